This is an optimization exercise on Yosys and OpenROAD, whose aim is small area, a short achievable clock period and few clock cycles per item, not a production implementation. RTL that was checked went through simulation tests only; none was proved equivalent to the original. Order is by start time. A run may have started before the one above it ended, and the first run may already hold edits. Not every run is shown, and edits may drop behaviour that the tests do not exercise. No functional check of the RTL was part of runs 3 to 12, 27, 29, 32 to 35, 38, 42, 43, 46 to 48, 50, 51 and 53.

==> flow/design.v <==
module half_adder
  (
   input  A,
   input  B,
   output S,
   output CO
   );
   assign S  = (A^B);
   assign CO = (A&B);
endmodule
module full_adder
  (
   input  A,
   input  B,
   input  CI,
   output S,
   output CO
   );
   assign S  = (A^B) ^ CI;
   assign CO = ((A^B)&CI) | (A&B);
endmodule
`timescale 1ns / 1ps
module mult(
    input [7:0] a,
    input [7:0] b,
    output [15:0] x
    );
    wire S11, S12, S13, S14, S15, S16, S17, S18, S19, S1A, S1B, S1C, S1D;
    wire C11, C12, C13, C14, C15, C16, C17, C18, C19, C1A, C1B, C1C, C1D;
    wire S24, S25, S26, S27, S28, S29, S2A;
    wire C24, C25, C26, C27, C28, C29, C2A;
    wire S37;
    wire C37;
    wire S42, S43, S44, S45, S46, S47, S48, S49, S4A, S4B;
    wire C42, C43, C44, C45, C46, C47, C48, C49, C4A, C4B;
    wire S56, S57, S58;
    wire C56, C57, C58;
    wire S63, S64, S65, S66, S67, S68, S69, S6A, S6B, S6C;
    wire C63, C64, C65, C66, C67, C68, C69, C6A, C6B, C6C;
    wire S74, S75, S76, S77, S78, S79, S7A, S7B, S7C, S7D, S7E;
    wire C74, C75, C76, C77, C78, C79, C7A, C7B, C7C, C7D, C7E;
    half_adder ha11(a[1] & b[0], a[0] & b[1],              S11, C11);
    full_adder fa11(a[2] & b[0], a[1] & b[1], a[0] & b[2], S12, C12);
    full_adder fa12(a[3] & b[0], a[2] & b[1], a[1] & b[2], S13, C13);
    full_adder fa13(a[4] & b[0], a[3] & b[1], a[2] & b[2], S14, C14);
    full_adder fa14(a[5] & b[0], a[4] & b[1], a[3] & b[2], S15, C15);
    full_adder fa15(a[6] & b[0], a[5] & b[1], a[4] & b[2], S16, C16);
    full_adder fa16(a[7] & b[0], a[6] & b[1], a[5] & b[2], S17, C17);
    full_adder fa17(a[7] & b[1], a[6] & b[2], a[5] & b[3], S18, C18);
    full_adder fa18(a[7] & b[2], a[6] & b[3], a[5] & b[4], S19, C19);
    full_adder fa19(a[7] & b[3], a[6] & b[4], a[5] & b[5], S1A, C1A);
    full_adder fa1A(a[7] & b[4], a[6] & b[5], a[5] & b[6], S1B, C1B);
    full_adder fa1B(a[7] & b[5], a[6] & b[6], a[5] & b[7], S1C, C1C);
    half_adder ha12(a[7] & b[6], a[6] & b[7],              S1D, C1D);
    half_adder ha13(a[1] & b[3], a[0] & b[4],              S24, C24);
    full_adder fa1C(a[2] & b[3], a[1] & b[4], a[0] & b[5], S25, C25);
    full_adder fa1D(a[3] & b[3], a[2] & b[4], a[1] & b[5], S26, C26);
    full_adder fa1E(a[4] & b[3], a[3] & b[4], a[2] & b[5], S27, C27);
    full_adder fa1F(a[4] & b[4], a[3] & b[5], a[2] & b[6], S28, C28);
    full_adder fa1G(a[4] & b[5], a[3] & b[6], a[2] & b[7], S29, C29);
    half_adder ha14(a[4] & b[6], a[3] & b[7],              S2A, C2A);
    half_adder ha15(a[1] & b[6], a[0] & b[7],              S37, C37);
    half_adder ha21(S12, C11,              S42, C42);
    full_adder fa21(S13, C12, a[0] & b[3], S43, C43);
    full_adder fa22(S14, C13, S24,         S44, C44);
    full_adder fa23(S15, C14, S25,         S45, C45);
    full_adder fa24(S16, C15, S26,         S46, C46);
    full_adder fa25(S17, C16, S27,         S47, C47);
    full_adder fa26(S18, C17, S28,         S48, C48);
    full_adder fa27(S19, C18, S29,         S49, C49);
    full_adder fa28(S1A, C19, S2A,         S4A, C4A);
    full_adder fa29(S1B, C1A, a[4] & b[7], S4B, C4B);
    half_adder ha22(C25, a[0] & b[6],      S56, C56);
    half_adder ha23(C26, S37,              S57, C57);
    full_adder fa2A(C27, a[1] & b[7], C37, S58, C58);
    half_adder ha31(S43, C42,      S63, C63);
    half_adder ha32(S44, C43,      S64, C64);
    full_adder fa31(S45, C44, C24, S65, C65);
    full_adder fa32(S46, C45, S56, S66, C66);
    full_adder fa33(S47, C46, S57, S67, C67);       
    full_adder fa34(S48, C47, S58, S68, C68);
    full_adder fa35(S49, C48, C28, S69, C69);
    full_adder fa36(S4A, C49, C29, S6A, C6A);
    full_adder fa37(S4B, C4A, C2A, S6B, C6B);
    full_adder fa38(S1C, C1B, C4B, S6C, C6C);
    half_adder ha41(S64,         C63,      S74, C74);
    half_adder ha42(S65,         C64,      S75, C75);
    half_adder ha43(S66,         C65,      S76, C76);
    full_adder fa41(S67,         C66, C56, S77, C77);
    full_adder fa42(S68,         C67, C57, S78, C78);
    full_adder fa43(S69,         C68, C58, S79, C79);
    half_adder ha44(S6A,         C69,      S7A, C7A);
    half_adder ha45(S6B,         C6A,      S7B, C7B);
    half_adder ha46(S6C,         C6B,      S7C, C7C);
    full_adder fa44(S1D,         C1C, C6C, S7D, C7D);
    half_adder ha47(a[7] & b[7], C1D,      S7E, C7E);
    assign x = {1'b0, S7E, S7D, S7C, S7B, S7A, S79, S78, S77, S76, S75,  S74,  S63,  S42,  S11, a[0] & b[0]}
             + {C7E,  C7D, C7C, C7B, C7A, C79, C78, C77, C76, C75, C74, 1'b0, 1'b0, 1'b0, 1'b0, 1'b0};
endmodule
`timescale 1ns / 1ps
module fifo
(
    input CLK,
    input RST,
    input WR,
    input RD,
    input [15:0] DIN,
    output reg [15:0] DOUT,
    output reg almostFULL,
    output reg FULL,
    output reg OVER,
    output reg EMPTY,
    output reg UNDER,
    output reg VALID
);
reg [2:0] WPTR;          
reg [2:0] RPTR;          
reg [15:0] MEM [0:7];    
always @(posedge CLK) begin
    if (WR == 1'b1 && FULL != 1'b1) begin
        MEM[WPTR] <= DIN;
    end
end
always @(posedge CLK) begin
    if (RST == 1'b1) begin
        WPTR <= 3'b000;
    end else if (WR == 1'b1 && FULL != 1'b1) begin
        WPTR <= WPTR + 3'b001;
    end
end
always @(posedge CLK) begin
    if (RST == 1'b1) begin
        RPTR <= 3'b000;
    end else if (RD == 1'b1 && EMPTY != 1'b1) begin
        RPTR <= RPTR + 3'b001;
    end
end
always @(posedge CLK) begin
    if (RST == 1'b1) begin
        almostFULL <= 1'b0;
    end else if (WPTR + 3'b010 == RPTR && WR == 1'b1 && RD == 1'b0) begin
        almostFULL <= 1'b1;
    end else if (WPTR + 3'b001 == RPTR && WR == 1'b0 && RD == 1'b1) begin
        almostFULL <= 1'b0;
    end
end
always @(posedge CLK) begin
    if (RST == 1'b1) begin
        FULL <= 1'b0;
    end else if (WPTR + 3'b001 == RPTR && WR == 1'b1 && RD == 1'b0) begin
        FULL <= 1'b1;
    end else if (RPTR == WPTR && RD == 1'b1) begin
        FULL <= 1'b0;
    end
end
always @(posedge CLK) begin
    if (RST == 1'b1) begin
        OVER <= 1'b0;
    end else if (FULL == 1'b1 && WR == 1'b1) begin
        OVER <= 1'b1;
    end else begin
        OVER <= 1'b0;
    end
end
always @(posedge CLK) begin
    if (RST == 1'b1) begin
        EMPTY <= 1'b1;
    end else if (RPTR + 3'b001 == WPTR && RD == 1'b1 && WR == 1'b0) begin
        EMPTY <= 1'b1;
    end else if (EMPTY == 1'b1 && WR == 1'b1) begin
        EMPTY <= 1'b0;
    end
end
always @(posedge CLK) begin
    if (RST == 1'b1) begin
        UNDER <= 1'b0;
    end else if (EMPTY == 1'b1 && RD == 1'b1) begin
        UNDER <= 1'b1;
    end else begin
        UNDER <= 1'b0;
    end
end
always @(posedge CLK) begin
    if (RST == 1'b1) begin
        DOUT <= 16'd0;
    end else if (RD == 1'b1 && EMPTY == 1'b0) begin
        DOUT <= MEM[RPTR];
    end
end
always @(posedge CLK) begin
    if (RST == 1'b1) begin
        VALID <= 1'b0;
    end else if (RD == 1'b1 && EMPTY == 1'b0) begin
        VALID <= 1'b1;
    end else begin
        VALID <= 1'b0;
    end
end
endmodule    
`timescale 1ns / 1ps
module kadai4 (
    input CLK,
    input RST,
    input [7:0] A,
    input [7:0] B,
    input ACK,
    input START,
    input HALT,
    output [15:0] X,
    output X_VALID,
    output REQ_AB
);
reg [1:0] CUR;
reg [1:0] NXT;
wire UNI_RST;
wire WR_0, WR_1;
wire RD_0, RD_1;
wire FULL_0, FULL_1;
wire EMPTY_0, EMPTY_1;
wire [15:0] DOUT_0;
wire [15:0] DIN_1;
wire VALID_0;
fifo u_fifo0 (
    .CLK(CLK),
    .RST(UNI_RST),
    .WR(WR_0),
    .RD(RD_0),
    .DIN({A, B}),
    .DOUT(DOUT_0),
    .FULL(FULL_0),
    .EMPTY(EMPTY_0),
    .VALID(VALID_0)
);
mult ml (
    .a(DOUT_0[15:8]),
    .b(DOUT_0[7:0]),
    .x(DIN_1)
);
fifo u_fifo1 (
    .CLK(CLK),
    .RST(UNI_RST),
    .WR(WR_1),
    .RD(RD_1),
    .DIN(DIN_1),
    .DOUT(X),
    .FULL(FULL_1),
    .EMPTY(EMPTY_1),
    .VALID(X_VALID)
);
localparam  S_IDLE = 2'b00,
            S_INPUT = 2'b01,
            S_EXEC = 2'b10,
            S_OUTPUT = 2'b11;
assign UNI_RST = RST || HALT;
always @(posedge CLK) begin
    if (RST == 1'b1) begin
        CUR <= S_IDLE;
    end else begin
        CUR <= NXT;
    end
end
always @* begin
    case (CUR)
        S_IDLE:     
            if (START == 1'b1) begin
                NXT <= S_INPUT;
            end else begin
                NXT <= S_IDLE;
            end
        S_INPUT:
            if (HALT == 1'b1) begin
                NXT <= S_IDLE;
            end else if (FULL_0 == 1'b1) begin
                NXT <= S_EXEC;
            end else begin
                NXT <= S_INPUT;
            end
        S_EXEC:
            if (HALT == 1'b1) begin
                NXT <= S_IDLE;
            end else if (FULL_1 == 1'b1) begin
                NXT <= S_OUTPUT;
            end else begin
                NXT <= S_EXEC;
            end
        S_OUTPUT:
            if (HALT == 1'b1) begin
                NXT <= S_IDLE;
            end else if (EMPTY_1 == 1'b1) begin
                NXT <= S_IDLE;
            end else begin
                NXT <= S_OUTPUT;
            end
        default:
            NXT <= S_IDLE;
    endcase
end
assign REQ_AB = (CUR == S_INPUT) && !FULL_0;
assign WR_0 = (CUR == S_INPUT) && REQ_AB && ACK;
assign RD_0 = (CUR == S_EXEC) && !EMPTY_0 && !FULL_1;
assign WR_1 = (CUR == S_EXEC) && VALID_0;
assign RD_1 = (CUR == S_OUTPUT) && !EMPTY_1;
endmodule    
==> flow/run.sh <==
#!/bin/bash
# synth_recipe.tcl (not shown) runs the flow's synth.tcl, then flattens the netlist and writes it again
# the make line also repeats each setting of config.mk as NAME=value (left out here)
make -C /OpenROAD-flow-scripts/flow DESIGN_CONFIG=/design/flow/config.mk WORK_HOME=/design/flow/orfs CLKGATE_MAP_FILE= SYNTH_SCRIPT=/design/flow/synth_recipe.tcl finish
==> flow/config.mk <==
export PLATFORM = sky130hd
export DESIGN_NAME = kadai4
export DESIGN_NICKNAME = kadai4
export VERILOG_FILES = /design/flow/design.v
export SDC_FILE = /design/flow/constraint.sdc
export NUM_CORES = 4
export LEC_CHECK = 0
export CAP_MARGIN = 20
export CORE_MARGIN = 2
export CORE_UTILIZATION = 40
export SLEW_MARGIN = 20
==> flow/constraint.sdc <==
create_clock -name core_clock -period 5.0 [get_ports {CLK}]
set_input_delay 1.0000 -clock core_clock [delete_from_list [all_inputs] [get_ports {CLK}]]
set_output_delay 1.0000 -clock core_clock [all_outputs]
set_load 0.01 [all_outputs]
==> summary.txt, run 1 <==
Run status
  – Run status: no timing/DRC/antenna violations

Critical path
  – Worst R2R Setup Slack: 320 ps
  – Critical path class: register to register
  – Crit. End Element: register
  – Worst path required time: 5270 ps
  – CP Launch Type: register
  – Critical Path AT: 4950 ps
  – Crit-path max FO: 9

Routing
  – DR vias: 6923
  – Initial drt markers: 316
  – First-pass DRT Iterations: 5
  – Drt via density: 5.08
  – DRT antenna net count: 0
  – WL/cell: 18.6 um
  – DRC viols: 0
  – Total Wirelength: 25.3 mm

Logic synthesis
  – Top_reg_cell synth: edfxtp_1
  – Post-Syn Nets: 922
  – Seq cells post-synth: 308
  – Post-synth EDFFs: 256
  – Syn Area/Cell: 16.5 sq um
  – Yosys warns: 2
  – Synth Cell Area: 13700 sq um
  – Ys async rst share: 0%
  – Cells after synthesis: 831
  – Count of cell types in the netlist: 52
  – Sequential share of the synthesized area: 63.8%

STA
  – Final Setup Violations: 0
  – Relative slew slack: 38.1%
  – Final hold violation count: 0
  – RSZ-0062 raised after global routing: no
  – Tcrit/Tclk final: 93.7%
  – Final setup skew: 11.8 ps
  – Final hold slack: 520 ps
  – Worst Max-Slew Pin Slew: 928 ps
  – Crit path time final: 4680 ps
  – Setup TNS: 0 ps
  – Max-slew violation count: 0
  – Highest clock rate: 0.213 GHz

Floorplan
  – Initial Util: 40.7%
  – # rows: 67
  – DIE HEIGHT: 189 um
  – Num ports: 39
  – Die footprint: 35700 sq um
  – CORE AREA: 33600 sq um
  – Die X: 189 um

Global route
  – Largest net degree at the start of global routing: 37
  – Vias in the first global route: 7117
  – Most Crowded Layer GR: met2
  – Initial antenna violation count: 0
  – M1 GR Usage: 19.8%
  – Grt total ovfl: 0
  – First-pass GRT wire length: 40.5 mm
  – GR Util met3: 1.98%
  – Total track usage: 14.4%
  – GR Util met2: 24.4%

Flow run
  – Max cap viols: 0

Finish
  – Antenna Cells: 0
  – Fin util: 46.2%
  – Commonest non-fill, non-tap cell in the layout: edfxtp_1
  – Synth-to-Final Area Change: 13.6%
  – Total Nets Final: 981
  – Layout cell share with drive strength beyond 1: 15.8%
  – Commonest non-fill, non-tap cells in the layout: 256 x edfxtp_1, 61 x mux4_2, 50 x dfxtp_1
  – Post-route cell area: 15500 sq um

Hold path
  – Hold WC Path Type: register to register

CTS
  – CTS tree: built
  – Hold buffers post-CTS: 0
  – H-tree lvl count: 1
  – CTS Buf Count: 31
  – Clock Pin Slew Worst Setup and Hold Paths: 60 ps
  – Clock Latency Late Sink: 550 ps
  – Maximum buffer depth of the clock tree: 3
  – CTS sink count: 308
  – Setup Fix Bufs, Post-CTS: 0
  – Clock Tree Root: clkbuf_16
  – Post-CTS sizing: 0

Place
  – Dpl hpwl: 15.8 mm
  – GPL Wtd Cong: 0.777
  – Area after DPL: 14600 sq um
  – I/O Buffers: 38
[area by class of cell]
class	count	area (sq um)
inverters	40	150
repair buffers	69	613
flip-flops and latches	308	8730
clock inverters	10	46.3
fillers	2909	18100
multi-input cells	440	4550
well taps	448	561
clock buffers	48	891
[logic make-up after synthesis]
kind of cell | after synthesis | share of synthesized area, %
compound gates | 92 | 3.76
xor+xnor | 30 | 1.92
fa+ha+maj | 70 | 8.54
buf+inv | 83 | 3.14
flops | 308 | 63.8
mux | 99 | 13.2
simple gates | 149 | 5.69
[worst max-delay path, stage by stage (launching register included)]
cell and delay [ps]:
dfxtp_1 390, and2_1 200, fa_1 550, inv_1 60, fa_1 460, fa_1 550
inv_1 40, ha_1 280, ha_1 230, fa_1 400, a21o_1 240, a2111oi_2 380
a21oi_1 150, xor2_1 480
[routing by layer]
metal / routed length [um] / vias to the layer above
li1: - / 3247
met1: 11700 / 3532
met2: 12400 / 105
met3: 773 / 39
met4: 501 / 0
met5: 0 / -
[cell usage after synthesis (all sizes together) (14+ instances only)]
| master | number | area share (%) |
|---|---|---|
| o21ai | 34 | 1.2 |
| ha | 31 | 2.8 |
| fa | 39 | 5.7 |
| edfxtp | 256 | 56 |
| nand2 | 44 | 1.2 |
| xor2 | 14 | 0.90 |
| buf | 31 | 1.7 |
| dfxtp | 52 | 7.6 |
| mux4 | 64 | 11 |
| xnor2 | 16 | 1.0 |
| nor2 | 34 | 0.93 |
| inv | 40 | 1.1 |
| mux2i | 35 | 2.6 |
| a21oi | 43 | 1.6 |
| and2 | 37 | 1.7 |
[state kept, by name (all words and copies together), names as in the netlist]
signal / flops
u_fifo0.FULL: 1
u_fifo0.EMPTY: 1
u_fifo1.MEM: 128
u_fifo1.RPTR: 3
u_fifo1.FULL: 1
u_fifo0.MEM: 128
u_fifo1.EMPTY: 1
u_fifo1.DOUT: 16
u_fifo1.WPTR: 3
u_fifo0.DOUT: 16
CUR: 2
u_fifo0.WPTR: 3
u_fifo1.VALID: 1
u_fifo0.RPTR: 3
u_fifo0.VALID: 1
[metrics by stage]
stage,instances,setup WS [ps]
after CTS,1363,277
final,1363,316
after floorplan,831,676
after detailed placement,1305,305
after global routing,1363,29.0
after global placement,1305,462
[path summary, 6_finish.rpt]
check	startpoint	end	cells past startpoint
max	u_fifo0.DOUT[3]$_SDFFE_PP0P_	u_fifo1.MEM[7][13]$_DFFE_PP_	13
min	u_fifo1.DOUT[3]$_SDFFE_PP0P_	u_fifo1.DOUT[3]$_SDFFE_PP0P_	2
max reg2reg	u_fifo0.DOUT[3]$_SDFFE_PP0P_	u_fifo1.MEM[7][13]$_DFFE_PP_	13
min reg2reg	u_fifo1.DOUT[3]$_SDFFE_PP0P_	u_fifo1.DOUT[3]$_SDFFE_PP0P_	2
Testbench counts, summed over its fixed seeds: cycles 5,568, items 1,536.
Power of run 1 is not shown: the default activity estimate is doubtful for this run.
==> run 2: changes to the inputs <==
==> flow/design.v (replaced) <==
module mult(
    input [7:0] a,
    input [7:0] b,
    output [15:0] x
    );
    assign x = a * b;
endmodule
`timescale 1ns / 1ps
module kadai4 (
    input CLK,
    input RST,
    input [7:0] A,
    input [7:0] B,
    input ACK,
    input START,
    input HALT,
    output [15:0] X,
    output X_VALID,
    output REQ_AB
);
localparam  S_IDLE = 2'd0,
            S_INPUT = 2'd1,
            S_OUTPUT = 2'd2;
reg [15:0] r0, r1, r2, r3, r4, r5, r6, r7;
reg [1:0] st;
reg [2:0] cnt;       
reg [2:0] w;         
reg req;
reg vld;
wire abort = RST | HALT;
wire acc = req & ACK;
wire last_acc = acc & (cnt == 3'd7);
wire conv = last_acc | (st == S_OUTPUT);
wire [15:0] prod;
mult ml (
    .a(r6[15:8]),
    .b(r6[7:0]),
    .x(prod)
);
always @(posedge CLK) begin
    r0 <= acc ? {A, B} : r7;
    r1 <= r0;
    r2 <= r1;
    r3 <= r2;
    r4 <= r3;
    r5 <= r4;
    r6 <= r5;
    r7 <= conv ? prod : r6;
end
always @(posedge CLK) begin
    if (abort) begin
        st <= S_IDLE;
        req <= 1'b0;
        vld <= 1'b0;
    end else begin
        vld <= conv;
        case (st)
            S_IDLE:
                if (START) begin
                    st <= S_INPUT;
                    req <= 1'b1;
                    cnt <= 3'd0;
                end
            S_INPUT:
                if (acc) begin
                    cnt <= cnt + 3'd1;
                    if (cnt == 3'd7) begin
                        st <= S_OUTPUT;
                        req <= 1'b0;
                    end
                end else if (req) begin
                    req <= 1'b0;
                    w <= 3'd7;
                end else begin
                    w <= w - 3'd1;
                    if (w == 3'd1) req <= 1'b1;
                end
            default: begin
                cnt <= cnt + 3'd1;
                if (cnt == 3'd6) st <= S_IDLE;
            end
        endcase
    end
end
assign X = r7;
assign X_VALID = vld;
assign REQ_AB = req;
endmodule    
==> run 2 against run 1 <==
- flip-flop and latch count fell by 170
- setup slack better by 270 ps
- die area down 59%
- register-to-register slack improved by 270 ps
- count of clock-buffer cells in the layout shrank 28
- synthesized area down 60%
- cell count shrank 48%
- non-clock buffer count shrank 29
- design area down 57%
- highest routed layer unchanged
==> summary.txt, run 2 <==
Logic synthesis
  – Yosys warns: 1 (-1)
  – Commonest cells in the netlist: 132 x dfxtp_1, 53 x and2_1, 50 x inv_1, 41 x ha_1, 37 x nand2_1
  – Top post-synthesis cells by area: dfxtp_1 48%, fa_1 13%, ha_1 9.3%
  – Syn Area/Cell: 11.7 sq um (-29%)
  – Count of cell types in the netlist: 42 (-19%)
  – Sequential share of the synthesized area: 51.1% (-13 points)
  – Yosys top cell by area: dfxtp_1
  – Seq cells post-synth: 138 (-55%)
  – Ys async rst share: 0% (unchanged)
  – Post-synth EDFFs: 6 (-98%)
  – Post-Syn Nets: 569 (-38%)
  – Synth Cell Area: 5520 sq um (-60%)
  – Top_reg_cell synth: dfxtp_1
  – Synth top area share: 47.9% (-8.3 points)
  – Most common cell in the netlist: dfxtp_1
  – Cells after synthesis: 471 (-43%)

STA
  – Final setup skew: 5.38 ps (-6.38 ps)
  – Highest clock rate: 0.227 GHz (+6.1%)
  – Relative slew slack: 39.5% (+1.4 points)
  – RSZ-0062 raised after global routing: no
  – Final hold violation count: 0 (unchanged)
  – Setup ws final: 586 ps (+270 ps)
  – Tcrit/Tclk final: 88.3% (-5.4 points)
  – Crit path time final: 4410 ps (-270 ps)
  – Worst Max-Slew Pin Slew: 907 ps (-20.8 ps)
  – Max-slew violation count: 0 (unchanged)
  – Final Setup Violations: 0 (unchanged)
  – Setup TNS: 0 ps (unchanged)

Floorplan
  – Initial Util: 41.3% (+0.64 points)
  – DIE HEIGHT: 121 um (-36%)
  – # rows: 42 (-37%)
  – Num ports: 39 (unchanged)
  – Die X: 121 um (-36%)
  – CORE AREA: 13300 sq um (-60%)
  – Die footprint: 14800 sq um (-59%)

Critical path
  – Worst path buffer plus inverter count: 3 (+1)
  – Reg2reg path depth: 14 (+1)
  – Reg-to-reg startpoint: r6[5]$_DFF_P_
  – CP Launch Type: register
  – Critical path class: register to register
  – Family with the most delay on the worst path: adder cells
  – Most common cell on crit path: fa_1
  – Reg2Reg Capture Point: r7[13]$_DFF_P_
  – CP peak stage delay: 580 ps (+30 ps)
  – CP Cell Sequence: nand2_1 -> fa_1 -> fa_1 -> inv_1 -> fa_1 -> inv_1 -> fa_1 -> inv_1 -> ha_1 -> o211ai_1 -> a21oi_1 -> o2111ai_1 -> and3b_1 -> o31ai_1
  – Worst R2R Setup Slack: 590 ps (+270 ps)
  – Crit-path max FO: 9 (unchanged)
  – Critical Path AT: 4740 ps (-210 ps)
  – Critical path's slowest cell: dfxtp_1
  – Worst path required time: 5330 ps (+60 ps)
  – Crit. End Element: register

Hold path
  – Worst hold stages: 0 (-2)
  – Hold_sp: r4[2]$_DFF_P_
  – Hold path endpoint: r5[2]$_DFF_P_
  – Hold WC Path Type: register to register

CTS
  – CTS Buf Count: 17 (-45%)
  – Clock Pin Slew Worst Setup and Hold Paths: 60 ps (about the same)
  – CTS tree: built
  – Post-CTS sizing: 0 (unchanged)
  – Clock Tree Root: clkbuf_16
  – Clock Latency Late Sink: 410 ps (-140 ps)
  – H-tree lvl count: 4 (+3)
  – Hold buffers post-CTS: 0 (unchanged)
  – CTS sink count: 138 (-55%)
  – Setup Fix Bufs, Post-CTS: 0 (unchanged)
  – Maximum buffer depth of the clock tree: 2 (-1)

Global route
  – Largest net degree at the start of global routing: 19 (-49%)
  – First-pass GRT wire length: 16.6 mm (-59%)
  – Initial antenna violation count: 0 (unchanged)
  – Total track usage: 15.1% (+0.66 points)
  – Vias in the first global route: 3412 (-52%)
  – Grt total ovfl: 0 (unchanged)

Flow run
  – Max cap viols: 0 (unchanged)

Routing
  – DRT antenna net count: 0 (unchanged)
  – Drt via density: 4.55 (-11%)
  – DR vias: 3241 (-53%)
  – Total Wirelength: 9.75 mm (-61%)
  – Initial drt markers: 122 (-61%)
  – WL/cell: 13.7 um (-26%)
  – DRC viols: 0 (unchanged)
  – First-pass DRT Iterations: 5 (unchanged)

Place
  – Pre-CTS setup slack: 615 ps (+310 ps)
  – I/O Buffers: 38 (unchanged)
  – Dpl hpwl: 7.10 mm (-55%)
  – GPL Wtd Cong: 0.859 (+10%)
  – Area after DPL: 6090 sq um (-58%)

Finish
  – Commonest non-fill, non-tap cell in the layout: dfxtp_1
  – Multi-input gate area: 2460 sq um (-46%)
  – Antenna Cells: 0 (unchanged)
  – Register area: 2820 sq um (-68%)
  – Synth-to-Final Area Change: 21.4%
  – Post-route cell area: 6700 sq um (-57%)
  – Fin util: 50.2% (+4.0 points)
  – Total Nets Final: 622 (-37%)
  – Commonest non-fill, non-tap cells in the layout: 132 x dfxtp_1, 53 x and2_1, 50 x inv_1
  – Fillcell total: 1255 (-57%)
  – Layout cell share with drive strength beyond 1: 10.4% (-5.4 points)

Run status
  – Run status: no timing/DRC/antenna violations
## run 2: worst max-delay path by stage
stage,start,endpoint,depth (start not counted)
after CTS,r6[9]$_DFF_P_,r7[13]$_DFF_P_,14
after global routing,r6[9]$_DFF_P_,r7[15]$_DFF_P_,14
after floorplan,r6[7]$_DFF_P_,r7[15]$_DFF_P_,14
after detailed placement,r6[9]$_DFF_P_,r7[13]$_DFF_P_,14
after global placement,r6[9]$_DFF_P_,r7[13]$_DFF_P_,14
final,r6[5]$_DFF_P_,r7[13]$_DFF_P_,14
## run 2: final cells by class
| class | count | share of cell area, % |
|---|---|---|
| Clock buffer | 20 | 7.13 |
| Clock inverter | 12 | 2.03 |
| Sequential cell | 138 | 42.1 |
| Timing Repair Buffer | 40 | 5.90 |
| Tap cell | 176 | 3.29 |
| Inverter | 51 | 2.89 |
| Multi-Input combinational cell | 276 | 36.6 |
## run 2: per-layer routing
layer	track usage, %	wire (um)	vias to the layer above
li1	-	-	1615
met1	19.1	4520	1560
met2	23.7	4770	52
met3	4.37	309	14
met4	7.18	161	0
met5	0	0	-
## run 2: cells by family (layout without fill, tap and decap cells)
group           after synthesis  after routing  synth area share [%]
mux                          16             16                  3.26
compound gates               45             45                  5.24
simple gates                127            127                  11.9
flops                       138            138                  51.1
buf+inv                      57            123                  4.35
xor+xnor                     11             11                  1.75
fa+ha+maj                    77             77                  22.4
## run 2: per-stage QoR
| stage | hold WS, ps | std cells |
|---|---|---|
| global route | 324 | 713 |
| detailed placement | 312 | 681 |
| floorplan | 310 | 471 |
| finish | 319 | 713 |
| global placement | 310 | 681 |
| CTS | 320 | 713 |
Testbench counts for the RTL of run 2, summed over its fixed seeds: cycles 3,264, items 1,536.
Power of run 2 is not shown: the default activity estimate is doubtful for this run.
==> run 3: changes to the inputs <==
--- a/flow/design.v
+++ b/flow/design.v
@@ -31,4 +31,2 @@
 wire acc = req & ACK;
-wire last_acc = acc & (cnt == 3'd7);
-wire conv = last_acc | (st == S_OUTPUT);
 wire [15:0] prod;
@@ -40,3 +38,3 @@
 always @(posedge CLK) begin
-    r0 <= acc ? {A, B} : r7;
+    r0 <= acc ? {A, B} : r6;
     r1 <= r0;
@@ -47,3 +45,3 @@
     r6 <= r5;
-    r7 <= conv ? prod : r6;
+    r7 <= prod;
 end
@@ -55,3 +53,2 @@
     end else begin
-        vld <= conv;
         case (st)
@@ -69,2 +66,3 @@
                         req <= 1'b0;
+                        vld <= 1'b1;
                     end
@@ -72,3 +70,3 @@
                     req <= 1'b0;
-                    w <= 3'd7;
+                    w <= 3'd6;
                 end else begin
@@ -79,3 +77,6 @@
                 cnt <= cnt + 3'd1;
-                if (cnt == 3'd6) st <= S_IDLE;
+                if (cnt == 3'd7) begin
+                    st <= S_IDLE;
+                    vld <= 1'b0;
+                end
             end
--- a/flow/config.mk
+++ b/flow/config.mk
@@ -7,2 +7,3 @@
 export LEC_CHECK = 0
+export ABC_CLOCK_PERIOD_IN_PS = 2500
 export CAP_MARGIN = 20
@@ -10,2 +11,3 @@
 export CORE_UTILIZATION = 40
+export SETUP_SLACK_MARGIN = 2.5
 export SLEW_MARGIN = 20
==> run 3 against run 2 <==
- flip-flop and latch count unchanged
- cell count down 1.5%
- register-to-register slack better by 710 ps
- synthesized cell count down 5.9%
- non-clock buffer count up 15
- global-route usage down 1.1 points
- utilization up 2.6 points
- fmax up 19%
==> summary.txt, run 3 <==
Run status
  – Run status: no timing/DRC/antenna violations

Floorplan
  – # rows: 42 (unchanged)
  – Initial Util: 40.8% (-0.54 points)
  – CORE AREA: 13200 sq um (-1.2%)
  – Die X: 120 um (-1.2%)
  – Num ports: 39 (unchanged)
  – DIE HEIGHT: 120 um (-1.2%)
  – Die footprint: 14400 sq um (-2.4%)

Logic synthesis
  – Ys async rst share: 0% (unchanged)
  – Top_reg_cell synth: dfxtp_1
  – Top post-synthesis cells by area: dfxtp_1 49%, fa_1 13%, ha_1 9.3%
  – Synth top area share: 49.1% (+1.2 points)
  – Yosys warns: 1 (unchanged)
  – Yosys top cell by area: dfxtp_1
  – Most common cell in the netlist: dfxtp_1
  – Post-synth EDFFs: 6 (unchanged)
  – Count of cell types in the netlist: 41 (-2.4%)
  – Syn Area/Cell: 12.2 sq um (+3.7%)
  – Seq cells post-synth: 138 (unchanged)
  – Post-Syn Nets: 540 (-5.1%)
  – Commonest cells in the netlist: 132 x dfxtp_1, 59 x inv_1, 54 x and2_1, 40 x ha_1, 36 x fa_1
  – Sequential share of the synthesized area: 52.4% (+1.3 points)
  – Cells after synthesis: 443 (-5.9%)
  – Synth Cell Area: 5380 sq um (-2.5%)

Global route
  – Grt total ovfl: 0 (unchanged)
  – Total track usage: 14.0% (-1.1 points)
  – Largest net degree at the start of global routing: 22 (+3)
  – First-pass GRT wire length: 15.4 mm (-7.0%)
  – Vias in the first global route: 3319 (-2.7%)
  – Initial antenna violation count: 0 (unchanged)

Place
  – Area after DPL: 6130 sq um (+0.68%)
  – GPL Wtd Cong: 0.827 (-3.7%)
  – Dpl hpwl: 6.34 mm (-11%)
  – I/O Buffers: 38 (unchanged)

Finish
  – Fin util: 52.8% (+2.6 points)
  – Layout cell share with drive strength beyond 1: 24.5% (+14 points)
  – Antenna Cells: 0 (unchanged)
  – Synth-to-Final Area Change: 29.4%
  – Post-route cell area: 6970 sq um (+3.9%)
  – Commonest non-fill, non-tap cell in the layout: dfxtp_1
  – Total Nets Final: 610 (-1.9%)
  – Commonest non-fill, non-tap cells in the layout: 116 x dfxtp_1, 51 x inv_1, 45 x and2_1
  – Fillcell total: 1133 (-9.7%)

CTS
  – CTS tree: built
  – CTS sink count: 138 (unchanged)
  – Hold buffers post-CTS: 0 (unchanged)
  – Clock Tree Root: clkbuf_16
  – Clock Pin Slew Worst Setup and Hold Paths: 60 ps (about the same)
  – Clock Latency Late Sink: 410 ps (about the same)
  – CTS Buf Count: 17 (unchanged)
  – Maximum buffer depth of the clock tree: 2 (unchanged)
  – H-tree lvl count: 4 (unchanged)

Hold path
  – Hold WC Path Type: register to register

Critical path
  – CP Launch Type: register
  – Crit-path max FO: 7 (-2)
  – Critical Path AT: 3990 ps (-750 ps)
  – Worst path required time: 5290 ps (-40 ps)
  – Crit. End Element: register
  – Critical path class: register to register

Routing
  – First-pass DRT Iterations: 4 (-1)
  – Total Wirelength: 9.06 mm (-7.1%)
  – Drt via density: 4.44 (-2.4%)
  – Initial drt markers: 99 (-19%)
  – DR vias: 3116 (-3.9%)
  – DRC viols: 0 (unchanged)
  – WL/cell: 12.9 um (-5.7%)
  – DRT antenna net count: 0 (unchanged)

STA
  – Highest clock rate: 0.270 GHz (+19%)
  – Worst Max-Slew Pin Slew: 468 ps (-439 ps)
  – Final setup skew: 7.47 ps (+2.09 ps)
  – Max-slew violation count: 0 (unchanged)
  – RSZ-0062 raised after global routing: yes
  – Relative slew slack: 68.6% (+29 points)
  – Final Setup Violations: 0 (unchanged)
  – Final hold slack: 316 ps (-2.71 ps)
  – Setup TNS: 0 ps (unchanged)
  – Final hold violation count: 0 (unchanged)
  – Tcrit/Tclk final: 74.0% (-14 points)
  – Crit path time final: 3700 ps (-712 ps)

Flow run
  – Max cap viols: 0 (unchanged)
==> run 3: cell types whose count changed after synthesis, moves of 3 or more <==
cell,delta
a21oi_1,-4
buf_6,-3
inv_1,+9
nand2_1,-20
nand3_1,+5
nor2_1,-7
o21ai_0,-6
xnor2_1,+7
xor2_1,-7
==> run 3: layer usage <==
metal	track usage (%)	wire length, um
met1	16.7	4360
met3	4.90	305
met5	0	0
met4	6.25	179
met2	22.7	4210
==> run 3: cell families after synthesis <==
family / count (synthesis) / synth area share [%]
AO/OA/AOI/OAI: 33 / 4.49
XOR/XNOR: 11 / 1.79
adder cells (fa/ha/maj): 76 / 22.7
buffers and inverters: 63 / 4.49
flip-flops: 138 / 52.4
multiplexers: 16 / 3.35
AND/OR/NAND/NOR: 106 / 10.8
==> run 3: cell type report <==
| type | count | area (sq um) | area share, % |
|---|---|---|---|
| Tap cell | 176 | 220 | 3.16 |
| Sequential cell | 138 | 2870 | 41.2 |
| Clock inverter | 7 | 65.1 | 0.934 |
| Multi-Input combinational cell | 242 | 2560 | 36.8 |
| Clock buffer | 25 | 495 | 7.11 |
| Timing Repair Buffer | 55 | 527 | 7.56 |
| Inverter | 59 | 221 | 3.18 |
==> run 3: path summary, 6_finish.rpt <==
check	from	slack, ps	cells after the start	endpoint
hold / removal	r2[8]$_DFF_P_	320	0	r3[8]$_DFF_P_
setup / recovery	r6[5]$_DFF_P_	1300	14	r7[15]$_DFF_P_
hold reg to reg	r2[8]$_DFF_P_	320	0	r3[8]$_DFF_P_
setup reg to reg	r6[5]$_DFF_P_	1300	14	r7[15]$_DFF_P_
==> run 3: worst max-delay path, cell delays in order (launching register included) <==
cell and delay [ps]:
dfxtp_4 380, nand2_2 70, fa_1 520, fa_1 500, inv_1 50, fa_1 480
inv_1 50, fa_1 490, inv_2 50, ha_4 240, a21oi_4 180, nor2_2 80
a211oi_4 240, o2111a_1 230, a211oi_2 40
==> run 3: timing repair <==
item / 4_1_cts / 5_1_grt
setup buffers: 11 / 6
resized for setup: 22 / 22
pin swaps: 15 / 14
cloned: 0 / 0
endpoints found under the setup margin: 18 / 19
==> run 3: metrics by stage <==
step | std cells | setup WS [ps]
2_1_floorplan | 443 | 1430
3_3_place_gp | 653 | 1210
3_5_place_dp | 653 | 1140
4_1_cts | 696 | 1280
5_1_grt | 702 | 1120
6_report | 702 | 1300
Power of run 3 is not shown: the default activity estimate is doubtful for this run.
==> run 4: changes to the inputs <==
--- a/flow/config.mk
+++ b/flow/config.mk
@@ -7,3 +7,3 @@
 export LEC_CHECK = 0
-export ABC_CLOCK_PERIOD_IN_PS = 2500
+export ABC_CLOCK_PERIOD_IN_PS = 2000
 export CAP_MARGIN = 20
@@ -11,3 +11,3 @@
 export CORE_UTILIZATION = 40
-export SETUP_SLACK_MARGIN = 2.5
+export SETUP_SLACK_MARGIN = 2.0
 export SLEW_MARGIN = 20
==> run 4 against run 3 <==
- still clean
- hold slack improved by 3.4 ps
- synthesized cell count did not move
- setup slack got worse by 9.3 ps
- die area did not move
- critical path depth fell by 1
- sequential share of layout area fell by 0.073 points
- via count fell by 0.16%
- wire length fell by 1.3%
- first-iteration DRC count fell by 12%
- highest routed layer unchanged
==> summary.txt, run 4 <==
Place
  – Pre-CTS setup slack: 1180 ps (+32.5 ps)
  – I/O Buffers: 38 (unchanged)
  – Dpl hpwl: 6.16 mm (-2.8%)
  – GPL Wtd Cong: 0.817 (-1.2%)

Routing
  – First-pass DRT Iterations: 4 (unchanged)
  – Total Wirelength: 8.94 mm (-1.3%)
  – WL/cell: 12.7 um (-1.6%)
  – Drt via density: 4.42 (-0.44%)
  – DRT antenna net count: 0 (unchanged)
  – DR vias: 3111 (-0.16%)
  – DRC viols: 0 (unchanged)
  – Initial drt markers: 87 (-12%)

Critical path
  – Worst path buffer plus inverter count: 3 (unchanged)
  – Critical path's slowest cell: fa_1
  – CP Launch Type: register
  – Most common cell on crit path: fa_1
  – Crit-path max FO: 6 (-1)
  – Family with the most delay on the worst path: adder cells
  – CP peak stage delay: 530 ps (about the same)
  – Crit. End Element: register
  – Critical Path AT: 4040 ps (+50 ps)
  – CP Cell Sequence: buf_6 -> and2_4 -> fa_2 -> fa_1 -> inv_2 -> fa_1 -> fa_1 -> inv_2 -> ha_4 -> and3_4 -> a211oi_4 -> o21ai_2 -> a211oi_2
  – Critical path class: register to register
  – Worst path required time: 5330 ps (+40 ps)

Global route
  – Total track usage: 13.8% (-0.24 points)
  – Largest net degree at the start of global routing: 22 (unchanged)
  – Vias in the first global route: 3224 (-2.9%)
  – Grt total ovfl: 0 (unchanged)
  – First-pass GRT wire length: 15.1 mm (-2.0%)
  – Initial antenna violation count: 0 (unchanged)

Logic synthesis
  – Sequential share of the synthesized area: 52.4% (unchanged)
  – Most common cell in the netlist: dfxtp_1
  – Post-synth EDFFs: 6 (unchanged)
  – Synth Cell Area: 5380 sq um (unchanged)
  – Syn Area/Cell: 12.2 sq um (unchanged)
  – Top post-synthesis cells by area: dfxtp_1 49%, fa_1 13%, ha_1 9.3%
  – Commonest cells in the netlist: 132 x dfxtp_1, 59 x inv_1, 54 x and2_1, 40 x ha_1, 36 x fa_1
  – Count of cell types in the netlist: 41 (unchanged)
  – Yosys top cell by area: dfxtp_1
  – Top_reg_cell synth: dfxtp_1
  – Yosys warns: 1 (unchanged)
  – Cells after synthesis: 443 (unchanged)
  – Seq cells post-synth: 138 (unchanged)
  – Ys async rst share: 0% (unchanged)
  – Synth top area share: 49.1% (unchanged)
  – Post-Syn Nets: 540 (unchanged)

STA
  – Setup TNS: 0 ps (unchanged)
  – Worst Max-Slew Pin Slew: 994 ps (+526 ps)
  – Max-slew violation count: 0 (unchanged)
  – Final hold violation count: 0 (unchanged)
  – RSZ-0062 raised after global routing: yes
  – Final setup skew: 3.87 ps (-3.60 ps)
  – Tcrit/Tclk final: 74.2% (+0.19 points)
  – Crit path time final: 3710 ps (+9.33 ps)
  – Final Setup Violations: 0 (unchanged)
  – Relative slew slack: 33.7% (-35 points)
  – Setup ws final: 1290 ps (-9.33 ps)
  – Highest clock rate: 0.269 GHz (-0.25%)

Finish
  – Layout cell share with drive strength beyond 1: 23.1% (-1.4 points)
  – Fillcell total: 1125 (-0.71%)
  – Antenna Cells: 0 (unchanged)
  – Synth-to-Final Area Change: 29.5% (about the same)
  – Commonest non-fill, non-tap cell in the layout: dfxtp_1
  – Total Nets Final: 614 (+0.66%)
  – Commonest non-fill, non-tap cells in the layout: 118 x dfxtp_1, 50 x and2_1, 49 x inv_1

Floorplan
  – CORE AREA: 13200 sq um (unchanged)
  – Num ports: 39 (unchanged)
  – DIE HEIGHT: 120 um (unchanged)
  – Initial Util: 40.8% (unchanged)
  – Die footprint: 14400 sq um (unchanged)
  – Die X: 120 um (unchanged)
  – # rows: 42 (unchanged)

CTS
  – Clock Tree Root: clkbuf_16
  – Maximum buffer depth of the clock tree: 2 (unchanged)
  – Clock Pin Slew Worst Setup and Hold Paths: 60 ps (about the same)
  – CTS Buf Count: 17 (unchanged)
  – CTS tree: built
  – Clock Latency Late Sink: 410 ps (about the same)
  – H-tree lvl count: 4 (unchanged)
  – CTS sink count: 138 (unchanged)

Run status
  – Run status: no timing/DRC/antenna violations

Flow run
  – Max cap viols: 0 (unchanged)

Hold path
  – Hold WC Path Type: register to register
## run 4: worst register-to-register path, cell delays in order, from the launching register on
cell and delay [ps]:
dfxtp_4 360, buf_6 120, and2_4 130, fa_2 370, fa_1 510, inv_2 40
fa_1 470, fa_1 530, inv_2 50, ha_4 260, and3_4 190, a211oi_4 300
o21ai_2 130, a211oi_2 180
## run 4: logic make-up (layout without fill, tap and decap cells)
family	Yosys count	after routing	synth area share, %
DFF	138	138	52.4
and+or+nand+nor	106	106	10.8
adders and majority gates	76	76	22.7
buffers and inverters	63	148	4.49
AOI/OAI and AO/OA	33	33	4.49
muxes	16	16	3.35
xor gates and xnor gates	11	11	1.79
## run 4: area by class of cell
type / instances / area, sq um / share of cell area (%)
Sequential cell: 138 / 2870 / 41.2
Multi-Input combinational cell: 242 / 2540 / 36.4
Timing Repair Buffer: 59 / 561 / 8.04
Clock buffer: 23 / 468 / 6.71
Inverter: 59 / 221 / 3.18
Tap cell: 176 / 220 / 3.16
Clock inverter: 7 / 92.6 / 1.33
## run 4: final timing paths
path                       start        endpoint  slack [ps]  cells past startpoint
hold reg to reg    r5[9]$_DFF_P_   r6[9]$_DFF_P_         320                      0
hold / removal     r5[9]$_DFF_P_   r6[9]$_DFF_P_         320                      0
setup reg to reg  r6[11]$_DFF_P_  r7[15]$_DFF_P_        1290                     13
setup / recovery  r6[11]$_DFF_P_  r7[15]$_DFF_P_        1290                     13
## run 4: metrics by stage
stage	util, %	cells	area [sq um]	hold WS [ps]
after floorplan	-	443	5520	309
after global placement	46.2	653	6100	310
after detailed placement	46.2	653	6100	312
after CTS	51.7	693	6810	321
after global routing	52.9	704	6970	325
final	52.9	704	6970	319
## run 4: repair_timing
item	in CTS	in global routing
cloned	0	0
endpoints found under the setup margin	10	11
pin swaps	20	14
hold endpoints to repair	0	0
buffers inserted	10	11
gates resized for setup	22	26
hold buffers	0	0
## run 4: layer usage
layer	track usage, %	up-vias	part of all wire (%)
li1	-	1559	-
met1	17.1	1492	47
met2	21.6	41	47
met3	4.56	19	3.4
met4	6.62	0	2.1
met5	0	-	0
Power of run 4 is not shown: the default activity estimate is doubtful for this run.
==> run 5: changes to the inputs <==
--- a/flow/design.v
+++ b/flow/design.v
@@ -1,7 +1,19 @@
-module mult(
+module mult_part1(
     input [7:0] a,
     input [7:0] b,
+    output [10:0] p0,
+    output [10:0] p1,
+    output [9:0] p2
+    );
+    assign p0 = a * b[2:0];
+    assign p1 = a * b[5:3];
+    assign p2 = a * b[7:6];
+endmodule
+module mult_part2(
+    input [10:0] p0,
+    input [10:0] p1,
+    input [9:0] p2,
     output [15:0] x
     );
-    assign x = a * b;
+    assign x = p0 + {p1, 3'b000} + {p2, 6'b000000};
 endmodule
@@ -31,6 +43,18 @@
 wire acc = req & ACK;
+wire [10:0] pp0, pp1;
+wire [9:0] pp2;
+reg [10:0] e0, e1;
+reg [9:0] e2;
 wire [15:0] prod;
-mult ml (
-    .a(r6[15:8]),
-    .b(r6[7:0]),
+mult_part1 ml1 (
+    .a(r5[15:8]),
+    .b(r5[7:0]),
+    .p0(pp0),
+    .p1(pp1),
+    .p2(pp2)
+);
+mult_part2 ml2 (
+    .p0(e0),
+    .p1(e1),
+    .p2(e2),
     .x(prod)
@@ -45,2 +69,5 @@
     r6 <= r5;
+    e0 <= pp0;
+    e1 <= pp1;
+    e2 <= pp2;
     r7 <= prod;
--- a/flow/config.mk
+++ b/flow/config.mk
@@ -11,3 +11,3 @@
 export CORE_UTILIZATION = 40
-export SETUP_SLACK_MARGIN = 2.0
+export SETUP_SLACK_MARGIN = 3.0
 export SLEW_MARGIN = 20
==> run 5 against run 4 <==
- design area rose by 20%
- utilization rose by 1.9 points
- sequential share of layout area rose by 0.96 points
- clock skew rose by 2.2 ps
- critical path type unchanged
- cell count rose by 24%
- critical path depth did not move
- synthesized area rose by 17%
- count of clock-buffer cells in the layout fell by 4
==> summary.txt, run 5 <==
STA
  – Highest clock rate: 0.368 GHz (+37%)
  – Final setup skew: 6.10 ps (+2.22 ps)
  – Crit path time final: 2720 ps (-995 ps)
  – Final hold violation count: 0 (unchanged)
  – RSZ-0062 raised after global routing: yes
  – Setup TNS: 0 ps (unchanged)
  – Setup ws final: 2280 ps (+995 ps)
  – Max-slew violation count: 0 (unchanged)
  – Final Setup Violations: 0 (unchanged)
  – Tcrit/Tclk final: 54.3% (-20 points)
  – Relative slew slack: 74.3% (+41 points)
  – Worst Max-Slew Pin Slew: 384 ps (-610 ps)

Routing
  – Initial drt markers: 130 (+49%)
  – First-pass DRT Iterations: 4 (unchanged)
  – Drt via density: 4.61 (+4.3%)
  – DRT antenna net count: 0 (unchanged)
  – DRC viols: 0 (unchanged)
  – WL/cell: 13.2 um (+4.3%)
  – DR vias: 4029 (+30%)
  – Total Wirelength: 11.6 mm (+30%)

CTS
  – CTS tree: built
  – Clock Tree Root: clkbuf_16
  – Clock Latency Late Sink: 420 ps (about the same)
  – CTS Buf Count: 17 (unchanged)
  – Hold buffers post-CTS: 0 (unchanged)
  – Maximum buffer depth of the clock tree: 2 (unchanged)
  – CTS sink count: 170 (+23%)
  – H-tree lvl count: 4 (unchanged)
  – Clock Pin Slew Worst Setup and Hold Paths: 70 ps (about the same)

Logic synthesis
  – Post-Syn Nets: 638 (+18%)
  – Ys async rst share: 0% (unchanged)
  – Top_reg_cell synth: dfxtp_1
  – Post-Synth XOR/XNOR Area: 4.61% (+2.8 points)
  – Adder-Cell Fraction of Synth Area: 15.0% (-7.7 points)
  – Most common cell in the netlist: dfxtp_1
  – Yosys warns: 1 (unchanged)
  – Complex-gate fraction of the synthesized area: 7.36% (+2.9 points)
  – Commonest cells in the netlist: 164 x dfxtp_1, 53 x nand2_1, 48 x ha_1, 47 x inv_1, 29 x nor2_1
  – Synth Cell Area: 6270 sq um (+17%)
  – Top post-synthesis cells by area: dfxtp_1 52%, ha_1 9.6%, fa_1 5.4%
  – Mux share of post-synthesis cell area: 2.87% (-0.47 points)
  – Post-synth EDFFs: 6 (unchanged)
  – Main combinational cell family by area after synthesis: adder cells
  – Sequential share of the synthesized area: 55.2% (+2.8 points)
  – Count of cell types in the netlist: 45 (+9.8%)
  – Cells after synthesis: 552 (+25%)
  – Synth top area share: 52.4% (+3.3 points)
  – Syn Area/Cell: 11.4 sq um (-6.5%)
  – Simple-gate share of the synthesized area: 11.8% (+1.0 points)
  – Seq cells post-synth: 170 (+23%)
  – Yosys top cell by area: dfxtp_1

Floorplan
  – Die X: 129 um (+7.7%)
  – # rows: 45 (+7.1%)
  – DIE HEIGHT: 129 um (+7.7%)
  – Die footprint: 16700 sq um (+16%)
  – Num ports: 39 (unchanged)
  – CORE AREA: 15300 sq um (+16%)
  – Initial Util: 41.1% (+0.29 points)

Critical path
  – Critical Path AT: 3080 ps (-960 ps)
  – Reg-to-reg startpoint: e1[0]$_DFF_P_
  – Critical path class: register to register
  – CP startpoint: e1[0]$_DFF_P_
  – Worst path required time: 5360 ps (+30 ps)
  – Crit-path max FO: 2 (-4)
  – Crit. End Element: register
  – CP Launch Type: register

Place
  – I/O Buffers: 38 (unchanged)
  – Pre-CTS setup slack: 1830 ps (+652 ps)
  – GPL Wtd Cong: 0.767 (-6.1%)
  – Area after DPL: 7020 sq um (+15%)
  – Cell total after placement: 797 (+22%)
  – Dpl hpwl: 7.43 mm (+21%)

Finish
  – Synth-to-Final Area Change: 33.3%
  – Total Nets Final: 736 (+20%)
  – Final non-filler cell total: 874 (+24%)
  – Post-route cell area: 8360 sq um (+20%)
  – Layout cell share with drive strength beyond 1: 33.9% (+11 points)
  – Commonest non-fill, non-tap cell in the layout: dfxtp_1
  – Commonest non-fill, non-tap cells in the layout: 143 x dfxtp_1, 44 x nand2_1, 36 x inv_1
  – Antenna Cells: 0 (unchanged)

Global route
  – Initial antenna violation count: 0 (unchanged)
  – First-pass GRT wire length: 19.6 mm (+30%)
  – Largest net degree at the start of global routing: 17 (-23%)
  – Total track usage: 15.4% (+1.7 points)
  – Grt total ovfl: 0 (unchanged)
  – Vias in the first global route: 4129 (+28%)

Flow run
  – Max cap viols: 0 (unchanged)

Hold path
  – Hold WC Path Type: register to register
  – Hold_sp: r0[13]$_DFF_P_

Run status
  – Run status: no timing/DRC/antenna violations
## run 5: cell types whose count changed in the layout (fill, tap and decap cells not counted), sizes merged, moves of 7 or more
cell,delta
and2,-26
buf,+26
clkdlybuf4s50,-18
dfxtp,+32
fa,-19
ha,+8
inv,-7
nand2,+36
nor2,+16
nor3,+10
xnor2,+15
xor2,+7
## run 5: through the flow
step,utilization (%),hold slack [ps]
global placement,46.0,310
finish,54.8,324
global route,54.8,331
floorplan,-,310
detailed placement,46.0,312
CTS,53.9,322
## run 5: what timing repair did
item,CTS,global route
cloned,1,0
setup endpoints to repair,68,40
gates resized for setup,123,41
endpoints found under the hold margin,0,0
pin swaps,71,43
buffers inserted,38,6
## run 5: kinds of logic (layout without fill, tap and decap cells)
| logic type | after synthesis | after routing |
|---|---|---|
| buf+inv | 51 | 161 |
| compound gates | 64 | 64 |
| simple gates | 153 | 154 |
| fa+ha+maj | 65 | 65 |
| mux | 16 | 16 |
| flops | 170 | 170 |
| xor+xnor | 33 | 33 |
## run 5: worst max-delay path, stage by stage, from the launching register on
cell,delay (ps)
dfxtp_2,330
ha_4,160
buf_4,140
a211oi_4,250
o211ai_1,150
a31oi_1,260
nand2b_1,150
xnor2_1,120
ha_1,270
a21o_1,170
a21o_1,180
a41o_1,220
a21oi_2,130
xnor2_1,120
## run 5: final timing paths
path	endpoint	slack, ps	cells past startpoint
hold / removal	r1[13]$_DFF_P_	320	0
hold reg to reg	r1[13]$_DFF_P_	320	0
setup reg to reg	r7[15]$_DFF_P_	2280	13
setup / recovery	r7[15]$_DFF_P_	2280	13
## run 5: layer usage
metal	up-vias	global-route usage (%)	routed length, um
li1	2030	-	-
met5	-	0	0
met1	1908	18.3	5280
met2	70	25.5	5550
met3	21	5.04	460
met4	0	7.16	289
## run 5: cell type report
type	count	area [sq um]
fillers	1300	6900
flip-flops and latches	170	3520
multi-input cells	332	3140
repair buffers	82	697
clock buffers	19	433
well taps	211	264
inverters	47	176
clock inverters	13	130
Power of run 5 is not shown: the default activity estimate is doubtful for this run.
==> run 6: changes to the inputs <==
--- a/flow/config.mk
+++ b/flow/config.mk
@@ -7,3 +7,3 @@
 export LEC_CHECK = 0
-export ABC_CLOCK_PERIOD_IN_PS = 2000
+export ABC_CLOCK_PERIOD_IN_PS = 2300
 export CAP_MARGIN = 20
@@ -11,3 +11,3 @@
 export CORE_UTILIZATION = 40
-export SETUP_SLACK_MARGIN = 3.0
+export SETUP_SLACK_MARGIN = 2.7
 export SLEW_MARGIN = 20
==> run 6 against run 5 <==
- still clean
- die area unchanged
- global-route usage down 1.2 points
- non-clock buffer count down 8
- fmax up 1.5%
- clock skew up 3.8 ps
- critical path type unchanged
- largest cell class unchanged
==> summary.txt, run 6 <==
CTS
  – CTS Buf Count: 17 (unchanged)
  – Clock Latency Late Sink: 430 ps (about the same)
  – Maximum buffer depth of the clock tree: 2 (unchanged)
  – CTS tree: built
  – CTS sink count: 170 (unchanged)
  – Clock Tree Root: clkbuf_16
  – H-tree lvl count: 4 (unchanged)
  – Clock Pin Slew Worst Setup and Hold Paths: 60 ps (about the same)

Logic synthesis
  – Commonest cells in the netlist: 164 x dfxtp_1, 53 x nand2_1, 48 x ha_1, 47 x inv_1, 29 x nor2_1
  – Ys async rst share: 0% (unchanged)
  – Yosys top cell by area: dfxtp_1
  – Seq cells post-synth: 170 (unchanged)
  – Synth Cell Area: 6270 sq um (unchanged)
  – Top post-synthesis cells by area: dfxtp_1 52%, ha_1 9.6%, fa_1 5.4%
  – Yosys warns: 1 (unchanged)
  – Mux share of post-synthesis cell area: 2.87% (unchanged)
  – Top_reg_cell synth: dfxtp_1
  – Main combinational cell family by area after synthesis: adder cells
  – Count of cell types in the netlist: 45 (unchanged)
  – Cells after synthesis: 552 (unchanged)
  – Simple-gate share of the synthesized area: 11.8% (unchanged)
  – Complex-gate fraction of the synthesized area: 7.36% (unchanged)
  – Post-Syn Nets: 638 (unchanged)
  – Sequential share of the synthesized area: 55.2% (unchanged)
  – Adder-Cell Fraction of Synth Area: 15.0% (unchanged)
  – Post-synth EDFFs: 6 (unchanged)
  – Synth top area share: 52.4% (unchanged)
  – Most common cell in the netlist: dfxtp_1
  – Syn Area/Cell: 11.4 sq um (unchanged)
  – Post-Synth XOR/XNOR Area: 4.61% (unchanged)

Global route
  – Vias in the first global route: 4114 (-0.36%)
  – Grt total ovfl: 0 (unchanged)
  – Largest net degree at the start of global routing: 21 (+4)
  – First-pass GRT wire length: 18.4 mm (-6.0%)
  – Initial antenna violation count: 0 (unchanged)
  – Total track usage: 14.3% (-1.2 points)

STA
  – RSZ-0062 raised after global routing: yes
  – Final Setup Violations: 0 (unchanged)
  – Final hold violation count: 0 (unchanged)
  – Final setup skew: 9.89 ps (+3.80 ps)
  – Worst Max-Slew Pin Slew: 610 ps (+226 ps)
  – Setup TNS: 0 ps (unchanged)
  – Tcrit/Tclk final: 53.5% (-0.81 points)
  – Setup ws final: 2320 ps (+40.7 ps)
  – Highest clock rate: 0.374 GHz (+1.5%)
  – Relative slew slack: 58.9% (-15 points)
  – Crit path time final: 2680 ps (-40.7 ps)
  – Max-slew violation count: 0 (unchanged)

Critical path
  – Critical path class: register to register
  – Critical Path AT: 3030 ps (-50 ps)
  – Crit-path max FO: 3 (+1)
  – CP Launch Type: register
  – Worst path required time: 5360 ps (about the same)
  – Crit. End Element: register

Floorplan
  – # rows: 45 (unchanged)
  – CORE AREA: 15300 sq um (unchanged)
  – Die X: 129 um (unchanged)
  – Die footprint: 16700 sq um (unchanged)
  – Initial Util: 41.1% (unchanged)
  – Num ports: 39 (unchanged)
  – DIE HEIGHT: 129 um (unchanged)

Routing
  – DRT antenna net count: 0 (unchanged)
  – Drt via density: 4.57 (-0.87%)
  – DRC viols: 0 (unchanged)
  – DR vias: 3953 (-1.9%)
  – WL/cell: 13.0 um (-2.1%)
  – Initial drt markers: 147 (+13%)
  – First-pass DRT Iterations: 4 (unchanged)
  – Total Wirelength: 11.2 mm (-3.1%)

Finish
  – Commonest non-fill, non-tap cells in the layout: 145 x dfxtp_1, 46 x nand2_1, 43 x inv_1
  – Final non-filler cell total: 865 (-1.0%)
  – Fin util: 54.2% (-0.59 points)
  – Antenna Cells: 0 (unchanged)
  – Total Nets Final: 727 (-1.2%)
  – Layout cell share with drive strength beyond 1: 27.7% (-6.3 points)
  – Commonest non-fill, non-tap cell in the layout: dfxtp_1
  – Synth-to-Final Area Change: 31.9%

Place
  – Dpl hpwl: 7.17 mm (-3.5%)
  – GPL Wtd Cong: 0.803 (+4.7%)
  – Cell total after placement: 797 (unchanged)
  – I/O Buffers: 38 (unchanged)
  – Pre-CTS setup slack: 1760 ps (-65.6 ps)

Hold path
  – Hold WC Path Type: register to register

Run status
  – Run status: no timing/DRC/antenna violations

Flow run
  – Max cap viols: 0 (unchanged)
run 6: repair_timing:
action / in CTS / in global routing
setup buffers: 18 / 18
pin swaps: 36 / 54
hold buffers: 0 / 0
setup endpoints to repair: 44 / 26
gates resized for setup: 65 / 57
run 6: area by class of cell:
class | count | area [sq um]
Clock buffer | 18 | 439
Clock inverter | 14 | 163
Fill cell | 1300 | 6990
Inverter | 47 | 176
Multi-Input combinational cell | 331 | 3000
Sequential cell | 170 | 3520
Tap cell | 211 | 264
Timing Repair Buffer | 74 | 703
run 6: layer usage:
layer / track usage (%) / vias up / share of wire [%]
li1: - / 2007 / -
met1: 16.2 / 1863 / 45
met2: 24.2 / 61 / 50
met3: 4.34 / 22 / 3.2
met4: 7.67 / 0 / 2.3
met5: 0 / - / 0
run 6: worst max-delay path, stage by stage, from the launching register on:
cell and delay (ps):
dfxtp_2 340, ha_4 140, inv_2 30, fa_2 330
nand2b_4 160, a21oi_4 150, o31ai_4 90, a211oi_2 250
xor2_1 200, ha_1 270, a21o_1 180, a41o_1 210
a21oi_2 130, xnor2_1 120
run 6: final timing paths:
check / depth (start not counted) / slack [ps] / to / startpoint
setup reg to reg: 13 / 2320 / r7[15]$_DFF_P_ / e0[3]$_DFF_P_
hold / removal: 0 / 320 / r5[8]$_DFF_P_ / r4[8]$_DFF_P_
hold reg to reg: 0 / 320 / r5[8]$_DFF_P_ / r4[8]$_DFF_P_
setup / recovery: 13 / 2320 / r7[15]$_DFF_P_ / e0[3]$_DFF_P_
run 6: cells by family after synthesis:
logic type,after synthesis
DFF,170
buffers and inverters,51
and+or+nand+nor,153
adders and majority gates,65
AOI/OAI and AO/OA,64
muxes,16
xor gates and xnor gates,33
run 6: metrics by stage:
stage	hold WS, ps	area, sq um
floorplan	310	6290
global placement	310	6910
detailed placement	312	6910
CTS	325	7840
global route	329	8270
finish	325	8270
Power of run 6 is not shown: the default activity estimate is doubtful for this run.
--- run 7: outline of the changes from run 6 ---
flow/design.v: 116 -> 227 lines; modules unchanged: 0
  mult_s1: new, 106 lines, not shown
  mult_s2: new, 32 lines, not shown
  kadai4: edited, 96 -> 88 lines, not shown
  removed: mult_part1, mult_part2
--- a/flow/config.mk
+++ b/flow/config.mk
@@ -7,3 +7,3 @@
 export LEC_CHECK = 0
-export ABC_CLOCK_PERIOD_IN_PS = 2300
+export ABC_CLOCK_PERIOD_IN_PS = 2000
 export CAP_MARGIN = 20
@@ -11,3 +11,3 @@
 export CORE_UTILIZATION = 40
-export SETUP_SLACK_MARGIN = 2.7
+export SETUP_SLACK_MARGIN = 3.0
 export SLEW_MARGIN = 20
==> run 7 against run 6 <==
- still clean on timing, DRC and antenna
- design area decreased by 11%
- wire length fell by 19%
- register-to-register slack improved by 440 ps
- global-route usage decreased by 1.4 points
- critical endpoint is now r7[11]$_DFF_P_
- largest cell class unchanged
==> summary.txt, run 7 <==
Run status
  – Run status: no timing/DRC/antenna violations

Critical path
  – Worst R2R Setup Slack: 2760 ps (+440 ps)
  – CP Launch Type: register
  – Critical path class: register to register
  – Reg-to-reg startpoint: e[12]$_DFF_P_
  – Reg2reg path depth: 9 (-4)
  – Worst path required time: 5300 ps (-60 ps)
  – Critical Path AT: 2540 ps (-490 ps)
  – Crit-path max FO: 5 (+2)
  – Crit. End Element: register
  – Reg2Reg Capture Point: r7[11]$_DFF_P_

CTS
  – CTS Buf Count: 17 (unchanged)
  – CTS sink count: 178 (+4.7%)
  – Clock Tree Root: clkbuf_16
  – Clock Pin Slew Worst Setup and Hold Paths: 60 ps (about the same)
  – H-tree lvl count: 4 (unchanged)
  – CTS tree: built
  – Maximum buffer depth of the clock tree: 2 (unchanged)
  – Hold buffers post-CTS: 0 (unchanged)
  – Clock Latency Late Sink: 420 ps (about the same)

Finish
  – Max reg flops: 40
  – Antenna Cells: 0 (unchanged)
  – Layout cell share with drive strength beyond 1: 22.9% (-4.8 points)
  – Fillcell total: 1314 (+1.1%)
  – Total Nets Final: 598 (-18%)
  – Largest register by flop count: e
  – Final non-filler cell total: 712 (-18%)
  – Register area: 3660 sq um (+4.0%)
  – Commonest non-fill, non-tap cell in the layout: dfxtp_1
  – Synth-to-Final Area Change: 23.2%
  – Commonest non-fill, non-tap cells in the layout: 160 x dfxtp_1, 51 x and2_1, 32 x inv_1, 32 x fa_1
  – Fin util: 50.5% (-3.7 points)
  – Multi-input gate area: 2290 sq um (-24%)

Global route
  – Total track usage: 12.9% (-1.4 points)
  – Vias in the first global route: 3272 (-20%)
  – Initial antenna violation count: 0 (unchanged)
  – Largest net degree at the start of global routing: 20 (-4.8%)
  – Grt total ovfl: 0 (unchanged)
  – First-pass GRT wire length: 15.8 mm (-14%)

STA
  – Final Setup Violations: 0 (unchanged)
  – Highest clock rate: 0.447 GHz (+20%)
  – Tcrit/Tclk final: 44.8% (-8.8 points)
  – RSZ-0062 raised after global routing: yes
  – Setup ws final: 2760 ps (+439 ps)
  – Final hold violation count: 0 (unchanged)
  – Relative slew slack: 75.9% (+17 points)
  – Max-slew violation count: 0 (unchanged)
  – Final setup skew: 8.71 ps (-1.18 ps)
  – Crit path time final: 2240 ps (-439 ps)
  – Setup TNS: 0 ps (unchanged)
  – Worst Max-Slew Pin Slew: 361 ps (-249 ps)

Routing
  – DR vias: 3093 (-22%)
  – DRT antenna net count: 0 (unchanged)
  – DRC viols: 0 (unchanged)
  – WL/cell: 12.7 um (-1.9%)
  – Drt via density: 4.34 (-4.9%)
  – Total Wirelength: 9.06 mm (-19%)
  – First-pass DRT Iterations: 4 (unchanged)
  – Initial drt markers: 115 (-22%)

Place
  – GPL Wtd Cong: 0.776 (-3.3%)
  – I/O Buffers: 38 (unchanged)
  – Pre-CTS setup slack: 2180 ps (+421 ps)
  – Cell total after placement: 666 (-16%)
  – Dpl hpwl: 6.09 mm (-15%)

Hold path
  – Worst hold stages: 0 (unchanged)
  – Hold path endpoint: r2[9]$_DFF_P_
  – Hold WC Path Type: register to register
  – Hold_sp: r1[9]$_DFF_P_

Logic synthesis
  – Sequential share of the synthesized area: 60.9% (+5.6 points)
  – Top post-synthesis cells by area: dfxtp_1 58%, fa_1 12%, and2_1 6.1%
  – Yosys top cell by area: dfxtp_1
  – Post-Syn Nets: 530 (-17%)
  – Count of cell types in the netlist: 36 (-20%)
  – Commonest cells in the netlist: 172 x dfxtp_1, 58 x and2_1, 40 x inv_1, 36 x fa_1, 25 x ha_1
  – Post-synth EDFFs: 6 (unchanged)
  – Top_reg_cell synth: dfxtp_1
  – Ys async rst share: 0% (unchanged)
  – Cells after synthesis: 448 (-19%)
  – Synth top area share: 57.8% (+5.5 points)
  – Syn Area/Cell: 13.3 sq um (+17%)
  – Seq cells post-synth: 178 (+4.7%)
  – Synth Cell Area: 5950 sq um (-5.1%)
  – Most common cell in the netlist: dfxtp_1
  – Yosys warns: 1 (unchanged)

Floorplan
  – Die footprint: 15900 sq um (-4.9%)
  – # rows: 44 (-2.2%)
  – CORE AREA: 14500 sq um (-4.7%)
  – DIE HEIGHT: 126 um (-2.5%)
  – Initial Util: 41.0% (-0.14 points)
  – Die X: 126 um (-2.5%)
  – Num ports: 39 (unchanged)

Flow run
  – Max cap viols: 0 (unchanged)
-- run 7: cell types whose count changed in the layout (fill, tap and decap cells not counted), sizes merged, moves of 7 or more --
cell and delta:
a211oi -8, and2 +31, buf -19, clkbuf +13, clkdlybuf4s50 -9, dfxtp +8
dlymetal6s2s -7, fa +19, ha -23, inv -10, nand2 -38, nor2 -17
nor3 -11, xnor2 -15
-- run 7: cells by family (layout without fill, tap and decap cells) --
group | Yosys count | count (layout) | share of synthesized area [%]
AO/OA/AOI/OAI | 35 | 35 | 4.39
multiplexers | 16 | 16 | 3.03
AND/OR/NAND/NOR | 101 | 101 | 9.63
adder cells (fa/ha/maj) | 61 | 61 | 17.4
flip-flops | 178 | 178 | 60.9
XOR/XNOR | 13 | 13 | 1.91
buffers and inverters | 44 | 124 | 2.82
-- run 7: final cells by class --
class | instances | area share, %
timing repair buffer | 53 | 5.95
multi-input combinational | 226 | 31.2
clock inverter | 10 | 1.36
clock buffer | 21 | 6.41
inverter | 40 | 2.05
tap | 184 | 3.14
sequential | 178 | 49.9
-- run 7: metal layers --
metal  global-route usage [%]  part of all wire (%)
met1                     15.9                    47
met3                     4.33                   3.5
met4                     5.62                   1.9
met5                        0                     0
met2                     20.6                    47
-- run 7: how the worst max path moves through the flow --
stage / start / end / slack (ps) / cells after the start
floorplan: e[14]$_DFF_P_ / r7[11]$_DFF_P_ / 2850 / 9
global placement: ACK / w[0]$_SDFFCE_PP0P_ / 2250 / 3
detailed placement: ACK / w[2]$_SDFFCE_PP1P_ / 2180 / 3
CTS: e[12]$_DFF_P_ / r7[11]$_DFF_P_ / 2700 / 9
global route: e[12]$_DFF_P_ / r7[15]$_DFF_P_ / 2650 / 9
finish: e[12]$_DFF_P_ / r7[11]$_DFF_P_ / 2760 / 9
-- run 7: repair_timing --
item	in CTS	in global routing
resized for setup	62	25
setup endpoints to repair	60	29
pin swaps	14	7
setup buffers	9	6
-- run 7: stage by stage --
step | hold slack (ps) | cell area [sq um]
5_1_grt | 326 | 7340
4_1_cts | 323 | 7320
2_1_floorplan | 310 | 6020
3_5_place_dp | 312 | 6610
3_3_place_gp | 310 | 6610
6_report | 323 | 7340
-- run 7: critical path, stage by stage, from the launching register on --
cell and delay [ps]:
dfxtp_2 320, inv_2 30, fa_1 540, inv_2 50, ha_4 230, a21o_4 230, a221oi_4 340, nand2_1 110
a21boi_2 190, xnor2_1 90
Power of run 7 is not shown: the default activity estimate is doubtful for this run.
==> run 8: changes to the inputs <==
--- a/flow/design.v
+++ b/flow/design.v
@@ -3,3 +3,3 @@
     input [7:0] b,
-    output [39:0] e
+    output [28:0] e
     );
@@ -65,2 +65,26 @@
     wire t60 = (t40 & (a[5] & b[7])) | (t40 & (a[6] & b[6])) | ((a[5] & b[7]) & (a[6] & b[6]));
+    wire t61 = (a[0] & b[2]) ^ (a[1] & b[1]);
+    wire t62 = (a[0] & b[2]) & (a[1] & b[1]);
+    wire t63 = t41 ^ (a[2] & b[1]) ^ (a[3] & b[0]);
+    wire t64 = (t41 & (a[2] & b[1])) | (t41 & (a[3] & b[0])) | ((a[2] & b[1]) & (a[3] & b[0]));
+    wire t65 = t42 ^ t43 ^ (a[4] & b[0]);
+    wire t66 = (t42 & t43) | (t42 & (a[4] & b[0])) | (t43 & (a[4] & b[0]));
+    wire t67 = t44 ^ t45 ^ (a[5] & b[0]);
+    wire t68 = (t44 & t45) | (t44 & (a[5] & b[0])) | (t45 & (a[5] & b[0]));
+    wire t69 = t46 ^ t47 ^ t21;
+    wire t70 = (t46 & t47) | (t46 & t21) | (t47 & t21);
+    wire t71 = t48 ^ t49 ^ t25;
+    wire t72 = (t48 & t49) | (t48 & t25) | (t49 & t25);
+    wire t73 = t50 ^ t51 ^ t29;
+    wire t74 = (t50 & t51) | (t50 & t29) | (t51 & t29);
+    wire t75 = t52 ^ t53 ^ t33;
+    wire t76 = (t52 & t53) | (t52 & t33) | (t53 & t33);
+    wire t77 = t54 ^ t55 ^ t37;
+    wire t78 = (t54 & t55) | (t54 & t37) | (t55 & t37);
+    wire t79 = t56 ^ t57 ^ (a[7] & b[4]);
+    wire t80 = (t56 & t57) | (t56 & (a[7] & b[4])) | (t57 & (a[7] & b[4]));
+    wire t81 = t58 ^ t59 ^ (a[7] & b[5]);
+    wire t82 = (t58 & t59) | (t58 & (a[7] & b[5])) | (t59 & (a[7] & b[5]));
+    wire t83 = t60 ^ (a[6] & b[7]) ^ (a[7] & b[6]);
+    wire t84 = (t60 & (a[6] & b[7])) | (t60 & (a[7] & b[6])) | ((a[6] & b[7]) & (a[7] & b[6]));
     assign e[0] = (a[0] & b[0]);
@@ -68,70 +92,35 @@
     assign e[2] = (a[1] & b[0]);
-    assign e[3] = (a[0] & b[2]);
-    assign e[4] = (a[1] & b[1]);
-    assign e[5] = (a[2] & b[0]);
-    assign e[6] = t41;
-    assign e[7] = (a[2] & b[1]);
-    assign e[8] = (a[3] & b[0]);
-    assign e[9] = t42;
-    assign e[10] = t43;
-    assign e[11] = (a[4] & b[0]);
-    assign e[12] = t44;
-    assign e[13] = t45;
-    assign e[14] = (a[5] & b[0]);
-    assign e[15] = t46;
-    assign e[16] = t47;
-    assign e[17] = t21;
-    assign e[18] = t48;
-    assign e[19] = t49;
-    assign e[20] = t25;
-    assign e[21] = t50;
-    assign e[22] = t51;
-    assign e[23] = t29;
-    assign e[24] = t52;
-    assign e[25] = t53;
-    assign e[26] = t33;
-    assign e[27] = t54;
-    assign e[28] = t55;
-    assign e[29] = t37;
-    assign e[30] = t56;
-    assign e[31] = t57;
-    assign e[32] = (a[7] & b[4]);
-    assign e[33] = t58;
-    assign e[34] = t59;
-    assign e[35] = (a[7] & b[5]);
-    assign e[36] = t60;
-    assign e[37] = (a[6] & b[7]);
-    assign e[38] = (a[7] & b[6]);
-    assign e[39] = (a[7] & b[7]);
+    assign e[3] = t61;
+    assign e[4] = (a[2] & b[0]);
+    assign e[5] = t62;
+    assign e[6] = t63;
+    assign e[7] = t64;
+    assign e[8] = t65;
+    assign e[9] = t66;
+    assign e[10] = t67;
+    assign e[11] = t68;
+    assign e[12] = t69;
+    assign e[13] = t70;
+    assign e[14] = t71;
+    assign e[15] = t72;
+    assign e[16] = t73;
+    assign e[17] = t74;
+    assign e[18] = t75;
+    assign e[19] = t76;
+    assign e[20] = t77;
+    assign e[21] = t78;
+    assign e[22] = t79;
+    assign e[23] = t80;
+    assign e[24] = t81;
+    assign e[25] = t82;
+    assign e[26] = t83;
+    assign e[27] = t84;
+    assign e[28] = (a[7] & b[7]);
 endmodule
 module mult_s2(
-    input [39:0] e,
+    input [28:0] e,
     output [15:0] x
     );
-    wire t1 = e[3] ^ e[4];
-    wire t2 = e[3] & e[4];
-    wire t3 = e[6] ^ e[7] ^ e[8];
-    wire t4 = (e[6] & e[7]) | (e[6] & e[8]) | (e[7] & e[8]);
-    wire t5 = e[9] ^ e[10] ^ e[11];
-    wire t6 = (e[9] & e[10]) | (e[9] & e[11]) | (e[10] & e[11]);
-    wire t7 = e[12] ^ e[13] ^ e[14];
-    wire t8 = (e[12] & e[13]) | (e[12] & e[14]) | (e[13] & e[14]);
-    wire t9 = e[15] ^ e[16] ^ e[17];
-    wire t10 = (e[15] & e[16]) | (e[15] & e[17]) | (e[16] & e[17]);
-    wire t11 = e[18] ^ e[19] ^ e[20];
-    wire t12 = (e[18] & e[19]) | (e[18] & e[20]) | (e[19] & e[20]);
-    wire t13 = e[21] ^ e[22] ^ e[23];
-    wire t14 = (e[21] & e[22]) | (e[21] & e[23]) | (e[22] & e[23]);
-    wire t15 = e[24] ^ e[25] ^ e[26];
-    wire t16 = (e[24] & e[25]) | (e[24] & e[26]) | (e[25] & e[26]);
-    wire t17 = e[27] ^ e[28] ^ e[29];
-    wire t18 = (e[27] & e[28]) | (e[27] & e[29]) | (e[28] & e[29]);
-    wire t19 = e[30] ^ e[31] ^ e[32];
-    wire t20 = (e[30] & e[31]) | (e[30] & e[32]) | (e[31] & e[32]);
-    wire t21 = e[33] ^ e[34] ^ e[35];
-    wire t22 = (e[33] & e[34]) | (e[33] & e[35]) | (e[34] & e[35]);
-    wire t23 = e[36] ^ e[37] ^ e[38];
-    wire t24 = (e[36] & e[37]) | (e[36] & e[38]) | (e[37] & e[38]);
-    wire [15:0] r0 = {1'b0, t24, t22, t20, t18, t16, t14, t12, t10, t8, t6, t4, t2, t1, e[1], e[0]};
-    wire [15:0] r1 = {1'b0, e[39], t23, t21, t19, t17, t15, t13, t11, t9, t7, t5, t3, e[5], e[2], 1'b0};
+    wire [15:0] r0 = {1'b0, e[27], e[25], e[23], e[21], e[19], e[17], e[15], e[13], e[11], e[9], e[7], e[5], e[3], e[1], e[0]};
+    wire [15:0] r1 = {1'b0, e[28], e[26], e[24], e[22], e[20], e[18], e[16], e[14], e[12], e[10], e[8], e[6], e[4], e[2], 1'b0};
     assign x = r0 + r1;
@@ -155,3 +144,3 @@
 reg [15:0] r0, r1, r2, r3, r4, r5, r6, r7;
-reg [39:0] e;
+reg [28:0] e;
 reg [1:0] st;
@@ -163,3 +152,3 @@
 wire acc = req & ACK;
-wire [39:0] part;
+wire [28:0] part;
 wire [15:0] prod;
==> run 8 against run 7 <==
- fmax fell by 15%
- design area shrank 0.87%
- critical path depth decreased by 2
- register-to-register slack got worse by 410 ps
- clock skew grew 2.0 ps
- largest cell class unchanged
- synthesized cell count rose by 0.45%
==> summary.txt, run 8 <==
Logic synthesis
  – Count of cell types in the netlist: 39 (+8.3%)
  – Synth top area share: 56.2% (-1.7 points)
  – Yosys top cell by area: dfxtp_1
  – Top post-synthesis cells by area: dfxtp_1 56%, fa_1 13%, ha_1 5.5%
  – Syn Area/Cell: 12.7 sq um (-4.1%)
  – Commonest cells in the netlist: 161 x dfxtp_1, 47 x and2_1, 39 x inv_1, 36 x fa_1
  – Most common cell in the netlist: dfxtp_1
  – Ys async rst share: 0% (unchanged)
  – Top_reg_cell synth: dfxtp_1
  – Synth Cell Area: 5740 sq um (-3.6%)
  – Cells after synthesis: 450 (+0.45%)
  – Post-Syn Nets: 532 (+0.38%)
  – Seq cells post-synth: 167 (-6.2%)
  – Yosys warns: 1 (unchanged)
  – Post-synth EDFFs: 6 (unchanged)
  – Sequential share of the synthesized area: 59.3% (-1.5 points)

Floorplan
  – Die footprint: 15300 sq um (-3.5%)
  – Die X: 124 um (-1.8%)
  – DIE HEIGHT: 124 um (-1.8%)
  – # rows: 43 (-2.3%)
  – CORE AREA: 13900 sq um (-4.1%)
  – Initial Util: 41.2% (+0.21 points)
  – Num ports: 39 (unchanged)

Critical path
  – Critical Path AT: 3000 ps (+460 ps)
  – CP peak stage delay: 510 ps (-30 ps)
  – CP Launch Type: register
  – Crit. End Element: register
  – Critical path class: register to register
  – Worst path required time: 5350 ps (+50 ps)
  – Critical path's slowest cell: fa_2
  – CP Cell Sequence: and2_4 -> fa_2 -> fa_1 -> inv_1 -> fa_1 -> inv_2 -> fa_2
  – Crit-path max FO: 6 (+1)

STA
  – Final hold violation count: 0 (unchanged)
  – Tcrit/Tclk final: 52.9% (+8.1 points)
  – Setup ws final: 2360 ps (-407 ps)
  – Highest clock rate: 0.378 GHz (-15%)
  – Max-slew violation count: 0 (unchanged)
  – Worst Max-Slew Pin Slew: 383 ps (+21.9 ps)
  – Relative slew slack: 74.5% (-1.5 points)
  – Setup TNS: 0 ps (unchanged)
  – RSZ-0062 raised after global routing: yes
  – Final setup skew: 10.7 ps (+1.98 ps)
  – Final Setup Violations: 0 (unchanged)
  – Crit path time final: 2640 ps (+407 ps)

Routing
  – Drt via density: 4.47 (+3.0%)
  – DR vias: 3181 (+2.8%)
  – DRC viols: 0 (unchanged)
  – WL/cell: 12.7 um (-0.17%)
  – Initial drt markers: 104 (-9.6%)
  – First-pass DRT Iterations: 4 (unchanged)
  – DRT antenna net count: 0 (unchanged)
  – Total Wirelength: 9.03 mm (-0.31%)

Place
  – GPL Wtd Cong: 0.861 (+11%)
  – Pre-CTS setup slack: 2340 ps (+153 ps)
  – Dpl hpwl: 6.14 mm (+0.94%)
  – I/O Buffers: 38 (unchanged)

Finish
  – Total Nets Final: 601 (+0.50%)
  – Synth-to-Final Area Change: 26.8%
  – Commonest non-fill, non-tap cells in the layout: 150 x dfxtp_1, 37 x and2_1, 28 x inv_1
  – Fin util: 52.2% (+1.7 points)
  – Layout cell share with drive strength beyond 1: 25.2% (+2.3 points)
  – Commonest non-fill, non-tap cell in the layout: dfxtp_1
  – Antenna Cells: 0 (unchanged)
  – Fillcell total: 1195 (-9.1%)
  – Multi-input gate area: 2320 sq um (+1.6%)
  – Max reg flops: 29 (-28%)
  – Largest register by flop count: e
  – Register area: 3440 sq um (-6.0%)

Global route
  – Vias in the first global route: 3314 (+1.3%)
  – Largest net degree at the start of global routing: 20 (unchanged)
  – First-pass GRT wire length: 15.3 mm (-2.8%)
  – Grt total ovfl: 0 (unchanged)
  – Initial antenna violation count: 0 (unchanged)
  – Total track usage: 13.4% (+0.54 points)

Hold path
  – Hold WC Path Type: register to register

CTS
  – CTS Buf Count: 17 (unchanged)
  – H-tree lvl count: 4 (unchanged)
  – Hold buffers post-CTS: 0 (unchanged)
  – Maximum buffer depth of the clock tree: 2 (unchanged)
  – Clock Latency Late Sink: 420 ps (about the same)
  – Clock Tree Root: clkbuf_16
  – CTS tree: built
  – Clock Pin Slew Worst Setup and Hold Paths: 60 ps (about the same)
  – CTS sink count: 167 (-6.2%)

Run status
  – Run status: no timing/DRC/antenna violations

Flow run
  – Max cap viols: 0 (unchanged)
## run 8: cell count changes after synthesis, moves of 3 or more
cell and delta:
dfxtp_1 -11, o21ai_0 +4, nor2_1 +3, nand2b_1 +3, and2_1 -11, nand2_1 +10
## run 8: kinds of logic (layout without fill, tap and decap cells)
| logic type | after synthesis | in the layout | synth area share (%) |
|---|---|---|---|
| adders and majority gates | 61 | 61 | 18.0 |
| and+or+nand+nor | 113 | 113 | 10.6 |
| xor gates and xnor gates | 11 | 11 | 1.68 |
| DFF | 167 | 167 | 59.3 |
| buffers and inverters | 44 | 125 | 2.94 |
| muxes | 17 | 17 | 3.32 |
| AOI/OAI and AO/OA | 37 | 37 | 4.10 |
## run 8: routing by layer
layer / vias to the layer above / wire length, um / global-route usage, %
met1: 1512 / 4150 / 15.7
met2: 58 / 4240 / 21.5
li1: 1589 / - / -
met3: 22 / 399 / 4.99
met4: 0 / 242 / 7.03
met5: - / 0 / 0
## run 8: final timing paths
check	slack, ps	from	depth (start not counted)	to
worst max-delay path	2360	r5[9]$_DFF_P_	7	e[16]$_DFF_P_
worst min-delay path	320	r3[6]$_DFF_P_	0	r4[6]$_DFF_P_
worst max register to register	2360	r5[9]$_DFF_P_	7	e[16]$_DFF_P_
worst min register to register	320	r3[6]$_DFF_P_	0	r4[6]$_DFF_P_
## run 8: layout make-up
type | instances | share of cell area (%)
clock buffers | 22 | 6.95
clock inverters | 9 | 1.55
inverters | 39 | 2.01
multi-input cells | 239 | 32.0
flip-flops and latches | 167 | 47.3
well taps | 180 | 3.10
repair buffers | 55 | 7.11
## run 8: repair_timing
action | in CTS | in global routing
setup endpoints to repair | 43 | 35
setup buffers | 11 | 6
pin swaps | 15 | 14
gates resized for setup | 72 | 18
## run 8: through the flow
stage / instance area [sq um] / std cells / hold WS, ps
after floorplan: 5810 / 450 / 309
after global placement: 6390 / 663 / 310
after detailed placement: 6390 / 663 / 312
after CTS: 7180 / 705 / 322
after global routing: 7270 / 711 / 328
final: 7270 / 711 / 321
## run 8: worst max-delay path: cells and delay by family, from the launching register on
family | cells | cell delay, ps
buffers and inverters | 2 | 90
and+or+nand+nor | 1 | 160
adders and majority gates | 4 | 1960
DFF | 1 | 360
Power of run 8 is not shown: the default activity estimate is doubtful for this run.
==> run 9: changes to the inputs <==
==> flow/design.v: back to that of run 7 <==
--- a/flow/config.mk
+++ b/flow/config.mk
@@ -11,2 +11,5 @@
 export CORE_UTILIZATION = 40
+export CTS_BUF_LIST = sky130_fd_sc_hd__clkbuf_4 sky130_fd_sc_hd__clkbuf_8
+export CTS_CLUSTER_DIAMETER = 200
+export CTS_CLUSTER_SIZE = 50
 export SETUP_SLACK_MARGIN = 3.0
==> run 9 against run 8 <==
- global-route usage shrank 0.48 points
- highest routed layer unchanged
- still clean
- count of clock-buffer cells in the layout fell by 1
- critical endpoint is now r7[11]$_DFF_P_
- non-clock buffer count is 1 lower
- cell count increased by 0.28%
- flip-flop and latch count grew 11
- fmax increased by 19%
- design area down 2.0%
- utilization fell by 3.2 points
==> summary.txt, run 9 <==
Run status
  – Run status: no timing/DRC/antenna violations

Finish
  – Synth-to-Final Area Change: 19.7%
  – Fin util: 49.0% (-3.2 points)
  – Commonest non-fill, non-tap cell in the layout: dfxtp_1
  – Commonest non-fill, non-tap cells in the layout: 159 x dfxtp_1, 50 x and2_1, 32 x inv_1, 32 x fa_1
  – Total Nets Final: 599 (-0.33%)
  – Post-route cell area: 7120 sq um (-2.0%)
  – Layout cell share with drive strength beyond 1: 25.0% (-0.28 points)
  – Antenna Cells: 0 (unchanged)
  – Max reg flops: 40 (+38%)
  – Largest register by flop count: e
  – Fillcell total: 1356 (+13%)

Flow run
  – Max cap viols: 0 (unchanged)

STA
  – Final hold violation count: 0 (unchanged)
  – Highest clock rate: 0.449 GHz (+19%)
  – Final hold slack: 327 ps (+5.46 ps)
  – Setup TNS: 0 ps (unchanged)
  – Max-slew violation count: 0 (unchanged)
  – RSZ-0062 raised after global routing: yes
  – Final setup skew: 11.5 ps (+0.752 ps)
  – Relative slew slack: 75.0% (+0.53 points)
  – Crit path time final: 2230 ps (-419 ps)
  – Tcrit/Tclk final: 44.5% (-8.4 points)
  – Worst Max-Slew Pin Slew: 375 ps (-7.99 ps)
  – Final Setup Violations: 0 (unchanged)

Logic synthesis
  – Post-synth EDFFs: 6 (unchanged)
  – Seq cells post-synth: 178 (+6.6%)
  – Synth Cell Area: 5950 sq um (+3.8%)
  – Sequential share of the synthesized area: 60.9% (+1.5 points)
  – Top post-synthesis cells by area: dfxtp_1 58%, fa_1 12%, and2_1 6.1%
  – Most common cell in the netlist: dfxtp_1
  – Cells after synthesis: 448 (-0.44%)
  – Syn Area/Cell: 13.3 sq um (+4.2%)
  – Synth top area share: 57.8% (+1.7 points)
  – Post-Syn Nets: 530 (-0.38%)
  – Commonest cells in the netlist: 172 x dfxtp_1, 58 x and2_1, 40 x inv_1, 36 x fa_1, 25 x ha_1
  – Yosys warns: 1 (unchanged)
  – Top_reg_cell synth: dfxtp_1
  – Ys async rst share: 0% (unchanged)
  – Count of cell types in the netlist: 36 (-7.7%)
  – Yosys top cell by area: dfxtp_1

Critical path
  – Critical Path AT: 2560 ps (-440 ps)
  – Critical path class: register to register
  – Reg2reg path depth: 9 (+2)
  – CP Depth: 9 (+2)
  – Worst R2R Setup Slack: 2770 ps (+420 ps)
  – Worst path buffer plus inverter count: 2 (unchanged)
  – Worst setup path end: r7[11]$_DFF_P_
  – Critical path's slowest cell: fa_1
  – Worst path required time: 5340 ps (about the same)
  – Reg-to-reg startpoint: e[12]$_DFF_P_
  – CP Launch Type: register
  – Most common cell on crit path: inv_2
  – Crit. End Element: register
  – Reg2Reg Capture Point: r7[11]$_DFF_P_
  – Family with the most delay on the worst path: adder cells
  – CP Cell Sequence: inv_2 -> fa_1 -> inv_2 -> ha_4 -> a21o_4 -> a221oi_4 -> nand2_1 -> a21boi_2 -> xnor2_1
  – CP startpoint: e[12]$_DFF_P_
  – CP peak stage delay: 540 ps (+30 ps)
  – Crit-path max FO: 5 (-1)

CTS
  – Maximum buffer depth of the clock tree: 2 (unchanged)
  – Clock Latency Late Sink: 450 ps (+30 ps)
  – Clock Pin Slew Worst Setup and Hold Paths: 80 ps (+20 ps)
  – H-tree lvl count: 4 (unchanged)
  – Hold buffers post-CTS: 0 (unchanged)
  – Clock Tree Root: clkbuf_8
  – CTS tree: built
  – CTS sink count: 178 (+6.6%)
  – CTS Buf Count: 17 (unchanged)

Hold path
  – Hold_sp: r4[12]$_DFF_P_
  – Hold WC Path Type: register to register

Floorplan
  – Num ports: 39 (unchanged)
  – # rows: 44 (+2.3%)
  – CORE AREA: 14500 sq um (+4.3%)
  – DIE HEIGHT: 126 um (+1.8%)
  – Initial Util: 41.0% (-0.21 points)
  – Die footprint: 15900 sq um (+3.7%)
  – Die X: 126 um (+1.8%)

Global route
  – First-pass GRT wire length: 15.8 mm (+3.4%)
  – Grt total ovfl: 0 (unchanged)
  – Initial antenna violation count: 0 (unchanged)
  – Total track usage: 12.9% (-0.48 points)
  – Largest net degree at the start of global routing: 20 (unchanged)
  – Vias in the first global route: 3280 (-1.0%)

Routing
  – DRT antenna net count: 0 (unchanged)
  – DR vias: 3091 (-2.8%)
  – First-pass DRT Iterations: 4 (unchanged)
  – Total Wirelength: 9.16 mm (+1.3%)
  – DRC viols: 0 (unchanged)
  – Initial drt markers: 134 (+29%)
  – Drt via density: 4.34 (-3.1%)
  – WL/cell: 12.8 um (+1.1%)

Place
  – Dpl hpwl: 6.09 mm (-0.93%)
  – I/O Buffers: 38 (unchanged)
  – GPL Wtd Cong: 0.776 (-9.9%)
  – Area after DPL: 6610 sq um (+3.4%)
run 9: final cells by class:
cell class                      instances  area (sq um)  share of cell area [%]
Timing Repair Buffer                   54           414                    5.81
Tap cell                              184           230                    3.23
Multi-Input combinational cell        226          2280                    32.1
Clock inverter                         10           100                    1.41
Clock buffer                           21           283                    3.97
Sequential cell                       178          3660                    51.4
Inverter                               40           150                    2.11
run 9: what timing repair did:
| action | CTS | global route |
|---|---|---|
| setup buffers | 11 | 5 |
| endpoints found under the hold margin | 0 | 0 |
| cloned | 0 | 0 |
| pin swaps | 14 | 9 |
| gates resized for setup | 95 | 16 |
| setup endpoints to repair | 58 | 22 |
run 9: worst min-delay path by stage:
stage | to | cells past startpoint
2_1_floorplan | r5[10]$_DFF_P_ | 0
5_1_grt | r4[11]$_DFF_P_ | 0
3_5_place_dp | r5[12]$_DFF_P_ | 0
4_1_cts | r5[12]$_DFF_P_ | 0
6_report | r5[12]$_DFF_P_ | 0
3_3_place_gp | r4[11]$_DFF_P_ | 0
run 9: per-layer routing:
metal,GRT usage (%),up-vias,routed length (um)
met2,20.6,47,4350
li1,-,1568,-
met1,16.2,1464,4280
met4,6.01,0,171
met5,0,-,0
met3,3.99,12,349
run 9: cells by family (layout without fill, tap and decap cells):
logic type               count (synthesis)  in the layout  synth area share, %
buffers and inverters                   44            125                 2.82
adder cells (fa/ha/maj)                 61             61                 17.4
XOR/XNOR                                13             13                 1.91
AND/OR/NAND/NOR                        101            101                 9.63
flip-flops                             178            178                 60.9
AO/OA/AOI/OAI                           35             35                 4.39
multiplexers                            16             16                 3.03
run 9: metrics by stage:
stage,cells,setup WS [ps]
after global routing,713,2660
after floorplan,448,2850
after CTS,708,2700
final,713,2770
after detailed placement,666,2180
after global placement,666,2250
Power of run 9 is not shown: the default activity estimate is doubtful for this run.
==> run 10: changes to the inputs <==
--- a/flow/config.mk
+++ b/flow/config.mk
@@ -11,5 +11,5 @@
 export CORE_UTILIZATION = 40
-export CTS_BUF_LIST = sky130_fd_sc_hd__clkbuf_4 sky130_fd_sc_hd__clkbuf_8
-export CTS_CLUSTER_DIAMETER = 200
-export CTS_CLUSTER_SIZE = 50
+export CTS_BUF_LIST = sky130_fd_sc_hd__clkbuf_8
+export CTS_CLUSTER_DIAMETER = 100
+export CTS_CLUSTER_SIZE = 30
 export SETUP_SLACK_MARGIN = 3.0
==> run 10 against run 9 <==
- utilization about the same
- critical path depth unchanged
- synthesized area unchanged
- critical path type unchanged
- highest routed layer unchanged
==> summary.txt, run 10 <==
STA
  – Final setup skew: 11.3 ps (-0.190 ps)
  – RSZ-0062 raised after global routing: yes
  – Max-slew violation count: 0 (unchanged)
  – Worst Max-Slew Pin Slew: 386 ps (+11.2 ps)
  – Relative slew slack: 74.2% (-0.75 points)
  – Final hold slack: 327 ps (+0.00900 ps)
  – Crit path time final: 2220 ps (-0.670 ps)
  – Final Setup Violations: 0 (unchanged)
  – Highest clock rate: 0.450 GHz (about the same)
  – Setup TNS: 0 ps (unchanged)
  – Tcrit/Tclk final: 44.5% (about the same)
  – Final hold violation count: 0 (unchanged)

Finish
  – Max reg flops: 40 (unchanged)
  – Post-route cell area: 7120 sq um (about the same)
  – Largest register by flop count: e
  – Total Nets Final: 599 (unchanged)
  – Commonest non-fill, non-tap cells in the layout: 159 x dfxtp_1, 50 x and2_1, 33 x inv_1
  – Layout cell share with drive strength beyond 1: 24.8% (-0.19 points)
  – Antenna Cells: 0 (unchanged)
  – Synth-to-Final Area Change: 19.6% (about the same)
  – Commonest non-fill, non-tap cell in the layout: dfxtp_1

CTS
  – Clock Latency Late Sink: 450 ps (about the same)
  – Clock Tree Root: clkbuf_8
  – CTS sink count: 178 (unchanged)
  – CTS Buf Count: 17 (unchanged)
  – Clock Pin Slew Worst Setup and Hold Paths: 80 ps (about the same)
  – Hold buffers post-CTS: 0 (unchanged)
  – H-tree lvl count: 4 (unchanged)
  – CTS tree: built
  – Maximum buffer depth of the clock tree: 2 (unchanged)

Floorplan
  – Die footprint: 15900 sq um (unchanged)
  – Num ports: 39 (unchanged)
  – CORE AREA: 14500 sq um (unchanged)
  – DIE HEIGHT: 126 um (unchanged)
  – # rows: 44 (unchanged)
  – Initial Util: 41.0% (unchanged)
  – Die X: 126 um (unchanged)

Hold path
  – Worst hold stages: 0 (unchanged)
  – Hold WC Path Type: register to register
  – Hold path endpoint: r5[12]$_DFF_P_
  – Hold_sp: r4[12]$_DFF_P_

Global route
  – Grt total ovfl: 0 (unchanged)
  – GR Util met3: 3.99% (unchanged)
  – GR Util met2: 20.7% (+0.032 points)
  – Initial antenna violation count: 0 (unchanged)
  – Most Crowded Layer GR: met2
  – Total track usage: 13.0% (+0.062 points)
  – Largest net degree at the start of global routing: 20 (unchanged)
  – M1 GR Usage: 16.3% (+0.16 points)
  – Vias in the first global route: 3289 (+0.27%)
  – First-pass GRT wire length: 15.9 mm (+0.57%)

Logic synthesis
  – Syn Area/Cell: 13.3 sq um (unchanged)
  – Synth Cell Area: 5950 sq um (unchanged)
  – Commonest cells in the netlist: 172 x dfxtp_1, 58 x and2_1, 40 x inv_1, 36 x fa_1, 25 x ha_1
  – Top_reg_cell synth: dfxtp_1
  – Synth top area share: 57.8% (unchanged)
  – Seq cells post-synth: 178 (unchanged)
  – Sequential share of the synthesized area: 60.9% (unchanged)
  – Yosys warns: 1 (unchanged)
  – Post-Syn Nets: 530 (unchanged)
  – Cells after synthesis: 448 (unchanged)
  – Most common cell in the netlist: dfxtp_1
  – Post-synth EDFFs: 6 (unchanged)
  – Count of cell types in the netlist: 36 (unchanged)
  – Ys async rst share: 0% (unchanged)
  – Top post-synthesis cells by area: dfxtp_1 58%, fa_1 12%, and2_1 6.1%
  – Yosys top cell by area: dfxtp_1

Place
  – GPL Wtd Cong: 0.776 (unchanged)
  – I/O Buffers: 38 (unchanged)
  – Dpl hpwl: 6.09 mm (unchanged)
  – Area after DPL: 6610 sq um (unchanged)

Critical path
  – Worst path required time: 5380 ps (+40 ps)
  – Reg-to-reg startpoint: e[12]$_DFF_P_
  – Critical path class: register to register
  – CP Launch Type: register
  – Crit-path max FO: 5 (unchanged)
  – Critical Path AT: 2600 ps (+40 ps)
  – Reg2Reg Capture Point: r7[11]$_DFF_P_
  – Reg2reg path depth: 9 (unchanged)
  – CP startpoint: e[12]$_DFF_P_
  – Worst R2R Setup Slack: 2780 ps (about the same)
  – Crit. End Element: register

Flow run
  – Max cap viols: 0 (unchanged)

Routing
  – DRC viols: 0 (unchanged)
  – DR vias: 3086 (-0.16%)
  – Total Wirelength: 9.17 mm (+0.11%)
  – DRT antenna net count: 0 (unchanged)
  – WL/cell: 12.9 um (+0.11%)
  – Initial drt markers: 133 (-0.75%)
  – Drt via density: 4.33 (-0.16%)
  – First-pass DRT Iterations: 4 (unchanged)

Run status
  – Run status: no timing/DRC/antenna violations
==> run 10: cell types whose count changed in the layout (fill, tap and decap cells not counted) <==
cell,delta
clkbuf_4,-1
inv_1,+1
==> run 10: kinds of logic (layout without fill, tap and decap cells) <==
kind of cell	count (synthesis)	count (layout)	synth area share, %
xor gates and xnor gates	13	13	1.91
buffers and inverters	44	125	2.82
AOI/OAI and AO/OA	35	35	4.39
DFF	178	178	60.9
muxes	16	16	3.03
and+or+nand+nor	101	101	9.63
adders and majority gates	61	61	17.4
==> run 10: layer usage <==
metal  share of wire (%)  wire (um)  vias to the layer above
li1                    -          -                     1568
met1                  47       4280                     1459
met2                  48       4360                       47
met3                 3.8        349                       12
met4                 1.9        171                        0
met5                   0          0                        -
==> run 10: area by class of cell <==
| cell class | count | area [sq um] |
|---|---|---|
| Clock buffer | 20 | 275 |
| Fill cell | 1357 | 7410 |
| Sequential cell | 178 | 3660 |
| Inverter | 40 | 150 |
| Multi-Input combinational cell | 226 | 2280 |
| Clock inverter | 11 | 104 |
| Tap cell | 184 | 230 |
| Timing Repair Buffer | 54 | 414 |
==> run 10: how the worst max path moves through the flow <==
stage	end	slack, ps
2_1_floorplan	r7[11]$_DFF_P_	2850
3_3_place_gp	w[0]$_SDFFCE_PP0P_	2250
3_5_place_dp	w[2]$_SDFFCE_PP1P_	2180
4_1_cts	r7[11]$_DFF_P_	2700
5_1_grt	r7[15]$_DFF_P_	2660
6_report	r7[11]$_DFF_P_	2780
==> run 10: what timing repair did <==
action	4_1_cts	5_1_grt
endpoints found under the setup margin	58	22
gates resized for setup	95	16
buffers inserted	11	5
pin swaps	14	9
==> run 10: through the flow <==
step                      util, %  instances  setup WS [ps]
after global routing         49.0        713           2660
after global placement       45.5        666           2250
after floorplan                 -        448           2850
after detailed placement     45.5        666           2180
after CTS                    48.6        708           2700
final                        49.0        713           2780
==> run 10: critical path, stage by stage, from the launching register on <==
cell,delay [ps]
dfxtp_2,330
inv_2,30
fa_1,540
inv_2,50
ha_4,230
a21o_4,220
a221oi_4,340
nand2_1,110
a21boi_2,180
xnor2_1,130
Power of run 10 is not shown: the default activity estimate is doubtful for this run.
==> run 11: changes to the inputs <==
--- a/flow/config.mk
+++ b/flow/config.mk
@@ -10,6 +10,7 @@
 export CORE_MARGIN = 2
-export CORE_UTILIZATION = 40
+export CORE_UTILIZATION = 60
 export CTS_BUF_LIST = sky130_fd_sc_hd__clkbuf_8
-export CTS_CLUSTER_DIAMETER = 100
-export CTS_CLUSTER_SIZE = 30
+export CTS_CLUSTER_DIAMETER = 400
+export CTS_CLUSTER_SIZE = 60
+export PLACE_DENSITY = 0.7
 export SETUP_SLACK_MARGIN = 3.0
==> run 11 against run 10 <==
- flip-flop and latch count did not move
- clock skew fell by 0.81 ps
- first-iteration DRC count fell by 45%
- hold slack got worse by 1.8 ps
- wire length fell by 4.9%
- count of clock-buffer cells in the layout fell by 2
- sequential share of layout area fell by 0.099 points
- utilization rose by 25 points
- largest cell class unchanged
- setup slack got worse by 45 ps
- via count rose by 2.2%
- die area fell by 32%
- cell count fell by 6.5%
==> summary.txt, run 11 <==
Logic synthesis
  – Post-Syn Nets: 530 (unchanged)
  – Seq cells post-synth: 178 (unchanged)
  – Adder-Cell Fraction of Synth Area: 17.4% (unchanged)
  – Cells after synthesis: 448 (unchanged)
  – Synth Cell Area: 5950 sq um (unchanged)
  – Post-Synth XOR/XNOR Area: 1.91% (unchanged)
  – Count of cell types in the netlist: 36 (unchanged)
  – Ys async rst share: 0% (unchanged)
  – Simple-gate share of the synthesized area: 9.63% (unchanged)
  – Most common cell in the netlist: dfxtp_1
  – Yosys warns: 1 (unchanged)
  – Main combinational cell family by area after synthesis: adder cells
  – Top post-synthesis cells by area: dfxtp_1 58%, fa_1 12%, and2_1 6.1%
  – Sequential share of the synthesized area: 60.9% (unchanged)
  – Yosys top cell by area: dfxtp_1
  – Post-synth EDFFs: 6 (unchanged)
  – Top_reg_cell synth: dfxtp_1
  – Commonest cells in the netlist: 172 x dfxtp_1, 58 x and2_1, 40 x inv_1, 36 x fa_1, 25 x ha_1
  – Synth top area share: 57.8% (unchanged)
  – Mux share of post-synthesis cell area: 3.03% (unchanged)
  – Complex-gate fraction of the synthesized area: 4.39% (unchanged)
  – Syn Area/Cell: 13.3 sq um (unchanged)

CTS
  – CTS Buf Count: 17 (unchanged)
  – CTS sink count: 178 (unchanged)
  – Clock Latency Late Sink: 440 ps (about the same)
  – CTS tree: built
  – Hold buffers post-CTS: 0 (unchanged)
  – Clock Tree Root: clkbuf_8
  – Maximum buffer depth of the clock tree: 2 (unchanged)
  – Clock Pin Slew Worst Setup and Hold Paths: 90 ps (about the same)
  – H-tree lvl count: 4 (unchanged)

STA
  – Highest clock rate: 0.441 GHz (-2.0%)
  – RSZ-0062 raised after global routing: yes
  – Setup TNS: 0 ps (unchanged)
  – Max-slew violation count: 0 (unchanged)
  – Final hold slack: 325 ps (-1.77 ps)
  – Final Setup Violations: 0 (unchanged)
  – Final setup skew: 10.4 ps (-0.814 ps)
  – Relative slew slack: 76.0% (+1.8 points)
  – Worst Max-Slew Pin Slew: 359 ps (-27.1 ps)
  – Crit path time final: 2270 ps (+45.0 ps)
  – Tcrit/Tclk final: 45.4% (+0.90 points)
  – Final hold violation count: 0 (unchanged)

Routing
  – Uppermost layer routed: met4
  – DRC viols: 0 (unchanged)
  – Initial drt markers: 73 (-45%)
  – First-pass DRT Iterations: 4 (unchanged)
  – DRT antenna net count: 0 (unchanged)
  – DR WL met2: 4.19 mm (-3.9%)
  – Drt via density: 4.73 (+9.3%)
  – Detailed-routed wire length on met3: 283 um (-19%)
  – Total Wirelength: 8.71 mm (-4.9%)
  – WL/cell: 13.1 um (+1.6%)
  – Routed length on met1: 4.06 mm (-5.2%)
  – DR vias: 3154 (+2.2%)

Hold path
  – Hold_sp: r0[0]$_DFF_P_
  – Hold WC Path Type: register to register

Finish
  – Largest register by flop count: e
  – Max reg flops: 40 (unchanged)
  – Total Nets Final: 603 (+0.67%)
  – Commonest non-fill, non-tap cells in the layout: 157 x dfxtp_1, 52 x and2_1, 31 x inv_1, 31 x fa_1
  – Commonest non-fill, non-tap cell in the layout: dfxtp_1
  – Layout cell share with drive strength beyond 1: 26.0% (+1.3 points)
  – Synth-to-Final Area Change: 19.8%
  – Antenna Cells: 0 (unchanged)

Critical path
  – Crit-path max FO: 5 (unchanged)
  – Worst path required time: 5370 ps (about the same)
  – Crit. End Element: register
  – Critical path class: register to register
  – CP Launch Type: register
  – Reg-to-reg startpoint: e[14]$_DFF_P_
  – CP startpoint: e[14]$_DFF_P_
  – Critical Path AT: 2640 ps (+40 ps)

Floorplan
  – Num ports: 39 (unchanged)
  – Die footprint: 10700 sq um (-32%)
  – Initial Util: 61.5% (+21 points)
  – DIE HEIGHT: 104 um (-18%)
  – CORE AREA: 9680 sq um (-33%)
  – Die X: 104 um (-18%)
  – # rows: 36 (-18%)

Place
  – Dpl hpwl: 5.90 mm (-3.1%)
  – I/O Buffers: 38 (unchanged)
  – GPL Wtd Cong: 0.749 (-3.6%)

Flow run
  – Max cap viols: 0 (unchanged)

Global route
  – Vias in the first global route: 3353 (+1.9%)
  – Initial antenna violation count: 0 (unchanged)
  – First-pass GRT wire length: 15.3 mm (-3.9%)
  – Largest net degree at the start of global routing: 20 (unchanged)
  – Total track usage: 18.3% (+5.2 points)
  – Grt total ovfl: 0 (unchanged)

Run status
  – Run status: no timing/DRC/antenna violations
[run 11: cell counts after synthesis]
Identical to the previous run, type by type.
[run 11: what timing repair did]
action                     in CTS  in global routing
gates cloned                    0                  0
setup endpoints to repair      58                 25
buffers inserted               15                  5
resized for setup              95                 19
pin swaps                      17                 14
[run 11: layout make-up]
| type | instances | area (sq um) |
|---|---|---|
| fillers | 691 | 2550 |
| inverters | 40 | 150 |
| repair buffers | 58 | 452 |
| well taps | 133 | 166 |
| clock inverters | 14 | 169 |
| multi-input cells | 226 | 2290 |
| clock buffers | 18 | 248 |
| flip-flops and latches | 178 | 3660 |
[run 11: layer usage]
metal | up-vias | track usage [%]
met4 | 0 | 8.59
met2 | 46 | 30.4
met3 | 17 | 4.72
li1 | 1584 | -
met5 | - | 0
met1 | 1507 | 22.3
[run 11: worst max-delay path, stage by stage (launching register included)]
cell,delay [ps]
dfxtp_2,330
inv_2,30
fa_1,540
inv_2,50
ha_4,220
a21o_4,220
a221oi_4,360
nand2_1,110
a21boi_2,200
xnor2_1,140
[run 11: through the flow]
step	instances	worst slack, ps	utilization, %	area (sq um)
after floorplan	448	2850	-	6020
after global placement	615	2280	67.6	6540
after detailed placement	615	2220	67.6	6540
after CTS	662	2710	73.2	7090
after global routing	667	2660	73.7	7130
final	667	2730	73.7	7130
[run 11: kinds of logic (layout without fill, tap and decap cells)]
| logic type | count (synthesis) | after routing |
|---|---|---|
| buffers and inverters | 44 | 130 |
| flip-flops | 178 | 178 |
| adder cells (fa/ha/maj) | 61 | 61 |
| XOR/XNOR | 13 | 13 |
| AO/OA/AOI/OAI | 35 | 35 |
| multiplexers | 16 | 16 |
| AND/OR/NAND/NOR | 101 | 101 |
[run 11: worst paths after layout]
check	to	slack (ps)	cells past startpoint
worst max-delay path	r7[11]$_DFF_P_	2730	9
worst min-delay path	r1[0]$_DFF_P_	320	0
worst max register to register	r7[11]$_DFF_P_	2730	9
worst min register to register	r1[0]$_DFF_P_	320	0
Power of run 11 is not shown: the default activity estimate is doubtful for this run.
==> run 12: changes to the inputs <==
--- a/flow/config.mk
+++ b/flow/config.mk
@@ -10,7 +10,5 @@
 export CORE_MARGIN = 2
-export CORE_UTILIZATION = 60
+export CORE_UTILIZATION = 70
 export CTS_BUF_LIST = sky130_fd_sc_hd__clkbuf_8
-export CTS_CLUSTER_DIAMETER = 400
-export CTS_CLUSTER_SIZE = 60
-export PLACE_DENSITY = 0.7
+export PLACE_DENSITY = 0.8
 export SETUP_SLACK_MARGIN = 3.0
==> run 12 against run 11 <==
- count of clock-buffer cells in the layout down 1
- design area shrank 0.49%
- flip-flop and latch count stayed put
- wire length is 22% higher
- clock skew is 1.9 ps higher
- register-to-register slack better by 30 ps
- non-clock buffer count increased by 1
- cell count fell by 4.0%
- global-route usage is 6.4 points higher
- synthesized cell count unchanged
- critical path type unchanged
- via count increased by 4.1%
- still clean
==> summary.txt, run 12 <==
Finish
  – Layout cell share with drive strength beyond 1: 27.1% (+1.1 points)
  – Synth-to-Final Area Change: 19.2%
  – Largest register by flop count: e
  – Commonest non-fill, non-tap cell in the layout: dfxtp_1
  – Total Nets Final: 604 (+0.17%)
  – Max reg flops: 40 (unchanged)
  – Commonest non-fill, non-tap cells in the layout: 158 x dfxtp_1, 49 x and2_1, 31 x fa_1
  – Fin util: 86.4% (+13 points)
  – Antenna Cells: 0 (unchanged)

Logic synthesis
  – Seq cells post-synth: 178 (unchanged)
  – Commonest cells in the netlist: 172 x dfxtp_1, 58 x and2_1, 40 x inv_1, 36 x fa_1, 25 x ha_1
  – Mux share of post-synthesis cell area: 3.03% (unchanged)
  – Post-synth EDFFs: 6 (unchanged)
  – Top post-synthesis cells by area: dfxtp_1 58%, fa_1 12%, and2_1 6.1%
  – Main combinational cell family by area after synthesis: adder cells
  – Simple-gate share of the synthesized area: 9.63% (unchanged)
  – Ys async rst share: 0% (unchanged)
  – Syn Area/Cell: 13.3 sq um (unchanged)
  – Yosys warns: 1 (unchanged)
  – Top_reg_cell synth: dfxtp_1
  – Complex-gate fraction of the synthesized area: 4.39% (unchanged)
  – Most common cell in the netlist: dfxtp_1
  – Synth Cell Area: 5950 sq um (unchanged)
  – Yosys top cell by area: dfxtp_1
  – Synth top area share: 57.8% (unchanged)
  – Adder-Cell Fraction of Synth Area: 17.4% (unchanged)
  – Cells after synthesis: 448 (unchanged)
  – Post-Syn Nets: 530 (unchanged)
  – Sequential share of the synthesized area: 60.9% (unchanged)
  – Post-Synth XOR/XNOR Area: 1.91% (unchanged)
  – Count of cell types in the netlist: 36 (unchanged)

Global route
  – Largest net degree at the start of global routing: 20 (unchanged)
  – Total track usage: 24.6% (+6.4 points)
  – Initial antenna violation count: 0 (unchanged)
  – Grt total ovfl: 0 (unchanged)
  – Vias in the first global route: 3385 (+0.95%)
  – First-pass GRT wire length: 16.2 mm (+6.1%)

STA
  – Relative slew slack: 71.0% (-5.1 points)
  – Max-slew violation count: 0 (unchanged)
  – RSZ-0062 raised after global routing: yes
  – Setup TNS: 0 ps (unchanged)
  – Highest clock rate: 0.446 GHz (+1.2%)
  – Tcrit/Tclk final: 44.8% (-0.55 points)
  – Worst Max-Slew Pin Slew: 435 ps (+76.2 ps)
  – Final Setup Violations: 0 (unchanged)
  – Final hold violation count: 0 (unchanged)
  – Final setup skew: 12.3 ps (+1.89 ps)
  – Crit path time final: 2240 ps (-27.4 ps)

Floorplan
  – Die footprint: 9260 sq um (-14%)
  – CORE AREA: 8220 sq um (-15%)
  – DIE HEIGHT: 96.2 um (-7.1%)
  – Num ports: 39 (unchanged)
  – Die X: 96.2 um (-7.1%)
  – # rows: 33 (-8.3%)
  – Initial Util: 72.5% (+11 points)

Routing
  – DRT antenna net count: 0 (unchanged)
  – WL/cell: 16.6 um (+27%)
  – Drt via density: 5.13 (+8.5%)
  – Initial drt markers: 108 (+48%)
  – First-pass DRT Iterations: 4 (unchanged)
  – DRC viols: 0 (unchanged)
  – Total Wirelength: 10.6 mm (+22%)
  – DR vias: 3284 (+4.1%)

Critical path
  – CP Launch Type: register
  – Worst path required time: 5390 ps (+20 ps)
  – Critical path class: register to register
  – Crit. End Element: register
  – Critical Path AT: 2630 ps (about the same)
  – Crit-path max FO: 6 (+1)

Place
  – GPL Wtd Cong: 0.742 (-0.84%)
  – I/O Buffers: 38 (unchanged)
  – Dpl hpwl: 6.51 mm (+10%)

CTS
  – H-tree lvl count: 4 (unchanged)
  – Clock Latency Late Sink: 440 ps (about the same)
  – Clock Pin Slew Worst Setup and Hold Paths: 100 ps (about the same)
  – Clock Tree Root: clkbuf_8
  – CTS Buf Count: 17 (unchanged)
  – CTS sink count: 178 (unchanged)
  – CTS tree: built
  – Maximum buffer depth of the clock tree: 2 (unchanged)
  – Hold buffers post-CTS: 0 (unchanged)

Flow run
  – Max cap viols: 0 (unchanged)

Hold path
  – Hold WC Path Type: register to register

Run status
  – Run status: no timing/DRC/antenna violations
[run 12: cell type report]
type                       instances  area [sq um]
tap                              105           131
timing repair buffer              59           455
multi-input combinational        226          2300
clock buffer                      17           234
sequential                       178          3660
fill                             371          1120
inverter                          40           150
clock inverter                    15           166
[run 12: what timing repair did]
action / in CTS / in global routing
pin swaps: 18 / 9
endpoints found under the hold margin: 0 / 0
gates resized for setup: 97 / 22
buffers inserted: 13 / 8
endpoints found under the setup margin: 59 / 31
[run 12: worst paths after layout]
kind	cells past startpoint	endpoint	slack, ps	start
max	6	e[25]$_DFF_P_	2760	r5[5]$_DFF_P_
max reg2reg	6	e[25]$_DFF_P_	2760	r5[5]$_DFF_P_
min	0	r4[9]$_DFF_P_	330	r3[9]$_DFF_P_
min reg2reg	0	r4[9]$_DFF_P_	330	r3[9]$_DFF_P_
[run 12: cell families after synthesis]
group	Yosys count
mux	16
flops	178
simple gates	101
compound gates	35
fa+ha+maj	61
xor+xnor	13
buf+inv	44
[run 12: critical path, stage by stage (launching register included)]
cell and delay [ps]:
dfxtp_4 390, and2_4 150, fa_1 540, inv_1 50, fa_2 520, inv_2 40
fa_2 500
[run 12: stage by stage]
step	std cells	cell area [sq um]	setup WS, ps	hold slack (ps)
after floorplan	448	6020	2850	310
after global placement	587	6510	2300	310
after detailed placement	587	6510	2240	312
after CTS	632	7030	2750	328
after global routing	640	7100	2710	334
final	640	7100	2760	333
[run 12: layer usage]
metal / vias to the layer above / routed length [um] / global-route usage, %
met5: - / 0 / 0
met4: 0 / 178 / 9.29
met3: 14 / 323 / 6.42
met2: 70 / 5720 / 43.9
met1: 1621 / 4420 / 28.3
li1: 1579 / - / -
Power of run 12 is not shown: the default activity estimate is doubtful for this run.
--- run 13: outline of the changes from run 12 ---
flow/design.v: 227 -> 216 lines; modules unchanged: 0
  mult_s1: edited, 106 -> 91 lines, not shown
  mult_s2: edited, 32 -> 34 lines, not shown
  kadai4: edited, 88 -> 90 lines, not shown
--- a/flow/config.mk
+++ b/flow/config.mk
@@ -7,9 +7,10 @@
 export LEC_CHECK = 0
-export ABC_CLOCK_PERIOD_IN_PS = 2000
+export ABC_CLOCK_PERIOD_IN_PS = 1800
 export CAP_MARGIN = 20
 export CORE_MARGIN = 2
-export CORE_UTILIZATION = 70
+export CORE_UTILIZATION = 40
 export CTS_BUF_LIST = sky130_fd_sc_hd__clkbuf_8
-export PLACE_DENSITY = 0.8
-export SETUP_SLACK_MARGIN = 3.0
+export CTS_CLUSTER_DIAMETER = 100
+export CTS_CLUSTER_SIZE = 30
+export SETUP_SLACK_MARGIN = 3.2
 export SLEW_MARGIN = 20
==> run 13 against run 12 <==
- still clean
- synthesized area down 3.8%
- hold slack worse by 8.5 ps
- clock skew down 1.5 ps
- die area up 65%
- non-clock buffer count down 6
- wire length down 9.5%
- flip-flop and latch count down 15
- register-to-register slack worse by 98 ps
- highest routed layer unchanged
==> summary.txt, run 13 <==
STA
  – Final hold slack: 324 ps (-8.55 ps)
  – RSZ-0062 raised after global routing: yes
  – Crit path time final: 2340 ps (+97.7 ps)
  – Max-slew violation count: 0 (unchanged)
  – Relative slew slack: 71.7% (+0.78 points)
  – Highest clock rate: 0.427 GHz (-4.2%)
  – Worst Max-Slew Pin Slew: 418 ps (-16.6 ps)
  – Final setup skew: 10.8 ps (-1.54 ps)
  – Setup TNS: 0 ps (unchanged)
  – Tcrit/Tclk final: 46.8% (+2.0 points)
  – Final Setup Violations: 0 (unchanged)
  – Final hold violation count: 0 (unchanged)

Hold path
  – Hold WC Path Type: register to register

Global route
  – Largest net degree at the start of global routing: 17 (-15%)
  – Grt total ovfl: 0 (unchanged)
  – Vias in the first global route: 3418 (+0.97%)
  – Initial antenna violation count: 0 (unchanged)
  – First-pass GRT wire length: 16.2 mm (-0.21%)
  – Total track usage: 14.3% (-10 points)

Critical path
  – Critical path class: register to register
  – Crit. End Element: register
  – CP Launch Type: register
  – Worst path required time: 5310 ps (-80 ps)
  – Critical Path AT: 2650 ps (+20 ps)
  – Crit-path max FO: 5 (-1)

Routing
  – DRC viols: 0 (unchanged)
  – Initial drt markers: 177 (+64%)
  – DRT antenna net count: 0 (unchanged)
  – Total Wirelength: 9.62 mm (-9.5%)
  – DR vias: 3220 (-1.9%)
  – Drt via density: 4.50 (-12%)
  – WL/cell: 13.5 um (-19%)
  – First-pass DRT Iterations: 4 (unchanged)

Floorplan
  – CORE AREA: 13900 sq um (+70%)
  – Die footprint: 15300 sq um (+65%)
  – Initial Util: 41.1% (-31 points)
  – DIE HEIGHT: 124 um (+29%)
  – Die X: 124 um (+29%)
  – # rows: 43 (+30%)
  – Num ports: 39 (unchanged)

Finish
  – Commonest non-fill, non-tap cells in the layout: 138 x dfxtp_1, 46 x inv_1, 45 x and2_1
  – Commonest non-fill, non-tap cell in the layout: dfxtp_1
  – Fillcell total: 1194 (+220%)
  – Largest register by flop count: e
  – Max reg flops: 25 (-38%)
  – Total Nets Final: 605 (+0.17%)
  – Antenna Cells: 0 (unchanged)
  – Post-route cell area: 7080 sq um (-0.19%)
  – Final non-filler cell total: 715 (+12%)
  – Layout cell share with drive strength beyond 1: 26.7% (-0.37 points)
  – Synth-to-Final Area Change: 23.7%

CTS
  – Clock Tree Root: clkbuf_8
  – CTS tree: built
  – CTS Buf Count: 17 (unchanged)
  – Clock Latency Late Sink: 450 ps (about the same)
  – H-tree lvl count: 4 (unchanged)
  – Maximum buffer depth of the clock tree: 2 (unchanged)
  – Clock Pin Slew Worst Setup and Hold Paths: 80 ps (-20 ps)
  – CTS sink count: 163 (-8.4%)

Logic synthesis
  – Synth Cell Area: 5730 sq um (-3.8%)
  – Post-synth EDFFs: 6 (unchanged)
  – Post-Syn Nets: 539 (+1.7%)
  – Ys async rst share: 0% (unchanged)
  – Syn Area/Cell: 12.5 sq um (-5.7%)
  – Commonest cells in the netlist: 157 x dfxtp_1, 51 x and2_1, 45 x inv_1, 36 x fa_1, 25 x ha_1
  – Seq cells post-synth: 163 (-8.4%)
  – Yosys top cell by area: dfxtp_1
  – Top post-synthesis cells by area: dfxtp_1 55%, fa_1 13%, and2_1 5.6%
  – Top_reg_cell synth: dfxtp_1
  – Synth top area share: 54.9% (-3.0 points)
  – Most common cell in the netlist: dfxtp_1
  – Cells after synthesis: 457 (+2.0%)
  – Sequential share of the synthesized area: 58.0% (-2.8 points)
  – Yosys warns: 1 (unchanged)
  – Count of cell types in the netlist: 36 (unchanged)

Place
  – Dpl hpwl: 6.82 mm (+4.7%)
  – GPL Wtd Cong: 0.775 (+4.3%)
  – Cell total after placement: 669 (+14%)
  – Area after DPL: 6420 sq um (-1.3%)
  – I/O Buffers: 38 (unchanged)

Run status
  – Run status: no timing/DRC/antenna violations

Flow run
  – Max cap viols: 0 (unchanged)
==> run 13: cell count changes in the layout (fill, tap and decap cells not counted), sizes merged, moves of 4 or more <==
cell / delta
and2: -7
buf: -5
dfxtp: -15
inv: +5
nand2: +5
nand3: +4
nor2: +7
nor3: +6
==> run 13: metrics by stage <==
step	setup WS (ps)	util (%)
3_5_place_dp	2570	46.1
5_1_grt	2600	50.8
4_1_cts	2700	50.0
2_1_floorplan	2800	-
3_3_place_gp	2630	46.1
6_report	2660	50.8
==> run 13: critical path: stages (launching register included) <==
cell       delay [ps]
dfxtp_4           380
nand2_2            70
fa_1              490
inv_2              50
ha_4              260
a21o_1            190
a21oi_2            80
buf_4             150
o221ai_4          210
mux2i_1           290
a2111oi_2          50
==> run 13: timing repair <==
action                                  in CTS  in global routing
resized for setup                          109                 26
endpoints found under the setup margin      46                 46
pin swaps                                   22                 16
hold buffers                                 0                  0
buffers inserted                            12                  3
hold endpoints to repair                     0                  0
==> run 13: cell families (layout without fill, tap and decap cells) <==
group | after synthesis | after routing | synth area share, %
DFF | 163 | 163 | 58.0
and+or+nand+nor | 117 | 117 | 10.9
adders and majority gates | 61 | 61 | 18.0
buffers and inverters | 51 | 129 | 3.39
AOI/OAI and AO/OA | 38 | 38 | 4.83
muxes | 17 | 17 | 3.32
xor gates and xnor gates | 10 | 10 | 1.53
==> run 13: path summary, 6_finish.rpt <==
path	startpoint	to	slack [ps]	cells past startpoint
worst max-delay path	r6[0]$_DFF_P_	r7[13]$_DFF_P_	2660	10
worst min-delay path	r4[11]$_DFF_P_	r5[11]$_DFF_P_	320	0
worst max register to register	r6[0]$_DFF_P_	r7[13]$_DFF_P_	2660	10
worst min register to register	r4[11]$_DFF_P_	r5[11]$_DFF_P_	320	0
==> run 13: area by class of cell <==
cell class / count / area, sq um / share of cell area, %
Timing Repair Buffer: 53 / 473 / 6.68
Sequential cell: 163 / 3370 / 47.6
Tap cell: 180 / 225 / 3.18
Multi-Input combinational cell: 243 / 2450 / 34.6
Inverter: 45 / 169 / 2.38
Clock inverter: 13 / 145 / 2.05
Clock buffer: 18 / 248 / 3.50
==> run 13: per-layer routing <==
metal | track usage, % | part of all wire, %
met3 | 5.82 | 4.9
met1 | 17.2 | 45
met4 | 5.82 | 2.0
met5 | 0 | 0
met2 | 22.9 | 48
Testbench counts for the RTL of run 13, summed over its fixed seeds: cycles 3,264, items 1,536.
Power of run 13 is not shown: the default activity estimate is doubtful for this run.
==> run 14: changes to the inputs <==
--- a/flow/config.mk
+++ b/flow/config.mk
@@ -7,3 +7,3 @@
 export LEC_CHECK = 0
-export ABC_CLOCK_PERIOD_IN_PS = 1800
+export ABC_CLOCK_PERIOD_IN_PS = 2000
 export CAP_MARGIN = 20
@@ -14,3 +14,3 @@
 export CTS_CLUSTER_SIZE = 30
-export SETUP_SLACK_MARGIN = 3.2
+export SETUP_SLACK_MARGIN = 3.0
 export SLEW_MARGIN = 20
==> run 14 against run 13 <==
- register-to-register slack improved by 40 ps
- setup slack improved by 41 ps
- still clean
- count of clock-buffer cells in the layout decreased by 1
- synthesized cell count did not move
- wire length fell by 4.3%
- synthesized area is the same
- flip-flop and latch count stayed put
- cell count decreased by 0.14%
- clock skew up 1.7 ps
- design area is 2.4% lower
- sequential share of layout area is 1.1 points higher
==> summary.txt, run 14 <==
Floorplan
  – Num ports: 39 (unchanged)
  – # rows: 43 (unchanged)
  – Initial Util: 41.1% (unchanged)
  – CORE AREA: 13900 sq um (unchanged)
  – DIE HEIGHT: 124 um (unchanged)
  – Die footprint: 15300 sq um (unchanged)
  – Die X: 124 um (unchanged)

Routing
  – First-pass DRT Iterations: 6 (+2)
  – Total Wirelength: 9.21 mm (-4.3%)
  – Initial drt markers: 128 (-28%)
  – WL/cell: 12.9 um (-4.2%)
  – DRT antenna net count: 0 (unchanged)
  – DRC viols: 0 (unchanged)
  – Drt via density: 4.55 (+0.98%)
  – DR vias: 3247 (+0.84%)

Global route
  – Total track usage: 13.4% (-0.91 points)
  – Grt total ovfl: 0 (unchanged)
  – Vias in the first global route: 3312 (-3.1%)
  – First-pass GRT wire length: 15.2 mm (-6.1%)
  – Largest net degree at the start of global routing: 20 (+3)
  – Initial antenna violation count: 0 (unchanged)

Logic synthesis
  – Syn Area/Cell: 12.5 sq um (unchanged)
  – Count of cell types in the netlist: 36 (unchanged)
  – Top post-synthesis cells by area: dfxtp_1 55%, fa_1 13%, and2_1 5.6%
  – Synth Cell Area: 5730 sq um (unchanged)
  – Post-synth EDFFs: 6 (unchanged)
  – Ys async rst share: 0% (unchanged)
  – Top_reg_cell synth: dfxtp_1
  – Cells after synthesis: 457 (unchanged)
  – Most common cell in the netlist: dfxtp_1
  – Commonest cells in the netlist: 157 x dfxtp_1, 51 x and2_1, 45 x inv_1, 36 x fa_1, 25 x ha_1
  – Sequential share of the synthesized area: 58.0% (unchanged)
  – Synth top area share: 54.9% (unchanged)
  – Seq cells post-synth: 163 (unchanged)
  – Yosys top cell by area: dfxtp_1
  – Post-Syn Nets: 539 (unchanged)
  – Yosys warns: 1 (unchanged)

Finish
  – Multi-input gate area: 2390 sq um (-2.6%)
  – Antenna Cells: 0 (unchanged)
  – Largest register by flop count: e
  – Synth-to-Final Area Change: 20.7%
  – Total Nets Final: 604 (-0.17%)
  – Commonest non-fill, non-tap cell in the layout: dfxtp_1
  – Layout cell share with drive strength beyond 1: 25.1% (-1.6 points)
  – Commonest non-fill, non-tap cells in the layout: 142 x dfxtp_1, 45 x and2_1, 44 x inv_1
  – Fillcell total: 1227 (+2.8%)
  – Register area: 3370 sq um (-0.15%)
  – Max reg flops: 25 (unchanged)

CTS
  – Hold buffers post-CTS: 0 (unchanged)
  – CTS sink count: 163 (unchanged)
  – H-tree lvl count: 4 (unchanged)
  – Clock Tree Root: clkbuf_8
  – CTS tree: built
  – CTS Buf Count: 17 (unchanged)
  – Clock Pin Slew Worst Setup and Hold Paths: 80 ps (about the same)
  – Maximum buffer depth of the clock tree: 2 (unchanged)
  – Clock Latency Late Sink: 440 ps (about the same)

Run status
  – Run status: no timing/DRC/antenna violations

STA
  – Final setup skew: 12.5 ps (+1.75 ps)
  – Relative slew slack: 74.2% (+2.5 points)
  – Max-slew violation count: 0 (unchanged)
  – Setup TNS: 0 ps (unchanged)
  – Final Setup Violations: 0 (unchanged)
  – Final hold violation count: 0 (unchanged)
  – Worst Max-Slew Pin Slew: 384 ps (-33.9 ps)
  – Highest clock rate: 0.435 GHz (+1.8%)
  – Crit path time final: 2300 ps (-40.6 ps)
  – RSZ-0062 raised after global routing: yes
  – Tcrit/Tclk final: 46.0% (-0.81 points)

Critical path
  – Crit. End Element: register
  – Reg-to-reg startpoint: r6[0]$_DFF_P_
  – Worst path required time: 5350 ps (+40 ps)
  – CP peak stage delay: 500 ps (about the same)
  – Worst setup path end: r7[8]$_DFF_P_
  – Reg2Reg Capture Point: r7[8]$_DFF_P_
  – Critical path's slowest cell: fa_1
  – Crit-path max FO: 5 (unchanged)
  – Worst path buffer plus inverter count: 1 (-1)
  – Worst R2R Setup Slack: 2700 ps (+40 ps)
  – CP Launch Type: register
  – CP Depth: 9 (-1)
  – Family with the most delay on the worst path: adder cells
  – Critical path class: register to register
  – Reg2reg path depth: 9 (-1)
  – CP Cell Sequence: nand2_2 -> fa_1 -> inv_2 -> ha_4 -> a21o_1 -> a31oi_4 -> a21boi_2 -> or4_1 -> o311ai_1
  – Critical Path AT: 2650 ps (about the same)
  – CP startpoint: r6[0]$_DFF_P_

Place
  – Dpl hpwl: 6.68 mm (-2.0%)
  – GPL Wtd Cong: 0.837 (+8.1%)
  – I/O Buffers: 38 (unchanged)

Flow run
  – Max cap viols: 0 (unchanged)

Hold path
  – Hold WC Path Type: register to register
-- run 14: cell types whose count changed in the layout (fill, tap and decap cells not counted), sizes merged, moves of 2 or more --
cell	delta
dlymetal6s2s	-3
clkinvlp	+3
clkdlybuf4s50	+3
bufinv	-2
-- run 14: cells by family after synthesis --
kind of cell | after synthesis | synth area share (%)
adder cells (fa/ha/maj) | 61 | 18.0
AND/OR/NAND/NOR | 117 | 10.9
multiplexers | 17 | 3.32
XOR/XNOR | 10 | 1.53
flip-flops | 163 | 58.0
buffers and inverters | 51 | 3.39
AO/OA/AOI/OAI | 38 | 4.83
-- run 14: layout make-up --
cell class,instances,area share (%)
clock buffers,17,3.38
clock inverters,14,1.65
inverters,45,2.44
multi-input cells,243,34.5
flip-flops and latches,163,48.7
well taps,180,3.26
repair buffers,52,6.03
-- run 14: metal layers --
metal,part of all wire [%],vias up,GRT usage [%]
li1,-,1606,-
met1,47,1561,16.4
met2,46,55,21.2
met3,3.8,25,4.08
met4,2.9,0,7.24
met5,0,-,0
-- run 14: what timing repair did --
item / 4_1_cts / 5_1_grt
resized for setup: 115 / 19
endpoints found under the setup margin: 61 / 24
buffers inserted: 10 / 4
pin swaps: 17 / 10
-- run 14: metrics by stage --
stage,hold slack [ps],cell area [sq um],instances,utilization (%),setup slack [ps]
finish,325,6910,714,49.6,2700
global route,328,6910,714,49.6,2600
CTS,325,6860,710,49.2,2690
detailed placement,312,6360,669,45.7,2190
global placement,310,6360,669,45.7,2250
floorplan,310,5790,457,-,2800
-- run 14: worst min-delay path by stage --
stage	startpoint	to	slack, ps	depth (start not counted)
after floorplan	r4[10]$_DFF_P_	r5[10]$_DFF_P_	310	0
after global placement	r2[4]$_DFF_P_	r3[4]$_DFF_P_	310	0
after detailed placement	r4[5]$_DFF_P_	r5[5]$_DFF_P_	310	0
after CTS	r4[12]$_DFF_P_	r5[12]$_DFF_P_	330	0
after global routing	r4[12]$_DFF_P_	r5[12]$_DFF_P_	330	0
final	r4[12]$_DFF_P_	r5[12]$_DFF_P_	320	0
Power of run 14 is not shown: the default activity estimate is doubtful for this run.
==> run 15: changes to the inputs <==
==> flow/flow/run.sh (new file) <==
#!/bin/bash
# The standard layout, with Yosys's full-adder extraction left out: the adder
# trees are mapped by ABC from plain gates instead of sky130 fa/ha cells.
set -euo pipefail
bash standard.sh ADDER_MAP_FILE= finish > flow.log 2>&1
==> flow/standard.sh (new file) <==
#!/bin/bash
# synth_recipe.tcl (not shown) runs the flow's synth.tcl, then flattens the netlist and writes it again
# the make line also repeats each setting of config.mk as NAME=value (left out here)
make -C /OpenROAD-flow-scripts/flow DESIGN_CONFIG=/design/flow/config.mk WORK_HOME=/design/flow/orfs CLKGATE_MAP_FILE= SYNTH_SCRIPT=/design/flow/synth_recipe.tcl "${@:-finish}"
removed: flow/run.sh
==> run 15 against run 14 <==
- via count grew 34%
- synthesized cell count grew 39%
- still clean on timing, DRC and antenna
- cell count grew 29%
- sequential share of layout area shrank 3.9 points
- synthesized area grew 11%
==> summary.txt, run 15 <==
Run status
  – Run status: no timing/DRC/antenna violations

Floorplan
  – CORE AREA: 15700 sq um (+13%)
  – Initial Util: 40.4% (-0.72 points)
  – DIE HEIGHT: 130 um (+5.1%)
  – Num ports: 39 (unchanged)
  – Die footprint: 16900 sq um (+10%)
  – Die X: 130 um (+5.1%)
  – # rows: 46 (+7.0%)

Logic synthesis
  – Simple-gate share of the synthesized area: 13.7% (+2.9 points)
  – Count of cell types in the netlist: 64 (+78%)
  – Adder-Cell Fraction of Synth Area: 2.86% (-15 points)
  – Post-Synth XOR/XNOR Area: 12.5% (+11 points)
  – Most common cell in the netlist: dfxtp_1
  – Commonest cells in the netlist: 157 x dfxtp_1, 103 x nand2_1, 53 x xnor2_1, 47 x nor2_1, 32 x xor2_1
  – Ys async rst share: 0% (unchanged)
  – Complex-gate fraction of the synthesized area: 12.7% (+7.9 points)
  – Top post-synthesis cells by area: dfxtp_1 50%, xnor2_1 7.3%, nand2_1 6.1%
  – Sequential share of the synthesized area: 52.4% (-5.6 points)
  – Post-synth EDFFs: 6 (unchanged)
  – Post-Syn Nets: 654 (+21%)
  – Main combinational cell family by area after synthesis: simple AND/OR/NAND/NOR gates
  – Seq cells post-synth: 163 (unchanged)
  – Synth top area share: 49.5% (-5.3 points)
  – Mux share of post-synthesis cell area: 3.18% (-0.15 points)
  – Synth Cell Area: 6340 sq um (+11%)
  – Yosys warns: 1 (unchanged)
  – Cells after synthesis: 633 (+39%)
  – Syn Area/Cell: 10.0 sq um (-20%)
  – Top_reg_cell synth: dfxtp_1
  – Yosys top cell by area: dfxtp_1

Global route
  – Grt total ovfl: 0 (unchanged)
  – Initial antenna violation count: 0 (unchanged)
  – Total track usage: 14.5% (+1.1 points)
  – Vias in the first global route: 3978 (+20%)
  – First-pass GRT wire length: 19.0 mm (+25%)
  – Largest net degree at the start of global routing: 24 (+20%)

STA
  – RSZ-0062 raised after global routing: yes
  – Final hold violation count: 0 (unchanged)
  – Setup TNS: 0 ps (unchanged)
  – Highest clock rate: 0.480 GHz (+10%)
  – Crit path time final: 2080 ps (-216 ps)
  – Relative slew slack: 66.9% (-7.3 points)
  – Worst Max-Slew Pin Slew: 496 ps (+112 ps)
  – Tcrit/Tclk final: 41.7% (-4.3 points)
  – Final setup skew: 9.09 ps (-3.46 ps)
  – Max-slew violation count: 0 (unchanged)
  – Final Setup Violations: 0 (unchanged)

Finish
  – Synth-to-Final Area Change: 18.9%
  – Largest register by flop count: e
  – Fin util: 48.0% (-1.6 points)
  – Total Nets Final: 710 (+18%)
  – Commonest non-fill, non-tap cell in the layout: dfxtp_1
  – Final non-filler cell total: 918 (+29%)
  – Commonest non-fill, non-tap cells in the layout: 136 x dfxtp_1, 102 x nand2_1, 51 x xnor2_1
  – Antenna Cells: 0 (unchanged)
  – Max reg flops: 25 (unchanged)
  – Layout cell share with drive strength beyond 1: 20.1% (-5.0 points)

Critical path
  – CP Cell Sequence: nand4_4 -> o21bai_4 -> a41oi_4 -> o31ai_4 -> o2bb2ai_2 -> a31oi_2 -> or3_4 -> xnor2_1
  – Family with the most delay on the worst path: compound AO/OA/AOI/OAI gates
  – Critical Path AT: 2430 ps (-220 ps)
  – Crit-path max FO: 5 (unchanged)
  – Critical path's slowest cell: dfxtp_4
  – Critical path class: register to register
  – Worst path buffer plus inverter count: 0 (-1)
  – Crit. End Element: register
  – Worst path required time: 5340 ps (about the same)
  – CP Launch Type: register
  – CP peak stage delay: 400 ps (-100 ps)

CTS
  – Hold buffers post-CTS: 0 (unchanged)
  – CTS sink count: 163 (unchanged)
  – Maximum buffer depth of the clock tree: 2 (unchanged)
  – CTS tree: built
  – Clock Tree Root: clkbuf_8
  – Clock Latency Late Sink: 450 ps (about the same)
  – CTS Buf Count: 17 (unchanged)
  – Clock Pin Slew Worst Setup and Hold Paths: 80 ps (about the same)
  – H-tree lvl count: 4 (unchanged)

Routing
  – First-pass DRT Iterations: 6 (unchanged)
  – DRT antenna net count: 0 (unchanged)
  – DR vias: 4358 (+34%)
  – WL/cell: 12.5 um (-3.4%)
  – DRC viols: 0 (unchanged)
  – Drt via density: 4.75 (+4.4%)
  – Total Wirelength: 11.4 mm (+24%)
  – Initial drt markers: 210 (+64%)

Place
  – I/O Buffers: 38 (unchanged)
  – Dpl hpwl: 7.93 mm (+19%)
  – GPL Wtd Cong: 0.777 (-7.1%)
  – Cell total after placement: 864 (+29%)

Hold path
  – Hold WC Path Type: register to register

Flow run
  – Max cap viols: 0 (unchanged)
run 15: cell types whose count changed in the layout (fill, tap and decap cells not counted), moves of 17 or more:
cell	before	now
nand2_1	16	102
fa_1	29	0
nor2_1	18	46
xor2_1	0	31
ha_1	19	0
and2_1	45	12
maj3_1	0	17
xnor2_1	10	51
o21ai_0	1	21
inv_1	44	18
run 15: worst reg2reg max path, stage by stage (launching register included):
cell and delay (ps):
dfxtp_4 400, nand4_4 160, o21bai_4 200, a41oi_4 130, o31ai_4 260, o2bb2ai_2 180, a31oi_2 140, or3_4 400
xnor2_1 130
run 15: worst paths after layout:
path | start | endpoint | slack (ps) | cells after the start
worst max-delay path | r6[8]$_DFF_P_ | r7[10]$_DFF_P_ | 2920 | 8
worst min-delay path | r4[7]$_DFF_P_ | r5[7]$_DFF_P_ | 320 | 0
worst max register to register | r6[8]$_DFF_P_ | r7[10]$_DFF_P_ | 2920 | 8
worst min register to register | r4[7]$_DFF_P_ | r5[7]$_DFF_P_ | 320 | 0
run 15: cell type report:
cell class,instances,area [sq um]
Timing Repair Buffer,60,459
Clock inverter,12,120
Inverter,17,63.8
Sequential cell,163,3380
Tap cell,216,270
Fill cell,1461,8170
Clock buffer,20,275
Multi-Input combinational cell,430,2980
run 15: cell families (layout without fill, tap and decap cells):
| family | Yosys count | count (layout) |
|---|---|---|
| multiplexers | 18 | 18 |
| AO/OA/AOI/OAI | 112 | 112 |
| AND/OR/NAND/NOR | 195 | 195 |
| XOR/XNOR | 87 | 87 |
| adder cells (fa/ha/maj) | 18 | 18 |
| flip-flops | 163 | 163 |
| buffers and inverters | 40 | 109 |
run 15: per-layer routing:
layer | up-vias | GRT usage [%] | routed length (um)
met5 | - | 0 | 0
met4 | 0 | 5.69 | 151
met3 | 12 | 3.90 | 507
met2 | 104 | 22.9 | 5450
met1 | 1996 | 18.9 | 5330
li1 | 2246 | - | -
run 15: through the flow:
stage,hold WS [ps],worst slack [ps],area (sq um)
floorplan,310,2960,6380
global route,326,2780,7540
detailed placement,312,2200,6920
global placement,310,2290,6920
CTS,328,2860,7480
finish,325,2920,7540
run 15: what timing repair did:
| action | CTS | global route |
|---|---|---|
| buffers inserted | 18 | 4 |
| setup endpoints to repair | 55 | 17 |
| pin swaps | 19 | 3 |
| gates resized for setup | 110 | 14 |
Power of run 15 is not shown: the default activity estimate is doubtful for this run.
==> run 16: changes to the inputs <==
--- a/flow/config.mk
+++ b/flow/config.mk
@@ -7,3 +7,3 @@
 export LEC_CHECK = 0
-export ABC_CLOCK_PERIOD_IN_PS = 2000
+export ABC_CLOCK_PERIOD_IN_PS = 1500
 export CAP_MARGIN = 20
==> run 16 against run 15 <==
- register-to-register slack about the same
- flip-flop and latch count unchanged
- utilization unchanged
- sequential share of layout area unchanged
- global-route usage unchanged
- fmax unchanged
==> summary.txt, run 16 <==
Logic synthesis
  – Most common cell in the netlist: dfxtp_1
  – Ys async rst share: 0% (unchanged)
  – Syn Area/Cell: 10.0 sq um (unchanged)
  – Yosys warns: 1 (unchanged)
  – Seq cells post-synth: 163 (unchanged)
  – Count of cell types in the netlist: 64 (unchanged)
  – Commonest cells in the netlist: 157 x dfxtp_1, 103 x nand2_1, 53 x xnor2_1, 47 x nor2_1, 32 x xor2_1
  – Post-synth EDFFs: 6 (unchanged)
  – Sequential share of the synthesized area: 52.4% (unchanged)
  – Post-Syn Nets: 654 (unchanged)
  – Top post-synthesis cells by area: dfxtp_1 50%, xnor2_1 7.3%, nand2_1 6.1%
  – Yosys top cell by area: dfxtp_1
  – Top_reg_cell synth: dfxtp_1
  – Synth Cell Area: 6340 sq um (unchanged)
  – Cells after synthesis: 633 (unchanged)
  – Synth top area share: 49.5% (unchanged)

Finish
  – Commonest non-fill, non-tap cell in the layout: dfxtp_1
  – Final non-filler cell total: 918 (unchanged)
  – Synth-to-Final Area Change: 18.9% (unchanged)
  – Max reg flops: 25 (unchanged)
  – Layout cell share with drive strength beyond 1: 20.1% (unchanged)
  – Multi-input gate area: 2980 sq um (unchanged)
  – Fillcell total: 1461 (unchanged)
  – Commonest non-fill, non-tap cells in the layout: 136 x dfxtp_1, 102 x nand2_1, 51 x xnor2_1
  – Largest register by flop count: e
  – Register area: 3380 sq um (unchanged)
  – Total Nets Final: 710 (unchanged)
  – Antenna Cells: 0 (unchanged)

Critical path
  – Worst R2R Setup Slack: 2920 ps (about the same)
  – Critical Path AT: 2430 ps (about the same)
  – Worst path required time: 5340 ps (about the same)
  – CP Launch Type: register
  – Critical path's slowest cell: dfxtp_4
  – Crit-path max FO: 5 (unchanged)
  – Reg2Reg Capture Point: r7[10]$_DFF_P_
  – Critical path class: register to register
  – CP Depth: 8 (unchanged)
  – Reg-to-reg startpoint: r6[8]$_DFF_P_
  – Crit. End Element: register
  – Family with the most delay on the worst path: compound AO/OA/AOI/OAI gates
  – Worst path buffer plus inverter count: 0 (unchanged)
  – CP Cell Sequence: nand4_4 -> o21bai_4 -> a41oi_4 -> o31ai_4 -> o2bb2ai_2 -> a31oi_2 -> or3_4 -> xnor2_1
  – CP peak stage delay: 400 ps (about the same)
  – Reg2reg path depth: 8 (unchanged)

Global route
  – Vias in the first global route: 3978 (unchanged)
  – Largest net degree at the start of global routing: 24 (unchanged)
  – Total track usage: 14.5% (unchanged)
  – Grt total ovfl: 0 (unchanged)
  – First-pass GRT wire length: 19.0 mm (unchanged)
  – Initial antenna violation count: 0 (unchanged)

STA
  – Worst Max-Slew Pin Slew: 496 ps (unchanged)
  – Setup TNS: 0 ps (unchanged)
  – Final setup skew: 9.09 ps (unchanged)
  – Highest clock rate: 0.480 GHz (unchanged)
  – Max-slew violation count: 0 (unchanged)
  – Relative slew slack: 66.9% (unchanged)
  – Final hold violation count: 0 (unchanged)
  – Tcrit/Tclk final: 41.7% (unchanged)
  – RSZ-0062 raised after global routing: yes
  – Final Setup Violations: 0 (unchanged)
  – Crit path time final: 2080 ps (unchanged)

Place
  – Cell total after placement: 864 (unchanged)
  – GPL Wtd Cong: 0.777 (unchanged)
  – Dpl hpwl: 7.93 mm (unchanged)
  – I/O Buffers: 38 (unchanged)

Hold path
  – Hold_sp: r4[7]$_DFF_P_
  – Hold path endpoint: r5[7]$_DFF_P_
  – Worst hold stages: 0 (unchanged)
  – Hold WC Path Type: register to register

Flow run
  – Max cap viols: 0 (unchanged)

CTS
  – Clock Tree Root: clkbuf_8
  – Maximum buffer depth of the clock tree: 2 (unchanged)
  – CTS Buf Count: 17 (unchanged)
  – Hold buffers post-CTS: 0 (unchanged)
  – CTS sink count: 163 (unchanged)
  – Clock Latency Late Sink: 450 ps (about the same)
  – CTS tree: built
  – H-tree lvl count: 4 (unchanged)
  – Clock Pin Slew Worst Setup and Hold Paths: 80 ps (about the same)

Floorplan
  – # rows: 46 (unchanged)
  – Die footprint: 16900 sq um (unchanged)
  – Num ports: 39 (unchanged)
  – Die X: 130 um (unchanged)
  – Initial Util: 40.4% (unchanged)
  – CORE AREA: 15700 sq um (unchanged)
  – DIE HEIGHT: 130 um (unchanged)

Routing
  – DRC viols: 0 (unchanged)
  – Drt via density: 4.75 (unchanged)
  – DR vias: 4358 (unchanged)
  – Total Wirelength: 11.4 mm (unchanged)
  – DRT antenna net count: 0 (unchanged)
  – Initial drt markers: 210 (unchanged)
  – WL/cell: 12.5 um (unchanged)
  – First-pass DRT Iterations: 6 (unchanged)

Run status
  – Run status: no timing/DRC/antenna violations
==> run 16: kinds of logic after synthesis <==
logic type / count (synthesis) / share of synthesized area, %
xor+xnor: 87 / 12.5
fa+ha+maj: 18 / 2.86
mux: 18 / 3.18
compound gates: 112 / 12.7
simple gates: 195 / 13.7
flops: 163 / 52.4
buf+inv: 40 / 2.64
==> run 16: area by class of cell <==
type                            instances  share of cell area [%]
Multi-Input combinational cell        430                    39.5
Tap cell                              216                    3.58
Clock buffer                           20                    3.65
Timing Repair Buffer                   60                    6.09
Clock inverter                         12                    1.59
Inverter                               17                   0.846
Sequential cell                       163                    44.8
==> run 16: routing by layer <==
metal	share of wire (%)	GRT usage (%)	wire (um)
met5	0	0	0
met4	1.3	5.69	151
met3	4.4	3.90	507
met2	48	22.9	5450
met1	47	18.9	5330
==> run 16: worst register-to-register path, stage by stage, from the launching register on <==
cell and delay [ps]:
dfxtp_4 400, nand4_4 160, o21bai_4 200, a41oi_4 130, o31ai_4 260, o2bb2ai_2 180
a31oi_2 140, or3_4 400, xnor2_1 130
==> run 16: what timing repair did <==
action,CTS,global route
gates resized for setup,110,14
endpoints found under the setup margin,55,17
buffers inserted,18,4
pin swaps,19,3
==> run 16: worst max-delay path by stage <==
stage,startpoint,to,slack [ps]
4_1_cts,r6[8]$_DFF_P_,r7[10]$_DFF_P_,2860
6_report,r6[8]$_DFF_P_,r7[10]$_DFF_P_,2920
3_3_place_gp,ACK,w[0]$_SDFFCE_PP0P_,2290
2_1_floorplan,r6[8]$_DFF_P_,r7[10]$_DFF_P_,2960
5_1_grt,r6[8]$_DFF_P_,r7[10]$_DFF_P_,2780
3_5_place_dp,ACK,w[2]$_SDFFCE_PP1P_,2200
==> run 16: stage by stage <==
stage,hold slack (ps),cell area (sq um),worst slack (ps),util [%]
after CTS,328,7480,2860,47.6
after global placement,310,6920,2290,44.1
after detailed placement,312,6920,2200,44.1
after floorplan,310,6380,2960,-
after global routing,326,7540,2780,48.0
final,325,7540,2920,48.0
Power of run 16 is not shown: the default activity estimate is doubtful for this run.
==> run 17: changes to the inputs <==
--- a/flow/design.v
+++ b/flow/design.v
@@ -3,3 +3,3 @@
     input [7:0] b,
-    output [24:0] e
+    output [23:0] e
     );
@@ -65,27 +65,50 @@
     wire t60 = (t40 & (a[5] & b[7])) | (t40 & (a[6] & b[6])) | ((a[5] & b[7]) & (a[6] & b[6]));
-    assign e[0] = t41;
-    assign e[1] = t42;
-    assign e[2] = t43;
-    assign e[3] = t44;
-    assign e[4] = t45;
-    assign e[5] = t46;
-    assign e[6] = t47;
-    assign e[7] = t21;
-    assign e[8] = t48;
-    assign e[9] = t49;
-    assign e[10] = t25;
-    assign e[11] = t50;
-    assign e[12] = t51;
-    assign e[13] = t29;
-    assign e[14] = t52;
-    assign e[15] = t53;
-    assign e[16] = t33;
-    assign e[17] = t54;
-    assign e[18] = t55;
-    assign e[19] = t37;
-    assign e[20] = t56;
-    assign e[21] = t57;
-    assign e[22] = t58;
-    assign e[23] = t59;
-    assign e[24] = t60;
+    wire t61 = (a[0] & b[2]) ^ (a[1] & b[1]);
+    wire t62 = (a[0] & b[2]) & (a[1] & b[1]);
+    wire t63 = t41 ^ (a[2] & b[1]) ^ (a[3] & b[0]);
+    wire t64 = (t41 & (a[2] & b[1])) | (t41 & (a[3] & b[0])) | ((a[2] & b[1]) & (a[3] & b[0]));
+    wire t65 = t42 ^ t43 ^ (a[4] & b[0]);
+    wire t66 = (t42 & t43) | (t42 & (a[4] & b[0])) | (t43 & (a[4] & b[0]));
+    wire t67 = t44 ^ t45 ^ (a[5] & b[0]);
+    wire t68 = (t44 & t45) | (t44 & (a[5] & b[0])) | (t45 & (a[5] & b[0]));
+    wire t69 = t46 ^ t47 ^ t21;
+    wire t70 = (t46 & t47) | (t46 & t21) | (t47 & t21);
+    wire t71 = t48 ^ t49 ^ t25;
+    wire t72 = (t48 & t49) | (t48 & t25) | (t49 & t25);
+    wire t73 = t50 ^ t51 ^ t29;
+    wire t74 = (t50 & t51) | (t50 & t29) | (t51 & t29);
+    wire t75 = t52 ^ t53 ^ t33;
+    wire t76 = (t52 & t53) | (t52 & t33) | (t53 & t33);
+    wire t77 = t54 ^ t55 ^ t37;
+    wire t78 = (t54 & t55) | (t54 & t37) | (t55 & t37);
+    wire t79 = t56 ^ t57 ^ (a[7] & b[4]);
+    wire t80 = (t56 & t57) | (t56 & (a[7] & b[4])) | (t57 & (a[7] & b[4]));
+    wire t81 = t58 ^ t59 ^ (a[7] & b[5]);
+    wire t82 = (t58 & t59) | (t58 & (a[7] & b[5])) | (t59 & (a[7] & b[5]));
+    wire t83 = t60 ^ (a[6] & b[7]) ^ (a[7] & b[6]);
+    wire t84 = (t60 & (a[6] & b[7])) | (t60 & (a[7] & b[6])) | ((a[6] & b[7]) & (a[7] & b[6]));
+    assign e[0] = t61;
+    assign e[1] = t62;
+    assign e[2] = t63;
+    assign e[3] = t64;
+    assign e[4] = t65;
+    assign e[5] = t66;
+    assign e[6] = t67;
+    assign e[7] = t68;
+    assign e[8] = t69;
+    assign e[9] = t70;
+    assign e[10] = t71;
+    assign e[11] = t72;
+    assign e[12] = t73;
+    assign e[13] = t74;
+    assign e[14] = t75;
+    assign e[15] = t76;
+    assign e[16] = t77;
+    assign e[17] = t78;
+    assign e[18] = t79;
+    assign e[19] = t80;
+    assign e[20] = t81;
+    assign e[21] = t82;
+    assign e[22] = t83;
+    assign e[23] = t84;
 endmodule
@@ -94,31 +117,7 @@
     input [7:0] b,
-    input [24:0] e,
+    input [23:0] e,
     output [15:0] x
     );
-    wire t1 = (a[0] & b[2]) ^ (a[1] & b[1]);
-    wire t2 = (a[0] & b[2]) & (a[1] & b[1]);
-    wire t3 = e[0] ^ (a[2] & b[1]) ^ (a[3] & b[0]);
-    wire t4 = (e[0] & (a[2] & b[1])) | (e[0] & (a[3] & b[0])) | ((a[2] & b[1]) & (a[3] & b[0]));
-    wire t5 = e[1] ^ e[2] ^ (a[4] & b[0]);
-    wire t6 = (e[1] & e[2]) | (e[1] & (a[4] & b[0])) | (e[2] & (a[4] & b[0]));
-    wire t7 = e[3] ^ e[4] ^ (a[5] & b[0]);
-    wire t8 = (e[3] & e[4]) | (e[3] & (a[5] & b[0])) | (e[4] & (a[5] & b[0]));
-    wire t9 = e[5] ^ e[6] ^ e[7];
-    wire t10 = (e[5] & e[6]) | (e[5] & e[7]) | (e[6] & e[7]);
-    wire t11 = e[8] ^ e[9] ^ e[10];
-    wire t12 = (e[8] & e[9]) | (e[8] & e[10]) | (e[9] & e[10]);
-    wire t13 = e[11] ^ e[12] ^ e[13];
-    wire t14 = (e[11] & e[12]) | (e[11] & e[13]) | (e[12] & e[13]);
-    wire t15 = e[14] ^ e[15] ^ e[16];
-    wire t16 = (e[14] & e[15]) | (e[14] & e[16]) | (e[15] & e[16]);
-    wire t17 = e[17] ^ e[18] ^ e[19];
-    wire t18 = (e[17] & e[18]) | (e[17] & e[19]) | (e[18] & e[19]);
-    wire t19 = e[20] ^ e[21] ^ (a[7] & b[4]);
-    wire t20 = (e[20] & e[21]) | (e[20] & (a[7] & b[4])) | (e[21] & (a[7] & b[4]));
-    wire t21 = e[22] ^ e[23] ^ (a[7] & b[5]);
-    wire t22 = (e[22] & e[23]) | (e[22] & (a[7] & b[5])) | (e[23] & (a[7] & b[5]));
-    wire t23 = e[24] ^ (a[6] & b[7]) ^ (a[7] & b[6]);
-    wire t24 = (e[24] & (a[6] & b[7])) | (e[24] & (a[7] & b[6])) | ((a[6] & b[7]) & (a[7] & b[6]));
-    wire [15:0] r0 = {1'b0, t24, t22, t20, t18, t16, t14, t12, t10, t8, t6, t4, t2, t1, (a[0] & b[1]), (a[0] & b[0])};
-    wire [15:0] r1 = {1'b0, (a[7] & b[7]), t23, t21, t19, t17, t15, t13, t11, t9, t7, t5, t3, (a[2] & b[0]), (a[1] & b[0]), 1'b0};
+    wire [15:0] r0 = {1'b0, e[23], e[21], e[19], e[17], e[15], e[13], e[11], e[9], e[7], e[5], e[3], e[1], e[0], (a[0] & b[1]), (a[0] & b[0])};
+    wire [15:0] r1 = {1'b0, (a[7] & b[7]), e[22], e[20], e[18], e[16], e[14], e[12], e[10], e[8], e[6], e[4], e[2], (a[2] & b[0]), (a[1] & b[0]), 1'b0};
     assign x = r0 + r1;
@@ -142,3 +141,3 @@
 reg [15:0] r0, r1, r2, r3, r4, r5, r6, r7;
-reg [24:0] e;
+reg [23:0] e;
 reg [1:0] st;
@@ -150,3 +149,3 @@
 wire acc = req & ACK;
-wire [24:0] part;
+wire [23:0] part;
 wire [15:0] prod;
--- a/flow/config.mk
+++ b/flow/config.mk
@@ -7,3 +7,3 @@
 export LEC_CHECK = 0
-export ABC_CLOCK_PERIOD_IN_PS = 1500
+export ABC_CLOCK_PERIOD_IN_PS = 2000
 export CAP_MARGIN = 20
==> run 17 against run 16 <==
- still clean
- synthesized cell count down 13%
- clock skew up 0.58 ps
- setup slack better by 82 ps
- global-route usage down 1.0 points
- sequential share of layout area up 1.4 points
- utilization up 2.6 points
- critical path type unchanged
- largest cell class unchanged
==> summary.txt, run 17 <==
Run status
  – Run status: no timing/DRC/antenna violations

Logic synthesis
  – Commonest cells in the netlist: 156 x dfxtp_1, 72 x nand2_1, 70 x xnor2_1, 38 x nor2_1, 27 x xor2_1
  – Sequential share of the synthesized area: 56.4% (+4.1 points)
  – Yosys warns: 1 (unchanged)
  – Most common cell in the netlist: dfxtp_1
  – Ys async rst share: 0% (unchanged)
  – Top post-synthesis cells by area: dfxtp_1 53%, xnor2_1 10%, nand2_1 4.6%
  – Count of cell types in the netlist: 50 (-22%)
  – Post-Syn Nets: 572 (-13%)
  – Synth Cell Area: 5850 sq um (-7.8%)
  – Post-synth EDFFs: 6 (unchanged)
  – Synth top area share: 53.4% (+3.8 points)
  – Seq cells post-synth: 162 (-0.61%)
  – Cells after synthesis: 551 (-13%)
  – Top_reg_cell synth: dfxtp_1
  – Yosys top cell by area: dfxtp_1
  – Syn Area/Cell: 10.6 sq um (+6.0%)

STA
  – Final hold violation count: 0 (unchanged)
  – Max-slew violation count: 0 (unchanged)
  – Tcrit/Tclk final: 40.0% (-1.6 points)
  – Worst Max-Slew Pin Slew: 358 ps (-139 ps)
  – Setup TNS: 0 ps (unchanged)
  – Highest clock rate: 0.500 GHz (+4.1%)
  – Final Setup Violations: 0 (unchanged)
  – Crit path time final: 2000 ps (-82.3 ps)
  – Final setup skew: 9.67 ps (+0.578 ps)
  – Relative slew slack: 76.0% (+9.1 points)
  – RSZ-0062 raised after global routing: yes

Critical path
  – Critical path class: register to register
  – Crit-path max FO: 8 (+3)
  – Critical Path AT: 2340 ps (-90 ps)
  – Worst path required time: 5340 ps (about the same)
  – Crit. End Element: register
  – CP Launch Type: register
  – Worst R2R Setup Slack: 3000 ps (+80 ps)

Finish
  – Commonest non-fill, non-tap cell in the layout: dfxtp_1
  – Largest register by flop count: e
  – Antenna Cells: 0 (unchanged)
  – Max reg flops: 24 (-4.0%)
  – Commonest non-fill, non-tap cells in the layout: 134 x dfxtp_1, 67 x nand2_1, 61 x xnor2_1
  – Synth-to-Final Area Change: 24.6%
  – Layout cell share with drive strength beyond 1: 28.1% (+8.0 points)
  – Total Nets Final: 645 (-9.2%)

CTS
  – CTS tree: built
  – CTS Buf Count: 17 (unchanged)
  – Hold buffers post-CTS: 0 (unchanged)
  – Clock Tree Root: clkbuf_8
  – CTS sink count: 162 (-0.61%)
  – Clock Latency Late Sink: 440 ps (about the same)
  – Clock Pin Slew Worst Setup and Hold Paths: 80 ps (about the same)
  – H-tree lvl count: 4 (unchanged)
  – Maximum buffer depth of the clock tree: 2 (unchanged)

Global route
  – Total track usage: 13.5% (-1.0 points)
  – Initial antenna violation count: 0 (unchanged)
  – First-pass GRT wire length: 16.7 mm (-12%)
  – Largest net degree at the start of global routing: 18 (-25%)
  – Grt total ovfl: 0 (unchanged)
  – Vias in the first global route: 3645 (-8.4%)

Floorplan
  – CORE AREA: 14400 sq um (-8.2%)
  – Die footprint: 15600 sq um (-7.5%)
  – Die X: 125 um (-3.8%)
  – # rows: 44 (-4.3%)
  – Initial Util: 40.6% (+0.20 points)
  – DIE HEIGHT: 125 um (-3.8%)
  – Num ports: 39 (unchanged)

Routing
  – WL/cell: 12.4 um (-0.39%)
  – DRT antenna net count: 0 (unchanged)
  – First-pass DRT Iterations: 4 (-2)
  – Total Wirelength: 10.2 mm (-11%)
  – Drt via density: 4.67 (-1.6%)
  – DR vias: 3834 (-12%)
  – Initial drt markers: 209 (-0.48%)
  – DRC viols: 0 (unchanged)

Place
  – Dpl hpwl: 6.47 mm (-18%)
  – GPL Wtd Cong: 0.777 (about the same)
  – I/O Buffers: 38 (unchanged)

Hold path
  – Hold WC Path Type: register to register

Flow run
  – Max cap viols: 0 (unchanged)
[run 17: stage by stage]
step / setup WS, ps / hold WS, ps / std cells / util [%] / instance area (sq um)
6_report: 3000 / 326 / 821 / 50.6 / 7290
4_1_cts: 2990 / 326 / 813 / 49.1 / 7080
5_1_grt: 2910 / 330 / 821 / 50.6 / 7290
2_1_floorplan: 2990 / 310 / 551 / - / 5870
3_5_place_dp: 2190 / 312 / 755 / 44.2 / 6370
3_3_place_gp: 2240 / 310 / 755 / 44.2 / 6370
[run 17: cells by family (layout without fill, tap and decap cells)]
group                    Yosys count  after routing  share of synthesized area [%]
flip-flops                       162            162                           56.4
XOR/XNOR                          99             99                           15.1
multiplexers                      16             16                           3.08
AO/OA/AOI/OAI                     70             70                           7.31
adder cells (fa/ha/maj)           23             23                           4.08
buffers and inverters             28            114                           2.39
AND/OR/NAND/NOR                  153            153                           11.6
[run 17: per-layer routing]
metal | vias to the layer above | global-route usage, % | part of all wire, %
li1 | 1969 | - | -
met1 | 1764 | 15.7 | 45
met2 | 80 | 21.8 | 48
met3 | 21 | 4.58 | 4.3
met4 | 0 | 7.52 | 2.6
met5 | - | 0 | 0
[run 17: final cells by class]
cell class | count | area, sq um
multi-input combinational | 361 | 2670
fill | 1298 | 7130
tap | 184 | 230
clock inverter | 14 | 185
inverter | 10 | 37.5
timing repair buffer | 72 | 557
clock buffer | 18 | 248
sequential | 162 | 3370
[run 17: worst max-delay path, cell delays in order (launching register included)]
cell and delay [ps]:
dfxtp_4 420, nand2_2 70, maj3_2 330, xnor2_2 200, xor2_2 190, and3_1 200
nor2_2 60, xnor2_2 150, maj3_2 290
[run 17: final timing paths]
| kind | from | end | cells past startpoint |
|---|---|---|---|
| worst max register to register | r5[10]$_DFF_P_ | e[13]$_DFF_P_ | 8 |
| worst max-delay path | r5[10]$_DFF_P_ | e[13]$_DFF_P_ | 8 |
| worst min-delay path | r4[12]$_DFF_P_ | r5[12]$_DFF_P_ | 0 |
| worst min register to register | r4[12]$_DFF_P_ | r5[12]$_DFF_P_ | 0 |
[run 17: what timing repair did]
action | 4_1_cts | 5_1_grt
endpoints found under the hold margin | 0 | 0
setup endpoints to repair | 54 | 14
buffers inserted | 26 | 8
pin swaps | 13 | 25
gates resized for setup | 125 | 37
Testbench counts for the RTL of run 17, summed over its fixed seeds: cycles 3,264, items 1,536.
Power of run 17 is not shown: the default activity estimate is doubtful for this run.
==> run 18: changes to the inputs <==
--- a/flow/config.mk
+++ b/flow/config.mk
@@ -14,3 +14,3 @@
 export CTS_CLUSTER_SIZE = 30
-export SETUP_SLACK_MARGIN = 3.0
+export SETUP_SLACK_MARGIN = 2.8
 export SLEW_MARGIN = 20
==> run 18 against run 17 <==
- register-to-register slack worse by 110 ps
- design area down 4.8%
- sequential share of layout area up 2.1 points
- critical endpoint is now e[15]$_DFF_P_
- largest cell class unchanged
==> summary.txt, run 18 <==
Run status
  – Run status: no timing/DRC/antenna violations

Critical path
  – CP Launch Type: register
  – Worst path required time: 5330 ps (about the same)
  – Critical Path AT: 2440 ps (+100 ps)
  – Worst path buffer plus inverter count: 1 (+1)
  – Family with the most delay on the worst path: compound AO/OA/AOI/OAI gates
  – Crit-path max FO: 13 (+5)
  – Most common cell on crit path: a21oi_1
  – Crit. End Element: register
  – CP Cell Sequence: buf_4 -> xor2_1 -> a22o_1 -> nand2_1 -> o311ai_0 -> a21oi_1 -> a21oi_1 -> maj3_1
  – Critical path class: register to register
  – Critical path's slowest cell: dfxtp_4
  – CP peak stage delay: 390 ps (-30 ps)

STA
  – Crit path time final: 2110 ps (+108 ps)
  – Final setup skew: 13.4 ps (+3.71 ps)
  – Setup TNS: 0 ps (unchanged)
  – Relative slew slack: 70.1% (-5.9 points)
  – RSZ-0062 raised after global routing: no
  – Max-slew violation count: 0 (unchanged)
  – Final hold violation count: 0 (unchanged)
  – Highest clock rate: 0.474 GHz (-5.1%)
  – Final Setup Violations: 0 (unchanged)
  – Worst Max-Slew Pin Slew: 445 ps (+87.5 ps)
  – Tcrit/Tclk final: 42.2% (+2.2 points)

Finish
  – Total Nets Final: 619 (-4.0%)
  – Synth-to-Final Area Change: 18.6%
  – Layout cell share with drive strength beyond 1: 15.5% (-13 points)
  – Fillcell total: 1354 (+4.3%)
  – Commonest non-fill, non-tap cell in the layout: dfxtp_1
  – Commonest non-fill, non-tap cells in the layout: 142 x dfxtp_1, 71 x nand2_1, 67 x xnor2_1
  – Largest register by flop count: e
  – Antenna Cells: 0 (unchanged)
  – Max reg flops: 24 (unchanged)

Logic synthesis
  – Post-synth EDFFs: 6 (unchanged)
  – Top_reg_cell synth: dfxtp_1
  – Seq cells post-synth: 162 (unchanged)
  – Cells after synthesis: 551 (unchanged)
  – Yosys top cell by area: dfxtp_1
  – Count of cell types in the netlist: 50 (unchanged)
  – Sequential share of the synthesized area: 56.4% (unchanged)
  – Syn Area/Cell: 10.6 sq um (unchanged)
  – Synth Cell Area: 5850 sq um (unchanged)
  – Most common cell in the netlist: dfxtp_1
  – Commonest cells in the netlist: 156 x dfxtp_1, 72 x nand2_1, 70 x xnor2_1, 38 x nor2_1, 27 x xor2_1
  – Synth top area share: 53.4% (unchanged)
  – Top post-synthesis cells by area: dfxtp_1 53%, xnor2_1 10%, nand2_1 4.6%
  – Post-Syn Nets: 572 (unchanged)
  – Ys async rst share: 0% (unchanged)
  – Yosys warns: 1 (unchanged)

Place
  – GPL Wtd Cong: 0.786 (+1.2%)
  – I/O Buffers: 38 (unchanged)
  – Dpl hpwl: 6.50 mm (+0.49%)

Floorplan
  – Die X: 125 um (unchanged)
  – DIE HEIGHT: 125 um (unchanged)
  – Initial Util: 40.6% (unchanged)
  – CORE AREA: 14400 sq um (unchanged)
  – Num ports: 39 (unchanged)
  – Die footprint: 15600 sq um (unchanged)
  – # rows: 44 (unchanged)

Routing
  – Drt via density: 4.64 (-0.58%)
  – First-pass DRT Iterations: 4 (unchanged)
  – DRT antenna net count: 0 (unchanged)
  – Initial drt markers: 272 (+30%)
  – DRC viols: 0 (unchanged)
  – Total Wirelength: 9.32 mm (-8.6%)
  – WL/cell: 11.7 um (-5.6%)
  – DR vias: 3691 (-3.7%)

CTS
  – Clock Pin Slew Worst Setup and Hold Paths: 80 ps (about the same)
  – Hold buffers post-CTS: 0 (unchanged)
  – Maximum buffer depth of the clock tree: 2 (unchanged)
  – Clock Latency Late Sink: 440 ps (about the same)
  – H-tree lvl count: 4 (unchanged)
  – CTS sink count: 162 (unchanged)
  – CTS Buf Count: 17 (unchanged)
  – CTS tree: built
  – Clock Tree Root: clkbuf_8

Global route
  – Largest net degree at the start of global routing: 20 (+2)
  – Vias in the first global route: 3494 (-4.1%)
  – Grt total ovfl: 0 (unchanged)
  – Total track usage: 12.6% (-0.83 points)
  – First-pass GRT wire length: 15.8 mm (-5.1%)
  – Initial antenna violation count: 0 (unchanged)

Hold path
  – Hold WC Path Type: register to register

Flow run
  – Max cap viols: 0 (unchanged)
-- run 18: cell counts after synthesis --
No cell type changed its count.
-- run 18: per-layer routing --
layer / vias up / wire (um) / GRT usage [%] / part of all wire (%)
met4: 0 / 104 / 4.90 / 1.1
met1: 1703 / 4350 / 15.4 / 47
li1: 1915 / - / - / -
met5: - / 0 / 0 / 0
met3: 8 / 398 / 4.62 / 4.3
met2: 65 / 4470 / 20.5 / 48
-- run 18: layout make-up --
class | count | area (sq um) | share of cell area (%)
sequential | 162 | 3350 | 48.3
multi-input combinational | 361 | 2500 | 36.0
timing repair buffer | 46 | 422 | 6.08
clock buffer | 21 | 289 | 4.17
tap | 184 | 230 | 3.32
clock inverter | 11 | 113 | 1.62
inverter | 10 | 37.5 | 0.541
-- run 18: per-stage QoR --
stage	std cells	area (sq um)	utilization, %	hold WS (ps)	setup slack [ps]
2_1_floorplan	551	5850	-	310	2930
3_3_place_gp	755	6360	44.1	310	2160
3_5_place_dp	755	6360	44.1	312	2060
4_1_cts	788	6780	47.0	317	2540
5_1_grt	795	6940	48.1	323	2810
6_report	795	6940	48.1	315	2890
-- run 18: kinds of logic after synthesis --
kind of cell | count (synthesis) | synth area share (%)
adders and majority gates | 23 | 4.08
DFF | 162 | 56.4
buffers and inverters | 28 | 2.39
AOI/OAI and AO/OA | 70 | 7.31
and+or+nand+nor | 153 | 11.6
xor gates and xnor gates | 99 | 15.1
muxes | 16 | 3.08
-- run 18: timing repair --
item                                    4_1_cts  5_1_grt
gates resized for setup                      33       26
pin swaps                                     1        3
gates cloned                                  0        0
buffers inserted                              1        7
endpoints found under the setup margin       34       15
-- run 18: worst paths after layout --
kind / from / end / slack (ps) / depth (start not counted)
worst min-delay path: r4[7]$_DFF_P_ / r5[7]$_DFF_P_ / 310 / 0
worst max register to register: r5[7]$_DFF_P_ / e[15]$_DFF_P_ / 2890 / 8
worst max-delay path: r5[7]$_DFF_P_ / e[15]$_DFF_P_ / 2890 / 8
worst min register to register: r4[7]$_DFF_P_ / r5[7]$_DFF_P_ / 310 / 0
-- run 18: worst reg2reg max path, delay by kind of cell (launching register included) --
| family | cells | cell delay (ps) |
|---|---|---|
| fa+ha+maj | 1 | 360 |
| flops | 1 | 390 |
| compound gates | 4 | 880 |
| xor+xnor | 1 | 150 |
| simple gates | 1 | 80 |
| buf+inv | 1 | 150 |
Power of run 18 is not shown: the default activity estimate is doubtful for this run.
==> run 19: changes to the inputs <==
==> flow/flow/run.sh (replaced) <==
#!/bin/bash
# The standard layout, with Yosys's full-adder extraction left out (the adder
# trees are mapped by ABC from plain gates instead of sky130 fa/ha cells),
# plain buffers on the ports, and no dummy loads in the clock tree.
set -euo pipefail
bash standard.sh ADDER_MAP_FILE= \
  "BUFFER_PORTS_ARGS=-buffer_cell sky130_fd_sc_hd__buf_2" \
  "CTS_ARGS=-sink_clustering_enable -repair_clock_nets -dont_use_dummy_load -sink_clustering_size 30 -sink_clustering_max_diameter 100 -buf_list sky130_fd_sc_hd__clkbuf_8" \
  finish > flow.log 2>&1
--- a/flow/config.mk
+++ b/flow/config.mk
@@ -14,3 +14,3 @@
 export CTS_CLUSTER_SIZE = 30
-export SETUP_SLACK_MARGIN = 2.8
+export SETUP_SLACK_MARGIN = 3.0
 export SLEW_MARGIN = 20
==> run 19 against run 18 <==
- still clean
- sequential share of layout area shrank 0.22 points
- via count up 2.2%
- synthesized cell count did not move
- cell count up 2.0%
- global-route usage grew 0.43 points
- first-iteration DRC count fell by 39%
- synthesized area unchanged
- die area unchanged
- hold slack improved by 1.4 ps
- register-to-register slack better by 90 ps
- critical path type unchanged
==> summary.txt, run 19 <==
Place
  – I/O Buffers: 38 (unchanged)
  – Cell total after placement: 755 (unchanged)
  – GPL Wtd Cong: 0.768 (-2.3%)
  – Area after DPL: 6180 sq um (-2.8%)
  – Dpl hpwl: 6.41 mm (-1.4%)

Logic synthesis
  – Sequential share of the synthesized area: 56.4% (unchanged)
  – Top post-synthesis cells by area: dfxtp_1 53%, xnor2_1 10%, nand2_1 4.6%
  – Most common cell in the netlist: dfxtp_1
  – Mux share of post-synthesis cell area: 3.08% (unchanged)
  – Syn Area/Cell: 10.6 sq um (unchanged)
  – Yosys warns: 1 (unchanged)
  – Main combinational cell family by area after synthesis: XOR/XNOR gates
  – Synth Cell Area: 5850 sq um (unchanged)
  – Post-Syn Nets: 572 (unchanged)
  – Seq cells post-synth: 162 (unchanged)
  – Simple-gate share of the synthesized area: 11.6% (unchanged)
  – Complex-gate fraction of the synthesized area: 7.31% (unchanged)
  – Yosys top cell by area: dfxtp_1
  – Ys async rst share: 0% (unchanged)
  – Synth top area share: 53.4% (unchanged)
  – Cells after synthesis: 551 (unchanged)
  – Post-Synth XOR/XNOR Area: 15.1% (unchanged)
  – Top_reg_cell synth: dfxtp_1
  – Post-synth EDFFs: 6 (unchanged)
  – Commonest cells in the netlist: 156 x dfxtp_1, 72 x nand2_1, 70 x xnor2_1, 38 x nor2_1, 27 x xor2_1
  – Adder-Cell Fraction of Synth Area: 4.08% (unchanged)
  – Count of cell types in the netlist: 50 (unchanged)

Finish
  – Commonest non-fill, non-tap cell in the layout: dfxtp_1
  – Post-route cell area: 7010 sq um (+1.1%)
  – Fillcell total: 1327 (-2.0%)
  – Final non-filler cell total: 811 (+2.0%)
  – Largest register by flop count: e
  – Register area: 3370 sq um (+0.60%)
  – Synth-to-Final Area Change: 19.8%
  – Multi-input gate area: 2650 sq um (+6.0%)
  – Antenna Cells: 0 (unchanged)
  – Layout cell share with drive strength beyond 1: 29.8% (+14 points)
  – Max reg flops: 24 (unchanged)
  – Commonest non-fill, non-tap cells in the layout: 132 x dfxtp_1, 71 x nand2_1, 61 x xnor2_1
  – Total Nets Final: 650 (+5.0%)

Run status
  – Run status: no timing/DRC/antenna violations

CTS
  – CTS sink count: 162 (unchanged)
  – Hold buffers post-CTS: 0 (unchanged)
  – H-tree lvl count: 4 (unchanged)
  – CTS Buf Count: 17 (unchanged)
  – Clock Tree Root: clkbuf_8
  – Clock Latency Late Sink: 440 ps (about the same)
  – Maximum buffer depth of the clock tree: 2 (unchanged)
  – Clock Pin Slew Worst Setup and Hold Paths: 90 ps (about the same)
  – CTS tree: built

Routing
  – First-pass DRT Iterations: 4 (unchanged)
  – Initial drt markers: 167 (-39%)
  – Drt via density: 4.65 (+0.15%)
  – DR vias: 3771 (+2.2%)
  – DRC viols: 0 (unchanged)
  – Total Wirelength: 9.81 mm (+5.3%)
  – DRT antenna net count: 0 (unchanged)
  – WL/cell: 12.1 um (+3.2%)

STA
  – Worst Max-Slew Pin Slew: 455 ps (+9.79 ps)
  – Tcrit/Tclk final: 40.3% (-1.8 points)
  – Crit path time final: 2020 ps (-92.3 ps)
  – Final setup skew: 21.3 ps (+7.95 ps)
  – Relative slew slack: 69.6% (-0.53 points)
  – Setup TNS: 0 ps (unchanged)
  – Final hold violation count: 0 (unchanged)
  – RSZ-0062 raised after global routing: yes
  – Highest clock rate: 0.496 GHz (+4.6%)
  – Final Setup Violations: 0 (unchanged)
  – Max-slew violation count: 0 (unchanged)

Critical path
  – Crit. End Element: register
  – CP Launch Type: register
  – Critical path class: register to register
  – Worst path required time: 5320 ps (about the same)
  – Crit-path max FO: 9 (-4)
  – Worst R2R Setup Slack: 2980 ps (+90 ps)
  – Critical Path AT: 2330 ps (-110 ps)

Global route
  – GR Util met3: 4.41% (-0.21 points)
  – GR Util met2: 21.7% (+1.3 points)
  – Initial antenna violation count: 0 (unchanged)
  – M1 GR Usage: 15.1% (-0.28 points)
  – First-pass GRT wire length: 16.2 mm (+2.3%)
  – Vias in the first global route: 3577 (+2.4%)
  – Most Crowded Layer GR: met2
  – Largest net degree at the start of global routing: 18 (-10%)
  – Total track usage: 13.1% (+0.43 points)
  – Grt total ovfl: 0 (unchanged)

Floorplan
  – Num ports: 39 (unchanged)
  – CORE AREA: 14400 sq um (unchanged)
  – Die footprint: 15600 sq um (unchanged)
  – Die X: 125 um (unchanged)
  – Initial Util: 40.6% (unchanged)
  – # rows: 44 (unchanged)
  – DIE HEIGHT: 125 um (unchanged)

Hold path
  – Hold WC Path Type: register to register

Flow run
  – Max cap viols: 0 (unchanged)
[run 19: cell counts after synthesis]
Identical to the previous run, type by type.
[run 19: per-stage QoR]
| stage | utilization (%) | hold WS, ps | setup slack, ps |
|---|---|---|---|
| floorplan | - | 310 | 2990 |
| global placement | 42.9 | 310 | 2580 |
| detailed placement | 42.9 | 312 | 2500 |
| CTS | 47.1 | 320 | 2980 |
| global route | 48.6 | 326 | 2860 |
| finish | 48.6 | 316 | 2980 |
[run 19: final cells by class]
| class | count | share of cell area [%] |
|---|---|---|
| Inverter | 10 | 0.535 |
| Clock buffer | 17 | 3.34 |
| Tap cell | 184 | 3.28 |
| Timing Repair Buffer | 77 | 7.03 |
| Sequential cell | 162 | 48.1 |
| Multi-Input combinational cell | 361 | 37.8 |
[run 19: path summary, 6_finish.rpt]
kind	start	endpoint	cells past startpoint
worst max-delay path	r5[5]$_DFF_P_	e[13]$_DFF_P_	8
worst min-delay path	r2[4]$_DFF_P_	r3[4]$_DFF_P_	0
worst max register to register	r5[5]$_DFF_P_	e[13]$_DFF_P_	8
worst min register to register	r2[4]$_DFF_P_	r3[4]$_DFF_P_	0
[run 19: kinds of logic (layout without fill, tap and decap cells)]
group | Yosys count | in the layout
muxes | 16 | 16
xor gates and xnor gates | 99 | 99
AOI/OAI and AO/OA | 70 | 70
adders and majority gates | 23 | 23
DFF | 162 | 162
and+or+nand+nor | 153 | 153
buffers and inverters | 28 | 104
[run 19: worst max-delay path: stages (launching register included)]
cell and delay, ps:
dfxtp_4 400, buf_4 150, and2_2 170, o22ai_1 90, a31oi_1 140, nand2_1 110
xor2_2 170, maj3_2 360, maj3_2 290
[run 19: repair_timing]
item                                    4_1_cts  5_1_grt
buffers inserted                             24       15
endpoints found under the setup margin       19       17
pin swaps                                    12       17
resized for setup                            54       26
[run 19: metal layers]
| layer | vias up | share of wire (%) |
|---|---|---|
| met5 | - | 0 |
| met4 | 0 | 2.3 |
| met3 | 20 | 5.0 |
| met2 | 91 | 47 |
| met1 | 1701 | 46 |
| li1 | 1959 | - |
Power of run 19 is not shown: the default activity estimate is doubtful for this run.
==> run 20: changes to the inputs <==
--- a/flow/flow/run.sh
+++ b/flow/flow/run.sh
@@ -7,3 +7,3 @@
   "BUFFER_PORTS_ARGS=-buffer_cell sky130_fd_sc_hd__buf_2" \
-  "CTS_ARGS=-sink_clustering_enable -repair_clock_nets -dont_use_dummy_load -sink_clustering_size 30 -sink_clustering_max_diameter 100 -buf_list sky130_fd_sc_hd__clkbuf_8" \
+  "CTS_ARGS=-sink_clustering_enable -repair_clock_nets -dont_use_dummy_load -sink_clustering_size 40 -sink_clustering_max_diameter 150 -buf_list {sky130_fd_sc_hd__clkbuf_4 sky130_fd_sc_hd__clkbuf_8}" \
   finish > flow.log 2>&1
==> run 20 against run 19 <==
- utilization did not move
- hold slack did not move
- synthesized cell count did not move
- via count did not move
- design area did not move
- first-iteration DRC count did not move
- sequential share of layout area did not move
- non-clock buffer count did not move
- die area did not move
- critical path depth did not move
- register-to-register slack barely moved
- critical path type unchanged
- critical endpoint unchanged
- largest cell class unchanged
- highest routed layer unchanged
==> summary.txt, run 20 <==
Logic synthesis
  – Count of cell types in the netlist: 50 (unchanged)
  – Yosys top cell by area: dfxtp_1
  – Most common cell in the netlist: dfxtp_1
  – Cells after synthesis: 551 (unchanged)
  – Top post-synthesis cells by area: dfxtp_1 53%, xnor2_1 10%, nand2_1 4.6%
  – Post-Syn Nets: 572 (unchanged)
  – Syn Area/Cell: 10.6 sq um (unchanged)
  – Top_reg_cell synth: dfxtp_1
  – Seq cells post-synth: 162 (unchanged)
  – Yosys warns: 1 (unchanged)
  – Synth Cell Area: 5850 sq um (unchanged)
  – Sequential share of the synthesized area: 56.4% (unchanged)
  – Commonest cells in the netlist: 156 x dfxtp_1, 72 x nand2_1, 70 x xnor2_1, 38 x nor2_1, 27 x xor2_1
  – Post-synth EDFFs: 6 (unchanged)
  – Synth top area share: 53.4% (unchanged)
  – Ys async rst share: 0% (unchanged)

Finish
  – Max reg flops: 24 (unchanged)
  – Largest register by flop count: e
  – Commonest non-fill, non-tap cells in the layout: 132 x dfxtp_1, 71 x nand2_1, 61 x xnor2_1
  – Commonest non-fill, non-tap cell in the layout: dfxtp_1
  – Antenna Cells: 0 (unchanged)
  – Layout cell share with drive strength beyond 1: 29.8% (unchanged)
  – Synth-to-Final Area Change: 19.8% (unchanged)
  – Total Nets Final: 650 (unchanged)

Critical path
  – Crit. End Element: register
  – Critical Path AT: 2330 ps (about the same)
  – Critical path class: register to register
  – Crit-path max FO: 9 (unchanged)
  – Worst path required time: 5320 ps (about the same)
  – CP Launch Type: register

CTS
  – CTS tree: built
  – Clock Pin Slew Worst Setup and Hold Paths: 90 ps (about the same)
  – CTS sink count: 162 (unchanged)
  – Maximum buffer depth of the clock tree: 2 (unchanged)
  – Hold buffers post-CTS: 0 (unchanged)
  – H-tree lvl count: 4 (unchanged)
  – Clock Tree Root: clkbuf_8
  – CTS Buf Count: 17 (unchanged)
  – Clock Latency Late Sink: 440 ps (about the same)

Routing
  – Drt via density: 4.65 (unchanged)
  – DRT antenna net count: 0 (unchanged)
  – DR vias: 3771 (unchanged)
  – DRC viols: 0 (unchanged)
  – First-pass DRT Iterations: 4 (unchanged)
  – Total Wirelength: 9.81 mm (unchanged)
  – WL/cell: 12.1 um (unchanged)
  – Initial drt markers: 167 (unchanged)

Floorplan
  – # rows: 44 (unchanged)
  – Die X: 125 um (unchanged)
  – Die footprint: 15600 sq um (unchanged)
  – CORE AREA: 14400 sq um (unchanged)
  – DIE HEIGHT: 125 um (unchanged)
  – Initial Util: 40.6% (unchanged)
  – Num ports: 39 (unchanged)

Global route
  – Initial antenna violation count: 0 (unchanged)
  – First-pass GRT wire length: 16.2 mm (unchanged)
  – GR Util met3: 4.41% (unchanged)
  – Grt total ovfl: 0 (unchanged)
  – GR Util met2: 21.7% (unchanged)
  – M1 GR Usage: 15.1% (unchanged)
  – Most Crowded Layer GR: met2
  – Largest net degree at the start of global routing: 18 (unchanged)
  – Total track usage: 13.1% (unchanged)
  – Vias in the first global route: 3577 (unchanged)

STA
  – Max-slew violation count: 0 (unchanged)
  – Worst Max-Slew Pin Slew: 455 ps (unchanged)
  – RSZ-0062 raised after global routing: yes
  – Crit path time final: 2020 ps (unchanged)
  – Final hold violation count: 0 (unchanged)
  – Setup TNS: 0 ps (unchanged)
  – Relative slew slack: 69.6% (unchanged)
  – Tcrit/Tclk final: 40.3% (unchanged)
  – Final setup skew: 21.3 ps (unchanged)
  – Final Setup Violations: 0 (unchanged)
  – Highest clock rate: 0.496 GHz (unchanged)

Flow run
  – Max cap viols: 0 (unchanged)

Hold path
  – Hold WC Path Type: register to register

Place
  – GPL Wtd Cong: 0.768 (unchanged)
  – Dpl hpwl: 6.41 mm (unchanged)
  – I/O Buffers: 38 (unchanged)

Run status
  – Run status: no timing/DRC/antenna violations
run 20: worst max-delay path: stages, from the launching register on:
cell and delay [ps]:
dfxtp_4 400, buf_4 150, and2_2 170, o22ai_1 90
a31oi_1 140, nand2_1 110, xor2_2 170, maj3_2 360
maj3_2 290
run 20: worst paths after layout:
kind,start,cells after the start,slack [ps],endpoint
max,r5[5]$_DFF_P_,8,2980,e[13]$_DFF_P_
min,r2[4]$_DFF_P_,0,320,r3[4]$_DFF_P_
max reg2reg,r5[5]$_DFF_P_,8,2980,e[13]$_DFF_P_
min reg2reg,r2[4]$_DFF_P_,0,320,r3[4]$_DFF_P_
run 20: cell families after synthesis:
kind of cell    after synthesis  synth area share (%)
fa+ha+maj                    23                  4.08
flops                       162                  56.4
buf+inv                      28                  2.39
compound gates               70                  7.31
xor+xnor                     99                  15.1
simple gates                153                  11.6
mux                          16                  3.08
run 20: metrics by stage:
step | setup slack [ps] | cell area (sq um) | util, % | cells | hold slack (ps)
2_1_floorplan | 2990 | 5870 | - | 551 | 310
3_3_place_gp | 2580 | 6180 | 42.9 | 755 | 310
6_report | 2980 | 7010 | 48.6 | 811 | 316
5_1_grt | 2860 | 7010 | 48.6 | 811 | 326
3_5_place_dp | 2500 | 6180 | 42.9 | 755 | 312
4_1_cts | 2980 | 6800 | 47.1 | 796 | 320
run 20: cell type report:
cell class                      count  area (sq um)
Tap cell                          184           230
Inverter                           10          37.5
Multi-Input combinational cell    361          2650
Sequential cell                   162          3370
Clock buffer                       17           234
Fill cell                        1327          7410
Timing Repair Buffer               77           493
run 20: per-layer routing:
layer  share of wire, %  vias to the layer above
li1                   -                     1959
met4                2.3                        0
met1                 46                     1701
met3                5.0                       20
met5                  0                        -
met2                 47                       91
run 20: what timing repair did:
item | CTS | global route
setup buffers | 24 | 15
resized for setup | 54 | 26
setup endpoints to repair | 19 | 17
pin swaps | 12 | 17
Power of run 20 is not shown: the default activity estimate is doubtful for this run.
==> run 21: changes to the inputs <==
--- a/flow/flow/run.sh
+++ b/flow/flow/run.sh
@@ -7,3 +7,3 @@
   "BUFFER_PORTS_ARGS=-buffer_cell sky130_fd_sc_hd__buf_2" \
-  "CTS_ARGS=-sink_clustering_enable -repair_clock_nets -dont_use_dummy_load -sink_clustering_size 40 -sink_clustering_max_diameter 150 -buf_list {sky130_fd_sc_hd__clkbuf_4 sky130_fd_sc_hd__clkbuf_8}" \
+  "CTS_ARGS=-sink_clustering_enable -repair_clock_nets -dont_use_dummy_load -sink_clustering_size 30 -sink_clustering_max_diameter 100 -buf_list sky130_fd_sc_hd__clkbuf_8" \
   finish > flow.log 2>&1
--- a/flow/config.mk
+++ b/flow/config.mk
@@ -7,2 +7,3 @@
 export LEC_CHECK = 0
+export ABC_AREA = 1
 export ABC_CLOCK_PERIOD_IN_PS = 2000
==> run 21 against run 20 <==
- still clean on timing, DRC and antenna
- design area shrank 2.6%
- setup slack gained 83 ps
- wire length grew 12%
- global-route usage grew 1.7 points
- count of clock-buffer cells in the layout is the same
- critical path type is now register to output port
- largest cell class unchanged
==> summary.txt, run 21 <==
Critical path
  – CP Launch Type: register
  – Family with the most delay on the worst path: flip-flops
  – CP peak stage delay: 370 ps (-30 ps)
  – Worst R2R Setup Slack: 3210 ps (+230 ps)
  – Critical path class: register to output port
  – Reg2reg path depth: 9 (+1)
  – Reg-to-reg startpoint: r6[10]$_DFF_P_
  – Worst setup path end: REQ_AB
  – Crit-path max FO: 5 (-4)
  – Critical path's slowest cell: dfxtp_4
  – CP startpoint: req$_SDFFE_PP0P_
  – CP Depth: 1 (-7)
  – Reg2Reg Capture Point: r7[15]$_DFF_P_
  – Worst path buffer plus inverter count: 1 (unchanged)
  – Worst path required time: 4000 ps (-1320 ps)
  – Critical Path AT: 930 ps (-1400 ps)
  – CP Cell Sequence: buf_2
  – Crit. End Element: output port

Place
  – I/O Buffers: 38 (unchanged)
  – Pre-CTS setup slack: 2170 ps (-326 ps)
  – GPL Wtd Cong: 0.805 (+4.8%)
  – Area after DPL: 6560 sq um (+6.1%)
  – Dpl hpwl: 8.43 mm (+31%)

CTS
  – H-tree lvl count: 4 (unchanged)
  – CTS sink count: 162 (unchanged)
  – Clock Pin Slew Worst Setup and Hold Paths: 70 ps (-20 ps)
  – Clock Tree Root: clkbuf_8
  – CTS tree: built
  – CTS Buf Count: 17 (unchanged)
  – Maximum buffer depth of the clock tree: 2 (unchanged)
  – Clock Latency Late Sink: 440 ps (about the same)

Floorplan
  – Die footprint: 16500 sq um (+5.9%)
  – DIE HEIGHT: 129 um (+2.9%)
  – Die X: 129 um (+2.9%)
  – Initial Util: 40.8% (+0.27 points)
  – CORE AREA: 15200 sq um (+5.4%)
  – Num ports: 39 (unchanged)
  – # rows: 45 (+2.3%)

Global route
  – Largest net degree at the start of global routing: 19 (+1)
  – Total track usage: 14.8% (+1.7 points)
  – Grt total ovfl: 0 (unchanged)
  – Initial antenna violation count: 1 (+1)
  – First-pass GRT wire length: 19.1 mm (+18%)
  – Vias in the first global route: 4297 (+20%)

Routing
  – Total Wirelength: 11.0 mm (+12%)
  – Initial drt markers: 145 (-13%)
  – DR vias: 4672 (+24%)
  – DRC viols: 0 (unchanged)
  – First-pass DRT Iterations: 5 (+1)
  – WL/cell: 10.6 um (-12%)
  – DRT antenna net count: 0 (unchanged)
  – Drt via density: 4.53 (-2.6%)

STA
  – Max-slew violation count: 0 (unchanged)
  – RSZ-0062 raised after global routing: no
  – Relative slew slack: 70.9% (+1.4 points)
  – Setup ws final: 3070 ps (+82.5 ps)
  – Worst Max-Slew Pin Slew: 435 ps (-20.1 ps)
  – Final hold violation count: 0 (unchanged)
  – Tcrit/Tclk final: 38.7% (-1.7 points)
  – Final hold slack: 317 ps (+0.802 ps)
  – Crit path time final: 1930 ps (-82.5 ps)
  – Highest clock rate: 0.517 GHz (+4.3%)
  – Final Setup Violations: 0 (unchanged)
  – Final setup skew: 20.3 ps (-1.04 ps)
  – Setup TNS: 0 ps (unchanged)

Logic synthesis
  – Sequential share of the synthesized area: 53.2% (-3.2 points)
  – Syn Area/Cell: 7.74 sq um (-27%)
  – Yosys top cell by area: dfxtp_1
  – Synth Cell Area: 6210 sq um (+6.1%)
  – Ys async rst share: 0% (unchanged)
  – Seq cells post-synth: 162 (unchanged)
  – Top_reg_cell synth: dfxtp_1
  – Post-synth EDFFs: 6 (unchanged)
  – Post-Syn Nets: 823 (+44%)
  – Count of cell types in the netlist: 37 (-26%)
  – Cells after synthesis: 802 (+46%)
  – Commonest cells in the netlist: 318 x nand2_1, 156 x dfxtp_1, 82 x inv_1, 52 x nand3_1, 48 x nor2_1
  – Top post-synthesis cells by area: dfxtp_1 50%, nand2_1 19%, inv_1 5.0%
  – Most common cell in the netlist: nand2_1
  – Synth top area share: 50.3% (-3.1 points)
  – Yosys warns: 1 (unchanged)

Finish
  – Total Nets Final: 867 (+33%)
  – Antenna Cells: 0 (unchanged)
  – Synth-to-Final Area Change: 10.0%
  – Largest register by flop count: e
  – Commonest non-fill, non-tap cell in the layout: nand2_1
  – Commonest non-fill, non-tap cells in the layout: 317 x nand2_1, 143 x dfxtp_1, 82 x inv_1
  – Post-route cell area: 6830 sq um (-2.6%)
  – Max reg flops: 24 (unchanged)
  – Layout cell share with drive strength beyond 1: 12.1% (-18 points)

Hold path
  – Hold_sp: r4[12]$_DFF_P_
  – Hold WC Path Type: register to register

Run status
  – Run status: no timing/DRC/antenna violations

Flow run
  – Max cap viols: 0 (unchanged)
-- run 21: cell types whose count changed after synthesis, moves of 8 or more --
cell	change
nand2_1	+246
inv_1	+72
xnor2_1	-64
nand3_1	+46
maj3_1	-16
mux2_2	-16
nand3_2	+12
nor2_1	+10
and2_1	-9
nand2_2	+8
-- run 21: area by class of cell --
cell class / count / area [sq um]
Multi-Input combinational cell: 542 / 2520
Sequential cell: 162 / 3330
Tap cell: 188 / 235
Inverter: 84 / 317
Fill cell: 1543 / 8370
Timing Repair Buffer: 39 / 198
Clock buffer: 17 / 234
-- run 21: how the worst min path moves through the flow --
stage / to / cells after the start / slack [ps]
global route: r5[9]$_DFF_P_ / 0 / 330
detailed placement: r1[8]$_DFF_P_ / 0 / 310
finish: r5[12]$_DFF_P_ / 0 / 320
floorplan: r1[0]$_DFF_P_ / 0 / 310
CTS: r5[12]$_DFF_P_ / 0 / 310
global placement: r3[3]$_DFF_P_ / 0 / 310
-- run 21: routing by layer --
layer / track usage, % / routed length (um)
met1: 19.0 / 5590
met2: 22.9 / 4720
met3: 4.20 / 423
met4: 7.29 / 248
met5: 0 / 12
-- run 21: kinds of logic (layout without fill, tap and decap cells) --
kind of cell / count (synthesis) / in the layout / share of synthesized area [%]
flip-flops: 162 / 162 / 53.2
buffers and inverters: 98 / 140 / 6.31
AND/OR/NAND/NOR: 454 / 454 / 30.8
XOR/XNOR: 32 / 32 / 4.51
AO/OA/AOI/OAI: 56 / 56 / 5.18
-- run 21: what timing repair did --
item                       CTS  global route
setup endpoints to repair   18            23
hold buffers                 0             0
gates resized for setup      2            17
hold endpoints to repair     0             0
setup buffers                0             1
gates cloned                 0             0
-- run 21: stage by stage --
| stage | util [%] | cells |
|---|---|---|
| 3_5_place_dp | 43.1 | 1014 |
| 4_1_cts | 44.7 | 1031 |
| 3_3_place_gp | 43.1 | 1014 |
| 6_report | 44.9 | 1032 |
| 5_1_grt | 44.9 | 1032 |
| 2_1_floorplan | - | 802 |
Power of run 21 is not shown: the default activity estimate is doubtful for this run.
==> run 22: changes to the inputs <==
==> flow/design.v: back to that of run 13 <==
==> flow/run.sh (new file) <==
#!/bin/bash
# synth_recipe.tcl (not shown) runs the flow's synth.tcl, then flattens the netlist and writes it again
# the make line also repeats each setting of config.mk as NAME=value (left out here)
make -C /OpenROAD-flow-scripts/flow DESIGN_CONFIG=/design/flow/config.mk WORK_HOME=/design/flow/orfs CLKGATE_MAP_FILE= SYNTH_SCRIPT=/design/flow/synth_recipe.tcl finish
removed: flow/flow/run.sh
removed: flow/standard.sh
==> run 22 against run 21 <==
- via count fell by 19%
- hold slack improved by 7.2 ps
- count of clock-buffer cells in the layout rose by 1
- die area fell by 3.7%
- critical path type is now register to register
- wire length fell by 4.8%
- clock skew fell by 12 ps
- flip-flop and latch count rose by 1
- synthesized cell count fell by 24%
- sequential share of layout area fell by 2.8 points
- synthesized area fell by 3.8%
- critical path depth rose by 4
==> summary.txt, run 22 <==
Run status
  – Run status: no timing/DRC/antenna violations

Flow run
  – Max cap viols: 0 (unchanged)

Hold path
  – Hold WC Path Type: register to register
  – Worst hold stages: 0 (unchanged)
  – Hold path endpoint: r4[6]$_DFF_P_
  – Hold_sp: r3[6]$_DFF_P_

Logic synthesis
  – Cells after synthesis: 606 (-24%)
  – Count of cell types in the netlist: 29 (-22%)
  – Post-Syn Nets: 688 (-16%)
  – Yosys top cell by area: dfxtp_1
  – Post-synth EDFFs: 6 (unchanged)
  – Most common cell in the netlist: nand2_1
  – Commonest cells in the netlist: 177 x nand2_1, 157 x dfxtp_1, 118 x inv_1, 36 x fa_1
  – Sequential share of the synthesized area: 55.6% (+2.4 points)
  – Synth top area share: 52.6% (+2.3 points)
  – Synth Cell Area: 5970 sq um (-3.8%)
  – Top_reg_cell synth: dfxtp_1
  – Seq cells post-synth: 163 (+0.62%)
  – Top post-synthesis cells by area: dfxtp_1 53%, fa_1 12%, nand2_1 11%
  – Ys async rst share: 0% (unchanged)
  – Syn Area/Cell: 9.86 sq um (+27%)
  – Yosys warns: 1 (unchanged)

Finish
  – Post-route cell area: 7360 sq um (+7.7%)
  – Multi-input gate area: 2450 sq um (-2.7%)
  – Antenna Cells: 0 (unchanged)
  – Commonest non-fill, non-tap cells in the layout: 153 x nand2_1, 135 x dfxtp_1, 113 x inv_1
  – Final non-filler cell total: 874 (-15%)
  – Fin util: 50.5% (+5.5 points)
  – Register area: 3380 sq um (+1.5%)
  – Max reg flops: 25 (+4.2%)
  – Synth-to-Final Area Change: 23.2%
  – Layout cell share with drive strength beyond 1: 24.5% (+12 points)
  – Largest register by flop count: e
  – Commonest non-fill, non-tap cell in the layout: nand2_1
  – Fillcell total: 1380 (-11%)
  – Total Nets Final: 760 (-12%)

Critical path
  – CP Launch Type: register
  – Critical path class: register to register
  – Crit-path max FO: 4 (-1)
  – Critical Path AT: 2370 ps (+1440 ps)
  – Reg2Reg Capture Point: e[12]$_DFF_P_
  – CP Cell Sequence: nand2_2 -> inv_2 -> fa_2 -> fa_1 -> fa_1
  – Crit. End Element: register
  – CP peak stage delay: 570 ps (+200 ps)
  – Critical path's slowest cell: fa_2
  – Reg-to-reg startpoint: r5[7]$_DFF_P_
  – Most common cell on crit path: fa_1
  – Reg2reg path depth: 5 (-4)
  – Worst path required time: 5320 ps (+1320 ps)
  – Worst R2R Setup Slack: 2950 ps (-260 ps)

CTS
  – CTS Buf Count: 17 (unchanged)
  – CTS sink count: 163 (+0.62%)
  – Clock Pin Slew Worst Setup and Hold Paths: 80 ps (about the same)
  – H-tree lvl count: 4 (unchanged)
  – Maximum buffer depth of the clock tree: 2 (unchanged)
  – Hold buffers post-CTS: 0 (unchanged)
  – Clock Tree Root: clkbuf_8
  – Clock Latency Late Sink: 440 ps (about the same)
  – CTS tree: built

Floorplan
  – # rows: 44 (-2.2%)
  – DIE HEIGHT: 126 um (-1.8%)
  – CORE AREA: 14600 sq um (-4.0%)
  – Die footprint: 15900 sq um (-3.7%)
  – Die X: 126 um (-1.8%)
  – Num ports: 39 (unchanged)
  – Initial Util: 41.0% (+0.11 points)

Routing
  – First-pass DRT Iterations: 4 (-1)
  – DR vias: 3772 (-19%)
  – Drt via density: 4.32 (-4.7%)
  – DRC viols: 0 (unchanged)
  – Initial drt markers: 141 (-2.8%)
  – WL/cell: 12.0 um (+12%)
  – Total Wirelength: 10.5 mm (-4.8%)
  – DRT antenna net count: 0 (unchanged)

STA
  – RSZ-0062 raised after global routing: yes
  – Highest clock rate: 0.487 GHz (-5.7%)
  – Worst Max-Slew Pin Slew: 306 ps (-129 ps)
  – Final hold violation count: 0 (unchanged)
  – Max-slew violation count: 0 (unchanged)
  – Final hold slack: 324 ps (+7.24 ps)
  – Relative slew slack: 79.6% (+8.7 points)
  – Final Setup Violations: 0 (unchanged)
  – Tcrit/Tclk final: 41.0% (+2.4 points)
  – Setup ws final: 2950 ps (-118 ps)
  – Crit path time final: 2050 ps (+118 ps)
  – Final setup skew: 8.34 ps (-11.9 ps)
  – Setup TNS: 0 ps (unchanged)

Place
  – Pre-CTS setup slack: 2540 ps (+370 ps)
  – Area after DPL: 6580 sq um (+0.34%)
  – Dpl hpwl: 7.39 mm (-12%)
  – I/O Buffers: 38 (unchanged)
  – GPL Wtd Cong: 0.846 (+5.1%)
  – Cell total after placement: 825 (-19%)

Global route
  – Grt total ovfl: 0 (unchanged)
  – Largest net degree at the start of global routing: 19 (unchanged)
  – Vias in the first global route: 3799 (-12%)
  – Initial antenna violation count: 0 (-1)
  – Total track usage: 13.8% (-0.96 points)
  – First-pass GRT wire length: 17.1 mm (-10%)
==> run 22: cell types whose count changed in the layout (fill, tap and decap cells not counted), moves of 15 or more <==
cell and delta:
a21oi_1 -23, xor2_1 -23, buf_4 +15, nor2_1 -28, clkdlybuf4s50_1 +20, buf_2 -22, inv_1 +31, fa_1 +34
nand2_1 -164, nand3_1 -45, nand2_2 +16
==> run 22: how the worst max path moves through the flow <==
stage	start	to	slack [ps]	cells past startpoint
2_1_floorplan	r5[7]$_DFF_P_	e[9]$_DFF_P_	2990	5
3_3_place_gp	ACK	req$_SDFFE_PP0P_	2570	8
3_5_place_dp	ACK	req$_SDFFE_PP0P_	2540	8
4_1_cts	r5[7]$_DFF_P_	e[15]$_DFF_P_	2950	5
5_1_grt	r6[0]$_DFF_P_	r7[13]$_DFF_P_	2890	13
6_report	r5[7]$_DFF_P_	e[12]$_DFF_P_	2950	5
==> run 22: layer usage <==
metal,up-vias,wire [um],track usage (%)
li1,1927,-,-
met1,1747,4890,16.6
met2,79,4870,22.7
met3,19,472,4.16
met4,0,234,6.40
met5,-,0,0
==> run 22: worst max-delay path: cells and delay by family, from the launching register on <==
kind                     cells  cell delay, ps
adder cells (fa/ha/maj)      3            1450
buffers and inverters        1              40
flip-flops                   1             370
AND/OR/NAND/NOR              1              70
==> run 22: final cells by class <==
type	instances	share of cell area (%)
multi-input combinational	317	33.3
tap	184	3.13
inverter	123	6.31
sequential	163	45.9
timing repair buffer	56	6.17
clock buffer	18	3.37
clock inverter	13	1.80
==> run 22: cell families after synthesis <==
logic type | after synthesis | synth area share, %
flip-flops | 163 | 55.6
buffers and inverters | 126 | 7.94
XOR/XNOR | 8 | 1.17
adder cells (fa/ha/maj) | 61 | 17.3
AO/OA/AOI/OAI | 13 | 1.40
AND/OR/NAND/NOR | 235 | 16.6
==> run 22: what timing repair did <==
action | CTS | global route
gates cloned | 0 | 0
endpoints found under the setup margin | 36 | 24
pin swaps | 3 | 23
gates resized for setup | 100 | 66
buffers inserted | 10 | 8
Testbench counts for the RTL of run 22, summed over its fixed seeds: cycles 3,264, items 1,536.
Power of run 22 is not shown: the default activity estimate is doubtful for this run.
==> run 23: changes to the inputs <==
==> flow/flow/run.sh (new file) <==
#!/bin/bash
# The standard layout, with Yosys's full-adder extraction left out (the adder
# trees are mapped by ABC from plain gates instead of sky130 fa/ha cells),
# plain buffers on the ports, and no dummy loads in the clock tree.
set -euo pipefail
bash standard.sh ADDER_MAP_FILE= \
  "BUFFER_PORTS_ARGS=-buffer_cell sky130_fd_sc_hd__buf_2" \
  "CTS_ARGS=-sink_clustering_enable -repair_clock_nets -dont_use_dummy_load -sink_clustering_size 30 -sink_clustering_max_diameter 100 -buf_list sky130_fd_sc_hd__clkbuf_8" \
  finish > flow.log 2>&1
==> flow/standard.sh (new file) <==
#!/bin/bash
# synth_recipe.tcl (not shown) runs the flow's synth.tcl, then flattens the netlist and writes it again
# the make line also repeats each setting of config.mk as NAME=value (left out here)
make -C /OpenROAD-flow-scripts/flow DESIGN_CONFIG=/design/flow/config.mk WORK_HOME=/design/flow/orfs CLKGATE_MAP_FILE= SYNTH_SCRIPT=/design/flow/synth_recipe.tcl "${@:-finish}"
removed: flow/run.sh
==> run 23 against run 22 <==
- count of clock-buffer cells in the layout is 1 lower
- non-clock buffer count is 17 lower
- flip-flop and latch count unchanged
- register-to-register slack gained 330 ps
- cell count increased by 23%
- sequential share of layout area is 2.2 points higher
- die area increased by 4.7%
- hold slack worse by 24 ps
- critical path type is now register to output port
- via count rose by 21%
==> summary.txt, run 23 <==
Critical path
  – Critical Path AT: 900 ps (-1470 ps)
  – Critical path's slowest cell: dfxtp_4
  – Family with the most delay on the worst path: flip-flops
  – CP Cell Sequence: buf_2
  – CP Launch Type: register
  – Crit-path max FO: 2 (-2)
  – Critical path class: register to output port
  – Crit. End Element: output port
  – Worst path buffer plus inverter count: 1 (unchanged)
  – Worst R2R Setup Slack: 3280 ps (+330 ps)
  – Worst path required time: 4000 ps (-1320 ps)
  – CP peak stage delay: 340 ps (-230 ps)

Finish
  – Fin util: 45.5% (-5.0 points)
  – Antenna Cells: 0 (unchanged)
  – Commonest non-fill, non-tap cells in the layout: 327 x nand2_1, 151 x dfxtp_1, 98 x inv_1
  – Largest register by flop count: e
  – Layout cell share with drive strength beyond 1: 11.4% (-13 points)
  – Synth-to-Final Area Change: 10.7%
  – Total Nets Final: 885 (+16%)
  – Max reg flops: 25 (unchanged)
  – Commonest non-fill, non-tap cell in the layout: nand2_1

Floorplan
  – Die X: 129 um (+2.3%)
  – CORE AREA: 15300 sq um (+4.6%)
  – Num ports: 39 (unchanged)
  – DIE HEIGHT: 129 um (+2.3%)
  – Initial Util: 41.1% (+0.11 points)
  – Die footprint: 16700 sq um (+4.7%)
  – # rows: 45 (+2.3%)

Place
  – Dpl hpwl: 8.16 mm (+10%)
  – I/O Buffers: 38 (unchanged)
  – GPL Wtd Cong: 0.837 (-1.2%)
  – Pre-CTS setup slack: 2560 ps (+12.5 ps)

Global route
  – Grt total ovfl: 0 (unchanged)
  – Vias in the first global route: 4096 (+7.8%)
  – Initial antenna violation count: 0 (unchanged)
  – Largest net degree at the start of global routing: 20 (+1)
  – First-pass GRT wire length: 18.1 mm (+5.8%)
  – Total track usage: 13.9% (+0.064 points)

Logic synthesis
  – Top post-synthesis cells by area: dfxtp_1 50%, nand2_1 20%, inv_1 5.9%
  – Yosys top cell by area: dfxtp_1
  – Yosys warns: 1 (unchanged)
  – Seq cells post-synth: 163 (unchanged)
  – Post-synth EDFFs: 6 (unchanged)
  – Count of cell types in the netlist: 38 (+31%)
  – Syn Area/Cell: 7.70 sq um (-22%)
  – Commonest cells in the netlist: 328 x nand2_1, 157 x dfxtp_1, 98 x inv_1, 50 x nor2_1, 42 x nand3_1
  – Top_reg_cell synth: dfxtp_1
  – Ys async rst share: 0% (unchanged)
  – Synth Cell Area: 6260 sq um (+4.9%)
  – Cells after synthesis: 814 (+34%)
  – Most common cell in the netlist: nand2_1
  – Sequential share of the synthesized area: 53.0% (-2.6 points)
  – Synth top area share: 50.2% (-2.4 points)
  – Post-Syn Nets: 835 (+21%)

STA
  – Worst Max-Slew Pin Slew: 498 ps (+192 ps)
  – Setup ws final: 3100 ps (+148 ps)
  – Setup TNS: 0 ps (unchanged)
  – Highest clock rate: 0.525 GHz (+7.8%)
  – Crit path time final: 1900 ps (-148 ps)
  – Final Setup Violations: 0 (unchanged)
  – Final hold violation count: 0 (unchanged)
  – Tcrit/Tclk final: 38.1% (-3.0 points)
  – Final setup skew: 38.6 ps (+30.3 ps)
  – Max-slew violation count: 0 (unchanged)
  – RSZ-0062 raised after global routing: no
  – Relative slew slack: 66.7% (-13 points)

Flow run
  – Max cap viols: 0 (unchanged)

CTS
  – H-tree lvl count: 4 (unchanged)
  – Clock Tree Root: clkbuf_8
  – CTS tree: built
  – Clock Latency Late Sink: 440 ps (about the same)
  – Hold buffers post-CTS: 0 (unchanged)
  – CTS sink count: 163 (unchanged)
  – Maximum buffer depth of the clock tree: 2 (unchanged)
  – Clock Pin Slew Worst Setup and Hold Paths: 80 ps (about the same)
  – CTS Buf Count: 17 (unchanged)

Routing
  – Drt via density: 4.25 (-1.6%)
  – First-pass DRT Iterations: 4 (unchanged)
  – DRT antenna net count: 0 (unchanged)
  – WL/cell: 9.77 um (-18%)
  – DRC viols: 0 (unchanged)
  – DR vias: 4558 (+21%)
  – Total Wirelength: 10.5 mm (+0.17%)
  – Initial drt markers: 217 (+54%)

Hold path
  – Hold WC Path Type: register to register

Run status
  – Run status: no timing/DRC/antenna violations
## run 23: cell count changes after synthesis, sizes merged, moves of 5 or more
| cell | previous run | this run |
|---|---|---|
| nand2 | 186 | 345 |
| a21boi | 0 | 5 |
| ha | 25 | 0 |
| inv | 123 | 102 |
| fa | 36 | 0 |
| o21ai | 3 | 14 |
| a21oi | 7 | 17 |
| nand3 | 11 | 47 |
| xor2 | 3 | 31 |
| nor2 | 32 | 54 |
## run 23: timing repair
action,4_1_cts,5_1_grt
buffers inserted,0,1
endpoints found under the setup margin,1,34
pin swaps,0,0
resized for setup,1,7
cloned,0,0
## run 23: per-layer routing
layer | global-route usage (%) | share of wire, %
met1 | 17.6 | 52
met4 | 7.10 | 2.1
met3 | 3.22 | 3.1
met2 | 22.2 | 43
met5 | 0 | 0
## run 23: cells by family (layout without fill, tap and decap cells)
kind of cell,after synthesis,in the layout,synth area share (%)
compound gates,45,45,4.47
xor+xnor,34,34,4.87
buf+inv,112,160,6.87
flops,163,163,53.0
simple gates,460,460,30.7
## run 23: cell type report
class / count / area, sq um
clock buffers: 17 / 234
repair buffers: 39 / 198
well taps: 211 / 264
multi-input cells: 539 / 2510
fillers: 1530 / 8320
flip-flops and latches: 163 / 3330
inverters: 104 / 393
## run 23: worst paths after layout
check,from,endpoint,cells past startpoint
setup / recovery,req$_SDFFE_PP0P_,REQ_AB,1
hold / removal,r4[12]$_DFF_P_,r5[12]$_DFF_P_,0
setup reg to reg,r6[7]$_DFF_P_,r7[14]$_DFF_P_,11
hold reg to reg,r4[12]$_DFF_P_,r5[12]$_DFF_P_,0
## run 23: through the flow
stage / hold slack [ps] / area, sq um / cells
2_1_floorplan: 310 / 6260 / 814
3_3_place_gp: 310 / 6680 / 1055
3_5_place_dp: 312 / 6680 / 1055
4_1_cts: 303 / 6920 / 1072
5_1_grt: 310 / 6940 / 1073
6_report: 300 / 6940 / 1073
Power of run 23 is not shown: the default activity estimate is doubtful for this run.
==> run 24: changes to the inputs <==
==> flow/design.v: back to that of run 17 <==
--- a/flow/config.mk
+++ b/flow/config.mk
@@ -11,3 +11,3 @@
 export CORE_MARGIN = 2
-export CORE_UTILIZATION = 40
+export CORE_UTILIZATION = 55
 export CTS_BUF_LIST = sky130_fd_sc_hd__clkbuf_8
@@ -15,2 +15,3 @@
 export CTS_CLUSTER_SIZE = 30
+export PLACE_DENSITY = 0.7
 export SETUP_SLACK_MARGIN = 3.0
==> run 24 against run 23 <==
- flip-flop and latch count is 1 lower
- design area down 2.4%
- sequential share of layout area rose by 1.0 points
- first-iteration DRC count fell by 11%
- wire length rose by 3.8%
- critical path depth unchanged
- hold slack improved by 4.0 ps
- synthesized cell count down 1.5%
- register-to-register slack got worse by 70 ps
- synthesized area fell by 0.90%
- critical path type unchanged
- critical endpoint unchanged
==> summary.txt, run 24 <==
Critical path
  – Reg2Reg Capture Point: r7[15]$_DFF_P_
  – CP peak stage delay: 350 ps (about the same)
  – Worst path required time: 4000 ps (about the same)
  – Crit-path max FO: 3 (+1)
  – CP Cell Sequence: buf_2
  – Crit. End Element: output port
  – Reg2reg path depth: 10 (-1)
  – CP Launch Type: register
  – Critical Path AT: 920 ps (+20 ps)
  – Critical path's slowest cell: dfxtp_4
  – Critical path class: register to output port
  – Reg-to-reg startpoint: r6[0]$_DFF_P_
  – Worst R2R Setup Slack: 3210 ps (-70 ps)
  – Family with the most delay on the worst path: flip-flops
  – Worst path buffer plus inverter count: 1 (unchanged)

STA
  – Final Setup Violations: 0 (unchanged)
  – Tcrit/Tclk final: 38.4% (+0.30 points)
  – Setup TNS: 0 ps (unchanged)
  – RSZ-0062 raised after global routing: yes
  – Highest clock rate: 0.521 GHz (-0.79%)
  – Final setup skew: 31.7 ps (-6.91 ps)
  – Relative slew slack: 72.0% (+5.3 points)
  – Max-slew violation count: 0 (unchanged)
  – Worst Max-Slew Pin Slew: 419 ps (-79.2 ps)
  – Final hold violation count: 0 (unchanged)
  – Crit path time final: 1920 ps (+15.2 ps)

Floorplan
  – DIE HEIGHT: 110 um (-15%)
  – Initial Util: 56.8% (+16 points)
  – CORE AREA: 10900 sq um (-28%)
  – # rows: 38 (-16%)
  – Die X: 110 um (-15%)
  – Num ports: 39 (unchanged)
  – Die footprint: 12200 sq um (-27%)

Flow run
  – Max cap viols: 0 (unchanged)

Routing
  – Drt via density: 4.83 (+14%)
  – DRC viols: 0 (unchanged)
  – DRT antenna net count: 0 (unchanged)
  – WL/cell: 11.0 um (+13%)
  – DR vias: 4756 (+4.3%)
  – Total Wirelength: 10.9 mm (+3.8%)
  – Initial drt markers: 194 (-11%)
  – First-pass DRT Iterations: 4 (unchanged)

Finish
  – Commonest non-fill, non-tap cell in the layout: nand2_1
  – Total Nets Final: 868 (-1.9%)
  – Max reg flops: 24 (-4.0%)
  – Layout cell share with drive strength beyond 1: 12.2% (+0.82 points)
  – Largest register by flop count: e
  – Commonest non-fill, non-tap cells in the layout: 317 x nand2_1, 143 x dfxtp_1, 82 x inv_1
  – Fillcell total: 994 (-35%)
  – Synth-to-Final Area Change: 9.03%
  – Antenna Cells: 0 (unchanged)

CTS
  – Hold buffers post-CTS: 0 (unchanged)
  – CTS tree: built
  – CTS Buf Count: 17 (unchanged)
  – Clock Tree Root: clkbuf_8
  – CTS sink count: 162 (-0.61%)
  – H-tree lvl count: 4 (unchanged)
  – Clock Latency Late Sink: 440 ps (about the same)
  – Clock Pin Slew Worst Setup and Hold Paths: 70 ps (about the same)
  – Maximum buffer depth of the clock tree: 2 (unchanged)

Logic synthesis
  – Post-Syn Nets: 823 (-1.4%)
  – Count of cell types in the netlist: 37 (-2.6%)
  – Post-synth EDFFs: 6 (unchanged)
  – Cells after synthesis: 802 (-1.5%)
  – Yosys warns: 1 (unchanged)
  – Top_reg_cell synth: dfxtp_1
  – Ys async rst share: 0% (unchanged)
  – Sequential share of the synthesized area: 53.2% (+0.16 points)
  – Most common cell in the netlist: nand2_1
  – Synth Cell Area: 6210 sq um (-0.90%)
  – Yosys top cell by area: dfxtp_1
  – Synth top area share: 50.3% (+0.13 points)
  – Seq cells post-synth: 162 (-0.61%)
  – Top post-synthesis cells by area: dfxtp_1 50%, nand2_1 19%, inv_1 5.0%
  – Syn Area/Cell: 7.74 sq um (+0.58%)
  – Commonest cells in the netlist: 318 x nand2_1, 156 x dfxtp_1, 82 x inv_1, 52 x nand3_1, 48 x nor2_1

Global route
  – First-pass GRT wire length: 18.7 mm (+3.6%)
  – Vias in the first global route: 4506 (+10%)
  – Largest net degree at the start of global routing: 19 (-5.0%)
  – Grt total ovfl: 0 (unchanged)
  – Total track usage: 20.3% (+6.4 points)
  – Initial antenna violation count: 0 (unchanged)

Hold path
  – Hold WC Path Type: register to register
  – Hold path endpoint: r3[0]$_DFF_P_
  – Worst hold stages: 0 (unchanged)
  – Hold_sp: r2[0]$_DFF_P_

Place
  – GPL Wtd Cong: 0.819 (-2.1%)
  – I/O Buffers: 38 (unchanged)
  – Dpl hpwl: 8.19 mm (+0.39%)

Run status
  – Run status: no timing/DRC/antenna violations
-- run 24: worst max-delay path by stage --
stage | startpoint | endpoint | slack, ps | cells past startpoint
after floorplan | HALT | cnt[0]$_SDFFCE_PP0P_ | 3080 | 3
after global placement | ACK | req$_SDFFE_PP0P_ | 2280 | 6
after detailed placement | ACK | req$_SDFFE_PP0P_ | 2130 | 6
after CTS | req$_SDFFE_PP0P_ | REQ_AB | 3010 | 1
after global routing | r5[6]$_DFF_P_ | e[16]$_DFF_P_ | 2960 | 15
final | req$_SDFFE_PP0P_ | REQ_AB | 3080 | 1
-- run 24: layout make-up --
class | count | area (sq um) | share of cell area, %
Sequential cell | 162 | 3320 | 49.1
Multi-Input combinational cell | 542 | 2520 | 37.2
Inverter | 84 | 317 | 4.68
Clock buffer | 17 | 234 | 3.46
Timing Repair Buffer | 40 | 205 | 3.03
Tap cell | 140 | 175 | 2.59
-- run 24: repair_timing --
action / in CTS / in global routing
setup buffers: 0 / 2
resized for setup: 4 / 13
endpoints found under the setup margin: 18 / 19
pin swaps: 0 / 0
-- run 24: cell families (layout without fill, tap and decap cells) --
family	count (synthesis)	count (layout)	share of synthesized area [%]
AOI/OAI and AO/OA	56	56	5.18
DFF	162	162	53.2
xor gates and xnor gates	32	32	4.51
buffers and inverters	98	141	6.31
and+or+nand+nor	454	454	30.8
-- run 24: stage by stage --
| step | cells | utilization, % | setup WS (ps) | area, sq um | hold slack, ps |
|---|---|---|---|---|---|
| floorplan | 802 | - | 3080 | 6210 | 310 |
| global placement | 966 | 59.4 | 2280 | 6500 | 310 |
| detailed placement | 966 | 59.4 | 2130 | 6500 | 312 |
| CTS | 983 | 61.6 | 3010 | 6740 | 306 |
| global route | 985 | 61.9 | 2960 | 6770 | 310 |
| finish | 985 | 61.9 | 3080 | 6770 | 304 |
-- run 24: per-layer routing --
metal	track usage (%)	routed length, um	vias to the layer above
met2	33.8	5030	89
met3	6.58	468	25
met4	9.55	255	0
met5	0	0	-
li1	-	-	2568
met1	23.6	5120	2074
Testbench counts for the RTL of run 24, summed over its fixed seeds: cycles 3,264, items 1,536.
Power of run 24 is not shown: the default activity estimate is doubtful for this run.
==> run 25: changes to the inputs <==
--- a/flow/config.mk
+++ b/flow/config.mk
@@ -11,3 +11,3 @@
 export CORE_MARGIN = 2
-export CORE_UTILIZATION = 55
+export CORE_UTILIZATION = 40
 export CTS_BUF_LIST = sky130_fd_sc_hd__clkbuf_8
@@ -15,4 +15,3 @@
 export CTS_CLUSTER_SIZE = 30
-export PLACE_DENSITY = 0.7
-export SETUP_SLACK_MARGIN = 3.0
+export SETUP_SLACK_MARGIN = 3.2
 export SLEW_MARGIN = 20
==> run 25 against run 24 <==
- still clean
- critical path depth did not move
- flip-flop and latch count did not move
- hold slack improved by 19 ps
- critical path type unchanged
- critical endpoint unchanged
- highest routed layer unchanged
==> summary.txt, run 25 <==
Logic synthesis
  – Most common cell in the netlist: nand2_1
  – Yosys top cell by area: dfxtp_1
  – Main combinational cell family by area after synthesis: simple AND/OR/NAND/NOR gates
  – Top post-synthesis cells by area: dfxtp_1 50%, nand2_1 19%, inv_1 5.0%
  – Synth Cell Area: 6210 sq um (unchanged)
  – Sequential share of the synthesized area: 53.2% (unchanged)
  – Cells after synthesis: 802 (unchanged)
  – Seq cells post-synth: 162 (unchanged)
  – Post-synth EDFFs: 6 (unchanged)
  – Adder-Cell Fraction of Synth Area: 0% (unchanged)
  – Simple-gate share of the synthesized area: 30.8% (unchanged)
  – Synth top area share: 50.3% (unchanged)
  – Post-Synth XOR/XNOR Area: 4.51% (unchanged)
  – Complex-gate fraction of the synthesized area: 5.18% (unchanged)
  – Commonest cells in the netlist: 318 x nand2_1, 156 x dfxtp_1, 82 x inv_1, 52 x nand3_1, 48 x nor2_1
  – Syn Area/Cell: 7.74 sq um (unchanged)
  – Mux share of post-synthesis cell area: 0% (unchanged)
  – Post-Syn Nets: 823 (unchanged)
  – Yosys warns: 1 (unchanged)
  – Ys async rst share: 0% (unchanged)
  – Count of cell types in the netlist: 37 (unchanged)
  – Top_reg_cell synth: dfxtp_1

Global route
  – Vias in the first global route: 4271 (-5.2%)
  – Largest net degree at the start of global routing: 19 (unchanged)
  – Total track usage: 14.7% (-5.5 points)
  – Grt total ovfl: 0 (unchanged)
  – First-pass GRT wire length: 19.0 mm (+1.5%)
  – Initial antenna violation count: 0 (unchanged)

Critical path
  – Family with the most delay on the worst path: flip-flops
  – Crit. End Element: output port
  – CP peak stage delay: 350 ps (about the same)
  – Worst R2R Setup Slack: 3280 ps (+70 ps)
  – Critical path class: register to output port
  – CP Cell Sequence: buf_6
  – CP Launch Type: register
  – Worst path buffer plus inverter count: 1 (unchanged)
  – Critical path's slowest cell: dfxtp_4
  – Reg2reg path depth: 13 (+3)
  – Critical Path AT: 900 ps (-20 ps)
  – Crit-path max FO: 2 (-1)
  – Reg-to-reg startpoint: r5[8]$_DFF_P_
  – Worst path required time: 4000 ps (about the same)
  – Reg2Reg Capture Point: e[12]$_DFF_P_

STA
  – Crit path time final: 1900 ps (-19.4 ps)
  – Final hold violation count: 0 (unchanged)
  – Highest clock rate: 0.527 GHz (+1.0%)
  – Max-slew violation count: 0 (unchanged)
  – Tcrit/Tclk final: 38.0% (-0.39 points)
  – Relative slew slack: 69.7% (-2.3 points)
  – Setup TNS: 0 ps (unchanged)
  – Worst Max-Slew Pin Slew: 453 ps (+33.9 ps)
  – Final Setup Violations: 0 (unchanged)
  – RSZ-0062 raised after global routing: yes
  – Setup ws final: 3100 ps (+19.4 ps)
  – Final setup skew: 31.1 ps (-0.577 ps)

Place
  – GPL Wtd Cong: 0.782 (-4.5%)
  – Dpl hpwl: 8.46 mm (+3.3%)
  – Pre-CTS setup slack: 2660 ps (+533 ps)
  – I/O Buffers: 38 (unchanged)
  – Area after DPL: 6580 sq um (+1.3%)

CTS
  – CTS Buf Count: 17 (unchanged)
  – Clock Pin Slew Worst Setup and Hold Paths: 80 ps (about the same)
  – Clock Latency Late Sink: 430 ps (about the same)
  – CTS tree: built
  – Clock Tree Root: clkbuf_8
  – Maximum buffer depth of the clock tree: 2 (unchanged)
  – Hold buffers post-CTS: 0 (unchanged)
  – CTS sink count: 162 (unchanged)
  – H-tree lvl count: 4 (unchanged)

Hold path
  – Hold_sp: r1[9]$_DFF_P_
  – Hold path endpoint: r2[9]$_DFF_P_
  – Worst hold stages: 0 (unchanged)
  – Hold WC Path Type: register to register

Finish
  – Commonest non-fill, non-tap cell in the layout: nand2_1
  – Max reg flops: 24 (unchanged)
  – Total Nets Final: 884 (+1.8%)
  – Fin util: 47.2% (-15 points)
  – Antenna Cells: 0 (unchanged)
  – Commonest non-fill, non-tap cells in the layout: 300 x nand2_1, 138 x dfxtp_1, 77 x inv_1
  – Synth-to-Final Area Change: 15.6%
  – Layout cell share with drive strength beyond 1: 18.7% (+6.5 points)
  – Fillcell total: 1506 (+52%)
  – Largest register by flop count: e
  – Post-route cell area: 7180 sq um (+6.0%)

Routing
  – DRT antenna net count: 0 (unchanged)
  – DRC viols: 0 (unchanged)
  – Initial drt markers: 136 (-30%)
  – DR vias: 4770 (+0.29%)
  – WL/cell: 10.6 um (-3.7%)
  – Total Wirelength: 11.2 mm (+2.5%)
  – First-pass DRT Iterations: 4 (unchanged)
  – Drt via density: 4.55 (-5.8%)

Floorplan
  – CORE AREA: 15200 sq um (+39%)
  – Die X: 129 um (+17%)
  – # rows: 45 (+18%)
  – DIE HEIGHT: 129 um (+17%)
  – Num ports: 39 (unchanged)
  – Initial Util: 40.8% (-16 points)
  – Die footprint: 16500 sq um (+36%)

Run status
  – Run status: no timing/DRC/antenna violations

Flow run
  – Max cap viols: 0 (unchanged)
run 25: cell counts after synthesis:
No cell type changed its count.
run 25: stage by stage:
stage,instances,hold WS [ps]
final,1049,323
after global routing,1049,323
after CTS,1032,326
after detailed placement,1014,312
after global placement,1014,309
after floorplan,802,310
run 25: worst max-delay path by stage:
stage	slack, ps	to	startpoint	cells past startpoint
floorplan	3220	cnt[0]$_SDFFCE_PP0P_	ACK	4
global placement	2700	req$_SDFFE_PP0P_	ACK	6
detailed placement	2660	req$_SDFFE_PP0P_	ACK	6
CTS	3060	REQ_AB	req$_SDFFE_PP0P_	1
global route	3050	REQ_AB	req$_SDFFE_PP0P_	1
finish	3100	REQ_AB	req$_SDFFE_PP0P_	1
run 25: cell type report:
cell class | count | area (sq um) | area share, %
multi-input cells | 542 | 2680 | 37.4
flip-flops and latches | 162 | 3360 | 46.8
inverters | 84 | 320 | 4.46
clock buffers | 17 | 234 | 3.26
well taps | 188 | 235 | 3.28
repair buffers | 56 | 348 | 4.85
run 25: cells by family after synthesis:
group | after synthesis
AO/OA/AOI/OAI | 56
buffers and inverters | 98
XOR/XNOR | 32
AND/OR/NAND/NOR | 454
flip-flops | 162
run 25: worst reg2reg max path, cell delays in order (launching register included):
cell     delay [ps]
dfxtp_4         400
nand2_1          70
nand2_2         140
nand2_1         120
nand2_1         110
nand2_2          80
nand2_1          70
nand2_1          60
nand2_2          90
nand3_1         120
nand3_1         150
nand2_1          70
nand2_1          50
nand2_1          40
run 25: metal layers:
metal / up-vias / GRT usage (%) / part of all wire (%)
met2: 63 / 23.4 / 44
met4: 0 / 6.33 / 2.0
met1: 2082 / 19.0 / 50
met3: 15 / 3.99 / 3.6
li1: 2610 / - / -
met5: - / 0 / 0
run 25: repair_timing:
item / in CTS / in global routing
resized for setup: 20 / 59
endpoints found under the setup margin: 37 / 40
pin swaps: 0 / 7
buffers inserted: 1 / 17
Power of run 25 is not shown: the default activity estimate is doubtful for this run.
==> run 26: changes to the inputs <==
--- a/flow/flow/run.sh
+++ b/flow/flow/run.sh
@@ -7,3 +7,3 @@
   "BUFFER_PORTS_ARGS=-buffer_cell sky130_fd_sc_hd__buf_2" \
-  "CTS_ARGS=-sink_clustering_enable -repair_clock_nets -dont_use_dummy_load -sink_clustering_size 30 -sink_clustering_max_diameter 100 -buf_list sky130_fd_sc_hd__clkbuf_8" \
+  "CTS_ARGS=-sink_clustering_enable -repair_clock_nets -dont_use_dummy_load -sink_clustering_size 30 -sink_clustering_max_diameter 100 -root_buf sky130_fd_sc_hd__clkbuf_16 -buf_list sky130_fd_sc_hd__clkbuf_4" \
   finish > flow.log 2>&1
--- a/flow/config.mk
+++ b/flow/config.mk
@@ -15,3 +15,3 @@
 export CTS_CLUSTER_SIZE = 30
-export SETUP_SLACK_MARGIN = 3.2
+export SETUP_SLACK_MARGIN = 3.0
 export SLEW_MARGIN = 20
==> run 26 against run 25 <==
- still clean
- design area shrank 6.1%
- die area unchanged
- utilization is 2.9 points lower
- non-clock buffer count decreased by 18
- via count down 2.3%
- first-iteration DRC count increased by 5.9%
- register-to-register slack worse by 70 ps
- critical endpoint unchanged
==> summary.txt, run 26 <==
Critical path
  – Crit-path max FO: 7 (+5)
  – Critical Path AT: 920 ps (+20 ps)
  – CP peak stage delay: 400 ps (+50 ps)
  – Worst path buffer plus inverter count: 1 (unchanged)
  – CP Launch Type: register
  – Worst path required time: 4000 ps (about the same)
  – Crit. End Element: output port
  – CP Cell Sequence: buf_2
  – Critical path's slowest cell: dfxtp_2
  – Critical path class: register to output port
  – Family with the most delay on the worst path: flip-flops

Logic synthesis
  – Syn Area/Cell: 7.74 sq um (unchanged)
  – Synth top area share: 50.3% (unchanged)
  – Top_reg_cell synth: dfxtp_1
  – Sequential share of the synthesized area: 53.2% (unchanged)
  – Synth Cell Area: 6210 sq um (unchanged)
  – Cells after synthesis: 802 (unchanged)
  – Post-synth EDFFs: 6 (unchanged)
  – Count of cell types in the netlist: 37 (unchanged)
  – Post-Syn Nets: 823 (unchanged)
  – Commonest cells in the netlist: 318 x nand2_1, 156 x dfxtp_1, 82 x inv_1, 52 x nand3_1, 48 x nor2_1
  – Seq cells post-synth: 162 (unchanged)
  – Top post-synthesis cells by area: dfxtp_1 50%, nand2_1 19%, inv_1 5.0%
  – Yosys top cell by area: dfxtp_1
  – Most common cell in the netlist: nand2_1
  – Ys async rst share: 0% (unchanged)
  – Yosys warns: 1 (unchanged)

Global route
  – Vias in the first global route: 4301 (+0.70%)
  – Largest net degree at the start of global routing: 19 (unchanged)
  – Total track usage: 14.7% (about the same)
  – Initial antenna violation count: 1 (+1)
  – Grt total ovfl: 0 (unchanged)
  – First-pass GRT wire length: 19.1 mm (+0.40%)

Place
  – I/O Buffers: 38 (unchanged)
  – Dpl hpwl: 8.43 mm (-0.39%)
  – Area after DPL: 6560 sq um (-0.36%)
  – GPL Wtd Cong: 0.805 (+3.0%)

Finish
  – Largest register by flop count: e
  – Register area: 3330 sq um (-0.78%)
  – Layout cell share with drive strength beyond 1: 12.0% (-6.7 points)
  – Fillcell total: 1555 (+3.3%)
  – Antenna Cells: 0 (unchanged)
  – Commonest non-fill, non-tap cells in the layout: 317 x nand2_1, 143 x dfxtp_1, 82 x inv_1
  – Synth-to-Final Area Change: 8.54%
  – Multi-input gate area: 2520 sq um (-6.0%)
  – Total Nets Final: 866 (-2.0%)
  – Max reg flops: 24 (unchanged)
  – Commonest non-fill, non-tap cell in the layout: nand2_1
  – Post-route cell area: 6740 sq um (-6.1%)

CTS
  – Clock Tree Root: clkbuf_16
  – Clock Pin Slew Worst Setup and Hold Paths: 110 ps (+30 ps)
  – Maximum buffer depth of the clock tree: 2 (unchanged)
  – Clock Latency Late Sink: 370 ps (-60 ps)
  – CTS Buf Count: 17 (unchanged)
  – CTS sink count: 162 (unchanged)
  – Hold buffers post-CTS: 0 (unchanged)
  – CTS tree: built
  – H-tree lvl count: 4 (unchanged)
  – Setup Fix Bufs, Post-CTS: 0 (-1)

Routing
  – Total Wirelength: 11.0 mm (-1.5%)
  – Initial drt markers: 144 (+5.9%)
  – DR vias: 4661 (-2.3%)
  – Drt via density: 4.52 (-0.58%)
  – First-pass DRT Iterations: 6 (+2)
  – WL/cell: 10.7 um (+0.18%)
  – DRT antenna net count: 0 (unchanged)
  – DRC viols: 0 (unchanged)

STA
  – Max-slew violation count: 0 (unchanged)
  – Highest clock rate: 0.521 GHz (-1.1%)
  – Setup TNS: 0 ps (unchanged)
  – Tcrit/Tclk final: 38.4% (+0.41 points)
  – RSZ-0062 raised after global routing: yes
  – Relative slew slack: 70.9% (+1.2 points)
  – Final hold violation count: 0 (unchanged)
  – Final Setup Violations: 0 (unchanged)
  – Crit path time final: 1920 ps (+20.4 ps)
  – Final setup skew: 35.0 ps (+3.84 ps)
  – Worst Max-Slew Pin Slew: 435 ps (-18.3 ps)

Floorplan
  – Num ports: 39 (unchanged)
  – # rows: 45 (unchanged)
  – Initial Util: 40.8% (unchanged)
  – Die X: 129 um (unchanged)
  – CORE AREA: 15200 sq um (unchanged)
  – Die footprint: 16500 sq um (unchanged)
  – DIE HEIGHT: 129 um (unchanged)

Run status
  – Run status: no timing/DRC/antenna violations

Hold path
  – Hold WC Path Type: register to register

Flow run
  – Max cap viols: 0 (unchanged)
run 26: cell counts after synthesis:
No cell type changed its count.
run 26: stage by stage:
step                hold WS, ps  setup slack [ps]  instances  util (%)
floorplan                   310              3080        802         -
global route                327              2990       1031      44.3
finish                      309              3080       1031      44.3
detailed placement          312              2170       1014      43.1
global placement            310              2210       1014      43.1
CTS                         312              3040       1031      44.1
run 26: cell type report:
cell class                      instances  area share [%]
Clock buffer                           17            2.15
Inverter                               84            4.72
Multi-Input combinational cell        542            37.4
Sequential cell                       162            49.4
Tap cell                              188            3.49
Timing Repair Buffer                   38            2.82
run 26: worst paths after layout:
check | start | end | slack (ps) | cells after the start
hold / removal | r4[12]$_DFF_P_ | r5[12]$_DFF_P_ | 310 | 0
setup reg to reg | r6[0]$_DFF_P_ | r7[15]$_DFF_P_ | 3210 | 9
hold reg to reg | r4[12]$_DFF_P_ | r5[12]$_DFF_P_ | 310 | 0
setup / recovery | req$_SDFFE_PP0P_ | REQ_AB | 3080 | 1
run 26: cells by family (layout without fill, tap and decap cells):
family                 after synthesis  after routing  synth area share, %
AO/OA/AOI/OAI                       56             56                 5.18
buffers and inverters               98            139                 6.31
AND/OR/NAND/NOR                    454            454                 30.8
flip-flops                         162            162                 53.2
XOR/XNOR                            32             32                 4.51
run 26: layer usage:
metal / vias to the layer above / part of all wire [%] / wire length (um) / global-route usage (%)
met5: - / 0.11 / 12 / 0
met3: 17 / 3.8 / 412 / 4.20
li1: 2566 / - / - / -
met4: 2 / 1.8 / 201 / 6.59
met1: 2000 / 51 / 5580 / 19.0
met2: 76 / 44 / 4780 / 23.0
run 26: timing repair:
action / 4_1_cts / 5_1_grt
pin swaps: 0 / 0
gates resized for setup: 4 / 17
endpoints found under the setup margin: 19 / 19
Power of run 26 is not shown: the default activity estimate is doubtful for this run.
==> run 27: changes to the inputs <==
--- a/flow/design.v
+++ b/flow/design.v
@@ -137,12 +137,9 @@
 );
-localparam  S_IDLE = 2'd0,
-            S_INPUT = 2'd1,
-            S_OUTPUT = 2'd2;
 reg [15:0] r0, r1, r2, r3, r4, r5, r6, r7;
 reg [23:0] e;
-reg [1:0] st;
+reg inp;             
+reg outp;            
+reg req;             
 reg [2:0] cnt;       
 reg [2:0] w;         
-reg req;
-reg vld;
 wire abort = RST | HALT;
@@ -175,40 +172,31 @@
     if (abort) begin
-        st <= S_IDLE;
+        inp <= 1'b0;
+        outp <= 1'b0;
         req <= 1'b0;
-        vld <= 1'b0;
-    end else begin
-        case (st)
-            S_IDLE:
-                if (START) begin
-                    st <= S_INPUT;
-                    req <= 1'b1;
-                    cnt <= 3'd0;
-                end
-            S_INPUT:
-                if (acc) begin
-                    cnt <= cnt + 3'd1;
-                    if (cnt == 3'd7) begin
-                        st <= S_OUTPUT;
-                        req <= 1'b0;
-                        vld <= 1'b1;
-                    end
-                end else if (req) begin
-                    req <= 1'b0;
-                    w <= 3'd6;
-                end else begin
-                    w <= w - 3'd1;
-                    if (w == 3'd1) req <= 1'b1;
-                end
-            default: begin
-                cnt <= cnt + 3'd1;
-                if (cnt == 3'd7) begin
-                    st <= S_IDLE;
-                    vld <= 1'b0;
-                end
+    end else if (inp) begin
+        if (acc) begin
+            if (cnt == 3'd7) begin
+                inp <= 1'b0;
+                outp <= 1'b1;
+                req <= 1'b0;
             end
-        endcase
+        end else if (req) begin
+            req <= 1'b0;
+        end else if (w == 3'd1) begin
+            req <= 1'b1;
+        end
+    end else if (outp) begin
+        if (cnt == 3'd7) outp <= 1'b0;
+    end else if (START) begin
+        inp <= 1'b1;
+        req <= 1'b1;
     end
 end
+always @(posedge CLK) begin
+    if (!inp && !outp) cnt <= 3'd0;
+    else if (acc || outp) cnt <= cnt + 3'd1;
+    w <= (req && !ACK) ? 3'd6 : w - 3'd1;
+end
 assign X = r7;
-assign X_VALID = vld;
+assign X_VALID = outp;
 assign REQ_AB = req;
--- a/flow/flow/run.sh
+++ b/flow/flow/run.sh
@@ -7,3 +7,3 @@
   "BUFFER_PORTS_ARGS=-buffer_cell sky130_fd_sc_hd__buf_2" \
-  "CTS_ARGS=-sink_clustering_enable -repair_clock_nets -dont_use_dummy_load -sink_clustering_size 30 -sink_clustering_max_diameter 100 -root_buf sky130_fd_sc_hd__clkbuf_16 -buf_list sky130_fd_sc_hd__clkbuf_4" \
+  "CTS_ARGS=-sink_clustering_enable -repair_clock_nets -dont_use_dummy_load -sink_clustering_size 30 -sink_clustering_max_diameter 100 -buf_list sky130_fd_sc_hd__clkbuf_8" \
   finish > flow.log 2>&1
==> run 27 against run 26 <==
- still clean on timing, DRC and antenna
- cell count rose by 0.19%
- sequential share of layout area fell by 1.5 points
- die area fell by 1.3%
- synthesized cell count fell by 0.25%
- register-to-register slack barely moved
- flip-flop and latch count fell by 1
- fmax fell by 1.5%
- critical path type unchanged
- largest cell class unchanged
- highest routed layer is now met4
==> summary.txt, run 27 <==
Critical path
  – Critical path class: register to output port
  – Worst path buffer plus inverter count: 1 (unchanged)
  – CP Launch Type: register
  – Family with the most delay on the worst path: flip-flops
  – Critical Path AT: 950 ps (+30 ps)
  – Worst path required time: 4000 ps (about the same)
  – Crit. End Element: output port
  – Crit-path max FO: 3 (-4)
  – CP Depth: 1 (unchanged)
  – Reg2reg path depth: 13 (+4)
  – Critical path's slowest cell: dfxtp_1
  – Reg2Reg Capture Point: e[14]$_DFF_P_
  – CP Cell Sequence: buf_2
  – Reg-to-reg startpoint: r5[3]$_DFF_P_
  – Worst R2R Setup Slack: 3210 ps (about the same)
  – CP peak stage delay: 380 ps (-20 ps)

Routing
  – DRT antenna net count: 0 (unchanged)
  – WL/cell: 10.5 um (-1.0%)
  – Total Wirelength: 10.9 mm (-0.82%)
  – DRC viols: 0 (unchanged)
  – First-pass DRT Iterations: 4 (-2)
  – Drt via density: 4.43 (-2.0%)
  – DR vias: 4576 (-1.8%)
  – Initial drt markers: 223 (+55%)

STA
  – Setup TNS: 0 ps (unchanged)
  – Highest clock rate: 0.513 GHz (-1.5%)
  – Crit path time final: 1950 ps (+28.9 ps)
  – Final Setup Violations: 0 (unchanged)
  – Max-slew violation count: 0 (unchanged)
  – Relative slew slack: 72.7% (+1.7 points)
  – RSZ-0062 raised after global routing: yes
  – Final hold violation count: 0 (unchanged)
  – Worst Max-Slew Pin Slew: 410 ps (-25.3 ps)
  – Tcrit/Tclk final: 39.0% (+0.58 points)
  – Final setup skew: 30.3 ps (-4.68 ps)

Finish
  – Commonest non-fill, non-tap cell in the layout: nand2_1
  – Layout cell share with drive strength beyond 1: 13.0% (+1.0 points)
  – Max reg flops: 24 (unchanged)
  – Total Nets Final: 868 (+0.23%)
  – Commonest non-fill, non-tap cells in the layout: 315 x nand2_1, 147 x dfxtp_1, 84 x inv_1
  – Antenna Cells: 0 (unchanged)
  – Synth-to-Final Area Change: 10.6%
  – Fillcell total: 1532 (-1.5%)
  – Largest register by flop count: e

Floorplan
  – DIE HEIGHT: 128 um (-0.64%)
  – Die X: 128 um (-0.64%)
  – # rows: 45 (unchanged)
  – Num ports: 39 (unchanged)
  – Initial Util: 40.6% (-0.23 points)
  – Die footprint: 16300 sq um (-1.3%)
  – CORE AREA: 15100 sq um (-0.74%)

CTS
  – Maximum buffer depth of the clock tree: 2 (unchanged)
  – CTS sink count: 161 (-0.62%)
  – CTS tree: built
  – Hold buffers post-CTS: 0 (unchanged)
  – CTS Buf Count: 17 (unchanged)
  – H-tree lvl count: 4 (unchanged)
  – Clock Pin Slew Worst Setup and Hold Paths: 90 ps (-20 ps)
  – Clock Tree Root: clkbuf_8
  – Clock Latency Late Sink: 440 ps (+70 ps)

Global route
  – Largest net degree at the start of global routing: 19 (unchanged)
  – Vias in the first global route: 4045 (-6.0%)
  – First-pass GRT wire length: 18.6 mm (-2.4%)
  – Total track usage: 14.5% (-0.25 points)
  – Initial antenna violation count: 0 (-1)
  – Grt total ovfl: 0 (unchanged)

Logic synthesis
  – Syn Area/Cell: 7.66 sq um (-1.1%)
  – Top_reg_cell synth: dfxtp_1
  – Post-synth EDFFs: 0 (-6)
  – Post-Syn Nets: 821 (-0.24%)
  – Most common cell in the netlist: nand2_1
  – Seq cells post-synth: 161 (-0.62%)
  – Yosys top cell by area: dfxtp_1
  – Sequential share of the synthesized area: 52.6% (-0.60 points)
  – Count of cell types in the netlist: 41 (+11%)
  – Top post-synthesis cells by area: dfxtp_1 53%, nand2_1 19%, inv_1 5.2%
  – Synth Cell Area: 6130 sq um (-1.3%)
  – Cells after synthesis: 800 (-0.25%)
  – Commonest cells in the netlist: 317 x nand2_1, 161 x dfxtp_1, 85 x inv_1, 56 x nand3_1, 46 x nor2_1
  – Ys async rst share: 0% (unchanged)
  – Synth top area share: 52.6% (+2.3 points)
  – Yosys warns: 1 (unchanged)

Hold path
  – Hold_sp: r1[3]$_DFF_P_
  – Hold path endpoint: r2[3]$_DFF_P_
  – Hold WC Path Type: register to register
  – Worst hold stages: 0 (unchanged)

Run status
  – Run status: no timing/DRC/antenna violations

Flow run
  – Max cap viols: 0 (unchanged)

Place
  – Dpl hpwl: 8.09 mm (-4.0%)
  – GPL Wtd Cong: 0.799 (-0.77%)
  – I/O Buffers: 38 (unchanged)
==> run 27: cell count changes after synthesis, moves of 4 or more <==
cell | before | now
a21oi_1 | 26 | 19
dfxtp_1 | 156 | 161
edfxtp_1 | 6 | 0
nand2_2 | 9 | 15
nand3_1 | 52 | 56
nand3_2 | 12 | 1
==> run 27: worst max path at each step <==
stage                           startpoint                   to  slack, ps
final                     req$_SDFFE_PP0P_               REQ_AB       3050
after global routing                   ACK  cnt[1]$_SDFFE_PP0P_       2960
after CTS                 req$_SDFFE_PP0P_               REQ_AB       3000
after detailed placement               ACK  cnt[1]$_SDFFE_PP0P_       2280
after global placement                 ACK  cnt[1]$_SDFFE_PP0P_       2330
after floorplan                        ACK       r0[10]$_DFF_P_       3060
==> run 27: logic make-up after synthesis <==
group	Yosys count	share of synthesized area (%)
AO/OA/AOI/OAI	47	4.51
XOR/XNOR	32	4.92
buffers and inverters	105	6.82
flip-flops	161	52.6
AND/OR/NAND/NOR	455	31.1
==> run 27: per-layer routing <==
metal	track usage, %	part of all wire (%)
met1	19.5	51
met2	22.0	43
met3	3.59	3.8
met4	6.59	2.1
met5	0	0
==> run 27: per-stage QoR <==
| step | worst slack, ps | cell area, sq um | hold slack [ps] | cells | utilization [%] |
|---|---|---|---|---|---|
| 4_1_cts | 3000 | 6720 | 311 | 1029 | 44.5 |
| 6_report | 3050 | 6780 | 316 | 1033 | 44.9 |
| 5_1_grt | 2960 | 6780 | 311 | 1033 | 44.9 |
| 3_3_place_gp | 2330 | 6470 | 310 | 1011 | 42.9 |
| 2_1_floorplan | 3060 | 6130 | 310 | 800 | - |
| 3_5_place_dp | 2280 | 6470 | 312 | 1011 | 42.9 |
==> run 27: cell type report <==
type | instances | area (sq um) | share of cell area [%]
clock buffers | 17 | 234 | 3.45
inverters | 90 | 342 | 5.04
multi-input cells | 534 | 2500 | 36.8
flip-flops and latches | 161 | 3240 | 47.9
well taps | 188 | 235 | 3.47
repair buffers | 42 | 220 | 3.25
repair inverters | 1 | 5.00 | 0.0739
==> run 27: repair_timing <==
action | in CTS | in global routing
cloned | 1 | 0
setup endpoints to repair | 5 | 24
buffers inserted | 0 | 4
gates resized for setup | 2 | 18
endpoints found under the hold margin | 0 | 0
Power of run 27 is not shown: the default activity estimate is doubtful for this run.
==> run 28: changes to the inputs <==
--- a/flow/design.v
+++ b/flow/design.v
@@ -144,2 +144,4 @@
 reg [2:0] w;         
+reg req_o;           
+reg vld;             
 wire abort = RST | HALT;
@@ -170,34 +172,43 @@
 end
+wire idle = !inp && !outp;
+wire cnt7 = (cnt == 3'd7);
+wire [2:0] cnt_up = cnt + 3'd1;
+wire [2:0] cnt_hold = idle ? 3'd0 : outp ? cnt_up : cnt;
+wire [2:0] cnt_acc = idle ? 3'd0 : (outp || req) ? cnt_up : cnt;
+wire req_nack = !abort && (inp ? (!req && w == 3'd1) : (idle && START));
+wire req_ack = !abort && (inp ? (req ? !cnt7 : w == 3'd1) : (idle && START));
+wire last = inp && req && cnt7;
+wire inp_nack = !abort && (inp || (idle && START));
+wire inp_ack = inp_nack && !last;
+wire outp_nack = !abort && outp && !cnt7;
+wire outp_ack = !abort && ((outp && !cnt7) || last);
 always @(posedge CLK) begin
+    cnt <= ACK ? cnt_acc : cnt_hold;
+    w <= (req && !ACK) ? 3'd6 : w - 3'd1;
+    req <= ACK ? req_ack : req_nack;
+    inp <= ACK ? inp_ack : inp_nack;
+    outp <= ACK ? outp_ack : outp_nack;
     if (abort) begin
-        inp <= 1'b0;
-        outp <= 1'b0;
-        req <= 1'b0;
+        req_o <= 1'b0;
+        vld <= 1'b0;
     end else if (inp) begin
         if (acc) begin
-            if (cnt == 3'd7) begin
-                inp <= 1'b0;
-                outp <= 1'b1;
-                req <= 1'b0;
+            if (cnt7) begin
+                req_o <= 1'b0;
+                vld <= 1'b1;
             end
-        end else if (req) begin
-            req <= 1'b0;
+        end else if (req_o) begin
+            req_o <= 1'b0;
         end else if (w == 3'd1) begin
-            req <= 1'b1;
+            req_o <= 1'b1;
         end
     end else if (outp) begin
-        if (cnt == 3'd7) outp <= 1'b0;
+        if (cnt7) vld <= 1'b0;
     end else if (START) begin
-        inp <= 1'b1;
-        req <= 1'b1;
+        req_o <= 1'b1;
     end
 end
-always @(posedge CLK) begin
-    if (!inp && !outp) cnt <= 3'd0;
-    else if (acc || outp) cnt <= cnt + 3'd1;
-    w <= (req && !ACK) ? 3'd6 : w - 3'd1;
-end
 assign X = r7;
-assign X_VALID = outp;
-assign REQ_AB = req;
+assign X_VALID = vld;
+assign REQ_AB = req_o;
 endmodule    
==> run 28 against run 27 <==
- wire length is 2.6% higher
- fmax rose by 3.1%
- first-iteration DRC count fell by 0.90%
- synthesized area grew 1.6%
==> summary.txt, run 28 <==
Run status
  – Run status: no timing/DRC/antenna violations

Critical path
  – CP Launch Type: register
  – Crit-path max FO: 3 (unchanged)
  – CP Cell Sequence: buf_2
  – Critical path class: register to output port
  – Family with the most delay on the worst path: flip-flops
  – CP peak stage delay: 340 ps (-40 ps)
  – Worst path buffer plus inverter count: 1 (unchanged)
  – CP startpoint: req_o$_SDFFE_PN0P_
  – Worst path required time: 4000 ps (about the same)
  – Critical path's slowest cell: dfxtp_2
  – Critical Path AT: 890 ps (-60 ps)
  – Reg-to-reg startpoint: r5[7]$_DFF_P_
  – Crit. End Element: output port

STA
  – Relative slew slack: 71.7% (-0.93 points)
  – Tcrit/Tclk final: 37.8% (-1.2 points)
  – Final setup skew: 28.7 ps (-1.60 ps)
  – Worst Max-Slew Pin Slew: 424 ps (+14.0 ps)
  – Final hold violation count: 0 (unchanged)
  – RSZ-0062 raised after global routing: yes
  – Setup TNS: 0 ps (unchanged)
  – Highest clock rate: 0.529 GHz (+3.1%)
  – Final Setup Violations: 0 (unchanged)
  – Crit path time final: 1890 ps (-58.7 ps)
  – Max-slew violation count: 0 (unchanged)

Finish
  – Fillcell total: 1526 (-0.39%)
  – Largest register by flop count: e
  – Synth-to-Final Area Change: 9.83%
  – Layout cell share with drive strength beyond 1: 11.7% (-1.3 points)
  – Commonest non-fill, non-tap cell in the layout: nand2_1
  – Antenna Cells: 0 (unchanged)
  – Max reg flops: 24 (unchanged)
  – Register area: 3310 sq um (+2.0%)
  – Commonest non-fill, non-tap cells in the layout: 334 x nand2_1, 149 x dfxtp_1, 84 x inv_1
  – Multi-input gate area: 2520 sq um (+0.80%)
  – Total Nets Final: 886 (+2.1%)

Logic synthesis
  – Seq cells post-synth: 163 (+1.2%)
  – Commonest cells in the netlist: 334 x nand2_1, 160 x dfxtp_1, 84 x inv_1, 54 x nand3_1, 53 x nor2_1
  – Yosys warns: 1 (unchanged)
  – Synth Cell Area: 6220 sq um (+1.6%)
  – Syn Area/Cell: 7.58 sq um (-1.0%)
  – Cells after synthesis: 821 (+2.6%)
  – Sequential share of the synthesized area: 52.9% (+0.32 points)
  – Synth top area share: 51.5% (-1.1 points)
  – Post-Syn Nets: 842 (+2.6%)
  – Count of cell types in the netlist: 38 (-7.3%)
  – Top_reg_cell synth: dfxtp_1
  – Top post-synthesis cells by area: dfxtp_1 51%, nand2_1 20%, inv_1 5.1%
  – Most common cell in the netlist: nand2_1
  – Post-synth EDFFs: 3 (+3)
  – Yosys top cell by area: dfxtp_1
  – Ys async rst share: 0% (unchanged)

Place
  – Dpl hpwl: 8.47 mm (+4.6%)
  – I/O Buffers: 38 (unchanged)
  – GPL Wtd Cong: 0.787 (-1.6%)

Global route
  – Largest net degree at the start of global routing: 21 (+2)
  – GR Util met3: 4.16% (+0.57 points)
  – Initial antenna violation count: 0 (unchanged)
  – Vias in the first global route: 4297 (+6.2%)
  – Total track usage: 15.0% (+0.56 points)
  – First-pass GRT wire length: 19.4 mm (+4.1%)
  – Most Crowded Layer GR: met2
  – M1 GR Usage: 19.6% (+0.16 points)
  – Grt total ovfl: 0 (unchanged)
  – GR Util met2: 23.4% (+1.4 points)

Floorplan
  – Initial Util: 40.9% (+0.32 points)
  – Die X: 129 um (+0.75%)
  – CORE AREA: 15200 sq um (+0.75%)
  – Die footprint: 16600 sq um (+1.5%)
  – Num ports: 39 (unchanged)
  – # rows: 45 (unchanged)
  – DIE HEIGHT: 129 um (+0.75%)

CTS
  – Clock Tree Root: clkbuf_8
  – Setup Fix Bufs, Post-CTS: 0 (unchanged)
  – Hold buffers post-CTS: 0 (unchanged)
  – Clock Latency Late Sink: 440 ps (about the same)
  – CTS Buf Count: 17 (unchanged)
  – CTS sink count: 163 (+1.2%)
  – CTS tree: built
  – Clock Pin Slew Worst Setup and Hold Paths: 90 ps (about the same)
  – H-tree lvl count: 4 (unchanged)
  – Post-CTS sizing: 1 (-1)
  – Maximum buffer depth of the clock tree: 2 (unchanged)

Hold path
  – Hold_sp: r1[2]$_DFF_P_
  – Hold WC Path Type: register to register

Flow run
  – Max cap viols: 0 (unchanged)

Routing
  – Drt via density: 4.50 (+1.6%)
  – WL/cell: 10.6 um (+0.86%)
  – DRT antenna net count: 0 (unchanged)
  – First-pass DRT Iterations: 6 (+2)
  – DRC viols: 0 (unchanged)
  – Total Wirelength: 11.2 mm (+2.6%)
  – Initial drt markers: 221 (-0.90%)
  – DR vias: 4728 (+3.3%)
[run 28: cells by family after synthesis]
family,after synthesis,share of synthesized area (%)
and+or+nand+nor,478,32.0
DFF,163,52.9
AOI/OAI and AO/OA,46,4.22
buffers and inverters,104,6.68
xor gates and xnor gates,30,4.22
[run 28: layer usage]
| layer | routed length, um | up-vias |
|---|---|---|
| met5 | 0 | - |
| met4 | 189 | 0 |
| met3 | 370 | 15 |
| met2 | 4840 | 62 |
| met1 | 5770 | 2048 |
| li1 | - | 2603 |
[run 28: cell type report]
cell class / count / share of cell area [%]
Inverter: 90 / 5.00
Clock buffer: 17 / 3.42
Timing Repair Buffer: 39 / 2.89
Multi-Input combinational cell: 554 / 36.8
Tap cell: 188 / 3.44
Sequential cell: 163 / 48.4
[run 28: through the flow]
| stage | setup slack (ps) | cells | hold slack (ps) | utilization [%] | instance area [sq um] |
|---|---|---|---|---|---|
| 2_1_floorplan | 3040 | 821 | 310 | - | 6220 |
| 3_3_place_gp | 2490 | 1034 | 310 | 43.3 | 6580 |
| 3_5_place_dp | 2430 | 1034 | 312 | 43.3 | 6580 |
| 4_1_cts | 3020 | 1051 | 326 | 44.8 | 6820 |
| 5_1_grt | 2990 | 1051 | 327 | 45.0 | 6830 |
| 6_report | 3110 | 1051 | 322 | 45.0 | 6830 |
[run 28: worst paths after layout]
check             endpoint  slack, ps  cells past startpoint
max                 REQ_AB       3110                      1
min          r2[2]$_DFF_P_        320                      0
max reg2reg  e[16]$_DFF_P_       3210                     15
min reg2reg  r2[2]$_DFF_P_        320                      0
Testbench counts for the RTL of run 28, summed over its fixed seeds: cycles 3,264, items 1,536.
Power of run 28 is not shown: the default activity estimate is doubtful for this run.
==> run 29: changes to the inputs <==
--- a/flow/design.v
+++ b/flow/design.v
@@ -184,2 +184,6 @@
 wire outp_ack = !abort && ((outp && !cnt7) || last);
+wire req_o_nack = !abort && (inp ? (!req_o && w == 3'd1) : (!vld && START));
+wire req_o_ack = !abort && (inp ? (req_o ? !cnt7 : w == 3'd1) : (!vld && START));
+wire vld_nack = !abort && vld && !cnt7;
+wire vld_ack = !abort && ((vld && !cnt7) || (inp && req_o && cnt7));
 always @(posedge CLK) begin
@@ -190,21 +194,4 @@
     outp <= ACK ? outp_ack : outp_nack;
-    if (abort) begin
-        req_o <= 1'b0;
-        vld <= 1'b0;
-    end else if (inp) begin
-        if (acc) begin
-            if (cnt7) begin
-                req_o <= 1'b0;
-                vld <= 1'b1;
-            end
-        end else if (req_o) begin
-            req_o <= 1'b0;
-        end else if (w == 3'd1) begin
-            req_o <= 1'b1;
-        end
-    end else if (outp) begin
-        if (cnt7) vld <= 1'b0;
-    end else if (START) begin
-        req_o <= 1'b1;
-    end
+    req_o <= ACK ? req_o_ack : req_o_nack;
+    vld <= ACK ? vld_ack : vld_nack;
 end
==> run 29 against run 28 <==
- synthesized area grew 0.12%
- flip-flop and latch count did not move
- die area is 0.12% higher
- synthesized cell count shrank 1.6%
- critical endpoint unchanged
- largest cell class unchanged
==> summary.txt, run 29 <==
STA
  – Setup ws final: 3080 ps (-28.5 ps)
  – Relative slew slack: 64.2% (-7.5 points)
  – Setup TNS: 0 ps (unchanged)
  – Final hold violation count: 0 (unchanged)
  – Highest clock rate: 0.521 GHz (-1.5%)
  – Final Setup Violations: 0 (unchanged)
  – Final setup skew: 41.4 ps (+12.7 ps)
  – Crit path time final: 1920 ps (+28.5 ps)
  – Worst Max-Slew Pin Slew: 533 ps (+109 ps)
  – Tcrit/Tclk final: 38.4% (+0.57 points)
  – RSZ-0062 raised after global routing: yes
  – Max-slew violation count: 0 (unchanged)

Logic synthesis
  – Yosys top cell by area: dfxtp_1
  – Commonest cells in the netlist: 319 x nand2_1, 160 x dfxtp_1, 81 x inv_1, 55 x nand3_1, 55 x nor2_1
  – Cells after synthesis: 808 (-1.6%)
  – Count of cell types in the netlist: 38 (unchanged)
  – Seq cells post-synth: 163 (unchanged)
  – Post-synth EDFFs: 3 (unchanged)
  – Sequential share of the synthesized area: 52.9% (-0.064 points)
  – Top_reg_cell synth: dfxtp_1
  – Ys async rst share: 0% (unchanged)
  – Yosys warns: 1 (unchanged)
  – Synth top area share: 51.4% (-0.062 points)
  – Top post-synthesis cells by area: dfxtp_1 51%, nand2_1 19%, inv_1 4.9%
  – Post-Syn Nets: 829 (-1.5%)
  – Syn Area/Cell: 7.71 sq um (+1.7%)
  – Most common cell in the netlist: nand2_1
  – Synth Cell Area: 6230 sq um (+0.12%)

Critical path
  – Crit-path max FO: 3 (unchanged)
  – CP Launch Type: register
  – Family with the most delay on the worst path: flip-flops
  – Critical path class: register to output port
  – Crit. End Element: output port
  – Worst path required time: 4000 ps (about the same)
  – CP peak stage delay: 350 ps (about the same)
  – Critical path's slowest cell: dfxtp_1
  – CP Cell Sequence: buf_2
  – Critical Path AT: 920 ps (+30 ps)
  – Worst path buffer plus inverter count: 1 (unchanged)

Place
  – Dpl hpwl: 8.32 mm (-1.8%)
  – Cell total after placement: 1020 (-1.4%)
  – GPL Wtd Cong: 0.814 (+3.5%)
  – I/O Buffers: 38 (unchanged)
  – Pre-CTS setup slack: 2550 ps (+114 ps)

CTS
  – Clock Tree Root: clkbuf_8
  – CTS Buf Count: 17 (unchanged)
  – Setup Fix Bufs, Post-CTS: 0 (unchanged)
  – CTS tree: built
  – Maximum buffer depth of the clock tree: 2 (unchanged)
  – Clock Latency Late Sink: 440 ps (about the same)
  – Clock Pin Slew Worst Setup and Hold Paths: 80 ps (about the same)
  – H-tree lvl count: 4 (unchanged)
  – CTS sink count: 163 (unchanged)

Floorplan
  – Die footprint: 16600 sq um (+0.12%)
  – Initial Util: 41.0% (+0.049 points)
  – # rows: 45 (unchanged)
  – CORE AREA: 15200 sq um (unchanged)
  – Die X: 129 um (about the same)
  – Num ports: 39 (unchanged)
  – DIE HEIGHT: 129 um (about the same)

Global route
  – Vias in the first global route: 4126 (-4.0%)
  – First-pass GRT wire length: 18.4 mm (-5.2%)
  – Total track usage: 14.2% (-0.86 points)
  – Initial antenna violation count: 0 (unchanged)
  – Grt total ovfl: 0 (unchanged)
  – Largest net degree at the start of global routing: 22 (+4.8%)

Hold path
  – Hold WC Path Type: register to register

Routing
  – DRC viols: 0 (unchanged)
  – WL/cell: 10.6 um (-0.60%)
  – Total Wirelength: 11.0 mm (-1.8%)
  – First-pass DRT Iterations: 4 (-2)
  – DRT antenna net count: 0 (unchanged)
  – Initial drt markers: 213 (-3.6%)
  – DR vias: 4652 (-1.6%)
  – Drt via density: 4.48 (-0.38%)

Finish
  – Antenna Cells: 0 (unchanged)
  – Largest register by flop count: e
  – Total Nets Final: 873 (-1.5%)
  – Commonest non-fill, non-tap cell in the layout: nand2_1
  – Fin util: 45.0% (about the same)
  – Fillcell total: 1533 (+0.46%)
  – Synth-to-Final Area Change: 9.78% (about the same)
  – Max reg flops: 24 (unchanged)
  – Commonest non-fill, non-tap cells in the layout: 318 x nand2_1, 148 x dfxtp_1, 80 x inv_1
  – Final non-filler cell total: 1038 (-1.2%)
  – Layout cell share with drive strength beyond 1: 12.1% (+0.41 points)

Run status
  – Run status: no timing/DRC/antenna violations

Flow run
  – Max cap viols: 0 (unchanged)
## run 29: repair_timing
action	4_1_cts	5_1_grt
setup endpoints to repair	0	25
gates resized for setup	0	20
hold buffers	0	0
## run 29: kinds of logic (layout without fill, tap and decap cells)
logic type / after synthesis / count (layout) / share of synthesized area [%]
AO/OA/AOI/OAI: 51 / 51 / 5.04
XOR/XNOR: 32 / 32 / 4.62
buffers and inverters: 99 / 141 / 6.61
flip-flops: 163 / 163 / 52.9
AND/OR/NAND/NOR: 463 / 463 / 30.9
## run 29: worst paths after layout
kind	slack, ps	to	start	depth (start not counted)
setup / recovery	3080	REQ_AB	req_o$_DFF_P_	1
hold / removal	310	r2[3]$_DFF_P_	r1[3]$_DFF_P_	0
setup reg to reg	3220	e[13]$_DFF_P_	r5[11]$_DFF_P_	12
hold reg to reg	310	r2[3]$_DFF_P_	r1[3]$_DFF_P_	0
## run 29: metrics by stage
step	hold WS [ps]	instance area, sq um
6_report	307	6840
5_1_grt	314	6840
4_1_cts	304	6800
3_5_place_dp	312	6560
3_3_place_gp	310	6560
2_1_floorplan	310	6230
## run 29: final cells by class
type / instances / area, sq um / share of cell area, %
repair inverters: 1 / 7.51 / 0.110
flip-flops and latches: 163 / 3320 / 48.5
well taps: 188 / 235 / 3.44
repair buffers: 38 / 190 / 2.78
multi-input cells: 546 / 2530 / 37.0
clock buffers: 17 / 234 / 3.42
inverters: 85 / 324 / 4.74
## run 29: metal layers
metal  up-vias  GRT usage [%]  part of all wire [%]
li1       2579              -                     -
met1      1985           19.1                    52
met2        71           21.5                    43
met3        17           3.78                   3.1
met4         0           6.20                   2.0
met5         -              0                     0
Power of run 29 is not shown: the default activity estimate is doubtful for this run.
==> run 30: changes to the inputs <==
--- a/flow/design.v
+++ b/flow/design.v
@@ -184,6 +184,2 @@
 wire outp_ack = !abort && ((outp && !cnt7) || last);
-wire req_o_nack = !abort && (inp ? (!req_o && w == 3'd1) : (!vld && START));
-wire req_o_ack = !abort && (inp ? (req_o ? !cnt7 : w == 3'd1) : (!vld && START));
-wire vld_nack = !abort && vld && !cnt7;
-wire vld_ack = !abort && ((vld && !cnt7) || (inp && req_o && cnt7));
 always @(posedge CLK) begin
@@ -194,4 +190,21 @@
     outp <= ACK ? outp_ack : outp_nack;
-    req_o <= ACK ? req_o_ack : req_o_nack;
-    vld <= ACK ? vld_ack : vld_nack;
+    if (abort) begin
+        req_o <= 1'b0;
+        vld <= 1'b0;
+    end else if (inp) begin
+        if (acc) begin
+            if (cnt7) begin
+                req_o <= 1'b0;
+                vld <= 1'b1;
+            end
+        end else if (req_o) begin
+            req_o <= 1'b0;
+        end else if (w == 3'd1) begin
+            req_o <= 1'b1;
+        end
+    end else if (outp) begin
+        if (cnt7) vld <= 1'b0;
+    end else if (START) begin
+        req_o <= 1'b1;
+    end
 end
--- a/flow/config.mk
+++ b/flow/config.mk
@@ -8,3 +8,3 @@
 export ABC_AREA = 1
-export ABC_CLOCK_PERIOD_IN_PS = 2000
+export ABC_CLOCK_PERIOD_IN_PS = 2600
 export CAP_MARGIN = 20
==> run 30 against run 29 <==
- critical path depth unchanged
- hold slack improved by 15 ps
- die area fell by 0.12%
- cell count up 1.3%
- clock skew shrank 13 ps
- fmax is 1.5% higher
- first-iteration DRC count rose by 3.8%
- setup slack improved by 28 ps
==> summary.txt, run 30 <==
Place
  – I/O Buffers: 38 (unchanged)
  – Dpl hpwl: 8.47 mm (+1.8%)
  – GPL Wtd Cong: 0.787 (-3.3%)

Global route
  – Initial antenna violation count: 0 (unchanged)
  – Largest net degree at the start of global routing: 21 (-4.5%)
  – Grt total ovfl: 0 (unchanged)
  – Total track usage: 15.0% (+0.86 points)
  – First-pass GRT wire length: 19.4 mm (+5.4%)
  – Vias in the first global route: 4297 (+4.1%)

Routing
  – DR vias: 4728 (+1.6%)
  – DRT antenna net count: 0 (unchanged)
  – First-pass DRT Iterations: 6 (+2)
  – DRC viols: 0 (unchanged)
  – Initial drt markers: 221 (+3.8%)
  – Total Wirelength: 11.2 mm (+1.9%)
  – Drt via density: 4.50 (+0.38%)
  – WL/cell: 10.6 um (+0.61%)

Logic synthesis
  – Top_reg_cell synth: dfxtp_1
  – Sequential share of the synthesized area: 52.9% (+0.064 points)
  – Seq cells post-synth: 163 (unchanged)
  – Synth top area share: 51.5% (+0.062 points)
  – Count of cell types in the netlist: 38 (unchanged)
  – Syn Area/Cell: 7.58 sq um (-1.7%)
  – Ys async rst share: 0% (unchanged)
  – Post-synth EDFFs: 3 (unchanged)
  – Post-Synth XOR/XNOR Area: 4.22% (-0.40 points)
  – Cells after synthesis: 821 (+1.6%)
  – Main combinational cell family by area after synthesis: simple AND/OR/NAND/NOR gates
  – Yosys top cell by area: dfxtp_1
  – Yosys warns: 1 (unchanged)
  – Adder-Cell Fraction of Synth Area: 0% (unchanged)
  – Post-Syn Nets: 842 (+1.6%)
  – Simple-gate share of the synthesized area: 32.0% (+1.1 points)
  – Complex-gate fraction of the synthesized area: 4.22% (-0.82 points)
  – Most common cell in the netlist: nand2_1
  – Synth Cell Area: 6220 sq um (-0.12%)
  – Mux share of post-synthesis cell area: 0% (unchanged)
  – Commonest cells in the netlist: 334 x nand2_1, 160 x dfxtp_1, 84 x inv_1, 54 x nand3_1, 53 x nor2_1
  – Top post-synthesis cells by area: dfxtp_1 51%, nand2_1 20%, inv_1 5.1%

STA
  – Final hold violation count: 0 (unchanged)
  – RSZ-0062 raised after global routing: yes
  – Crit path time final: 1890 ps (-28.5 ps)
  – Highest clock rate: 0.529 GHz (+1.5%)
  – Worst Max-Slew Pin Slew: 424 ps (-109 ps)
  – Tcrit/Tclk final: 37.8% (-0.57 points)
  – Max-slew violation count: 0 (unchanged)
  – Final setup skew: 28.7 ps (-12.7 ps)
  – Setup TNS: 0 ps (unchanged)
  – Final Setup Violations: 0 (unchanged)
  – Relative slew slack: 71.7% (+7.5 points)

Hold path
  – Hold path endpoint: r2[2]$_DFF_P_
  – Worst hold stages: 0 (unchanged)
  – Hold WC Path Type: register to register
  – Hold_sp: r1[2]$_DFF_P_

Critical path
  – Worst path buffer plus inverter count: 1 (unchanged)
  – Worst path required time: 4000 ps (about the same)
  – Reg2reg path depth: 15 (+3)
  – Critical path's slowest cell: dfxtp_2
  – Reg2Reg Capture Point: e[16]$_DFF_P_
  – CP peak stage delay: 340 ps (about the same)
  – Worst R2R Setup Slack: 3210 ps (about the same)
  – Crit-path max FO: 3 (unchanged)
  – Family with the most delay on the worst path: flip-flops
  – Critical path class: register to output port
  – Reg-to-reg startpoint: r5[7]$_DFF_P_
  – CP Cell Sequence: buf_2
  – Crit. End Element: output port
  – CP Launch Type: register
  – Critical Path AT: 890 ps (-30 ps)

CTS
  – H-tree lvl count: 4 (unchanged)
  – Maximum buffer depth of the clock tree: 2 (unchanged)
  – CTS tree: built
  – Clock Latency Late Sink: 440 ps (about the same)
  – Clock Pin Slew Worst Setup and Hold Paths: 90 ps (about the same)
  – CTS sink count: 163 (unchanged)
  – Hold buffers post-CTS: 0 (unchanged)
  – CTS Buf Count: 17 (unchanged)
  – Clock Tree Root: clkbuf_8

Finish
  – Antenna Cells: 0 (unchanged)
  – Largest register by flop count: e
  – Synth-to-Final Area Change: 9.83% (about the same)
  – Layout cell share with drive strength beyond 1: 11.7% (-0.41 points)
  – Commonest non-fill, non-tap cells in the layout: 334 x nand2_1, 149 x dfxtp_1, 84 x inv_1
  – Total Nets Final: 886 (+1.5%)
  – Max reg flops: 24 (unchanged)
  – Commonest non-fill, non-tap cell in the layout: nand2_1

Flow run
  – Max cap viols: 0 (unchanged)

Floorplan
  – # rows: 45 (unchanged)
  – CORE AREA: 15200 sq um (unchanged)
  – Num ports: 39 (unchanged)
  – Initial Util: 40.9% (-0.049 points)
  – DIE HEIGHT: 129 um (about the same)
  – Die X: 129 um (about the same)
  – Die footprint: 16600 sq um (-0.12%)

Run status
  – Run status: no timing/DRC/antenna violations
run 30: cell count changes after synthesis, sizes merged, moves of 2 or more:
cell | previous run | this run
and2 | 0 | 2
nand2 | 331 | 348
clkinv | 1 | 3
or2 | 1 | 5
a21oi | 20 | 24
nor3 | 6 | 3
inv | 84 | 87
o21ai | 18 | 12
a31o | 2 | 0
xnor2 | 6 | 4
nand3 | 61 | 59
run 30: final cells by class:
cell class | instances | area (sq um)
Tap cell | 188 | 235
Inverter | 90 | 342
Multi-Input combinational cell | 554 | 2520
Timing Repair Buffer | 39 | 198
Fill cell | 1526 | 8370
Sequential cell | 163 | 3310
Clock buffer | 17 | 234
run 30: worst max-delay path by stage:
stage / cells after the start / end / start / slack, ps
2_1_floorplan: 4 / cnt[0]$_SDFFCE_PP0P_ / ACK / 3040
3_3_place_gp: 7 / req_o$_SDFFE_PN0P_ / ACK / 2490
3_5_place_dp: 7 / req_o$_SDFFE_PN0P_ / ACK / 2430
4_1_cts: 13 / e[14]$_DFF_P_ / r5[12]$_DFF_P_ / 3020
5_1_grt: 15 / e[14]$_DFF_P_ / r5[6]$_DFF_P_ / 2990
6_report: 1 / REQ_AB / req_o$_SDFFE_PN0P_ / 3110
run 30: stage by stage:
step | setup slack, ps | hold slack (ps) | instance area (sq um) | utilization (%) | std cells
floorplan | 3040 | 310 | 6220 | - | 821
global placement | 2490 | 310 | 6580 | 43.3 | 1034
detailed placement | 2430 | 312 | 6580 | 43.3 | 1034
CTS | 3020 | 326 | 6820 | 44.8 | 1051
global route | 2990 | 327 | 6830 | 45.0 | 1051
finish | 3110 | 322 | 6830 | 45.0 | 1051
run 30: worst register-to-register path: cells and delay by family, from the launching register on:
family	cells	cell delay (ps)
AND/OR/NAND/NOR	14	1100
buffers and inverters	1	70
flip-flops	1	500
run 30: repair_timing:
item                                    CTS  global route
setup buffers                             0             0
endpoints found under the setup margin    1            18
resized for setup                         1            13
run 30: layer usage:
metal	global-route usage, %	vias up	share of wire [%]
met5	0	-	0
met4	6.65	0	1.7
met3	4.16	15	3.3
met2	23.4	62	43
met1	19.6	2048	52
li1	-	2603	-
run 30: kinds of logic after synthesis:
group	after synthesis
AND/OR/NAND/NOR	478
flip-flops	163
buffers and inverters	104
AO/OA/AOI/OAI	46
XOR/XNOR	30
Testbench counts for the RTL of run 30, summed over its fixed seeds: cycles 3,264, items 1,536.
Power of run 30 is not shown: the default activity estimate is doubtful for this run.
==> run 31: changes to the inputs <==
--- a/flow/config.mk
+++ b/flow/config.mk
@@ -8,3 +8,3 @@
 export ABC_AREA = 1
-export ABC_CLOCK_PERIOD_IN_PS = 2600
+export ABC_CLOCK_PERIOD_IN_PS = 1600
 export CAP_MARGIN = 20
==> run 31 against run 30 <==
- still clean on timing, DRC and antenna
- wire length stayed put
- count of clock-buffer cells in the layout unchanged
- synthesized area stayed put
- critical path depth unchanged
- synthesized cell count did not move
- setup slack is the same
- hold slack stayed put
- via count stayed put
- global-route usage unchanged
- register-to-register slack about the same
- critical path type unchanged
- highest routed layer unchanged
==> summary.txt, run 31 <==
Critical path
  – Critical Path AT: 890 ps (about the same)
  – CP Depth: 1 (unchanged)
  – CP Launch Type: register
  – Critical path class: register to output port
  – Worst path required time: 4000 ps (about the same)
  – Crit-path max FO: 3 (unchanged)
  – Reg2reg path depth: 15 (unchanged)
  – Crit. End Element: output port
  – Critical path's slowest cell: dfxtp_2
  – CP peak stage delay: 340 ps (about the same)
  – Worst path buffer plus inverter count: 1 (unchanged)
  – Family with the most delay on the worst path: flip-flops
  – CP Cell Sequence: buf_2

Floorplan
  – Die X: 129 um (unchanged)
  – Num ports: 39 (unchanged)
  – Die footprint: 16600 sq um (unchanged)
  – # rows: 45 (unchanged)
  – Initial Util: 40.9% (unchanged)
  – CORE AREA: 15200 sq um (unchanged)
  – DIE HEIGHT: 129 um (unchanged)

Routing
  – Routed length on met1: 5.77 mm (unchanged)
  – Uppermost layer routed: met4
  – WL/cell: 10.6 um (unchanged)
  – DR WL met2: 4.84 mm (unchanged)
  – DRC viols: 0 (unchanged)
  – DR vias: 4728 (unchanged)
  – First-pass DRT Iterations: 6 (unchanged)
  – DRT antenna net count: 0 (unchanged)
  – Drt via density: 4.50 (unchanged)
  – Initial drt markers: 221 (unchanged)
  – Detailed-routed wire length on met3: 370 um (unchanged)
  – Total Wirelength: 11.2 mm (unchanged)

Global route
  – Initial antenna violation count: 0 (unchanged)
  – First-pass GRT wire length: 19.4 mm (unchanged)
  – Largest net degree at the start of global routing: 21 (unchanged)
  – Vias in the first global route: 4297 (unchanged)
  – Total track usage: 15.0% (unchanged)
  – Grt total ovfl: 0 (unchanged)

Logic synthesis
  – Post-synth EDFFs: 3 (unchanged)
  – Post-Syn Nets: 842 (unchanged)
  – Top post-synthesis cells by area: dfxtp_1 51%, nand2_1 20%, inv_1 5.1%
  – Ys async rst share: 0% (unchanged)
  – Synth top area share: 51.5% (unchanged)
  – Most common cell in the netlist: nand2_1
  – Seq cells post-synth: 163 (unchanged)
  – Cells after synthesis: 821 (unchanged)
  – Yosys top cell by area: dfxtp_1
  – Count of cell types in the netlist: 38 (unchanged)
  – Yosys warns: 1 (unchanged)
  – Sequential share of the synthesized area: 52.9% (unchanged)
  – Commonest cells in the netlist: 334 x nand2_1, 160 x dfxtp_1, 84 x inv_1, 54 x nand3_1, 53 x nor2_1
  – Syn Area/Cell: 7.58 sq um (unchanged)
  – Synth Cell Area: 6220 sq um (unchanged)
  – Top_reg_cell synth: dfxtp_1

Place
  – I/O Buffers: 38 (unchanged)
  – Area after DPL: 6580 sq um (unchanged)
  – GPL Wtd Cong: 0.787 (unchanged)
  – Dpl hpwl: 8.47 mm (unchanged)

Finish
  – Commonest non-fill, non-tap cell in the layout: nand2_1
  – Multi-input gate area: 2520 sq um (unchanged)
  – Total Nets Final: 886 (unchanged)
  – Commonest non-fill, non-tap cells in the layout: 334 x nand2_1, 149 x dfxtp_1, 84 x inv_1
  – Layout cell share with drive strength beyond 1: 11.7% (unchanged)
  – Synth-to-Final Area Change: 9.83% (unchanged)
  – Post-route cell area: 6830 sq um (unchanged)
  – Max reg flops: 24 (unchanged)
  – Largest register by flop count: e
  – Fillcell total: 1526 (unchanged)
  – Antenna Cells: 0 (unchanged)
  – Register area: 3310 sq um (unchanged)

CTS
  – Clock Latency Late Sink: 440 ps (about the same)
  – CTS sink count: 163 (unchanged)
  – Clock Pin Slew Worst Setup and Hold Paths: 90 ps (about the same)
  – Hold buffers post-CTS: 0 (unchanged)
  – Setup Fix Bufs, Post-CTS: 0 (unchanged)
  – CTS Buf Count: 17 (unchanged)
  – H-tree lvl count: 4 (unchanged)
  – Clock Tree Root: clkbuf_8
  – Maximum buffer depth of the clock tree: 2 (unchanged)
  – CTS tree: built

STA
  – Worst Max-Slew Pin Slew: 424 ps (unchanged)
  – Final setup skew: 28.7 ps (unchanged)
  – Highest clock rate: 0.529 GHz (unchanged)
  – Final hold slack: 322 ps (unchanged)
  – Tcrit/Tclk final: 37.8% (unchanged)
  – Final hold violation count: 0 (unchanged)
  – Relative slew slack: 71.7% (unchanged)
  – RSZ-0062 raised after global routing: yes
  – Setup TNS: 0 ps (unchanged)
  – Crit path time final: 1890 ps (unchanged)
  – Final Setup Violations: 0 (unchanged)
  – Max-slew violation count: 0 (unchanged)

Flow run
  – Max cap viols: 0 (unchanged)

Run status
  – Run status: no timing/DRC/antenna violations

Hold path
  – Hold WC Path Type: register to register
  – Worst hold stages: 0 (unchanged)
[run 31: cell counts in the layout (fill, tap and decap cells not counted)]
No cell type changed its count.
[run 31: layout make-up]
class	count	share of cell area, %
clock buffer	17	3.42
inverter	90	5.00
multi-input combinational	554	36.8
sequential	163	48.4
tap	188	3.44
timing repair buffer	39	2.89
[run 31: repair_timing]
item                                    CTS  global route
endpoints found under the setup margin    1            18
resized for setup                         1            13
cloned                                    0             0
[run 31: cells by family (layout without fill, tap and decap cells)]
family / count (synthesis) / count (layout) / share of synthesized area (%)
buffers and inverters: 104 / 146 / 6.68
DFF: 163 / 163 / 52.9
xor gates and xnor gates: 30 / 30 / 4.22
AOI/OAI and AO/OA: 46 / 46 / 4.22
and+or+nand+nor: 478 / 478 / 32.0
[run 31: metrics by stage]
| step | instances | worst slack, ps | util, % |
|---|---|---|---|
| CTS | 1051 | 3020 | 44.8 |
| finish | 1051 | 3110 | 45.0 |
| global route | 1051 | 2990 | 45.0 |
| floorplan | 821 | 3040 | - |
| detailed placement | 1034 | 2430 | 43.3 |
| global placement | 1034 | 2490 | 43.3 |
[run 31: final timing paths]
path                           start       endpoint  slack, ps
setup reg to reg       r5[7]$_DFF_P_  e[16]$_DFF_P_       3210
setup / recovery  req_o$_SDFFE_PN0P_         REQ_AB       3110
hold / removal         r1[2]$_DFF_P_  r2[2]$_DFF_P_        320
hold reg to reg        r1[2]$_DFF_P_  r2[2]$_DFF_P_        320
[run 31: per-layer routing]
metal / vias up / global-route usage [%]
li1: 2603 / -
met1: 2048 / 19.6
met2: 62 / 23.4
met3: 15 / 4.16
met4: 0 / 6.65
met5: - / 0
Power of run 31 is not shown: the default activity estimate is doubtful for this run.
## Run 32: large edit since run 31, in outline
flow/design.v: 214 -> 258 lines; modules unchanged: 0
  mult_s1: edited, 114 -> 74 lines, not shown
  mult_s2: edited, 10 -> 75 lines, not shown
  mult_s3: new, 10 lines, not shown
  kadai4: edited, 89 -> 98 lines, not shown
--- a/flow/config.mk
+++ b/flow/config.mk
@@ -8,3 +8,3 @@
 export ABC_AREA = 1
-export ABC_CLOCK_PERIOD_IN_PS = 1600
+export ABC_CLOCK_PERIOD_IN_PS = 2000
 export CAP_MARGIN = 20
==> run 32 against run 31 <==
- synthesized cell count up 4.4%
- still clean on timing, DRC and antenna
- utilization up 0.16 points
- wire length up 3.9%
- critical path depth unchanged
- non-clock buffer count unchanged
- register-to-register slack better by 320 ps
- die area up 10%
- setup slack worse by 39 ps
- clock skew up 2.3 ps
==> summary.txt, run 32 <==
CTS
  – CTS tree: built
  – Clock Pin Slew Worst Setup and Hold Paths: 100 ps (about the same)
  – Clock Tree Root: clkbuf_8
  – Clock Latency Late Sink: 460 ps (+20 ps)
  – CTS sink count: 191 (+17%)
  – CTS Buf Count: 17 (unchanged)
  – H-tree lvl count: 4 (unchanged)
  – Maximum buffer depth of the clock tree: 2 (unchanged)

Finish
  – Commonest non-fill, non-tap cells in the layout: 330 x nand2_1, 187 x dfxtp_1, 106 x inv_1
  – Fin util: 45.1% (+0.16 points)
  – Synth-to-Final Area Change: 9.61%
  – Post-route cell area: 7530 sq um (+10%)
  – Antenna Cells: 0 (unchanged)
  – Max reg flops: 28 (+17%)
  – Total Nets Final: 926 (+4.5%)
  – Largest register by flop count: e1
  – Layout cell share with drive strength beyond 1: 9.86% (-1.8 points)
  – Commonest non-fill, non-tap cell in the layout: nand2_1
  – Fillcell total: 1665 (+9.1%)
  – Largest regs: e1 (28), e2 (24)

Flow run
  – Max cap viols: 0 (unchanged)

Logic synthesis
  – Yosys top cell by area: dfxtp_1
  – Top post-synthesis cells by area: dfxtp_1 55%, nand2_1 18%, inv_1 5.8%
  – Ys async rst share: 0% (unchanged)
  – Synth Cell Area: 6870 sq um (+10%)
  – Most common cell in the netlist: nand2_1
  – Post-Syn Nets: 878 (+4.3%)
  – Yosys warns: 1 (unchanged)
  – Top_reg_cell synth: dfxtp_1
  – Cells after synthesis: 857 (+4.4%)
  – Post-synth EDFFs: 3 (unchanged)
  – Sequential share of the synthesized area: 56.1% (+3.1 points)
  – Commonest cells in the netlist: 331 x nand2_1, 188 x dfxtp_1, 106 x inv_1, 52 x nor2_1, 40 x nand3_1
  – Count of cell types in the netlist: 32 (-16%)
  – Synth top area share: 54.8% (+3.3 points)
  – Seq cells post-synth: 191 (+17%)
  – Syn Area/Cell: 8.02 sq um (+5.8%)

Routing
  – DR vias: 4751 (+0.49%)
  – First-pass DRT Iterations: 4 (-2)
  – Total Wirelength: 11.6 mm (+3.9%)
  – DRT antenna net count: 0 (unchanged)
  – Initial drt markers: 199 (-10%)
  – DRC viols: 0 (unchanged)
  – WL/cell: 10.3 um (-2.8%)
  – Drt via density: 4.23 (-6.0%)

Run status
  – Run status: no timing/DRC/antenna violations

Floorplan
  – Die footprint: 18200 sq um (+10%)
  – CORE AREA: 16700 sq um (+9.9%)
  – # rows: 47 (+4.4%)
  – DIE HEIGHT: 135 um (+4.9%)
  – Die X: 135 um (+4.9%)
  – Num ports: 39 (unchanged)
  – Initial Util: 41.2% (+0.23 points)

STA
  – Tcrit/Tclk final: 38.6% (+0.78 points)
  – Relative slew slack: 70.6% (-1.1 points)
  – RSZ-0062 raised after global routing: no
  – Final Setup Violations: 0 (unchanged)
  – Highest clock rate: 0.518 GHz (-2.0%)
  – Crit path time final: 1930 ps (+38.9 ps)
  – Worst Max-Slew Pin Slew: 441 ps (+17.0 ps)
  – Final setup skew: 31.0 ps (+2.33 ps)
  – Final hold violation count: 0 (unchanged)
  – Setup TNS: 0 ps (unchanged)
  – Max-slew violation count: 0 (unchanged)
  – Setup ws final: 3070 ps (-38.9 ps)

Critical path
  – Reg-to-reg startpoint: r6[0]$_DFF_P_
  – Worst path buffer plus inverter count: 1 (unchanged)
  – Crit-path max FO: 3 (unchanged)
  – Critical path class: register to output port
  – Reg2reg path depth: 9 (-6)
  – Crit. End Element: output port
  – Worst path required time: 4000 ps (about the same)
  – Critical path's slowest cell: dfxtp_2
  – Family with the most delay on the worst path: flip-flops
  – CP peak stage delay: 350 ps (about the same)
  – CP startpoint: req_o$_SDFFE_PN0P_
  – CP Launch Type: register
  – Reg2Reg Capture Point: r7[10]$_DFF_P_
  – CP Depth: 1 (unchanged)
  – Worst setup path end: REQ_AB
  – Worst R2R Setup Slack: 3530 ps (+320 ps)
  – Critical Path AT: 930 ps (+40 ps)
  – CP Cell Sequence: buf_2

Place
  – Area after DPL: 7300 sq um (+11%)
  – GPL Wtd Cong: 0.804 (+2.2%)
  – Dpl hpwl: 8.77 mm (+3.6%)
  – I/O Buffers: 38 (unchanged)
  – Pre-CTS setup slack: 2610 ps (+172 ps)

Hold path
  – Hold WC Path Type: register to register

Global route
  – First-pass GRT wire length: 19.7 mm (+1.3%)
  – Grt total ovfl: 0 (unchanged)
  – Vias in the first global route: 4205 (-2.1%)
  – Largest net degree at the start of global routing: 21 (unchanged)
  – Total track usage: 13.9% (-1.1 points)
  – Initial antenna violation count: 0 (unchanged)
-- run 32: cells by family after synthesis --
| group | after synthesis | synth area share (%) |
|---|---|---|
| and+or+nand+nor | 463 | 28.1 |
| AOI/OAI and AO/OA | 38 | 3.15 |
| buffers and inverters | 119 | 6.68 |
| DFF | 191 | 56.1 |
| xor gates and xnor gates | 46 | 5.97 |
-- run 32: worst min-delay path by stage --
stage	startpoint	endpoint	slack, ps	depth (start not counted)
detailed placement	r0[10]$_DFF_P_	r1[10]$_DFF_P_	310	0
global placement	r3[15]$_DFF_P_	r4[15]$_DFF_P_	310	0
CTS	r1[11]$_DFF_P_	r2[11]$_DFF_P_	320	0
finish	r1[11]$_DFF_P_	r2[11]$_DFF_P_	320	0
global route	r1[11]$_DFF_P_	r2[11]$_DFF_P_	310	0
floorplan	r0[0]$_DFF_P_	r1[0]$_DFF_P_	310	0
-- run 32: repair_timing --
action                     4_1_cts  5_1_grt
gates resized for setup          0        2
buffers inserted                 0        0
hold endpoints to repair         0        0
setup endpoints to repair        0        3
hold buffers                     0        0
-- run 32: per-layer routing --
layer	share of wire, %	global-route usage, %	vias up
met5	0	0	-
met4	1.9	5.84	0
met3	3.2	4.43	16
met2	42	21.1	55
met1	53	18.4	2013
li1	-	-	2667
-- run 32: layout make-up --
cell class,instances,area [sq um],area share (%)
Timing Repair Buffer,39,198,2.62
Clock buffer,17,234,3.11
Inverter,109,409,5.43
Sequential cell,191,3850,51.2
Multi-Input combinational cell,547,2560,34.0
Tap cell,220,275,3.65
-- run 32: metrics by stage --
step	hold WS [ps]	instances
final	321	1123
after global routing	314	1123
after CTS	320	1123
after detailed placement	312	1106
after global placement	310	1106
after floorplan	310	857
Power of run 32 is not shown: the default activity estimate is doubtful for this run.
==> run 33: changes to the inputs <==
==> flow/flow/run.sh (replaced) <==
#!/bin/bash
# The standard layout, with plain buffers on the ports and no dummy loads in
# the clock tree.
set -euo pipefail
bash standard.sh \
  "BUFFER_PORTS_ARGS=-buffer_cell sky130_fd_sc_hd__buf_2" \
  "CTS_ARGS=-sink_clustering_enable -repair_clock_nets -dont_use_dummy_load -sink_clustering_size 30 -sink_clustering_max_diameter 100 -buf_list sky130_fd_sc_hd__clkbuf_8" \
  finish > flow.log 2>&1
==> run 33 against run 32 <==
- clock skew rose by 3.6 ps
- fmax fell by 0.52%
- die area fell by 5.5%
- sequential share of layout area rose by 2.6 points
- via count fell by 20%
- hold slack improved by 3.1 ps
- cell count fell by 19%
- wire length fell by 15%
- critical path type unchanged
- critical endpoint unchanged
==> summary.txt, run 33 <==
Logic synthesis
  – Syn Area/Cell: 10.1 sq um (+26%)
  – Ys async rst share: 0% (unchanged)
  – Most common cell in the netlist: dfxtp_1
  – Commonest cells in the netlist: 188 x dfxtp_1, 175 x nand2_1, 139 x inv_1, 36 x fa_1, 25 x ha_1
  – Count of cell types in the netlist: 25 (-22%)
  – Yosys warns: 1 (unchanged)
  – Sequential share of the synthesized area: 59.5% (+3.4 points)
  – Synth Cell Area: 6480 sq um (-5.7%)
  – Synth top area share: 58.1% (+3.3 points)
  – Top post-synthesis cells by area: dfxtp_1 58%, fa_1 11%, nand2_1 10%
  – Seq cells post-synth: 191 (unchanged)
  – Post-Syn Nets: 725 (-17%)
  – Post-synth EDFFs: 3 (unchanged)
  – Cells after synthesis: 643 (-25%)
  – Top_reg_cell synth: dfxtp_1
  – Yosys top cell by area: dfxtp_1

Critical path
  – Crit-path max FO: 3 (unchanged)
  – CP Cell Sequence: buf_2
  – Critical path class: register to output port
  – CP peak stage delay: 350 ps (about the same)
  – Critical path's slowest cell: dfxtp_1
  – Family with the most delay on the worst path: flip-flops
  – Worst path buffer plus inverter count: 1 (unchanged)
  – Critical Path AT: 940 ps (about the same)
  – Worst path required time: 4000 ps (about the same)
  – Reg-to-reg startpoint: r6[0]$_DFF_P_
  – CP startpoint: req_o$_SDFFE_PN0P_
  – CP Launch Type: register
  – Crit. End Element: output port

STA
  – Final hold slack: 324 ps (+3.14 ps)
  – Setup TNS: 0 ps (unchanged)
  – Max-slew violation count: 0 (unchanged)
  – Final hold violation count: 0 (unchanged)
  – Crit path time final: 1940 ps (+9.99 ps)
  – Relative slew slack: 76.3% (+5.7 points)
  – Final Setup Violations: 0 (unchanged)
  – Setup ws final: 3060 ps (-9.99 ps)
  – Tcrit/Tclk final: 38.8% (+0.20 points)
  – Final setup skew: 34.6 ps (+3.63 ps)
  – RSZ-0062 raised after global routing: no
  – Worst Max-Slew Pin Slew: 355 ps (-86.0 ps)
  – Highest clock rate: 0.516 GHz (-0.52%)

Finish
  – Commonest non-fill, non-tap cell in the layout: dfxtp_1
  – Antenna Cells: 0 (unchanged)
  – Fillcell total: 1519 (-8.8%)
  – Largest register by flop count: e1
  – Fin util: 45.1% (about the same)
  – Largest regs: e1 (28), e2 (24)
  – Layout cell share with drive strength beyond 1: 9.63% (-0.23 points)
  – Max reg flops: 28 (unchanged)
  – Synth-to-Final Area Change: 10.6%
  – Total Nets Final: 780 (-16%)
  – Commonest non-fill, non-tap cells in the layout: 187 x dfxtp_1, 175 x nand2_1, 139 x inv_1

Global route
  – Total track usage: 12.6% (-1.4 points)
  – First-pass GRT wire length: 17.4 mm (-12%)
  – Initial antenna violation count: 0 (unchanged)
  – Largest net degree at the start of global routing: 20 (-4.8%)
  – Vias in the first global route: 3927 (-6.6%)
  – Grt total ovfl: 0 (unchanged)

Floorplan
  – Initial Util: 40.8% (-0.36 points)
  – DIE HEIGHT: 131 um (-2.8%)
  – # rows: 46 (-2.1%)
  – Num ports: 39 (unchanged)
  – Die X: 131 um (-2.8%)
  – Die footprint: 17200 sq um (-5.5%)
  – CORE AREA: 15900 sq um (-4.9%)

CTS
  – Clock Latency Late Sink: 440 ps (-20 ps)
  – Clock Pin Slew Worst Setup and Hold Paths: 90 ps (about the same)
  – H-tree lvl count: 4 (unchanged)
  – CTS sink count: 191 (unchanged)
  – CTS tree: built
  – Hold buffers post-CTS: 0 (unchanged)
  – Maximum buffer depth of the clock tree: 2 (unchanged)
  – Clock Tree Root: clkbuf_8
  – CTS Buf Count: 17 (unchanged)

Routing
  – Total Wirelength: 9.93 mm (-15%)
  – WL/cell: 10.9 um (+5.3%)
  – DRC viols: 0 (unchanged)
  – Initial drt markers: 174 (-13%)
  – Drt via density: 4.17 (-1.4%)
  – DRT antenna net count: 0 (unchanged)
  – First-pass DRT Iterations: 4 (unchanged)
  – DR vias: 3806 (-20%)

Place
  – I/O Buffers: 38 (unchanged)
  – Pre-CTS setup slack: 2910 ps (+305 ps)
  – GPL Wtd Cong: 0.843 (+4.8%)
  – Dpl hpwl: 7.67 mm (-13%)

Hold path
  – Hold_sp: r3[6]$_DFF_P_
  – Hold WC Path Type: register to register

Flow run
  – Max cap viols: 0 (unchanged)

Run status
  – Run status: no timing/DRC/antenna violations
==> run 33: layer usage <==
layer  global-route usage [%]  up-vias  wire length (um)
li1                         -     1974                 -
met1                     15.3     1721              4740
met2                     20.5       85              4500
met3                     3.63       26               410
met4                     6.22        0               276
met5                        0        -                 0
==> run 33: logic make-up after synthesis <==
| kind of cell | after synthesis | synth area share [%] |
|---|---|---|
| adders and majority gates | 61 | 15.9 |
| DFF | 191 | 59.5 |
| and+or+nand+nor | 225 | 14.0 |
| buffers and inverters | 143 | 8.30 |
| xor gates and xnor gates | 7 | 0.946 |
| AOI/OAI and AO/OA | 16 | 1.35 |
==> run 33: what timing repair did <==
item | CTS | global route
resized for setup | 0 | 1
endpoints found under the setup margin | 0 | 1
setup buffers | 0 | 0
==> run 33: area by class of cell <==
cell class / instances / area [sq um] / area share (%)
Tap cell: 216 / 270 / 3.77
Sequential cell: 191 / 3850 / 53.8
Inverter: 141 / 529 / 7.38
Clock buffer: 17 / 234 / 3.26
Timing Repair Buffer: 38 / 190 / 2.65
Multi-Input combinational cell: 309 / 2090 / 29.1
==> run 33: worst paths after layout <==
check                        end  slack (ps)  cells after the start
setup / recovery          REQ_AB        3060                      1
hold / removal     r4[6]$_DFF_P_         320                      0
setup reg to reg  r7[13]$_DFF_P_        3160                     10
hold reg to reg    r4[6]$_DFF_P_         320                      0
==> run 33: through the flow <==
stage          instance area [sq um]  instances
2_1_floorplan                   6480        643
3_3_place_gp                    6930        895
5_1_grt                         7170        912
3_5_place_dp                    6930        895
6_report                        7170        912
4_1_cts                         7170        912
Power of run 33 is not shown: the default activity estimate is doubtful for this run.
==> run 34: too many edits to list; what changed since run 33 <==
flow/design.v: 258 -> 287 lines; modules unchanged: 0
  mult_s1: edited, 74 -> 114 lines, shown in part
  mult_s2: edited, 75 -> 83 lines, not shown
  kadai4: edited, 98 -> 89 lines, not shown
  removed: mult_s3
==> module mult_s1, changes in run 34, first 17 of 104 lines <==
@@ -3,3 +3,3 @@
     input [7:0] b,
-    output [27:0] eo
+    output [23:0] e
     );
@@ -45,30 +45,70 @@
     wire t40 = ((a[4] & b[7]) & (a[5] & b[6])) | ((a[4] & b[7]) & (a[6] & b[5])) | ((a[5] & b[6]) & (a[6] & b[5]));
-    assign eo[0] = t13;
-    assign eo[1] = t14;
-    assign eo[2] = t15;
-    assign eo[3] = t17;
-    assign eo[4] = t16;
-    assign eo[5] = t18;
-    assign eo[6] = t19;
-    assign eo[7] = t21;
-    assign eo[8] = t20;
-    assign eo[9] = t22;
--- a/flow/flow/run.sh
+++ b/flow/flow/run.sh
@@ -1,6 +1,7 @@
 #!/bin/bash
-# The standard layout, with plain buffers on the ports and no dummy loads in
-# the clock tree.
+# The standard layout, with Yosys's full-adder extraction left out (the adder
+# trees are mapped by ABC from plain gates instead of sky130 fa/ha cells),
+# plain buffers on the ports, and no dummy loads in the clock tree.
 set -euo pipefail
-bash standard.sh \
+bash standard.sh ADDER_MAP_FILE= \
   "BUFFER_PORTS_ARGS=-buffer_cell sky130_fd_sc_hd__buf_2" \
==> run 34 against run 33 <==
- still clean on timing, DRC and antenna
- critical path type unchanged
- non-clock buffer count grew 3
- utilization down 0.17 points
- die area shrank 5.3%
- highest routed layer unchanged
==> summary.txt, run 34 <==
CTS
  – Hold buffers post-CTS: 0 (unchanged)
  – CTS tree: built
  – Clock Latency Late Sink: 440 ps (about the same)
  – H-tree lvl count: 4 (unchanged)
  – CTS Buf Count: 17 (unchanged)
  – CTS sink count: 163 (-15%)
  – Clock Pin Slew Worst Setup and Hold Paths: 80 ps (about the same)
  – Clock Tree Root: clkbuf_8
  – Maximum buffer depth of the clock tree: 2 (unchanged)

Critical path
  – Worst path buffer plus inverter count: 1 (unchanged)
  – Critical path's slowest cell: dfxtp_1
  – CP peak stage delay: 350 ps (about the same)
  – Worst path required time: 4000 ps (about the same)
  – Family with the most delay on the worst path: flip-flops
  – CP Cell Sequence: buf_2
  – CP Launch Type: register
  – Crit-path max FO: 3 (unchanged)
  – Critical path class: register to output port
  – Critical Path AT: 920 ps (-20 ps)
  – Crit. End Element: output port

STA
  – Final setup skew: 24.8 ps (-9.86 ps)
  – Max-slew violation count: 0 (unchanged)
  – Crit path time final: 1920 ps (-23.2 ps)
  – RSZ-0062 raised after global routing: yes
  – Highest clock rate: 0.522 GHz (+1.2%)
  – Tcrit/Tclk final: 38.3% (-0.46 points)
  – Relative slew slack: 71.9% (-4.4 points)
  – Worst Max-Slew Pin Slew: 419 ps (+64.6 ps)
  – Final Setup Violations: 0 (unchanged)
  – Final hold violation count: 0 (unchanged)
  – Setup TNS: 0 ps (unchanged)

Finish
  – Max reg flops: 24 (-14%)
  – Register area: 3320 sq um (-14%)
  – Antenna Cells: 0 (unchanged)
  – Layout cell share with drive strength beyond 1: 11.7% (+2.1 points)
  – Fillcell total: 1511 (-0.53%)
  – Synth-to-Final Area Change: 10.7% (about the same)
  – Final non-filler cell total: 1040 (+14%)
  – Multi-input gate area: 2410 sq um (+15%)
  – Commonest non-fill, non-tap cells in the layout: 321 x nand2_1, 147 x dfxtp_1, 90 x inv_1
  – Largest register by flop count: e
  – Total Nets Final: 875 (+12%)
  – Commonest non-fill, non-tap cell in the layout: nand2_1

Logic synthesis
  – Post-Syn Nets: 828 (+14%)
  – Commonest cells in the netlist: 322 x nand2_1, 160 x dfxtp_1, 91 x inv_1, 66 x nand3_1, 47 x nor2_1
  – Seq cells post-synth: 163 (-15%)
  – Count of cell types in the netlist: 31 (+24%)
  – Top post-synthesis cells by area: dfxtp_1 52%, nand2_1 20%, inv_1 5.6%
  – Ys async rst share: 0% (unchanged)
  – Most common cell in the netlist: nand2_1
  – Synth top area share: 52.3% (-5.8 points)
  – Top_reg_cell synth: dfxtp_1
  – Sequential share of the synthesized area: 53.7% (-5.7 points)
  – Synth Cell Area: 6130 sq um (-5.5%)
  – Post-synth EDFFs: 3 (unchanged)
  – Yosys top cell by area: dfxtp_1
  – Yosys warns: 1 (unchanged)
  – Cells after synthesis: 807 (+26%)
  – Syn Area/Cell: 7.59 sq um (-25%)

Routing
  – DR vias: 4512 (+19%)
  – WL/cell: 9.77 um (-10%)
  – First-pass DRT Iterations: 4 (unchanged)
  – Total Wirelength: 10.2 mm (+2.4%)
  – DRT antenna net count: 0 (unchanged)
  – Initial drt markers: 209 (+20%)
  – Drt via density: 4.34 (+4.0%)
  – DRC viols: 0 (unchanged)

Floorplan
  – CORE AREA: 15100 sq um (-5.0%)
  – DIE HEIGHT: 128 um (-2.7%)
  – Initial Util: 40.6% (-0.19 points)
  – # rows: 45 (-2.2%)
  – Num ports: 39 (unchanged)
  – Die footprint: 16300 sq um (-5.3%)
  – Die X: 128 um (-2.7%)

Global route
  – Total track usage: 13.7% (+1.1 points)
  – Initial antenna violation count: 0 (unchanged)
  – Largest net degree at the start of global routing: 20 (unchanged)
  – Grt total ovfl: 0 (unchanged)
  – First-pass GRT wire length: 17.5 mm (+0.75%)
  – Vias in the first global route: 4036 (+2.8%)

Place
  – Dpl hpwl: 7.53 mm (-1.8%)
  – GPL Wtd Cong: 0.778 (-7.7%)
  – Cell total after placement: 1019 (+14%)
  – I/O Buffers: 38 (unchanged)

Run status
  – Run status: no timing/DRC/antenna violations

Flow run
  – Max cap viols: 0 (unchanged)

Hold path
  – Hold WC Path Type: register to register
run 34: cell types whose count changed in the layout (fill, tap and decap cells not counted), moves of 22 or more:
| cell | before | now |
|---|---|---|
| dfxtp_1 | 187 | 147 |
| xor2_1 | 4 | 26 |
| nor2_1 | 22 | 45 |
| nand2_1 | 175 | 321 |
| fa_1 | 36 | 0 |
| nand3_1 | 15 | 66 |
| inv_1 | 139 | 90 |
| ha_1 | 25 | 0 |
run 34: timing repair:
| action | in CTS | in global routing |
|---|---|---|
| buffers inserted | 0 | 3 |
| setup endpoints to repair | 1 | 20 |
| cloned | 1 | 0 |
| resized for setup | 2 | 21 |
run 34: final timing paths:
kind / from / to / slack [ps] / cells after the start
setup / recovery: req_o$_SDFFE_PN0P_ / REQ_AB / 3080 / 1
hold / removal: r1[1]$_DFF_P_ / r2[1]$_DFF_P_ / 310 / 0
setup reg to reg: r5[3]$_DFF_P_ / e[14]$_DFF_P_ / 3250 / 15
hold reg to reg: r1[1]$_DFF_P_ / r2[1]$_DFF_P_ / 310 / 0
run 34: stage by stage:
step / instance area, sq um / setup slack [ps] / hold WS (ps) / util, %
floorplan: 6130 / 3060 / 310 / -
global placement: 6480 / 2370 / 310 / 42.9
detailed placement: 6480 / 2380 / 312 / 42.9
CTS: 6720 / 3040 / 318 / 44.6
global route: 6780 / 2970 / 326 / 45.0
finish: 6780 / 3080 / 312 / 45.0
run 34: final cells by class:
type	count	share of cell area [%]
multi-input combinational	535	35.5
tap	188	3.47
sequential	163	49.0
clock buffer	17	3.45
timing repair inverter	1	0.0738
inverter	95	5.31
timing repair buffer	41	3.14
run 34: layer usage:
metal  up-vias  GRT usage [%]  part of all wire (%)
met4         0           6.79                   1.6
met5         -              0                     0
met3        10           3.13                   3.3
met2        60           21.7                    43
li1       2551              -                     -
met1      1891           17.6                    52
run 34: cells by family (layout without fill, tap and decap cells):
group | after synthesis | count (layout) | synth area share, %
and+or+nand+nor | 464 | 464 | 31.3
DFF | 163 | 163 | 53.7
AOI/OAI and AO/OA | 42 | 42 | 3.76
buffers and inverters | 109 | 154 | 7.02
xor gates and xnor gates | 29 | 29 | 4.15
Power of run 34 is not shown: the default activity estimate is doubtful for this run.
==> run 35: changes to the inputs <==
--- a/flow/design.v
+++ b/flow/design.v
@@ -125,57 +125,15 @@
     wire G1 = g[2] | (p[2] & g[1]);
-    wire P1 = p[2] & p[1];
-    wire G2 = g[4] | (p[4] & g[3]);
-    wire P2 = p[4] & p[3];
-    wire G3 = g[6] | (p[6] & g[5]);
-    wire P3 = p[6] & p[5];
-    wire G4 = g[8] | (p[8] & g[7]);
-    wire P4 = p[8] & p[7];
-    wire G5 = g[10] | (p[10] & g[9]);
-    wire P5 = p[10] & p[9];
-    wire G6 = g[12] | (p[12] & g[11]);
-    wire P6 = p[12] & p[11];
-    wire G7 = g[14] | (p[14] & g[13]);
-    wire P7 = p[14] & p[13];
-    wire G8 = g[3] | (p[3] & G1);
-    wire P8 = p[3] & P1;
-    wire G9 = G2 | (P2 & G1);
-    wire P9 = P2 & P1;
-    wire G10 = g[7] | (p[7] & G3);
-    wire P10 = p[7] & P3;
-    wire G11 = G4 | (P4 & G3);
-    wire P11 = P4 & P3;
-    wire G12 = g[11] | (p[11] & G5);
-    wire P12 = p[11] & P5;
-    wire G13 = G6 | (P6 & G5);
-    wire P13 = P6 & P5;
-    wire G14 = g[15] | (p[15] & G7);
-    wire P14 = p[15] & P7;
-    wire G15 = g[5] | (p[5] & G9);
-    wire P15 = p[5] & P9;
-    wire G16 = G3 | (P3 & G9);
-    wire P16 = P3 & P9;
-    wire G17 = G10 | (P10 & G9);
-    wire P17 = P10 & P9;
-    wire G18 = G11 | (P11 & G9);
-    wire P18 = P11 & P9;
-    wire G19 = g[13] | (p[13] & G13);
-    wire P19 = p[13] & P13;
-    wire G20 = G7 | (P7 & G13);
-    wire P20 = P7 & P13;
-    wire G21 = G14 | (P14 & G13);
-    wire P21 = P14 & P13;
-    wire G22 = g[9] | (p[9] & G18);
-    wire P22 = p[9] & P18;
-    wire G23 = G5 | (P5 & G18);
-    wire P23 = P5 & P18;
-    wire G24 = G12 | (P12 & G18);
-    wire P24 = P12 & P18;
-    wire G25 = G13 | (P13 & G18);
-    wire P25 = P13 & P18;
-    wire G26 = G19 | (P19 & G18);
-    wire P26 = P19 & P18;
-    wire G27 = G20 | (P20 & G18);
-    wire P27 = P20 & P18;
-    wire G28 = G21 | (P21 & G18);
-    wire P28 = P21 & P18;
+    wire G2 = g[3] | (p[3] & G1);
+    wire G3 = g[4] | (p[4] & G2);
+    wire G4 = g[5] | (p[5] & G3);
+    wire G5 = g[6] | (p[6] & G4);
+    wire G6 = g[7] | (p[7] & G5);
+    wire G7 = g[8] | (p[8] & G6);
+    wire G8 = g[9] | (p[9] & G7);
+    wire G9 = g[10] | (p[10] & G8);
+    wire G10 = g[11] | (p[11] & G9);
+    wire G11 = g[12] | (p[12] & G10);
+    wire G12 = g[13] | (p[13] & G11);
+    wire G13 = g[14] | (p[14] & G12);
+    wire G14 = g[15] | (p[15] & G13);
     assign x[0] = p[0];
@@ -184,14 +142,14 @@
     assign x[3] = p[3] ^ G1;
-    assign x[4] = p[4] ^ G8;
-    assign x[5] = p[5] ^ G9;
-    assign x[6] = p[6] ^ G15;
-    assign x[7] = p[7] ^ G16;
-    assign x[8] = p[8] ^ G17;
-    assign x[9] = p[9] ^ G18;
-    assign x[10] = p[10] ^ G22;
-    assign x[11] = p[11] ^ G23;
-    assign x[12] = p[12] ^ G24;
-    assign x[13] = p[13] ^ G25;
-    assign x[14] = p[14] ^ G26;
-    assign x[15] = p[15] ^ G27;
+    assign x[4] = p[4] ^ G2;
+    assign x[5] = p[5] ^ G3;
+    assign x[6] = p[6] ^ G4;
+    assign x[7] = p[7] ^ G5;
+    assign x[8] = p[8] ^ G6;
+    assign x[9] = p[9] ^ G7;
+    assign x[10] = p[10] ^ G8;
+    assign x[11] = p[11] ^ G9;
+    assign x[12] = p[12] ^ G10;
+    assign x[13] = p[13] ^ G11;
+    assign x[14] = p[14] ^ G12;
+    assign x[15] = p[15] ^ G13;
 endmodule
==> run 35 against run 34 <==
- design area up 3.1%
- synthesized area down 6.3%
- flip-flop and latch count unchanged
- still clean on timing, DRC and antenna
- count of clock-buffer cells in the layout unchanged
- hold slack worse by 3.5 ps
- synthesized cell count down 19%
- utilization up 5.2 points
- first-iteration DRC count down 48%
==> summary.txt, run 35 <==
Logic synthesis
  – Seq cells post-synth: 163 (unchanged)
  – Synth Cell Area: 5740 sq um (-6.3%)
  – Commonest cells in the netlist: 207 x nand2_1, 160 x dfxtp_1, 67 x inv_1, 50 x xor2_1, 45 x nor2_1
  – Post-synth EDFFs: 3 (unchanged)
  – Syn Area/Cell: 8.75 sq um (+15%)
  – Yosys top cell by area: dfxtp_1
  – Count of cell types in the netlist: 29 (-6.5%)
  – Post-Syn Nets: 677 (-18%)
  – Top post-synthesis cells by area: dfxtp_1 56%, nand2_1 14%, xor2_1 7.6%
  – Synth top area share: 55.8% (+3.5 points)
  – Yosys warns: 1 (unchanged)
  – Ys async rst share: 0% (unchanged)
  – Sequential share of the synthesized area: 57.4% (+3.6 points)
  – Most common cell in the netlist: nand2_1
  – Top_reg_cell synth: dfxtp_1
  – Cells after synthesis: 656 (-19%)

Finish
  – Largest register by flop count: e
  – Layout cell share with drive strength beyond 1: 27.1% (+15 points)
  – Commonest non-fill, non-tap cells in the layout: 194 x nand2_1, 142 x dfxtp_1, 65 x inv_1
  – Synth-to-Final Area Change: 21.8%
  – Commonest non-fill, non-tap cell in the layout: nand2_1
  – Total Nets Final: 775 (-11%)
  – Antenna Cells: 0 (unchanged)
  – Max reg flops: 24 (unchanged)
  – Post-route cell area: 6990 sq um (+3.1%)
  – Fillcell total: 1300 (-14%)

STA
  – RSZ-0062 raised after global routing: yes
  – Highest clock rate: 0.440 GHz (-16%)
  – Setup TNS: 0 ps (unchanged)
  – Tcrit/Tclk final: 45.4% (+7.1 points)
  – Final setup skew: 18.5 ps (-6.27 ps)
  – Crit path time final: 2270 ps (+356 ps)
  – Final hold violation count: 0 (unchanged)
  – Worst Max-Slew Pin Slew: 405 ps (-13.9 ps)
  – Relative slew slack: 72.9% (+0.99 points)
  – Final Setup Violations: 0 (unchanged)
  – Max-slew violation count: 0 (unchanged)

CTS
  – CTS Buf Count: 17 (unchanged)
  – CTS sink count: 163 (unchanged)
  – Clock Latency Late Sink: 440 ps (about the same)
  – Clock Tree Root: clkbuf_8
  – H-tree lvl count: 4 (unchanged)
  – Maximum buffer depth of the clock tree: 2 (unchanged)
  – Clock Pin Slew Worst Setup and Hold Paths: 70 ps (about the same)
  – CTS tree: built

Floorplan
  – CORE AREA: 13900 sq um (-7.7%)
  – Num ports: 39 (unchanged)
  – Die footprint: 15300 sq um (-6.1%)
  – DIE HEIGHT: 124 um (-3.1%)
  – Die X: 124 um (-3.1%)
  – Initial Util: 41.2% (+0.58 points)
  – # rows: 43 (-4.4%)

Critical path
  – Reg-to-reg startpoint: r6[0]$_DFF_P_
  – Reg2Reg Capture Point: r7[11]$_DFF_P_
  – Worst path buffer plus inverter count: 4 (+3)
  – Worst setup path end: r7[11]$_DFF_P_
  – CP Depth: 24 (+23)
  – Reg2reg path depth: 24 (+9)
  – Critical Path AT: 2580 ps (+1660 ps)
  – CP Launch Type: register
  – Crit. End Element: register
  – CP Cell Sequence: nand3_2 -> nand3_2 -> nand2_2 -> nand2_2 -> nand2_2 -> nand2_2 -> nand2_2 -> nand2_2 -> nand2_2 -> nand2_2 -> nand2_2 -> nand2_2 -> nand2_2 -> nand2_2 -> nand2_2 -> nand2_2 -> nand2_2 -> nand2_2 -> nand2_2 -> buf_4 -> buf_4 -> buf_4 -> buf_4 -> xor2_1
  – CP startpoint: r6[0]$_DFF_P_
  – Family with the most delay on the worst path: simple AND/OR/NAND/NOR gates
  – Worst R2R Setup Slack: 2730 ps (-520 ps)
  – Most common cell on crit path: nand2_2
  – Worst path required time: 5310 ps (+1310 ps)
  – Critical path class: register to register
  – CP peak stage delay: 380 ps (+30 ps)
  – Critical path's slowest cell: dfxtp_4
  – Crit-path max FO: 4 (+1)

Run status
  – Run status: no timing/DRC/antenna violations

Routing
  – DRT antenna net count: 0 (unchanged)
  – WL/cell: 10.5 um (+7.7%)
  – First-pass DRT Iterations: 4 (unchanged)
  – Initial drt markers: 109 (-48%)
  – DRC viols: 0 (unchanged)
  – DR vias: 4074 (-9.7%)
  – Total Wirelength: 9.80 mm (-3.5%)
  – Drt via density: 4.37 (+0.76%)

Place
  – Dpl hpwl: 6.63 mm (-12%)
  – GPL Wtd Cong: 0.781 (+0.39%)
  – I/O Buffers: 38 (unchanged)
  – Area after DPL: 6100 sq um (-5.8%)

Global route
  – GR Util met3: 4.58% (+1.4 points)
  – Most Crowded Layer GR: met2
  – GR Util met2: 23.6% (+2.0 points)
  – Grt total ovfl: 0 (unchanged)
  – M1 GR Usage: 16.3% (-1.3 points)
  – Vias in the first global route: 3746 (-7.2%)
  – First-pass GRT wire length: 16.3 mm (-6.8%)
  – Total track usage: 14.0% (+0.29 points)
  – Initial antenna violation count: 0 (unchanged)
  – Largest net degree at the start of global routing: 21 (+5.0%)

Hold path
  – Hold WC Path Type: register to register

Flow run
  – Max cap viols: 0 (unchanged)
==> run 35: worst min path at each step <==
stage	startpoint	to	slack [ps]	cells past startpoint
final	r3[6]$_DFF_P_	r4[6]$_DFF_P_	310	0
after global routing	r1[3]$_DFF_P_	r2[3]$_DFF_P_	320	0
after CTS	r1[3]$_DFF_P_	r2[3]$_DFF_P_	320	0
after detailed placement	r1[11]$_DFF_P_	r2[11]$_DFF_P_	310	0
after global placement	r3[13]$_DFF_P_	r4[13]$_DFF_P_	310	0
after floorplan	r0[0]$_DFF_P_	r1[0]$_DFF_P_	310	0
==> run 35: routing by layer <==
metal  share of wire (%)  wire length (um)
met1                  45              4430
met2                  50              4870
met3                 3.7               358
met4                 1.5               146
met5                   0                 0
==> run 35: logic make-up (layout without fill, tap and decap cells) <==
family,after synthesis,count (layout),synth area share (%)
simple gates,294,294,21.1
flops,163,163,57.4
buf+inv,84,180,5.49
xor+xnor,61,61,10.6
compound gates,51,51,4.91
fa+ha+maj,3,3,0.523
==> run 35: timing repair <==
action,4_1_cts,5_1_grt
gates resized for setup,29,58
endpoints found under the setup margin,31,39
pin swaps,8,32
setup buffers,32,23
hold buffers,0,0
==> run 35: through the flow <==
stage | instances | setup slack (ps) | hold WS (ps) | utilization, %
2_1_floorplan | 656 | 2860 | 310 | -
3_3_place_gp | 860 | 2150 | 310 | 43.8
3_5_place_dp | 860 | 2040 | 312 | 43.8
4_1_cts | 909 | 2730 | 316 | 47.7
5_1_grt | 932 | 2500 | 317 | 50.2
6_report | 932 | 2730 | 309 | 50.2
==> run 35: cell type report <==
cell class / count / area (sq um) / area share [%]
Clock buffer: 17 / 234 / 3.35
Tap cell: 180 / 225 / 3.22
Sequential cell: 163 / 3350 / 48.0
Timing Repair Buffer: 93 / 606 / 8.66
Inverter: 70 / 265 / 3.79
Multi-Input combinational cell: 409 / 2310 / 33.0
Power of run 35 is not shown: the default activity estimate is doubtful for this run.
==> run 36: changes to the inputs <==
--- a/flow/design.v
+++ b/flow/design.v
@@ -122,34 +122,3 @@
     wire [15:0] r1 = {1'b0, (a[7] & b[7]), e[22], e[20], e[18], e[16], e[14], e[12], e[10], e[8], e[6], e[4], e[2], (a[2] & b[0]), (a[1] & b[0]), 1'b0};
-    wire [15:0] p = r0 ^ r1;
-    wire [15:0] g = r0 & r1;
-    wire G1 = g[2] | (p[2] & g[1]);
-    wire G2 = g[3] | (p[3] & G1);
-    wire G3 = g[4] | (p[4] & G2);
-    wire G4 = g[5] | (p[5] & G3);
-    wire G5 = g[6] | (p[6] & G4);
-    wire G6 = g[7] | (p[7] & G5);
-    wire G7 = g[8] | (p[8] & G6);
-    wire G8 = g[9] | (p[9] & G7);
-    wire G9 = g[10] | (p[10] & G8);
-    wire G10 = g[11] | (p[11] & G9);
-    wire G11 = g[12] | (p[12] & G10);
-    wire G12 = g[13] | (p[13] & G11);
-    wire G13 = g[14] | (p[14] & G12);
-    wire G14 = g[15] | (p[15] & G13);
-    assign x[0] = p[0];
-    assign x[1] = p[1];
-    assign x[2] = p[2] ^ g[1];
-    assign x[3] = p[3] ^ G1;
-    assign x[4] = p[4] ^ G2;
-    assign x[5] = p[5] ^ G3;
-    assign x[6] = p[6] ^ G4;
-    assign x[7] = p[7] ^ G5;
-    assign x[8] = p[8] ^ G6;
-    assign x[9] = p[9] ^ G7;
-    assign x[10] = p[10] ^ G8;
-    assign x[11] = p[11] ^ G9;
-    assign x[12] = p[12] ^ G10;
-    assign x[13] = p[13] ^ G11;
-    assign x[14] = p[14] ^ G12;
-    assign x[15] = p[15] ^ G13;
+    assign x = r0 + r1;
 endmodule
--- a/flow/flow/run.sh
+++ b/flow/flow/run.sh
@@ -7,3 +7,3 @@
   "BUFFER_PORTS_ARGS=-buffer_cell sky130_fd_sc_hd__buf_2" \
-  "CTS_ARGS=-sink_clustering_enable -repair_clock_nets -dont_use_dummy_load -sink_clustering_size 30 -sink_clustering_max_diameter 100 -buf_list sky130_fd_sc_hd__clkbuf_8" \
+  "CTS_ARGS=-repair_clock_nets -dont_use_dummy_load -buf_list sky130_fd_sc_hd__clkbuf_8" \
   finish > flow.log 2>&1
==> run 36 against run 35 <==
- synthesized cell count rose by 25%
- hold slack better by 13 ps
- count of clock-buffer cells in the layout did not move
- fmax up 20%
- critical path type is now register to output port
==> summary.txt, run 36 <==
CTS
  – CTS sink count: 163 (unchanged)
  – H-tree lvl count: 4 (unchanged)
  – Clock Latency Late Sink: 440 ps (about the same)
  – CTS tree: built
  – CTS Buf Count: 17 (unchanged)
  – Clock Tree Root: clkbuf_8
  – Clock Pin Slew Worst Setup and Hold Paths: 90 ps (+20 ps)
  – Maximum buffer depth of the clock tree: 2 (unchanged)
  – Hold buffers post-CTS: 0 (unchanged)

Logic synthesis
  – Seq cells post-synth: 163 (unchanged)
  – Top post-synthesis cells by area: dfxtp_1 51%, nand2_1 20%, inv_1 5.1%
  – Post-synth EDFFs: 3 (unchanged)
  – Synth top area share: 51.5% (-4.3 points)
  – Count of cell types in the netlist: 38 (+31%)
  – Most common cell in the netlist: nand2_1
  – Yosys top cell by area: dfxtp_1
  – Commonest cells in the netlist: 334 x nand2_1, 160 x dfxtp_1, 84 x inv_1, 54 x nand3_1, 53 x nor2_1
  – Syn Area/Cell: 7.58 sq um (-13%)
  – Sequential share of the synthesized area: 52.9% (-4.5 points)
  – Cells after synthesis: 821 (+25%)
  – Yosys warns: 1 (unchanged)
  – Ys async rst share: 0% (unchanged)
  – Top_reg_cell synth: dfxtp_1
  – Synth Cell Area: 6220 sq um (+8.4%)
  – Post-Syn Nets: 842 (+24%)

STA
  – Highest clock rate: 0.529 GHz (+20%)
  – Setup TNS: 0 ps (unchanged)
  – Relative slew slack: 71.7% (-1.2 points)
  – Tcrit/Tclk final: 37.8% (-7.6 points)
  – Final Setup Violations: 0 (unchanged)
  – Max-slew violation count: 0 (unchanged)
  – Final hold violation count: 0 (unchanged)
  – Final hold slack: 322 ps (+13.4 ps)
  – Final setup skew: 28.7 ps (+10.2 ps)
  – RSZ-0062 raised after global routing: yes
  – Crit path time final: 1890 ps (-382 ps)
  – Worst Max-Slew Pin Slew: 424 ps (+18.3 ps)

Finish
  – Commonest non-fill, non-tap cells in the layout: 334 x nand2_1, 149 x dfxtp_1, 84 x inv_1
  – Max reg flops: 24 (unchanged)
  – Commonest non-fill, non-tap cell in the layout: nand2_1
  – Total Nets Final: 886 (+14%)
  – Antenna Cells: 0 (unchanged)
  – Synth-to-Final Area Change: 9.83%
  – Largest register by flop count: e
  – Layout cell share with drive strength beyond 1: 11.7% (-15 points)
  – Fillcell total: 1526 (+17%)

Flow run
  – Max cap viols: 0 (unchanged)

Critical path
  – Worst path required time: 4000 ps (-1310 ps)
  – Crit-path max FO: 3 (-1)
  – CP Cell Sequence: buf_2
  – Critical Path AT: 890 ps (-1690 ps)
  – Critical path class: register to output port
  – Family with the most delay on the worst path: flip-flops
  – Crit. End Element: output port
  – CP peak stage delay: 340 ps (-40 ps)
  – Critical path's slowest cell: dfxtp_2
  – Worst path buffer plus inverter count: 1 (-3)
  – CP Launch Type: register

Floorplan
  – # rows: 45 (+4.7%)
  – Num ports: 39 (unchanged)
  – CORE AREA: 15200 sq um (+9.1%)
  – Die X: 129 um (+4.0%)
  – DIE HEIGHT: 129 um (+4.0%)
  – Die footprint: 16600 sq um (+8.1%)
  – Initial Util: 40.9% (-0.26 points)

Run status
  – Run status: no timing/DRC/antenna violations

Routing
  – First-pass DRT Iterations: 6 (+2)
  – DR vias: 4728 (+16%)
  – WL/cell: 10.6 um (+1.1%)
  – DRC viols: 0 (unchanged)
  – Initial drt markers: 221 (+100%)
  – DRT antenna net count: 0 (unchanged)
  – Drt via density: 4.50 (+2.9%)
  – Total Wirelength: 11.2 mm (+14%)

Place
  – I/O Buffers: 38 (unchanged)
  – GPL Wtd Cong: 0.787 (+0.77%)
  – Dpl hpwl: 8.47 mm (+28%)

Global route
  – First-pass GRT wire length: 19.4 mm (+19%)
  – Largest net degree at the start of global routing: 21 (unchanged)
  – Grt total ovfl: 0 (unchanged)
  – Initial antenna violation count: 0 (unchanged)
  – Vias in the first global route: 4297 (+15%)
  – Total track usage: 15.0% (+1.1 points)

Hold path
  – Hold WC Path Type: register to register
==> run 36: kinds of logic after synthesis <==
group / share of synthesized area [%]
compound gates: 4.22
xor+xnor: 4.22
buf+inv: 6.68
flops: 52.9
simple gates: 32.0
==> run 36: metrics by stage <==
step,cell area (sq um),cells,setup WS (ps),util (%)
after detailed placement,6580,1034,2430,43.3
final,6830,1051,3110,45.0
after CTS,6820,1051,3020,44.8
after global routing,6830,1051,2990,45.0
after floorplan,6220,821,3040,-
after global placement,6580,1034,2490,43.3
==> run 36: area by class of cell <==
class                   instances  area [sq um]  area share (%)
clock buffers                  17           234            3.42
inverters                      90           342            5.00
multi-input cells             554          2520            36.8
flip-flops and latches        163          3310            48.4
well taps                     188           235            3.44
repair buffers                 39           198            2.89
==> run 36: worst paths after layout <==
check,from,to,slack (ps),cells past startpoint
setup / recovery,req_o$_SDFFE_PN0P_,REQ_AB,3110,1
hold / removal,r1[2]$_DFF_P_,r2[2]$_DFF_P_,320,0
setup reg to reg,r5[7]$_DFF_P_,e[16]$_DFF_P_,3210,15
hold reg to reg,r1[2]$_DFF_P_,r2[2]$_DFF_P_,320,0
==> run 36: what timing repair did <==
action | 4_1_cts | 5_1_grt
resized for setup | 1 | 13
setup buffers | 0 | 0
setup endpoints to repair | 1 | 18
==> run 36: metal layers <==
layer  vias up  wire length [um]  track usage, %
met1      2048              5770            19.6
met2        62              4840            23.4
met4         0               189            6.65
li1       2603                 -               -
met3        15               370            4.16
met5         -                 0               0
Testbench counts for the RTL of run 36, summed over its fixed seeds: cycles 3,264, items 1,536.
Power of run 36 is not shown: the default activity estimate is doubtful for this run.
==> run 37: changes to the inputs <==
--- a/flow/flow/run.sh
+++ b/flow/flow/run.sh
@@ -7,3 +7,3 @@
   "BUFFER_PORTS_ARGS=-buffer_cell sky130_fd_sc_hd__buf_2" \
-  "CTS_ARGS=-repair_clock_nets -dont_use_dummy_load -buf_list sky130_fd_sc_hd__clkbuf_8" \
+  "CTS_ARGS=-sink_clustering_enable -repair_clock_nets -dont_use_dummy_load -sink_clustering_size 40 -sink_clustering_max_diameter 300 -buf_list sky130_fd_sc_hd__clkbuf_16" \
   finish > flow.log 2>&1
==> run 37 against run 36 <==
- still clean
- first-iteration DRC count grew 14%
- sequential share of layout area shrank 1.3 points
- wire length grew 0.62%
- register-to-register slack is essentially flat
- largest cell class unchanged
==> summary.txt, run 37 <==
CTS
  – Clock Pin Slew Worst Setup and Hold Paths: 60 ps (-30 ps)
  – Hold buffers post-CTS: 0 (unchanged)
  – Maximum buffer depth of the clock tree: 2 (unchanged)
  – Clock Tree Root: clkbuf_16
  – H-tree lvl count: 4 (unchanged)
  – Setup Fix Bufs, Post-CTS: 0 (unchanged)
  – CTS sink count: 163 (unchanged)
  – Clock Latency Late Sink: 420 ps (-20 ps)
  – Post-CTS sizing: 1 (unchanged)
  – CTS Buf Count: 17 (unchanged)
  – CTS tree: built

Logic synthesis
  – Ys async rst share: 0% (unchanged)
  – Synth top area share: 51.5% (unchanged)
  – Most common cell in the netlist: nand2_1
  – Syn Area/Cell: 7.58 sq um (unchanged)
  – Cells after synthesis: 821 (unchanged)
  – Commonest cells in the netlist: 334 x nand2_1, 160 x dfxtp_1, 84 x inv_1, 54 x nand3_1, 53 x nor2_1
  – Synth Cell Area: 6220 sq um (unchanged)
  – Post-Syn Nets: 842 (unchanged)
  – Yosys top cell by area: dfxtp_1
  – Yosys warns: 1 (unchanged)
  – Sequential share of the synthesized area: 52.9% (unchanged)
  – Seq cells post-synth: 163 (unchanged)
  – Count of cell types in the netlist: 38 (unchanged)
  – Top_reg_cell synth: dfxtp_1
  – Top post-synthesis cells by area: dfxtp_1 51%, nand2_1 20%, inv_1 5.1%
  – Post-synth EDFFs: 3 (unchanged)

Finish
  – Largest register by flop count: e
  – Antenna Cells: 0 (unchanged)
  – Synth-to-Final Area Change: 12.9%
  – Fillcell total: 1501 (-1.6%)
  – Max reg flops: 24 (unchanged)
  – Commonest non-fill, non-tap cells in the layout: 334 x nand2_1, 150 x dfxtp_1, 84 x inv_1
  – Commonest non-fill, non-tap cell in the layout: nand2_1
  – Total Nets Final: 886 (unchanged)
  – Layout cell share with drive strength beyond 1: 11.6% (-0.12 points)
  – Fin util: 46.2% (+1.3 points)

Floorplan
  – Die X: 129 um (unchanged)
  – Num ports: 39 (unchanged)
  – CORE AREA: 15200 sq um (unchanged)
  – Initial Util: 40.9% (unchanged)
  – # rows: 45 (unchanged)
  – DIE HEIGHT: 129 um (unchanged)
  – Die footprint: 16600 sq um (unchanged)

STA
  – Worst Max-Slew Pin Slew: 410 ps (-13.9 ps)
  – Setup ws final: 3110 ps (-0.120 ps)
  – Final hold slack: 322 ps (+0.313 ps)
  – Final hold violation count: 0 (unchanged)
  – Crit path time final: 1890 ps (+0.120 ps)
  – Relative slew slack: 72.6% (+0.93 points)
  – Final Setup Violations: 0 (unchanged)
  – Highest clock rate: 0.529 GHz (about the same)
  – RSZ-0062 raised after global routing: no
  – Setup TNS: 0 ps (unchanged)
  – Final setup skew: 21.5 ps (-7.14 ps)
  – Tcrit/Tclk final: 37.8% (about the same)
  – Max-slew violation count: 0 (unchanged)

Run status
  – Run status: no timing/DRC/antenna violations

Routing
  – DRC viols: 0 (unchanged)
  – DRT antenna net count: 0 (unchanged)
  – DR vias: 4745 (+0.36%)
  – Total Wirelength: 11.2 mm (+0.62%)
  – First-pass DRT Iterations: 4 (-2)
  – Initial drt markers: 251 (+14%)
  – Drt via density: 4.51 (+0.36%)
  – WL/cell: 10.7 um (+0.62%)

Global route
  – Largest net degree at the start of global routing: 21 (unchanged)
  – Vias in the first global route: 4314 (+0.40%)
  – Initial antenna violation count: 0 (unchanged)
  – First-pass GRT wire length: 19.6 mm (+0.75%)
  – Grt total ovfl: 0 (unchanged)
  – Total track usage: 15.1% (+0.070 points)

Critical path
  – Critical Path AT: 890 ps (about the same)
  – Reg2Reg Capture Point: e[8]$_DFF_P_
  – Worst path buffer plus inverter count: 1 (unchanged)
  – Crit-path max FO: 3 (unchanged)
  – Reg2reg path depth: 13 (-2)
  – Critical path's slowest cell: dfxtp_1
  – Reg-to-reg startpoint: r5[8]$_DFF_P_
  – Worst path required time: 4000 ps (about the same)
  – Crit. End Element: output port
  – CP Depth: 1 (unchanged)
  – Critical path class: register to output port
  – CP Cell Sequence: buf_2
  – Worst setup path end: REQ_AB
  – CP Launch Type: register
  – CP startpoint: req_o$_SDFFE_PN0P_
  – CP peak stage delay: 350 ps (about the same)
  – Family with the most delay on the worst path: flip-flops
  – Worst R2R Setup Slack: 3220 ps (about the same)

Flow run
  – Max cap viols: 0 (unchanged)

Hold path
  – Hold WC Path Type: register to register
  – Hold_sp: r4[15]$_DFF_P_

Place
  – Pre-CTS setup slack: 2430 ps (unchanged)
  – Dpl hpwl: 8.47 mm (unchanged)
  – GPL Wtd Cong: 0.787 (unchanged)
  – I/O Buffers: 38 (unchanged)
run 37: cell counts after synthesis:
No cell type changed its count.
run 37: cell type report:
| cell class | count | area, sq um | share of cell area [%] |
|---|---|---|---|
| Multi-Input combinational cell | 554 | 2520 | 35.8 |
| Tap cell | 188 | 235 | 3.35 |
| Sequential cell | 163 | 3310 | 47.1 |
| Inverter | 90 | 343 | 4.88 |
| Clock buffer | 17 | 425 | 6.06 |
| Timing Repair Buffer | 39 | 198 | 2.81 |
run 37: per-layer routing:
metal | up-vias | wire, um | GRT usage (%)
met5 | - | 0 | 0
met1 | 2056 | 5800 | 19.7
li1 | 2602 | - | -
met3 | 19 | 389 | 4.24
met4 | 0 | 209 | 5.95
met2 | 68 | 4850 | 23.8
run 37: worst min path at each step:
stage / end / slack [ps] / depth (start not counted)
finish: r5[15]$_DFF_P_ / 320 / 0
detailed placement: r1[10]$_DFF_P_ / 310 / 0
floorplan: r1[0]$_DFF_P_ / 310 / 0
CTS: r5[15]$_DFF_P_ / 320 / 0
global route: r5[9]$_DFF_P_ / 330 / 0
global placement: r1[5]$_DFF_P_ / 310 / 0
run 37: through the flow:
step                cells  cell area (sq um)
floorplan             821               6220
global route         1051               7030
detailed placement   1034               6580
finish               1051               7030
CTS                  1051               7010
global placement     1034               6580
run 37: cells by family (layout without fill, tap and decap cells):
family / Yosys count / count (layout) / synth area share [%]
compound gates: 46 / 46 / 4.22
simple gates: 478 / 478 / 32.0
xor+xnor: 30 / 30 / 4.22
flops: 163 / 163 / 52.9
buf+inv: 104 / 146 / 6.68
Power of run 37 is not shown: the default activity estimate is doubtful for this run.
==> run 38: changes to the inputs <==
--- a/flow/design.v
+++ b/flow/design.v
@@ -184,2 +184,6 @@
 wire outp_ack = !abort && ((outp && !cnt7) || last);
+wire req_o_nack = !abort && (inp ? (!req_o && w == 3'd1) : (!vld && START));
+wire req_o_ack = !abort && (inp ? (req_o ? !cnt7 : w == 3'd1) : (!vld && START));
+wire vld_nack = !abort && vld && !cnt7;
+wire vld_ack = !abort && ((vld && !cnt7) || (inp && req_o && cnt7));
 always @(posedge CLK) begin
@@ -190,21 +194,4 @@
     outp <= ACK ? outp_ack : outp_nack;
-    if (abort) begin
-        req_o <= 1'b0;
-        vld <= 1'b0;
-    end else if (inp) begin
-        if (acc) begin
-            if (cnt7) begin
-                req_o <= 1'b0;
-                vld <= 1'b1;
-            end
-        end else if (req_o) begin
-            req_o <= 1'b0;
-        end else if (w == 3'd1) begin
-            req_o <= 1'b1;
-        end
-    end else if (outp) begin
-        if (cnt7) vld <= 1'b0;
-    end else if (START) begin
-        req_o <= 1'b1;
-    end
+    req_o <= ACK ? req_o_ack : req_o_nack;
+    vld <= ACK ? vld_ack : vld_nack;
 end
--- a/flow/flow/run.sh
+++ b/flow/flow/run.sh
@@ -7,3 +7,3 @@
   "BUFFER_PORTS_ARGS=-buffer_cell sky130_fd_sc_hd__buf_2" \
-  "CTS_ARGS=-sink_clustering_enable -repair_clock_nets -dont_use_dummy_load -sink_clustering_size 40 -sink_clustering_max_diameter 300 -buf_list sky130_fd_sc_hd__clkbuf_16" \
+  "CTS_ARGS=-sink_clustering_enable -repair_clock_nets -dont_use_dummy_load -sink_clustering_size 30 -sink_clustering_max_diameter 100 -buf_list sky130_fd_sc_hd__clkbuf_8" \
   finish > flow.log 2>&1
--- a/flow/config.mk
+++ b/flow/config.mk
@@ -15,3 +15,3 @@
 export CTS_CLUSTER_SIZE = 30
-export SETUP_SLACK_MARGIN = 3.0
+export SETUP_SLACK_MARGIN = 3.12
 export SLEW_MARGIN = 20
==> run 38 against run 37 <==
- cell count down 0.29%
- flip-flop and latch count unchanged
- utilization down 0.082 points
- non-clock buffer count up 9
- wire length down 1.7%
- synthesized area up 0.12%
- critical path type unchanged
- largest cell class unchanged
==> summary.txt, run 38 <==
Logic synthesis
  – Ys async rst share: 0% (unchanged)
  – Synth Cell Area: 6230 sq um (+0.12%)
  – Cells after synthesis: 808 (-1.6%)
  – Post-synth EDFFs: 3 (unchanged)
  – Yosys warns: 1 (unchanged)
  – Most common cell in the netlist: nand2_1
  – Sequential share of the synthesized area: 52.9% (-0.064 points)
  – Count of cell types in the netlist: 38 (unchanged)
  – Syn Area/Cell: 7.71 sq um (+1.7%)
  – Top_reg_cell synth: dfxtp_1
  – Yosys top cell by area: dfxtp_1
  – Top post-synthesis cells by area: dfxtp_1 51%, nand2_1 19%, inv_1 4.9%
  – Post-Syn Nets: 829 (-1.5%)
  – Synth top area share: 51.4% (-0.062 points)
  – Commonest cells in the netlist: 319 x nand2_1, 160 x dfxtp_1, 81 x inv_1, 55 x nand3_1, 55 x nor2_1
  – Seq cells post-synth: 163 (unchanged)

Hold path
  – Hold path endpoint: r2[3]$_DFF_P_
  – Hold WC Path Type: register to register
  – Worst hold stages: 0 (unchanged)
  – Hold_sp: r1[3]$_DFF_P_

STA
  – Worst Max-Slew Pin Slew: 617 ps (+207 ps)
  – RSZ-0062 raised after global routing: yes
  – Relative slew slack: 58.5% (-14 points)
  – Crit path time final: 1870 ps (-19.0 ps)
  – Final setup skew: 38.2 ps (+16.7 ps)
  – Final hold violation count: 0 (unchanged)
  – Highest clock rate: 0.534 GHz (+1.0%)
  – Setup TNS: 0 ps (unchanged)
  – Max-slew violation count: 0 (unchanged)
  – Setup ws final: 3130 ps (+19.0 ps)
  – Final Setup Violations: 0 (unchanged)
  – Tcrit/Tclk final: 37.4% (-0.38 points)

Critical path
  – CP peak stage delay: 330 ps (-20 ps)
  – Reg2Reg Capture Point: e[13]$_DFF_P_
  – Critical Path AT: 870 ps (-20 ps)
  – Critical path class: register to output port
  – Critical path's slowest cell: dfxtp_2
  – CP startpoint: req_o$_DFF_P_
  – Reg-to-reg startpoint: r5[7]$_DFF_P_
  – CP Launch Type: register
  – Worst R2R Setup Slack: 3260 ps (+40 ps)
  – Crit-path max FO: 2 (-1)
  – Worst path buffer plus inverter count: 1 (unchanged)
  – Family with the most delay on the worst path: flip-flops
  – Reg2reg path depth: 11 (-2)
  – CP Cell Sequence: buf_6
  – Worst path required time: 4000 ps (about the same)
  – Crit. End Element: output port

Routing
  – Drt via density: 4.47 (-0.96%)
  – WL/cell: 10.6 um (-1.4%)
  – Initial drt markers: 239 (-4.8%)
  – Total Wirelength: 11.1 mm (-1.7%)
  – DRT antenna net count: 0 (unchanged)
  – DR vias: 4686 (-1.2%)
  – DRC viols: 0 (unchanged)
  – First-pass DRT Iterations: 4 (unchanged)

Finish
  – Post-route cell area: 7010 sq um (-0.18%)
  – Commonest non-fill, non-tap cells in the layout: 314 x nand2_1, 142 x dfxtp_1, 79 x inv_1
  – Fillcell total: 1518 (+1.1%)
  – Multi-input gate area: 2560 sq um (+1.7%)
  – Max reg flops: 24 (unchanged)
  – Layout cell share with drive strength beyond 1: 14.9% (+3.3 points)
  – Synth-to-Final Area Change: 12.6%
  – Antenna Cells: 0 (unchanged)
  – Commonest non-fill, non-tap cell in the layout: nand2_1
  – Largest register by flop count: e
  – Register area: 3340 sq um (+1.1%)
  – Fin util: 46.1% (-0.082 points)
  – Total Nets Final: 883 (-0.34%)

Place
  – Pre-CTS setup slack: 2550 ps (+114 ps)
  – Dpl hpwl: 8.32 mm (-1.8%)
  – I/O Buffers: 38 (unchanged)
  – Area after DPL: 6560 sq um (-0.25%)
  – GPL Wtd Cong: 0.814 (+3.5%)

CTS
  – CTS sink count: 163 (unchanged)
  – CTS tree: built
  – H-tree lvl count: 4 (unchanged)
  – Hold buffers post-CTS: 0 (unchanged)
  – Clock Tree Root: clkbuf_8
  – CTS Buf Count: 17 (unchanged)
  – Maximum buffer depth of the clock tree: 2 (unchanged)
  – Clock Pin Slew Worst Setup and Hold Paths: 80 ps (+20 ps)
  – Clock Latency Late Sink: 440 ps (+20 ps)

Floorplan
  – Die footprint: 16600 sq um (+0.12%)
  – Initial Util: 41.0% (+0.049 points)
  – DIE HEIGHT: 129 um (about the same)
  – Num ports: 39 (unchanged)
  – # rows: 45 (unchanged)
  – Die X: 129 um (about the same)
  – CORE AREA: 15200 sq um (unchanged)

Global route
  – Vias in the first global route: 4168 (-3.4%)
  – Initial antenna violation count: 0 (unchanged)
  – Grt total ovfl: 0 (unchanged)
  – Total track usage: 14.4% (-0.72 points)
  – Largest net degree at the start of global routing: 18 (-14%)
  – First-pass GRT wire length: 18.6 mm (-4.7%)

Flow run
  – Max cap viols: 0 (unchanged)

Run status
  – Run status: no timing/DRC/antenna violations
==> run 38: final cells by class <==
cell class / instances / share of cell area [%]
Sequential cell: 163 / 47.7
Multi-Input combinational cell: 546 / 36.5
Inverter: 85 / 4.62
Timing Repair Buffer: 48 / 4.41
Tap cell: 188 / 3.35
Clock buffer: 17 / 3.34
Timing Repair inverter: 1 / 0.107
==> run 38: through the flow <==
stage / std cells / hold WS [ps]
global route: 1048 / 307
detailed placement: 1020 / 312
CTS: 1039 / 304
floorplan: 808 / 310
finish: 1048 / 304
global placement: 1020 / 310
==> run 38: how the worst max path moves through the flow <==
stage | cells past startpoint | slack (ps) | endpoint
2_1_floorplan | 3 | 3140 | cnt[0]$_SDFFCE_PP0P_
3_3_place_gp | 5 | 2620 | req$_DFF_P_
3_5_place_dp | 5 | 2550 | req$_DFF_P_
4_1_cts | 12 | 3080 | e[13]$_DFF_P_
5_1_grt | 15 | 3070 | e[16]$_DFF_P_
6_report | 1 | 3130 | REQ_AB
==> run 38: per-layer routing <==
layer	GRT usage, %	wire length (um)	part of all wire, %
met1	19.3	5680	51
met2	22.0	4780	43
met3	3.78	390	3.5
met4	6.20	201	1.8
met5	0	0	0
==> run 38: repair_timing <==
item                                    CTS  global route
endpoints found under the setup margin   14            38
cloned                                    1             0
setup buffers                             1             9
gates resized for setup                  12            36
==> run 38: cells by family (layout without fill, tap and decap cells) <==
kind of cell              after synthesis  count (layout)  synth area share, %
AOI/OAI and AO/OA                      51              51                 5.04
xor gates and xnor gates               32              32                 4.62
buffers and inverters                  99             151                 6.61
DFF                                   163             163                 52.9
and+or+nand+nor                       463             463                 30.9
Power of run 38 is not shown: the default activity estimate is doubtful for this run.
==> run 39: changes to the inputs <==
--- a/flow/design.v
+++ b/flow/design.v
@@ -184,6 +184,2 @@
 wire outp_ack = !abort && ((outp && !cnt7) || last);
-wire req_o_nack = !abort && (inp ? (!req_o && w == 3'd1) : (!vld && START));
-wire req_o_ack = !abort && (inp ? (req_o ? !cnt7 : w == 3'd1) : (!vld && START));
-wire vld_nack = !abort && vld && !cnt7;
-wire vld_ack = !abort && ((vld && !cnt7) || (inp && req_o && cnt7));
 always @(posedge CLK) begin
@@ -194,4 +190,21 @@
     outp <= ACK ? outp_ack : outp_nack;
-    req_o <= ACK ? req_o_ack : req_o_nack;
-    vld <= ACK ? vld_ack : vld_nack;
+    if (abort) begin
+        req_o <= 1'b0;
+        vld <= 1'b0;
+    end else if (inp) begin
+        if (acc) begin
+            if (cnt7) begin
+                req_o <= 1'b0;
+                vld <= 1'b1;
+            end
+        end else if (req_o) begin
+            req_o <= 1'b0;
+        end else if (w == 3'd1) begin
+            req_o <= 1'b1;
+        end
+    end else if (outp) begin
+        if (cnt7) vld <= 1'b0;
+    end else if (START) begin
+        req_o <= 1'b1;
+    end
 end
==> run 39 against run 38 <==
- die area down 0.12%
- hold slack better by 21 ps
- critical path depth did not move
- design area is 0.14% higher
- non-clock buffer count rose by 1
- utilization rose by 0.066 points
- clock skew fell by 15 ps
- cell count grew 1.2%
- global-route usage is 0.70 points higher
- synthesized cell count up 1.6%
- first-iteration DRC count fell by 15%
- largest cell class unchanged
- highest routed layer unchanged
==> summary.txt, run 39 <==
Run status
  – Run status: no timing/DRC/antenna violations

Routing
  – DR vias: 4762 (+1.6%)
  – DRC viols: 0 (unchanged)
  – Initial drt markers: 203 (-15%)
  – Drt via density: 4.49 (+0.38%)
  – WL/cell: 10.5 um (about the same)
  – Total Wirelength: 11.2 mm (+1.2%)
  – DRT antenna net count: 0 (unchanged)
  – First-pass DRT Iterations: 4 (unchanged)

Place
  – I/O Buffers: 38 (unchanged)
  – Dpl hpwl: 8.37 mm (+0.55%)
  – GPL Wtd Cong: 0.790 (-3.0%)

Finish
  – Max reg flops: 24 (unchanged)
  – Synth-to-Final Area Change: 12.9%
  – Register area: 3350 sq um (about the same)
  – Largest register by flop count: e
  – Multi-input gate area: 2550 sq um (-0.20%)
  – Total Nets Final: 896 (+1.5%)
  – Layout cell share with drive strength beyond 1: 15.3% (+0.47 points)
  – Antenna Cells: 0 (unchanged)
  – Commonest non-fill, non-tap cells in the layout: 329 x nand2_1, 138 x dfxtp_1, 83 x inv_1
  – Commonest non-fill, non-tap cell in the layout: nand2_1
  – Fillcell total: 1496 (-1.4%)

CTS
  – Maximum buffer depth of the clock tree: 2 (unchanged)
  – Clock Tree Root: clkbuf_8
  – Hold buffers post-CTS: 0 (unchanged)
  – Clock Pin Slew Worst Setup and Hold Paths: 80 ps (about the same)
  – CTS Buf Count: 17 (unchanged)
  – Clock Latency Late Sink: 430 ps (about the same)
  – H-tree lvl count: 4 (unchanged)
  – CTS tree: built
  – CTS sink count: 163 (unchanged)

Floorplan
  – DIE HEIGHT: 129 um (about the same)
  – # rows: 45 (unchanged)
  – CORE AREA: 15200 sq um (unchanged)
  – Die footprint: 16600 sq um (-0.12%)
  – Num ports: 39 (unchanged)
  – Initial Util: 40.9% (-0.049 points)
  – Die X: 129 um (about the same)

STA
  – Final hold violation count: 0 (unchanged)
  – RSZ-0062 raised after global routing: yes
  – Highest clock rate: 0.535 GHz (about the same)
  – Final Setup Violations: 0 (unchanged)
  – Final setup skew: 22.9 ps (-15.4 ps)
  – Max-slew violation count: 0 (unchanged)
  – Worst Max-Slew Pin Slew: 387 ps (-231 ps)
  – Tcrit/Tclk final: 37.4% (about the same)
  – Setup TNS: 0 ps (unchanged)
  – Crit path time final: 1870 ps (-1.19 ps)
  – Relative slew slack: 74.1% (+16 points)

Critical path
  – CP peak stage delay: 310 ps (-20 ps)
  – Critical Path AT: 870 ps (about the same)
  – Crit. End Element: output port
  – CP Launch Type: register
  – Worst path required time: 4000 ps (about the same)
  – Critical path class: register to output port
  – Worst path buffer plus inverter count: 1 (unchanged)
  – Family with the most delay on the worst path: flip-flops
  – CP Cell Sequence: buf_2
  – Crit-path max FO: 1 (-1)
  – Critical path's slowest cell: dfxtp_1

Global route
  – Vias in the first global route: 4460 (+7.0%)
  – First-pass GRT wire length: 19.7 mm (+5.6%)
  – Total track usage: 15.1% (+0.70 points)
  – Grt total ovfl: 0 (unchanged)
  – Largest net degree at the start of global routing: 21 (+3)
  – Initial antenna violation count: 0 (unchanged)

Logic synthesis
  – Cells after synthesis: 821 (+1.6%)
  – Ys async rst share: 0% (unchanged)
  – Yosys top cell by area: dfxtp_1
  – Synth Cell Area: 6220 sq um (-0.12%)
  – Commonest cells in the netlist: 334 x nand2_1, 160 x dfxtp_1, 84 x inv_1, 54 x nand3_1, 53 x nor2_1
  – Syn Area/Cell: 7.58 sq um (-1.7%)
  – Top_reg_cell synth: dfxtp_1
  – Count of cell types in the netlist: 38 (unchanged)
  – Sequential share of the synthesized area: 52.9% (+0.064 points)
  – Post-synth EDFFs: 3 (unchanged)
  – Yosys warns: 1 (unchanged)
  – Post-Syn Nets: 842 (+1.6%)
  – Most common cell in the netlist: nand2_1
  – Top post-synthesis cells by area: dfxtp_1 51%, nand2_1 20%, inv_1 5.1%
  – Synth top area share: 51.5% (+0.062 points)
  – Seq cells post-synth: 163 (unchanged)

Flow run
  – Max cap viols: 0 (unchanged)

Hold path
  – Hold WC Path Type: register to register
run 39: repair_timing:
item / CTS / global route
pin swaps: 0 / 3
setup buffers: 1 / 10
endpoints found under the hold margin: 0 / 0
gates resized for setup: 14 / 39
setup endpoints to repair: 40 / 40
run 39: routing by layer:
layer  up-vias  routed length [um]  part of all wire [%]  GRT usage (%)
li1       2609                   -                     -              -
met2        61                5040                    45           24.6
met5         -                   0                     0              0
met3        15                 348                   3.1           4.86
met4         0                 162                   1.4           5.12
met1      2077                5640                    50           18.9
run 39: cells by family after synthesis:
family	after synthesis	synth area share, %
buffers and inverters	104	6.68
xor gates and xnor gates	30	4.22
AOI/OAI and AO/OA	46	4.22
and+or+nand+nor	478	32.0
DFF	163	52.9
run 39: area by class of cell:
cell class	instances	area share (%)
multi-input cells	554	36.4
repair buffers	49	4.42
flip-flops and latches	163	47.6
inverters	90	4.88
well taps	188	3.35
clock buffers	17	3.33
run 39: worst paths after layout:
kind / start / endpoint / slack [ps] / depth (start not counted)
worst max-delay path: r7[0]$_DFF_P_ / X[0] / 3130 / 1
worst min register to register: r3[14]$_DFF_P_ / r4[14]$_DFF_P_ / 320 / 0
worst min-delay path: r3[14]$_DFF_P_ / r4[14]$_DFF_P_ / 320 / 0
worst max register to register: r6[0]$_DFF_P_ / r7[14]$_DFF_P_ / 3300 / 11
run 39: through the flow:
stage	setup WS (ps)	std cells	area [sq um]	hold slack, ps	utilization [%]
CTS	3090	1051	6840	324	45.0
finish	3130	1061	7020	325	46.2
global placement	2090	1033	6570	310	43.2
floorplan	3150	821	6220	310	-
detailed placement	2090	1033	6570	312	43.2
global route	3060	1061	7020	324	46.2
Testbench counts for the RTL of run 39, summed over its fixed seeds: cycles 3,264, items 1,536.
Power of run 39 is not shown: the default activity estimate is doubtful for this run.
==> run 40: changes to the inputs <==
--- a/flow/config.mk
+++ b/flow/config.mk
@@ -15,3 +15,4 @@
 export CTS_CLUSTER_SIZE = 30
-export SETUP_SLACK_MARGIN = 3.12
+export SETUP_SLACK_MARGIN = 3.15
 export SLEW_MARGIN = 20
+export TNS_END_PERCENT = 10
==> run 40 against run 39 <==
- fmax hardly changed
- count of clock-buffer cells in the layout stayed put
- design area is 0.36% lower
- die area stayed put
- sequential share of layout area is 0.081 points higher
- highest routed layer unchanged
- register-to-register slack worse by 150 ps
- hold slack hardly changed
- critical endpoint unchanged
- via count is 0.36% lower
- cell count is 0.19% lower
==> summary.txt, run 40 <==
Logic synthesis
  – Post-synth EDFFs: 3 (unchanged)
  – Yosys warns: 1 (unchanged)
  – Seq cells post-synth: 163 (unchanged)
  – Most common cell in the netlist: nand2_1
  – Commonest cells in the netlist: 334 x nand2_1, 160 x dfxtp_1, 84 x inv_1, 54 x nand3_1, 53 x nor2_1
  – Synth top area share: 51.5% (unchanged)
  – Syn Area/Cell: 7.58 sq um (unchanged)
  – Top post-synthesis cells by area: dfxtp_1 51%, nand2_1 20%, inv_1 5.1%
  – Synth Cell Area: 6220 sq um (unchanged)
  – Top_reg_cell synth: dfxtp_1
  – Sequential share of the synthesized area: 52.9% (unchanged)
  – Cells after synthesis: 821 (unchanged)
  – Ys async rst share: 0% (unchanged)
  – Yosys top cell by area: dfxtp_1
  – Count of cell types in the netlist: 38 (unchanged)
  – Post-Syn Nets: 842 (unchanged)

Critical path
  – Reg2reg path depth: 14 (+3)
  – Crit. End Element: output port
  – Reg-to-reg startpoint: r6[0]$_DFF_P_
  – Reg2Reg Capture Point: r7[11]$_DFF_P_
  – Critical Path AT: 870 ps (about the same)
  – Critical path class: register to output port
  – Family with the most delay on the worst path: flip-flops
  – Worst path required time: 4000 ps (about the same)
  – Worst R2R Setup Slack: 3150 ps (-150 ps)
  – Crit-path max FO: 1 (unchanged)
  – CP Cell Sequence: buf_2
  – CP Launch Type: register
  – Worst path buffer plus inverter count: 1 (unchanged)
  – Critical path's slowest cell: dfxtp_1
  – CP peak stage delay: 310 ps (about the same)

Finish
  – Antenna Cells: 0 (unchanged)
  – Commonest non-fill, non-tap cells in the layout: 326 x nand2_1, 145 x dfxtp_1, 82 x inv_1
  – Max reg flops: 24 (unchanged)
  – Commonest non-fill, non-tap cell in the layout: nand2_1
  – Layout cell share with drive strength beyond 1: 14.8% (-0.54 points)
  – Multi-input gate area: 2560 sq um (+0.34%)
  – Total Nets Final: 894 (-0.22%)
  – Register area: 3340 sq um (-0.19%)
  – Fillcell total: 1509 (+0.87%)
  – Largest register by flop count: e
  – Synth-to-Final Area Change: 12.5%

CTS
  – CTS tree: built
  – Clock Pin Slew Worst Setup and Hold Paths: 80 ps (about the same)
  – Maximum buffer depth of the clock tree: 2 (unchanged)
  – CTS Buf Count: 17 (unchanged)
  – H-tree lvl count: 4 (unchanged)
  – CTS sink count: 163 (unchanged)
  – Clock Latency Late Sink: 430 ps (about the same)
  – Clock Tree Root: clkbuf_8
  – Hold buffers post-CTS: 0 (unchanged)

STA
  – Final hold violation count: 0 (unchanged)
  – Worst Max-Slew Pin Slew: 389 ps (+2.56 ps)
  – Tcrit/Tclk final: 37.4% (about the same)
  – RSZ-0062 raised after global routing: yes
  – Highest clock rate: 0.535 GHz (about the same)
  – Max-slew violation count: 0 (unchanged)
  – Final setup skew: 23.3 ps (+0.456 ps)
  – Relative slew slack: 74.0% (-0.17 points)
  – Setup TNS: 0 ps (unchanged)
  – Final Setup Violations: 0 (unchanged)
  – Crit path time final: 1870 ps (-0.420 ps)

Routing
  – Initial drt markers: 209 (+3.0%)
  – DR vias: 4745 (-0.36%)
  – Drt via density: 4.48 (-0.17%)
  – First-pass DRT Iterations: 4 (unchanged)
  – Total Wirelength: 11.2 mm (+0.18%)
  – DRC viols: 0 (unchanged)
  – WL/cell: 10.6 um (+0.37%)
  – DRT antenna net count: 0 (unchanged)

Hold path
  – Hold_sp: r3[4]$_DFF_P_
  – Worst hold stages: 0 (unchanged)
  – Hold WC Path Type: register to register
  – Hold path endpoint: r4[4]$_DFF_P_

Global route
  – Grt total ovfl: 0 (unchanged)
  – Vias in the first global route: 4454 (-0.13%)
  – First-pass GRT wire length: 19.7 mm (-0.14%)
  – Largest net degree at the start of global routing: 21 (unchanged)
  – Total track usage: 15.1% (-0.018 points)
  – Initial antenna violation count: 0 (unchanged)

Floorplan
  – Num ports: 39 (unchanged)
  – # rows: 45 (unchanged)
  – DIE HEIGHT: 129 um (unchanged)
  – Initial Util: 40.9% (unchanged)
  – Die X: 129 um (unchanged)
  – Die footprint: 16600 sq um (unchanged)
  – CORE AREA: 15200 sq um (unchanged)

Place
  – Dpl hpwl: 8.37 mm (unchanged)
  – GPL Wtd Cong: 0.790 (unchanged)
  – I/O Buffers: 38 (unchanged)

Flow run
  – Max cap viols: 0 (unchanged)

Run status
  – Run status: no timing/DRC/antenna violations
-- run 40: cell type report --
class / count / area share (%)
Clock buffer: 17 / 3.34
Timing Repair Buffer: 47 / 4.04
Multi-Input combinational cell: 554 / 36.6
Tap cell: 188 / 3.36
Inverter: 90 / 4.90
Sequential cell: 163 / 47.7
-- run 40: worst max-delay path by stage --
stage,startpoint,endpoint,depth (start not counted)
finish,r7[0]$_DFF_P_,X[0],1
global placement,ACK,req_o$_SDFFE_PN0P_,6
floorplan,ACK,cnt[0]$_SDFFCE_PP0P_,4
detailed placement,ACK,req_o$_SDFFE_PN0P_,6
CTS,r7[0]$_DFF_P_,X[0],1
global route,r6[0]$_DFF_P_,r7[11]$_DFF_P_,14
-- run 40: cells by family (layout without fill, tap and decap cells) --
family | Yosys count | in the layout | synth area share, %
XOR/XNOR | 30 | 30 | 4.22
buffers and inverters | 104 | 154 | 6.68
AND/OR/NAND/NOR | 478 | 478 | 32.0
AO/OA/AOI/OAI | 46 | 46 | 4.22
flip-flops | 163 | 163 | 52.9
-- run 40: routing by layer --
layer  up-vias  share of wire, %  track usage (%)
li1       2609                 -                -
met1      2058                51             18.9
met2        65                45             24.5
met3        13               3.3             4.95
met4         0               1.2             5.12
met5         -                 0                0
-- run 40: repair_timing --
item                                    4_1_cts  5_1_grt
endpoints found under the setup margin       49       44
endpoints found under the hold margin         0        0
setup buffers                                 1        8
gates resized for setup                      11       37
-- run 40: per-stage QoR --
step | utilization, % | hold WS [ps] | setup WS [ps] | std cells | cell area, sq um
5_1_grt | 46.0 | 324 | 2950 | 1059 | 7000
4_1_cts | 45.0 | 324 | 3090 | 1051 | 6840
3_5_place_dp | 43.2 | 312 | 2090 | 1033 | 6570
2_1_floorplan | - | 310 | 3150 | 821 | 6220
6_report | 46.0 | 325 | 3130 | 1059 | 7000
3_3_place_gp | 43.2 | 310 | 2090 | 1033 | 6570
Power of run 40 is not shown: the default activity estimate is doubtful for this run.
==> run 41: changes to the inputs <==
--- a/flow/config.mk
+++ b/flow/config.mk
@@ -17,2 +17,2 @@
 export SLEW_MARGIN = 20
-export TNS_END_PERCENT = 10
+export TNS_END_PERCENT = 30
==> run 41 against run 40 <==
- cell count increased by 0.19%
- synthesized area did not move
- wire length about the same
- non-clock buffer count grew 2
- setup slack got worse by 1.2 ps
- clock skew hardly changed
- register-to-register slack better by 150 ps
- flip-flop and latch count unchanged
- synthesized cell count unchanged
- die area unchanged
==> summary.txt, run 41 <==
Floorplan
  – Num ports: 39 (unchanged)
  – Die X: 129 um (unchanged)
  – Die footprint: 16600 sq um (unchanged)
  – # rows: 45 (unchanged)
  – Initial Util: 40.9% (unchanged)
  – CORE AREA: 15200 sq um (unchanged)
  – DIE HEIGHT: 129 um (unchanged)

Routing
  – WL/cell: 10.6 um (-0.18%)
  – DRC viols: 0 (unchanged)
  – DRT antenna net count: 0 (unchanged)
  – Initial drt markers: 212 (+1.4%)
  – First-pass DRT Iterations: 4 (unchanged)
  – DR vias: 4739 (-0.13%)
  – Drt via density: 4.47 (-0.31%)
  – Total Wirelength: 11.2 mm (about the same)

Critical path
  – Crit-path max FO: 1 (unchanged)
  – Worst path required time: 4000 ps (about the same)
  – CP Cell Sequence: buf_2
  – Worst path buffer plus inverter count: 1 (unchanged)
  – CP Launch Type: register
  – Worst R2R Setup Slack: 3300 ps (+150 ps)
  – Family with the most delay on the worst path: flip-flops
  – Critical Path AT: 870 ps (about the same)
  – Crit. End Element: output port
  – Reg2reg path depth: 12 (-2)
  – CP Depth: 1 (unchanged)
  – Critical path's slowest cell: dfxtp_1
  – Critical path class: register to output port
  – CP peak stage delay: 310 ps (about the same)

STA
  – Worst Max-Slew Pin Slew: 411 ps (+22.0 ps)
  – Max-slew violation count: 0 (unchanged)
  – RSZ-0062 raised after global routing: yes
  – Setup TNS: 0 ps (unchanged)
  – Tcrit/Tclk final: 37.4% (about the same)
  – Final Setup Violations: 0 (unchanged)
  – Final hold violation count: 0 (unchanged)
  – Crit path time final: 1870 ps (+1.24 ps)
  – Highest clock rate: 0.535 GHz (about the same)
  – Relative slew slack: 72.5% (-1.4 points)
  – Final setup skew: 23.8 ps (+0.458 ps)

Finish
  – Synth-to-Final Area Change: 13.6%
  – Largest register by flop count: e
  – Final non-filler cell total: 1061 (+0.19%)
  – Commonest non-fill, non-tap cell in the layout: nand2_1
  – Fillcell total: 1494 (-0.99%)
  – Max reg flops: 24 (unchanged)
  – Total Nets Final: 896 (+0.22%)
  – Layout cell share with drive strength beyond 1: 17.0% (+2.1 points)
  – Commonest non-fill, non-tap cells in the layout: 318 x nand2_1, 140 x dfxtp_1, 82 x inv_1
  – Antenna Cells: 0 (unchanged)

Logic synthesis
  – Cells after synthesis: 821 (unchanged)
  – Most common cell in the netlist: nand2_1
  – Ys async rst share: 0% (unchanged)
  – Yosys top cell by area: dfxtp_1
  – Post-synth EDFFs: 3 (unchanged)
  – Synth Cell Area: 6220 sq um (unchanged)
  – Syn Area/Cell: 7.58 sq um (unchanged)
  – Post-Syn Nets: 842 (unchanged)
  – Top_reg_cell synth: dfxtp_1
  – Top post-synthesis cells by area: dfxtp_1 51%, nand2_1 20%, inv_1 5.1%
  – Sequential share of the synthesized area: 52.9% (unchanged)
  – Synth top area share: 51.5% (unchanged)
  – Commonest cells in the netlist: 334 x nand2_1, 160 x dfxtp_1, 84 x inv_1, 54 x nand3_1, 53 x nor2_1
  – Seq cells post-synth: 163 (unchanged)
  – Yosys warns: 1 (unchanged)
  – Count of cell types in the netlist: 38 (unchanged)

CTS
  – CTS tree: built
  – Clock Pin Slew Worst Setup and Hold Paths: 80 ps (about the same)
  – H-tree lvl count: 4 (unchanged)
  – Hold buffers post-CTS: 0 (unchanged)
  – Maximum buffer depth of the clock tree: 2 (unchanged)
  – CTS Buf Count: 17 (unchanged)
  – Clock Latency Late Sink: 430 ps (about the same)
  – Clock Tree Root: clkbuf_8
  – CTS sink count: 163 (unchanged)

Global route
  – Vias in the first global route: 4454 (unchanged)
  – Total track usage: 15.1% (unchanged)
  – Initial antenna violation count: 0 (unchanged)
  – First-pass GRT wire length: 19.7 mm (unchanged)
  – Largest net degree at the start of global routing: 21 (unchanged)
  – Grt total ovfl: 0 (unchanged)

Place
  – Dpl hpwl: 8.37 mm (unchanged)
  – Cell total after placement: 1033 (unchanged)
  – I/O Buffers: 38 (unchanged)
  – GPL Wtd Cong: 0.790 (unchanged)

Flow run
  – Max cap viols: 0 (unchanged)

Run status
  – Run status: no timing/DRC/antenna violations

Hold path
  – Hold WC Path Type: register to register
  – Worst hold stages: 0 (unchanged)
## run 41: cell count changes in the layout (fill, tap and decap cells not counted), moves of 2 or more
cell,previous run,this run
nand2_1,326,318
nand2_2,21,29
buf_4,8,10
dfxtp_4,11,14
nand3_2,7,10
nand3_1,52,49
dfxtp_1,145,140
dfxtp_2,4,6
## run 41: what timing repair did
| action | CTS | global route |
|---|---|---|
| setup buffers | 1 | 10 |
| pin swaps | 0 | 6 |
| resized for setup | 11 | 57 |
| setup endpoints to repair | 49 | 44 |
## run 41: kinds of logic after synthesis
kind of cell	share of synthesized area (%)
and+or+nand+nor	32.0
DFF	52.9
buffers and inverters	6.68
AOI/OAI and AO/OA	4.22
xor gates and xnor gates	4.22
## run 41: layout make-up
cell class | count | area, sq um | area share (%)
sequential | 163 | 3350 | 47.5
multi-input combinational | 554 | 2600 | 36.8
inverter | 90 | 343 | 4.85
timing repair buffer | 49 | 298 | 4.21
tap | 188 | 235 | 3.33
clock buffer | 17 | 234 | 3.31
## run 41: through the flow
step                cell area (sq um)  hold WS [ps]  util [%]  worst slack (ps)
floorplan                        6220           310         -              3150
global placement                 6570           310      43.2              2090
detailed placement               6570           312      43.2              2090
CTS                              6840           324      45.0              3090
global route                     7070           325      46.5              3060
finish                           7070           323      46.5              3130
## run 41: routing by layer
| layer | routed length [um] | up-vias | track usage [%] | part of all wire [%] |
|---|---|---|---|---|
| met2 | 4970 | 59 | 24.5 | 44 |
| li1 | - | 2612 | - | - |
| met3 | 371 | 16 | 4.95 | 3.3 |
| met1 | 5730 | 2052 | 18.9 | 51 |
| met5 | 0 | - | 0 | 0 |
| met4 | 134 | 0 | 5.12 | 1.2 |
## run 41: worst paths after layout
path | end | startpoint
max | X[0] | r7[0]$_DFF_P_
min | r4[14]$_DFF_P_ | r3[14]$_DFF_P_
max reg2reg | r7[12]$_DFF_P_ | e[10]$_DFF_P_
min reg2reg | r4[14]$_DFF_P_ | r3[14]$_DFF_P_
Power of run 41 is not shown: the default activity estimate is doubtful for this run.
--- run 42: outline of the changes from run 41 ---
flow/design.v: 214 -> 296 lines; modules unchanged: 0
  mult_s1: edited, 114 -> 123 lines, shown in part
  mult_s2: edited, 10 -> 83 lines, not shown
  kadai4: edited, 89 -> 89 lines
==> module mult_s1, changes in run 42, first 10 of 190 lines <==
@@ -3,3 +3,3 @@
     input [7:0] b,
-    output [23:0] e
+    output [22:0] e
     );
@@ -23,22 +23,22 @@
     wire t18 = (a[3] & b[2]) & (a[4] & b[1]);
-    wire t19 = t1 ^ (a[2] & b[4]) ^ (a[3] & b[3]);
-    wire t20 = (t1 & (a[2] & b[4])) | (t1 & (a[3] & b[3])) | ((a[2] & b[4]) & (a[3] & b[3]));
-    wire t21 = (a[4] & b[2]) ^ (a[5] & b[1]) ^ (a[6] & b[0]);
==> module kadai4, changes in run 42 <==
@@ -13,3 +13,3 @@
 reg [15:0] r0, r1, r2, r3, r4, r5, r6, r7;
-reg [23:0] e;
+reg [22:0] e;
 reg inp;             
@@ -23,3 +23,3 @@
 wire acc = req & ACK;
-wire [23:0] part;
+wire [22:0] part;
 wire [15:0] prod;
--- a/flow/config.mk
+++ b/flow/config.mk
@@ -15,4 +15,3 @@
 export CTS_CLUSTER_SIZE = 30
-export SETUP_SLACK_MARGIN = 3.15
+export SETUP_SLACK_MARGIN = 3.0
 export SLEW_MARGIN = 20
-export TNS_END_PERCENT = 30
==> run 42 against run 41 <==
- via count decreased by 8.4%
- critical path depth unchanged
- count of clock-buffer cells in the layout stayed put
- wire length down 10%
- synthesized area decreased by 2.3%
- critical path type unchanged
- largest cell class unchanged
- highest routed layer unchanged
==> summary.txt, run 42 <==
Floorplan
  – CORE AREA: 15000 sq um (-1.1%)
  – Num ports: 39 (unchanged)
  – Die X: 127 um (-1.1%)
  – Die footprint: 16200 sq um (-2.2%)
  – # rows: 45 (unchanged)
  – Initial Util: 40.5% (-0.47 points)
  – DIE HEIGHT: 127 um (-1.1%)

Critical path
  – CP Launch Type: register
  – Worst path buffer plus inverter count: 1 (unchanged)
  – CP Depth: 1 (unchanged)
  – Family with the most delay on the worst path: flip-flops
  – Reg2reg path depth: 12 (unchanged)
  – Critical Path AT: 930 ps (+60 ps)
  – Crit. End Element: output port
  – Critical path's slowest cell: dfxtp_1
  – CP Cell Sequence: buf_2
  – Crit-path max FO: 3 (+2)
  – CP peak stage delay: 360 ps (+50 ps)
  – Worst path required time: 4000 ps (about the same)
  – Critical path class: register to output port

Finish
  – Max reg flops: 23 (-4.2%)
  – Synth-to-Final Area Change: 8.89%
  – Fillcell total: 1508 (+0.94%)
  – Largest register by flop count: e
  – Commonest non-fill, non-tap cell in the layout: nand2_1
  – Total Nets Final: 845 (-5.7%)
  – Commonest non-fill, non-tap cells in the layout: 341 x nand2_1, 155 x dfxtp_1, 62 x inv_1
  – Antenna Cells: 0 (unchanged)
  – Final non-filler cell total: 1010 (-4.8%)
  – Layout cell share with drive strength beyond 1: 11.8% (-5.2 points)

CTS
  – Maximum buffer depth of the clock tree: 2 (unchanged)
  – Clock Latency Late Sink: 450 ps (+20 ps)
  – Setup Fix Bufs, Post-CTS: 0 (-1)
  – CTS sink count: 162 (-0.61%)
  – H-tree lvl count: 4 (unchanged)
  – CTS Buf Count: 17 (unchanged)
  – Hold buffers post-CTS: 0 (unchanged)
  – Clock Pin Slew Worst Setup and Hold Paths: 80 ps (about the same)
  – CTS tree: built
  – Clock Tree Root: clkbuf_8

Logic synthesis
  – Post-synth EDFFs: 3 (unchanged)
  – Synth top area share: 52.3% (+0.86 points)
  – Seq cells post-synth: 162 (-0.61%)
  – Post-Syn Nets: 807 (-4.2%)
  – Top post-synthesis cells by area: dfxtp_1 52%, nand2_1 21%, nand3_1 4.1%
  – Synth Cell Area: 6080 sq um (-2.3%)
  – Count of cell types in the netlist: 33 (-13%)
  – Yosys warns: 1 (unchanged)
  – Top_reg_cell synth: dfxtp_1
  – Syn Area/Cell: 7.74 sq um (+2.1%)
  – Commonest cells in the netlist: 342 x nand2_1, 159 x dfxtp_1, 62 x inv_1, 50 x nand3_1, 40 x nor2_1
  – Most common cell in the netlist: nand2_1
  – Sequential share of the synthesized area: 53.8% (+0.89 points)
  – Cells after synthesis: 786 (-4.3%)
  – Yosys top cell by area: dfxtp_1
  – Ys async rst share: 0% (unchanged)

Run status
  – Run status: no timing/DRC/antenna violations

Global route
  – Total track usage: 13.7% (-1.3 points)
  – Initial antenna violation count: 0 (unchanged)
  – Vias in the first global route: 3888 (-13%)
  – Grt total ovfl: 0 (unchanged)
  – Largest net degree at the start of global routing: 21 (unchanged)
  – First-pass GRT wire length: 17.6 mm (-10%)

STA
  – Setup TNS: 0 ps (unchanged)
  – RSZ-0062 raised after global routing: yes
  – Final hold violation count: 0 (unchanged)
  – Final setup skew: 34.4 ps (+10.7 ps)
  – Setup ws final: 3070 ps (-60.6 ps)
  – Tcrit/Tclk final: 38.6% (+1.2 points)
  – Highest clock rate: 0.518 GHz (-3.1%)
  – Final Setup Violations: 0 (unchanged)
  – Crit path time final: 1930 ps (+60.6 ps)
  – Worst Max-Slew Pin Slew: 541 ps (+130 ps)
  – Max-slew violation count: 0 (unchanged)
  – Relative slew slack: 63.9% (-8.7 points)

Routing
  – DR vias: 4342 (-8.4%)
  – DRT antenna net count: 0 (unchanged)
  – First-pass DRT Iterations: 5 (+1)
  – Initial drt markers: 200 (-5.7%)
  – DRC viols: 0 (unchanged)
  – Drt via density: 4.30 (-3.8%)
  – Total Wirelength: 10.0 mm (-10%)
  – WL/cell: 9.94 um (-5.9%)

Hold path
  – Worst hold stages: 0 (unchanged)
  – Hold WC Path Type: register to register

Place
  – Dpl hpwl: 7.43 mm (-11%)
  – I/O Buffers: 38 (unchanged)
  – Cell total after placement: 993 (-3.9%)
  – Pre-CTS setup slack: 2110 ps (+17.0 ps)
  – GPL Wtd Cong: 0.782 (-0.94%)

Flow run
  – Max cap viols: 0 (unchanged)
[run 42: cell types whose count changed in the layout (fill, tap and decap cells not counted), moves of 4 or more]
| cell | previous run | this run |
|---|---|---|
| dfxtp_4 | 14 | 0 |
| o21ai_0 | 11 | 6 |
| nand3_2 | 10 | 2 |
| inv_2 | 5 | 10 |
| xnor2_1 | 4 | 15 |
| nand2_1 | 318 | 341 |
| dfxtp_1 | 140 | 155 |
| buf_4 | 10 | 0 |
| a21oi_2 | 4 | 0 |
| xor2_1 | 26 | 15 |
| nor2_1 | 50 | 40 |
| inv_1 | 82 | 62 |
| nand2_2 | 29 | 11 |
[run 42: final cells by class]
class | instances | area (sq um) | area share, %
clock buffer | 17 | 234 | 3.53
inverter | 74 | 280 | 4.23
multi-input combinational | 531 | 2400 | 36.3
sequential | 162 | 3280 | 49.5
tap | 188 | 235 | 3.55
timing repair buffer | 38 | 190 | 2.87
[run 42: what timing repair did]
item	4_1_cts	5_1_grt
endpoints found under the setup margin	18	6
gates resized for setup	2	5
pin swaps	0	0
[run 42: logic make-up (layout without fill, tap and decap cells)]
logic type / after synthesis / in the layout / share of synthesized area [%]
AND/OR/NAND/NOR: 467 / 467 / 31.9
flip-flops: 162 / 162 / 53.8
buffers and inverters: 93 / 129 / 6.69
AO/OA/AOI/OAI: 33 / 33 / 3.04
XOR/XNOR: 31 / 31 / 4.59
[run 42: path summary, 6_finish.rpt]
path	slack (ps)	endpoint	from
setup / recovery	3070	REQ_AB	req_o$_SDFFE_PN0P_
setup reg to reg	3180	e[8]$_DFF_P_	r5[3]$_DFF_P_
hold reg to reg	320	r1[0]$_DFF_P_	r0[0]$_DFF_P_
hold / removal	320	r1[0]$_DFF_P_	r0[0]$_DFF_P_
[run 42: stage by stage]
stage | area, sq um | utilization [%] | hold slack [ps]
3_5_place_dp | 6380 | 42.4 | 312
3_3_place_gp | 6380 | 42.4 | 310
5_1_grt | 6620 | 44.1 | 329
2_1_floorplan | 6080 | - | 310
6_report | 6620 | 44.1 | 315
4_1_cts | 6620 | 44.0 | 319
[run 42: routing by layer]
layer / share of wire [%] / global-route usage (%)
met4: 1.9 / 6.01
met1: 54 / 18.8
met3: 3.4 / 3.73
met5: 0 / 0
met2: 41 / 20.4
Power of run 42 is not shown: the default activity estimate is doubtful for this run.
--- run 43: outline of the changes from run 42 ---
flow/design.v: 296 -> 302 lines; modules unchanged: 0
  mult_s1: edited, 123 -> 122 lines, not shown
  mult_s2: edited, 83 -> 90 lines, shown in part
  kadai4: edited, 89 -> 89 lines
==> module mult_s2, changes in run 43, first 22 of 150 lines <==
@@ -3,3 +3,3 @@
     input [7:0] b,
-    input [22:0] e,
+    input [23:0] e,
     output [15:0] x
@@ -11,30 +11,32 @@
     assign x[4] = e[3];
-    assign x[5] = e[4];
-    wire s6 = e[5] ^ e[6] ^ e[22];
-    wire g6 = (e[5] & e[6]) | (e[5] & e[22]) | (e[6] & e[22]);
-    wire p6 = 1'b0;
-    wire s7 = e[7] ^ e[8];
-    wire g7 = e[7] & e[8];
-    wire p7 = e[7] | e[8];
-    wire s8 = e[9] ^ e[10];
-    wire g8 = e[9] & e[10];
-    wire p8 = e[9] | e[10];
-    wire s9 = e[11] ^ e[12];
-    wire g9 = e[11] & e[12];
-    wire p9 = e[11] | e[12];
-    wire s10 = e[13] ^ e[14];
-    wire g10 = e[13] & e[14];
==> module kadai4, changes in run 43 <==
@@ -13,3 +13,3 @@
 reg [15:0] r0, r1, r2, r3, r4, r5, r6, r7;
-reg [22:0] e;
+reg [23:0] e;
 reg inp;             
@@ -23,3 +23,3 @@
 wire acc = req & ACK;
-wire [22:0] part;
+wire [23:0] part;
 wire [15:0] prod;
==> run 43 against run 42 <==
- cell count rose by 4.8%
- non-clock buffer count rose by 2
- die area grew 2.9%
- via count rose by 3.6%
- critical endpoint unchanged
- highest routed layer unchanged
==> summary.txt, run 43 <==
Run status
  – Run status: no timing/DRC/antenna violations

Routing
  – Total Wirelength: 10.0 mm (about the same)
  – DRC viols: 0 (unchanged)
  – DRT antenna net count: 0 (unchanged)
  – First-pass DRT Iterations: 4 (-1)
  – WL/cell: 9.48 um (-4.6%)
  – DR vias: 4498 (+3.6%)
  – Initial drt markers: 244 (+22%)
  – Drt via density: 4.25 (-1.1%)

Critical path
  – Critical Path AT: 890 ps (-40 ps)
  – Critical path's slowest cell: dfxtp_2
  – Worst path buffer plus inverter count: 1 (unchanged)
  – Worst R2R Setup Slack: 3210 ps (+30 ps)
  – CP peak stage delay: 340 ps (-20 ps)
  – Critical path class: register to output port
  – CP Launch Type: register
  – Crit-path max FO: 3 (unchanged)
  – CP startpoint: req_o$_SDFFE_PN0P_
  – Reg2Reg Capture Point: e[13]$_DFF_P_
  – CP Cell Sequence: buf_2
  – Reg-to-reg startpoint: r5[6]$_DFF_P_
  – Worst path required time: 4000 ps (about the same)
  – Reg2reg path depth: 11 (-1)
  – Crit. End Element: output port
  – Family with the most delay on the worst path: flip-flops

Logic synthesis
  – Yosys warns: 1 (unchanged)
  – Top_reg_cell synth: dfxtp_1
  – Count of cell types in the netlist: 35 (+6.1%)
  – Commonest cells in the netlist: 325 x nand2_1, 160 x dfxtp_1, 80 x inv_1, 53 x nand3_1, 43 x nor2_1
  – Top post-synthesis cells by area: dfxtp_1 51%, nand2_1 19%, inv_1 4.8%
  – Syn Area/Cell: 7.76 sq um (+0.28%)
  – Post-Syn Nets: 828 (+2.6%)
  – Ys async rst share: 0% (unchanged)
  – Yosys top cell by area: dfxtp_1
  – Synth Cell Area: 6260 sq um (+3.0%)
  – Post-synth EDFFs: 3 (unchanged)
  – Most common cell in the netlist: nand2_1
  – Sequential share of the synthesized area: 52.6% (-1.2 points)
  – Seq cells post-synth: 163 (+0.62%)
  – Synth top area share: 51.1% (-1.2 points)
  – Cells after synthesis: 807 (+2.7%)

Hold path
  – Hold_sp: e[1]$_DFF_P_
  – Worst hold stages: 0 (unchanged)
  – Hold WC Path Type: register to register
  – Hold path endpoint: r7[2]$_DFF_P_

Floorplan
  – Die footprint: 16700 sq um (+2.9%)
  – Initial Util: 41.0% (+0.58 points)
  – CORE AREA: 15300 sq um (+1.5%)
  – DIE HEIGHT: 129 um (+1.4%)
  – # rows: 45 (unchanged)
  – Num ports: 39 (unchanged)
  – Die X: 129 um (+1.4%)

STA
  – Setup TNS: 0 ps (unchanged)
  – Final setup skew: 25.9 ps (-8.54 ps)
  – Worst Max-Slew Pin Slew: 571 ps (+29.3 ps)
  – Crit path time final: 1890 ps (-39.6 ps)
  – RSZ-0062 raised after global routing: no
  – Final hold violation count: 0 (unchanged)
  – Max-slew violation count: 0 (unchanged)
  – Final Setup Violations: 0 (unchanged)
  – Tcrit/Tclk final: 37.8% (-0.79 points)
  – Relative slew slack: 61.9% (-2.0 points)
  – Highest clock rate: 0.529 GHz (+2.1%)

Finish
  – Total Nets Final: 870 (+3.0%)
  – Largest register by flop count: e
  – Commonest non-fill, non-tap cells in the layout: 324 x nand2_1, 159 x dfxtp_1, 79 x inv_1
  – Register area: 3290 sq um (+0.50%)
  – Final non-filler cell total: 1058 (+4.8%)
  – Post-route cell area: 6830 sq um (+3.2%)
  – Antenna Cells: 0 (unchanged)
  – Synth-to-Final Area Change: 9.09%
  – Max reg flops: 24 (+4.3%)
  – Fillcell total: 1560 (+3.4%)
  – Layout cell share with drive strength beyond 1: 13.7% (+1.9 points)
  – Commonest non-fill, non-tap cell in the layout: nand2_1
  – Multi-input gate area: 2490 sq um (+3.4%)

CTS
  – Clock Latency Late Sink: 430 ps (-20 ps)
  – CTS sink count: 163 (+0.62%)
  – Clock Tree Root: clkbuf_8
  – H-tree lvl count: 4 (unchanged)
  – Maximum buffer depth of the clock tree: 2 (unchanged)
  – CTS tree: built
  – CTS Buf Count: 17 (unchanged)
  – Clock Pin Slew Worst Setup and Hold Paths: 70 ps (about the same)

Place
  – Area after DPL: 6570 sq um (+3.0%)
  – I/O Buffers: 38 (unchanged)
  – Cell total after placement: 1038 (+4.5%)
  – Dpl hpwl: 7.50 mm (+0.92%)
  – GPL Wtd Cong: 0.821 (+4.9%)

Flow run
  – Max cap viols: 0 (unchanged)

Global route
  – Largest net degree at the start of global routing: 20 (-4.8%)
  – Vias in the first global route: 3758 (-3.3%)
  – First-pass GRT wire length: 16.9 mm (-3.9%)
  – Grt total ovfl: 0 (unchanged)
  – Initial antenna violation count: 0 (unchanged)
  – Total track usage: 12.9% (-0.83 points)
run 43: changes by cell type in the layout (fill, tap and decap cells not counted), sizes merged, moves of 2 or more:
| cell | change |
|---|---|
| inv | +14 |
| o21ai | +6 |
| a21oi | -5 |
| nand3 | +5 |
| xnor2 | -4 |
| nor2 | +3 |
| buf | +2 |
| clkinvlp | +2 |
| nand3b | -2 |
| nand4 | +2 |
| nor3 | +2 |
run 43: worst max path at each step:
stage	to	depth (start not counted)
floorplan	cnt[0]$_SDFFCE_PP0P_	3
global route	e[11]$_DFF_P_	13
CTS	REQ_AB	1
global placement	req_o$_SDFFE_PN0P_	6
detailed placement	req_o$_SDFFE_PN0P_	6
finish	REQ_AB	1
run 43: repair_timing:
item | in CTS | in global routing
hold buffers | 0 | 0
setup buffers | 0 | 2
endpoints found under the setup margin | 1 | 2
gates cloned | 1 | 0
gates resized for setup | 2 | 1
endpoints found under the hold margin | 0 | 0
run 43: logic make-up after synthesis:
group                     after synthesis  share of synthesized area [%]
xor gates and xnor gates               26                           3.88
AOI/OAI and AO/OA                      33                           3.04
buffers and inverters                 108                           7.73
and+or+nand+nor                       477                           32.8
DFF                                   163                           52.6
run 43: through the flow:
stage	worst slack [ps]	utilization, %	hold slack (ps)
global placement	2480	43.1	310
global route	3000	44.8	333
detailed placement	2410	43.1	312
CTS	3030	44.7	323
floorplan	3110	-	310
finish	3110	44.8	323
run 43: metal layers:
| metal | GRT usage [%] | share of wire (%) |
|---|---|---|
| met5 | 0 | 0 |
| met4 | 4.99 | 1.2 |
| met3 | 4.09 | 3.5 |
| met2 | 19.1 | 42 |
| met1 | 17.6 | 53 |
run 43: final cells by class:
type / instances / share of cell area (%)
repair buffers: 40 / 3.00
well taps: 211 / 3.86
clock buffers: 17 / 3.42
repair inverters: 1 / 0.0733
multi-input cells: 536 / 36.4
inverters: 90 / 5.00
flip-flops and latches: 163 / 48.2
Power of run 43 is not shown: the default activity estimate is doubtful for this run.
--- run 44: outline of the changes from run 43 ---
flow/design.v: 302 -> 279 lines; modules unchanged: 0
  mult_s1: edited, 122 -> 123 lines, not shown
  mult_s2: edited, 90 -> 83 lines, shown in part
  kadai4: edited, 89 -> 72 lines, not shown
==> module mult_s2, changes in run 44, first 30 of 150 lines <==
@@ -3,3 +3,3 @@
     input [7:0] b,
-    input [23:0] e,
+    input [22:0] e,
     output [15:0] x
@@ -11,32 +11,30 @@
     assign x[4] = e[3];
-    wire s5 = e[4] ^ e[5] ^ e[23];
-    wire g5 = (e[4] & e[5]) | (e[4] & e[23]) | (e[5] & e[23]);
-    wire p5 = 1'b0;
-    wire s6 = e[6] ^ e[7];
-    wire g6 = e[6] & e[7];
-    wire p6 = e[6] | e[7];
-    wire s7 = e[8] ^ e[9];
-    wire g7 = e[8] & e[9];
-    wire p7 = e[8] | e[9];
-    wire s8 = e[10] ^ e[11];
-    wire g8 = e[10] & e[11];
-    wire p8 = e[10] | e[11];
-    wire s9 = e[12] ^ e[13];
-    wire g9 = e[12] & e[13];
-    wire p9 = e[12] | e[13];
-    wire s10 = e[14] ^ e[15];
-    wire g10 = e[14] & e[15];
-    wire p10 = e[14] | e[15];
-    wire s11 = e[16] ^ e[17];
-    wire g11 = e[16] & e[17];
-    wire p11 = e[16] | e[17];
-    wire s12 = e[18] ^ e[19];
-    wire g12 = e[18] & e[19];
==> run 44 against run 43 <==
- synthesized cell count is 2.6% lower
- flip-flop and latch count down 1
- via count is 3.2% lower
- die area shrank 2.7%
- critical path type unchanged
- highest routed layer unchanged
==> summary.txt, run 44 <==
STA
  – Final setup skew: 30.7 ps (+4.84 ps)
  – Max-slew violation count: 0 (unchanged)
  – Setup TNS: 0 ps (unchanged)
  – RSZ-0062 raised after global routing: no
  – Final hold violation count: 0 (unchanged)
  – Highest clock rate: 0.524 GHz (-0.84%)
  – Tcrit/Tclk final: 38.1% (+0.32 points)
  – Relative slew slack: 72.1% (+10 points)
  – Final Setup Violations: 0 (unchanged)
  – Worst Max-Slew Pin Slew: 418 ps (-152 ps)
  – Crit path time final: 1910 ps (+16.0 ps)

Routing
  – Total Wirelength: 10.2 mm (+1.7%)
  – DRT antenna net count: 0 (unchanged)
  – DRC viols: 0 (unchanged)
  – Drt via density: 4.29 (+1.0%)
  – DR vias: 4355 (-3.2%)
  – First-pass DRT Iterations: 4 (unchanged)
  – WL/cell: 10.1 um (+6.1%)
  – Initial drt markers: 174 (-29%)

CTS
  – Hold buffers post-CTS: 0 (unchanged)
  – H-tree lvl count: 4 (unchanged)
  – CTS sink count: 162 (-0.61%)
  – Maximum buffer depth of the clock tree: 2 (unchanged)
  – Clock Latency Late Sink: 450 ps (+20 ps)
  – CTS Buf Count: 17 (unchanged)
  – Clock Pin Slew Worst Setup and Hold Paths: 90 ps (+20 ps)
  – Setup Fix Bufs, Post-CTS: 0 (unchanged)
  – CTS tree: built
  – Clock Tree Root: clkbuf_8

Finish
  – Commonest non-fill, non-tap cell in the layout: nand2_1
  – Largest register by flop count: e
  – Total Nets Final: 849 (-2.4%)
  – Post-route cell area: 6660 sq um (-2.5%)
  – Antenna Cells: 0 (unchanged)
  – Layout cell share with drive strength beyond 1: 13.4% (-0.26 points)
  – Final non-filler cell total: 1014 (-4.2%)
  – Synth-to-Final Area Change: 9.50%
  – Max reg flops: 23 (-4.2%)
  – Commonest non-fill, non-tap cells in the layout: 340 x nand2_1, 155 x dfxtp_1, 74 x inv_1

Critical path
  – CP Cell Sequence: buf_2
  – Worst path buffer plus inverter count: 1 (unchanged)
  – CP Launch Type: register
  – Family with the most delay on the worst path: flip-flops
  – Crit. End Element: output port
  – CP peak stage delay: 340 ps (about the same)
  – Critical path class: register to output port
  – Crit-path max FO: 1 (-2)
  – Critical path's slowest cell: dfxtp_1
  – Critical Path AT: 910 ps (+20 ps)
  – Worst path required time: 4000 ps (about the same)

Place
  – Area after DPL: 6420 sq um (-2.3%)
  – I/O Buffers: 38 (unchanged)
  – Cell total after placement: 997 (-3.9%)
  – Dpl hpwl: 7.43 mm (-0.94%)
  – GPL Wtd Cong: 0.784 (-4.5%)

Floorplan
  – Initial Util: 40.5% (-0.57 points)
  – Num ports: 39 (unchanged)
  – CORE AREA: 15000 sq um (-1.5%)
  – Die X: 127 um (-1.4%)
  – # rows: 45 (unchanged)
  – Die footprint: 16200 sq um (-2.7%)
  – DIE HEIGHT: 127 um (-1.4%)

Global route
  – Total track usage: 13.8% (+0.93 points)
  – Initial antenna violation count: 0 (unchanged)
  – Largest net degree at the start of global routing: 20 (unchanged)
  – Vias in the first global route: 3938 (+4.8%)
  – Grt total ovfl: 0 (unchanged)
  – First-pass GRT wire length: 17.7 mm (+4.4%)

Logic synthesis
  – Post-Syn Nets: 807 (-2.5%)
  – Yosys warns: 1 (unchanged)
  – Count of cell types in the netlist: 38 (+8.6%)
  – Seq cells post-synth: 162 (-0.61%)
  – Sequential share of the synthesized area: 53.8% (+1.2 points)
  – Cells after synthesis: 786 (-2.6%)
  – Synth Cell Area: 6080 sq um (-2.8%)
  – Commonest cells in the netlist: 341 x nand2_1, 159 x dfxtp_1, 74 x inv_1, 45 x nand3_1, 34 x nor2_1
  – Synth top area share: 52.3% (+1.2 points)
  – Ys async rst share: 0% (unchanged)
  – Top post-synthesis cells by area: dfxtp_1 52%, nand2_1 21%, inv_1 4.6%
  – Syn Area/Cell: 7.74 sq um (-0.24%)
  – Top_reg_cell synth: dfxtp_1
  – Post-synth EDFFs: 3 (unchanged)
  – Most common cell in the netlist: nand2_1
  – Yosys top cell by area: dfxtp_1

Flow run
  – Max cap viols: 0 (unchanged)

Run status
  – Run status: no timing/DRC/antenna violations

Hold path
  – Hold WC Path Type: register to register
==> run 44: changes by cell type in the layout (fill, tap and decap cells not counted), moves of 3 or more <==
cell	previous run	this run
dfxtp_1	159	155
nand3_1	53	45
nand2_2	27	23
nor2_2	1	4
inv_1	79	74
o21ai_0	9	6
nand2_1	324	340
nand4_1	8	4
nor2_1	43	34
dfxtp_2	1	4
==> run 44: final timing paths <==
path,cells past startpoint,slack (ps),from,to
worst max-delay path,1,3090,req_o$_DFF_P_,REQ_AB
worst min-delay path,0,310,r0[14]$_DFF_P_,r1[14]$_DFF_P_
worst max register to register,11,3250,r5[12]$_DFF_P_,e[14]$_DFF_P_
worst min register to register,0,310,r0[14]$_DFF_P_,r1[14]$_DFF_P_
==> run 44: repair_timing <==
item | in CTS | in global routing
hold endpoints to repair | 0 | 0
setup endpoints to repair | 19 | 10
pin swaps | 0 | 0
resized for setup | 1 | 5
==> run 44: stage by stage <==
step / setup slack (ps) / util [%] / hold slack (ps)
floorplan: 3090 / - / 310
global placement: 2280 / 42.7 / 310
detailed placement: 2300 / 42.7 / 312
CTS: 3050 / 44.3 / 315
global route: 3020 / 44.3 / 326
finish: 3090 / 44.3 / 313
==> run 44: kinds of logic (layout without fill, tap and decap cells) <==
kind of cell / after synthesis / in the layout / synth area share, %
AND/OR/NAND/NOR: 473 / 473 / 33.1
AO/OA/AOI/OAI: 28 / 28 / 2.61
buffers and inverters: 96 / 136 / 6.48
flip-flops: 162 / 162 / 53.8
XOR/XNOR: 27 / 27 / 4.01
==> run 44: final cells by class <==
class	instances	area (sq um)
clock buffer	17	234
fill	1519	8370
inverter	81	305
multi-input combinational	528	2420
sequential	162	3280
tap	188	235
timing repair buffer	38	190
==> run 44: per-layer routing <==
metal	track usage, %	part of all wire, %	up-vias
met1	18.8	54	1828
met3	4.27	3.3	11
li1	-	-	2455
met5	0	0	-
met2	20.6	42	61
met4	5.43	1.1	0
==> run 44: worst register-to-register path: stages, from the launching register on <==
cell	delay [ps]
dfxtp_1	580
nand2_2	140
nor2_1	210
nor2_1	100
nand2_1	130
nand2_2	80
nand3_1	110
nand2_1	60
nand2_1	90
nand2_1	50
nand2_1	50
nand2_1	40
Testbench counts for the RTL of run 44, summed over its fixed seeds: cycles 3,264, items 1,536.
Power of run 44 is not shown: the default activity estimate is doubtful for this run.
==> run 45: changes to the inputs <==
--- a/flow/design.v
+++ b/flow/design.v
@@ -3,3 +3,3 @@
     input [7:0] b,
-    output [22:0] e
+    output [21:0] e
     );
@@ -99,2 +99,4 @@
     wire t94 = (t66 & t67) | (t66 & t92) | (t67 & t92);
+    wire t95 = t68 ^ t69 ^ t94;
+    wire t96 = (t68 & t69) | (t68 & t94) | (t69 & t94);
     assign e[0] = t85;
@@ -104,20 +106,19 @@
     assign e[4] = t93;
-    assign e[5] = t68;
-    assign e[6] = t69;
-    assign e[7] = t70;
-    assign e[8] = t71;
-    assign e[9] = t72;
-    assign e[10] = t73;
-    assign e[11] = t74;
-    assign e[12] = t75;
-    assign e[13] = t76;
-    assign e[14] = t77;
-    assign e[15] = t78;
-    assign e[16] = t79;
-    assign e[17] = t80;
-    assign e[18] = t81;
-    assign e[19] = t82;
-    assign e[20] = t83;
-    assign e[21] = t84;
-    assign e[22] = t94;
+    assign e[5] = t95;
+    assign e[6] = t70;
+    assign e[7] = t71;
+    assign e[8] = t72;
+    assign e[9] = t73;
+    assign e[10] = t74;
+    assign e[11] = t75;
+    assign e[12] = t76;
+    assign e[13] = t77;
+    assign e[14] = t78;
+    assign e[15] = t79;
+    assign e[16] = t80;
+    assign e[17] = t81;
+    assign e[18] = t82;
+    assign e[19] = t83;
+    assign e[20] = t84;
+    assign e[21] = t96;
 endmodule
@@ -126,3 +127,3 @@
     input [7:0] b,
-    input [22:0] e,
+    input [21:0] e,
     output [15:0] x
@@ -135,29 +136,27 @@
     assign x[5] = e[4];
-    wire s6 = e[5] ^ e[6] ^ e[22];
-    wire g6 = (e[5] & e[6]) | (e[5] & e[22]) | (e[6] & e[22]);
-    wire p6 = 1'b0;
-    wire s7 = e[7] ^ e[8];
-    wire g7 = e[7] & e[8];
-    wire p7 = e[7] | e[8];
-    wire s8 = e[9] ^ e[10];
-    wire g8 = e[9] & e[10];
-    wire p8 = e[9] | e[10];
-    wire s9 = e[11] ^ e[12];
-    wire g9 = e[11] & e[12];
-    wire p9 = e[11] | e[12];
-    wire s10 = e[13] ^ e[14];
-    wire g10 = e[13] & e[14];
-    wire p10 = e[13] | e[14];
-    wire s11 = e[15] ^ e[16];
-    wire g11 = e[15] & e[16];
-    wire p11 = e[15] | e[16];
-    wire s12 = e[17] ^ e[18];
-    wire g12 = e[17] & e[18];
-    wire p12 = e[17] | e[18];
-    wire s13 = e[19] ^ e[20];
-    wire g13 = e[19] & e[20];
-    wire p13 = e[19] | e[20];
-    wire s14 = e[21] ^ (a[7] & b[7]);
-    wire g14 = e[21] & (a[7] & b[7]);
-    wire p14 = e[21] | (a[7] & b[7]);
+    assign x[6] = e[5];
+    wire s7 = e[6] ^ e[7] ^ e[21];
+    wire g7 = (e[6] & e[7]) | (e[6] & e[21]) | (e[7] & e[21]);
+    wire p7 = 1'b0;
+    wire s8 = e[8] ^ e[9];
+    wire g8 = e[8] & e[9];
+    wire p8 = e[8] | e[9];
+    wire s9 = e[10] ^ e[11];
+    wire g9 = e[10] & e[11];
+    wire p9 = e[10] | e[11];
+    wire s10 = e[12] ^ e[13];
+    wire g10 = e[12] & e[13];
+    wire p10 = e[12] | e[13];
+    wire s11 = e[14] ^ e[15];
+    wire g11 = e[14] & e[15];
+    wire p11 = e[14] | e[15];
+    wire s12 = e[16] ^ e[17];
+    wire g12 = e[16] & e[17];
+    wire p12 = e[16] | e[17];
+    wire s13 = e[18] ^ e[19];
+    wire g13 = e[18] & e[19];
+    wire p13 = e[18] | e[19];
+    wire s14 = e[20] ^ (a[7] & b[7]);
+    wire g14 = e[20] & (a[7] & b[7]);
+    wire p14 = e[20] | (a[7] & b[7]);
     wire s15 = 1'b0 ^ 1'b0;
@@ -165,42 +164,37 @@
     wire p15 = 1'b0 | 1'b0;
-    wire G1 = g7 | (p7 & g6);
-    wire P1 = p7 & p6;
-    wire G2 = g9 | (p9 & g8);
-    wire P2 = p9 & p8;
-    wire G3 = g11 | (p11 & g10);
-    wire P3 = p11 & p10;
-    wire G4 = g13 | (p13 & g12);
-    wire P4 = p13 & p12;
-    wire G5 = g15 | (p15 & g14);
-    wire P5 = p15 & p14;
-    wire G6 = g8 | (p8 & G1);
-    wire P6 = p8 & P1;
-    wire G7 = G2 | (P2 & G1);
-    wire P7 = P2 & P1;
-    wire G8 = g12 | (p12 & G3);
-    wire P8 = p12 & P3;
-    wire G9 = G4 | (P4 & G3);
-    wire P9 = P4 & P3;
-    wire G10 = g10 | (p10 & G7);
-    wire P10 = p10 & P7;
-    wire G11 = G3 | (P3 & G7);
-    wire P11 = P3 & P7;
-    wire G12 = G8 | (P8 & G7);
-    wire P12 = P8 & P7;
-    wire G13 = G9 | (P9 & G7);
-    wire P13 = P9 & P7;
-    wire G14 = g14 | (p14 & G13);
-    wire P14 = p14 & P13;
-    wire G15 = G5 | (P5 & G13);
-    wire P15 = P5 & P13;
-    assign x[6] = s6;
-    assign x[7] = s7 ^ g6;
-    assign x[8] = s8 ^ G1;
-    assign x[9] = s9 ^ G6;
-    assign x[10] = s10 ^ G7;
-    assign x[11] = s11 ^ G10;
-    assign x[12] = s12 ^ G11;
-    assign x[13] = s13 ^ G12;
-    assign x[14] = s14 ^ G13;
-    assign x[15] = s15 ^ G14;
+    wire G1 = g8 | (p8 & g7);
+    wire P1 = p8 & p7;
+    wire G2 = g10 | (p10 & g9);
+    wire P2 = p10 & p9;
+    wire G3 = g12 | (p12 & g11);
+    wire P3 = p12 & p11;
+    wire G4 = g14 | (p14 & g13);
+    wire P4 = p14 & p13;
+    wire G5 = g9 | (p9 & G1);
+    wire P5 = p9 & P1;
+    wire G6 = G2 | (P2 & G1);
+    wire P6 = P2 & P1;
+    wire G7 = g13 | (p13 & G3);
+    wire P7 = p13 & P3;
+    wire G8 = G4 | (P4 & G3);
+    wire P8 = P4 & P3;
+    wire G9 = g11 | (p11 & G6);
+    wire P9 = p11 & P6;
+    wire G10 = G3 | (P3 & G6);
+    wire P10 = P3 & P6;
+    wire G11 = G7 | (P7 & G6);
+    wire P11 = P7 & P6;
+    wire G12 = G8 | (P8 & G6);
+    wire P12 = P8 & P6;
+    wire G13 = g15 | (p15 & G12);
+    wire P13 = p15 & P12;
+    assign x[7] = s7;
+    assign x[8] = s8 ^ g7;
+    assign x[9] = s9 ^ G1;
+    assign x[10] = s10 ^ G5;
+    assign x[11] = s11 ^ G6;
+    assign x[12] = s12 ^ G9;
+    assign x[13] = s13 ^ G10;
+    assign x[14] = s14 ^ G11;
+    assign x[15] = s15 ^ G12;
 endmodule
@@ -220,3 +214,3 @@
 reg [15:0] r0, r1, r2, r3, r4, r5, r6, r7;
-reg [22:0] e;
+reg [21:0] e;
 reg inp;             
@@ -230,3 +224,3 @@
 wire acc = req & ACK;
-wire [22:0] part;
+wire [21:0] part;
 wire [15:0] prod;
==> run 45 against run 44 <==
- cell count is 3.1% lower
- critical path depth stayed put
- flip-flop and latch count is 1 lower
- non-clock buffer count stayed put
- die area is 0.84% lower
- critical endpoint is now X_VALID
- fmax is 2.1% higher
- hold slack better by 2.7 ps
- via count is 2.1% lower
- sequential share of layout area is 0.51 points higher
- highest routed layer unchanged
- largest cell class unchanged
- utilization is 0.66 points higher
- synthesized area is 0.86% lower
==> summary.txt, run 45 <==
Global route
  – Grt total ovfl: 0 (unchanged)
  – M1 GR Usage: 17.3% (-1.5 points)
  – Most Crowded Layer GR: met2
  – Initial antenna violation count: 0 (unchanged)
  – GR Util met2: 19.5% (-1.1 points)
  – First-pass GRT wire length: 16.4 mm (-7.1%)
  – Largest net degree at the start of global routing: 20 (unchanged)
  – Total track usage: 12.9% (-0.95 points)
  – GR Util met3: 3.75% (-0.52 points)
  – Vias in the first global route: 3722 (-5.5%)

Floorplan
  – Die X: 127 um (-0.42%)
  – CORE AREA: 14600 sq um (-2.6%)
  – Num ports: 39 (unchanged)
  – # rows: 44 (-2.2%)
  – Initial Util: 41.2% (+0.72 points)
  – Die footprint: 16100 sq um (-0.84%)
  – DIE HEIGHT: 127 um (-0.42%)

Finish
  – Max reg flops: 22 (-4.3%)
  – Commonest non-fill, non-tap cells in the layout: 332 x nand2_1, 143 x dfxtp_1, 58 x inv_1
  – Layout cell share with drive strength beyond 1: 14.3% (+0.83 points)
  – Total Nets Final: 822 (-3.2%)
  – Final non-filler cell total: 983 (-3.1%)
  – Commonest non-fill, non-tap cell in the layout: nand2_1
  – Largest register by flop count: e
  – Post-route cell area: 6590 sq um (-1.1%)
  – Synth-to-Final Area Change: 9.19%
  – Antenna Cells: 0 (unchanged)

Critical path
  – Worst R2R Setup Slack: 3230 ps (-20 ps)
  – CP peak stage delay: 310 ps (-30 ps)
  – Reg2Reg Capture Point: e[9]$_DFF_P_
  – Worst path buffer plus inverter count: 1 (unchanged)
  – Critical path class: register to output port
  – Crit. End Element: output port
  – Reg2reg path depth: 12 (+1)
  – CP startpoint: vld$_DFF_P_
  – Reg-to-reg startpoint: r5[12]$_DFF_P_
  – Critical path's slowest cell: dfxtp_1
  – Critical Path AT: 870 ps (-40 ps)
  – Family with the most delay on the worst path: flip-flops
  – CP Cell Sequence: buf_2
  – CP Launch Type: register
  – Crit-path max FO: 1 (unchanged)
  – Worst path required time: 4000 ps (about the same)

Logic synthesis
  – Yosys top cell by area: dfxtp_1
  – Post-synth EDFFs: 3 (unchanged)
  – Top post-synthesis cells by area: dfxtp_1 52%, nand2_1 21%, inv_1 3.6%
  – Synth Cell Area: 6030 sq um (-0.86%)
  – Ys async rst share: 0% (unchanged)
  – Commonest cells in the netlist: 333 x nand2_1, 158 x dfxtp_1, 58 x inv_1, 43 x nand3_1, 32 x nor2_1
  – Sequential share of the synthesized area: 53.9% (+0.14 points)
  – Post-Syn Nets: 783 (-3.0%)
  – Yosys warns: 1 (unchanged)
  – Most common cell in the netlist: nand2_1
  – Syn Area/Cell: 7.92 sq um (+2.3%)
  – Synth top area share: 52.4% (+0.12 points)
  – Top_reg_cell synth: dfxtp_1
  – Cells after synthesis: 762 (-3.1%)
  – Count of cell types in the netlist: 36 (-5.3%)
  – Seq cells post-synth: 161 (-0.62%)

Place
  – Cell total after placement: 966 (-3.1%)
  – Area after DPL: 6330 sq um (-1.4%)
  – Dpl hpwl: 7.13 mm (-3.9%)
  – I/O Buffers: 38 (unchanged)
  – Pre-CTS setup slack: 2370 ps (+67.6 ps)
  – GPL Wtd Cong: 0.809 (+3.2%)

STA
  – Setup ws final: 3130 ps (+39.4 ps)
  – Final Setup Violations: 0 (unchanged)
  – Crit path time final: 1870 ps (-39.4 ps)
  – Max-slew violation count: 0 (unchanged)
  – Setup TNS: 0 ps (unchanged)
  – Highest clock rate: 0.535 GHz (+2.1%)
  – RSZ-0062 raised after global routing: yes
  – Tcrit/Tclk final: 37.4% (-0.79 points)
  – Worst Max-Slew Pin Slew: 333 ps (-85.1 ps)
  – Relative slew slack: 77.7% (+5.6 points)
  – Final hold violation count: 0 (unchanged)
  – Final setup skew: 20.2 ps (-10.5 ps)

CTS
  – Clock Latency Late Sink: 430 ps (-20 ps)
  – Clock Pin Slew Worst Setup and Hold Paths: 80 ps (about the same)
  – CTS sink count: 161 (-0.62%)
  – H-tree lvl count: 4 (unchanged)
  – Clock Tree Root: clkbuf_8
  – CTS tree: built
  – CTS Buf Count: 17 (unchanged)
  – Hold buffers post-CTS: 0 (unchanged)
  – Maximum buffer depth of the clock tree: 2 (unchanged)
  – Setup Fix Bufs, Post-CTS: 0 (unchanged)

Routing
  – Initial drt markers: 207 (+19%)
  – WL/cell: 9.81 um (-2.6%)
  – DRC viols: 0 (unchanged)
  – Total Wirelength: 9.64 mm (-5.5%)
  – Drt via density: 4.34 (+1.0%)
  – First-pass DRT Iterations: 6 (+2)
  – DRT antenna net count: 0 (unchanged)
  – DR vias: 4264 (-2.1%)

Flow run
  – Max cap viols: 0 (unchanged)

Hold path
  – Hold WC Path Type: register to register
  – Worst hold stages: 0 (unchanged)
  – Hold_sp: r2[15]$_DFF_P_
  – Hold path endpoint: r3[15]$_DFF_P_

Run status
  – Run status: no timing/DRC/antenna violations
## run 45: cell count changes after synthesis, moves of 3 or more
| cell | delta |
|---|---|
| inv_1 | -16 |
| nand2_1 | -8 |
| nand4_1 | +7 |
| nand3_2 | -5 |
| xor2_1 | +5 |
| nand2_2 | -4 |
| nand2_4 | +4 |
| a21oi_1 | -3 |
| buf_4 | +3 |
| nor2_2 | -3 |
## run 45: final cells by class
| type | instances | area (sq um) |
|---|---|---|
| Sequential cell | 161 | 3270 |
| Fill cell | 1470 | 8060 |
| Timing Repair Buffer | 38 | 190 |
| Clock buffer | 17 | 234 |
| Multi-Input combinational cell | 516 | 2400 |
| Inverter | 67 | 253 |
| Tap cell | 184 | 230 |
## run 45: layer usage
metal	wire length, um	share of wire (%)	up-vias
met5	0	0	-
met4	136	1.4	0
met3	291	3.0	9
met2	4030	42	55
met1	5180	54	1809
li1	-	-	2391
## run 45: logic make-up (layout without fill, tap and decap cells)
family / Yosys count / in the layout / share of synthesized area [%]
AO/OA/AOI/OAI: 27 / 27 / 2.51
XOR/XNOR: 33 / 33 / 5.16
buffers and inverters: 85 / 122 / 6.24
flip-flops: 161 / 161 / 53.9
AND/OR/NAND/NOR: 456 / 456 / 32.2
## run 45: how the worst max path moves through the flow
stage	end	slack, ps	depth (start not counted)
final	X_VALID	3130	1
after global routing	e[7]$_DFF_P_	2990	11
after CTS	e[9]$_DFF_P_	3030	12
after detailed placement	outp$_DFF_P_	2370	5
after global placement	outp$_DFF_P_	2420	5
after floorplan	cnt[0]$_SDFFCE_PP0P_	3090	3
## run 45: through the flow
step                      utilization (%)  hold slack (ps)
after floorplan                         -              310
after global placement               43.2              310
after detailed placement             43.2              312
after CTS                            44.8              324
after global routing                 45.0              325
final                                45.0              316
## run 45: what timing repair did
action	4_1_cts	5_1_grt
gates cloned	0	0
pin swaps	0	0
setup endpoints to repair	21	15
resized for setup	2	16
Testbench counts for the RTL of run 45, summed over its fixed seeds: cycles 3,264, items 1,536.
Power of run 45 is not shown: the default activity estimate is doubtful for this run.
==> run 46: changes to the inputs <==
--- a/flow/design.v
+++ b/flow/design.v
@@ -3,3 +3,3 @@
     input [7:0] b,
-    output [21:0] e
+    output [20:0] e
     );
@@ -101,2 +101,4 @@
     wire t96 = (t68 & t69) | (t68 & t94) | (t69 & t94);
+    wire t97 = t70 ^ t71 ^ t96;
+    wire t98 = (t70 & t71) | (t70 & t96) | (t71 & t96);
     assign e[0] = t85;
@@ -107,18 +109,17 @@
     assign e[5] = t95;
-    assign e[6] = t70;
-    assign e[7] = t71;
-    assign e[8] = t72;
-    assign e[9] = t73;
-    assign e[10] = t74;
-    assign e[11] = t75;
-    assign e[12] = t76;
-    assign e[13] = t77;
-    assign e[14] = t78;
-    assign e[15] = t79;
-    assign e[16] = t80;
-    assign e[17] = t81;
-    assign e[18] = t82;
-    assign e[19] = t83;
-    assign e[20] = t84;
-    assign e[21] = t96;
+    assign e[6] = t97;
+    assign e[7] = t72;
+    assign e[8] = t73;
+    assign e[9] = t74;
+    assign e[10] = t75;
+    assign e[11] = t76;
+    assign e[12] = t77;
+    assign e[13] = t78;
+    assign e[14] = t79;
+    assign e[15] = t80;
+    assign e[16] = t81;
+    assign e[17] = t82;
+    assign e[18] = t83;
+    assign e[19] = t84;
+    assign e[20] = t98;
 endmodule
@@ -127,3 +128,3 @@
     input [7:0] b,
-    input [21:0] e,
+    input [20:0] e,
     output [15:0] x
@@ -137,26 +138,24 @@
     assign x[6] = e[5];
-    wire s7 = e[6] ^ e[7] ^ e[21];
-    wire g7 = (e[6] & e[7]) | (e[6] & e[21]) | (e[7] & e[21]);
-    wire p7 = 1'b0;
-    wire s8 = e[8] ^ e[9];
-    wire g8 = e[8] & e[9];
-    wire p8 = e[8] | e[9];
-    wire s9 = e[10] ^ e[11];
-    wire g9 = e[10] & e[11];
-    wire p9 = e[10] | e[11];
-    wire s10 = e[12] ^ e[13];
-    wire g10 = e[12] & e[13];
-    wire p10 = e[12] | e[13];
-    wire s11 = e[14] ^ e[15];
-    wire g11 = e[14] & e[15];
-    wire p11 = e[14] | e[15];
-    wire s12 = e[16] ^ e[17];
-    wire g12 = e[16] & e[17];
-    wire p12 = e[16] | e[17];
-    wire s13 = e[18] ^ e[19];
-    wire g13 = e[18] & e[19];
-    wire p13 = e[18] | e[19];
-    wire s14 = e[20] ^ (a[7] & b[7]);
-    wire g14 = e[20] & (a[7] & b[7]);
-    wire p14 = e[20] | (a[7] & b[7]);
+    assign x[7] = e[6];
+    wire s8 = e[7] ^ e[8] ^ e[20];
+    wire g8 = (e[7] & e[8]) | (e[7] & e[20]) | (e[8] & e[20]);
+    wire p8 = 1'b0;
+    wire s9 = e[9] ^ e[10];
+    wire g9 = e[9] & e[10];
+    wire p9 = e[9] | e[10];
+    wire s10 = e[11] ^ e[12];
+    wire g10 = e[11] & e[12];
+    wire p10 = e[11] | e[12];
+    wire s11 = e[13] ^ e[14];
+    wire g11 = e[13] & e[14];
+    wire p11 = e[13] | e[14];
+    wire s12 = e[15] ^ e[16];
+    wire g12 = e[15] & e[16];
+    wire p12 = e[15] | e[16];
+    wire s13 = e[17] ^ e[18];
+    wire g13 = e[17] & e[18];
+    wire p13 = e[17] | e[18];
+    wire s14 = e[19] ^ (a[7] & b[7]);
+    wire g14 = e[19] & (a[7] & b[7]);
+    wire p14 = e[19] | (a[7] & b[7]);
     wire s15 = 1'b0 ^ 1'b0;
@@ -164,20 +163,20 @@
     wire p15 = 1'b0 | 1'b0;
-    wire G1 = g8 | (p8 & g7);
-    wire P1 = p8 & p7;
-    wire G2 = g10 | (p10 & g9);
-    wire P2 = p10 & p9;
-    wire G3 = g12 | (p12 & g11);
-    wire P3 = p12 & p11;
-    wire G4 = g14 | (p14 & g13);
-    wire P4 = p14 & p13;
-    wire G5 = g9 | (p9 & G1);
-    wire P5 = p9 & P1;
+    wire G1 = g9 | (p9 & g8);
+    wire P1 = p9 & p8;
+    wire G2 = g11 | (p11 & g10);
+    wire P2 = p11 & p10;
+    wire G3 = g13 | (p13 & g12);
+    wire P3 = p13 & p12;
+    wire G4 = g15 | (p15 & g14);
+    wire P4 = p15 & p14;
+    wire G5 = g10 | (p10 & G1);
+    wire P5 = p10 & P1;
     wire G6 = G2 | (P2 & G1);
     wire P6 = P2 & P1;
-    wire G7 = g13 | (p13 & G3);
-    wire P7 = p13 & P3;
+    wire G7 = g14 | (p14 & G3);
+    wire P7 = p14 & P3;
     wire G8 = G4 | (P4 & G3);
     wire P8 = P4 & P3;
-    wire G9 = g11 | (p11 & G6);
-    wire P9 = p11 & P6;
+    wire G9 = g12 | (p12 & G6);
+    wire P9 = p12 & P6;
     wire G10 = G3 | (P3 & G6);
@@ -188,13 +187,10 @@
     wire P12 = P8 & P6;
-    wire G13 = g15 | (p15 & G12);
-    wire P13 = p15 & P12;
-    assign x[7] = s7;
-    assign x[8] = s8 ^ g7;
-    assign x[9] = s9 ^ G1;
-    assign x[10] = s10 ^ G5;
-    assign x[11] = s11 ^ G6;
-    assign x[12] = s12 ^ G9;
-    assign x[13] = s13 ^ G10;
-    assign x[14] = s14 ^ G11;
-    assign x[15] = s15 ^ G12;
+    assign x[8] = s8;
+    assign x[9] = s9 ^ g8;
+    assign x[10] = s10 ^ G1;
+    assign x[11] = s11 ^ G5;
+    assign x[12] = s12 ^ G6;
+    assign x[13] = s13 ^ G9;
+    assign x[14] = s14 ^ G10;
+    assign x[15] = s15 ^ G11;
 endmodule
@@ -214,3 +210,3 @@
 reg [15:0] r0, r1, r2, r3, r4, r5, r6, r7;
-reg [21:0] e;
+reg [20:0] e;
 reg inp;             
@@ -224,3 +220,3 @@
 wire acc = req & ACK;
-wire [21:0] part;
+wire [20:0] part;
 wire [15:0] prod;
==> run 46 against run 45 <==
- die area decreased by 0.24%
- largest cell class unchanged
- cell count decreased by 2.0%
- synthesized area decreased by 0.25%
- design area decreased by 0.44%
- first-iteration DRC count decreased by 8.7%
- register-to-register slack about the same
- hold slack got worse by 9.6 ps
- synthesized cell count decreased by 2.8%
- critical path type unchanged
- global-route usage increased by 0.40 points
==> summary.txt, run 46 <==
Run status
  – Run status: no timing/DRC/antenna violations

CTS
  – Setup Fix Bufs, Post-CTS: 0 (unchanged)
  – Hold buffers post-CTS: 0 (unchanged)
  – CTS Buf Count: 17 (unchanged)
  – Post-CTS sizing: 2 (unchanged)
  – Maximum buffer depth of the clock tree: 2 (unchanged)
  – H-tree lvl count: 4 (unchanged)
  – Clock Pin Slew Worst Setup and Hold Paths: 80 ps (about the same)
  – Clock Tree Root: clkbuf_8
  – Clock Latency Late Sink: 440 ps (about the same)
  – CTS tree: built
  – CTS sink count: 160 (-0.62%)

Finish
  – Fillcell total: 1482 (+0.82%)
  – Antenna Cells: 0 (unchanged)
  – Commonest non-fill, non-tap cells in the layout: 296 x nand2_1, 142 x dfxtp_1, 58 x inv_1
  – Largest register by flop count: e
  – Fin util: 44.9% (about the same)
  – Max reg flops: 21 (-4.5%)
  – Total Nets Final: 802 (-2.4%)
  – Commonest non-fill, non-tap cell in the layout: nand2_1
  – Synth-to-Final Area Change: 8.98%
  – Layout cell share with drive strength beyond 1: 16.8% (+2.5 points)
  – Final non-filler cell total: 963 (-2.0%)

Logic synthesis
  – Post-Syn Nets: 762 (-2.7%)
  – Most common cell in the netlist: nand2_1
  – Syn Area/Cell: 8.12 sq um (+2.6%)
  – Post-synth EDFFs: 3 (unchanged)
  – Top post-synthesis cells by area: dfxtp_1 52%, nand2_1 19%, inv_1 3.6%
  – Yosys top cell by area: dfxtp_1
  – Synth Cell Area: 6020 sq um (-0.25%)
  – Commonest cells in the netlist: 297 x nand2_1, 157 x dfxtp_1, 58 x inv_1, 42 x nand3_1, 29 x nor2_1
  – Yosys warns: 1 (unchanged)
  – Sequential share of the synthesized area: 53.7% (-0.20 points)
  – Seq cells post-synth: 160 (-0.62%)
  – Synth top area share: 52.2% (-0.20 points)
  – Cells after synthesis: 741 (-2.8%)
  – Ys async rst share: 0% (unchanged)
  – Top_reg_cell synth: dfxtp_1
  – Count of cell types in the netlist: 37 (+2.8%)

Global route
  – Largest net degree at the start of global routing: 20 (unchanged)
  – Total track usage: 13.3% (+0.40 points)
  – First-pass GRT wire length: 17.1 mm (+4.1%)
  – Vias in the first global route: 3789 (+1.8%)
  – Initial antenna violation count: 0 (unchanged)
  – Grt total ovfl: 0 (unchanged)

Routing
  – Total Wirelength: 9.69 mm (+0.46%)
  – DR vias: 4233 (-0.73%)
  – Drt via density: 4.40 (+1.3%)
  – DRC viols: 0 (unchanged)
  – Initial drt markers: 189 (-8.7%)
  – WL/cell: 10.1 um (+2.5%)
  – First-pass DRT Iterations: 4 (-2)
  – DRT antenna net count: 0 (unchanged)

Floorplan
  – Num ports: 39 (unchanged)
  – Die footprint: 16000 sq um (-0.24%)
  – # rows: 44 (unchanged)
  – Initial Util: 41.2% (+0.053 points)
  – CORE AREA: 14600 sq um (-0.38%)
  – Die X: 127 um (-0.12%)
  – DIE HEIGHT: 127 um (-0.12%)

Critical path
  – CP peak stage delay: 320 ps (about the same)
  – Reg2reg path depth: 15 (+3)
  – Reg-to-reg startpoint: r5[2]$_DFF_P_
  – Worst R2R Setup Slack: 3220 ps (about the same)
  – Critical path class: register to output port
  – Crit. End Element: output port
  – Crit-path max FO: 1 (unchanged)
  – Family with the most delay on the worst path: flip-flops
  – Reg2Reg Capture Point: e[20]$_DFF_P_
  – Critical path's slowest cell: dfxtp_1
  – Worst path buffer plus inverter count: 1 (unchanged)
  – CP Cell Sequence: buf_2
  – Critical Path AT: 870 ps (about the same)
  – Worst path required time: 4000 ps (about the same)
  – CP Launch Type: register

Place
  – GPL Wtd Cong: 0.816 (+0.85%)
  – I/O Buffers: 38 (unchanged)
  – Dpl hpwl: 7.10 mm (-0.51%)
  – Cell total after placement: 946 (-2.1%)

STA
  – Relative slew slack: 75.1% (-2.6 points)
  – Max-slew violation count: 0 (unchanged)
  – Highest clock rate: 0.534 GHz (-0.16%)
  – RSZ-0062 raised after global routing: yes
  – Final setup skew: 27.0 ps (+6.79 ps)
  – Final hold violation count: 0 (unchanged)
  – Setup TNS: 0 ps (unchanged)
  – Crit path time final: 1870 ps (+3.04 ps)
  – Worst Max-Slew Pin Slew: 373 ps (+39.9 ps)
  – Tcrit/Tclk final: 37.4% (+0.061 points)
  – Final Setup Violations: 0 (unchanged)

Hold path
  – Hold_sp: r4[8]$_DFF_P_
  – Worst hold stages: 0 (unchanged)
  – Hold WC Path Type: register to register
  – Hold path endpoint: r5[8]$_DFF_P_

Flow run
  – Max cap viols: 0 (unchanged)
[run 46: area by class of cell]
cell class                 instances  area [sq um]  share of cell area (%)
multi-input combinational        497          2380                    36.3
tap                              184           230                    3.51
timing repair buffer              38           190                    2.90
clock buffer                      17           234                    3.57
inverter                          67           253                    3.85
sequential                       160          3270                    49.9
[run 46: cell families after synthesis]
kind of cell / after synthesis / synth area share, %
and+or+nand+nor: 432 / 31.3
DFF: 160 / 53.7
xor gates and xnor gates: 34 / 5.20
AOI/OAI and AO/OA: 31 / 2.99
buffers and inverters: 84 / 6.74
[run 46: how the worst max path moves through the flow]
stage / start / endpoint / slack, ps / depth (start not counted)
2_1_floorplan: ACK / cnt[0]$_SDFFCE_PP0P_ / 3110 / 3
6_report: vld$_DFF_P_ / X_VALID / 3130 / 1
3_3_place_gp: ACK / outp$_DFF_P_ / 2370 / 5
5_1_grt: r5[11]$_DFF_P_ / e[6]$_DFF_P_ / 2940 / 17
3_5_place_dp: ACK / outp$_DFF_P_ / 2370 / 5
4_1_cts: r5[11]$_DFF_P_ / e[20]$_DFF_P_ / 3000 / 13
[run 46: through the flow]
| stage | hold slack [ps] | cell area (sq um) | worst slack, ps |
|---|---|---|---|
| global route | 317 | 6560 | 2940 |
| detailed placement | 312 | 6280 | 2370 |
| CTS | 313 | 6520 | 3000 |
| finish | 306 | 6560 | 3130 |
| global placement | 310 | 6280 | 2370 |
| floorplan | 310 | 6020 | 3110 |
[run 46: layer usage]
| layer | up-vias | GRT usage, % | wire length (um) |
|---|---|---|---|
| met4 | 0 | 5.04 | 116 |
| met2 | 66 | 19.3 | 4010 |
| met3 | 11 | 3.96 | 350 |
| met1 | 1820 | 18.6 | 5200 |
| met5 | - | 0 | 0 |
| li1 | 2336 | - | - |
Power of run 46 is not shown: the default activity estimate is doubtful for this run.
==> run 47: changes to the inputs <==
--- a/flow/design.v
+++ b/flow/design.v
@@ -3,3 +3,3 @@
     input [7:0] b,
-    output [20:0] e
+    output [19:0] e
     );
@@ -103,2 +103,4 @@
     wire t98 = (t70 & t71) | (t70 & t96) | (t71 & t96);
+    wire t99 = t72 ^ t73 ^ t98;
+    wire t100 = (t72 & t73) | (t72 & t98) | (t73 & t98);
     assign e[0] = t85;
@@ -110,16 +112,15 @@
     assign e[6] = t97;
-    assign e[7] = t72;
-    assign e[8] = t73;
-    assign e[9] = t74;
-    assign e[10] = t75;
-    assign e[11] = t76;
-    assign e[12] = t77;
-    assign e[13] = t78;
-    assign e[14] = t79;
-    assign e[15] = t80;
-    assign e[16] = t81;
-    assign e[17] = t82;
-    assign e[18] = t83;
-    assign e[19] = t84;
-    assign e[20] = t98;
+    assign e[7] = t99;
+    assign e[8] = t74;
+    assign e[9] = t75;
+    assign e[10] = t76;
+    assign e[11] = t77;
+    assign e[12] = t78;
+    assign e[13] = t79;
+    assign e[14] = t80;
+    assign e[15] = t81;
+    assign e[16] = t82;
+    assign e[17] = t83;
+    assign e[18] = t84;
+    assign e[19] = t100;
 endmodule
@@ -128,3 +129,3 @@
     input [7:0] b,
-    input [20:0] e,
+    input [19:0] e,
     output [15:0] x
@@ -139,23 +140,21 @@
     assign x[7] = e[6];
-    wire s8 = e[7] ^ e[8] ^ e[20];
-    wire g8 = (e[7] & e[8]) | (e[7] & e[20]) | (e[8] & e[20]);
-    wire p8 = 1'b0;
-    wire s9 = e[9] ^ e[10];
-    wire g9 = e[9] & e[10];
-    wire p9 = e[9] | e[10];
-    wire s10 = e[11] ^ e[12];
-    wire g10 = e[11] & e[12];
-    wire p10 = e[11] | e[12];
-    wire s11 = e[13] ^ e[14];
-    wire g11 = e[13] & e[14];
-    wire p11 = e[13] | e[14];
-    wire s12 = e[15] ^ e[16];
-    wire g12 = e[15] & e[16];
-    wire p12 = e[15] | e[16];
-    wire s13 = e[17] ^ e[18];
-    wire g13 = e[17] & e[18];
-    wire p13 = e[17] | e[18];
-    wire s14 = e[19] ^ (a[7] & b[7]);
-    wire g14 = e[19] & (a[7] & b[7]);
-    wire p14 = e[19] | (a[7] & b[7]);
+    assign x[8] = e[7];
+    wire s9 = e[8] ^ e[9] ^ e[19];
+    wire g9 = (e[8] & e[9]) | (e[8] & e[19]) | (e[9] & e[19]);
+    wire p9 = 1'b0;
+    wire s10 = e[10] ^ e[11];
+    wire g10 = e[10] & e[11];
+    wire p10 = e[10] | e[11];
+    wire s11 = e[12] ^ e[13];
+    wire g11 = e[12] & e[13];
+    wire p11 = e[12] | e[13];
+    wire s12 = e[14] ^ e[15];
+    wire g12 = e[14] & e[15];
+    wire p12 = e[14] | e[15];
+    wire s13 = e[16] ^ e[17];
+    wire g13 = e[16] & e[17];
+    wire p13 = e[16] | e[17];
+    wire s14 = e[18] ^ (a[7] & b[7]);
+    wire g14 = e[18] & (a[7] & b[7]);
+    wire p14 = e[18] | (a[7] & b[7]);
     wire s15 = 1'b0 ^ 1'b0;
@@ -163,34 +162,27 @@
     wire p15 = 1'b0 | 1'b0;
-    wire G1 = g9 | (p9 & g8);
-    wire P1 = p9 & p8;
-    wire G2 = g11 | (p11 & g10);
-    wire P2 = p11 & p10;
-    wire G3 = g13 | (p13 & g12);
-    wire P3 = p13 & p12;
-    wire G4 = g15 | (p15 & g14);
-    wire P4 = p15 & p14;
-    wire G5 = g10 | (p10 & G1);
-    wire P5 = p10 & P1;
-    wire G6 = G2 | (P2 & G1);
-    wire P6 = P2 & P1;
-    wire G7 = g14 | (p14 & G3);
-    wire P7 = p14 & P3;
-    wire G8 = G4 | (P4 & G3);
-    wire P8 = P4 & P3;
-    wire G9 = g12 | (p12 & G6);
-    wire P9 = p12 & P6;
-    wire G10 = G3 | (P3 & G6);
-    wire P10 = P3 & P6;
-    wire G11 = G7 | (P7 & G6);
-    wire P11 = P7 & P6;
-    wire G12 = G8 | (P8 & G6);
-    wire P12 = P8 & P6;
-    assign x[8] = s8;
-    assign x[9] = s9 ^ g8;
-    assign x[10] = s10 ^ G1;
-    assign x[11] = s11 ^ G5;
-    assign x[12] = s12 ^ G6;
-    assign x[13] = s13 ^ G9;
-    assign x[14] = s14 ^ G10;
-    assign x[15] = s15 ^ G11;
+    wire G1 = g10 | (p10 & g9);
+    wire P1 = p10 & p9;
+    wire G2 = g12 | (p12 & g11);
+    wire P2 = p12 & p11;
+    wire G3 = g14 | (p14 & g13);
+    wire P3 = p14 & p13;
+    wire G4 = g11 | (p11 & G1);
+    wire P4 = p11 & P1;
+    wire G5 = G2 | (P2 & G1);
+    wire P5 = P2 & P1;
+    wire G6 = g15 | (p15 & G3);
+    wire P6 = p15 & P3;
+    wire G7 = g13 | (p13 & G5);
+    wire P7 = p13 & P5;
+    wire G8 = G3 | (P3 & G5);
+    wire P8 = P3 & P5;
+    wire G9 = G6 | (P6 & G5);
+    wire P9 = P6 & P5;
+    assign x[9] = s9;
+    assign x[10] = s10 ^ g9;
+    assign x[11] = s11 ^ G1;
+    assign x[12] = s12 ^ G4;
+    assign x[13] = s13 ^ G5;
+    assign x[14] = s14 ^ G7;
+    assign x[15] = s15 ^ G8;
 endmodule
@@ -210,3 +202,3 @@
 reg [15:0] r0, r1, r2, r3, r4, r5, r6, r7;
-reg [20:0] e;
+reg [19:0] e;
 reg inp;             
@@ -220,3 +212,3 @@
 wire acc = req & ACK;
-wire [20:0] part;
+wire [19:0] part;
 wire [15:0] prod;
==> run 47 against run 46 <==
- clock skew fell by 3.7 ps
- fmax fell by 0.72%
- first-iteration DRC count rose by 1.1%
- design area rose by 3.5%
- via count barely moved
- die area fell by 0.63%
- count of clock-buffer cells in the layout did not move
- critical path depth did not move
==> summary.txt, run 47 <==
STA
  – Setup ws final: 3120 ps (-13.6 ps)
  – Final setup skew: 23.3 ps (-3.74 ps)
  – Worst Max-Slew Pin Slew: 343 ps (-30.6 ps)
  – Highest clock rate: 0.531 GHz (-0.72%)
  – Max-slew violation count: 0 (unchanged)
  – Final Setup Violations: 0 (unchanged)
  – RSZ-0062 raised after global routing: yes
  – Relative slew slack: 77.1% (+2.0 points)
  – Crit path time final: 1880 ps (+13.6 ps)
  – Final hold violation count: 0 (unchanged)
  – Tcrit/Tclk final: 37.7% (+0.27 points)
  – Setup TNS: 0 ps (unchanged)

Logic synthesis
  – Cells after synthesis: 742 (+0.13%)
  – Ys async rst share: 0% (unchanged)
  – Seq cells post-synth: 159 (-0.63%)
  – Synth Cell Area: 5980 sq um (-0.64%)
  – Post-synth EDFFs: 3 (unchanged)
  – Yosys warns: 1 (unchanged)
  – Top_reg_cell synth: dfxtp_1
  – Most common cell in the netlist: nand2_1
  – Post-Syn Nets: 763 (+0.13%)
  – Top post-synthesis cells by area: dfxtp_1 52%, nand2_1 18%, inv_1 3.8%
  – Synth top area share: 52.2% (about the same)
  – Count of cell types in the netlist: 36 (-2.7%)
  – Commonest cells in the netlist: 293 x nand2_1, 156 x dfxtp_1, 60 x inv_1, 34 x nor2_1, 32 x nand3_1
  – Sequential share of the synthesized area: 53.7% (about the same)
  – Yosys top cell by area: dfxtp_1
  – Syn Area/Cell: 8.06 sq um (-0.78%)

Critical path
  – Critical Path AT: 880 ps (about the same)
  – Worst path required time: 4000 ps (about the same)
  – CP peak stage delay: 320 ps (about the same)
  – Reg-to-reg startpoint: r5[3]$_DFF_P_
  – Family with the most delay on the worst path: flip-flops
  – CP Launch Type: register
  – Reg2Reg Capture Point: e[19]$_DFF_P_
  – Worst R2R Setup Slack: 3140 ps (-80 ps)
  – Critical path's slowest cell: dfxtp_1
  – Reg2reg path depth: 20 (+5)
  – Critical path class: register to output port
  – Worst setup path end: X_VALID
  – CP startpoint: vld$_DFF_P_
  – Worst path buffer plus inverter count: 1 (unchanged)
  – CP Depth: 1 (unchanged)
  – Crit-path max FO: 1 (unchanged)
  – Crit. End Element: output port
  – CP Cell Sequence: buf_2

CTS
  – CTS tree: built
  – H-tree lvl count: 4 (unchanged)
  – CTS sink count: 159 (-0.63%)
  – Clock Tree Root: clkbuf_8
  – Clock Pin Slew Worst Setup and Hold Paths: 80 ps (about the same)
  – Maximum buffer depth of the clock tree: 2 (unchanged)
  – Clock Latency Late Sink: 430 ps (about the same)
  – CTS Buf Count: 17 (unchanged)
  – Hold buffers post-CTS: 0 (unchanged)

Routing
  – First-pass DRT Iterations: 4 (unchanged)
  – WL/cell: 10.3 um (+2.2%)
  – DRC viols: 0 (unchanged)
  – DRT antenna net count: 0 (unchanged)
  – Initial drt markers: 191 (+1.1%)
  – DR vias: 4229 (-0.094%)
  – Total Wirelength: 10.0 mm (+3.6%)
  – Drt via density: 4.33 (-1.4%)

Finish
  – Fin util: 46.5% (+1.6 points)
  – Max reg flops: 20 (-4.8%)
  – Multi-input gate area: 2470 sq um (+3.8%)
  – Synth-to-Final Area Change: 13.5%
  – Layout cell share with drive strength beyond 1: 21.7% (+4.9 points)
  – Register area: 3270 sq um (about the same)
  – Fillcell total: 1416 (-4.5%)
  – Commonest non-fill, non-tap cells in the layout: 278 x nand2_1, 140 x dfxtp_1, 59 x inv_1
  – Antenna Cells: 0 (unchanged)
  – Total Nets Final: 815 (+1.6%)
  – Largest register by flop count: e
  – Commonest non-fill, non-tap cell in the layout: nand2_1

Hold path
  – Hold_sp: r4[12]$_DFF_P_
  – Hold WC Path Type: register to register

Place
  – I/O Buffers: 38 (unchanged)
  – Pre-CTS setup slack: 2330 ps (-41.9 ps)
  – Dpl hpwl: 7.02 mm (-1.0%)
  – GPL Wtd Cong: 0.805 (-1.4%)

Run status
  – Run status: no timing/DRC/antenna violations

Floorplan
  – Die footprint: 15900 sq um (-0.63%)
  – Die X: 126 um (-0.32%)
  – CORE AREA: 14600 sq um (unchanged)
  – Num ports: 39 (unchanged)
  – DIE HEIGHT: 126 um (-0.32%)
  – # rows: 44 (unchanged)
  – Initial Util: 41.0% (-0.27 points)

Global route
  – Total track usage: 13.3% (about the same)
  – Vias in the first global route: 3829 (+1.1%)
  – Grt total ovfl: 0 (unchanged)
  – Initial antenna violation count: 0 (unchanged)
  – First-pass GRT wire length: 16.9 mm (-1.2%)
  – Largest net degree at the start of global routing: 20 (unchanged)

Flow run
  – Max cap viols: 0 (unchanged)
## run 47: changes by cell type after synthesis, sizes merged, moves of 2 or more
cell | previous run | this run
a21oi | 13 | 16
nand3 | 47 | 36
o21ai | 12 | 20
inv | 66 | 68
a22oi | 0 | 2
nor2 | 37 | 42
o21bai | 0 | 2
xnor2 | 17 | 13
or2 | 9 | 3
## run 47: worst min-delay path by stage
stage	cells after the start	end	slack [ps]
floorplan	0	r1[0]$_DFF_P_	310
global placement	0	r4[4]$_DFF_P_	310
detailed placement	0	r1[14]$_DFF_P_	310
CTS	0	r5[12]$_DFF_P_	310
global route	0	r5[12]$_DFF_P_	310
finish	0	r5[12]$_DFF_P_	310
## run 47: area by class of cell
class | count | share of cell area, %
inverter | 69 | 3.83
tap | 184 | 3.39
timing repair buffer | 51 | 4.77
clock buffer | 17 | 3.45
sequential | 159 | 48.1
multi-input combinational | 496 | 36.4
## run 47: logic make-up (layout without fill, tap and decap cells)
kind of cell | count (synthesis) | after routing | share of synthesized area (%)
AND/OR/NAND/NOR | 420 | 420 | 30.6
adder cells (fa/ha/maj) | 1 | 1 | 0.167
flip-flops | 159 | 159 | 53.7
buffers and inverters | 87 | 137 | 6.59
XOR/XNOR | 31 | 31 | 4.79
AO/OA/AOI/OAI | 44 | 44 | 4.14
## run 47: metal layers
layer / vias up / wire (um) / GRT usage [%]
li1: 2361 / - / -
met1: 1797 / 5110 / 17.6
met2: 62 / 4450 / 20.2
met3: 9 / 363 / 4.16
met4: 0 / 109 / 5.43
met5: - / 0 / 0
## run 47: repair_timing
action                                  CTS  global route
endpoints found under the setup margin   25            15
resized for setup                        14            59
pin swaps                                 0            10
buffers inserted                          0            13
## run 47: through the flow
step	std cells	hold WS (ps)	cell area [sq um]
floorplan	742	310	5980
global placement	946	310	6260
detailed placement	946	312	6260
CTS	963	311	6520
global route	976	313	6790
finish	976	311	6790
Power of run 47 is not shown: the default activity estimate is doubtful for this run.
==> run 48: changes to the inputs <==
--- a/flow/design.v
+++ b/flow/design.v
@@ -3,3 +3,3 @@
     input [7:0] b,
-    output [19:0] e
+    output [20:0] e
     );
@@ -103,4 +103,2 @@
     wire t98 = (t70 & t71) | (t70 & t96) | (t71 & t96);
-    wire t99 = t72 ^ t73 ^ t98;
-    wire t100 = (t72 & t73) | (t72 & t98) | (t73 & t98);
     assign e[0] = t85;
@@ -112,15 +110,16 @@
     assign e[6] = t97;
-    assign e[7] = t99;
-    assign e[8] = t74;
-    assign e[9] = t75;
-    assign e[10] = t76;
-    assign e[11] = t77;
-    assign e[12] = t78;
-    assign e[13] = t79;
-    assign e[14] = t80;
-    assign e[15] = t81;
-    assign e[16] = t82;
-    assign e[17] = t83;
-    assign e[18] = t84;
-    assign e[19] = t100;
+    assign e[7] = t72;
+    assign e[8] = t73;
+    assign e[9] = t74;
+    assign e[10] = t75;
+    assign e[11] = t76;
+    assign e[12] = t77;
+    assign e[13] = t78;
+    assign e[14] = t79;
+    assign e[15] = t80;
+    assign e[16] = t81;
+    assign e[17] = t82;
+    assign e[18] = t83;
+    assign e[19] = t84;
+    assign e[20] = t98;
 endmodule
@@ -129,3 +128,3 @@
     input [7:0] b,
-    input [19:0] e,
+    input [20:0] e,
     output [15:0] x
@@ -140,49 +139,17 @@
     assign x[7] = e[6];
-    assign x[8] = e[7];
-    wire s9 = e[8] ^ e[9] ^ e[19];
-    wire g9 = (e[8] & e[9]) | (e[8] & e[19]) | (e[9] & e[19]);
-    wire p9 = 1'b0;
-    wire s10 = e[10] ^ e[11];
-    wire g10 = e[10] & e[11];
-    wire p10 = e[10] | e[11];
-    wire s11 = e[12] ^ e[13];
-    wire g11 = e[12] & e[13];
-    wire p11 = e[12] | e[13];
-    wire s12 = e[14] ^ e[15];
-    wire g12 = e[14] & e[15];
-    wire p12 = e[14] | e[15];
-    wire s13 = e[16] ^ e[17];
-    wire g13 = e[16] & e[17];
-    wire p13 = e[16] | e[17];
-    wire s14 = e[18] ^ (a[7] & b[7]);
-    wire g14 = e[18] & (a[7] & b[7]);
-    wire p14 = e[18] | (a[7] & b[7]);
-    wire s15 = 1'b0 ^ 1'b0;
-    wire g15 = 1'b0 & 1'b0;
-    wire p15 = 1'b0 | 1'b0;
-    wire G1 = g10 | (p10 & g9);
-    wire P1 = p10 & p9;
-    wire G2 = g12 | (p12 & g11);
-    wire P2 = p12 & p11;
-    wire G3 = g14 | (p14 & g13);
-    wire P3 = p14 & p13;
-    wire G4 = g11 | (p11 & G1);
-    wire P4 = p11 & P1;
-    wire G5 = G2 | (P2 & G1);
-    wire P5 = P2 & P1;
-    wire G6 = g15 | (p15 & G3);
-    wire P6 = p15 & P3;
-    wire G7 = g13 | (p13 & G5);
-    wire P7 = p13 & P5;
-    wire G8 = G3 | (P3 & G5);
-    wire P8 = P3 & P5;
-    wire G9 = G6 | (P6 & G5);
-    wire P9 = P6 & P5;
-    assign x[9] = s9;
-    assign x[10] = s10 ^ g9;
-    assign x[11] = s11 ^ G1;
-    assign x[12] = s12 ^ G4;
-    assign x[13] = s13 ^ G5;
-    assign x[14] = s14 ^ G7;
-    assign x[15] = s15 ^ G8;
+    assign x[8] = e[7] ^ e[8] ^ e[20];
+    wire c1 = (e[7] & e[8]) | (e[7] & e[20]) | (e[8] & e[20]);
+    assign x[9] = e[9] ^ e[10] ^ c1;
+    wire c2 = (e[9] & e[10]) | (e[9] & c1) | (e[10] & c1);
+    assign x[10] = e[11] ^ e[12] ^ c2;
+    wire c3 = (e[11] & e[12]) | (e[11] & c2) | (e[12] & c2);
+    assign x[11] = e[13] ^ e[14] ^ c3;
+    wire c4 = (e[13] & e[14]) | (e[13] & c3) | (e[14] & c3);
+    assign x[12] = e[15] ^ e[16] ^ c4;
+    wire c5 = (e[15] & e[16]) | (e[15] & c4) | (e[16] & c4);
+    assign x[13] = e[17] ^ e[18] ^ c5;
+    wire c6 = (e[17] & e[18]) | (e[17] & c5) | (e[18] & c5);
+    assign x[14] = e[19] ^ (a[7] & b[7]) ^ c6;
+    wire c7 = (e[19] & (a[7] & b[7])) | (e[19] & c6) | ((a[7] & b[7]) & c6);
+    assign x[15] = c7;
 endmodule
@@ -202,3 +169,3 @@
 reg [15:0] r0, r1, r2, r3, r4, r5, r6, r7;
-reg [19:0] e;
+reg [20:0] e;
 reg inp;             
@@ -212,3 +179,3 @@
 wire acc = req & ACK;
-wire [19:0] part;
+wire [20:0] part;
 wire [15:0] prod;
==> run 48 against run 47 <==
- hold slack better by 6.4 ps
- flip-flop and latch count is 1 higher
- utilization is 1.6 points lower
- die area is 1.2% higher
- synthesized cell count is 0.94% higher
- register-to-register slack better by 80 ps
- largest cell class unchanged
- design area is 3.2% lower
- critical endpoint unchanged
==> summary.txt, run 48 <==
Run status
  – Run status: no timing/DRC/antenna violations

Floorplan
  – DIE HEIGHT: 127 um (+0.62%)
  – Num ports: 39 (unchanged)
  – Initial Util: 41.3% (+0.37 points)
  – Die X: 127 um (+0.62%)
  – CORE AREA: 14600 sq um (+0.38%)
  – # rows: 44 (unchanged)
  – Die footprint: 16100 sq um (+1.2%)

Critical path
  – Worst path required time: 4000 ps (about the same)
  – Worst path buffer plus inverter count: 1 (unchanged)
  – Worst setup path end: X_VALID
  – Worst R2R Setup Slack: 3220 ps (+80 ps)
  – CP Depth: 1 (unchanged)
  – Crit-path max FO: 1 (unchanged)
  – Critical Path AT: 880 ps (about the same)
  – Crit. End Element: output port
  – Critical path's slowest cell: dfxtp_1
  – CP Cell Sequence: buf_2
  – CP peak stage delay: 320 ps (about the same)
  – CP Launch Type: register
  – Critical path class: register to output port
  – Reg-to-reg startpoint: r5[5]$_DFF_P_
  – Reg2Reg Capture Point: e[6]$_DFF_P_
  – Reg2reg path depth: 15 (-25%)
  – CP startpoint: vld$_DFF_P_
  – Family with the most delay on the worst path: flip-flops

Finish
  – Commonest non-fill, non-tap cell in the layout: nand2_1
  – Max reg flops: 21 (+5.0%)
  – Synth-to-Final Area Change: 8.56%
  – Final non-filler cell total: 971 (-0.51%)
  – Layout cell share with drive strength beyond 1: 16.0% (-5.7 points)
  – Multi-input gate area: 2400 sq um (-2.9%)
  – Fillcell total: 1464 (+3.4%)
  – Post-route cell area: 6570 sq um (-3.2%)
  – Largest register by flop count: e
  – Commonest non-fill, non-tap cells in the layout: 298 x nand2_1, 142 x dfxtp_1, 64 x inv_1
  – Register area: 3250 sq um (-0.42%)
  – Antenna Cells: 0 (unchanged)
  – Total Nets Final: 810 (-0.61%)

Logic synthesis
  – Commonest cells in the netlist: 299 x nand2_1, 157 x dfxtp_1, 64 x inv_1, 45 x nand3_1, 32 x nor2_1
  – Top post-synthesis cells by area: dfxtp_1 52%, nand2_1 19%, inv_1 4.0%
  – Most common cell in the netlist: nand2_1
  – Top_reg_cell synth: dfxtp_1
  – Synth Cell Area: 6050 sq um (+1.3%)
  – Cells after synthesis: 749 (+0.94%)
  – Seq cells post-synth: 160 (+0.63%)
  – Synth top area share: 51.9% (-0.33 points)
  – Sequential share of the synthesized area: 53.4% (-0.35 points)
  – Syn Area/Cell: 8.08 sq um (+0.33%)
  – Yosys top cell by area: dfxtp_1
  – Post-synth EDFFs: 3 (unchanged)
  – Post-Syn Nets: 770 (+0.92%)
  – Yosys warns: 1 (unchanged)
  – Ys async rst share: 0% (unchanged)
  – Count of cell types in the netlist: 38 (+5.6%)

CTS
  – Clock Pin Slew Worst Setup and Hold Paths: 80 ps (about the same)
  – Clock Tree Root: clkbuf_8
  – Maximum buffer depth of the clock tree: 2 (unchanged)
  – CTS Buf Count: 17 (unchanged)
  – Clock Latency Late Sink: 440 ps (about the same)
  – CTS sink count: 160 (+0.63%)
  – H-tree lvl count: 4 (unchanged)
  – CTS tree: built

Routing
  – WL/cell: 9.91 um (-3.6%)
  – DRC viols: 0 (unchanged)
  – First-pass DRT Iterations: 4 (unchanged)
  – DR vias: 4213 (-0.38%)
  – Initial drt markers: 160 (-16%)
  – DRT antenna net count: 0 (unchanged)
  – Drt via density: 4.34 (+0.13%)
  – Total Wirelength: 9.63 mm (-4.0%)

Place
  – GPL Wtd Cong: 0.820 (+2.0%)
  – Dpl hpwl: 7.16 mm (+1.9%)
  – Cell total after placement: 954 (+0.85%)
  – I/O Buffers: 38 (unchanged)
  – Area after DPL: 6310 sq um (+0.80%)

Global route
  – Vias in the first global route: 3871 (+1.1%)
  – Largest net degree at the start of global routing: 20 (unchanged)
  – Grt total ovfl: 0 (unchanged)
  – Initial antenna violation count: 0 (unchanged)
  – First-pass GRT wire length: 17.0 mm (+0.74%)
  – Total track usage: 13.2% (-0.082 points)

STA
  – RSZ-0062 raised after global routing: yes
  – Final hold violation count: 0 (unchanged)
  – Highest clock rate: 0.531 GHz (+0.16%)
  – Worst Max-Slew Pin Slew: 387 ps (+44.2 ps)
  – Setup TNS: 0 ps (unchanged)
  – Final Setup Violations: 0 (unchanged)
  – Tcrit/Tclk final: 37.6% (-0.062 points)
  – Crit path time final: 1880 ps (-3.09 ps)
  – Max-slew violation count: 0 (unchanged)
  – Relative slew slack: 74.2% (-2.9 points)
  – Final setup skew: 28.9 ps (+5.62 ps)

Hold path
  – Hold WC Path Type: register to register

Flow run
  – Max cap viols: 0 (unchanged)
[run 48: cell count changes after synthesis, moves of 3 or more]
cell     change
buf_4        -5
nand2_1      +6
nand2_4      -3
nand4_1      -3
buf_6        +7
or2_1        +4
inv_1        +4
a21oi_1      -3
buf_2        -3
inv_2        -3
nand3_1     +13
o21ai_0      -8
[run 48: layout make-up]
type | count | area share, %
clock buffers | 17 | 3.56
inverters | 70 | 4.02
multi-input cells | 502 | 36.5
flip-flops and latches | 160 | 49.5
well taps | 184 | 3.50
repair buffers | 38 | 2.89
[run 48: kinds of logic (layout without fill, tap and decap cells)]
kind of cell / Yosys count / count (layout) / share of synthesized area, %
AND/OR/NAND/NOR: 434 / 434 / 31.0
XOR/XNOR: 32 / 32 / 4.88
AO/OA/AOI/OAI: 36 / 36 / 3.68
flip-flops: 160 / 160 / 53.4
buffers and inverters: 87 / 125 / 7.01
[run 48: worst min-delay path by stage]
| stage | cells past startpoint | start | to | slack, ps |
|---|---|---|---|---|
| finish | 0 | r0[14]$_DFF_P_ | r1[14]$_DFF_P_ | 320 |
| global route | 0 | r3[13]$_DFF_P_ | r4[13]$_DFF_P_ | 330 |
| CTS | 0 | r0[14]$_DFF_P_ | r1[14]$_DFF_P_ | 320 |
| detailed placement | 0 | r0[9]$_DFF_P_ | r1[9]$_DFF_P_ | 310 |
| global placement | 0 | r0[2]$_DFF_P_ | r1[2]$_DFF_P_ | 310 |
| floorplan | 0 | r0[0]$_DFF_P_ | r1[0]$_DFF_P_ | 310 |
[run 48: per-stage QoR]
stage / hold slack (ps) / worst slack (ps) / utilization (%)
finish: 317 / 3120 / 44.9
global route: 331 / 2920 / 44.9
CTS: 319 / 3030 / 44.7
detailed placement: 312 / 2270 / 43.1
global placement: 310 / 2310 / 43.1
floorplan: 310 / 3090 / -
[run 48: repair_timing]
| item | in CTS | in global routing |
|---|---|---|
| hold buffers | 0 | 0 |
| gates resized for setup | 1 | 17 |
| setup buffers | 0 | 0 |
| endpoints found under the setup margin | 19 | 14 |
[run 48: layer usage]
layer,share of wire [%],global-route usage [%]
met1,53,17.5
met2,41,20.2
met5,0,0
met3,3.6,3.52
met4,1.9,6.08
Power of run 48 is not shown: the default activity estimate is doubtful for this run.
==> run 49: changes to the inputs <==
--- a/flow/design.v
+++ b/flow/design.v
@@ -3,3 +3,3 @@
     input [7:0] b,
-    output [20:0] e
+    output [21:0] e
     );
@@ -101,4 +101,2 @@
     wire t96 = (t68 & t69) | (t68 & t94) | (t69 & t94);
-    wire t97 = t70 ^ t71 ^ t96;
-    wire t98 = (t70 & t71) | (t70 & t96) | (t71 & t96);
     assign e[0] = t85;
@@ -109,17 +107,18 @@
     assign e[5] = t95;
-    assign e[6] = t97;
-    assign e[7] = t72;
-    assign e[8] = t73;
-    assign e[9] = t74;
-    assign e[10] = t75;
-    assign e[11] = t76;
-    assign e[12] = t77;
-    assign e[13] = t78;
-    assign e[14] = t79;
-    assign e[15] = t80;
-    assign e[16] = t81;
-    assign e[17] = t82;
-    assign e[18] = t83;
-    assign e[19] = t84;
-    assign e[20] = t98;
+    assign e[6] = t70;
+    assign e[7] = t71;
+    assign e[8] = t72;
+    assign e[9] = t73;
+    assign e[10] = t74;
+    assign e[11] = t75;
+    assign e[12] = t76;
+    assign e[13] = t77;
+    assign e[14] = t78;
+    assign e[15] = t79;
+    assign e[16] = t80;
+    assign e[17] = t81;
+    assign e[18] = t82;
+    assign e[19] = t83;
+    assign e[20] = t84;
+    assign e[21] = t96;
 endmodule
@@ -128,3 +127,3 @@
     input [7:0] b,
-    input [20:0] e,
+    input [21:0] e,
     output [15:0] x
@@ -138,18 +137,19 @@
     assign x[6] = e[5];
-    assign x[7] = e[6];
-    assign x[8] = e[7] ^ e[8] ^ e[20];
-    wire c1 = (e[7] & e[8]) | (e[7] & e[20]) | (e[8] & e[20]);
-    assign x[9] = e[9] ^ e[10] ^ c1;
-    wire c2 = (e[9] & e[10]) | (e[9] & c1) | (e[10] & c1);
-    assign x[10] = e[11] ^ e[12] ^ c2;
-    wire c3 = (e[11] & e[12]) | (e[11] & c2) | (e[12] & c2);
-    assign x[11] = e[13] ^ e[14] ^ c3;
-    wire c4 = (e[13] & e[14]) | (e[13] & c3) | (e[14] & c3);
-    assign x[12] = e[15] ^ e[16] ^ c4;
-    wire c5 = (e[15] & e[16]) | (e[15] & c4) | (e[16] & c4);
-    assign x[13] = e[17] ^ e[18] ^ c5;
-    wire c6 = (e[17] & e[18]) | (e[17] & c5) | (e[18] & c5);
-    assign x[14] = e[19] ^ (a[7] & b[7]) ^ c6;
-    wire c7 = (e[19] & (a[7] & b[7])) | (e[19] & c6) | ((a[7] & b[7]) & c6);
-    assign x[15] = c7;
+    assign x[7] = e[6] ^ e[7] ^ e[21];
+    wire c1 = (e[6] & e[7]) | (e[6] & e[21]) | (e[7] & e[21]);
+    assign x[8] = e[8] ^ e[9] ^ c1;
+    wire c2 = (e[8] & e[9]) | (e[8] & c1) | (e[9] & c1);
+    assign x[9] = e[10] ^ e[11] ^ c2;
+    wire c3 = (e[10] & e[11]) | (e[10] & c2) | (e[11] & c2);
+    assign x[10] = e[12] ^ e[13] ^ c3;
+    wire c4 = (e[12] & e[13]) | (e[12] & c3) | (e[13] & c3);
+    assign x[11] = e[14] ^ e[15] ^ c4;
+    wire c5 = (e[14] & e[15]) | (e[14] & c4) | (e[15] & c4);
+    assign x[12] = e[16] ^ e[17] ^ c5;
+    wire c6 = (e[16] & e[17]) | (e[16] & c5) | (e[17] & c5);
+    assign x[13] = e[18] ^ e[19] ^ c6;
+    wire c7 = (e[18] & e[19]) | (e[18] & c6) | (e[19] & c6);
+    assign x[14] = e[20] ^ (a[7] & b[7]) ^ c7;
+    wire c8 = (e[20] & (a[7] & b[7])) | (e[20] & c7) | ((a[7] & b[7]) & c7);
+    assign x[15] = c8;
 endmodule
@@ -169,3 +169,3 @@
 reg [15:0] r0, r1, r2, r3, r4, r5, r6, r7;
-reg [20:0] e;
+reg [21:0] e;
 reg inp;             
@@ -179,3 +179,3 @@
 wire acc = req & ACK;
-wire [20:0] part;
+wire [21:0] part;
 wire [15:0] prod;
==> run 49 against run 48 <==
- sequential share of layout area grew 2.5 points
- clock skew shrank 6.5 ps
- non-clock buffer count is the same
- wire length shrank 4.7%
- highest routed layer unchanged
- fmax grew 1.1%
- synthesized cell count shrank 6.3%
- register-to-register slack lost 30 ps
- first-iteration DRC count grew 22%
- still clean on timing, DRC and antenna
- cell count shrank 5.4%
- hold slack is essentially flat
- setup slack gained 20 ps
==> summary.txt, run 49 <==
Routing
  – DRC viols: 0 (unchanged)
  – DRT antenna net count: 0 (unchanged)
  – WL/cell: 9.98 um (+0.65%)
  – Initial drt markers: 195 (+22%)
  – Drt via density: 4.33 (-0.26%)
  – DR vias: 3977 (-5.6%)
  – First-pass DRT Iterations: 4 (unchanged)
  – Total Wirelength: 9.17 mm (-4.7%)

CTS
  – Maximum buffer depth of the clock tree: 2 (unchanged)
  – Clock Pin Slew Worst Setup and Hold Paths: 80 ps (about the same)
  – Hold buffers post-CTS: 0 (unchanged)
  – CTS tree: built
  – Clock Tree Root: clkbuf_8
  – Clock Latency Late Sink: 440 ps (about the same)
  – CTS sink count: 161 (+0.63%)
  – H-tree lvl count: 4 (unchanged)
  – CTS Buf Count: 17 (unchanged)

Critical path
  – Crit-path max FO: 1 (unchanged)
  – Critical Path AT: 860 ps (-20 ps)
  – CP startpoint: vld$_DFF_P_
  – CP Depth: 1 (unchanged)
  – Critical path's slowest cell: dfxtp_1
  – CP Cell Sequence: buf_2
  – Worst setup path end: X_VALID
  – Reg2reg path depth: 14 (-1)
  – CP Launch Type: register
  – Worst R2R Setup Slack: 3190 ps (-30 ps)
  – CP peak stage delay: 310 ps (about the same)
  – Reg2Reg Capture Point: e[5]$_DFF_P_
  – Family with the most delay on the worst path: flip-flops
  – Reg-to-reg startpoint: r5[14]$_DFF_P_
  – Critical path class: register to output port
  – Worst path required time: 4000 ps (about the same)
  – Worst path buffer plus inverter count: 1 (unchanged)
  – Crit. End Element: output port

Floorplan
  – Num ports: 39 (unchanged)
  – Die footprint: 15300 sq um (-5.2%)
  – Initial Util: 41.1% (-0.22 points)
  – DIE HEIGHT: 124 um (-2.6%)
  – # rows: 43 (-2.3%)
  – Die X: 124 um (-2.6%)
  – CORE AREA: 13900 sq um (-4.8%)

Logic synthesis
  – Top post-synthesis cells by area: dfxtp_1 55%, nand2_1 20%, xor2_1 3.8%
  – Commonest cells in the netlist: 310 x nand2_1, 158 x dfxtp_1, 41 x inv_1, 30 x nand3_1, 27 x nor2_1
  – Cells after synthesis: 702 (-6.3%)
  – Synth Cell Area: 5730 sq um (-5.4%)
  – Post-Syn Nets: 723 (-6.1%)
  – Most common cell in the netlist: nand2_1
  – Seq cells post-synth: 161 (+0.63%)
  – Yosys warns: 1 (unchanged)
  – Top_reg_cell synth: dfxtp_1
  – Yosys top cell by area: dfxtp_1
  – Post-synth EDFFs: 3 (unchanged)
  – Syn Area/Cell: 8.16 sq um (+0.98%)
  – Synth top area share: 55.2% (+3.3 points)
  – Ys async rst share: 0% (unchanged)
  – Sequential share of the synthesized area: 56.8% (+3.4 points)
  – Count of cell types in the netlist: 30 (-21%)

Run status
  – Run status: no timing/DRC/antenna violations

STA
  – Final Setup Violations: 0 (unchanged)
  – Final hold violation count: 0 (unchanged)
  – Max-slew violation count: 0 (unchanged)
  – Final setup skew: 22.4 ps (-6.45 ps)
  – Relative slew slack: 71.6% (-2.6 points)
  – Highest clock rate: 0.537 GHz (+1.1%)
  – RSZ-0062 raised after global routing: yes
  – Worst Max-Slew Pin Slew: 426 ps (+39.0 ps)
  – Tcrit/Tclk final: 37.2% (-0.40 points)
  – Setup TNS: 0 ps (unchanged)
  – Crit path time final: 1860 ps (-19.9 ps)

Global route
  – Largest net degree at the start of global routing: 20 (unchanged)
  – Vias in the first global route: 3557 (-8.1%)
  – Grt total ovfl: 0 (unchanged)
  – Total track usage: 13.2% (-0.033 points)
  – First-pass GRT wire length: 15.5 mm (-8.9%)
  – Initial antenna violation count: 0 (unchanged)

Place
  – I/O Buffers: 38 (unchanged)
  – Dpl hpwl: 6.61 mm (-7.6%)
  – GPL Wtd Cong: 0.868 (+5.7%)

Flow run
  – Max cap viols: 0 (unchanged)

Finish
  – Layout cell share with drive strength beyond 1: 13.4% (-2.6 points)
  – Synth-to-Final Area Change: 9.65%
  – Commonest non-fill, non-tap cells in the layout: 309 x nand2_1, 146 x dfxtp_1, 41 x inv_1
  – Commonest non-fill, non-tap cell in the layout: nand2_1
  – Antenna Cells: 0 (unchanged)
  – Max reg flops: 22 (+4.8%)
  – Largest register by flop count: e
  – Total Nets Final: 762 (-5.9%)

Hold path
  – Hold WC Path Type: register to register
## run 49: logic make-up (layout without fill, tap and decap cells)
kind of cell           count (synthesis)  after routing  synth area share, %
flip-flops                           161            161                 56.8
buffers and inverters                 70            107                 5.46
XOR/XNOR                              41             41                 6.53
AO/OA/AOI/OAI                         25             25                 2.40
AND/OR/NAND/NOR                      405            405                 28.8
## run 49: layout make-up
| class | instances | area (sq um) |
|---|---|---|
| Multi-Input combinational cell | 471 | 2170 |
| Fill cell | 1316 | 7650 |
| Tap cell | 180 | 225 |
| Sequential cell | 161 | 3270 |
| Inverter | 52 | 196 |
| Timing Repair Buffer | 38 | 190 |
| Clock buffer | 17 | 234 |
## run 49: worst min path at each step
stage / start / to / cells after the start / slack, ps
4_1_cts: r0[5]$_DFF_P_ / r1[5]$_DFF_P_ / 0 / 310
3_5_place_dp: r3[14]$_DFF_P_ / r4[14]$_DFF_P_ / 0 / 310
3_3_place_gp: r3[0]$_DFF_P_ / r4[0]$_DFF_P_ / 0 / 310
2_1_floorplan: r0[0]$_DFF_P_ / r1[0]$_DFF_P_ / 0 / 310
5_1_grt: r4[9]$_DFF_P_ / r5[9]$_DFF_P_ / 0 / 330
6_report: r0[5]$_DFF_P_ / r1[5]$_DFF_P_ / 0 / 320
## run 49: layer usage
layer	share of wire (%)	vias up	GRT usage, %
met3	4.2	15	4.26
li1	-	2203	-
met5	0	-	0
met2	45	79	20.5
met4	1.7	0	6.53
met1	49	1680	16.4
## run 49: through the flow
step                      area (sq um)  hold WS, ps  setup WS (ps)  std cells  utilization (%)
after global placement            6030          310           2470        902             43.3
after detailed placement          6030          312           2330        902             43.3
final                             6280          317           3140        919             45.1
after CTS                         6260          315           3030        919             44.9
after floorplan                   5730          310           3090        702                -
after global routing              6280          329           2920        919             45.1
## run 49: timing repair
item | 4_1_cts | 5_1_grt
gates resized for setup | 1 | 14
setup endpoints to repair | 19 | 14
buffers inserted | 0 | 0
Testbench counts for the RTL of run 49, summed over its fixed seeds: cycles 3,264, items 1,536.
Power of run 49 is not shown: the default activity estimate is doubtful for this run.
==> run 50: changes to the inputs <==
--- a/flow/design.v
+++ b/flow/design.v
@@ -3,3 +3,3 @@
     input [7:0] b,
-    output [21:0] e
+    output [22:0] e
     );
@@ -99,4 +99,2 @@
     wire t94 = (t66 & t67) | (t66 & t92) | (t67 & t92);
-    wire t95 = t68 ^ t69 ^ t94;
-    wire t96 = (t68 & t69) | (t68 & t94) | (t69 & t94);
     assign e[0] = t85;
@@ -106,19 +104,20 @@
     assign e[4] = t93;
-    assign e[5] = t95;
-    assign e[6] = t70;
-    assign e[7] = t71;
-    assign e[8] = t72;
-    assign e[9] = t73;
-    assign e[10] = t74;
-    assign e[11] = t75;
-    assign e[12] = t76;
-    assign e[13] = t77;
-    assign e[14] = t78;
-    assign e[15] = t79;
-    assign e[16] = t80;
-    assign e[17] = t81;
-    assign e[18] = t82;
-    assign e[19] = t83;
-    assign e[20] = t84;
-    assign e[21] = t96;
+    assign e[5] = t68;
+    assign e[6] = t69;
+    assign e[7] = t70;
+    assign e[8] = t71;
+    assign e[9] = t72;
+    assign e[10] = t73;
+    assign e[11] = t74;
+    assign e[12] = t75;
+    assign e[13] = t76;
+    assign e[14] = t77;
+    assign e[15] = t78;
+    assign e[16] = t79;
+    assign e[17] = t80;
+    assign e[18] = t81;
+    assign e[19] = t82;
+    assign e[20] = t83;
+    assign e[21] = t84;
+    assign e[22] = t94;
 endmodule
@@ -127,3 +126,3 @@
     input [7:0] b,
-    input [21:0] e,
+    input [22:0] e,
     output [15:0] x
@@ -136,20 +135,21 @@
     assign x[5] = e[4];
-    assign x[6] = e[5];
-    assign x[7] = e[6] ^ e[7] ^ e[21];
-    wire c1 = (e[6] & e[7]) | (e[6] & e[21]) | (e[7] & e[21]);
-    assign x[8] = e[8] ^ e[9] ^ c1;
-    wire c2 = (e[8] & e[9]) | (e[8] & c1) | (e[9] & c1);
-    assign x[9] = e[10] ^ e[11] ^ c2;
-    wire c3 = (e[10] & e[11]) | (e[10] & c2) | (e[11] & c2);
-    assign x[10] = e[12] ^ e[13] ^ c3;
-    wire c4 = (e[12] & e[13]) | (e[12] & c3) | (e[13] & c3);
-    assign x[11] = e[14] ^ e[15] ^ c4;
-    wire c5 = (e[14] & e[15]) | (e[14] & c4) | (e[15] & c4);
-    assign x[12] = e[16] ^ e[17] ^ c5;
-    wire c6 = (e[16] & e[17]) | (e[16] & c5) | (e[17] & c5);
-    assign x[13] = e[18] ^ e[19] ^ c6;
-    wire c7 = (e[18] & e[19]) | (e[18] & c6) | (e[19] & c6);
-    assign x[14] = e[20] ^ (a[7] & b[7]) ^ c7;
-    wire c8 = (e[20] & (a[7] & b[7])) | (e[20] & c7) | ((a[7] & b[7]) & c7);
-    assign x[15] = c8;
+    assign x[6] = e[5] ^ e[6] ^ e[22];
+    wire c1 = (e[5] & e[6]) | (e[5] & e[22]) | (e[6] & e[22]);
+    assign x[7] = e[7] ^ e[8] ^ c1;
+    wire c2 = (e[7] & e[8]) | (e[7] & c1) | (e[8] & c1);
+    assign x[8] = e[9] ^ e[10] ^ c2;
+    wire c3 = (e[9] & e[10]) | (e[9] & c2) | (e[10] & c2);
+    assign x[9] = e[11] ^ e[12] ^ c3;
+    wire c4 = (e[11] & e[12]) | (e[11] & c3) | (e[12] & c3);
+    assign x[10] = e[13] ^ e[14] ^ c4;
+    wire c5 = (e[13] & e[14]) | (e[13] & c4) | (e[14] & c4);
+    assign x[11] = e[15] ^ e[16] ^ c5;
+    wire c6 = (e[15] & e[16]) | (e[15] & c5) | (e[16] & c5);
+    assign x[12] = e[17] ^ e[18] ^ c6;
+    wire c7 = (e[17] & e[18]) | (e[17] & c6) | (e[18] & c6);
+    assign x[13] = e[19] ^ e[20] ^ c7;
+    wire c8 = (e[19] & e[20]) | (e[19] & c7) | (e[20] & c7);
+    assign x[14] = e[21] ^ (a[7] & b[7]) ^ c8;
+    wire c9 = (e[21] & (a[7] & b[7])) | (e[21] & c8) | ((a[7] & b[7]) & c8);
+    assign x[15] = c9;
 endmodule
@@ -169,3 +169,3 @@
 reg [15:0] r0, r1, r2, r3, r4, r5, r6, r7;
-reg [21:0] e;
+reg [22:0] e;
 reg inp;             
@@ -179,3 +179,3 @@
 wire acc = req & ACK;
-wire [21:0] part;
+wire [22:0] part;
 wire [15:0] prod;
==> run 50 against run 49 <==
- count of clock-buffer cells in the layout unchanged
- global-route usage increased by 0.054 points
- sequential share of layout area increased by 1.3 points
- die area decreased by 1.8%
- cell count decreased by 6.1%
- setup slack got worse by 30 ps
- critical endpoint is now X[15]
- highest routed layer unchanged
==> summary.txt, run 50 <==
Place
  – GPL Wtd Cong: 0.810 (-6.6%)
  – Dpl hpwl: 6.56 mm (-0.83%)
  – Area after DPL: 5910 sq um (-2.0%)
  – I/O Buffers: 38 (unchanged)

Routing
  – Total Wirelength: 8.77 mm (-4.3%)
  – First-pass DRT Iterations: 4 (unchanged)
  – WL/cell: 10.2 um (+1.9%)
  – Drt via density: 4.35 (+0.46%)
  – DR vias: 3752 (-5.7%)
  – DRT antenna net count: 0 (unchanged)
  – DRC viols: 0 (unchanged)
  – Initial drt markers: 116 (-41%)

STA
  – Crit path time final: 1890 ps (+29.7 ps)
  – Relative slew slack: 60.9% (-11 points)
  – Final hold violation count: 0 (unchanged)
  – Final hold slack: 319 ps (+1.81 ps)
  – Setup TNS: 0 ps (unchanged)
  – Final Setup Violations: 0 (unchanged)
  – Max-slew violation count: 0 (unchanged)
  – Final setup skew: 27.5 ps (+5.08 ps)
  – RSZ-0062 raised after global routing: yes
  – Worst Max-Slew Pin Slew: 584 ps (+159 ps)
  – Tcrit/Tclk final: 37.8% (+0.59 points)
  – Highest clock rate: 0.529 GHz (-1.6%)

Finish
  – Layout cell share with drive strength beyond 1: 13.5% (+0.074 points)
  – Register area: 3290 sq um (+0.50%)
  – Max reg flops: 23 (+4.5%)
  – Fillcell total: 1327 (+0.84%)
  – Total Nets Final: 706 (-7.3%)
  – Synth-to-Final Area Change: 9.63% (about the same)
  – Antenna Cells: 0 (unchanged)
  – Commonest non-fill, non-tap cells in the layout: 248 x nand2_1, 148 x dfxtp_1, 38 x inv_1, 38 x buf_2, 33 x nor2_1
  – Multi-input gate area: 2080 sq um (-4.1%)
  – Post-route cell area: 6170 sq um (-1.9%)
  – Largest register by flop count: e
  – Fin util: 44.6% (-0.50 points)
  – Commonest non-fill, non-tap cell in the layout: nand2_1

Logic synthesis
  – Most common cell in the netlist: nand2_1
  – Top_reg_cell synth: dfxtp_1
  – Synth top area share: 56.6% (+1.4 points)
  – Sequential share of the synthesized area: 58.2% (+1.4 points)
  – Count of cell types in the netlist: 35 (+17%)
  – Top post-synthesis cells by area: dfxtp_1 57%, nand2_1 17%, xor2_1 5.0%
  – Seq cells post-synth: 162 (+0.62%)
  – Syn Area/Cell: 8.71 sq um (+6.7%)
  – Ys async rst share: 0% (unchanged)
  – Cells after synthesis: 646 (-8.0%)
  – Yosys top cell by area: dfxtp_1
  – Synth Cell Area: 5620 sq um (-1.9%)
  – Yosys warns: 1 (unchanged)
  – Commonest cells in the netlist: 251 x nand2_1, 159 x dfxtp_1, 38 x inv_1, 33 x nor2_1, 32 x xor2_1
  – Post-Syn Nets: 667 (-7.7%)
  – Post-synth EDFFs: 3 (unchanged)

CTS
  – CTS tree: built
  – Hold buffers post-CTS: 0 (unchanged)
  – H-tree lvl count: 4 (unchanged)
  – Clock Latency Late Sink: 440 ps (about the same)
  – CTS Buf Count: 17 (unchanged)
  – CTS sink count: 162 (+0.62%)
  – Clock Pin Slew Worst Setup and Hold Paths: 80 ps (about the same)
  – Maximum buffer depth of the clock tree: 2 (unchanged)
  – Clock Tree Root: clkbuf_8
  – Setup Fix Bufs, Post-CTS: 0 (unchanged)

Critical path
  – CP peak stage delay: 330 ps (+20 ps)
  – CP Launch Type: register
  – Critical path's slowest cell: dfxtp_1
  – Critical path class: register to output port
  – Crit. End Element: output port
  – Worst path buffer plus inverter count: 1 (unchanged)
  – Family with the most delay on the worst path: flip-flops
  – CP Cell Sequence: buf_2
  – Worst path required time: 4000 ps (about the same)
  – Critical Path AT: 890 ps (+30 ps)
  – Worst R2R Setup Slack: 3190 ps (about the same)
  – Crit-path max FO: 1 (unchanged)

Global route
  – First-pass GRT wire length: 15.1 mm (-2.8%)
  – Vias in the first global route: 3614 (+1.6%)
  – Initial antenna violation count: 0 (unchanged)
  – Total track usage: 13.2% (+0.054 points)
  – Largest net degree at the start of global routing: 20 (unchanged)
  – Grt total ovfl: 0 (unchanged)

Floorplan
  – Die X: 123 um (-0.90%)
  – DIE HEIGHT: 123 um (-0.90%)
  – Initial Util: 40.7% (-0.45 points)
  – # rows: 43 (unchanged)
  – Num ports: 39 (unchanged)
  – CORE AREA: 13800 sq um (-0.77%)
  – Die footprint: 15000 sq um (-1.8%)

Flow run
  – Max cap viols: 0 (unchanged)

Hold path
  – Hold WC Path Type: register to register

Run status
  – Run status: no timing/DRC/antenna violations
run 50: layout make-up:
type,instances,share of cell area [%]
sequential,162,53.3
timing repair buffer,38,3.08
tap,180,3.65
multi-input combinational,426,33.7
inverter,40,2.46
clock buffer,17,3.79
run 50: per-stage QoR:
step	instances	worst slack, ps
global placement	846	2500
global route	863	2970
detailed placement	846	2420
floorplan	646	3090
CTS	863	3040
finish	863	3110
run 50: final timing paths:
path,start,endpoint,cells after the start
max reg2reg,r5[2]$_DFF_P_,e[12]$_DFF_P_,8
max,r7[15]$_DFF_P_,X[15],1
min,r2[9]$_DFF_P_,r3[9]$_DFF_P_,0
min reg2reg,r2[9]$_DFF_P_,r3[9]$_DFF_P_,0
run 50: cells by family (layout without fill, tap and decap cells):
group | count (synthesis) | in the layout | share of synthesized area, %
buf+inv | 58 | 95 | 4.98
compound gates | 51 | 51 | 5.23
xor+xnor | 49 | 49 | 8.03
flops | 162 | 162 | 58.2
simple gates | 326 | 326 | 23.6
run 50: routing by layer:
layer	track usage [%]	wire length [um]	part of all wire [%]	vias to the layer above
met5	0	0	0	-
met4	7.47	219	2.5	0
met3	5.07	378	4.3	16
met2	21.3	4050	46	66
met1	15.0	4130	47	1625
li1	-	-	-	2045
run 50: repair_timing:
| action | 4_1_cts | 5_1_grt |
|---|---|---|
| setup endpoints to repair | 9 | 13 |
| hold endpoints to repair | 0 | 0 |
| cloned | 0 | 0 |
| pin swaps | 0 | 0 |
| gates resized for setup | 1 | 14 |
Power of run 50 is not shown: the default activity estimate is doubtful for this run.
==> run 51: changes to the inputs <==
--- a/flow/design.v
+++ b/flow/design.v
@@ -3,3 +3,3 @@
     input [7:0] b,
-    output [22:0] e
+    output [21:0] e
     );
@@ -99,2 +99,4 @@
     wire t94 = (t66 & t67) | (t66 & t92) | (t67 & t92);
+    wire t95 = t68 ^ t69 ^ t94;
+    wire t96 = (t68 & t69) | (t68 & t94) | (t69 & t94);
     assign e[0] = t85;
@@ -104,20 +106,19 @@
     assign e[4] = t93;
-    assign e[5] = t68;
-    assign e[6] = t69;
-    assign e[7] = t70;
-    assign e[8] = t71;
-    assign e[9] = t72;
-    assign e[10] = t73;
-    assign e[11] = t74;
-    assign e[12] = t75;
-    assign e[13] = t76;
-    assign e[14] = t77;
-    assign e[15] = t78;
-    assign e[16] = t79;
-    assign e[17] = t80;
-    assign e[18] = t81;
-    assign e[19] = t82;
-    assign e[20] = t83;
-    assign e[21] = t84;
-    assign e[22] = t94;
+    assign e[5] = t95;
+    assign e[6] = t70;
+    assign e[7] = t71;
+    assign e[8] = t72;
+    assign e[9] = t73;
+    assign e[10] = t74;
+    assign e[11] = t75;
+    assign e[12] = t76;
+    assign e[13] = t77;
+    assign e[14] = t78;
+    assign e[15] = t79;
+    assign e[16] = t80;
+    assign e[17] = t81;
+    assign e[18] = t82;
+    assign e[19] = t83;
+    assign e[20] = t84;
+    assign e[21] = t96;
 endmodule
@@ -126,3 +127,3 @@
     input [7:0] b,
-    input [22:0] e,
+    input [21:0] e,
     output [15:0] x
@@ -135,21 +136,20 @@
     assign x[5] = e[4];
-    assign x[6] = e[5] ^ e[6] ^ e[22];
-    wire c1 = (e[5] & e[6]) | (e[5] & e[22]) | (e[6] & e[22]);
-    assign x[7] = e[7] ^ e[8] ^ c1;
-    wire c2 = (e[7] & e[8]) | (e[7] & c1) | (e[8] & c1);
-    assign x[8] = e[9] ^ e[10] ^ c2;
-    wire c3 = (e[9] & e[10]) | (e[9] & c2) | (e[10] & c2);
-    assign x[9] = e[11] ^ e[12] ^ c3;
-    wire c4 = (e[11] & e[12]) | (e[11] & c3) | (e[12] & c3);
-    assign x[10] = e[13] ^ e[14] ^ c4;
-    wire c5 = (e[13] & e[14]) | (e[13] & c4) | (e[14] & c4);
-    assign x[11] = e[15] ^ e[16] ^ c5;
-    wire c6 = (e[15] & e[16]) | (e[15] & c5) | (e[16] & c5);
-    assign x[12] = e[17] ^ e[18] ^ c6;
-    wire c7 = (e[17] & e[18]) | (e[17] & c6) | (e[18] & c6);
-    assign x[13] = e[19] ^ e[20] ^ c7;
-    wire c8 = (e[19] & e[20]) | (e[19] & c7) | (e[20] & c7);
-    assign x[14] = e[21] ^ (a[7] & b[7]) ^ c8;
-    wire c9 = (e[21] & (a[7] & b[7])) | (e[21] & c8) | ((a[7] & b[7]) & c8);
-    assign x[15] = c9;
+    assign x[6] = e[5];
+    assign x[7] = e[6] ^ e[7] ^ e[21];
+    wire c1 = (e[6] & e[7]) | (e[6] & e[21]) | (e[7] & e[21]);
+    assign x[8] = e[8] ^ e[9] ^ c1;
+    wire c2 = (e[8] & e[9]) | (e[8] & c1) | (e[9] & c1);
+    assign x[9] = e[10] ^ e[11] ^ c2;
+    wire c3 = (e[10] & e[11]) | (e[10] & c2) | (e[11] & c2);
+    assign x[10] = e[12] ^ e[13] ^ c3;
+    wire c4 = (e[12] & e[13]) | (e[12] & c3) | (e[13] & c3);
+    assign x[11] = e[14] ^ e[15] ^ c4;
+    wire c5 = (e[14] & e[15]) | (e[14] & c4) | (e[15] & c4);
+    assign x[12] = e[16] ^ e[17] ^ c5;
+    wire c6 = (e[16] & e[17]) | (e[16] & c5) | (e[17] & c5);
+    assign x[13] = e[18] ^ e[19] ^ c6;
+    wire c7 = (e[18] & e[19]) | (e[18] & c6) | (e[19] & c6);
+    assign x[14] = e[20] ^ (a[7] & b[7]) ^ c7;
+    wire c8 = (e[20] & (a[7] & b[7])) | (e[20] & c7) | ((a[7] & b[7]) & c7);
+    assign x[15] = c8;
 endmodule
@@ -169,3 +169,3 @@
 reg [15:0] r0, r1, r2, r3, r4, r5, r6, r7;
-reg [22:0] e;
+reg [21:0] e;
 reg inp;             
@@ -177,5 +177,6 @@
 reg vld;             
+reg req_m;           
 wire abort = RST | HALT;
 wire acc = req & ACK;
-wire [22:0] part;
+wire [21:0] part;
 wire [15:0] prod;
@@ -193,3 +194,3 @@
 always @(posedge CLK) begin
-    r0 <= acc ? {A, B} : r6;
+    r0 <= (req_m & ACK) ? {A, B} : r6;
     r1 <= r0;
@@ -223,2 +224,3 @@
     vld <= !abort && (inp ? (acc && cnt7) : (outp && !cnt7));
+    req_m <= !abort && (inp ? (req_m ? (ACK && !cnt7) : w == 3'd1) : (!outp && START));
 end
==> run 51 against run 50 <==
- largest cell class unchanged
- utilization fell by 0.44 points
- design area increased by 2.9%
- first-iteration DRC count is 9.5% higher
- critical path depth unchanged
- die area increased by 3.1%
- fmax increased by 0.54%
- wire length rose by 3.5%
- hold slack got worse by 5.7 ps
- count of clock-buffer cells in the layout stayed put
==> summary.txt, run 51 <==
Global route
  – Largest net degree at the start of global routing: 18 (-10%)
  – First-pass GRT wire length: 15.7 mm (+4.3%)
  – Total track usage: 12.6% (-0.62 points)
  – Initial antenna violation count: 0 (unchanged)
  – Vias in the first global route: 3800 (+5.1%)
  – Grt total ovfl: 0 (unchanged)

Routing
  – First-pass DRT Iterations: 5 (+1)
  – DRC viols: 0 (unchanged)
  – Total Wirelength: 9.08 mm (+3.5%)
  – Initial drt markers: 127 (+9.5%)
  – DR vias: 4049 (+7.9%)
  – DRT antenna net count: 0 (unchanged)
  – WL/cell: 9.85 um (-3.1%)
  – Drt via density: 4.39 (+1.0%)

CTS
  – Clock Latency Late Sink: 440 ps (about the same)
  – H-tree lvl count: 4 (unchanged)
  – Maximum buffer depth of the clock tree: 2 (unchanged)
  – Clock Tree Root: clkbuf_8
  – Hold buffers post-CTS: 0 (unchanged)
  – CTS sink count: 162 (unchanged)
  – CTS Buf Count: 17 (unchanged)
  – CTS tree: built
  – Clock Pin Slew Worst Setup and Hold Paths: 70 ps (about the same)

Finish
  – Commonest non-fill, non-tap cell in the layout: nand2_1
  – Max reg flops: 22 (-4.3%)
  – Commonest non-fill, non-tap cells in the layout: 316 x nand2_1, 146 x dfxtp_1, 49 x inv_1
  – Layout cell share with drive strength beyond 1: 12.6% (-0.87 points)
  – Largest register by flop count: e
  – Antenna Cells: 0 (unchanged)
  – Total Nets Final: 761 (+7.8%)
  – Post-route cell area: 6340 sq um (+2.9%)
  – Synth-to-Final Area Change: 9.27%
  – Fillcell total: 1429 (+7.7%)

STA
  – Final setup skew: 30.1 ps (+2.62 ps)
  – Final hold slack: 313 ps (-5.69 ps)
  – Highest clock rate: 0.532 GHz (+0.54%)
  – Tcrit/Tclk final: 37.6% (-0.20 points)
  – Final hold violation count: 0 (unchanged)
  – RSZ-0062 raised after global routing: yes
  – Worst Max-Slew Pin Slew: 515 ps (-69.4 ps)
  – Relative slew slack: 65.6% (+4.6 points)
  – Setup ws final: 3120 ps (+10.1 ps)
  – Setup TNS: 0 ps (unchanged)
  – Max-slew violation count: 0 (unchanged)
  – Crit path time final: 1880 ps (-10.1 ps)
  – Final Setup Violations: 0 (unchanged)

Logic synthesis
  – Simple-gate share of the synthesized area: 28.4% (+4.8 points)
  – Synth Cell Area: 5810 sq um (+3.2%)
  – Top post-synthesis cells by area: dfxtp_1 55%, nand2_1 20%, xor2_1 3.9%
  – Mux share of post-synthesis cell area: 0% (unchanged)
  – Complex-gate fraction of the synthesized area: 2.15% (-3.1 points)
  – Cells after synthesis: 702 (+8.7%)
  – Synth top area share: 54.8% (-1.8 points)
  – Count of cell types in the netlist: 30 (-14%)
  – Yosys warns: 1 (unchanged)
  – Ys async rst share: 0% (unchanged)
  – Seq cells post-synth: 162 (unchanged)
  – Commonest cells in the netlist: 316 x nand2_1, 159 x dfxtp_1, 49 x inv_1, 31 x nand3_1, 26 x xor2_1
  – Most common cell in the netlist: nand2_1
  – Syn Area/Cell: 8.27 sq um (-5.0%)
  – Sequential share of the synthesized area: 56.4% (-1.8 points)
  – Post-synth EDFFs: 3 (unchanged)
  – Top_reg_cell synth: dfxtp_1
  – Post-Synth XOR/XNOR Area: 7.30% (-0.73 points)
  – Adder-Cell Fraction of Synth Area: 0% (unchanged)
  – Post-Syn Nets: 723 (+8.4%)
  – Main combinational cell family by area after synthesis: simple AND/OR/NAND/NOR gates
  – Yosys top cell by area: dfxtp_1

Critical path
  – Critical Path AT: 880 ps (about the same)
  – Critical path's slowest cell: dfxtp_1
  – Crit. End Element: output port
  – Family with the most delay on the worst path: flip-flops
  – Crit-path max FO: 1 (unchanged)
  – CP Cell Sequence: buf_2
  – Critical path class: register to output port
  – Reg-to-reg startpoint: r5[6]$_DFF_P_
  – CP peak stage delay: 320 ps (about the same)
  – Worst path buffer plus inverter count: 1 (unchanged)
  – Reg2reg path depth: 11 (+3)
  – CP Launch Type: register
  – Worst R2R Setup Slack: 3190 ps (about the same)
  – Reg2Reg Capture Point: e[13]$_DFF_P_
  – Worst path required time: 4000 ps (about the same)

Flow run
  – Max cap viols: 0 (unchanged)

Floorplan
  – Die footprint: 15500 sq um (+3.1%)
  – Die X: 124 um (+1.6%)
  – Num ports: 39 (unchanged)
  – # rows: 44 (+2.3%)
  – DIE HEIGHT: 124 um (+1.6%)
  – CORE AREA: 14400 sq um (+3.9%)
  – Initial Util: 40.4% (-0.26 points)

Hold path
  – Hold_sp: r2[10]$_DFF_P_
  – Worst hold stages: 0 (unchanged)
  – Hold path endpoint: r3[10]$_DFF_P_
  – Hold WC Path Type: register to register

Place
  – I/O Buffers: 38 (unchanged)
  – Pre-CTS setup slack: 2490 ps (+69.4 ps)
  – GPL Wtd Cong: 0.865 (+6.8%)
  – Area after DPL: 6090 sq um (+3.0%)
  – Dpl hpwl: 6.78 mm (+3.4%)

Run status
  – Run status: no timing/DRC/antenna violations
run 51: cells by family (layout without fill, tap and decap cells):
group | after synthesis | count (layout)
xor gates and xnor gates | 45 | 45
DFF | 162 | 162
buffers and inverters | 71 | 107
AOI/OAI and AO/OA | 21 | 21
and+or+nand+nor | 403 | 403
run 51: layout make-up:
type / count / area [sq um] / share of cell area (%)
flip-flops and latches: 162 / 3300 / 52.0
multi-input cells: 469 / 2200 / 34.6
clock buffers: 17 / 234 / 3.69
inverters: 52 / 196 / 3.10
repair buffers: 38 / 190 / 3.00
well taps: 184 / 230 / 3.63
run 51: repair_timing:
action,CTS,global route
setup endpoints to repair,1,11
resized for setup,1,16
setup buffers,0,0
run 51: how the worst max path moves through the flow:
stage	startpoint	endpoint	slack (ps)	depth (start not counted)
floorplan	ACK	r0[10]$_DFF_P_	3210	5
global placement	ACK	req_m$_DFF_P_	2560	5
detailed placement	ACK	req_m$_DFF_P_	2490	5
CTS	r5[10]$_DFF_P_	e[5]$_DFF_P_	3010	14
global route	r5[10]$_DFF_P_	e[5]$_DFF_P_	2980	14
finish	req_o$_DFF_P_	REQ_AB	3120	1
run 51: stage by stage:
stage / utilization (%) / cells
detailed placement: 42.4 / 905
floorplan: - / 702
CTS: 44.0 / 922
finish: 44.2 / 922
global route: 44.2 / 922
global placement: 42.4 / 905
run 51: metal layers:
| layer | track usage, % | vias to the layer above | routed length [um] |
|---|---|---|---|
| met2 | 19.9 | 81 | 4130 |
| li1 | - | 2199 | - |
| met3 | 4.30 | 13 | 426 |
| met5 | 0 | - | 0 |
| met1 | 15.0 | 1756 | 4380 |
| met4 | 7.14 | 0 | 152 |
Power of run 51 is not shown: the default activity estimate is doubtful for this run.
==> run 52: changes to the inputs <==
--- a/flow/design.v
+++ b/flow/design.v
@@ -3,3 +3,3 @@
     input [7:0] b,
-    output [21:0] e
+    output [22:0] e
     );
@@ -99,4 +99,2 @@
     wire t94 = (t66 & t67) | (t66 & t92) | (t67 & t92);
-    wire t95 = t68 ^ t69 ^ t94;
-    wire t96 = (t68 & t69) | (t68 & t94) | (t69 & t94);
     assign e[0] = t85;
@@ -106,19 +104,20 @@
     assign e[4] = t93;
-    assign e[5] = t95;
-    assign e[6] = t70;
-    assign e[7] = t71;
-    assign e[8] = t72;
-    assign e[9] = t73;
-    assign e[10] = t74;
-    assign e[11] = t75;
-    assign e[12] = t76;
-    assign e[13] = t77;
-    assign e[14] = t78;
-    assign e[15] = t79;
-    assign e[16] = t80;
-    assign e[17] = t81;
-    assign e[18] = t82;
-    assign e[19] = t83;
-    assign e[20] = t84;
-    assign e[21] = t96;
+    assign e[5] = t68;
+    assign e[6] = t69;
+    assign e[7] = t70;
+    assign e[8] = t71;
+    assign e[9] = t72;
+    assign e[10] = t73;
+    assign e[11] = t74;
+    assign e[12] = t75;
+    assign e[13] = t76;
+    assign e[14] = t77;
+    assign e[15] = t78;
+    assign e[16] = t79;
+    assign e[17] = t80;
+    assign e[18] = t81;
+    assign e[19] = t82;
+    assign e[20] = t83;
+    assign e[21] = t84;
+    assign e[22] = t94;
 endmodule
@@ -127,3 +126,3 @@
     input [7:0] b,
-    input [21:0] e,
+    input [22:0] e,
     output [15:0] x
@@ -136,20 +135,21 @@
     assign x[5] = e[4];
-    assign x[6] = e[5];
-    assign x[7] = e[6] ^ e[7] ^ e[21];
-    wire c1 = (e[6] & e[7]) | (e[6] & e[21]) | (e[7] & e[21]);
-    assign x[8] = e[8] ^ e[9] ^ c1;
-    wire c2 = (e[8] & e[9]) | (e[8] & c1) | (e[9] & c1);
-    assign x[9] = e[10] ^ e[11] ^ c2;
-    wire c3 = (e[10] & e[11]) | (e[10] & c2) | (e[11] & c2);
-    assign x[10] = e[12] ^ e[13] ^ c3;
-    wire c4 = (e[12] & e[13]) | (e[12] & c3) | (e[13] & c3);
-    assign x[11] = e[14] ^ e[15] ^ c4;
-    wire c5 = (e[14] & e[15]) | (e[14] & c4) | (e[15] & c4);
-    assign x[12] = e[16] ^ e[17] ^ c5;
-    wire c6 = (e[16] & e[17]) | (e[16] & c5) | (e[17] & c5);
-    assign x[13] = e[18] ^ e[19] ^ c6;
-    wire c7 = (e[18] & e[19]) | (e[18] & c6) | (e[19] & c6);
-    assign x[14] = e[20] ^ (a[7] & b[7]) ^ c7;
-    wire c8 = (e[20] & (a[7] & b[7])) | (e[20] & c7) | ((a[7] & b[7]) & c7);
-    assign x[15] = c8;
+    assign x[6] = e[5] ^ e[6] ^ e[22];
+    wire c1 = (e[5] & e[6]) | (e[5] & e[22]) | (e[6] & e[22]);
+    assign x[7] = e[7] ^ e[8] ^ c1;
+    wire c2 = (e[7] & e[8]) | (e[7] & c1) | (e[8] & c1);
+    assign x[8] = e[9] ^ e[10] ^ c2;
+    wire c3 = (e[9] & e[10]) | (e[9] & c2) | (e[10] & c2);
+    assign x[9] = e[11] ^ e[12] ^ c3;
+    wire c4 = (e[11] & e[12]) | (e[11] & c3) | (e[12] & c3);
+    assign x[10] = e[13] ^ e[14] ^ c4;
+    wire c5 = (e[13] & e[14]) | (e[13] & c4) | (e[14] & c4);
+    assign x[11] = e[15] ^ e[16] ^ c5;
+    wire c6 = (e[15] & e[16]) | (e[15] & c5) | (e[16] & c5);
+    assign x[12] = e[17] ^ e[18] ^ c6;
+    wire c7 = (e[17] & e[18]) | (e[17] & c6) | (e[18] & c6);
+    assign x[13] = e[19] ^ e[20] ^ c7;
+    wire c8 = (e[19] & e[20]) | (e[19] & c7) | (e[20] & c7);
+    assign x[14] = e[21] ^ (a[7] & b[7]) ^ c8;
+    wire c9 = (e[21] & (a[7] & b[7])) | (e[21] & c8) | ((a[7] & b[7]) & c8);
+    assign x[15] = c9;
 endmodule
@@ -169,3 +169,3 @@
 reg [15:0] r0, r1, r2, r3, r4, r5, r6, r7;
-reg [21:0] e;
+reg [22:0] e;
 reg inp;             
@@ -180,3 +180,3 @@
 wire acc = req & ACK;
-wire [21:0] part;
+wire [22:0] part;
 wire [15:0] prod;
==> run 52 against run 51 <==
- synthesized area decreased by 2.1%
- global-route usage increased by 0.12 points
- critical path type unchanged
- count of clock-buffer cells in the layout unchanged
- still clean on timing, DRC and antenna
==> summary.txt, run 52 <==
Finish
  – Antenna Cells: 0 (unchanged)
  – Commonest non-fill, non-tap cells in the layout: 256 x nand2_1, 148 x dfxtp_1, 39 x inv_1
  – Fin util: 44.8% (+0.66 points)
  – Total Nets Final: 722 (-5.1%)
  – Max reg flops: 23 (+4.5%)
  – Largest register by flop count: e
  – Layout cell share with drive strength beyond 1: 13.6% (+0.99 points)
  – Synth-to-Final Area Change: 9.42%
  – Commonest non-fill, non-tap cell in the layout: nand2_1

Global route
  – Largest net degree at the start of global routing: 18 (unchanged)
  – Initial antenna violation count: 0 (unchanged)
  – Total track usage: 12.7% (+0.12 points)
  – Grt total ovfl: 0 (unchanged)
  – First-pass GRT wire length: 14.8 mm (-5.6%)
  – Vias in the first global route: 3444 (-9.4%)

Logic synthesis
  – Synth Cell Area: 5690 sq um (-2.1%)
  – Sequential share of the synthesized area: 57.9% (+1.6 points)
  – Count of cell types in the netlist: 31 (+3.3%)
  – Yosys top cell by area: dfxtp_1
  – Post-synth EDFFs: 3 (unchanged)
  – Syn Area/Cell: 8.58 sq um (+3.7%)
  – Commonest cells in the netlist: 258 x nand2_1, 160 x dfxtp_1, 39 x inv_1, 37 x nor2_1, 31 x xor2_1
  – Top_reg_cell synth: dfxtp_1
  – Cells after synthesis: 663 (-5.6%)
  – Ys async rst share: 0% (unchanged)
  – Post-Syn Nets: 684 (-5.4%)
  – Synth top area share: 56.3% (+1.5 points)
  – Seq cells post-synth: 163 (+0.62%)
  – Top post-synthesis cells by area: dfxtp_1 56%, nand2_1 17%, xor2_1 4.8%
  – Yosys warns: 1 (unchanged)
  – Most common cell in the netlist: nand2_1

Critical path
  – Critical path class: register to output port
  – Worst path buffer plus inverter count: 1 (unchanged)
  – CP peak stage delay: 320 ps (about the same)
  – Critical Path AT: 880 ps (about the same)
  – Worst path required time: 4000 ps (about the same)
  – CP Cell Sequence: buf_2
  – Crit. End Element: output port
  – CP Launch Type: register
  – Crit-path max FO: 1 (unchanged)
  – Family with the most delay on the worst path: flip-flops
  – Critical path's slowest cell: dfxtp_1

Routing
  – DRT antenna net count: 0 (unchanged)
  – Detailed-routed wire length on met3: 348 um (-18%)
  – DR WL met2: 3.76 mm (-8.8%)
  – WL/cell: 9.88 um (+0.33%)
  – Total Wirelength: 8.69 mm (-4.3%)
  – DR vias: 3831 (-5.4%)
  – First-pass DRT Iterations: 4 (-1)
  – Initial drt markers: 159 (+25%)
  – Routed length on met1: 4.32 mm (-1.3%)
  – DRC viols: 0 (unchanged)
  – Drt via density: 4.36 (-0.76%)
  – Uppermost layer routed: met4

CTS
  – Clock Pin Slew Worst Setup and Hold Paths: 80 ps (about the same)
  – Clock Latency Late Sink: 450 ps (about the same)
  – Maximum buffer depth of the clock tree: 2 (unchanged)
  – Setup Fix Bufs, Post-CTS: 0 (unchanged)
  – Clock Tree Root: clkbuf_8
  – Hold buffers post-CTS: 0 (unchanged)
  – CTS Buf Count: 17 (unchanged)
  – CTS sink count: 163 (+0.62%)
  – CTS tree: built
  – H-tree lvl count: 4 (unchanged)

Hold path
  – Hold WC Path Type: register to register

Floorplan
  – CORE AREA: 13900 sq um (-3.4%)
  – Initial Util: 41.0% (+0.55 points)
  – Num ports: 39 (unchanged)
  – Die X: 123 um (-1.0%)
  – Die footprint: 15200 sq um (-2.0%)
  – # rows: 43 (-2.3%)
  – DIE HEIGHT: 123 um (-1.0%)

Flow run
  – Max cap viols: 0 (unchanged)

STA
  – Crit path time final: 1880 ps (+0.460 ps)
  – Max-slew violation count: 0 (unchanged)
  – Relative slew slack: 65.2% (-0.35 points)
  – Final hold slack: 318 ps (+5.10 ps)
  – Highest clock rate: 0.531 GHz (about the same)
  – Worst Max-Slew Pin Slew: 520 ps (+5.25 ps)
  – Final Setup Violations: 0 (unchanged)
  – Tcrit/Tclk final: 37.6% (about the same)
  – RSZ-0062 raised after global routing: yes
  – Setup TNS: 0 ps (unchanged)
  – Final hold violation count: 0 (unchanged)
  – Final setup skew: 28.8 ps (-1.35 ps)

Place
  – GPL Wtd Cong: 0.829 (-4.2%)
  – I/O Buffers: 38 (unchanged)
  – Dpl hpwl: 6.36 mm (-6.2%)

Run status
  – Run status: no timing/DRC/antenna violations
run 52: cell types whose count changed in the layout (fill, tap and decap cells not counted), sizes merged, moves of 2 or more:
cell	previous run	this run
nand3	31	12
a21o	2	5
nand4	7	5
a21boi	5	1
a21oi	7	12
inv	51	41
nand2	324	269
o21ai	6	28
xor2	29	32
nor2	21	38
run 52: per-stage QoR:
stage | instances | worst slack [ps] | instance area, sq um
after detailed placement | 862 | 2480 | 5970
final | 879 | 3120 | 6220
after CTS | 879 | 3070 | 6200
after global routing | 879 | 2950 | 6220
after floorplan | 663 | 3210 | 5690
after global placement | 862 | 2540 | 5970
run 52: cell type report:
| cell class | instances | area (sq um) |
|---|---|---|
| Sequential cell | 163 | 3310 |
| Inverter | 42 | 159 |
| Timing Repair Buffer | 38 | 190 |
| Multi-Input combinational cell | 439 | 2100 |
| Clock buffer | 17 | 234 |
| Tap cell | 180 | 225 |
| Fill cell | 1393 | 7660 |
run 52: final timing paths:
check | startpoint | endpoint | slack (ps) | cells past startpoint
setup / recovery | r7[0]$_DFF_P_ | X[0] | 3120 | 1
hold / removal | e[1]$_DFF_P_ | r7[2]$_DFF_P_ | 320 | 0
setup reg to reg | r5[7]$_DFF_P_ | e[12]$_DFF_P_ | 3190 | 12
hold reg to reg | e[1]$_DFF_P_ | r7[2]$_DFF_P_ | 320 | 0
run 52: cells by family after synthesis:
logic type             count (synthesis)  synth area share (%)
AO/OA/AOI/OAI                         47                  4.64
AND/OR/NAND/NOR                      343                  24.6
buffers and inverters                 61                  5.15
flip-flops                           163                  57.9
XOR/XNOR                              49                  7.68
run 52: what timing repair did:
item,in CTS,in global routing
pin swaps,0,0
resized for setup,1,14
endpoints found under the setup margin,1,13
run 52: metal layers:
layer,track usage (%),vias up
li1,-,2107
met1,16.0,1627
met2,19.3,73
met3,3.51,24
met4,7.95,0
met5,0,-
Testbench counts for the RTL of run 52, summed over its fixed seeds: cycles 3,264, items 1,536.
Power of run 52 is not shown: the default activity estimate is doubtful for this run.
==> run 53: changes to the inputs <==
--- a/flow/design.v
+++ b/flow/design.v
@@ -3,3 +3,3 @@
     input [7:0] b,
-    output [22:0] e
+    output [23:0] e
     );
@@ -97,4 +97,2 @@
     wire t92 = (t64 & t65) | (t64 & t90) | (t65 & t90);
-    wire t93 = t66 ^ t67 ^ t92;
-    wire t94 = (t66 & t67) | (t66 & t92) | (t67 & t92);
     assign e[0] = t85;
@@ -103,21 +101,22 @@
     assign e[3] = t91;
-    assign e[4] = t93;
-    assign e[5] = t68;
-    assign e[6] = t69;
-    assign e[7] = t70;
-    assign e[8] = t71;
-    assign e[9] = t72;
-    assign e[10] = t73;
-    assign e[11] = t74;
-    assign e[12] = t75;
-    assign e[13] = t76;
-    assign e[14] = t77;
-    assign e[15] = t78;
-    assign e[16] = t79;
-    assign e[17] = t80;
-    assign e[18] = t81;
-    assign e[19] = t82;
-    assign e[20] = t83;
-    assign e[21] = t84;
-    assign e[22] = t94;
+    assign e[4] = t66;
+    assign e[5] = t67;
+    assign e[6] = t68;
+    assign e[7] = t69;
+    assign e[8] = t70;
+    assign e[9] = t71;
+    assign e[10] = t72;
+    assign e[11] = t73;
+    assign e[12] = t74;
+    assign e[13] = t75;
+    assign e[14] = t76;
+    assign e[15] = t77;
+    assign e[16] = t78;
+    assign e[17] = t79;
+    assign e[18] = t80;
+    assign e[19] = t81;
+    assign e[20] = t82;
+    assign e[21] = t83;
+    assign e[22] = t84;
+    assign e[23] = t92;
 endmodule
@@ -126,3 +125,3 @@
     input [7:0] b,
-    input [22:0] e,
+    input [23:0] e,
     output [15:0] x
@@ -134,22 +133,23 @@
     assign x[4] = e[3];
-    assign x[5] = e[4];
-    assign x[6] = e[5] ^ e[6] ^ e[22];
-    wire c1 = (e[5] & e[6]) | (e[5] & e[22]) | (e[6] & e[22]);
-    assign x[7] = e[7] ^ e[8] ^ c1;
-    wire c2 = (e[7] & e[8]) | (e[7] & c1) | (e[8] & c1);
-    assign x[8] = e[9] ^ e[10] ^ c2;
-    wire c3 = (e[9] & e[10]) | (e[9] & c2) | (e[10] & c2);
-    assign x[9] = e[11] ^ e[12] ^ c3;
-    wire c4 = (e[11] & e[12]) | (e[11] & c3) | (e[12] & c3);
-    assign x[10] = e[13] ^ e[14] ^ c4;
-    wire c5 = (e[13] & e[14]) | (e[13] & c4) | (e[14] & c4);
-    assign x[11] = e[15] ^ e[16] ^ c5;
-    wire c6 = (e[15] & e[16]) | (e[15] & c5) | (e[16] & c5);
-    assign x[12] = e[17] ^ e[18] ^ c6;
-    wire c7 = (e[17] & e[18]) | (e[17] & c6) | (e[18] & c6);
-    assign x[13] = e[19] ^ e[20] ^ c7;
-    wire c8 = (e[19] & e[20]) | (e[19] & c7) | (e[20] & c7);
-    assign x[14] = e[21] ^ (a[7] & b[7]) ^ c8;
-    wire c9 = (e[21] & (a[7] & b[7])) | (e[21] & c8) | ((a[7] & b[7]) & c8);
-    assign x[15] = c9;
+    assign x[5] = e[4] ^ e[5] ^ e[23];
+    wire c1 = (e[4] & e[5]) | (e[4] & e[23]) | (e[5] & e[23]);
+    assign x[6] = e[6] ^ e[7] ^ c1;
+    wire c2 = (e[6] & e[7]) | (e[6] & c1) | (e[7] & c1);
+    assign x[7] = e[8] ^ e[9] ^ c2;
+    wire c3 = (e[8] & e[9]) | (e[8] & c2) | (e[9] & c2);
+    assign x[8] = e[10] ^ e[11] ^ c3;
+    wire c4 = (e[10] & e[11]) | (e[10] & c3) | (e[11] & c3);
+    assign x[9] = e[12] ^ e[13] ^ c4;
+    wire c5 = (e[12] & e[13]) | (e[12] & c4) | (e[13] & c4);
+    assign x[10] = e[14] ^ e[15] ^ c5;
+    wire c6 = (e[14] & e[15]) | (e[14] & c5) | (e[15] & c5);
+    assign x[11] = e[16] ^ e[17] ^ c6;
+    wire c7 = (e[16] & e[17]) | (e[16] & c6) | (e[17] & c6);
+    assign x[12] = e[18] ^ e[19] ^ c7;
+    wire c8 = (e[18] & e[19]) | (e[18] & c7) | (e[19] & c7);
+    assign x[13] = e[20] ^ e[21] ^ c8;
+    wire c9 = (e[20] & e[21]) | (e[20] & c8) | (e[21] & c8);
+    assign x[14] = e[22] ^ (a[7] & b[7]) ^ c9;
+    wire c10 = (e[22] & (a[7] & b[7])) | (e[22] & c9) | ((a[7] & b[7]) & c9);
+    assign x[15] = c10;
 endmodule
@@ -169,3 +169,3 @@
 reg [15:0] r0, r1, r2, r3, r4, r5, r6, r7;
-reg [22:0] e;
+reg [23:0] e;
 reg inp;             
@@ -180,3 +180,3 @@
 wire acc = req & ACK;
-wire [22:0] part;
+wire [23:0] part;
 wire [15:0] prod;
==> run 53 against run 52 <==
- still clean on timing, DRC and antenna
- clock skew decreased by 8.3 ps
- synthesized cell count grew 0.15%
- critical endpoint unchanged
- global-route usage grew 0.36 points
- flip-flop and latch count is 1 higher
==> summary.txt, run 53 <==
Logic synthesis
  – Post-Syn Nets: 685 (+0.15%)
  – Commonest cells in the netlist: 245 x nand2_1, 161 x dfxtp_1, 44 x inv_1, 37 x nor2_1, 36 x xor2_1
  – Complex-gate fraction of the synthesized area: 5.47% (+0.83 points)
  – Syn Area/Cell: 8.57 sq um (about the same)
  – Top_reg_cell synth: dfxtp_1
  – Cells after synthesis: 664 (+0.15%)
  – Yosys warns: 1 (unchanged)
  – Main combinational cell family by area after synthesis: simple AND/OR/NAND/NOR gates
  – Sequential share of the synthesized area: 58.2% (+0.30 points)
  – Most common cell in the netlist: nand2_1
  – Seq cells post-synth: 164 (+0.61%)
  – Adder-Cell Fraction of Synth Area: 0% (unchanged)
  – Count of cell types in the netlist: 30 (-3.2%)
  – Yosys top cell by area: dfxtp_1
  – Simple-gate share of the synthesized area: 23.8% (-0.79 points)
  – Synth top area share: 56.6% (+0.30 points)
  – Synth Cell Area: 5690 sq um (about the same)
  – Top post-synthesis cells by area: dfxtp_1 57%, nand2_1 16%, xor2_1 5.5%
  – Mux share of post-synthesis cell area: 0% (unchanged)
  – Ys async rst share: 0% (unchanged)
  – Post-synth EDFFs: 3 (unchanged)
  – Post-Synth XOR/XNOR Area: 7.52% (-0.16 points)

Routing
  – WL/cell: 9.94 um (+0.58%)
  – Drt via density: 4.35 (-0.31%)
  – Total Wirelength: 8.76 mm (+0.81%)
  – First-pass DRT Iterations: 4 (unchanged)
  – DRT antenna net count: 0 (unchanged)
  – Initial drt markers: 122 (-23%)
  – DRC viols: 0 (unchanged)
  – DR vias: 3828 (-0.078%)

Finish
  – Fillcell total: 1390 (-0.22%)
  – Max reg flops: 24 (+4.3%)
  – Fin util: 45.0% (+0.21 points)
  – Commonest non-fill, non-tap cells in the layout: 245 x nand2_1, 152 x dfxtp_1, 44 x inv_1
  – Final non-filler cell total: 881 (+0.23%)
  – Antenna Cells: 0 (unchanged)
  – Largest register by flop count: e
  – Layout cell share with drive strength beyond 1: 14.1% (+0.53 points)
  – Total Nets Final: 724 (+0.28%)
  – Commonest non-fill, non-tap cell in the layout: nand2_1
  – Synth-to-Final Area Change: 9.83%

CTS
  – CTS sink count: 164 (+0.61%)
  – CTS tree: built
  – Clock Latency Late Sink: 440 ps (about the same)
  – Maximum buffer depth of the clock tree: 2 (unchanged)
  – CTS Buf Count: 17 (unchanged)
  – Hold buffers post-CTS: 0 (unchanged)
  – Clock Tree Root: clkbuf_8
  – Clock Pin Slew Worst Setup and Hold Paths: 70 ps (about the same)
  – H-tree lvl count: 4 (unchanged)

Critical path
  – Crit-path max FO: 1 (unchanged)
  – Worst path buffer plus inverter count: 1 (unchanged)
  – CP Cell Sequence: buf_2
  – Worst path required time: 4000 ps (about the same)
  – CP Launch Type: register
  – CP peak stage delay: 330 ps (about the same)
  – Critical Path AT: 890 ps (about the same)
  – Critical path's slowest cell: dfxtp_1
  – Critical path class: register to output port
  – Family with the most delay on the worst path: flip-flops
  – Crit. End Element: output port

Floorplan
  – Die X: 123 um (about the same)
  – CORE AREA: 13900 sq um (unchanged)
  – DIE HEIGHT: 123 um (about the same)
  – Die footprint: 15200 sq um (about the same)
  – Num ports: 39 (unchanged)
  – # rows: 43 (unchanged)
  – Initial Util: 41.0% (about the same)

STA
  – Worst Max-Slew Pin Slew: 522 ps (+2.04 ps)
  – Highest clock rate: 0.529 GHz (-0.53%)
  – Final hold slack: 315 ps (-2.99 ps)
  – Final setup skew: 20.5 ps (-8.33 ps)
  – Final Setup Violations: 0 (unchanged)
  – Max-slew violation count: 0 (unchanged)
  – Setup TNS: 0 ps (unchanged)
  – Final hold violation count: 0 (unchanged)
  – Tcrit/Tclk final: 37.8% (+0.20 points)
  – Relative slew slack: 65.1% (-0.14 points)
  – Crit path time final: 1890 ps (+10.0 ps)
  – RSZ-0062 raised after global routing: no

Hold path
  – Hold WC Path Type: register to register

Global route
  – Vias in the first global route: 3473 (+0.84%)
  – Grt total ovfl: 0 (unchanged)
  – First-pass GRT wire length: 15.1 mm (+1.7%)
  – Largest net degree at the start of global routing: 18 (unchanged)
  – Total track usage: 13.1% (+0.36 points)
  – Initial antenna violation count: 0 (unchanged)

Place
  – Cell total after placement: 864 (+0.23%)
  – Dpl hpwl: 6.52 mm (+2.6%)
  – I/O Buffers: 38 (unchanged)
  – GPL Wtd Cong: 0.829 (about the same)

Flow run
  – Max cap viols: 0 (unchanged)

Run status
  – Run status: no timing/DRC/antenna violations
-- run 53: kinds of logic after synthesis --
kind of cell | count (synthesis)
AOI/OAI and AO/OA | 54
DFF | 164
and+or+nand+nor | 332
xor gates and xnor gates | 48
buffers and inverters | 66
-- run 53: final cells by class --
type                            count  area (sq um)  area share (%)
Sequential cell                   164          3320            53.2
Tap cell                          180           225            3.60
Clock buffer                       17           234            3.74
Multi-Input combinational cell    434          2090            33.5
Inverter                           48           181            2.90
Timing Repair Buffer               38           190            3.04
-- run 53: final timing paths --
kind                       from            end  slack, ps  cells after the start
setup / recovery  r7[0]$_DFF_P_           X[0]       3110                      1
hold / removal    r1[6]$_DFF_P_  r2[6]$_DFF_P_        320                      0
setup reg to reg  r5[4]$_DFF_P_  e[15]$_DFF_P_       3160                      9
hold reg to reg   r1[6]$_DFF_P_  r2[6]$_DFF_P_        320                      0
-- run 53: timing repair --
| action | CTS | global route |
|---|---|---|
| setup buffers | 0 | 0 |
| endpoints found under the setup margin | 1 | 5 |
| gates resized for setup | 1 | 9 |
-- run 53: through the flow --
step | instance area [sq um] | setup slack [ps]
3_5_place_dp | 6000 | 2490
3_3_place_gp | 6000 | 2560
5_1_grt | 6250 | 3010
4_1_cts | 6240 | 3090
6_report | 6250 | 3110
2_1_floorplan | 5690 | 3210
-- run 53: metal layers --
layer  GRT usage (%)  wire [um]
met5               0          0
met4            6.39        186
met3            4.57        354
met2            20.3       4010
met1            16.2       4210
Power of run 53 is not shown: the default activity estimate is doubtful for this run.

-- re-timing with driven ports --
The flow's constraints put no driver on any port. The routed layouts listed below were extracted and timed again, unchanged, in two steps.
Step 1: set_driving_cell puts a clkbuf_16 on CLK and a buf_2 on each other input, an assumption about the parent block.
Step 2 times the ports against the registers' clock, not the clock port: input delays grow and output delays shrink by t, the midpoint of the rising clock arrivals with the driver on.
a / b / c = ideal ports / drivers / drivers and shift; a / b = the first two.
run	t (ns)	slack for setup (ns)	worst setup path at the end
run 1	0.597	0.316 / 0.316 / 0.316	register to register
run 2	0.449	0.586 / 0.586 / 0.586	register to register
run 3	0.447	1.298 / 1.298 / 1.298	register to register
run 4	0.449	1.288 / 1.288 / 1.288	register to register
run 5	0.459	2.283 / 2.283 / 2.283	register to register
run 6	0.462	2.324 / 2.324 / 2.324	register to register
run 7	0.453	2.762 / 2.762 / 2.648	input to register
run 8	0.452	2.356 / 2.356 / 2.356	register to register
run 9	0.477	2.775 / 2.775 / 2.621	input to register
run 10	0.477	2.776 / 2.776 / 2.622	input to register
run 11	0.468	2.731 / 2.731 / 2.629	input to register
run 12	0.475	2.758 / 2.758 / 2.630	input to register
run 13	0.475	2.660 / 2.660 / 2.660	register to register
run 14	0.473	2.701 / 2.701 / 2.604	input to register
run 15	0.478	2.917 / 2.917 / 2.591	input to register
run 16	0.478	2.917 / 2.917 / 2.591	input to register
run 17	0.474	2.999 / 2.999 / 2.593	input to register
run 18	0.471	2.891 / 2.891 / 2.443	input to register
run 19	0.470	2.983 / 2.983 / 2.818	input to register
run 20	0.470	2.983 / 2.983 / 2.818	input to register
run 21	0.463	3.066 / 3.030 / 2.747	input to register
run 22	0.474	2.948 / 2.948 / 2.605	input to register
run 23	0.458	3.097 / 3.059 / 2.825	input to register
run 24	0.462	3.081 / 3.048 / 2.714	input to register
run 25	0.453	3.101 / 3.066 / 2.962	input to register
run 26	0.395	3.080 / 3.039 / 2.850	input to register
run 27	0.457	3.051 / 3.017 / 2.684	input to register
run 28	0.461	3.110 / 3.076 / 2.744	input to register
run 29	0.454	3.082 / 3.048 / 2.830	input to register
run 30	0.461	3.110 / 3.076 / 2.744	input to register
run 31	0.461	3.110 / 3.076 / 2.744	input to register
run 32	0.482	3.071 / 3.032 / 2.918	input to register
run 33	0.460	3.061 / 3.027 / 2.941	input to register
run 34	0.463	3.084 / 3.048 / 2.748	input to register
run 35	0.462	2.728 / 2.728 / 2.728	register to register
run 36	0.461	3.110 / 3.076 / 2.744	input to register
run 37	0.444	3.110 / 3.070 / 2.942	input to register
run 38	0.456	3.129 / 3.094 / 2.833	input to register
run 39	0.458	3.130 / 3.094 / 2.908	input to register
run 40	0.457	3.131 / 3.095 / 2.902	input to register
run 41	0.458	3.129 / 3.094 / 2.902	input to register
run 42	0.465	3.069 / 3.034 / 2.899	input to register
run 43	0.456	3.109 / 3.074 / 2.809	input to register
run 44	0.468	3.093 / 3.058 / 2.920	input to register
run 45	0.458	3.132 / 3.097 / 2.954	input to register
run 46	0.458	3.129 / 3.096 / 2.938	input to register
run 47	0.460	3.115 / 3.081 / 2.938	input to register
run 48	0.464	3.118 / 3.082 / 2.894	input to register
run 49	0.458	3.138 / 3.105 / 2.926	input to register
run 50	0.467	3.109 / 3.071 / 2.680	input to register
run 51	0.460	3.119 / 3.086 / 2.758	input to register
run 52	0.464	3.118 / 3.086 / 2.758	input to register
run 53	0.468	3.108 / 3.074 / 2.754	input to register
After both steps setup and hold are still met in every run listed. The setup slack of run 18, which loses most, moves by 0.000 ns with the drivers and by -0.448 ns with both steps.
